Source: an optimization exercise on an open RTL-to-GDS flow (aim: small area and a short achievable clock period). Production flows keep margins and buffers that such runs may drop. Where RTL was checked, it was by simulation tests only, not by an equivalence proof against the original. The runs stand in the order in which they began. Some may have run side by side, so a run need not build on the results above it, and the first need not be the original design. Not every run is shown, and edits may drop behaviour that the tests do not exercise. Function not checked in runs 4 to 12, 17, 18 and 24: the RTL went through the layout flow alone. No activity file was given, so power comes from the tool's default toggle rates.

[design.v]
module ALU (clk, inA, inB, Sign, ALUFun,outZ);
input [31:0] inA,inB;
input Sign, clk; 
input [5:0]ALUFun;
output [31:0] outZ;
wire [31:0] outZ;
wire tempZ,tempV,tempN;
wire [31:0] result1,result2,result3,result4;
ALU1 addsub(.clk(clk),.inA(inA),.inB(inB),.Sign(Sign),.ALUFun(ALUFun[0]),
	.outZ(tempZ),.outN(tempN),.outV(tempV),.result(result1));
ALU2 compare(.clk(clk),.ALUFun(ALUFun[3:1]),.Z(tempZ),.V(tempV),.N(tempN),
	.result(result2));
ALU3 logic_unit(.clk(clk),.ALUFun(ALUFun[3:0]),.inA(inA),.inB(inB),
	.result(result3));
ALU4 shift(.clk(clk),.ALUFun(ALUFun[1:0]),.inA(inA),.inB(inB),
	.result(result4));
FourMux mux(.clk(clk),.control(ALUFun[5:4]),
	.input1(result1),.input2(result2),.input3(result3),.input4(result4),
	.outZ(outZ));
endmodule
module FourMux(clk,control,input1,input2,input3,input4,outZ);
input [31:0] input1,input2,input3,input4;
input [1:0] control;
input clk;
output [31:0] outZ;
assign outZ = (control == 2'b00) ? input1:
			 (control == 2'b11) ? input2:
			 (control == 2'b01) ? input3:
			 (control == 2'b10) ? input4:
			 32'b0;
endmodule  
module ALU1 (clk, inA, inB, Sign, ALUFun, outZ, outV, outN, result);
input [31:0] inA,inB;
input Sign,ALUFun,clk;
output reg outZ,outV,outN;
output reg [31:0] result;
reg upper;
wire [32:0] in1,in2,in3;
reg [32:0] temp;
assign in1 = {inA[31],inA};
assign in2 = ALUFun ? ~{inB[31],inB} + 1 : {inB[31],inB};
always @(*)
begin
	temp = {in1 + in2};
	result = temp[31:0];
	outZ = Sign ? (temp[31:0] == 32'b0) : (temp[32:0] == 33'b0);
	outV = Sign ? (inA[31] && inB[31] && ~temp[31])||(~inA[31] && ~inB[31] && temp[31]) : (in1[32] + in2[32] != temp[32]);
	outN = Sign ? (result[31]) : 0;
end		
endmodule
module ALU2 (clk,ALUFun,Z,V,N,result);
input clk,Z,V,N;
input [2:0] ALUFun;
output wire [31:0] result;
reg flag;
assign result = {31'b0,flag};
always @(*)
begin
		case(ALUFun)
			3'b000: flag <= ~Z;
			3'b001: flag <= Z;
			3'b010: flag <= N;
			3'b110: flag <= N|Z;
			3'b101: flag <= N;
			3'b111: flag <= ~N;
			default: flag <= 1'b0;
		endcase  
end
endmodule
module ALU3(clk,ALUFun,inA,inB,result);
input clk;
input [3:0] ALUFun;
input [31:0] inA,inB;
output reg [31:0] result;
always @(*)
begin
	case (ALUFun)
		4'b1000: result <= inA & inB;
		4'b1110: result <= inA | inB;
		4'b0110: result <= inA ^ inB;
		4'b0001: result <= ~(inA | inB);
		4'b1010: result <= inA;
		default : result <= 0;
	endcase
end
endmodule  
module ALU4(clk,ALUFun,inA,inB,result);
input clk;
input [1:0] ALUFun;
input [31:0] inA,inB;
output reg [31:0] result;
always @(*)
begin
	result = inB;
	case (ALUFun)
		2'b00:
		begin
			result = inA[4] ? {result[15:0],16'b0} : result;
			result = inA[3] ? {result[23:0],8'b0} : result;
			result = inA[2] ? {result[27:0],4'b0} : result;
			result = inA[1] ? {result[29:0],2'b0} : result;
			result = inA[0] ? {result[30:0],1'b0} : result;
		end 
		2'b01:
		begin
			result = inA[4] ? {16'b0,result[31:16]} : result;
			result = inA[3] ? {8'b0,result[31:8]} : result;
			result = inA[2] ? {4'b0,result[31:4]} : result;
			result = inA[1] ? {2'b0,result[31:2]} : result;
			result = inA[0] ? {1'b0,result[31:1]} : result;
		end
		2'b11: 
		begin
			result = inA[4] ? {{16{inB[31]}},result[31:16]} : result;
			result = inA[3] ? {{8{inB[31]}},result[31:8]} : result;
			result = inA[2] ? {{4{inB[31]}},result[31:4]} : result;
			result = inA[1] ? {{2{inB[31]}},result[31:2]} : result;
			result = inA[0] ? {{inB[31]},result[31:1]} : result;
		end
		default : result = 0;
	endcase
end
endmodule  
module Control(OpCode, Funct, IRQ, 
	PCSrc, RegWrite, RegDst, 
	MemRead, MemWrite, MemtoReg, 
	ALUSrc1, ALUSrc2, ExtOp, LuOp, ALUFun, Sign);
	input [5:0] OpCode;
	input [5:0] Funct;
	input IRQ;
	output [2:0] PCSrc;
	output RegWrite;
	output [1:0] RegDst;
	output MemRead;
	output MemWrite;
	output [1:0] MemtoReg;
	output ALUSrc1;
	output ALUSrc2;
	output ExtOp;
	output LuOp;
	output Sign;
	output [5:0] ALUFun;
	assign PCSrc = 
		IRQ ? 3'b100:
		((OpCode >= 6'h04 && OpCode <= 6'h07) || OpCode == 6'h01) ? 3'b001:
		(OpCode == 6'h02 || OpCode == 6'h03) ? 3'b010:
		(OpCode == 0 && (Funct == 6'h08 || Funct == 6'h09)) ? 3'b011:
		(OpCode >= 6'h08 && OpCode <= 6'h10) ? 3'b000:
		(OpCode == 6'h23 || OpCode == 6'h2b) ? 3'b000:
		(OpCode == 0 && (Funct >= 6'h20 && Funct <= 6'h27)) ? 3'b000:
		(OpCode == 0 && (Funct == 6'h00 || Funct == 6'h02 || Funct == 6'h03 || Funct == 6'h2a)) ? 3'b000:
		3'b101;
	assign RegWrite = 
		(OpCode == 6'h10 || OpCode == 6'h2b) ? 1'b0:
		(OpCode >= 6'h01 && OpCode <= 6'h07 && OpCode != 6'h03) ? 1'b0:
		(OpCode == 6'h00 && Funct == 6'h08) ? 1'b0:
		1'b1;
	assign RegDst = 
		(OpCode == 6'h00 )? 2'b00:
		(OpCode == 6'h03 )? 2'b10:
		(OpCode >= 6'h04 && OpCode <= 6'h10)? 2'b01:
		(OpCode == 6'h01 || OpCode == 6'h02 || OpCode == 6'h23 || OpCode == 6'h2b)? 2'b01:
		2'b11;
	assign MemRead = 
		(OpCode == 6'h23)? 1'b1:
		1'b0;
	assign MemWrite = 
		(OpCode == 6'h2b)? 1'b1:
		1'b0;
	assign MemtoReg = 
		(OpCode == 6'h23)? 2'b01:
		(OpCode >= 6'h08 && OpCode <= 6'h0f) ? 2'b00:
		(OpCode == 0 && (Funct >= 6'h20 && Funct <= 6'h27)) ? 2'b00:
		(OpCode == 0 && (Funct == 6'h00 || Funct == 6'h02 || Funct == 6'h03 || Funct == 6'h2a)) ? 2'b00:
		2'b10;
	assign ALUSrc1 = 
		(OpCode == 6'h00 && Funct <= 6'h03)? 1'b1:
		1'b0;
	assign ALUSrc2 = 
		(OpCode >= 6'h08 && OpCode != 6'h10)? 1'b1:
		1'b0;
	assign ExtOp = 
		(OpCode >= 6'h0c && OpCode <= 6'h0e)? 1'b0:
		1'b1;
	assign LuOp =
		(OpCode == 6'h0f)? 1'b1:
		1'b0;
	assign Sign = 
		(OpCode == 6'h10 || OpCode == 6'h09 || OpCode == 6'h0b) ? 1'b0:
		(OpCode == 6'h00 && Funct <= 6'h01) ? 1'b0:
		1'b1;
	assign ALUFun[5:0] = 
		(OpCode == 6'h00 && (Funct == 6'h22 || Funct == 6'h23))? 6'b000001:
		(OpCode == 6'h00 && Funct == 6'h24)? 6'b011000:
		(OpCode == 6'h0d || (OpCode == 6'h00 && Funct == 6'h25))? 6'b011110: 
		(OpCode == 6'h0e || (OpCode == 6'h00 && Funct == 6'h26))? 6'b010110:
		(OpCode == 6'h00 && Funct == 6'h27)? 6'b010001:
		(OpCode == 6'h0c)? 6'b011000:
		(OpCode == 6'h00 && Funct == 6'h00)? 6'b100000:
		(OpCode == 6'h00 && Funct == 6'h02)? 6'b100001:
		(OpCode == 6'h00 && Funct == 6'h03)? 6'b100011:
		(OpCode == 6'h00 && Funct == 6'h2a)? 6'b110101:
		(OpCode == 6'h0a || OpCode == 6'h0b)? 6'b110101:
		(OpCode == 6'h04)? 6'b110011:
		(OpCode == 6'h05)? 6'b110001:
		(OpCode == 6'h06)? 6'b111101:
		(OpCode == 6'h07)? 6'b111111:
		(OpCode == 6'h01)? 6'b111011:
		6'b000000;
endmodule
module Forward(IDEX_rs,IDEX_rt,IDEX_alusrc2,IDEX_alusrc1,IDEX_memrd,IDEX_memwr,EXMEM_regwr,MEMWB_regwr,EXMEM_rd,EXMEM_rt,MEMWB_rd,EXMEM_memwr,EXMEM_aluctrl2,
	IFID_rs,IFID_rt,IFID_pcsrc,
	ALUctrl1,ALUctrl2,MemWritectrl,CMPctrl1,CMPctrl2);
input [4:0] IDEX_rs,IDEX_rt,EXMEM_rd,MEMWB_rd,EXMEM_rt,IFID_rs,IFID_rt;
input EXMEM_regwr,MEMWB_regwr,IDEX_alusrc2,IDEX_alusrc1,EXMEM_memwr,IDEX_memwr,IDEX_memrd;
input [1:0] EXMEM_aluctrl2;
input [2:0] IFID_pcsrc;
output [1:0] ALUctrl1,ALUctrl2;
output MemWritectrl;
output CMPctrl1,CMPctrl2;
assign ALUctrl1 = 
		(IDEX_rs == EXMEM_rd && EXMEM_regwr && ~IDEX_alusrc1 && EXMEM_rd != 5'b0)? 2'b10:
		(IDEX_rs == MEMWB_rd && MEMWB_regwr && ~IDEX_alusrc1 && MEMWB_rd != 5'b0 && (~EXMEM_regwr || EXMEM_rd != IDEX_rs))? 2'b01:
		2'b00;
assign ALUctrl2 = 
		(IDEX_rt == EXMEM_rd && EXMEM_regwr && (~IDEX_alusrc2 || (IDEX_alusrc2 && IDEX_memwr)) && EXMEM_rd != 5'b0)? 2'b10:
      (IDEX_rt == MEMWB_rd && MEMWB_regwr && (~IDEX_alusrc2 || (IDEX_alusrc2 && IDEX_memwr)) && MEMWB_rd != 5'b0 && (~EXMEM_regwr || EXMEM_rd != IDEX_rs))? 2'b01:
        2'b00;
assign MemWritectrl = 
		(EXMEM_memwr && MEMWB_regwr && EXMEM_rt == MEMWB_rd && EXMEM_aluctrl2 == 2'b00)? 1'b1:
		1'b0;
assign CMPctrl1 = 
		((IFID_pcsrc == 3'b001 || IFID_pcsrc == 3'b011) && EXMEM_rd != 5'b0 && EXMEM_rd == IFID_rs && EXMEM_regwr)? 1'b1:
		1'b0;
assign CMPctrl2 = 
		((IFID_pcsrc == 3'b001 || IFID_pcsrc == 3'b011) && EXMEM_rd != 5'b0 && EXMEM_rd == IFID_rt && EXMEM_regwr)? 1'b1:
		1'b0;
endmodule
module Hazard(IDEX_memread,IFID_memwr,IDEX_jump,IRQ,IDEX_regwr,IDEX_rt,IFID_rs,IFID_rt,EXMEM_rd,IFID_pcsrc,stall,PCWrite,IFFlush,EXFlush,special);
input IDEX_memread,IFID_memwr,IDEX_jump,IDEX_regwr,IRQ;
input [4:0] IDEX_rt,IFID_rs,IFID_rt,EXMEM_rd;
input [2:0] IFID_pcsrc;
output stall,PCWrite,IFFlush,EXFlush,special;
wire special;
assign special = (IDEX_regwr && (IFID_pcsrc == 3'b001 || IFID_pcsrc == 3'b011) && (IFID_rt == EXMEM_rd || IFID_rs == EXMEM_rd) && (EXMEM_rd != 0));
assign PCWrite = ~stall;
assign IFFlush = IRQ? 1'b1:
		IDEX_jump? 1'b1:
		(IFID_pcsrc == 3'b001)? 1'b1:
		(~IFID_memwr && IDEX_memread && (IDEX_rt == IFID_rs || IDEX_rt == IFID_rt))? 1'b1:
		(IDEX_regwr && (IFID_pcsrc == 3'b001 || IFID_pcsrc == 3'b011) && (IFID_rt == EXMEM_rd || IFID_rs == EXMEM_rd) && (EXMEM_rd != 0))? 1'b1:
		1'b0;
assign EXFlush = 
		(~IFID_memwr && IDEX_memread && (IDEX_rt == IFID_rs || IDEX_rt == IFID_rt))? 1'b1:
		(IDEX_regwr && (IFID_pcsrc == 3'b001 || IFID_pcsrc == 3'b011) && (IFID_rt == EXMEM_rd || IFID_rs == EXMEM_rd) && (EXMEM_rd != 0))? 1'b1:
		1'b0;
endmodule  
module RegisterFile(reset, clk, RegWrite, Read_register1, Read_register2, Write_register, Write_data, Read_data1, Read_data2);
	input reset, clk;
	input RegWrite;
	input [4:0] Read_register1, Read_register2, Write_register;
	input [31:0] Write_data;
	output [31:0] Read_data1, Read_data2;
	reg [31:0] RF_data[31:1];
	wire wr_en = RegWrite && (Write_register != 5'b00000);
	assign Read_data1 = (Read_register1 == 5'b00000)? 32'h00000000:
		(wr_en && Write_register == Read_register1)? Write_data: RF_data[Read_register1];
	assign Read_data2 = (Read_register2 == 5'b00000)? 32'h00000000:
		(wr_en && Write_register == Read_register2)? Write_data: RF_data[Read_register2];
	integer i;
	always @(negedge reset or posedge clk)
		if (!reset)
			for (i = 1; i < 32; i = i + 1)
				RF_data[i] <= 32'h00000000;
		else if (wr_en)
			RF_data[Write_register] <= Write_data;
endmodule
module regIFID(clk, reset, IFFlush, PC_plus_4, Instruction, PC_plus_4_ID, Instruction_ID);
	input clk,reset,IFFlush;
 	input [31:0] PC_plus_4;
 	input [31:0] Instruction;
 	output reg [31:0] PC_plus_4_ID;
 	output reg [31:0] Instruction_ID;
 	always @(negedge reset  or posedge clk)
	begin
		if (~reset)
		  begin
			PC_plus_4_ID <= 32'h0;
			Instruction_ID <= 0;
			end
		else if(IFFlush)
		begin
			PC_plus_4_ID <= 32'h0;
			Instruction_ID <= 0;
		end
		else begin
			PC_plus_4_ID <= PC_plus_4;
			Instruction_ID <= Instruction;
		end
	end
 endmodule  
module regIDEX(reset,clk,PC_plus_4_ID, PCSrc, RegWrite, MemRead, MemWrite, MemtoReg, 
	ALUFun, Sign, ALUSrc1, ALUSrc2, Instruction, EXFlush, 
	Databus1, Databus2, Lu_out, Branch_target, RegDst,
	PCSrc_EX, RegWrite_EX, MemRead_EX, MemWrite_EX, MemtoReg_EX, 
	ALUFun_EX, Sign_EX, PC_plus_4_EX, inA_EX, inB_EX, 
	ALUSrc1_EX, ALUSrc2_EX, Instruction_EX,
	Databus1_EX, Databus2_EX, Lu_out_EX, Branch_target_EX, RegDst_EX);
	input reset,clk;
	input [31:0] PC_plus_4_ID, Instruction, Databus1, Databus2, Lu_out, Branch_target;
	input [2:0] PCSrc;
	input [1:0] RegDst;
	input EXFlush;
	input RegWrite;
	input MemRead;
	input MemWrite;
	input [1:0] MemtoReg;
	input ALUSrc1,ALUSrc2;
	input [5:0] ALUFun;
	input Sign;
	output reg [2:0] PCSrc_EX;
	output reg RegWrite_EX;
	output reg MemRead_EX;
	output reg MemWrite_EX;
	output reg [1:0] MemtoReg_EX;
	output reg [5:0] ALUFun_EX;
	output reg Sign_EX;
	output reg [31:0] PC_plus_4_EX,Instruction_EX, Databus1_EX,Databus2_EX, Lu_out_EX, Branch_target_EX,inA_EX,inB_EX;
	output reg [1:0] RegDst_EX;
	output reg ALUSrc1_EX,ALUSrc2_EX;
	always @(negedge reset or posedge clk)
	begin
		if (~reset)
		begin
			PC_plus_4_EX <= 32'h0;
			PCSrc_EX <= 3'b0;
			RegWrite_EX <= 0;
			MemRead_EX <= 0;
			MemWrite_EX <= 0;
			MemtoReg_EX <= 0;
			ALUFun_EX <= 0;
			Sign_EX <= 0;
			Lu_out_EX <= 0;
			Branch_target_EX <= 0;
			Instruction_EX <= 0;
			Databus1_EX <= 0;
			Databus2_EX <= 0;
			RegDst_EX <= 0;
			ALUSrc1_EX<=0;
			ALUSrc2_EX<=0;
		end
		else if(EXFlush)
		begin
			PC_plus_4_EX <= 32'h0;
			PCSrc_EX <= 3'b0;
			RegWrite_EX <= 0;
			MemRead_EX <= 0;
			MemWrite_EX <= 0;
			MemtoReg_EX <= 0;
			ALUFun_EX <= 0;
			Sign_EX <= 0;
			Lu_out_EX <= 0;
			Branch_target_EX <= 0;
			Instruction_EX <= 0;
			Databus1_EX <= 0;
			Databus2_EX <= 0;
			RegDst_EX <= 0;
			ALUSrc1_EX<=0;
			ALUSrc2_EX<=0;
		end
		else 
		begin
			PC_plus_4_EX <= PC_plus_4_ID;
			PCSrc_EX <= PCSrc;
			Instruction_EX <= Instruction;
			RegWrite_EX <= RegWrite;
			MemRead_EX <= MemRead;
			MemWrite_EX <= MemWrite;
			MemtoReg_EX <= MemtoReg;
			ALUFun_EX <= ALUFun;
			Sign_EX <= Sign;
			Lu_out_EX <= Lu_out;
			Branch_target_EX <= Branch_target;
			Databus1_EX <= Databus1;
			Databus2_EX <= Databus2;
			RegDst_EX <= RegDst;
			ALUSrc1_EX<=ALUSrc1;
			ALUSrc2_EX<=ALUSrc2;
		end
	end
endmodule  
module regEXMEM(reset,clk,Instruction, outZ, Databus1, Databus2, PC_plus_4_EX, PCSrc_EX, RegWrite_EX, 
	MemRead_EX, MemWrite_EX, MemtoReg_EX, Write_register_EX,Branch_target,
	Instruction_MEM, outZ_MEM, Databus1_MEM, Databus2_MEM, PCSrc_MEM, RegWrite_MEM, MemRead_MEM,
	MemWrite_MEM, MemtoReg_MEM, PC_plus_4_MEM, Write_register_MEM,
	Branch_target_MEM);
	input reset,clk;
	input [31:0] Instruction, outZ, Databus1, Databus2,Branch_target;
	input [31:0] PC_plus_4_EX;
	input [2:0] PCSrc_EX;
	input RegWrite_EX;
	input MemRead_EX;
	input MemWrite_EX;
	input [1:0] MemtoReg_EX;
	input [1:0] Write_register_EX;
	output reg [31:0] Instruction_MEM, outZ_MEM, Databus1_MEM,Databus2_MEM,Branch_target_MEM;
	output reg [2:0] PCSrc_MEM;
	output reg RegWrite_MEM;
	output reg MemRead_MEM;
	output reg MemWrite_MEM;
	output reg [1:0] MemtoReg_MEM;
	output reg [31:0] PC_plus_4_MEM;
	output reg [1:0] Write_register_MEM;
	always @(negedge reset or posedge clk)
	begin
		if (~reset)
		begin
			Branch_target_MEM <= 0;
			Instruction_MEM <= 0;
			outZ_MEM <= 0;
			Databus1_MEM <= 0;
			Databus2_MEM <= 0;
			PCSrc_MEM <= 0;
			RegWrite_MEM <= 0;
			MemRead_MEM <= 0;
			MemWrite_MEM <= 0;
			MemtoReg_MEM <= 0;
			PC_plus_4_MEM <= 0;
			Write_register_MEM <= 0;
		end
		else 
		begin
			Branch_target_MEM <= Branch_target;
			Instruction_MEM <= Instruction;
			outZ_MEM <= outZ;
			Databus1_MEM <= Databus1;
			Databus2_MEM <= Databus2;
			PCSrc_MEM <= PCSrc_EX;
			RegWrite_MEM <= RegWrite_EX;
			MemRead_MEM <= MemRead_EX;
			MemWrite_MEM <= MemWrite_EX;
			MemtoReg_MEM <= MemtoReg_EX;
			PC_plus_4_MEM <= PC_plus_4_EX;
			Write_register_MEM <= Write_register_EX;
		end
	end
endmodule  
module regMEMWB(reset,clk,PC_plus_4_MEM, RegWrite_MEM, MemtoReg_MEM, Write_register_MEM, Instruction_MEM,
	Read_Data, outZ, IRQ,
	RegWrite_WB, MemtoReg_WB, PC_plus_4_WB, Write_register_WB,Instruction_WB,
	Read_Data_WB, outZ_WB);
	input reset,clk;
	input IRQ;
	input [31:0] PC_plus_4_MEM, Read_Data,outZ,Instruction_MEM;
	input RegWrite_MEM;
	input [1:0] MemtoReg_MEM;
	input [1:0] Write_register_MEM;
	output reg RegWrite_WB;
	output reg [1:0] MemtoReg_WB;
	output reg [31:0] PC_plus_4_WB, Read_Data_WB,outZ_WB,Instruction_WB;
	output reg [1:0] Write_register_WB;
	always @(negedge reset or posedge clk)
	begin
		if (~reset)
		begin
			Read_Data_WB <= 0;
			RegWrite_WB <= 0;
			MemtoReg_WB <= 0;
			PC_plus_4_WB <= 0;
			Write_register_WB <= 0;
			outZ_WB <=0;
			Instruction_WB<=0;
		end
		else 
		begin
			Read_Data_WB <= Read_Data;
			RegWrite_WB <= RegWrite_MEM;
			MemtoReg_WB <= MemtoReg_MEM;
			PC_plus_4_WB <= PC_plus_4_MEM;
			Write_register_WB <= Write_register_MEM;
			outZ_WB <=outZ;
			Instruction_WB<=Instruction_MEM;
		end
	end
endmodule  
module CPU(reset, clk, imem_addr, imem_data, mem_addr, mem_wdata, mem_rdata, mem_read, mem_write);
input reset, clk;
output [31:0] imem_addr;
input [31:0] imem_data;
output [31:0] mem_addr;
output [31:0] mem_wdata;
input [31:0] mem_rdata;
output mem_read;
output mem_write;
reg [31:0] PC_ID,PC_WB;
wire [31:0] PC_plus_ID;
wire [31:0] PC_plus_4_ID, PC_plus_4_EX, PC_plus_4_MEM, PC_plus_4_WB;
wire [31:0] Instruction,Instruction_ID, Instruction_EX, Instruction_MEM,Instruction_WB;
wire [2:0] PCSrc_ID, PCSrc_EX, PCSrc_MEM;
wire RegWrite_ID, RegWrite_EX, RegWrite_MEM, RegWrite_WB;
wire [1:0] RegDst_ID, RegDst_EX, RegDst_MEM, RegDst_WB;
wire MemRead_ID, MemRead_EX, MemRead_MEM;
wire MemWrite_ID, MemWrite_EX,MemWrite_MEM;
wire [1:0] MemtoReg_ID, MemtoReg_EX, MemtoReg_MEM, MemtoReg_WB;
wire ALUSrc1_ID,ALUSrc1_EX;
wire ALUSrc2_ID,ALUSrc2_EX;
wire ExtOp_ID;
wire LuOp_ID;
wire Sign_ID,Sign_EX;
wire IRQ;
assign IRQ = 1'b0;
wire [5:0]ALUFun_ID, ALUFun_EX;
wire [31:0] Databus1_ID, Databus1_EX, Databus1_MEM;
wire [31:0] Databus2_ID, Databus2_EX, Databus2_MEM;
wire [31:0] Databus3_WB;
wire [4:0] Write_register_EX;
wire [4:0] Write_register_MEM;
wire [4:0] Write_register_WB;
assign Write_register_EX = 
						(RegDst_EX == 2'b01)? Instruction_EX[20:16]: 
						(RegDst_EX == 2'b00)? Instruction_EX[15:11]: 
						(RegDst_EX == 2'b10)? 5'b11111:
						5'd26;
assign Write_register_MEM = 
						(RegDst_MEM == 2'b01)? Instruction_MEM[20:16]: 
						(RegDst_MEM == 2'b00)? Instruction_MEM[15:11]: 
						(RegDst_MEM == 2'b10)? 5'b11111:
						5'd26;
assign Write_register_WB = IRQ? 5'd26:
						(RegDst_WB == 2'b01)? Instruction_WB[20:16]: 
						(RegDst_WB == 2'b00)? Instruction_WB[15:11]: 
						(RegDst_WB == 2'b10)? 5'b11111:
						0;
wire [31:0] Ext_out_ID;
assign Ext_out_ID = {ExtOp_ID? {16{Instruction_ID[15]}}: 16'h0000, Instruction_ID[15:0]};
wire [31:0] LU_out_ID, LU_out_EX;
assign LU_out_ID = LuOp_ID? {Instruction_ID[15:0], 16'h0000}: Ext_out_ID;
wire [31:0] ALU_inA;
wire [31:0] ALU_inB;
wire [31:0] outZ_EX,outZ_MEM,outZ_WB;
wire [1:0] alusrc1,alusrc2;
wire [31:0] Databus22_EX;
assign Databus22_EX = 
			     (alusrc2==2'b00)? Databus2_EX:
				 (alusrc2==2'b10)? outZ_MEM: 
				 outZ_WB;
assign ALU_inA = ALUSrc1_EX? {17'h00000, Instruction_EX[10:6]}:
				 (alusrc1==2'b00)? Databus1_EX:
				 (alusrc1==2'b10)? outZ_MEM: outZ_WB;
assign ALU_inB = ALUSrc2_EX? LU_out_EX: 
				 Databus22_EX;
wire [31:0] Read_data_MEM,Read_data_WB;
wire [31:0] Read_data1_MEM;
wire [31:0] Read_data2_MEM;						
reg [31:0] PC;
assign Read_data_MEM = mem_rdata;
wire [31:0] Jump_target_MEM;
assign Jump_target_MEM = {PC_plus_4_MEM[31:28], Instruction_MEM[25:0], 2'b00};
wire [31:0] Branch_target_ID,Branch_target_EX,Branch_target_MEM;
assign Branch_target_ID = PC_plus_4_ID + {Ext_out_ID[29:0], 2'b00};
wire pcsrc1,pcsrc2;
wire [31:0] PC_next;
wire [31:0] PC_plus;
wire [31:0] PC_plus_4;
wire [3:0] pcsrc;
assign PC_plus_4 = PC + 32'd4;
wire [31:0] compare1,compare2;
assign compare1 = (pcsrc1 == 1)? outZ_MEM:Databus1_ID;
assign compare2 = (pcsrc2 == 1)? outZ_MEM:Databus2_ID;
wire compare;
assign compare = (compare1 == compare2)? 1:0;
wire special;
assign Databus3_WB = 
				  (IRQ && special)? PC:
				  (IRQ && compare && PCSrc_EX == 3'b001)? PC:
				  (IRQ && PCSrc_EX == 3'b010)? PC:
				  IRQ? PC-4:			  
				  (MemtoReg_WB == 2'b00)? outZ_WB: 
				  (MemtoReg_WB == 2'b01)? Read_data_WB: 
				  (MemtoReg_WB == 2'b10)? PC_plus_4_WB:
				  0;
wire [31:0] Jump_target;
assign Jump_target = {PC_plus_4[31:28], Instruction_ID[25:0], 2'b00};
wire [31:0] Branch_target;
assign Branch_target =(compare==1)? PC + {LU_out_ID[29:0], 2'b00}: PC;
wire PCWrite;
wire IFFlush,EXFlush;
assign PC_next =(PCSrc_ID == 3'b100)? 32'h00000004: 
				(PCSrc_ID == 3'b101)? 32'h00000008:
				(EXFlush)? PC - 4:
				(PCSrc_ID == 3'b001)? Branch_target:
				(PCSrc_ID == 3'b010)? Jump_target:
				(PCSrc_ID == 3'b011)? Databus1_ID:
				(IFFlush)? PC:				
				(PCSrc_ID == 3'b000)? PC_plus_4: 			
				32'h0;	
assign mem_addr = outZ_MEM;
assign mem_wdata = Databus2_MEM;
assign mem_read = MemRead_MEM;
assign mem_write = MemWrite_MEM;
always @(negedge reset  or posedge clk)
	if (~reset)
		PC <= 32'h0;
	else
		PC <= PC_next;
assign imem_addr = PC;
assign Instruction = imem_data;
regIFID IFID1(.clk(clk), .reset(reset), .IFFlush(IFFlush), .PC_plus_4(PC_plus_4), .Instruction(Instruction),
	.PC_plus_4_ID(PC_plus_4_ID), .Instruction_ID(Instruction_ID));
Control Control1(.OpCode(Instruction_ID[31:26]), .Funct(Instruction_ID[5:0]), .IRQ(IRQ), 
	.PCSrc(PCSrc_ID), .RegWrite(RegWrite_ID), .RegDst(RegDst_ID), 
	.MemRead(MemRead_ID), .MemWrite(MemWrite_ID), .MemtoReg(MemtoReg_ID), 
	.ALUSrc1(ALUSrc1_ID), .ALUSrc2(ALUSrc2_ID), .ExtOp(ExtOp_ID), .LuOp(LuOp_ID), .ALUFun(ALUFun_ID), .Sign(Sign_ID));
wire regwrite22;
assign regwrite22 = RegWrite_WB || IRQ;
RegisterFile register(.reset(reset), .clk(clk), .RegWrite(regwrite22), .Read_register1(Instruction_ID[25:21]), 
	.Read_register2(Instruction_ID[20:16]), .Write_register(Write_register_WB), .Write_data(Databus3_WB), 
	.Read_data1(Databus1_ID), .Read_data2(Databus2_ID));
regIDEX IDEX1(.reset(reset),.clk(clk),.Databus1(Databus1_ID), .Databus2(Databus2_ID),.PC_plus_4_ID(PC_plus_4_ID), .Instruction(Instruction_ID),
	.PCSrc(PCSrc_ID), .RegWrite(RegWrite_ID), .MemRead(MemRead_ID), .MemWrite(MemWrite_ID), .MemtoReg(MemtoReg_ID), 
	.ALUSrc1(ALUSrc1_ID), .ALUSrc2(ALUSrc2_ID),.ALUFun(ALUFun_ID), .Sign(Sign_ID), .EXFlush(EXFlush),
	.Lu_out(LU_out_ID), .Branch_target(Branch_target_ID), .RegDst(RegDst_ID),
	.PCSrc_EX(PCSrc_EX), .RegWrite_EX(RegWrite_EX), .MemRead_EX(MemRead_EX), .MemWrite_EX(MemWrite_EX), 
	.MemtoReg_EX(MemtoReg_EX), .ALUFun_EX(ALUFun_EX), .Sign_EX(Sign_EX), .PC_plus_4_EX(PC_plus_4_EX), 
	.ALUSrc1_EX(ALUSrc1_EX), .ALUSrc2_EX(ALUSrc2_EX), .Instruction_EX(Instruction_EX),
	.Databus1_EX(Databus1_EX), .Databus2_EX(Databus2_EX), .Lu_out_EX(LU_out_EX), .Branch_target_EX(Branch_target_EX),
	.RegDst_EX(RegDst_EX));
ALU alu1(.clk(clk), .inA(ALU_inA), .inB(ALU_inB), .Sign(Sign_EX), .ALUFun(ALUFun_EX), .outZ(outZ_EX));
regEXMEM EXMEM1(.reset(reset),.clk(clk),.Instruction(Instruction_EX),.outZ(outZ_EX), .Databus1(Databus1_EX), .Databus2(Databus22_EX), .PC_plus_4_EX(PC_plus_4_EX), .PCSrc_EX(PCSrc_EX), .RegWrite_EX(RegWrite_EX), 
	.MemRead_EX(MemRead_EX), .MemWrite_EX(MemWrite_EX), .MemtoReg_EX(MemtoReg_EX), .Write_register_EX(RegDst_EX),
	.Branch_target(Branch_target_EX),
	.Instruction_MEM(Instruction_MEM), .outZ_MEM(outZ_MEM), .Databus1_MEM(Databus1_MEM), .Databus2_MEM(Databus2_MEM), .PCSrc_MEM(PCSrc_MEM),.RegWrite_MEM(RegWrite_MEM), .MemRead_MEM(MemRead_MEM), 
	.MemWrite_MEM(MemWrite_MEM), .MemtoReg_MEM(MemtoReg_MEM), .PC_plus_4_MEM(PC_plus_4_MEM), .Write_register_MEM(RegDst_MEM),
	.Branch_target_MEM(Branch_target_MEM));
regMEMWB MEMWB1(.reset(reset),.clk(clk),.PC_plus_4_MEM(PC_plus_4_MEM), .RegWrite_MEM(RegWrite_MEM), .MemtoReg_MEM(MemtoReg_MEM), .Write_register_MEM(RegDst_MEM), 
	.Read_Data(Read_data_MEM), .outZ(outZ_MEM),.Instruction_MEM(Instruction_MEM), .IRQ(IRQ),
	.RegWrite_WB(RegWrite_WB), .MemtoReg_WB(MemtoReg_WB), .PC_plus_4_WB(PC_plus_4_WB), .Write_register_WB(RegDst_WB),
	.Read_Data_WB(Read_data_WB), .outZ_WB(outZ_WB),.Instruction_WB(Instruction_WB));
Forward Forward1(.IDEX_rs(Instruction_EX[25:21]),.IDEX_rt(Instruction_EX[20:16]),.IDEX_alusrc2(ALUSrc2_EX),.IDEX_alusrc1(ALUSrc1_EX),
	.EXMEM_regwr(RegWrite_MEM),.MEMWB_regwr(RegWrite_WB),.EXMEM_rd(Write_register_MEM),.EXMEM_rt(),.MEMWB_rd(Write_register_WB),
	.EXMEM_memwr(MemWrite_MEM),.IDEX_memwr(MemWrite_EX),.EXMEM_aluctrl2(),.IFID_rs(Instruction_ID[25:21]),.IFID_rt(Instruction_ID[20:16]),
	.IDEX_memrd(MemRead_EX),
	.ALUctrl1(alusrc1),.ALUctrl2(alusrc2),.MemWritectrl(),.IFID_pcsrc(PCSrc_ID),
	.CMPctrl1(pcsrc1),.CMPctrl2(pcsrc2));
wire Ifjump;
assign Ifjump = (Instruction_ID[31:26]==6'b000010) || (Instruction_ID[31:26] == 6'b000011) || 
				(Instruction_ID[31:26] == 6'b0 && (Instruction_ID[5:0] == 6'b001000 || Instruction_ID[5:0] == 6'b001001));
Hazard Hd1(.IDEX_memread(MemRead_EX),.IFID_memwr(MemWrite_ID),.IDEX_jump(Ifjump), .IRQ(IRQ), .IDEX_regwr(RegWrite_EX),
		   .IDEX_rt(Instruction_EX[20:16]),.IFID_rs(Instruction_ID[25:21]),.IFID_rt(Instruction_ID[20:16]),
		   .EXMEM_rd(Write_register_EX),.IFID_pcsrc(PCSrc_ID),.stall(),.PCWrite(PCWrite),.IFFlush(IFFlush),.EXFlush(EXFlush),
		   .special(special));
endmodule
[run.sh]
#!/bin/bash
# synth_recipe.tcl (not shown) runs the flow's synth.tcl, then flattens the netlist and writes it again
# the make line also repeats each setting of config.mk as NAME=value (left out here)
make -C /OpenROAD-flow-scripts/flow DESIGN_CONFIG=/design/flow/config.mk WORK_HOME=/design/flow/orfs CLKGATE_MAP_FILE= SYNTH_SCRIPT=/design/flow/synth_recipe.tcl finish
[config.mk]
export PLATFORM = sky130hd
export DESIGN_NAME = CPU
export DESIGN_NICKNAME = CPU
export VERILOG_FILES = /design/flow/design.v
export SDC_FILE = /design/flow/constraint.sdc
export NUM_CORES = 8
export LEC_CHECK = 0
export CAP_MARGIN = 20
export CORE_MARGIN = 2
export CORE_UTILIZATION = 40
export SLEW_MARGIN = 20
[constraint.sdc]
create_clock -name core_clock -period 10.0 [get_ports {clk}]
set_input_delay 2.0000 -clock core_clock [delete_from_list [all_inputs] [get_ports {clk}]]
set_output_delay 2.0000 -clock core_clock [all_outputs]
set_load 0.01 [all_outputs]
==> impl_metrics.csv, run 1 <==
group,metric,value,unit
drt,wl_met3,74500,um
final_layout,layoutNonFillerInstCount,11900,
synth,synthCells,9204,
global_route,grt_antenna_before_repair,60,
setup_path,cp_slowest_cell,"or4_4",
flow_run,maxCapViolCount,0,
die,die_h,455,um
setup_path,startpoint,"EXMEM1.Write_register_MEM[0]",
final_layout,fill_cells,19300,
clock_network,ctsHoldBuffers,0,
place,dp_hpwl,298000,um
clock_network,cts_setup_buffers,0,
sta,max_freq,0.112,GHz
drt,drt_pass1_iterations,14,
clock_network,insertion_delay,0.86,ns
place,port_buffers,163,
drt,viasPerCell,7.21,
synth,avgSynthCellArea,8.83,sq um
global_route,grt_overflow_total,0,
synth,ys_types,109,
synth,async_reset_ff_share,100,%
die,initial_core_util,40.2,%
sta,holdWs,0.335,ns
die,die-area,207000,sq um
final_layout,largest_reg_flops,992,
clock_network,cts.sinks,1474,
synth,yosysTopAreaCell,"dfrtp_1",
run_status,status,"timing/DRC/antenna clean",
synth,ys_seq_area_share,45.4,%
drt,wirelength,463000,um
synth,ys_ff_latch,1474,
clock_network,cts.repair.resized,0,
place,placed_area,86500,sq um
synth,synth_top_area_share,45.4,%
sta,slew_violations,0,
power_and_ir_drop,vdd_ir_drop_max,0.000176,V
setup_path,max_stage_delay,0.78,ns
global_route,grt_pass1_wl,632000,um
clock_network,cts-root-buf,"clkbuf_16",
clock_network,cts_max_level,4,
synth,synth-edff-count,0,
clock_network,cts_inserted_buffers,165,
final_layout,final_util,45.8,%
setup_path,critPathMaxFanout,12,
sta,hold_violations,0,
power_and_ir_drop,p_total,28.2,mW
setup_path,arrival,9.74,ns
final_layout,seq_area,36900,sq um
worst_hold_path,hp-class,"flop to flop",
drt,top_layer_used,"met5",
sta,setup_tns,0,ns
sta,fin_crit,8.95,ns
setup_path,worstSetupStartpointType,"flop",
sta,rsz0062_at_grt,"false",
drt,dr_wl_met2,177000,um
final_layout,syn_to_final_growth,13.8,%
final_layout,largest_register,"register.RF_data",
setup_path,required,10.80,ns
synth,ys_warn_count,11,
sta,worst_pin_slew,1.35,ns
setup_path,path_class,"flop to flop",
clock_network,cts_tree,"built",
setup_path,end_kind,"flop",
setup_path,r2r-start,"EXMEM1.Write_register_MEM[0]",
clock_network,clk_pin_slew_worst_paths,0.08,ns
sta,clock_skew,0.0372,ns
worst_hold_path,hold_start,"EXMEM1.PC_plus_4_MEM[26]",
final_layout,multi_input_area,41500,sq um
drt,drc,0,
drt,antenna_left,0,
die,core-area,202000,sq um
place,dp_cells,11500,
sta,finalCritPeriodShare,89.5,%
power_and_ir_drop,leakage,39.6,nW
synth,synth_commonest_cells,"dfrtp_1 (1474), nor2_1 (975), nand2_1 (835)",
global_route,grt_pass1_vias,78100,
drt,met1_length,172000,um
final_layout,layout.nets,9240,
drt,wl_per_cell,38.9,um
synth,ys.flop_type,"dfrtp_1",
synth,yosys.cell_count.top_type,"dfrtp_1",
die,io_pins,164,
drt,vias,85900,
synth,netlist_top_cells_area,"dfrtp_1 (45%), a22oi_1 (6.4%), a21oi_1 (5.1%)",
drt,detail_route.iter0.violations,17300,
die,rows,165,
sta,setup_viol,0,
die,die_x,455,um
sta,timing.final.ws_setup,1.05,ns
place,pre_cts_slack,1.14,ns
clock_network,cts.path.max_buffers,3,
power_and_ir_drop,power.density,305,nW/um^2
sta,relSlewSlack,8.65,%
final_layout,drive_gt1_share,10.3,%
synth,netlist_area,81300,sq um
final_layout,fin_area,92500,sq um
global_route,grt_use_total,43.4,%
global_route,grt_max_degree,174,
place,globalplace.congestion,1.04,
critical path: cells and delay by family, from the launching register on:
kind            cells  cell delay [ns]
mux                 4             1.54
xor+xnor            2             0.34
buf+inv             1             0.06
flops               1             0.58
simple gates       11             3.50
fa+ha+maj           2             0.68
compound gates      9             2.19
area by class of cell:
class / instances / share of cell area, %
multi-input cells: 6754 / 44.9
flip-flops and latches: 1474 / 39.9
clock buffers: 229 / 5.14
repair buffers: 499 / 4.70
well taps: 2672 / 3.61
clock inverters: 75 / 1.03
inverters: 149 / 0.605
diodes: 51 / 0.138
cell usage in the layout, fill, tap and decap left out, drive strengths merged, types with 59 or more instances in the layout:
cell,synthesis,layout
clkbuf,702,229
nand4,163,163
nor2,980,980
a21oi,835,835
ha,129,129
mux2,76,76
and3,312,312
a221oi,59,59
nand2,835,835
o21ai,705,705
clkdlybuf4s50,0,162
mux2i,137,137
nor3,135,135
xor2,59,59
and2,90,90
nand3,296,296
a2111oi,75,75
buf,125,337
xnor2,142,142
dfrtp,1474,1474
a22oi,694,694
inv,144,156
o22ai,69,69
report_power, final:
part / switching (mW) / internal [mW] / total, mW
registers: 2.09 / 7.64 / 9.73
logic: 8.06 / 3.83 / 11.9
clock network: 2.82 / 3.74 / 6.56
worst paths after layout:
check / endpoint / slack (ns) / cells after the start
hold / removal: MEMWB1.PC_plus_4_WB[26] / 0.34 / 0
max in group asynchronous: register.RF_data[7][31] / 6.63 / 3
setup / recovery: EXMEM1.outZ_MEM[0] / 1.05 / 29
setup reg to reg: EXMEM1.outZ_MEM[0] / 1.05 / 29
min in group asynchronous: register.RF_data[19][1] / 1.15 / 1
hold reg to reg: MEMWB1.PC_plus_4_WB[26] / 0.34 / 0
per-layer routing:
metal  track usage (%)  up-vias
li1                  -    33500
met3              19.7     2302
met5             0.483        -
met1              57.0    41700
met2              57.0     8265
met4              27.9       48
cells by family (layout without fill, tap and decap cells):
| kind of cell | count (synthesis) | after routing | synth area share (%) |
|---|---|---|---|
| simple gates | 3114 | 3114 | 18.1 |
| compound gates | 3089 | 3089 | 24.7 |
| xor+xnor | 201 | 201 | 2.17 |
| flops | 1474 | 1474 | 45.4 |
| other cells | 0 | 51 | 0 |
| mux | 219 | 219 | 2.97 |
| fa+ha+maj | 131 | 131 | 2.04 |
| buf+inv | 976 | 952 | 4.66 |
==> run 2, diff against run 1 <==
==> design.v (replaced) <==
module CPU(reset, clk, imem_addr, imem_data, mem_addr, mem_wdata, mem_rdata, mem_read, mem_write);
input reset, clk;
output [31:0] imem_addr;
input [31:0] imem_data;
output [31:0] mem_addr;
output [31:0] mem_wdata;
input [31:0] mem_rdata;
output mem_read;
output mem_write;
reg [31:0] PC;
reg [31:0] ir;           
reg [31:0] pc4_id;       
reg [31:0] d1_ex, d2_ex, imm_ex;
reg        fwdA_ex, fwdB_ex;
reg        alusrc2_ex, link_ex;
reg        mrd_ex, mwr_ex, rw_ex, mv_ex, wv_ex;
reg [4:0]  wreg_ex;
reg        sub_ex;
reg [2:0]  rsel_ex;      
reg [1:0]  lop_ex;       
reg [1:0]  sop_ex;       
reg [31:0] outZ_mem, d2_mem;
reg        mrd_mem, mwr_mem, mv_mem, wv_mem, link_mem;
reg [4:0]  wreg_mem;
reg [31:0] rf [1:31];
reg [31:1] rvalid;
wire [5:0] op = ir[31:26];
wire [5:0] fn = ir[5:0];
wire [4:0] rs = ir[25:21];
wire [4:0] rt = ir[20:16];
wire [4:0] rd = ir[15:11];
wire [4:0] sh = ir[10:6];
wire [15:0] imm16 = ir[15:0];
wire opR = (op == 6'h00);
wire fn_alu = (fn[5:3] == 3'b100);                        
wire fn_sh  = (fn == 6'h00) || (fn == 6'h02) || (fn == 6'h03);
wire fn_slt = (fn == 6'h2a);
wire fn_jr  = (fn == 6'h08) || (fn == 6'h09);
wire is_branch = (op == 6'h01) || (op[5:2] == 4'b0001);
wire is_jump   = (op == 6'h02) || (op == 6'h03);
wire is_jr     = opR && fn_jr;
wire is_itype  = (op[5:3] == 3'b001) || (op == 6'h10);      
wire is_lw = (op == 6'h23);
wire is_sw = (op == 6'h2b);
wire defined = is_branch || is_jump || is_itype || is_lw || is_sw ||
               (opR && (fn_jr || fn_alu || fn_sh || fn_slt));
wire undef = !defined;
wire regwrite = !((op == 6'h10) || is_sw || ((op[5:3] == 3'b000) && op != 6'h00 && op != 6'h03) ||
                  (opR && fn == 6'h08));
wire [1:0] regdst = opR ? 2'b00 : (op == 6'h03) ? 2'b10 :
                    ((op >= 6'h04 && op <= 6'h10) || op == 6'h01 || op == 6'h02 || is_lw || is_sw) ? 2'b01 : 2'b11;
wire [4:0] wreg = (regdst == 2'b00) ? rd : (regdst == 2'b01) ? rt : (regdst == 2'b10) ? 5'd31 : 5'd26;
wire mv = regwrite && (wreg != 5'd0);
wire wv = mv && (regdst != 2'b11);
wire alusrc1 = opR && (fn[5:2] == 4'b0000);
wire alusrc2 = (op[5:3] != 3'b000) && (op != 6'h10);
wire memtoreg_alu = is_itype && op != 6'h10 || (opR && (fn_alu || fn_sh || fn_slt));
wire link = regwrite && !is_lw && !memtoreg_alu && (regdst != 2'b11);    
wire extop = !(op == 6'h0c || op == 6'h0d || op == 6'h0e);
wire luop = (op == 6'h0f);
wire [31:0] lu_out = luop ? {imm16, 16'h0000} : {extop ? {16{imm16[15]}} : 16'h0000, imm16};
reg sub_d; reg [2:0] rsel_d; reg [1:0] lop_d; reg [1:0] sop_d;
always @(*) begin
    sub_d = 1'b0; rsel_d = 3'd0; lop_d = 2'd0; sop_d = 2'd0;
    if (opR) begin
        case (fn)
        6'h22, 6'h23: sub_d = 1'b1;
        6'h24: begin rsel_d = 3'd3; lop_d = 2'd0; end
        6'h25: begin rsel_d = 3'd3; lop_d = 2'd1; end
        6'h26: begin rsel_d = 3'd3; lop_d = 2'd2; end
        6'h27: begin rsel_d = 3'd3; lop_d = 2'd3; end
        6'h00: begin rsel_d = 3'd4; sop_d = 2'b00; end
        6'h02: begin rsel_d = 3'd4; sop_d = 2'b01; end
        6'h03: begin rsel_d = 3'd4; sop_d = 2'b11; end
        6'h2a: begin rsel_d = 3'd1; sub_d = 1'b1; end
        default: ;
        endcase
    end else begin
        case (op)
        6'h0c: begin rsel_d = 3'd3; lop_d = 2'd0; end
        6'h0d: begin rsel_d = 3'd3; lop_d = 2'd1; end
        6'h0e: begin rsel_d = 3'd3; lop_d = 2'd2; end
        6'h0a: begin rsel_d = 3'd1; sub_d = 1'b1; end
        6'h0b: rsel_d = 3'd2;
        default: ;
        endcase
    end
end
wire [31:0] rf1 = (rs != 5'd0 && rvalid[rs]) ? rf[rs] : 32'h0;
wire [31:0] rf2 = (rt != 5'd0 && rvalid[rt]) ? rf[rt] : 32'h0;
wire ex_hit_rs = (wreg_ex == rs);
wire ex_hit_rt = (wreg_ex == rt);
wire loaduse = !is_sw && mrd_ex && (ex_hit_rs || ex_hit_rt);
wire special = rw_ex && (is_branch || is_jr) && (wreg_ex != 5'd0) && (ex_hit_rs || ex_hit_rt);
wire exflush = loaduse || special;
wire ifflush = is_branch || is_jump || is_jr || exflush;
wire fwdA_d = !alusrc1 && mv_ex && ex_hit_rs;
wire fwdB_d = (!alusrc2 || is_sw) && mv_ex && ex_hit_rt;
wire mem_hit_rs = (wreg_mem == rs);
wire mem_hit_rt = (wreg_mem == rt);
wire wbA = !alusrc1 && wv_mem && mem_hit_rs;
wire wbB = (!alusrc2 || is_sw) && wv_mem && mem_hit_rt && !(rw_ex && ex_hit_rs);
wire cmp1 = mv_mem && mem_hit_rs;
wire cmp2 = mv_mem && mem_hit_rt;
wire [31:0] c1 = cmp1 ? outZ_mem : rf1;
wire [31:0] c2 = cmp2 ? outZ_mem : rf2;
wire taken = (c1 == c2);
wire [31:0] off = {lu_out[29:0], 2'b00};
wire [31:0] addend = exflush ? 32'hfffffffc : is_branch ? off : 32'd4;
wire [31:0] sum = PC + addend;
wire [31:0] PC_next = undef ? 32'h8 :
                      exflush ? sum :
                      is_branch ? (taken ? sum : PC) :
                      is_jump ? {sum[31:28], ir[25:0], 2'b00} :
                      is_jr ? rf1 :
                      sum;
assign imem_addr = PC;
always @(negedge reset or posedge clk)
    if (!reset) PC <= 32'h0;
    else PC <= PC_next;
always @(negedge reset or posedge clk)
    if (!reset) ir <= 32'h0;
    else ir <= ifflush ? 32'h0 : imem_data;
always @(posedge clk) pc4_id <= sum;
always @(posedge clk) begin
    d1_ex  <= alusrc1 ? {27'h0, sh} : (wbA ? outZ_mem : rf1);
    d2_ex  <= wbB ? outZ_mem : rf2;
    imm_ex <= link ? pc4_id : lu_out;
    wreg_ex <= wreg;
    sub_ex <= sub_d; rsel_ex <= rsel_d; lop_ex <= lop_d; sop_ex <= sop_d;
    alusrc2_ex <= alusrc2;
    link_ex <= link;
end
always @(negedge reset or posedge clk)
    if (!reset) begin
        fwdA_ex <= 1'b0; fwdB_ex <= 1'b0; mrd_ex <= 1'b0; mwr_ex <= 1'b0;
        rw_ex <= 1'b0; mv_ex <= 1'b0; wv_ex <= 1'b0;
    end else if (exflush) begin
        fwdA_ex <= 1'b0; fwdB_ex <= 1'b0; mrd_ex <= 1'b0; mwr_ex <= 1'b0;
        rw_ex <= 1'b0; mv_ex <= 1'b0; wv_ex <= 1'b0;
    end else begin
        fwdA_ex <= fwdA_d; fwdB_ex <= fwdB_d; mrd_ex <= is_lw; mwr_ex <= is_sw;
        rw_ex <= regwrite; mv_ex <= mv; wv_ex <= wv;
    end
wire [31:0] inA = fwdA_ex ? outZ_mem : d1_ex;
wire [31:0] d2f = fwdB_ex ? outZ_mem : d2_ex;
wire [31:0] inB = alusrc2_ex ? imm_ex : d2f;
wire [31:0] s = inA + (sub_ex ? ~inB : inB) + {31'h0, sub_ex};
reg [31:0] lres;
always @(*)
    case (lop_ex)
    2'd0: lres = inA & inB;
    2'd1: lres = inA | inB;
    2'd2: lres = inA ^ inB;
    default: lres = ~(inA | inB);
    endcase
wire [63:0] sraw = {{32{inB[31]}}, inB} >> inA[4:0];
reg [31:0] shres;
always @(*)
    case (sop_ex)
    2'b00: shres = inB << inA[4:0];
    2'b01: shres = inB >> inA[4:0];
    2'b11: shres = sraw[31:0];
    default: shres = 32'h0;
    endcase
reg [31:0] alu;
always @(*)
    case (rsel_ex)
    3'd0: alu = s;
    3'd1: alu = {31'h0, s[31]};
    3'd3: alu = lres;
    3'd4: alu = shres;
    default: alu = 32'h0;
    endcase
always @(posedge clk) begin
    outZ_mem <= alu;
    d2_mem <= link_ex ? imm_ex : d2f;
    wreg_mem <= wreg_ex;
    link_mem <= link_ex;
end
always @(negedge reset or posedge clk)
    if (!reset) begin
        mrd_mem <= 1'b0; mwr_mem <= 1'b0; mv_mem <= 1'b0; wv_mem <= 1'b0;
    end else begin
        mrd_mem <= mrd_ex; mwr_mem <= mwr_ex; mv_mem <= mv_ex; wv_mem <= wv_ex;
    end
assign mem_addr = outZ_mem;
assign mem_wdata = d2_mem;
assign mem_read = mrd_mem;
assign mem_write = mwr_mem;
wire [31:0] wdata = mrd_mem ? mem_rdata : link_mem ? d2_mem : outZ_mem;
integer i;
always @(posedge clk)
    for (i = 1; i < 32; i = i + 1)
        if (wv_mem && wreg_mem == i) rf[i] <= wdata;
always @(negedge reset or posedge clk)
    if (!reset) rvalid <= 31'h0;
    else for (i = 1; i < 32; i = i + 1)
        if (wv_mem && wreg_mem == i) rvalid[i] <= 1'b1;
endmodule
==> impl_metrics.csv, run 2 <==
group,metric,value,unit
run_status,status,"timing/DRC/antenna clean",
place,dp_hpwl,238000,um
final_layout,layout_common_cells,"edfxtp_1 (992), a22oi_1 (515), nand2_1 (466), buf_4 (280), o21ai_0 (278)",
final_layout,largest_register,"rf",
setup_path,worstReg2RegEnd,"PC[3]",
clock_network,cts_inserted_buffers,149,
global_route,grt_antenna_before_repair,25,
setup_path,crit_buf_inv,3,
clock_network,cts_tree,"built",
clock_network,cts.repair.resized,0,
die,die_h,413,um
final_layout,syn_to_final_growth,16.3,%
power_and_ir_drop,vdd_ir_drop_max,0.000152,V
clock_network,cts.path.max_buffers,3,
synth,synth_commonest_cells,"edfxtp_1 (992), a22oi_1 (517), nand2_1 (466)",
global_route,grt_pass1_wl,495000,um
sta,hold_violations,0,
drt,wl_met3,57700,um
synth,ys_types,98,
sta,setup_tns,0,ns
setup_path,critPathTopFamily,"compound AO/OA/AOI/OAI gates",
synth,synthCells,5841,
power_and_ir_drop,power.density,275,nW/um^2
final_layout,layoutNonFillerInstCount,8308,
synth,ys.flop_type,"edfxtp_1",
global_route,grt_overflow_total,0,
die,die-area,170000,sq um
place,port_buffers,163,
sta,rsz0062_at_grt,"false",
setup_path,cp_slowest_cell,"dfrtp_1",
synth,ys_seq_area_share,55.0,%
drt,drc,0,
final_layout,layout.nets,6176,
die,io_pins,164,
synth,synth_top_area_share,44.6,%
global_route,grt_pass1_vias,57400,
final_layout,fin_area,77700,sq um
final_layout,drive_gt1_share,14.8,%
synth,async_reset_ff_share,8.09,%
clock_network,cts_setup_buffers,0,
setup_path,path_class,"flop to flop",
sta,clock_skew,0.0440,ns
synth,synth-edff-count,992,
setup_path,startpoint,"ir[21]",
setup_path,crit_cells,17,
setup_path,required,10.68,ns
drt,drt_pass1_iterations,13,
die,initial_core_util,40.4,%
global_route,grt_use_total,42.6,%
sta,slew_violations,0,
sta,relSlewSlack,7.19,%
sta,max_freq,0.140,GHz
setup_path,reg2reg_slack,2.84,ns
sta,holdWs,0.340,ns
synth,yosys.cell_count.top_type,"edfxtp_1",
flow_run,maxCapViolCount,0,
clock_network,insertion_delay,0.84,ns
clock_network,cts-root-buf,"clkbuf_16",
setup_path,crit_path_frequent_cell,"buf_4",
final_layout,layout_commonest_cell,"edfxtp_1",
drt,viasPerCell,7.48,
drt,detail_route.iter0.violations,14200,
drt,top_layer_used,"met5",
synth,yosysTopAreaCell,"edfxtp_1",
clock_network,ctsHoldBuffers,0,
drt,dr_wl_met2,150000,um
clock_network,clk_pin_slew_worst_paths,0.06,ns
synth,netlist_area,66800,sq um
drt,met1_length,129000,um
worst_hold_path,hp-class,"flop to flop",
synth,netlist_top_cells_area,"edfxtp_1 (45%), dfxtp_1 (6.4%), a22oi_1 (5.8%)",
final_layout,largest_reg_flops,992,
setup_path,critPathMaxFanout,58,
die,rows,149,
place,placed_area,72400,sq um
setup_path,crit_end,"PC[3]",
setup_path,worstPathCellList,"ha_1, buf_4, and4b_2, buf_4, a22o_1, a221oi_1, nand3_1, a211o_1, o221ai_1, o221a_2, o221ai_1, nand4_1, nor4_1, a31oi_4, buf_4, a2111oi_0, a21oi_1",
setup_path,r2r-start,"ir[21]",
drt,wirelength,374000,um
setup_path,end_kind,"flop",
die,core-area,165000,sq um
sta,fin_crit,7.16,ns
final_layout,fill_cells,14900,
setup_path,max_stage_delay,0.85,ns
synth,ys_warn_count,34,
place,dp_cells,8006,
drt,antenna_left,0,
place,globalplace.congestion,1.05,
sta,finalCritPeriodShare,71.6,%
drt,wl_per_cell,45.1,um
power_and_ir_drop,leakage,27.8,nW
setup_path,worstSetupStartpointType,"flop",
drt,vias,62100,
setup_path,r2r_cells,17,
power_and_ir_drop,p_total,21.4,mW
sta,worst_pin_slew,1.39,ns
setup_path,arrival,7.84,ns
die,die_x,413,um
clock_network,cts.sinks,1311,
sta,setup_viol,0,
clock_network,cts_max_level,4,
global_route,grt_max_degree,67,
synth,ys_ff_latch,1311,
synth,avgSynthCellArea,11.4,sq um
[run 2: how the worst min path moves through the flow]
stage                     slack, ns  startpoint        to  depth (start not counted)
final                          0.34       wv_ex    wv_mem                          0
after global routing           0.35       wv_ex    wv_mem                          0
after CTS                      0.35       wv_ex    wv_mem                          0
after detailed placement       0.34       wv_ex    wv_mem                          0
after global placement         0.34      mwr_ex   mwr_mem                          0
after floorplan                0.33     link_ex  link_mem                          0
[run 2: routing by layer]
| layer | global-route usage (%) | vias to the layer above |
|---|---|---|
| li1 | - | 23300 |
| met1 | 51.0 | 30100 |
| met2 | 59.4 | 6527 |
| met3 | 18.6 | 2089 |
| met4 | 33.4 | 31 |
| met5 | 1.24 | - |
[run 2: cell families after synthesis]
group | after synthesis | synth area share [%]
AOI/OAI and AO/OA | 1937 | 20.8
buffers and inverters | 613 | 3.73
and+or+nand+nor | 1344 | 10.1
adders and majority gates | 139 | 2.63
muxes | 362 | 5.99
DFF | 1311 | 55.0
xor gates and xnor gates | 135 | 1.78
[run 2: cell type report]
type	count	area (sq um)	area share, %
sequential	1311	36700	47.3
multi-input combinational	3917	28500	36.7
clock buffer	194	4090	5.27
timing repair buffer	454	3940	5.07
tap	2189	2740	3.53
clock inverter	82	1080	1.39
inverter	138	518	0.667
antenna	23	57.6	0.0741
[run 2: metrics by stage]
step                      utilization, %  setup WS, ns
final                               47.0          2.84
after floorplan                        -          3.90
after CTS                           46.9          2.92
after global placement              43.7          2.65
after global routing                47.0          2.22
after detailed placement            43.8          2.97
[run 2: power breakdown]
| group | leakage [nW] | internal (mW) | switching [mW] | total [mW] |
|---|---|---|---|---|
| clock | 2.50 | 3.42 | 2.47 | 5.89 |
| combinational | 13.1 | 2.45 | 5.46 | 7.91 |
| sequential | 12.2 | 6.98 | 0.625 | 7.61 |
==> run 3, diff against run 2 <==
--- a/design.v
+++ b/design.v
@@ -86,8 +86,23 @@
         endcase
     end
 end
-wire [31:0] rf1 = (rs != 5'd0 && rvalid[rs]) ? rf[rs] : 32'h0;
-wire [31:0] rf2 = (rt != 5'd0 && rvalid[rt]) ? rf[rt] : 32'h0;
+wire [30:0] sel1, sel2;
+wire [31:0] rf1, rf2;
+genvar gj, gb;
+generate
+    for (gj = 1; gj < 32; gj = gj + 1) begin : dec
+        assign sel1[gj-1] = rvalid[gj] && (rs == gj);
+        assign sel2[gj-1] = rvalid[gj] && (rt == gj);
+    end
+    for (gb = 0; gb < 32; gb = gb + 1) begin : rdcol
+        wire [30:0] col;
+        for (gj = 1; gj < 32; gj = gj + 1) begin : c
+            assign col[gj-1] = rf[gj][gb];
+        end
+        rf_rdbit u1 (.s(sel1), .d(col), .y(rf1[gb]));
+        rf_rdbit u2 (.s(sel2), .d(col), .y(rf2[gb]));
+    end
+endgenerate
 wire ex_hit_rs = (wreg_ex == rs);
 wire ex_hit_rt = (wreg_ex == rt);
 wire loaduse = !is_sw && mrd_ex && (ex_hit_rs || ex_hit_rt);
@@ -105,11 +120,11 @@
 wire [31:0] c1 = cmp1 ? outZ_mem : rf1;
 wire [31:0] c2 = cmp2 ? outZ_mem : rf2;
 wire taken = (c1 == c2);
-wire [31:0] off = {lu_out[29:0], 2'b00};
-wire [31:0] addend = exflush ? 32'hfffffffc : is_branch ? off : 32'd4;
-wire [31:0] sum = PC + addend;
+wire [31:0] off = {{14{imm16[15]}}, imm16, 2'b00};
+wire [31:0] sum = PC + (is_branch ? off : 32'd4);
+wire [31:0] pcm4 = {PC[31:2] - 30'd1, PC[1:0]};
 wire [31:0] PC_next = undef ? 32'h8 :
-                      exflush ? sum :
+                      exflush ? pcm4 :
                       is_branch ? (taken ? sum : PC) :
                       is_jump ? {sum[31:28], ir[25:0], 2'b00} :
                       is_jr ? rf1 :
@@ -198,3 +213,21 @@
     else for (i = 1; i < 32; i = i + 1)
         if (wv_mem && wreg_mem == i) rvalid[i] <= 1'b1;
 endmodule
+module rf_rdbit(s, d, y);
+input [30:0] s, d;
+output y;
+wire [10:0] g;
+genvar k;
+generate
+    for (k = 0; k < 10; k = k + 1) begin : grp
+        rf_aoi222 u (.a(s[3*k]), .b(d[3*k]), .c(s[3*k+1]), .d(d[3*k+1]), .e(s[3*k+2]), .f(d[3*k+2]), .y(g[k]));
+    end
+endgenerate
+assign g[10] = ~(s[30] & d[30]);
+assign y = ~(&g);
+endmodule
+module rf_aoi222(a, b, c, d, e, f, y);
+input a, b, c, d, e, f;
+output y;
+assign y = ~((a & b) | (c & d) | (e & f));
+endmodule
--- a/config.mk
+++ b/config.mk
@@ -9,3 +9,4 @@
 export CORE_MARGIN = 2
 export CORE_UTILIZATION = 40
 export SLEW_MARGIN = 20
+export SYNTH_HIERARCHICAL = 1
==> impl_metrics.csv, run 3 <==
group,metric,value,unit
run_status,status,"timing/DRC/antenna clean",
die,initial_core_util,40.3,%
synth,yosysTopAreaCell,"edfxtp_1",
clock_network,cts.repair.resized,0,
drt,met1_length,104000,um
sta,relSlewSlack,18.3,%
sta,finalCritPeriodShare,65.0,%
sta,setup_tns,0,ns
final_layout,largest_register,"rf",
drt,top_layer_used,"met5",
drt,wl_per_cell,36.8,um
sta,hold_violations,0,
clock_network,clk_pin_slew_worst_paths,0.07,ns
sta,slew_violations,0,
synth,netlist_area,63000,sq um
clock_network,cts.path.max_buffers,3,
sta,clock_skew,0.0339,ns
clock_network,cts_setup_buffers,0,
setup_path,worstPathCellList,"nor2b_1, nor2b_1, and3_1, buf_4, a222oi_1, nand4_1, a2111o_1, xor2_1, nor3_1, a211oi_1, a2111oi_0, nand4_1, o31ai_4, buf_4, and2_0, a32o_1",
global_route,grt_max_degree,72,
clock_network,cts-root-buf,"clkbuf_16",
synth,ys_types,89,
synth,synthCells,4999,
global_route,grt_use_total,32.6,%
power_and_ir_drop,leakage,25.9,nW
synth,netlist_top_cells_area,"edfxtp_1 (47%), a222oi_1 (10%), dfxtp_1 (6.8%)",
synth,ys_seq_area_share,58.3,%
die,rows,145,
sta,max_freq,0.154,GHz
die,die_h,401,um
setup_path,path_class,"flop to flop",
place,port_buffers,163,
final_layout,layout_common_cells,"edfxtp_1 (992), a222oi_1 (640), nand2_1 (442), o21ai_0 (220), dfxtp_1 (209)",
clock_network,cts_tree,"built",
synth,synth_commonest_cells,"edfxtp_1 (992), a222oi_1 (640), nand2_1 (442)",
synth,ys_ff_latch,1311,
final_layout,drive_gt1_share,12.6,%
power_and_ir_drop,vdd_ir_drop_max,0.000186,V
setup_path,worstSetupStartpointType,"flop",
setup_path,required,10.73,ns
global_route,grt_pass1_wl,375000,um
clock_network,cts.sinks,1311,
synth,async_reset_ff_share,8.09,%
power_and_ir_drop,power.density,258,nW/um^2
global_route,grt_overflow_total,0,
synth,avgSynthCellArea,12.6,sq um
place,pre_cts_slack,3.83,ns
drt,detail_route.iter0.violations,13000,
die,die_x,401,um
synth,synth_top_area_share,47.3,%
drt,drc,0,
setup_path,cp_slowest_cell,"and2_0",
global_route,grt_pass1_vias,48300,
drt,viasPerCell,7.12,
place,dp_hpwl,179000,um
final_layout,largest_reg_flops,992,
setup_path,max_stage_delay,0.82,ns
sta,timing.final.ws_setup,3.50,ns
drt,wirelength,273000,um
drt,dr_wl_met2,113000,um
die,core-area,156000,sq um
final_layout,layout.nets,5421,
sta,fin_crit,6.50,ns
setup_path,arrival,7.23,ns
die,io_pins,164,
flow_run,maxCapViolCount,0,
worst_hold_path,hp-class,"flop to flop",
setup_path,end_kind,"flop",
sta,rsz0062_at_grt,"false",
drt,drt_pass1_iterations,14,
clock_network,insertion_delay,0.82,ns
synth,ys.flop_type,"edfxtp_1",
clock_network,cts_max_level,4,
synth,yosys.cell_count.top_type,"edfxtp_1",
sta,worst_pin_slew,1.19,ns
setup_path,critPathMaxFanout,46,
clock_network,ctsHoldBuffers,0,
final_layout,syn_to_final_growth,15.3,%
global_route,grt_antenna_before_repair,18,
die,die-area,161000,sq um
drt,vias,52800,
drt,antenna_left,0,
final_layout,layout_commonest_cell,"edfxtp_1",
drt,wl_met3,40800,um
sta,setup_viol,0,
clock_network,cts_inserted_buffers,139,
synth,ys_warn_count,8,
synth,synth-edff-count,992,
place,globalplace.congestion,1.00,
run 3: cell types whose count changed after synthesis, moves of 40 or more:
| cell | previous run | this run |
|---|---|---|
| nor2_1 | 250 | 210 |
| and2_1 | 22 | 75 |
| nand3_1 | 117 | 49 |
| buf_2 | 95 | 31 |
| a222oi_1 | 28 | 640 |
| a21oi_1 | 249 | 196 |
| clkbuf_1 | 310 | 161 |
| a221oi_1 | 167 | 2 |
| o21ai_0 | 312 | 252 |
| a22oi_1 | 517 | 24 |
| a2111o_1 | 2 | 64 |
| a22o_1 | 151 | 33 |
run 3: path summary, 6_finish.rpt:
| check | endpoint | start | cells past startpoint | slack (ns) |
|---|---|---|---|---|
| worst max-delay path | PC[19] | ir[22] | 16 | 3.50 |
| worst min-delay path | wv_mem | wv_ex | 0 | 0.36 |
| worst max register to register | PC[19] | ir[22] | 16 | 3.50 |
| worst min register to register | wv_mem | wv_ex | 0 | 0.36 |
| max in group asynchronous | rvalid[8] | reset | 2 | 7.46 |
| min in group asynchronous | ir[7] | reset | 1 | 1.25 |
run 3: per-stage QoR:
step           hold slack (ns)  cell area [sq um]  util, %  cells  power [mW]
2_1_floorplan            0.329              63000        -   4999        10.6
3_3_place_gp             0.332              68000     43.5   7156        13.4
3_5_place_dp             0.337              68000     43.6   7157        13.4
4_1_cts                  0.359              72500     46.4   7408        18.5
5_1_grt                  0.370              72600     46.5   7412        19.2
6_report                 0.359              72600     46.5   7417        18.7
run 3: cells by family after synthesis:
kind of cell | after synthesis | share of synthesized area (%)
compound gates | 1558 | 20.0
xor+xnor | 137 | 1.91
simple gates | 1186 | 9.10
flops | 1311 | 58.3
buf+inv | 369 | 2.34
fa+ha+maj | 113 | 2.27
mux | 325 | 6.09
run 3: area by class of cell:
type / instances / area [sq um]
inverter: 143 / 537
tap: 2058 / 2570
clock inverter: 72 / 732
timing repair buffer: 328 / 2910
fill: 13800 / 83600
multi-input combinational: 3319 / 25400
clock buffer: 179 / 3720
antenna: 7 / 17.5
sequential: 1311 / 36700
run 3: layer usage:
metal / vias up / global-route usage, %
li1: 21500 / -
met1: 26200 / 44.9
met2: 4453 / 46.6
met3: 681 / 10.6
met4: 12 / 14.2
met5: - / 2.29
run 3: critical path: cells and delay by family (launching register included):
kind,cells,cell delay [ns]
xor gates and xnor gates,1,0.12
buffers and inverters,2,0.94
DFF,1,0.52
AOI/OAI and AO/OA,6,1.82
and+or+nand+nor,7,2.96
run 3: per-module statistics from Yosys (local to each module, per instance):
module     copies in the design  flops+latches  cells  cell area (sq um)
CPU                           1           1311   4103              54800
rf_rdbit                     64              0      4               27.5
rf_aoi222                   640              0      1               10.0
run 3: power by group:
group | total (mW) | internal [mW] | switching (mW)
registers | 7.54 | 6.94 | 0.601
logic | 6.09 | 1.94 | 4.15
clock network | 5.12 | 2.82 | 2.29
==> run 4, diff against run 3 <==
==> design.v (replaced) <==
module CPU(reset, clk, imem_addr, imem_data, mem_addr, mem_wdata, mem_rdata, mem_read, mem_write);
input reset, clk;
output [31:0] imem_addr;
input [31:0] imem_data;
output [31:0] mem_addr;
output [31:0] mem_wdata;
input [31:0] mem_rdata;
output mem_read;
output mem_write;
reg [31:0] PC;
reg [31:0] ir;           
reg [31:0] pc4_id;       
reg [31:0] d1_ex;        
reg [31:0] d2_ex;        
reg [31:0] e_ex;         
reg        fwdA_ex, fwdB_ex, fwdS_ex;
reg        mrd_ex, mwr_ex, rw_ex, mv_ex, wv_ex, link_ex;
reg [4:0]  wreg_ex;
reg        sub_ex, add_ex, slt_ex, log_ex, sh_ex;
reg [1:0]  lop_ex, sop_ex;
reg [31:0] outZ_mem, d2_mem;
reg        mrd_mem, mwr_mem, mv_mem, wv_mem, link_mem;
reg [4:0]  wreg_mem;
reg [31:0] rf [1:31];
reg [31:1] rvalid;
wire [4:0] rs = ir[25:21];
wire [4:0] rt = ir[20:16];
wire is_branch, is_jump, is_jr, undef, is_lw, is_sw, regwrite, mv, wv;
wire alusrc1, alusrc2, link;
wire [4:0] wreg;
wire sub_d, add_d, slt_d, log_d, sh_d;
wire [1:0] lop_d, sop_d;
wire [31:0] lu_out;
id_decode dec (.ir(ir), .is_branch(is_branch), .is_jump(is_jump), .is_jr(is_jr), .undef(undef),
    .is_lw(is_lw), .is_sw(is_sw), .regwrite(regwrite), .wreg(wreg), .mv(mv), .wv(wv),
    .alusrc1(alusrc1), .alusrc2(alusrc2), .link(link),
    .sub(sub_d), .add(add_d), .slt(slt_d), .log(log_d), .sh(sh_d), .lop(lop_d), .sop(sop_d),
    .lu_out(lu_out));
wire [30:0] sel1, sel2;
wire [31:0] rf1, rf2;
genvar gj, gb;
generate
    for (gj = 1; gj < 32; gj = gj + 1) begin : dec1
        assign sel1[gj-1] = rvalid[gj] && (rs == gj);
        assign sel2[gj-1] = rvalid[gj] && (rt == gj);
    end
    for (gb = 0; gb < 32; gb = gb + 1) begin : rdcol
        wire [30:0] col;
        for (gj = 1; gj < 32; gj = gj + 1) begin : c
            assign col[gj-1] = rf[gj][gb];
        end
        rf_rdbit u1 (.s(sel1), .d(col), .y(rf1[gb]));
        rf_rdbit u2 (.s(sel2), .d(col), .y(rf2[gb]));
    end
endgenerate
wire ex_hit_rs = (wreg_ex == rs);
wire ex_hit_rt = (wreg_ex == rt);
wire loaduse = !is_sw && mrd_ex && (ex_hit_rs || ex_hit_rt);
wire special = rw_ex && (is_branch || is_jr) && (wreg_ex != 5'd0) && (ex_hit_rs || ex_hit_rt);
wire exflush = loaduse || special;
wire ifflush = is_branch || is_jump || is_jr || exflush;
wire fwdA_d = !alusrc1 && mv_ex && ex_hit_rs;
wire fwdB_d = !alusrc2 && mv_ex && ex_hit_rt;
wire fwdS_d = is_sw && mv_ex && ex_hit_rt;
wire mem_hit_rs = (wreg_mem == rs);
wire mem_hit_rt = (wreg_mem == rt);
wire wbA = !alusrc1 && wv_mem && mem_hit_rs;
wire wbB = (!alusrc2 || is_sw) && wv_mem && mem_hit_rt && !(rw_ex && ex_hit_rs);
wire [31:0] rt_val = wbB ? outZ_mem : rf2;
wire taken;
br_compare cmp (.a(rf1), .b(rf2), .z(outZ_mem), .fa(mv_mem && mem_hit_rs), .fb(mv_mem && mem_hit_rt), .eq(taken));
wire [31:0] PC_next;
next_pc npc (.pc(PC), .ir(ir), .rf1(rf1), .undef(undef), .exflush(exflush), .is_branch(is_branch),
    .taken(taken), .is_jump(is_jump), .is_jr(is_jr), .pc_next(PC_next), .pc4(pc4_next));
wire [31:0] pc4_next;
assign imem_addr = PC;
always @(negedge reset or posedge clk)
    if (!reset) PC <= 32'h0;
    else PC <= PC_next;
always @(negedge reset or posedge clk)
    if (!reset) ir <= 32'h0;
    else ir <= ifflush ? 32'h0 : imem_data;
always @(posedge clk) pc4_id <= pc4_next;
always @(posedge clk) begin
    d1_ex <= alusrc1 ? {27'h0, ir[10:6]} : (wbA ? outZ_mem : rf1);
    d2_ex <= alusrc2 ? lu_out : rt_val;
    e_ex  <= link ? pc4_id : rt_val;
    wreg_ex <= wreg;
    sub_ex <= sub_d; add_ex <= add_d; slt_ex <= slt_d; log_ex <= log_d; sh_ex <= sh_d;
    lop_ex <= lop_d; sop_ex <= sop_d;
    link_ex <= link;
end
always @(negedge reset or posedge clk)
    if (!reset) begin
        fwdA_ex <= 1'b0; fwdB_ex <= 1'b0; fwdS_ex <= 1'b0; mrd_ex <= 1'b0; mwr_ex <= 1'b0;
        rw_ex <= 1'b0; mv_ex <= 1'b0; wv_ex <= 1'b0;
    end else if (exflush) begin
        fwdA_ex <= 1'b0; fwdB_ex <= 1'b0; fwdS_ex <= 1'b0; mrd_ex <= 1'b0; mwr_ex <= 1'b0;
        rw_ex <= 1'b0; mv_ex <= 1'b0; wv_ex <= 1'b0;
    end else begin
        fwdA_ex <= fwdA_d; fwdB_ex <= fwdB_d; fwdS_ex <= fwdS_d; mrd_ex <= is_lw; mwr_ex <= is_sw;
        rw_ex <= regwrite; mv_ex <= mv; wv_ex <= wv;
    end
wire [31:0] inA = fwdA_ex ? outZ_mem : d1_ex;
wire [31:0] inB = fwdB_ex ? outZ_mem : d2_ex;
wire [31:0] alu_out;
alu alu0 (.a(inA), .b(inB), .sub(sub_ex), .add(add_ex), .slt(slt_ex), .log(log_ex), .sh(sh_ex),
    .lop(lop_ex), .sop(sop_ex), .y(alu_out));
always @(posedge clk) begin
    outZ_mem <= alu_out;
    d2_mem <= fwdS_ex ? outZ_mem : e_ex;
    wreg_mem <= wreg_ex;
    link_mem <= link_ex;
end
always @(negedge reset or posedge clk)
    if (!reset) begin
        mrd_mem <= 1'b0; mwr_mem <= 1'b0; mv_mem <= 1'b0; wv_mem <= 1'b0;
    end else begin
        mrd_mem <= mrd_ex; mwr_mem <= mwr_ex; mv_mem <= mv_ex; wv_mem <= wv_ex;
    end
assign mem_addr = outZ_mem;
assign mem_wdata = d2_mem;
assign mem_read = mrd_mem;
assign mem_write = mwr_mem;
wire [31:0] wdata = mrd_mem ? mem_rdata : link_mem ? d2_mem : outZ_mem;
integer i;
always @(posedge clk)
    for (i = 1; i < 32; i = i + 1)
        if (wv_mem && wreg_mem == i) rf[i] <= wdata;
always @(negedge reset or posedge clk)
    if (!reset) rvalid <= 31'h0;
    else for (i = 1; i < 32; i = i + 1)
        if (wv_mem && wreg_mem == i) rvalid[i] <= 1'b1;
endmodule
module id_decode(ir, is_branch, is_jump, is_jr, undef, is_lw, is_sw, regwrite, wreg, mv, wv,
    alusrc1, alusrc2, link, sub, add, slt, log, sh, lop, sop, lu_out);
input [31:0] ir;
output is_branch, is_jump, is_jr, undef, is_lw, is_sw, regwrite, mv, wv, alusrc1, alusrc2, link;
output [4:0] wreg;
output reg sub, add, slt, log, sh;
output reg [1:0] lop, sop;
output [31:0] lu_out;
wire [5:0] op = ir[31:26];
wire [5:0] fn = ir[5:0];
wire [4:0] rt = ir[20:16];
wire [4:0] rd = ir[15:11];
wire [15:0] imm16 = ir[15:0];
wire opR = (op == 6'h00);
wire fn_alu = (fn[5:3] == 3'b100);                        
wire fn_sh  = (fn == 6'h00) || (fn == 6'h02) || (fn == 6'h03);
wire fn_slt = (fn == 6'h2a);
wire fn_jr  = (fn == 6'h08) || (fn == 6'h09);
assign is_branch = (op == 6'h01) || (op[5:2] == 4'b0001);
assign is_jump   = (op == 6'h02) || (op == 6'h03);
assign is_jr     = opR && fn_jr;
wire is_itype  = (op[5:3] == 3'b001) || (op == 6'h10);      
assign is_lw = (op == 6'h23);
assign is_sw = (op == 6'h2b);
wire defined = is_branch || is_jump || is_itype || is_lw || is_sw ||
               (opR && (fn_jr || fn_alu || fn_sh || fn_slt));
assign undef = !defined;
assign regwrite = !((op == 6'h10) || is_sw || ((op[5:3] == 3'b000) && op != 6'h00 && op != 6'h03) ||
                    (opR && fn == 6'h08));
wire [1:0] regdst = opR ? 2'b00 : (op == 6'h03) ? 2'b10 :
                    ((op >= 6'h04 && op <= 6'h10) || op == 6'h01 || op == 6'h02 || is_lw || is_sw) ? 2'b01 : 2'b11;
assign wreg = (regdst == 2'b00) ? rd : (regdst == 2'b01) ? rt : (regdst == 2'b10) ? 5'd31 : 5'd26;
assign mv = regwrite && (wreg != 5'd0);
assign wv = mv && (regdst != 2'b11);
assign alusrc1 = opR && (fn[5:2] == 4'b0000);
assign alusrc2 = (op[5:3] != 3'b000) && (op != 6'h10);
wire memtoreg_alu = is_itype && op != 6'h10 || (opR && (fn_alu || fn_sh || fn_slt));
assign link = regwrite && !is_lw && !memtoreg_alu && (regdst != 2'b11);    
wire extop = !(op == 6'h0c || op == 6'h0d || op == 6'h0e);
wire luop = (op == 6'h0f);
assign lu_out = luop ? {imm16, 16'h0000} : {extop ? {16{imm16[15]}} : 16'h0000, imm16};
always @(*) begin
    sub = 1'b0; add = 1'b1; slt = 1'b0; log = 1'b0; sh = 1'b0; lop = 2'd0; sop = 2'd0;
    if (opR) begin
        case (fn)
        6'h22, 6'h23: sub = 1'b1;
        6'h24: begin add = 1'b0; log = 1'b1; lop = 2'd0; end
        6'h25: begin add = 1'b0; log = 1'b1; lop = 2'd1; end
        6'h26: begin add = 1'b0; log = 1'b1; lop = 2'd2; end
        6'h27: begin add = 1'b0; log = 1'b1; lop = 2'd3; end
        6'h00: begin add = 1'b0; sh = 1'b1; sop = 2'b00; end
        6'h02: begin add = 1'b0; sh = 1'b1; sop = 2'b01; end
        6'h03: begin add = 1'b0; sh = 1'b1; sop = 2'b11; end
        6'h2a: begin add = 1'b0; slt = 1'b1; sub = 1'b1; end
        default: ;
        endcase
    end else begin
        case (op)
        6'h0c: begin add = 1'b0; log = 1'b1; lop = 2'd0; end
        6'h0d: begin add = 1'b0; log = 1'b1; lop = 2'd1; end
        6'h0e: begin add = 1'b0; log = 1'b1; lop = 2'd2; end
        6'h0a: begin add = 1'b0; slt = 1'b1; sub = 1'b1; end
        6'h0b: add = 1'b0;
        default: ;
        endcase
    end
end
endmodule
module br_compare(a, b, z, fa, fb, eq);
input [31:0] a, b, z;
input fa, fb;
output eq;
wire [31:0] x = fa ? z : a;
wire [31:0] y = fb ? z : b;
assign eq = (x == y);
endmodule
module next_pc(pc, ir, rf1, undef, exflush, is_branch, taken, is_jump, is_jr, pc_next, pc4);
input [31:0] pc, ir, rf1;
input undef, exflush, is_branch, taken, is_jump, is_jr;
output [31:0] pc_next, pc4;
wire [31:0] off = {{14{ir[15]}}, ir[15:0], 2'b00};
wire [31:0] sum = pc + (is_branch ? off : 32'd4);
wire [31:0] pcm4 = {pc[31:2] - 30'd1, pc[1:0]};
assign pc4 = sum;
assign pc_next = undef ? 32'h8 :
                 exflush ? pcm4 :
                 is_branch ? (taken ? sum : pc) :
                 is_jump ? {sum[31:28], ir[25:0], 2'b00} :
                 is_jr ? rf1 :
                 sum;
endmodule
module alu(a, b, sub, add, slt, log, sh, lop, sop, y);
input [31:0] a, b;
input sub, add, slt, log, sh;
input [1:0] lop, sop;       
output [31:0] y;
wire [31:0] s = a + (sub ? ~b : b) + {31'h0, sub};
reg [31:0] l;
always @(*)
    case (lop)
    2'd0: l = a & b;
    2'd1: l = a | b;
    2'd2: l = a ^ b;
    default: l = ~(a | b);
    endcase
wire [31:0] br, sr, shv;
wire [63:0] sx;
genvar k;
generate for (k = 0; k < 32; k = k + 1) begin : rv
    assign br[k] = sop[0] ? b[k] : b[31-k];
    assign shv[k] = sop[0] ? sr[k] : sr[31-k];
end endgenerate
assign sx = {{32{sop[1] & b[31]}}, br} >> a[4:0];
assign sr = sx[31:0];
assign y = ({32{add}} & s) | {31'h0, slt & s[31]} | ({32{log}} & l) | ({32{sh}} & shv);
endmodule
module rf_rdbit(s, d, y);
input [30:0] s, d;
output y;
wire [10:0] g;
genvar k;
generate
    for (k = 0; k < 10; k = k + 1) begin : grp
        rf_aoi222 u (.a(s[3*k]), .b(d[3*k]), .c(s[3*k+1]), .d(d[3*k+1]), .e(s[3*k+2]), .f(d[3*k+2]), .y(g[k]));
    end
endgenerate
assign g[10] = ~(s[30] & d[30]);
assign y = ~(&g);
endmodule
module rf_aoi222(a, b, c, d, e, f, y);
input a, b, c, d, e, f;
output y;
assign y = ~((a & b) | (c & d) | (e & f));
endmodule
--- a/config.mk
+++ b/config.mk
@@ -8,5 +8,6 @@
 export CAP_MARGIN = 20
 export CORE_MARGIN = 2
 export CORE_UTILIZATION = 40
+export SETUP_SLACK_MARGIN = 5
 export SLEW_MARGIN = 20
 export SYNTH_HIERARCHICAL = 1
==> impl_metrics.csv, run 4 <==
group,metric,value,unit
run_status,status,"timing/DRC/antenna clean",
drt,drt_pass1_iterations,14,
sta,slew_violations,0,
global_route,grt_overflow_total,0,
synth,netlist_area,63700,sq um
setup_path,worstReg2RegEnd,"PC[27]",
synth,ys_types,99,
power_and_ir_drop,p_total,18.9,mW
sta,rsz0062_at_grt,"true",
sta,clock_skew,0.0412,ns
final_layout,fill_cells,14000,
clock_network,insertion_delay,0.83,ns
clock_network,cts_tree,"built",
final_layout,layout.nets,5513,
sta,hold_violations,0,
setup_path,startpoint,"ir[25]",
final_layout,largest_reg_flops,992,
synth,avgSynthCellArea,12.7,sq um
drt,vias,53700,
setup_path,end_kind,"flop",
drt,wl_per_cell,37.0,um
sta,worst_pin_slew,1.19,ns
sta,setup_viol,0,
synth,netlist_top_cells_area,"edfxtp_1 (47%), a222oi_1 (10%), dfxtp_1 (6.7%)",
setup_path,r2r-start,"ir[25]",
sta,setup_tns,0,ns
setup_path,path_class,"flop to flop",
synth,ys_warn_count,10,
synth,yosysTopAreaCell,"edfxtp_1",
die,rows,146,
setup_path,arrival,6.40,ns
flow_run,maxCapViolCount,0,
place,pre_cts_slack,3.57,ns
final_layout,layout_common_cells,"edfxtp_1 (992), a222oi_1 (647), nand2_1 (305), a21oi_1 (258), buf_4 (216)",
global_route,grt_use_total,33.0,%
global_route,grt_max_degree,87,
worst_hold_path,hp-class,"flop to flop",
clock_network,cts.sinks,1312,
power_and_ir_drop,power.density,252,nW/um^2
power_and_ir_drop,leakage,26.8,nW
synth,ys_ff_latch,1312,
die,die-area,162000,sq um
synth,synth_top_area_share,46.8,%
place,globalplace.congestion,0.989,
setup_path,crit_end,"PC[27]",
drt,viasPerCell,7.14,
worst_hold_path,holdPathStages,0,
final_layout,largest_register,"rf",
die,die_h,403,um
die,initial_core_util,40.2,%
sta,finalCritPeriodShare,57.2,%
synth,ys_seq_area_share,57.7,%
synth,ys.flop_type,"edfxtp_1",
synth,synthCells,5002,
power_and_ir_drop,vdd_ir_drop_max,0.000215,V
drt,antenna_left,0,
drt,drc,0,
sta,timing.final.ws_setup,4.28,ns
sta,max_freq,0.175,GHz
setup_path,worstSetupStartpointType,"flop",
drt,detail_route.iter0.violations,13700,
clock_network,cts_max_level,4,
drt,wirelength,278000,um
setup_path,r2r_cells,21,
die,io_pins,164,
clock_network,clk_pin_slew_worst_paths,0.06,ns
setup_path,required,10.68,ns
die,core-area,158000,sq um
setup_path,reg2reg_slack,4.28,ns
synth,synth-edff-count,992,
global_route,grt_pass1_vias,49500,
sta,fin_crit,5.72,ns
synth,synth_commonest_cells,"edfxtp_1 (992), a222oi_1 (647), nand2_1 (307)",
final_layout,layout_commonest_cell,"edfxtp_1",
die,die_x,403,um
global_route,grt_antenna_before_repair,27,
clock_network,cts_inserted_buffers,139,
clock_network,cts-root-buf,"clkbuf_16",
setup_path,critPathMaxFanout,16,
final_layout,final_util,47.4,%
place,port_buffers,163,
synth,async_reset_ff_share,8.16,%
final_layout,syn_to_final_growth,17.7,%
final_layout,drive_gt1_share,16.9,%
sta,relSlewSlack,20.1,%
synth,yosys.cell_count.top_type,"edfxtp_1",
clock_network,cts.path.max_buffers,3,
place,dp_hpwl,174000,um
global_route,grt_pass1_wl,383000,um
-- run 4: changes by cell type after synthesis, sizes merged, moves of 20 or more --
cell,previous run,this run
nand2,442,308
nor2b,27,107
a21oi,196,272
xor2,46,106
nor4,11,49
o21ai,258,223
mux2i,182,149
a22o,33,4
mux2,108,136
o221ai,38,10
o22ai,46,26
-- run 4: cell type report --
cell class,count,area [sq um],share of cell area (%)
antenna,2,5.00,0.00668
clock buffer,174,3730,4.98
clock inverter,82,900,1.20
inverter,130,492,0.656
multi-input combinational,3323,26200,35.0
sequential,1312,36800,49.0
tap,2072,2590,3.46
timing repair buffer,428,4250,5.67
-- run 4: cells by family (layout without fill, tap and decap cells) --
| logic type | count (synthesis) | after routing | synth area share [%] |
|---|---|---|---|
| compound gates | 1492 | 1492 | 18.8 |
| flops | 1312 | 1312 | 57.7 |
| simple gates | 1194 | 1194 | 9.88 |
| buf+inv | 367 | 814 | 2.40 |
| mux | 325 | 325 | 6.19 |
| xor+xnor | 199 | 199 | 2.75 |
| fa+ha+maj | 113 | 113 | 2.24 |
| other cells | 0 | 2 | 0 |
-- run 4: worst max-delay path, cell delays in order (launching register included) --
cell and delay [ns]:
dfrtp_2 0.52, and2_4 0.20, and3_4 0.21, buf_12 0.17, a222oi_1 0.43, nand4_1 0.60, a2111o_1 0.62, mux2i_1 0.20
xor2_1 0.24, nand4_1 0.14, nor4_2 0.31, a31oi_1 0.16, a211oi_4 0.34, buf_12 0.17, clkinvlp_4 0.12, nor2_4 0.12
a21oi_2 0.06, buf_6 0.16, or3_1 0.32, a211o_1 0.29, o2111ai_2 0.10, nor2_1 0.06
-- run 4: how the worst min path moves through the flow --
stage                        from        to
after CTS                 link_ex  link_mem
final                     link_ex  link_mem
after floorplan           link_ex  link_mem
after global routing      link_ex  link_mem
after global placement    link_ex  link_mem
after detailed placement  link_ex  link_mem
-- run 4: metal layers --
layer | track usage [%] | share of wire (%) | wire length (um) | vias up
met3 | 10.1 | 15 | 40900 | 825
li1 | - | - | - | 21600
met5 | 0 | 0.037 | 104 | -
met1 | 45.0 | 37 | 104000 | 26600
met4 | 15.9 | 6.0 | 16800 | 16
met2 | 47.9 | 42 | 117000 | 4713
-- run 4: timing repair --
action | in CTS | in global routing
gates cloned | 14 | 0
resized for setup | 133 | 45
endpoints found under the setup margin | 30 | 31
pin swaps | 53 | 13
hold buffers | 0 | 0
buffers inserted | 49 | 20
-- run 4: through the flow --
stage                     hold slack [ns]  cell area, sq um  cells
after floorplan                     0.310             63700   5002
after global placement              0.311             68700   7179
after detailed placement            0.313             68700   7180
after CTS                           0.322             74600   7499
after global routing                0.322             74900   7522
final                               0.325             75000   7523
-- run 4: modules after synthesis, one instance, submodules excluded --
module,copies in the design,flip-flops and latches,cells
rf_aoi222,640,0,1
rf_rdbit,64,0,4
CPU,1,1312,2198
br_compare,1,0,140
id_decode,1,0,144
next_pc,1,0,616
alu,1,0,1008
-- run 4: where the power goes --
| group | internal, mW | switching, mW |
|---|---|---|
| Sequential | 7.05 | 0.571 |
| Clock | 2.99 | 2.30 |
| Combinational | 1.90 | 4.04 |
| Total | 11.9 | 6.92 |
==> run 5, diff against run 4 <==
--- a/config.mk
+++ b/config.mk
@@ -8,6 +8,5 @@
 export CAP_MARGIN = 20
 export CORE_MARGIN = 2
 export CORE_UTILIZATION = 40
-export SETUP_SLACK_MARGIN = 5
 export SLEW_MARGIN = 20
 export SYNTH_HIERARCHICAL = 1
==> impl_metrics.csv, run 5 <==
group,metric,value,unit
run_status,status,"timing/DRC/antenna clean",
place,port_buffers,163,
setup_path,worstReg2RegEnd,"PC[29]",
sta,clock_skew,0.0365,ns
power_and_ir_drop,leakage,26.2,nW
worst_hold_path,holdPathEnd,"link_mem",
place,placed_area,68700,sq um
synth,netlist_top_cells_area,"edfxtp_1 (47%), a222oi_1 (10%), dfxtp_1 (6.7%)",
synth,ys_seq_area_share,57.7,%
final_layout,fin_area,73400,sq um
final_layout,layout.nets,5429,
worst_hold_path,hold_start,"link_ex",
setup_path,reg2reg_slack,3.03,ns
synth,ys_types,99,
power_and_ir_drop,vdd_ir_drop_max,0.000216,V
drt,wirelength,273000,um
drt,vias,52900,
sta,max_freq,0.143,GHz
setup_path,critPathMaxFanout,32,
die,core-area,158000,sq um
setup_path,crit_buf_inv,2,
place,globalplace.congestion,0.989,
synth,avgSynthCellArea,12.7,sq um
synth,ys_ff_latch,1312,
sta,fin_crit,6.97,ns
place,pre_cts_slack,3.57,ns
drt,drc,0,
final_layout,syn_to_final_growth,15.2,%
sta,rsz0062_at_grt,"false",
die,io_pins,164,
final_layout,drive_gt1_share,14.1,%
setup_path,max_stage_delay,1.02,ns
synth,synthCells,5002,
drt,detail_route.iter0.violations,13000,
setup_path,end_kind,"flop",
sta,setup_viol,0,
sta,relSlewSlack,15.4,%
die,die_x,403,um
setup_path,critPathTopFamily,"simple AND/OR/NAND/NOR gates",
synth,netlist_area,63700,sq um
clock_network,cts_tree,"built",
die,initial_core_util,40.2,%
drt,drt_pass1_iterations,14,
die,die_h,403,um
sta,holdWs,0.323,ns
worst_hold_path,hp-class,"flop to flop",
sta,setup_tns,0,ns
global_route,grt_overflow_total,0,
final_layout,layout_common_cells,"edfxtp_1 (992), a222oi_1 (647), nand2_1 (306), a21oi_1 (269), dfxtp_1 (208)",
synth,ys.flop_type,"edfxtp_1",
synth,synth_commonest_cells,"edfxtp_1 (992), a222oi_1 (647), nand2_1 (307)",
clock_network,cts_max_level,4,
setup_path,r2r_cells,20,
clock_network,cts_setup_buffers,0,
setup_path,worstPathCellList,"nor2b_1, nor2b_1, and3_2, a222oi_1, nand4_1, a2111o_1, mux2i_1, xor2_1, nand4_1, nor4_1, a31oi_1, a211oi_4, buf_4, inv_1, nand2_1, o21ai_0, nand2_1, a41oi_1, a2111oi_0, a221oi_1",
final_layout,layout_commonest_cell,"edfxtp_1",
place,dp_cells,7180,
setup_path,cp_slowest_cell,"and3_2",
setup_path,arrival,7.62,ns
power_and_ir_drop,p_total,18.7,mW
synth,synth-edff-count,992,
global_route,grt_max_degree,87,
final_layout,final_util,46.4,%
sta,slew_violations,0,
clock_network,cts-root-buf,"clkbuf_16",
drt,wl_per_cell,36.6,um
flow_run,maxCapViolCount,0,
power_and_ir_drop,power.density,255,nW/um^2
drt,antenna_left,0,
clock_network,cts_inserted_buffers,139,
clock_network,cts.path.max_buffers,3,
synth,synth_top_area_share,46.8,%
synth,yosys.cell_count.top_type,"edfxtp_1",
clock_network,cts.sinks,1312,
global_route,grt_use_total,32.4,%
clock_network,clk_pin_slew_worst_paths,0.06,ns
clock_network,ctsHoldBuffers,0,
final_layout,layoutNonFillerInstCount,7442,
synth,ys_warn_count,10,
die,die-area,162000,sq um
worst_hold_path,holdPathStages,0,
sta,finalCritPeriodShare,69.7,%
drt,viasPerCell,7.11,
final_layout,largest_reg_flops,992,
synth,async_reset_ff_share,8.16,%
synth,yosysTopAreaCell,"edfxtp_1",
setup_path,r2r-start,"ir[22]",
sta,hold_violations,0,
setup_path,required,10.66,ns
sta,worst_pin_slew,1.26,ns
setup_path,worstSetupStartpointType,"flop",
place,dp_hpwl,174000,um
die,rows,146,
final_layout,largest_register,"rf",
global_route,grt_pass1_vias,49000,
clock_network,insertion_delay,0.82,ns
global_route,grt_antenna_before_repair,30,
sta,timing.final.ws_setup,3.03,ns
global_route,grt_pass1_wl,376000,um
clock_network,cts.repair.resized,0,
setup_path,path_class,"flop to flop",
run 5: cell families (layout without fill, tap and decap cells):
logic type / count (synthesis) / in the layout / synth area share [%]
adder cells (fa/ha/maj): 113 / 113 / 2.24
XOR/XNOR: 199 / 199 / 2.75
multiplexers: 325 / 325 / 6.19
AO/OA/AOI/OAI: 1492 / 1492 / 18.8
other: 0 / 5 / 0
flip-flops: 1312 / 1312 / 57.7
buffers and inverters: 367 / 730 / 2.40
AND/OR/NAND/NOR: 1194 / 1194 / 9.88
run 5: final cells by class:
type / count / area, sq um
clock buffer: 174 / 3730
timing repair buffer: 344 / 3000
antenna: 5 / 12.5
inverter: 130 / 488
multi-input combinational: 3323 / 25900
sequential: 1312 / 36700
tap: 2072 / 2590
clock inverter: 82 / 900
fill: 14100 / 84800
run 5: layer usage:
layer / vias to the layer above / track usage (%) / share of wire (%)
met5: - / 0.0297 / 0.052
met4: 22 / 14.8 / 5.5
met3: 795 / 10.6 / 15
met2: 4627 / 46.8 / 42
met1: 26000 / 44.1 / 38
li1: 21400 / - / -
run 5: worst max path at each step:
stage                       from      to  slack, ns  cells past startpoint
after floorplan           ir[18]  PC[27]       5.26                     19
after global placement    ir[22]  PC[29]       3.44                     20
after detailed placement  ir[22]  PC[29]       3.57                     20
after CTS                 ir[22]  PC[29]       3.51                     20
after global routing      ir[22]  PC[29]       2.99                     20
final                     ir[22]  PC[29]       3.03                     20
run 5: per-module statistics from Yosys, one instance, submodules excluded:
module	flops+latches	cells inside
id_decode	0	144
rf_rdbit	0	4
alu	0	1008
CPU	1312	2198
rf_aoi222	0	1
next_pc	0	616
br_compare	0	140
run 5: where the power goes:
| part | internal [mW] | switching (mW) |
|---|---|---|
| logic | 1.83 | 3.98 |
| clock network | 2.99 | 2.30 |
| registers | 7.05 | 0.573 |
==> run 6, diff against run 5 <==
--- a/config.mk
+++ b/config.mk
@@ -7,6 +7,7 @@
 export LEC_CHECK = 0
 export CAP_MARGIN = 20
 export CORE_MARGIN = 2
-export CORE_UTILIZATION = 40
+export CORE_UTILIZATION = 30
+export SETUP_SLACK_MARGIN = 5
 export SLEW_MARGIN = 20
 export SYNTH_HIERARCHICAL = 1
==> impl_metrics.csv, run 6 <==
group,metric,value,unit
power_and_ir_drop,power.share.sequential,40.0,%
global_route,grt_overflow_total,0,
power_and_ir_drop,power_frac_clock,27.9,%
final_layout,largest_register,"rf",
power_and_ir_drop,p_total,19.2,mW
power_and_ir_drop,internal_power,12.1,mW
synth,ys_seq_area_share,57.7,%
sta,setup_viol,0,
clock_network,clk_pin_slew_worst_paths,0.06,ns
final_layout,final_util,36.5,%
synth,synth_top_area_share,46.8,%
die,die_h,465,um
drt,vias,54100,
drt,detail_route.iter0.violations,13000,
setup_path,reg2reg_slack,4.40,ns
die,core-area,211000,sq um
die,rows,169,
drt,viasPerCell,6.50,
synth,yosys.cell_count.top_type,"edfxtp_1",
sta,fin_crit,5.60,ns
synth,ys_ff_latch,1312,
place,dp_hpwl,176000,um
sta,rsz0062_at_grt,"true",
synth,netlist_area,63700,sq um
place,placed_area,69600,sq um
setup_path,arrival,6.30,ns
clock_network,cts.sinks,1312,
global_route,grt_pass1_vias,49700,
global_route,grt_pass1_wl,389000,um
setup_path,required,10.70,ns
synth,async_reset_ff_share,8.16,%
final_layout,largest_reg_flops,992,
setup_path,max_stage_delay,0.64,ns
synth,synthCells,5002,
place,pre_cts_slack,3.43,ns
global_route,grt_antenna_before_repair,15,
power_and_ir_drop,leakage,27.3,nW
final_layout,drive_gt1_share,18.3,%
setup_path,worstPathCellList,"nor2b_4, and2_4, and3_4, buf_12, buf_16, buf_4, a222oi_1, nand4_1, a2111o_1, xnor2_1, nand4_1, nor4_2, a31oi_1, a21o_1, a211oi_4, buf_12, clkinvlp_4, nor2_4, a21oi_4, or3_1, a211o_1, o2111ai_2, nor2_1",
sta,slew_violations,0,
final_layout,fin_area,77200,sq um
final_layout,syn_to_final_growth,21.3,%
clock_network,insertion_delay,0.85,ns
final_layout,layout_common_cells,"edfxtp_1 (992), a222oi_1 (647), nand2_1 (303), a21oi_1 (257), buf_4 (209)",
sta,clock_skew,0.0596,ns
power_and_ir_drop,combinationalPowerShare,32.1,%
global_route,grt_use_total,25.0,%
power_and_ir_drop,vdd_ir_drop_max,0.000197,V
synth,ys.flop_type,"edfxtp_1",
clock_network,cts-root-buf,"clkbuf_16",
final_layout,layout_commonest_cell,"edfxtp_1",
power_and_ir_drop,power.density,248,nW/um^2
clock_network,ctsHoldBuffers,0,
clock_network,cts_inserted_buffers,138,
synth,netlist_top_cells_area,"edfxtp_1 (47%), a222oi_1 (10%), dfxtp_1 (6.7%)",
place,port_buffers,163,
clock_network,cts.path.max_buffers,3,
global_route,grt_max_degree,87,
synth,synth-edff-count,992,
setup_path,path_class,"flop to flop",
power_and_ir_drop,switching_power,7.07,mW
setup_path,cp_slowest_cell,"a2111o_1",
sta,finalCritPeriodShare,56.0,%
clock_network,cts_tree,"built",
setup_path,worstSetupStartpointType,"flop",
power_and_ir_drop,p_sw_share,36.9,%
drt,drc,0,
die,die-area,216000,sq um
drt,wirelength,289000,um
die,initial_core_util,30.1,%
setup_path,end_kind,"flop",
sta,max_freq,0.179,GHz
synth,ys_types,99,
die,die_x,465,um
synth,synth_commonest_cells,"edfxtp_1 (992), a222oi_1 (647), nand2_1 (307)",
synth,avgSynthCellArea,12.7,sq um
synth,yosysTopAreaCell,"edfxtp_1",
die,io_pins,164,
sta,setup_tns,0,ns
sta,hold_violations,0,
place,globalplace.congestion,0.991,
drt,wl_per_cell,34.7,um
run_status,status,"timing/DRC/antenna clean",
drt,drt_pass1_iterations,15,
worst_hold_path,hp-class,"flop to flop",
sta,timing.final.ws_setup,4.40,ns
sta,relSlewSlack,15.1,%
flow_run,maxCapViolCount,0,
clock_network,cts_max_level,4,
final_layout,layout.nets,5561,
setup_path,critPathMaxFanout,14,
synth,ys_warn_count,10,
drt,antenna_left,0,
final_layout,fill_cells,20300,
sta,worst_pin_slew,1.24,ns
[run 6: cell counts after synthesis]
Identical to the previous run, type by type.
[run 6: modules after synthesis (local to each module, per instance)]
module      copies in the design  flip-flops and latches  area (sq um)
rf_rdbit                      64                       0          27.5
rf_aoi222                    640                       0          10.0
alu                            1                       0          7170
next_pc                        1                       0          3860
br_compare                     1                       0          1150
CPU                            1                    1312         42400
id_decode                      1                       0           932
[run 6: path summary, 6_finish.rpt]
check | start | to | cells past startpoint
max in group asynchronous | reset | ir[22] | 2
setup reg to reg | ir[24] | PC[27] | 23
setup / recovery | ir[24] | PC[27] | 23
hold reg to reg | link_ex | link_mem | 0
min in group asynchronous | reset | mwr_mem | 1
hold / removal | link_ex | link_mem | 0
[run 6: cell type report]
| type | instances | area, sq um | share of cell area [%] |
|---|---|---|---|
| flip-flops and latches | 1312 | 36800 | 47.6 |
| clock buffers | 175 | 3740 | 4.84 |
| clock inverters | 77 | 986 | 1.28 |
| diodes | 5 | 12.5 | 0.0162 |
| well taps | 2821 | 3530 | 4.57 |
| multi-input cells | 3323 | 26400 | 34.2 |
| repair buffers | 477 | 5280 | 6.83 |
| inverters | 130 | 492 | 0.637 |
[run 6: metal layers]
metal / GRT usage [%] / vias to the layer above / share of wire (%)
met5: 0.111 / - / 0.011
met4: 15.9 / 6 / 7.9
met3: 6.96 / 971 / 14
met2: 35.9 / 4834 / 41
met1: 33.1 / 26600 / 37
li1: - / 21700 / -
[run 6: critical path: cells and delay by family, from the launching register on]
family | cells | cell delay, ns
compound gates | 8 | 2.10
simple gates | 9 | 1.91
buf+inv | 5 | 0.75
flops | 1 | 0.46
xor+xnor | 1 | 0.24
[run 6: kinds of logic (layout without fill, tap and decap cells)]
| kind of cell | Yosys count | count (layout) | synth area share [%] |
|---|---|---|---|
| AO/OA/AOI/OAI | 1492 | 1492 | 18.8 |
| XOR/XNOR | 199 | 199 | 2.75 |
| adder cells (fa/ha/maj) | 113 | 113 | 2.24 |
| buffers and inverters | 367 | 859 | 2.40 |
| flip-flops | 1312 | 1312 | 57.7 |
| multiplexers | 325 | 325 | 6.19 |
| other | 0 | 5 | 0 |
| AND/OR/NAND/NOR | 1194 | 1194 | 9.88 |
[run 6: stage by stage]
step | std cells | hold slack (ns)
after floorplan | 5002 | 0.310
after global placement | 7923 | 0.312
after detailed placement | 7925 | 0.312
after CTS | 8247 | 0.325
after global routing | 8316 | 0.329
final | 8320 | 0.326
[run 6: power by group through the flow]
stage	logic, mW	clock network [mW]	registers [mW]
2_1_floorplan	2.94	0	7.54
6_report	6.14	5.35	7.66
5_1_grt	6.34	5.59	7.68
3_5_place_dp	5.62	0	7.75
3_3_place_gp	5.52	0	7.74
4_1_cts	5.74	5.37	7.64
[run 6: timing repair]
item / 4_1_cts / 5_1_grt
hold endpoints to repair: 0 / 0
setup buffers: 57 / 52
pin swaps: 64 / 79
gates resized for setup: 175 / 135
setup endpoints to repair: 30 / 33
cloned: 13 / 11
==> run 7, diff against run 6 <==
--- a/config.mk
+++ b/config.mk
@@ -7,7 +7,8 @@
 export LEC_CHECK = 0
 export CAP_MARGIN = 20
 export CORE_MARGIN = 2
-export CORE_UTILIZATION = 30
+export CORE_UTILIZATION = 40
+export CTS_BUF_LIST = sky130_fd_sc_hd__clkbuf_8
 export SETUP_SLACK_MARGIN = 5
 export SLEW_MARGIN = 20
 export SYNTH_HIERARCHICAL = 1
==> impl_metrics.csv, run 7 <==
group,metric,value,unit
worst_hold_path,hp-class,"flop to flop",
synth,synth_top_area_share,46.8,%
synth,ys_ff_latch,1312,
setup_path,end_kind,"flop",
synth,synthCells,5002,
sta,hold_violations,0,
final_layout,largest_register,"rf",
global_route,grt_use_total,33.1,%
global_route,grt_max_degree,87,
power_and_ir_drop,power.density,243,nW/um^2
setup_path,worstSetupStartpointType,"flop",
global_route,busiest_layer,"met2",
synth,ys.flop_type,"edfxtp_1",
worst_hold_path,hold_start,"link_ex",
drt,antenna_left,0,
drt,drt_pass1_iterations,12,
place,port_buffers,163,
synth,synth-edff-count,992,
global_route,grt_overflow_total,0,
sta,max_freq,0.174,GHz
power_and_ir_drop,switching_power,6.89,mW
setup_path,path_class,"flop to flop",
clock_network,cts.path.max_buffers,3,
setup_path,crit_buf_inv,6,
final_layout,largest_reg_flops,992,
drt,vias,54000,
setup_path,required,10.86,ns
sta,clock_skew,0.0649,ns
clock_network,cts-root-buf,"clkbuf_8",
power_and_ir_drop,power.share.sequential,42.2,%
drt,wl_per_cell,36.5,um
clock_network,clk_pin_slew_worst_paths,0.06,ns
final_layout,layout_commonest_cell,"edfxtp_1",
final_layout,drive_gt1_share,17.5,%
synth,ys_types,99,
flow_run,maxCapViolCount,0,
synth,ys_seq_area_share,57.7,%
synth,avgSynthCellArea,12.7,sq um
synth,yosys.cell_count.top_type,"edfxtp_1",
die,die_h,403,um
clock_network,cts_max_level,4,
clock_network,cts_tree,"built",
power_and_ir_drop,internal_power,11.2,mW
final_layout,final_util,47.0,%
die,die-area,162000,sq um
die,initial_core_util,40.2,%
global_route,grt_pass1_vias,50100,
power_and_ir_drop,leakage,26.8,nW
clock_network,cts.sinks,1312,
synth,synth_commonest_cells,"edfxtp_1 (992), a222oi_1 (647), nand2_1 (307)",
setup_path,worstReg2RegEnd,"PC[29]",
setup_path,r2r_cells,23,
sta,rsz0062_at_grt,"true",
sta,setup_viol,0,
synth,netlist_top_cells_area,"edfxtp_1 (47%), a222oi_1 (10%), dfxtp_1 (6.7%)",
synth,ys_warn_count,10,
power_and_ir_drop,power_frac_clock,24.8,%
setup_path,r2r-start,"ir[18]",
final_layout,layout.nets,5576,
sta,fin_crit,5.75,ns
clock_network,insertion_delay,1.02,ns
place,globalplace.congestion,0.989,
setup_path,max_stage_delay,0.60,ns
die,die_x,403,um
sta,holdWs,0.330,ns
die,rows,146,
power_and_ir_drop,combinationalPowerShare,32.9,%
drt,detail_route.iter0.violations,13400,
global_route,grt_use_met2,47.9,%
global_route,grt_pass1_wl,384000,um
global_route,grtUsageMet3,11.7,%
setup_path,arrival,6.62,ns
setup_path,crit_path_frequent_cell,"buf_6",
power_and_ir_drop,vdd_ir_drop_max,0.000274,V
synth,async_reset_ff_share,8.16,%
worst_hold_path,holdPathEnd,"link_mem",
sta,setup_tns,0,ns
sta,finalCritPeriodShare,57.5,%
sta,slew_violations,0,
synth,yosysTopAreaCell,"edfxtp_1",
synth,netlist_area,63700,sq um
setup_path,critPathTopFamily,"compound AO/OA/AOI/OAI gates",
sta,worst_pin_slew,1.25,ns
die,core-area,158000,sq um
worst_hold_path,holdPathStages,0,
place,dp_hpwl,174000,um
die,io_pins,164,
setup_path,reg2reg_slack,4.25,ns
clock_network,cts_inserted_buffers,208,
drt,drc,0,
power_and_ir_drop,p_sw_share,38.2,%
run_status,status,"timing/DRC/antenna clean",
drt,wirelength,279000,um
global_route,grt_antenna_before_repair,30,
final_layout,layout_common_cells,"edfxtp_1 (992), a222oi_1 (647), nand2_1 (304), a21oi_1 (261), clkbuf_8 (217)",
power_and_ir_drop,p_total,18.1,mW
sta,relSlewSlack,16.4,%
drt,viasPerCell,7.05,
setup_path,worstPathCellList,"and3b_1, and3_1, buf_6, a222oi_1, nand4_1, a2111o_1, xor2_1, nor4_1, mux2i_1, nor3_1, a31oi_1, a211oi_4, buf_12, clkinvlp_4, buf_6, buf_6, buf_6, nand2_4, o21ai_2, nand2_1, a41oi_2, a2111oi_4, a221oi_2",
setup_path,cp_slowest_cell,"a2111o_1",
final_layout,syn_to_final_growth,16.7,%
setup_path,critPathMaxFanout,32,
global_route,globalRouteMet1Util,44.1,%
## run 7: cell counts after synthesis
No cell type changed its count.
## run 7: worst register-to-register path, cell delays in order, from the launching register on
cell	delay (ns)
dfrtp_2	0.51
and3b_1	0.28
and3_1	0.20
buf_6	0.23
a222oi_1	0.47
nand4_1	0.49
a2111o_1	0.60
xor2_1	0.21
nor4_1	0.31
mux2i_1	0.14
nor3_1	0.27
a31oi_1	0.17
a211oi_4	0.33
buf_12	0.16
clkinvlp_4	0.13
buf_6	0.14
buf_6	0.10
buf_6	0.11
nand2_4	0.09
o21ai_2	0.06
nand2_1	0.10
a41oi_2	0.07
a2111oi_4	0.36
a221oi_2	0.10
## run 7: power by group through the flow
stage | Sequential (mW) | Clock, mW | Combinational, mW
global route | 7.63 | 4.72 | 6.13
floorplan | 7.54 | 0 | 2.94
CTS | 7.58 | 4.49 | 5.65
global placement | 7.69 | 0 | 5.50
finish | 7.62 | 4.48 | 5.95
detailed placement | 7.69 | 0 | 5.55
## run 7: per-layer routing
metal  wire [um]  part of all wire [%]
met3       42500                    15
met2      118000                    42
met4       15700                   5.6
met1      103000                    37
met5         141                 0.051
## run 7: timing repair
| item | CTS | global route |
|---|---|---|
| cloned | 13 | 0 |
| endpoints found under the hold margin | 0 | 0 |
| setup buffers | 38 | 27 |
| setup endpoints to repair | 30 | 31 |
| hold buffers | 0 | 0 |
| pin swaps | 59 | 18 |
| resized for setup | 137 | 62 |
## run 7: stage by stage
| stage | setup slack (ns) | instance area [sq um] | instances |
|---|---|---|---|
| 6_report | 4.25 | 74300 | 7657 |
| 3_5_place_dp | 3.57 | 68700 | 7180 |
| 2_1_floorplan | 5.26 | 63700 | 5002 |
| 3_3_place_gp | 3.44 | 68700 | 7179 |
| 4_1_cts | 4.68 | 73800 | 7618 |
| 5_1_grt | 4.27 | 74300 | 7647 |
## run 7: cell families after synthesis
family,Yosys count,synth area share [%]
AO/OA/AOI/OAI,1492,18.8
XOR/XNOR,199,2.75
adder cells (fa/ha/maj),113,2.24
buffers and inverters,367,2.40
flip-flops,1312,57.7
multiplexers,325,6.19
AND/OR/NAND/NOR,1194,9.88
## run 7: modules after synthesis, one instance, submodules excluded
| module | times used | cells inside |
|---|---|---|
| CPU | 1 | 2198 |
| alu | 1 | 1008 |
| rf_rdbit | 64 | 4 |
| id_decode | 1 | 144 |
| br_compare | 1 | 140 |
| next_pc | 1 | 616 |
| rf_aoi222 | 640 | 1 |
## run 7: cell type report
class / instances / area, sq um
diodes: 11 / 27.5
well taps: 2072 / 2590
clock buffers: 217 / 2990
fillers: 14100 / 83900
inverters: 130 / 492
multi-input cells: 3323 / 26300
clock inverters: 170 / 997
flip-flops and latches: 1312 / 36800
repair buffers: 422 / 4190
## run 7: worst max path at each step
| stage | startpoint | cells after the start | to | slack, ns |
|---|---|---|---|---|
| floorplan | ir[18] | 19 | PC[27] | 5.26 |
| global placement | ir[22] | 20 | PC[29] | 3.44 |
| detailed placement | ir[22] | 20 | PC[29] | 3.57 |
| CTS | ir[24] | 23 | PC[27] | 4.68 |
| global route | ir[18] | 21 | PC[27] | 4.27 |
| finish | ir[18] | 23 | PC[29] | 4.25 |
==> run 8, diff against run 7 <==
--- a/design.v
+++ b/design.v
@@ -69,10 +69,17 @@
 wire [31:0] rt_val = wbB ? outZ_mem : rf2;
 wire taken;
 br_compare cmp (.a(rf1), .b(rf2), .z(outZ_mem), .fa(mv_mem && mem_hit_rs), .fb(mv_mem && mem_hit_rt), .eq(taken));
-wire [31:0] PC_next;
+wire [31:0] pc_other, pc_sum, pc4_next;
 next_pc npc (.pc(PC), .ir(ir), .rf1(rf1), .undef(undef), .exflush(exflush), .is_branch(is_branch),
-    .taken(taken), .is_jump(is_jump), .is_jr(is_jr), .pc_next(PC_next), .pc4(pc4_next));
-wire [31:0] pc4_next;
+    .is_jump(is_jump), .is_jr(is_jr), .pc_other(pc_other), .sum(pc_sum));
+assign pc4_next = pc_sum;
+wire brt = taken && is_branch && !undef && !exflush;
+wire [31:0] PC_next;
+generate
+    for (gb = 0; gb < 32; gb = gb + 1) begin : pcm
+        cpu_mux2 m (.a0(pc_other[gb]), .a1(pc_sum[gb]), .s(brt), .y(PC_next[gb]));
+    end
+endgenerate
 assign imem_addr = PC;
 always @(negedge reset or posedge clk)
     if (!reset) PC <= 32'h0;
@@ -208,45 +215,66 @@
 wire [31:0] y = fb ? z : b;
 assign eq = (x == y);
 endmodule
-module next_pc(pc, ir, rf1, undef, exflush, is_branch, taken, is_jump, is_jr, pc_next, pc4);
+module next_pc(pc, ir, rf1, undef, exflush, is_branch, is_jump, is_jr, pc_other, sum);
 input [31:0] pc, ir, rf1;
-input undef, exflush, is_branch, taken, is_jump, is_jr;
-output [31:0] pc_next, pc4;
+input undef, exflush, is_branch, is_jump, is_jr;
+output [31:0] pc_other, sum;
 wire [31:0] off = {{14{ir[15]}}, ir[15:0], 2'b00};
-wire [31:0] sum = pc + (is_branch ? off : 32'd4);
+cpu_adder32 add (.a(pc), .b(is_branch ? off : 32'd4), .cin(1'b0), .y(sum));
 wire [31:0] pcm4 = {pc[31:2] - 30'd1, pc[1:0]};
-assign pc4 = sum;
-assign pc_next = undef ? 32'h8 :
-                 exflush ? pcm4 :
-                 is_branch ? (taken ? sum : pc) :
-                 is_jump ? {sum[31:28], ir[25:0], 2'b00} :
-                 is_jr ? rf1 :
-                 sum;
+assign pc_other = undef ? 32'h8 :
+                  exflush ? pcm4 :
+                  is_branch ? pc :
+                  is_jump ? {sum[31:28], ir[25:0], 2'b00} :
+                  is_jr ? rf1 :
+                  sum;
+endmodule
+module cpu_mux2(a0, a1, s, y);
+input a0, a1, s;
+output y;
+assign y = s ? a1 : a0;
 endmodule
 module alu(a, b, sub, add, slt, log, sh, lop, sop, y);
 input [31:0] a, b;
 input sub, add, slt, log, sh;
 input [1:0] lop, sop;       
 output [31:0] y;
-wire [31:0] s = a + (sub ? ~b : b) + {31'h0, sub};
-reg [31:0] l;
-always @(*)
-    case (lop)
-    2'd0: l = a & b;
-    2'd1: l = a | b;
-    2'd2: l = a ^ b;
-    default: l = ~(a | b);
-    endcase
-wire [31:0] br, sr, shv;
-wire [63:0] sx;
+wire [31:0] bb = b ^ {32{sub}};
+wire [31:0] s;
+cpu_adder32 add0 (.a(a), .b(bb), .cin(sub), .y(s));
+wire [31:0] g = a & bb, p = a ^ bb, gp = g | p;
+wire [31:0] l = lop[1] ? (lop[0] ? ~gp : p) : (lop[0] ? gp : g);
+wire [31:0] shv;
+alu_shift shf (.b(b), .a(a[4:0]), .sop(sop), .shv(shv));
+assign y = ({32{add}} & s) | {31'h0, slt & s[31]} | ({32{log}} & l) | ({32{sh}} & shv);
+endmodule
+module alu_shift(b, a, sop, shv);
+input [31:0] b;
+input [4:0] a;
+input [1:0] sop;            
+output [31:0] shv;
+wire f = sop[1] & b[31];    
+wire [31:0] l0, l1, l2, l3, l4, l5;
 genvar k;
-generate for (k = 0; k < 32; k = k + 1) begin : rv
-    assign br[k] = sop[0] ? b[k] : b[31-k];
-    assign shv[k] = sop[0] ? sr[k] : sr[31-k];
+generate for (k = 0; k < 32; k = k + 1) begin : g
+    alu_mx2i m0 (.a0(b[31-k]), .a1(b[k]), .s(sop[0]), .y(l0[k]));
+    if (k < 16) begin : s16 alu_mx2i m (.a0(l0[k]), .a1(l0[k+16]), .s(a[4]), .y(l1[k])); end
+    else begin : f16 alu_mx2i m (.a0(l0[k]), .a1(~f), .s(a[4]), .y(l1[k])); end
+    if (k < 24) begin : s8 alu_mx2i m (.a0(l1[k]), .a1(l1[k+8]), .s(a[3]), .y(l2[k])); end
+    else begin : f8 alu_mx2i m (.a0(l1[k]), .a1(f), .s(a[3]), .y(l2[k])); end
+    if (k < 28) begin : s4 alu_mx2i m (.a0(l2[k]), .a1(l2[k+4]), .s(a[2]), .y(l3[k])); end
+    else begin : f4 alu_mx2i m (.a0(l2[k]), .a1(~f), .s(a[2]), .y(l3[k])); end
+    if (k < 30) begin : s2 alu_mx2i m (.a0(l3[k]), .a1(l3[k+2]), .s(a[1]), .y(l4[k])); end
+    else begin : f2 alu_mx2i m (.a0(l3[k]), .a1(f), .s(a[1]), .y(l4[k])); end
+    if (k < 31) begin : s1 alu_mx2i m (.a0(l4[k]), .a1(l4[k+1]), .s(a[0]), .y(l5[k])); end
+    else begin : f1 alu_mx2i m (.a0(l4[k]), .a1(~f), .s(a[0]), .y(l5[k])); end
+    assign shv[k] = sop[0] ? l5[k] : l5[31-k];
 end endgenerate
-assign sx = {{32{sop[1] & b[31]}}, br} >> a[4:0];
-assign sr = sx[31:0];
-assign y = ({32{add}} & s) | {31'h0, slt & s[31]} | ({32{log}} & l) | ({32{sh}} & shv);
+endmodule
+module alu_mx2i(a0, a1, s, y);
+input a0, a1, s;
+output y;
+assign y = ~(s ? a1 : a0);
 endmodule
 module rf_rdbit(s, d, y);
 input [30:0] s, d;
@@ -266,3 +294,172 @@
 output y;
 assign y = ~((a & b) | (c & d) | (e & f));
 endmodule
+module cpu_adder32(a, b, cin, y);
+input [31:0] a, b;
+input cin;
+output [31:0] y;
+wire [31:0] g = a & b, p = a ^ b;
+wire g0c = g[0] | (p[0] & cin);
+wire n0_g = g[1] | (p[1] & g0c);
+wire n0_p = p[1] & p[0];
+wire n1_g = g[3] | (p[3] & g[2]);
+wire n1_p = p[3] & p[2];
+wire n2_g = g[5] | (p[5] & g[4]);
+wire n2_p = p[5] & p[4];
+wire n3_g = g[7] | (p[7] & g[6]);
+wire n3_p = p[7] & p[6];
+wire n4_g = g[9] | (p[9] & g[8]);
+wire n4_p = p[9] & p[8];
+wire n5_g = g[11] | (p[11] & g[10]);
+wire n5_p = p[11] & p[10];
+wire n6_g = g[13] | (p[13] & g[12]);
+wire n6_p = p[13] & p[12];
+wire n7_g = g[15] | (p[15] & g[14]);
+wire n7_p = p[15] & p[14];
+wire n8_g = g[17] | (p[17] & g[16]);
+wire n8_p = p[17] & p[16];
+wire n9_g = g[19] | (p[19] & g[18]);
+wire n9_p = p[19] & p[18];
+wire n10_g = g[21] | (p[21] & g[20]);
+wire n10_p = p[21] & p[20];
+wire n11_g = g[23] | (p[23] & g[22]);
+wire n11_p = p[23] & p[22];
+wire n12_g = g[25] | (p[25] & g[24]);
+wire n12_p = p[25] & p[24];
+wire n13_g = g[27] | (p[27] & g[26]);
+wire n13_p = p[27] & p[26];
+wire n14_g = g[29] | (p[29] & g[28]);
+wire n14_p = p[29] & p[28];
+wire n15_g = g[31] | (p[31] & g[30]);
+wire n15_p = p[31] & p[30];
+wire n16_g = g[2] | (p[2] & n0_g);
+wire n16_p = p[2] & n0_p;
+wire n17_g = n1_g | (n1_p & n0_g);
+wire n17_p = n1_p & n0_p;
+wire n18_g = g[6] | (p[6] & n2_g);
+wire n18_p = p[6] & n2_p;
+wire n19_g = n3_g | (n3_p & n2_g);
+wire n19_p = n3_p & n2_p;
+wire n20_g = g[10] | (p[10] & n4_g);
+wire n20_p = p[10] & n4_p;
+wire n21_g = n5_g | (n5_p & n4_g);
+wire n21_p = n5_p & n4_p;
+wire n22_g = g[14] | (p[14] & n6_g);
+wire n22_p = p[14] & n6_p;
+wire n23_g = n7_g | (n7_p & n6_g);
+wire n23_p = n7_p & n6_p;
+wire n24_g = g[18] | (p[18] & n8_g);
+wire n24_p = p[18] & n8_p;
+wire n25_g = n9_g | (n9_p & n8_g);
+wire n25_p = n9_p & n8_p;
+wire n26_g = g[22] | (p[22] & n10_g);
+wire n26_p = p[22] & n10_p;
+wire n27_g = n11_g | (n11_p & n10_g);
+wire n27_p = n11_p & n10_p;
+wire n28_g = g[26] | (p[26] & n12_g);
+wire n28_p = p[26] & n12_p;
+wire n29_g = n13_g | (n13_p & n12_g);
+wire n29_p = n13_p & n12_p;
+wire n30_g = g[30] | (p[30] & n14_g);
+wire n30_p = p[30] & n14_p;
+wire n31_g = n15_g | (n15_p & n14_g);
+wire n31_p = n15_p & n14_p;
+wire n32_g = g[4] | (p[4] & n17_g);
+wire n32_p = p[4] & n17_p;
+wire n33_g = n2_g | (n2_p & n17_g);
+wire n33_p = n2_p & n17_p;
+wire n34_g = n18_g | (n18_p & n17_g);
+wire n34_p = n18_p & n17_p;
+wire n35_g = n19_g | (n19_p & n17_g);
+wire n35_p = n19_p & n17_p;
+wire n36_g = g[12] | (p[12] & n21_g);
+wire n36_p = p[12] & n21_p;
+wire n37_g = n6_g | (n6_p & n21_g);
+wire n37_p = n6_p & n21_p;
+wire n38_g = n22_g | (n22_p & n21_g);
+wire n38_p = n22_p & n21_p;
+wire n39_g = n23_g | (n23_p & n21_g);
+wire n39_p = n23_p & n21_p;
+wire n40_g = g[20] | (p[20] & n25_g);
+wire n40_p = p[20] & n25_p;
+wire n41_g = n10_g | (n10_p & n25_g);
+wire n41_p = n10_p & n25_p;
+wire n42_g = n26_g | (n26_p & n25_g);
+wire n42_p = n26_p & n25_p;
+wire n43_g = n27_g | (n27_p & n25_g);
+wire n43_p = n27_p & n25_p;
+wire n44_g = g[28] | (p[28] & n29_g);
+wire n44_p = p[28] & n29_p;
+wire n45_g = n14_g | (n14_p & n29_g);
+wire n45_p = n14_p & n29_p;
+wire n46_g = n30_g | (n30_p & n29_g);
+wire n46_p = n30_p & n29_p;
+wire n47_g = n31_g | (n31_p & n29_g);
+wire n47_p = n31_p & n29_p;
+wire n48_g = g[8] | (p[8] & n35_g);
+wire n48_p = p[8] & n35_p;
+wire n49_g = n4_g | (n4_p & n35_g);
+wire n49_p = n4_p & n35_p;
+wire n50_g = n20_g | (n20_p & n35_g);
+wire n50_p = n20_p & n35_p;
+wire n51_g = n21_g | (n21_p & n35_g);
+wire n51_p = n21_p & n35_p;
+wire n52_g = n36_g | (n36_p & n35_g);
+wire n52_p = n36_p & n35_p;
+wire n53_g = n37_g | (n37_p & n35_g);
+wire n53_p = n37_p & n35_p;
+wire n54_g = n38_g | (n38_p & n35_g);
+wire n54_p = n38_p & n35_p;
+wire n55_g = n39_g | (n39_p & n35_g);
+wire n55_p = n39_p & n35_p;
+wire n56_g = g[24] | (p[24] & n43_g);
+wire n56_p = p[24] & n43_p;
+wire n57_g = n12_g | (n12_p & n43_g);
+wire n57_p = n12_p & n43_p;
+wire n58_g = n28_g | (n28_p & n43_g);
+wire n58_p = n28_p & n43_p;
+wire n59_g = n29_g | (n29_p & n43_g);
+wire n59_p = n29_p & n43_p;
+wire n60_g = n44_g | (n44_p & n43_g);
+wire n60_p = n44_p & n43_p;
+wire n61_g = n45_g | (n45_p & n43_g);
+wire n61_p = n45_p & n43_p;
+wire n62_g = n46_g | (n46_p & n43_g);
+wire n62_p = n46_p & n43_p;
+wire n63_g = n47_g | (n47_p & n43_g);
+wire n63_p = n47_p & n43_p;
+wire n64_g = g[16] | (p[16] & n55_g);
+wire n64_p = p[16] & n55_p;
+wire n65_g = n8_g | (n8_p & n55_g);
+wire n65_p = n8_p & n55_p;
+wire n66_g = n24_g | (n24_p & n55_g);
+wire n66_p = n24_p & n55_p;
+wire n67_g = n25_g | (n25_p & n55_g);
+wire n67_p = n25_p & n55_p;
+wire n68_g = n40_g | (n40_p & n55_g);
+wire n68_p = n40_p & n55_p;
+wire n69_g = n41_g | (n41_p & n55_g);
+wire n69_p = n41_p & n55_p;
+wire n70_g = n42_g | (n42_p & n55_g);
+wire n70_p = n42_p & n55_p;
+wire n71_g = n43_g | (n43_p & n55_g);
+wire n71_p = n43_p & n55_p;
+wire n72_g = n56_g | (n56_p & n55_g);
+wire n72_p = n56_p & n55_p;
+wire n73_g = n57_g | (n57_p & n55_g);
+wire n73_p = n57_p & n55_p;
+wire n74_g = n58_g | (n58_p & n55_g);
+wire n74_p = n58_p & n55_p;
+wire n75_g = n59_g | (n59_p & n55_g);
+wire n75_p = n59_p & n55_p;
+wire n76_g = n60_g | (n60_p & n55_g);
+wire n76_p = n60_p & n55_p;
+wire n77_g = n61_g | (n61_p & n55_g);
+wire n77_p = n61_p & n55_p;
+wire n78_g = n62_g | (n62_p & n55_g);
+wire n78_p = n62_p & n55_p;
+wire n79_g = n63_g | (n63_p & n55_g);
+wire n79_p = n63_p & n55_p;
+wire [31:0] c = {n78_g, n77_g, n76_g, n75_g, n74_g, n73_g, n72_g, n71_g, n70_g, n69_g, n68_g, n67_g, n66_g, n65_g, n64_g, n55_g, n54_g, n53_g, n52_g, n51_g, n50_g, n49_g, n48_g, n35_g, n34_g, n33_g, n32_g, n17_g, n16_g, n0_g, g0c, cin};
+assign y = p ^ c;
+endmodule
--- a/config.mk
+++ b/config.mk
@@ -8,7 +8,6 @@
 export CAP_MARGIN = 20
 export CORE_MARGIN = 2
 export CORE_UTILIZATION = 40
-export CTS_BUF_LIST = sky130_fd_sc_hd__clkbuf_8
 export SETUP_SLACK_MARGIN = 5
 export SLEW_MARGIN = 20
 export SYNTH_HIERARCHICAL = 1
==> impl_metrics.csv, run 8 <==
group,metric,value,unit
setup_path,cp_slowest_cell,"a2111o_2",
synth,yosysTopAreaCell,"edfxtp_1",
sta,slew_violations,0,
synth,ys_ff_latch,1312,
final_layout,final_util,47.3,%
clock_network,insertion_delay,0.82,ns
power_and_ir_drop,power.density,252,nW/um^2
synth,yosys.cell_count.top_type,"edfxtp_1",
synth,avgSynthCellArea,13.7,sq um
setup_path,max_stage_delay,0.73,ns
drt,viasPerCell,7.12,
setup_path,required,10.67,ns
clock_network,clk_pin_slew_worst_paths,0.06,ns
clock_network,cts_max_level,4,
power_and_ir_drop,vdd_ir_drop_max,0.000181,V
synth,netlist_area,62500,sq um
drt,drc,0,
die,die-area,159000,sq um
place,placed_area,67500,sq um
clock_network,cts_inserted_buffers,140,
synth,netlist_top_cells_area,"edfxtp_1 (48%), a222oi_1 (10%), dfxtp_1 (6.8%)",
clock_network,cts_tree,"built",
drt,wl_per_cell,37.7,um
clock_network,cts.sinks,1312,
sta,worst_pin_slew,1.13,ns
die,io_pins,164,
synth,ys_types,94,
synth,synth_top_area_share,47.7,%
place,globalplace.congestion,0.984,
die,rows,145,
drt,wirelength,268000,um
synth,synth-edff-count,992,
setup_path,path_class,"flop to flop",
clock_network,ctsHoldBuffers,0,
worst_hold_path,hp-class,"flop to flop",
setup_path,worstPathCellList,"buf_4, and3_4, and3_4, buf_12, a222oi_1, nand4_1, a2111o_2, mux2i_1, xor2_1, nand4_1, nor3_1, a31oi_1, a211oi_2, buf_4, and4b_4, clkbuf_16, mux2_4",
global_route,grt_pass1_vias,46600,
global_route,grt_use_total,31.6,%
setup_path,end_kind,"flop",
synth,synth_commonest_cells,"edfxtp_1 (992), a222oi_1 (641), mux2i_1 (299)",
setup_path,crit_buf_inv,4,
place,port_buffers,163,
die,core-area,156000,sq um
drt,drt_pass1_iterations,17,
final_layout,drive_gt1_share,17.6,%
setup_path,critPathMaxFanout,16,
place,dp_hpwl,164000,um
setup_path,worstSetupStartpointType,"flop",
synth,ys.flop_type,"edfxtp_1",
run_status,status,"timing/DRC/antenna clean",
final_layout,fill_cells,13700,
die,die_h,399,um
synth,ys_warn_count,9,
final_layout,layout.nets,5101,
final_layout,syn_to_final_growth,18.0,%
drt,vias,50700,
global_route,grt_overflow_total,0,
sta,clock_skew,0.0474,ns
sta,finalCritPeriodShare,50.7,%
setup_path,arrival,5.74,ns
final_layout,largest_reg_flops,992,
drt,detail_route.iter0.violations,12600,
final_layout,fin_area,73700,sq um
sta,setup_tns,0,ns
global_route,grt_antenna_before_repair,16,
clock_network,cts.path.max_buffers,3,
sta,rsz0062_at_grt,"true",
drt,antenna_left,0,
synth,async_reset_ff_share,8.16,%
synth,synthCells,4545,
setup_path,critPathTopFamily,"compound AO/OA/AOI/OAI gates",
power_and_ir_drop,leakage,26.2,nW
synth,ys_seq_area_share,58.8,%
final_layout,layout_common_cells,"edfxtp_1 (992), a222oi_1 (641), mux2i_1 (298), dfxtp_1 (210), buf_4 (188)",
global_route,grt_max_degree,68,
die,initial_core_util,40.1,%
sta,fin_crit,5.07,ns
final_layout,layout_commonest_cell,"edfxtp_1",
flow_run,maxCapViolCount,0,
sta,max_freq,0.197,GHz
clock_network,cts-root-buf,"clkbuf_16",
die,die_x,399,um
sta,hold_violations,0,
global_route,grt_pass1_wl,358000,um
sta,setup_viol,0,
sta,relSlewSlack,24.6,%
final_layout,largest_register,"rf",
run 8: through the flow:
stage          instances  power [mW]  hold WS (ns)  setup WS, ns
2_1_floorplan       4547        10.4         0.310          5.02
3_3_place_gp        6761        13.0         0.312          3.77
3_5_place_dp        6761        13.0         0.312          3.66
4_1_cts             7035        18.2         0.329          5.00
5_1_grt             7105        19.0         0.340          4.95
6_report            7115        18.6         0.330          4.93
run 8: final timing paths:
| kind | slack [ns] | cells past startpoint | start | end |
|---|---|---|---|---|
| setup / recovery | 4.93 | 17 | ir[23] | PC[7] |
| min in group asynchronous | 1.27 | 1 | reset | mwr_mem |
| hold reg to reg | 0.33 | 0 | link_ex | link_mem |
| hold / removal | 0.33 | 0 | link_ex | link_mem |
| max in group asynchronous | 7.35 | 2 | reset | ir[23] |
| setup reg to reg | 4.93 | 17 | ir[23] | PC[7] |
run 8: cells by family (layout without fill, tap and decap cells):
group	count (synthesis)	in the layout	synth area share (%)
xor gates and xnor gates	213	213	3.11
DFF	1312	1312	58.8
and+or+nand+nor	935	940	8.34
adders and majority gates	103	103	2.21
muxes	472	472	8.29
buffers and inverters	215	710	1.65
AOI/OAI and AO/OA	1294	1294	17.6
other	1	13	0.00600
run 8: timing repair:
| item | CTS | global route |
|---|---|---|
| setup endpoints to repair | 33 | 33 |
| cloned | 2 | 15 |
| setup buffers | 15 | 55 |
| resized for setup | 76 | 148 |
| pin swaps | 32 | 94 |
run 8: power by group:
part	internal (mW)	switching [mW]	total, mW
Sequential	7.05	0.643	7.69
Clock	2.89	2.29	5.18
Combinational	1.94	3.74	5.68
run 8: per-module statistics from Yosys (local to each module, per instance), a selection:
module       cells inside  flops+latches
id_decode             144              0
cpu_mux2                1              0
rf_rdbit                4              0
alu_shift              38              0
CPU                  2199           1312
cpu_adder32           155              0
rf_aoi222               1              0
alu                   290              0
run 8: worst register-to-register path: stages (launching register included):
cell and delay (ns):
dfrtp_2 0.45, buf_4 0.18, and3_4 0.20, and3_4 0.22, buf_12 0.17, a222oi_1 0.46
nand4_1 0.45, a2111o_2 0.73, mux2i_1 0.23, xor2_1 0.18, nand4_1 0.12, nor3_1 0.20
a31oi_1 0.14, a211oi_2 0.22, buf_4 0.19, and4b_4 0.31, clkbuf_16 0.20, mux2_4 0.30
run 8: cell type report:
class	instances	area [sq um]	share of cell area [%]
Inverter	47	180	0.245
Multi-Input combinational cell	3025	25600	34.7
Clock inverter	74	742	1.01
Antenna cell	10	25.0	0.0340
Timing Repair Buffer	406	4030	5.46
Tap cell	2058	2570	3.49
Sequential cell	1312	36800	49.9
Clock buffer	183	3790	5.14
run 8: routing by layer:
layer | global-route usage, % | part of all wire, % | up-vias
li1 | - | - | 20300
met1 | 42.7 | 37 | 25000
met2 | 44.9 | 42 | 4513
met3 | 11.3 | 16 | 832
met4 | 15.2 | 5.8 | 18
met5 | 0 | 0.047 | -
==> run 9, diff against run 8 <==
==> flow/run.sh (new file) <==
#!/bin/bash
# Standard ORFS layout, with timing repair aimed below the clock period:
# repair_timing works until the setup slack reaches SETUP_SLACK_MARGIN.
set -euo pipefail
bash standard.sh SETUP_SLACK_MARGIN=6.5 finish > standard_flow.log 2>&1
==> standard.sh (new file) <==
#!/bin/bash
# synth_recipe.tcl (not shown) runs the flow's synth.tcl, then flattens the netlist and writes it again
# the make line also repeats each setting of config.mk as NAME=value (left out here)
make -C /OpenROAD-flow-scripts/flow DESIGN_CONFIG=/design/flow/config.mk WORK_HOME=/design/flow/orfs CLKGATE_MAP_FILE= SYNTH_SCRIPT=/design/flow/synth_recipe.tcl "${@:-finish}"
--- a/config.mk
+++ b/config.mk
@@ -8,6 +8,5 @@
 export CAP_MARGIN = 20
 export CORE_MARGIN = 2
 export CORE_UTILIZATION = 40
-export SETUP_SLACK_MARGIN = 5
 export SLEW_MARGIN = 20
 export SYNTH_HIERARCHICAL = 1
removed: run.sh
==> impl_metrics.csv, run 9 <==
group,metric,value,unit
place,dp_hpwl,162000,um
sta,slew_violations,0,
synth,ys.flop_type,"edfxtp_1",
worst_hold_path,hp-class,"flop to flop",
sta,setup_viol,0,
sta,setup_tns,0,ns
drt,wl_met3,52400,um
power_and_ir_drop,vdd_ir_drop_max,0.000229,V
clock_network,clk_pin_slew_worst_paths,0.06,ns
final_layout,layout.nets,5359,
die,core-area,156000,sq um
die,die_h,399,um
final_layout,largest_reg_flops,992,
final_layout,layout_commonest_cell,"edfxtp_1",
drt,vias,54700,
die,die_x,399,um
synth,synth_top_area_share,47.7,%
synth,netlist_top_cells_area,"edfxtp_1 (48%), a222oi_1 (10%), dfxtp_1 (6.8%)",
synth,ys_types,94,
global_route,grt_overflow_total,0,
clock_network,cts-root-buf,"clkbuf_16",
final_layout,syn_to_final_growth,23.3,%
drt,drt_pass1_iterations,15,
sta,fin_crit,5.12,ns
final_layout,layout_common_cells,"edfxtp_1 (992), a222oi_1 (641), buf_4 (378), mux2i_1 (292), nand2_1 (181)",
clock_network,cts.path.max_buffers,3,
flow_run,maxCapViolCount,0,
synth,yosys.cell_count.top_type,"edfxtp_1",
synth,avgSynthCellArea,13.7,sq um
global_route,grt_use_total,33.2,%
synth,ys_warn_count,9,
sta,worst_pin_slew,1.15,ns
die,rows,145,
setup_path,max_stage_delay,0.66,ns
synth,ys_seq_area_share,58.8,%
setup_path,cp_slowest_cell,"a2111o_2",
synth,synth-edff-count,992,
die,io_pins,164,
place,dp_cells,6721,
drt,met1_length,104000,um
sta,hold_violations,0,
drt,detail_route.iter0.violations,14600,
sta,clock_skew,0.0383,ns
clock_network,cts.sinks,1312,
sta,finalCritPeriodShare,51.2,%
clock_network,insertion_delay,0.82,ns
drt,wl_per_cell,40.9,um
final_layout,drive_gt1_share,26.8,%
setup_path,critPathMaxFanout,10,
setup_path,required,10.67,ns
global_route,grt_max_degree,68,
setup_path,path_class,"flop to flop",
sta,timing.final.ws_setup,4.88,ns
power_and_ir_drop,leakage,27.9,nW
power_and_ir_drop,p_total,19.4,mW
synth,synth_commonest_cells,"edfxtp_1 (992), a222oi_1 (641), mux2i_1 (299)",
global_route,grt_pass1_vias,48100,
clock_network,cts_max_level,4,
setup_path,reg2reg_slack,4.88,ns
sta,max_freq,0.195,GHz
sta,rsz0062_at_grt,"true",
drt,wirelength,301000,um
place,globalplace.congestion,0.964,
sta,relSlewSlack,23.1,%
die,die-area,159000,sq um
drt,top_layer_used,"met5",
final_layout,largest_register,"rf",
drt,viasPerCell,7.42,
power_and_ir_drop,power.density,252,nW/um^2
place,port_buffers,163,
drt,antenna_left,0,
global_route,grt_antenna_before_repair,31,
final_layout,layoutNonFillerInstCount,7376,
drt,dr_wl_met2,121000,um
drt,drc,0,
setup_path,worstSetupStartpointType,"flop",
clock_network,cts_inserted_buffers,141,
worst_hold_path,holdPathStages,0,
setup_path,worstPathCellList,"and2_4, nor2b_4, and3_4, a222oi_1, nand4_1, a2111o_2, xor2_1, nor4_2, a32oi_1, nor3_2, a31oi_1, a211oi_2, buf_4, and4b_4, buf_12, mux2_4",
run_status,status,"timing/DRC/antenna clean",
clock_network,cts_tree,"built",
setup_path,r2r_cells,16,
die,initial_core_util,40.1,%
synth,synthCells,4545,
global_route,grt_pass1_wl,374000,um
synth,yosysTopAreaCell,"edfxtp_1",
synth,async_reset_ff_share,8.16,%
place,pre_cts_slack,4.45,ns
synth,ys_ff_latch,1312,
setup_path,end_kind,"flop",
setup_path,arrival,5.79,ns
synth,netlist_area,62500,sq um
run 9: per-stage QoR:
step | util [%] | area [sq um] | hold WS [ns]
floorplan | - | 63000 | 0.310
global placement | 43.4 | 67600 | 0.311
detailed placement | 43.4 | 67600 | 0.316
CTS | 47.5 | 74000 | 0.329
global route | 49.4 | 77000 | 0.330
finish | 49.5 | 77000 | 0.329
run 9: logic make-up (layout without fill, tap and decap cells):
kind of cell,Yosys count,after routing,share of synthesized area [%]
AOI/OAI and AO/OA,1294,1294,17.6
adders and majority gates,103,103,2.21
DFF,1312,1312,58.8
other,1,21,0.00600
xor gates and xnor gates,213,213,3.11
muxes,472,473,8.29
buffers and inverters,215,911,1.65
and+or+nand+nor,935,991,8.34
run 9: repair_timing:
item	4_1_cts	5_1_grt
hold buffers	0	0
pin swaps	65	162
buffers inserted	129	193
hold endpoints to repair	0	0
gates cloned	13	49
setup endpoints to repair	234	117
gates resized for setup	481	203
run 9: per-module statistics from Yosys (local to each module, per instance):
module / flip-flops and latches / copies in the design
rf_aoi222: 0 / 640
CPU: 1312 / 1
rf_rdbit: 0 / 64
alu_shift: 0 / 1
next_pc: 0 / 1
cpu_adder32: 0 / 2
cpu_mux2: 0 / 32
alu: 0 / 1
id_decode: 0 / 1
alu_mx2i: 0 / 192
br_compare: 0 / 1
run 9: path summary, 6_finish.rpt:
path / from / end
setup / recovery: ir[21] / PC[16]
hold / removal: link_ex / link_mem
setup reg to reg: ir[21] / PC[16]
hold reg to reg: link_ex / link_mem
max in group asynchronous: reset / ir[25]
min in group asynchronous: reset / mwr_mem
run 9: cell type report:
cell class / count / area, sq um
clock inverters: 78 / 885
diodes: 18 / 45.0
inverters: 47 / 183
flip-flops and latches: 1312 / 37000
clock buffers: 175 / 3730
repair buffers: 611 / 5540
fillers: 13400 / 78700
well taps: 2058 / 2570
multi-input cells: 3077 / 27000
run 9: routing by layer:
layer / global-route usage [%] / up-vias
met3: 12.5 / 1322
met1: 43.9 / 26900
li1: - / 20900
met5: 0.636 / -
met4: 18.2 / 36
met2: 46.6 / 5582
run 9: worst max-delay path: cells and delay by family, from the launching register on:
family,cells,cell delay (ns)
muxes,1,0.31
xor gates and xnor gates,1,0.21
and+or+nand+nor,7,2.00
DFF,1,0.49
AOI/OAI and AO/OA,5,1.58
buffers and inverters,2,0.37
run 9: power breakdown:
part | switching, mW | internal [mW]
Sequential | 0.597 | 7.11
Combinational | 4.17 | 2.17
Clock | 2.34 | 3.00
Total | 7.10 | 12.3
==> run 10, diff against run 9 <==
--- a/design.v
+++ b/design.v
@@ -10,6 +10,8 @@
 reg [31:0] PC;
 reg [31:0] ir;           
 reg [31:0] pc4_id;       
+reg [7:0]  rs_hi, rt_hi;  
+reg [3:0]  rs_lo, rt_lo;  
 reg [31:0] d1_ex;        
 reg [31:0] d2_ex;        
 reg [31:0] e_ex;         
@@ -41,8 +43,8 @@
 genvar gj, gb;
 generate
     for (gj = 1; gj < 32; gj = gj + 1) begin : dec1
-        assign sel1[gj-1] = rvalid[gj] && (rs == gj);
-        assign sel2[gj-1] = rvalid[gj] && (rt == gj);
+        assign sel1[gj-1] = rvalid[gj] && rs_hi[gj/4] && rs_lo[gj%4];
+        assign sel2[gj-1] = rvalid[gj] && rt_hi[gj/4] && rt_lo[gj%4];
     end
     for (gb = 0; gb < 32; gb = gb + 1) begin : rdcol
         wire [30:0] col;
@@ -84,9 +86,17 @@
 always @(negedge reset or posedge clk)
     if (!reset) PC <= 32'h0;
     else PC <= PC_next;
+wire [31:0] ir_next = ifflush ? 32'h0 : imem_data;
 always @(negedge reset or posedge clk)
     if (!reset) ir <= 32'h0;
-    else ir <= ifflush ? 32'h0 : imem_data;
+    else ir <= ir_next;
+always @(negedge reset or posedge clk)
+    if (!reset) begin
+        rs_hi <= 8'h01; rs_lo <= 4'h1; rt_hi <= 8'h01; rt_lo <= 4'h1;
+    end else begin
+        rs_hi <= 8'h01 << ir_next[25:23]; rs_lo <= 4'h1 << ir_next[22:21];
+        rt_hi <= 8'h01 << ir_next[20:18]; rt_lo <= 4'h1 << ir_next[17:16];
+    end
 always @(posedge clk) pc4_id <= pc4_next;
 always @(posedge clk) begin
     d1_ex <= alusrc1 ? {27'h0, ir[10:6]} : (wbA ? outZ_mem : rf1);
==> run.sh (new file) <==
#!/bin/bash
# synth_recipe.tcl (not shown) runs the flow's synth.tcl, then flattens the netlist and writes it again
# the make line also repeats each setting of config.mk as NAME=value (left out here)
make -C /OpenROAD-flow-scripts/flow DESIGN_CONFIG=/design/flow/config.mk WORK_HOME=/design/flow/orfs CLKGATE_MAP_FILE= SYNTH_SCRIPT=/design/flow/synth_recipe.tcl finish
--- a/config.mk
+++ b/config.mk
@@ -8,5 +8,6 @@
 export CAP_MARGIN = 20
 export CORE_MARGIN = 2
 export CORE_UTILIZATION = 40
+export SETUP_SLACK_MARGIN = 5
 export SLEW_MARGIN = 20
 export SYNTH_HIERARCHICAL = 1
removed: flow/run.sh
removed: standard.sh
==> impl_metrics.csv, run 10 <==
group,metric,value,unit
synth,synth_commonest_cells,"edfxtp_1 (992), a222oi_1 (641), mux2i_1 (299)",
sta,slew_violations,0,
setup_path,worstSetupStartpointType,"flop",
synth,ys.flop_type,"edfxtp_1",
setup_path,critPathMaxFanout,32,
final_layout,largest_reg_flops,992,
drt,vias,50000,
synth,netlist_area,63100,sq um
synth,yosys.cell_count.top_type,"edfxtp_1",
die,die_h,401,um
final_layout,syn_to_final_growth,16.5,%
synth,netlist_top_cells_area,"edfxtp_1 (47%), a222oi_1 (10%), dfxtp_1 (6.8%)",
worst_hold_path,hold_start,"link_ex",
synth,ys_ff_latch,1336,
die,die-area,161000,sq um
setup_path,startpoint,"rt_lo[3]",
die,io_pins,164,
worst_hold_path,hp-class,"flop to flop",
setup_path,required,10.67,ns
synth,synth-edff-count,992,
global_route,grt_overflow_total,0,
clock_network,cts_inserted_buffers,140,
die,die_x,401,um
die,core-area,156000,sq um
setup_path,end_kind,"flop",
synth,avgSynthCellArea,13.8,sq um
drt,wirelength,258000,um
final_layout,layout_common_cells,"edfxtp_1 (992), a222oi_1 (641), mux2i_1 (298), dfxtp_1 (210), a21oi_1 (189)",
sta,relSlewSlack,19.5,%
power_and_ir_drop,power_frac_clock,29.2,%
sta,holdWs,0.323,ns
run_status,status,"timing/DRC/antenna clean",
clock_network,cts.path.max_buffers,3,
sta,clock_skew,0.0479,ns
power_and_ir_drop,switching_power,6.36,mW
power_and_ir_drop,internal_power,12.0,mW
die,rows,145,
global_route,grt_max_degree,76,
synth,synthCells,4562,
synth,ys_seq_area_share,59.2,%
drt,viasPerCell,7.06,
setup_path,arrival,5.77,ns
global_route,grt_pass1_wl,356000,um
global_route,grt_pass1_vias,47100,
place,dp_hpwl,165000,um
clock_network,insertion_delay,0.80,ns
setup_path,path_class,"flop to flop",
place,globalplace.congestion,0.964,
drt,detail_route.iter0.violations,12300,
sta,max_freq,0.196,GHz
drt,drc,0,
clock_network,cts_tree,"built",
setup_path,r2r-start,"rt_lo[3]",
flow_run,maxCapViolCount,0,
place,port_buffers,163,
drt,wl_per_cell,36.4,um
synth,yosysTopAreaCell,"edfxtp_1",
power_and_ir_drop,p_total,18.4,mW
synth,async_reset_ff_share,9.81,%
drt,antenna_left,0,
sta,fin_crit,5.10,ns
synth,synth_top_area_share,47.2,%
place,dp_cells,6801,
final_layout,layout.nets,5076,
sta,setup_tns,0,ns
clock_network,cts-root-buf,"clkbuf_16",
clock_network,clk_pin_slew_worst_paths,0.06,ns
sta,rsz0062_at_grt,"true",
sta,worst_pin_slew,1.20,ns
final_layout,layoutNonFillerInstCount,7084,
power_and_ir_drop,combinationalPowerShare,28.8,%
power_and_ir_drop,p_sw_share,34.6,%
power_and_ir_drop,power.share.sequential,41.9,%
final_layout,largest_register,"rf",
power_and_ir_drop,power.density,250,nW/um^2
final_layout,layout_commonest_cell,"edfxtp_1",
clock_network,cts.sinks,1336,
clock_network,cts_max_level,4,
sta,hold_violations,0,
synth,ys_types,94,
drt,drt_pass1_iterations,12,
final_layout,final_util,47.0,%
power_and_ir_drop,vdd_ir_drop_max,0.000208,V
synth,ys_warn_count,9,
global_route,grt_use_total,30.8,%
global_route,grt_antenna_before_repair,13,
final_layout,drive_gt1_share,16.4,%
sta,setup_viol,0,
sta,finalCritPeriodShare,51.0,%
die,initial_core_util,40.3,%
power_and_ir_drop,leakage,26.3,nW
## run 10: cell types whose count changed in the layout (fill, tap and decap cells not counted), sizes merged, moves of 6 or more
cell           previous run  this run
and3                    140        91
diode                    18         2
clkdlybuf4s50            64       162
and2                     68        59
dlygate4sd2              47         0
dfrtp                   107       127
xnor2                    74        64
clkdlybuf4s15            22         0
xor2                    139       149
buf                     472       199
clkinv                   56        49
and4b                     4        10
nor2b                   108        99
## run 10: cell families (layout without fill, tap and decap cells)
group / after synthesis / in the layout / synth area share, %
flip-flops: 1336 / 1336 / 59.2
AO/OA/AOI/OAI: 1298 / 1298 / 17.5
AND/OR/NAND/NOR: 931 / 932 / 8.28
multiplexers: 472 / 472 / 8.21
XOR/XNOR: 213 / 213 / 3.09
buffers and inverters: 208 / 667 / 1.58
adder cells (fa/ha/maj): 103 / 103 / 2.19
other: 1 / 5 / 0.00595
## run 10: per-module statistics from Yosys (local to each module, per instance), excerpt
module	area, sq um	flip-flops and latches	times used	cells
id_decode	932	0	1	144
rf_rdbit	27.5	0	64	4
rf_aoi222	10.0	0	640	1
cpu_adder32	1290	0	2	155
cpu_mux2	15.0	0	32	1
next_pc	1980	0	1	304
alu_mx2i	10.0	0	192	1
br_compare	1150	0	1	140
CPU	43000	1336	1	2216
alu	2310	0	1	290
## run 10: path summary, 6_finish.rpt
path / endpoint / slack [ns] / cells after the start
min in group asynchronous: ir[13] / 1.17 / 1
min reg2reg: link_mem / 0.32 / 0
max reg2reg: PC[4] / 4.90 / 13
max in group asynchronous: rt_hi[0] / 7.65 / 3
max: PC[4] / 4.90 / 13
min: link_mem / 0.32 / 0
## run 10: layer usage
layer  vias up  global-route usage [%]  wire length, um
met5         -                       0               92
met4        14                    16.5            15900
met3       758                    8.09            35400
met2      4131                    45.0           110000
met1     24800                    41.8            97000
li1      20300                       -                -
## run 10: layout make-up
class	count	area (sq um)
antenna	2	5.00
clock buffer	178	3770
clock inverter	81	910
fill	13700	82900
inverter	46	176
multi-input combinational	3021	25400
sequential	1336	37400
tap	2058	2570
timing repair buffer	362	3290
## run 10: metrics by stage
stage	worst slack (ns)	instance area (sq um)
3_5_place_dp	4.35	68300
2_1_floorplan	5.30	63100
4_1_cts	5.02	73100
6_report	4.90	73400
3_3_place_gp	4.30	68300
5_1_grt	4.99	73400
## run 10: worst max-delay path: stages (launching register included)
cell	delay [ns]
dfrtp_1	0.50
and3_2	0.27
buf_4	0.30
a222oi_1	0.50
nand4_1	0.36
a2111o_1	0.65
xor2_1	0.22
o41ai_1	0.54
a31oi_1	0.15
a21o_1	0.25
a211oi_4	0.35
and4b_4	0.32
buf_12	0.19
mux2_4	0.31
## run 10: repair_timing
action / CTS / global route
resized for setup: 15 / 76
setup endpoints to repair: 32 / 35
cloned: 1 / 0
buffers inserted: 3 / 17
hold buffers: 0 / 0
pin swaps: 3 / 29
## run 10: power groups by stage
stage	Clock, mW	Combinational, mW	Sequential (mW)
after floorplan	0	2.70	7.63
after global placement	0	5.04	7.78
after detailed placement	0	5.08	7.79
after CTS	5.40	5.11	7.68
after global routing	5.63	5.51	7.72
final	5.37	5.30	7.71
==> run 11, diff against run 10 <==
--- a/design.v
+++ b/design.v
@@ -1,3 +1,1065 @@
+module ex_alu(d1, d2x, z, sub, fwdA, fwdB, add, slt, k1, k2, k3, sh, sop, y);
+input [31:0] d1;         
+input [31:0] d2x;        
+input [31:0] z;          
+input sub, fwdA, fwdB, add, slt, sh;
+input k1, k2, k3;        
+input [1:0] sop;         
+output [31:0] y;
+wire [31:0] an, bn, zx, g, p, s, ng, shv;
+cx_xor2 u1 (.a(z[0]), .b(sub), .y(zx[0]));
+cx_mx2i u2 (.a0(d1[0]), .a1(z[0]), .s(fwdA), .y(an[0]));
+cx_mx2i u3 (.a0(d2x[0]), .a1(zx[0]), .s(fwdB), .y(bn[0]));
+cx_nor2 u4 (.a(an[0]), .b(bn[0]), .y(g[0]));
+cx_xor2 u5 (.a(an[0]), .b(bn[0]), .y(p[0]));
+cx_xor2 u6 (.a(z[1]), .b(sub), .y(zx[1]));
+cx_mx2i u7 (.a0(d1[1]), .a1(z[1]), .s(fwdA), .y(an[1]));
+cx_mx2i u8 (.a0(d2x[1]), .a1(zx[1]), .s(fwdB), .y(bn[1]));
+cx_nor2 u9 (.a(an[1]), .b(bn[1]), .y(g[1]));
+cx_xor2 u10 (.a(an[1]), .b(bn[1]), .y(p[1]));
+cx_xor2 u11 (.a(z[2]), .b(sub), .y(zx[2]));
+cx_mx2i u12 (.a0(d1[2]), .a1(z[2]), .s(fwdA), .y(an[2]));
+cx_mx2i u13 (.a0(d2x[2]), .a1(zx[2]), .s(fwdB), .y(bn[2]));
+cx_nor2 u14 (.a(an[2]), .b(bn[2]), .y(g[2]));
+cx_xor2 u15 (.a(an[2]), .b(bn[2]), .y(p[2]));
+cx_xor2 u16 (.a(z[3]), .b(sub), .y(zx[3]));
+cx_mx2i u17 (.a0(d1[3]), .a1(z[3]), .s(fwdA), .y(an[3]));
+cx_mx2i u18 (.a0(d2x[3]), .a1(zx[3]), .s(fwdB), .y(bn[3]));
+cx_nor2 u19 (.a(an[3]), .b(bn[3]), .y(g[3]));
+cx_xor2 u20 (.a(an[3]), .b(bn[3]), .y(p[3]));
+cx_xor2 u21 (.a(z[4]), .b(sub), .y(zx[4]));
+cx_mx2i u22 (.a0(d1[4]), .a1(z[4]), .s(fwdA), .y(an[4]));
+cx_mx2i u23 (.a0(d2x[4]), .a1(zx[4]), .s(fwdB), .y(bn[4]));
+cx_nor2 u24 (.a(an[4]), .b(bn[4]), .y(g[4]));
+cx_xor2 u25 (.a(an[4]), .b(bn[4]), .y(p[4]));
+cx_xor2 u26 (.a(z[5]), .b(sub), .y(zx[5]));
+cx_mx2i u27 (.a0(d1[5]), .a1(z[5]), .s(fwdA), .y(an[5]));
+cx_mx2i u28 (.a0(d2x[5]), .a1(zx[5]), .s(fwdB), .y(bn[5]));
+cx_nor2 u29 (.a(an[5]), .b(bn[5]), .y(g[5]));
+cx_xor2 u30 (.a(an[5]), .b(bn[5]), .y(p[5]));
+cx_xor2 u31 (.a(z[6]), .b(sub), .y(zx[6]));
+cx_mx2i u32 (.a0(d1[6]), .a1(z[6]), .s(fwdA), .y(an[6]));
+cx_mx2i u33 (.a0(d2x[6]), .a1(zx[6]), .s(fwdB), .y(bn[6]));
+cx_nor2 u34 (.a(an[6]), .b(bn[6]), .y(g[6]));
+cx_xor2 u35 (.a(an[6]), .b(bn[6]), .y(p[6]));
+cx_xor2 u36 (.a(z[7]), .b(sub), .y(zx[7]));
+cx_mx2i u37 (.a0(d1[7]), .a1(z[7]), .s(fwdA), .y(an[7]));
+cx_mx2i u38 (.a0(d2x[7]), .a1(zx[7]), .s(fwdB), .y(bn[7]));
+cx_nor2 u39 (.a(an[7]), .b(bn[7]), .y(g[7]));
+cx_xor2 u40 (.a(an[7]), .b(bn[7]), .y(p[7]));
+cx_xor2 u41 (.a(z[8]), .b(sub), .y(zx[8]));
+cx_mx2i u42 (.a0(d1[8]), .a1(z[8]), .s(fwdA), .y(an[8]));
+cx_mx2i u43 (.a0(d2x[8]), .a1(zx[8]), .s(fwdB), .y(bn[8]));
+cx_nor2 u44 (.a(an[8]), .b(bn[8]), .y(g[8]));
+cx_xor2 u45 (.a(an[8]), .b(bn[8]), .y(p[8]));
+cx_xor2 u46 (.a(z[9]), .b(sub), .y(zx[9]));
+cx_mx2i u47 (.a0(d1[9]), .a1(z[9]), .s(fwdA), .y(an[9]));
+cx_mx2i u48 (.a0(d2x[9]), .a1(zx[9]), .s(fwdB), .y(bn[9]));
+cx_nor2 u49 (.a(an[9]), .b(bn[9]), .y(g[9]));
+cx_xor2 u50 (.a(an[9]), .b(bn[9]), .y(p[9]));
+cx_xor2 u51 (.a(z[10]), .b(sub), .y(zx[10]));
+cx_mx2i u52 (.a0(d1[10]), .a1(z[10]), .s(fwdA), .y(an[10]));
+cx_mx2i u53 (.a0(d2x[10]), .a1(zx[10]), .s(fwdB), .y(bn[10]));
+cx_nor2 u54 (.a(an[10]), .b(bn[10]), .y(g[10]));
+cx_xor2 u55 (.a(an[10]), .b(bn[10]), .y(p[10]));
+cx_xor2 u56 (.a(z[11]), .b(sub), .y(zx[11]));
+cx_mx2i u57 (.a0(d1[11]), .a1(z[11]), .s(fwdA), .y(an[11]));
+cx_mx2i u58 (.a0(d2x[11]), .a1(zx[11]), .s(fwdB), .y(bn[11]));
+cx_nor2 u59 (.a(an[11]), .b(bn[11]), .y(g[11]));
+cx_xor2 u60 (.a(an[11]), .b(bn[11]), .y(p[11]));
+cx_xor2 u61 (.a(z[12]), .b(sub), .y(zx[12]));
+cx_mx2i u62 (.a0(d1[12]), .a1(z[12]), .s(fwdA), .y(an[12]));
+cx_mx2i u63 (.a0(d2x[12]), .a1(zx[12]), .s(fwdB), .y(bn[12]));
+cx_nor2 u64 (.a(an[12]), .b(bn[12]), .y(g[12]));
+cx_xor2 u65 (.a(an[12]), .b(bn[12]), .y(p[12]));
+cx_xor2 u66 (.a(z[13]), .b(sub), .y(zx[13]));
+cx_mx2i u67 (.a0(d1[13]), .a1(z[13]), .s(fwdA), .y(an[13]));
+cx_mx2i u68 (.a0(d2x[13]), .a1(zx[13]), .s(fwdB), .y(bn[13]));
+cx_nor2 u69 (.a(an[13]), .b(bn[13]), .y(g[13]));
+cx_xor2 u70 (.a(an[13]), .b(bn[13]), .y(p[13]));
+cx_xor2 u71 (.a(z[14]), .b(sub), .y(zx[14]));
+cx_mx2i u72 (.a0(d1[14]), .a1(z[14]), .s(fwdA), .y(an[14]));
+cx_mx2i u73 (.a0(d2x[14]), .a1(zx[14]), .s(fwdB), .y(bn[14]));
+cx_nor2 u74 (.a(an[14]), .b(bn[14]), .y(g[14]));
+cx_xor2 u75 (.a(an[14]), .b(bn[14]), .y(p[14]));
+cx_xor2 u76 (.a(z[15]), .b(sub), .y(zx[15]));
+cx_mx2i u77 (.a0(d1[15]), .a1(z[15]), .s(fwdA), .y(an[15]));
+cx_mx2i u78 (.a0(d2x[15]), .a1(zx[15]), .s(fwdB), .y(bn[15]));
+cx_nor2 u79 (.a(an[15]), .b(bn[15]), .y(g[15]));
+cx_xor2 u80 (.a(an[15]), .b(bn[15]), .y(p[15]));
+cx_xor2 u81 (.a(z[16]), .b(sub), .y(zx[16]));
+cx_mx2i u82 (.a0(d1[16]), .a1(z[16]), .s(fwdA), .y(an[16]));
+cx_mx2i u83 (.a0(d2x[16]), .a1(zx[16]), .s(fwdB), .y(bn[16]));
+cx_nor2 u84 (.a(an[16]), .b(bn[16]), .y(g[16]));
+cx_xor2 u85 (.a(an[16]), .b(bn[16]), .y(p[16]));
+cx_xor2 u86 (.a(z[17]), .b(sub), .y(zx[17]));
+cx_mx2i u87 (.a0(d1[17]), .a1(z[17]), .s(fwdA), .y(an[17]));
+cx_mx2i u88 (.a0(d2x[17]), .a1(zx[17]), .s(fwdB), .y(bn[17]));
+cx_nor2 u89 (.a(an[17]), .b(bn[17]), .y(g[17]));
+cx_xor2 u90 (.a(an[17]), .b(bn[17]), .y(p[17]));
+cx_xor2 u91 (.a(z[18]), .b(sub), .y(zx[18]));
+cx_mx2i u92 (.a0(d1[18]), .a1(z[18]), .s(fwdA), .y(an[18]));
+cx_mx2i u93 (.a0(d2x[18]), .a1(zx[18]), .s(fwdB), .y(bn[18]));
+cx_nor2 u94 (.a(an[18]), .b(bn[18]), .y(g[18]));
+cx_xor2 u95 (.a(an[18]), .b(bn[18]), .y(p[18]));
+cx_xor2 u96 (.a(z[19]), .b(sub), .y(zx[19]));
+cx_mx2i u97 (.a0(d1[19]), .a1(z[19]), .s(fwdA), .y(an[19]));
+cx_mx2i u98 (.a0(d2x[19]), .a1(zx[19]), .s(fwdB), .y(bn[19]));
+cx_nor2 u99 (.a(an[19]), .b(bn[19]), .y(g[19]));
+cx_xor2 u100 (.a(an[19]), .b(bn[19]), .y(p[19]));
+cx_xor2 u101 (.a(z[20]), .b(sub), .y(zx[20]));
+cx_mx2i u102 (.a0(d1[20]), .a1(z[20]), .s(fwdA), .y(an[20]));
+cx_mx2i u103 (.a0(d2x[20]), .a1(zx[20]), .s(fwdB), .y(bn[20]));
+cx_nor2 u104 (.a(an[20]), .b(bn[20]), .y(g[20]));
+cx_xor2 u105 (.a(an[20]), .b(bn[20]), .y(p[20]));
+cx_xor2 u106 (.a(z[21]), .b(sub), .y(zx[21]));
+cx_mx2i u107 (.a0(d1[21]), .a1(z[21]), .s(fwdA), .y(an[21]));
+cx_mx2i u108 (.a0(d2x[21]), .a1(zx[21]), .s(fwdB), .y(bn[21]));
+cx_nor2 u109 (.a(an[21]), .b(bn[21]), .y(g[21]));
+cx_xor2 u110 (.a(an[21]), .b(bn[21]), .y(p[21]));
+cx_xor2 u111 (.a(z[22]), .b(sub), .y(zx[22]));
+cx_mx2i u112 (.a0(d1[22]), .a1(z[22]), .s(fwdA), .y(an[22]));
+cx_mx2i u113 (.a0(d2x[22]), .a1(zx[22]), .s(fwdB), .y(bn[22]));
+cx_nor2 u114 (.a(an[22]), .b(bn[22]), .y(g[22]));
+cx_xor2 u115 (.a(an[22]), .b(bn[22]), .y(p[22]));
+cx_xor2 u116 (.a(z[23]), .b(sub), .y(zx[23]));
+cx_mx2i u117 (.a0(d1[23]), .a1(z[23]), .s(fwdA), .y(an[23]));
+cx_mx2i u118 (.a0(d2x[23]), .a1(zx[23]), .s(fwdB), .y(bn[23]));
+cx_nor2 u119 (.a(an[23]), .b(bn[23]), .y(g[23]));
+cx_xor2 u120 (.a(an[23]), .b(bn[23]), .y(p[23]));
+cx_xor2 u121 (.a(z[24]), .b(sub), .y(zx[24]));
+cx_mx2i u122 (.a0(d1[24]), .a1(z[24]), .s(fwdA), .y(an[24]));
+cx_mx2i u123 (.a0(d2x[24]), .a1(zx[24]), .s(fwdB), .y(bn[24]));
+cx_nor2 u124 (.a(an[24]), .b(bn[24]), .y(g[24]));
+cx_xor2 u125 (.a(an[24]), .b(bn[24]), .y(p[24]));
+cx_xor2 u126 (.a(z[25]), .b(sub), .y(zx[25]));
+cx_mx2i u127 (.a0(d1[25]), .a1(z[25]), .s(fwdA), .y(an[25]));
+cx_mx2i u128 (.a0(d2x[25]), .a1(zx[25]), .s(fwdB), .y(bn[25]));
+cx_nor2 u129 (.a(an[25]), .b(bn[25]), .y(g[25]));
+cx_xor2 u130 (.a(an[25]), .b(bn[25]), .y(p[25]));
+cx_xor2 u131 (.a(z[26]), .b(sub), .y(zx[26]));
+cx_mx2i u132 (.a0(d1[26]), .a1(z[26]), .s(fwdA), .y(an[26]));
+cx_mx2i u133 (.a0(d2x[26]), .a1(zx[26]), .s(fwdB), .y(bn[26]));
+cx_nor2 u134 (.a(an[26]), .b(bn[26]), .y(g[26]));
+cx_xor2 u135 (.a(an[26]), .b(bn[26]), .y(p[26]));
+cx_xor2 u136 (.a(z[27]), .b(sub), .y(zx[27]));
+cx_mx2i u137 (.a0(d1[27]), .a1(z[27]), .s(fwdA), .y(an[27]));
+cx_mx2i u138 (.a0(d2x[27]), .a1(zx[27]), .s(fwdB), .y(bn[27]));
+cx_nor2 u139 (.a(an[27]), .b(bn[27]), .y(g[27]));
+cx_xor2 u140 (.a(an[27]), .b(bn[27]), .y(p[27]));
+cx_xor2 u141 (.a(z[28]), .b(sub), .y(zx[28]));
+cx_mx2i u142 (.a0(d1[28]), .a1(z[28]), .s(fwdA), .y(an[28]));
+cx_mx2i u143 (.a0(d2x[28]), .a1(zx[28]), .s(fwdB), .y(bn[28]));
+cx_nor2 u144 (.a(an[28]), .b(bn[28]), .y(g[28]));
+cx_xor2 u145 (.a(an[28]), .b(bn[28]), .y(p[28]));
+cx_xor2 u146 (.a(z[29]), .b(sub), .y(zx[29]));
+cx_mx2i u147 (.a0(d1[29]), .a1(z[29]), .s(fwdA), .y(an[29]));
+cx_mx2i u148 (.a0(d2x[29]), .a1(zx[29]), .s(fwdB), .y(bn[29]));
+cx_nor2 u149 (.a(an[29]), .b(bn[29]), .y(g[29]));
+cx_xor2 u150 (.a(an[29]), .b(bn[29]), .y(p[29]));
+cx_xor2 u151 (.a(z[30]), .b(sub), .y(zx[30]));
+cx_mx2i u152 (.a0(d1[30]), .a1(z[30]), .s(fwdA), .y(an[30]));
+cx_mx2i u153 (.a0(d2x[30]), .a1(zx[30]), .s(fwdB), .y(bn[30]));
+cx_nor2 u154 (.a(an[30]), .b(bn[30]), .y(g[30]));
+cx_xor2 u155 (.a(an[30]), .b(bn[30]), .y(p[30]));
+cx_xor2 u156 (.a(z[31]), .b(sub), .y(zx[31]));
+cx_mx2i u157 (.a0(d1[31]), .a1(z[31]), .s(fwdA), .y(an[31]));
+cx_mx2i u158 (.a0(d2x[31]), .a1(zx[31]), .s(fwdB), .y(bn[31]));
+cx_nor2 u159 (.a(an[31]), .b(bn[31]), .y(g[31]));
+cx_xor2 u160 (.a(an[31]), .b(bn[31]), .y(p[31]));
+wire gc161;
+cx_a21oi u162 (.a1(p[0]), .a2(sub), .b1(g[0]), .y(gc161));
+wire iv163;
+cx_inv u164 (.a(gc161), .y(iv163));
+wire G165;
+cx_a21oi u166 (.a1(p[1]), .a2(iv163), .b1(g[1]), .y(G165));
+wire G167;
+cx_a21oi u168 (.a1(p[3]), .a2(g[2]), .b1(g[3]), .y(G167));
+wire P169;
+cx_nand2 u170 (.a(p[3]), .b(p[2]), .y(P169));
+wire G171;
+cx_a21oi u172 (.a1(p[5]), .a2(g[4]), .b1(g[5]), .y(G171));
+wire P173;
+cx_nand2 u174 (.a(p[5]), .b(p[4]), .y(P173));
+wire G175;
+cx_a21oi u176 (.a1(p[7]), .a2(g[6]), .b1(g[7]), .y(G175));
+wire P177;
+cx_nand2 u178 (.a(p[7]), .b(p[6]), .y(P177));
+wire G179;
+cx_a21oi u180 (.a1(p[9]), .a2(g[8]), .b1(g[9]), .y(G179));
+wire P181;
+cx_nand2 u182 (.a(p[9]), .b(p[8]), .y(P181));
+wire G183;
+cx_a21oi u184 (.a1(p[11]), .a2(g[10]), .b1(g[11]), .y(G183));
+wire P185;
+cx_nand2 u186 (.a(p[11]), .b(p[10]), .y(P185));
+wire G187;
+cx_a21oi u188 (.a1(p[13]), .a2(g[12]), .b1(g[13]), .y(G187));
+wire P189;
+cx_nand2 u190 (.a(p[13]), .b(p[12]), .y(P189));
+wire G191;
+cx_a21oi u192 (.a1(p[15]), .a2(g[14]), .b1(g[15]), .y(G191));
+wire P193;
+cx_nand2 u194 (.a(p[15]), .b(p[14]), .y(P193));
+wire G195;
+cx_a21oi u196 (.a1(p[17]), .a2(g[16]), .b1(g[17]), .y(G195));
+wire P197;
+cx_nand2 u198 (.a(p[17]), .b(p[16]), .y(P197));
+wire G199;
+cx_a21oi u200 (.a1(p[19]), .a2(g[18]), .b1(g[19]), .y(G199));
+wire P201;
+cx_nand2 u202 (.a(p[19]), .b(p[18]), .y(P201));
+wire G203;
+cx_a21oi u204 (.a1(p[21]), .a2(g[20]), .b1(g[21]), .y(G203));
+wire P205;
+cx_nand2 u206 (.a(p[21]), .b(p[20]), .y(P205));
+wire G207;
+cx_a21oi u208 (.a1(p[23]), .a2(g[22]), .b1(g[23]), .y(G207));
+wire P209;
+cx_nand2 u210 (.a(p[23]), .b(p[22]), .y(P209));
+wire G211;
+cx_a21oi u212 (.a1(p[25]), .a2(g[24]), .b1(g[25]), .y(G211));
+wire P213;
+cx_nand2 u214 (.a(p[25]), .b(p[24]), .y(P213));
+wire G215;
+cx_a21oi u216 (.a1(p[27]), .a2(g[26]), .b1(g[27]), .y(G215));
+wire P217;
+cx_nand2 u218 (.a(p[27]), .b(p[26]), .y(P217));
+wire G219;
+cx_a21oi u220 (.a1(p[29]), .a2(g[28]), .b1(g[29]), .y(G219));
+wire P221;
+cx_nand2 u222 (.a(p[29]), .b(p[28]), .y(P221));
+wire G223;
+cx_a21oi u224 (.a1(p[31]), .a2(g[30]), .b1(g[31]), .y(G223));
+wire P225;
+cx_nand2 u226 (.a(p[31]), .b(p[30]), .y(P225));
+wire iv227;
+cx_inv u228 (.a(G165), .y(iv227));
+wire G229;
+cx_a21oi u230 (.a1(p[2]), .a2(iv227), .b1(g[2]), .y(G229));
+wire G231;
+cx_o21ai u232 (.a1(P169), .a2(G165), .b1(G167), .y(G231));
+wire iv233;
+cx_inv u234 (.a(G171), .y(iv233));
+wire G235;
+cx_a21oi u236 (.a1(p[6]), .a2(iv233), .b1(g[6]), .y(G235));
+wire iv237;
+cx_inv u238 (.a(P173), .y(iv237));
+wire P239;
+cx_nand2 u240 (.a(p[6]), .b(iv237), .y(P239));
+wire G241;
+cx_o21ai u242 (.a1(P177), .a2(G171), .b1(G175), .y(G241));
+wire P243;
+cx_nor2 u244 (.a(P177), .b(P173), .y(P243));
+wire iv245;
+cx_inv u246 (.a(G179), .y(iv245));
+wire G247;
+cx_a21oi u248 (.a1(p[10]), .a2(iv245), .b1(g[10]), .y(G247));
+wire iv249;
+cx_inv u250 (.a(P181), .y(iv249));
+wire P251;
+cx_nand2 u252 (.a(p[10]), .b(iv249), .y(P251));
+wire G253;
+cx_o21ai u254 (.a1(P185), .a2(G179), .b1(G183), .y(G253));
+wire P255;
+cx_nor2 u256 (.a(P185), .b(P181), .y(P255));
+wire iv257;
+cx_inv u258 (.a(G187), .y(iv257));
+wire G259;
+cx_a21oi u260 (.a1(p[14]), .a2(iv257), .b1(g[14]), .y(G259));
+wire iv261;
+cx_inv u262 (.a(P189), .y(iv261));
+wire P263;
+cx_nand2 u264 (.a(p[14]), .b(iv261), .y(P263));
+wire G265;
+cx_o21ai u266 (.a1(P193), .a2(G187), .b1(G191), .y(G265));
+wire P267;
+cx_nor2 u268 (.a(P193), .b(P189), .y(P267));
+wire iv269;
+cx_inv u270 (.a(G195), .y(iv269));
+wire G271;
+cx_a21oi u272 (.a1(p[18]), .a2(iv269), .b1(g[18]), .y(G271));
+wire iv273;
+cx_inv u274 (.a(P197), .y(iv273));
+wire P275;
+cx_nand2 u276 (.a(p[18]), .b(iv273), .y(P275));
+wire G277;
+cx_o21ai u278 (.a1(P201), .a2(G195), .b1(G199), .y(G277));
+wire P279;
+cx_nor2 u280 (.a(P201), .b(P197), .y(P279));
+wire iv281;
+cx_inv u282 (.a(G203), .y(iv281));
+wire G283;
+cx_a21oi u284 (.a1(p[22]), .a2(iv281), .b1(g[22]), .y(G283));
+wire iv285;
+cx_inv u286 (.a(P205), .y(iv285));
+wire P287;
+cx_nand2 u288 (.a(p[22]), .b(iv285), .y(P287));
+wire G289;
+cx_o21ai u290 (.a1(P209), .a2(G203), .b1(G207), .y(G289));
+wire P291;
+cx_nor2 u292 (.a(P209), .b(P205), .y(P291));
+wire iv293;
+cx_inv u294 (.a(G211), .y(iv293));
+wire G295;
+cx_a21oi u296 (.a1(p[26]), .a2(iv293), .b1(g[26]), .y(G295));
+wire iv297;
+cx_inv u298 (.a(P213), .y(iv297));
+wire P299;
+cx_nand2 u300 (.a(p[26]), .b(iv297), .y(P299));
+wire G301;
+cx_o21ai u302 (.a1(P217), .a2(G211), .b1(G215), .y(G301));
+wire P303;
+cx_nor2 u304 (.a(P217), .b(P213), .y(P303));
+wire iv305;
+cx_inv u306 (.a(G219), .y(iv305));
+wire G307;
+cx_a21oi u308 (.a1(p[30]), .a2(iv305), .b1(g[30]), .y(G307));
+wire iv309;
+cx_inv u310 (.a(P221), .y(iv309));
+wire P311;
+cx_nand2 u312 (.a(p[30]), .b(iv309), .y(P311));
+wire G313;
+cx_o21ai u314 (.a1(P225), .a2(G219), .b1(G223), .y(G313));
+wire P315;
+cx_nor2 u316 (.a(P225), .b(P221), .y(P315));
+wire G317;
+cx_a21oi u318 (.a1(p[4]), .a2(G231), .b1(g[4]), .y(G317));
+wire iv319;
+cx_inv u320 (.a(G231), .y(iv319));
+wire G321;
+cx_o21ai u322 (.a1(P173), .a2(iv319), .b1(G171), .y(G321));
+wire iv323;
+cx_inv u324 (.a(G231), .y(iv323));
+wire G325;
+cx_o21ai u326 (.a1(P239), .a2(iv323), .b1(G235), .y(G325));
+wire G327;
+cx_a21oi u328 (.a1(P243), .a2(G231), .b1(G241), .y(G327));
+wire G329;
+cx_a21oi u330 (.a1(p[12]), .a2(G253), .b1(g[12]), .y(G329));
+wire P331;
+cx_nand2 u332 (.a(p[12]), .b(P255), .y(P331));
+wire iv333;
+cx_inv u334 (.a(G253), .y(iv333));
+wire G335;
+cx_o21ai u336 (.a1(P189), .a2(iv333), .b1(G187), .y(G335));
+wire iv337;
+cx_inv u338 (.a(P255), .y(iv337));
+wire P339;
+cx_nor2 u340 (.a(P189), .b(iv337), .y(P339));
+wire iv341;
+cx_inv u342 (.a(G253), .y(iv341));
+wire G343;
+cx_o21ai u344 (.a1(P263), .a2(iv341), .b1(G259), .y(G343));
+wire iv345;
+cx_inv u346 (.a(P255), .y(iv345));
+wire P347;
+cx_nor2 u348 (.a(P263), .b(iv345), .y(P347));
+wire G349;
+cx_a21oi u350 (.a1(P267), .a2(G253), .b1(G265), .y(G349));
+wire P351;
+cx_nand2 u352 (.a(P267), .b(P255), .y(P351));
+wire G353;
+cx_a21oi u354 (.a1(p[20]), .a2(G277), .b1(g[20]), .y(G353));
+wire P355;
+cx_nand2 u356 (.a(p[20]), .b(P279), .y(P355));
+wire iv357;
+cx_inv u358 (.a(G277), .y(iv357));
+wire G359;
+cx_o21ai u360 (.a1(P205), .a2(iv357), .b1(G203), .y(G359));
+wire iv361;
+cx_inv u362 (.a(P279), .y(iv361));
+wire P363;
+cx_nor2 u364 (.a(P205), .b(iv361), .y(P363));
+wire iv365;
+cx_inv u366 (.a(G277), .y(iv365));
+wire G367;
+cx_o21ai u368 (.a1(P287), .a2(iv365), .b1(G283), .y(G367));
+wire iv369;
+cx_inv u370 (.a(P279), .y(iv369));
+wire P371;
+cx_nor2 u372 (.a(P287), .b(iv369), .y(P371));
+wire G373;
+cx_a21oi u374 (.a1(P291), .a2(G277), .b1(G289), .y(G373));
+wire P375;
+cx_nand2 u376 (.a(P291), .b(P279), .y(P375));
+wire G377;
+cx_a21oi u378 (.a1(p[28]), .a2(G301), .b1(g[28]), .y(G377));
+wire P379;
+cx_nand2 u380 (.a(p[28]), .b(P303), .y(P379));
+wire iv381;
+cx_inv u382 (.a(G301), .y(iv381));
+wire G383;
+cx_o21ai u384 (.a1(P221), .a2(iv381), .b1(G219), .y(G383));
+wire iv385;
+cx_inv u386 (.a(P303), .y(iv385));
+wire P387;
+cx_nor2 u388 (.a(P221), .b(iv385), .y(P387));
+wire iv389;
+cx_inv u390 (.a(G301), .y(iv389));
+wire G391;
+cx_o21ai u392 (.a1(P311), .a2(iv389), .b1(G307), .y(G391));
+wire iv393;
+cx_inv u394 (.a(P303), .y(iv393));
+wire P395;
+cx_nor2 u396 (.a(P311), .b(iv393), .y(P395));
+wire G397;
+cx_a21oi u398 (.a1(P315), .a2(G301), .b1(G313), .y(G397));
+wire P399;
+cx_nand2 u400 (.a(P315), .b(P303), .y(P399));
+wire iv401;
+cx_inv u402 (.a(G327), .y(iv401));
+wire G403;
+cx_a21oi u404 (.a1(p[8]), .a2(iv401), .b1(g[8]), .y(G403));
+wire G405;
+cx_o21ai u406 (.a1(P181), .a2(G327), .b1(G179), .y(G405));
+wire G407;
+cx_o21ai u408 (.a1(P251), .a2(G327), .b1(G247), .y(G407));
+wire iv409;
+cx_inv u410 (.a(G327), .y(iv409));
+wire G411;
+cx_a21oi u412 (.a1(P255), .a2(iv409), .b1(G253), .y(G411));
+wire G413;
+cx_o21ai u414 (.a1(P331), .a2(G327), .b1(G329), .y(G413));
+wire iv415;
+cx_inv u416 (.a(G327), .y(iv415));
+wire G417;
+cx_a21oi u418 (.a1(P339), .a2(iv415), .b1(G335), .y(G417));
+wire iv419;
+cx_inv u420 (.a(G327), .y(iv419));
+wire G421;
+cx_a21oi u422 (.a1(P347), .a2(iv419), .b1(G343), .y(G421));
+wire G423;
+cx_o21ai u424 (.a1(P351), .a2(G327), .b1(G349), .y(G423));
+wire iv425;
+cx_inv u426 (.a(G373), .y(iv425));
+wire G427;
+cx_a21oi u428 (.a1(p[24]), .a2(iv425), .b1(g[24]), .y(G427));
+wire iv429;
+cx_inv u430 (.a(P375), .y(iv429));
+wire P431;
+cx_nand2 u432 (.a(p[24]), .b(iv429), .y(P431));
+wire G433;
+cx_o21ai u434 (.a1(P213), .a2(G373), .b1(G211), .y(G433));
+wire P435;
+cx_nor2 u436 (.a(P213), .b(P375), .y(P435));
+wire G437;
+cx_o21ai u438 (.a1(P299), .a2(G373), .b1(G295), .y(G437));
+wire P439;
+cx_nor2 u440 (.a(P299), .b(P375), .y(P439));
+wire iv441;
+cx_inv u442 (.a(G373), .y(iv441));
+wire G443;
+cx_a21oi u444 (.a1(P303), .a2(iv441), .b1(G301), .y(G443));
+wire iv445;
+cx_inv u446 (.a(P375), .y(iv445));
+wire P447;
+cx_nand2 u448 (.a(P303), .b(iv445), .y(P447));
+wire G449;
+cx_o21ai u450 (.a1(P379), .a2(G373), .b1(G377), .y(G449));
+wire P451;
+cx_nor2 u452 (.a(P379), .b(P375), .y(P451));
+wire iv453;
+cx_inv u454 (.a(G373), .y(iv453));
+wire G455;
+cx_a21oi u456 (.a1(P387), .a2(iv453), .b1(G383), .y(G455));
+wire iv457;
+cx_inv u458 (.a(P375), .y(iv457));
+wire P459;
+cx_nand2 u460 (.a(P387), .b(iv457), .y(P459));
+wire iv461;
+cx_inv u462 (.a(G373), .y(iv461));
+wire G463;
+cx_a21oi u464 (.a1(P395), .a2(iv461), .b1(G391), .y(G463));
+wire iv465;
+cx_inv u466 (.a(P375), .y(iv465));
+wire P467;
+cx_nand2 u468 (.a(P395), .b(iv465), .y(P467));
+wire G469;
+cx_o21ai u470 (.a1(P399), .a2(G373), .b1(G397), .y(G469));
+wire P471;
+cx_nor2 u472 (.a(P399), .b(P375), .y(P471));
+wire G473;
+cx_a21oi u474 (.a1(p[16]), .a2(G423), .b1(g[16]), .y(G473));
+wire iv475;
+cx_inv u476 (.a(G423), .y(iv475));
+wire G477;
+cx_o21ai u478 (.a1(P197), .a2(iv475), .b1(G195), .y(G477));
+wire iv479;
+cx_inv u480 (.a(G423), .y(iv479));
+wire G481;
+cx_o21ai u482 (.a1(P275), .a2(iv479), .b1(G271), .y(G481));
+wire G483;
+cx_a21oi u484 (.a1(P279), .a2(G423), .b1(G277), .y(G483));
+wire iv485;
+cx_inv u486 (.a(G423), .y(iv485));
+wire G487;
+cx_o21ai u488 (.a1(P355), .a2(iv485), .b1(G353), .y(G487));
+wire G489;
+cx_a21oi u490 (.a1(P363), .a2(G423), .b1(G359), .y(G489));
+wire G491;
+cx_a21oi u492 (.a1(P371), .a2(G423), .b1(G367), .y(G491));
+wire iv493;
+cx_inv u494 (.a(G423), .y(iv493));
+wire G495;
+cx_o21ai u496 (.a1(P375), .a2(iv493), .b1(G373), .y(G495));
+wire iv497;
+cx_inv u498 (.a(G423), .y(iv497));
+wire G499;
+cx_o21ai u500 (.a1(P431), .a2(iv497), .b1(G427), .y(G499));
+wire G501;
+cx_a21oi u502 (.a1(P435), .a2(G423), .b1(G433), .y(G501));
+wire G503;
+cx_a21oi u504 (.a1(P439), .a2(G423), .b1(G437), .y(G503));
+wire iv505;
+cx_inv u506 (.a(G423), .y(iv505));
+wire G507;
+cx_o21ai u508 (.a1(P447), .a2(iv505), .b1(G443), .y(G507));
+wire G509;
+cx_a21oi u510 (.a1(P451), .a2(G423), .b1(G449), .y(G509));
+wire iv511;
+cx_inv u512 (.a(G423), .y(iv511));
+wire G513;
+cx_o21ai u514 (.a1(P459), .a2(iv511), .b1(G455), .y(G513));
+wire iv515;
+cx_inv u516 (.a(G423), .y(iv515));
+wire G517;
+cx_o21ai u518 (.a1(P467), .a2(iv515), .b1(G463), .y(G517));
+wire G519;
+cx_a21oi u520 (.a1(P471), .a2(G423), .b1(G469), .y(G519));
+cx_xor2 u521 (.a(p[0]), .b(sub), .y(s[0]));
+cx_xnor2 u522 (.a(p[1]), .b(gc161), .y(s[1]));
+cx_xnor2 u523 (.a(p[2]), .b(G165), .y(s[2]));
+cx_xnor2 u524 (.a(p[3]), .b(G229), .y(s[3]));
+cx_xor2 u525 (.a(p[4]), .b(G231), .y(s[4]));
+cx_xnor2 u526 (.a(p[5]), .b(G317), .y(s[5]));
+cx_xor2 u527 (.a(p[6]), .b(G321), .y(s[6]));
+cx_xor2 u528 (.a(p[7]), .b(G325), .y(s[7]));
+cx_xnor2 u529 (.a(p[8]), .b(G327), .y(s[8]));
+cx_xnor2 u530 (.a(p[9]), .b(G403), .y(s[9]));
+cx_xor2 u531 (.a(p[10]), .b(G405), .y(s[10]));
+cx_xor2 u532 (.a(p[11]), .b(G407), .y(s[11]));
+cx_xnor2 u533 (.a(p[12]), .b(G411), .y(s[12]));
+cx_xor2 u534 (.a(p[13]), .b(G413), .y(s[13]));
+cx_xnor2 u535 (.a(p[14]), .b(G417), .y(s[14]));
+cx_xnor2 u536 (.a(p[15]), .b(G421), .y(s[15]));
+cx_xor2 u537 (.a(p[16]), .b(G423), .y(s[16]));
+cx_xnor2 u538 (.a(p[17]), .b(G473), .y(s[17]));
+cx_xor2 u539 (.a(p[18]), .b(G477), .y(s[18]));
+cx_xor2 u540 (.a(p[19]), .b(G481), .y(s[19]));
+cx_xnor2 u541 (.a(p[20]), .b(G483), .y(s[20]));
+cx_xor2 u542 (.a(p[21]), .b(G487), .y(s[21]));
+cx_xnor2 u543 (.a(p[22]), .b(G489), .y(s[22]));
+cx_xnor2 u544 (.a(p[23]), .b(G491), .y(s[23]));
+cx_xor2 u545 (.a(p[24]), .b(G495), .y(s[24]));
+cx_xor2 u546 (.a(p[25]), .b(G499), .y(s[25]));
+cx_xnor2 u547 (.a(p[26]), .b(G501), .y(s[26]));
+cx_xnor2 u548 (.a(p[27]), .b(G503), .y(s[27]));
+cx_xor2 u549 (.a(p[28]), .b(G507), .y(s[28]));
+cx_xnor2 u550 (.a(p[29]), .b(G509), .y(s[29]));
+cx_xor2 u551 (.a(p[30]), .b(G513), .y(s[30]));
+cx_xor2 u552 (.a(p[31]), .b(G517), .y(s[31]));
+cx_nor2 u553 (.a(g[0]), .b(p[0]), .y(ng[0]));
+cx_nor2 u554 (.a(g[1]), .b(p[1]), .y(ng[1]));
+cx_nor2 u555 (.a(g[2]), .b(p[2]), .y(ng[2]));
+cx_nor2 u556 (.a(g[3]), .b(p[3]), .y(ng[3]));
+cx_nor2 u557 (.a(g[4]), .b(p[4]), .y(ng[4]));
+cx_nor2 u558 (.a(g[5]), .b(p[5]), .y(ng[5]));
+cx_nor2 u559 (.a(g[6]), .b(p[6]), .y(ng[6]));
+cx_nor2 u560 (.a(g[7]), .b(p[7]), .y(ng[7]));
+cx_nor2 u561 (.a(g[8]), .b(p[8]), .y(ng[8]));
+cx_nor2 u562 (.a(g[9]), .b(p[9]), .y(ng[9]));
+cx_nor2 u563 (.a(g[10]), .b(p[10]), .y(ng[10]));
+cx_nor2 u564 (.a(g[11]), .b(p[11]), .y(ng[11]));
+cx_nor2 u565 (.a(g[12]), .b(p[12]), .y(ng[12]));
+cx_nor2 u566 (.a(g[13]), .b(p[13]), .y(ng[13]));
+cx_nor2 u567 (.a(g[14]), .b(p[14]), .y(ng[14]));
+cx_nor2 u568 (.a(g[15]), .b(p[15]), .y(ng[15]));
+cx_nor2 u569 (.a(g[16]), .b(p[16]), .y(ng[16]));
+cx_nor2 u570 (.a(g[17]), .b(p[17]), .y(ng[17]));
+cx_nor2 u571 (.a(g[18]), .b(p[18]), .y(ng[18]));
+cx_nor2 u572 (.a(g[19]), .b(p[19]), .y(ng[19]));
+cx_nor2 u573 (.a(g[20]), .b(p[20]), .y(ng[20]));
+cx_nor2 u574 (.a(g[21]), .b(p[21]), .y(ng[21]));
+cx_nor2 u575 (.a(g[22]), .b(p[22]), .y(ng[22]));
+cx_nor2 u576 (.a(g[23]), .b(p[23]), .y(ng[23]));
+cx_nor2 u577 (.a(g[24]), .b(p[24]), .y(ng[24]));
+cx_nor2 u578 (.a(g[25]), .b(p[25]), .y(ng[25]));
+cx_nor2 u579 (.a(g[26]), .b(p[26]), .y(ng[26]));
+cx_nor2 u580 (.a(g[27]), .b(p[27]), .y(ng[27]));
+cx_nor2 u581 (.a(g[28]), .b(p[28]), .y(ng[28]));
+cx_nor2 u582 (.a(g[29]), .b(p[29]), .y(ng[29]));
+cx_nor2 u583 (.a(g[30]), .b(p[30]), .y(ng[30]));
+cx_nor2 u584 (.a(g[31]), .b(p[31]), .y(ng[31]));
+wire f = sop[1] & ~bn[31];    
+wire fn_ = ~f;
+wire [31:0] l0;
+wire [31:0] l1;
+wire [31:0] l2;
+wire [31:0] l3;
+wire [31:0] l4;
+wire [31:0] l5;
+cx_mx2i u585 (.a0(bn[31]), .a1(bn[0]), .s(sop[0]), .y(l0[0]));
+cx_mx2i u586 (.a0(bn[30]), .a1(bn[1]), .s(sop[0]), .y(l0[1]));
+cx_mx2i u587 (.a0(bn[29]), .a1(bn[2]), .s(sop[0]), .y(l0[2]));
+cx_mx2i u588 (.a0(bn[28]), .a1(bn[3]), .s(sop[0]), .y(l0[3]));
+cx_mx2i u589 (.a0(bn[27]), .a1(bn[4]), .s(sop[0]), .y(l0[4]));
+cx_mx2i u590 (.a0(bn[26]), .a1(bn[5]), .s(sop[0]), .y(l0[5]));
+cx_mx2i u591 (.a0(bn[25]), .a1(bn[6]), .s(sop[0]), .y(l0[6]));
+cx_mx2i u592 (.a0(bn[24]), .a1(bn[7]), .s(sop[0]), .y(l0[7]));
+cx_mx2i u593 (.a0(bn[23]), .a1(bn[8]), .s(sop[0]), .y(l0[8]));
+cx_mx2i u594 (.a0(bn[22]), .a1(bn[9]), .s(sop[0]), .y(l0[9]));
+cx_mx2i u595 (.a0(bn[21]), .a1(bn[10]), .s(sop[0]), .y(l0[10]));
+cx_mx2i u596 (.a0(bn[20]), .a1(bn[11]), .s(sop[0]), .y(l0[11]));
+cx_mx2i u597 (.a0(bn[19]), .a1(bn[12]), .s(sop[0]), .y(l0[12]));
+cx_mx2i u598 (.a0(bn[18]), .a1(bn[13]), .s(sop[0]), .y(l0[13]));
+cx_mx2i u599 (.a0(bn[17]), .a1(bn[14]), .s(sop[0]), .y(l0[14]));
+cx_mx2i u600 (.a0(bn[16]), .a1(bn[15]), .s(sop[0]), .y(l0[15]));
+cx_mx2i u601 (.a0(bn[15]), .a1(bn[16]), .s(sop[0]), .y(l0[16]));
+cx_mx2i u602 (.a0(bn[14]), .a1(bn[17]), .s(sop[0]), .y(l0[17]));
+cx_mx2i u603 (.a0(bn[13]), .a1(bn[18]), .s(sop[0]), .y(l0[18]));
+cx_mx2i u604 (.a0(bn[12]), .a1(bn[19]), .s(sop[0]), .y(l0[19]));
+cx_mx2i u605 (.a0(bn[11]), .a1(bn[20]), .s(sop[0]), .y(l0[20]));
+cx_mx2i u606 (.a0(bn[10]), .a1(bn[21]), .s(sop[0]), .y(l0[21]));
+cx_mx2i u607 (.a0(bn[9]), .a1(bn[22]), .s(sop[0]), .y(l0[22]));
+cx_mx2i u608 (.a0(bn[8]), .a1(bn[23]), .s(sop[0]), .y(l0[23]));
+cx_mx2i u609 (.a0(bn[7]), .a1(bn[24]), .s(sop[0]), .y(l0[24]));
+cx_mx2i u610 (.a0(bn[6]), .a1(bn[25]), .s(sop[0]), .y(l0[25]));
+cx_mx2i u611 (.a0(bn[5]), .a1(bn[26]), .s(sop[0]), .y(l0[26]));
+cx_mx2i u612 (.a0(bn[4]), .a1(bn[27]), .s(sop[0]), .y(l0[27]));
+cx_mx2i u613 (.a0(bn[3]), .a1(bn[28]), .s(sop[0]), .y(l0[28]));
+cx_mx2i u614 (.a0(bn[2]), .a1(bn[29]), .s(sop[0]), .y(l0[29]));
+cx_mx2i u615 (.a0(bn[1]), .a1(bn[30]), .s(sop[0]), .y(l0[30]));
+cx_mx2i u616 (.a0(bn[0]), .a1(bn[31]), .s(sop[0]), .y(l0[31]));
+cx_mx2i u617 (.a0(l0[16]), .a1(l0[0]), .s(an[4]), .y(l1[0]));
+cx_mx2i u618 (.a0(l0[17]), .a1(l0[1]), .s(an[4]), .y(l1[1]));
+cx_mx2i u619 (.a0(l0[18]), .a1(l0[2]), .s(an[4]), .y(l1[2]));
+cx_mx2i u620 (.a0(l0[19]), .a1(l0[3]), .s(an[4]), .y(l1[3]));
+cx_mx2i u621 (.a0(l0[20]), .a1(l0[4]), .s(an[4]), .y(l1[4]));
+cx_mx2i u622 (.a0(l0[21]), .a1(l0[5]), .s(an[4]), .y(l1[5]));
+cx_mx2i u623 (.a0(l0[22]), .a1(l0[6]), .s(an[4]), .y(l1[6]));
+cx_mx2i u624 (.a0(l0[23]), .a1(l0[7]), .s(an[4]), .y(l1[7]));
+cx_mx2i u625 (.a0(l0[24]), .a1(l0[8]), .s(an[4]), .y(l1[8]));
+cx_mx2i u626 (.a0(l0[25]), .a1(l0[9]), .s(an[4]), .y(l1[9]));
+cx_mx2i u627 (.a0(l0[26]), .a1(l0[10]), .s(an[4]), .y(l1[10]));
+cx_mx2i u628 (.a0(l0[27]), .a1(l0[11]), .s(an[4]), .y(l1[11]));
+cx_mx2i u629 (.a0(l0[28]), .a1(l0[12]), .s(an[4]), .y(l1[12]));
+cx_mx2i u630 (.a0(l0[29]), .a1(l0[13]), .s(an[4]), .y(l1[13]));
+cx_mx2i u631 (.a0(l0[30]), .a1(l0[14]), .s(an[4]), .y(l1[14]));
+cx_mx2i u632 (.a0(l0[31]), .a1(l0[15]), .s(an[4]), .y(l1[15]));
+cx_mx2i u633 (.a0(f), .a1(l0[16]), .s(an[4]), .y(l1[16]));
+cx_mx2i u634 (.a0(f), .a1(l0[17]), .s(an[4]), .y(l1[17]));
+cx_mx2i u635 (.a0(f), .a1(l0[18]), .s(an[4]), .y(l1[18]));
+cx_mx2i u636 (.a0(f), .a1(l0[19]), .s(an[4]), .y(l1[19]));
+cx_mx2i u637 (.a0(f), .a1(l0[20]), .s(an[4]), .y(l1[20]));
+cx_mx2i u638 (.a0(f), .a1(l0[21]), .s(an[4]), .y(l1[21]));
+cx_mx2i u639 (.a0(f), .a1(l0[22]), .s(an[4]), .y(l1[22]));
+cx_mx2i u640 (.a0(f), .a1(l0[23]), .s(an[4]), .y(l1[23]));
+cx_mx2i u641 (.a0(f), .a1(l0[24]), .s(an[4]), .y(l1[24]));
+cx_mx2i u642 (.a0(f), .a1(l0[25]), .s(an[4]), .y(l1[25]));
+cx_mx2i u643 (.a0(f), .a1(l0[26]), .s(an[4]), .y(l1[26]));
+cx_mx2i u644 (.a0(f), .a1(l0[27]), .s(an[4]), .y(l1[27]));
+cx_mx2i u645 (.a0(f), .a1(l0[28]), .s(an[4]), .y(l1[28]));
+cx_mx2i u646 (.a0(f), .a1(l0[29]), .s(an[4]), .y(l1[29]));
+cx_mx2i u647 (.a0(f), .a1(l0[30]), .s(an[4]), .y(l1[30]));
+cx_mx2i u648 (.a0(f), .a1(l0[31]), .s(an[4]), .y(l1[31]));
+cx_mx2i u649 (.a0(l1[8]), .a1(l1[0]), .s(an[3]), .y(l2[0]));
+cx_mx2i u650 (.a0(l1[9]), .a1(l1[1]), .s(an[3]), .y(l2[1]));
+cx_mx2i u651 (.a0(l1[10]), .a1(l1[2]), .s(an[3]), .y(l2[2]));
+cx_mx2i u652 (.a0(l1[11]), .a1(l1[3]), .s(an[3]), .y(l2[3]));
+cx_mx2i u653 (.a0(l1[12]), .a1(l1[4]), .s(an[3]), .y(l2[4]));
+cx_mx2i u654 (.a0(l1[13]), .a1(l1[5]), .s(an[3]), .y(l2[5]));
+cx_mx2i u655 (.a0(l1[14]), .a1(l1[6]), .s(an[3]), .y(l2[6]));
+cx_mx2i u656 (.a0(l1[15]), .a1(l1[7]), .s(an[3]), .y(l2[7]));
+cx_mx2i u657 (.a0(l1[16]), .a1(l1[8]), .s(an[3]), .y(l2[8]));
+cx_mx2i u658 (.a0(l1[17]), .a1(l1[9]), .s(an[3]), .y(l2[9]));
+cx_mx2i u659 (.a0(l1[18]), .a1(l1[10]), .s(an[3]), .y(l2[10]));
+cx_mx2i u660 (.a0(l1[19]), .a1(l1[11]), .s(an[3]), .y(l2[11]));
+cx_mx2i u661 (.a0(l1[20]), .a1(l1[12]), .s(an[3]), .y(l2[12]));
+cx_mx2i u662 (.a0(l1[21]), .a1(l1[13]), .s(an[3]), .y(l2[13]));
+cx_mx2i u663 (.a0(l1[22]), .a1(l1[14]), .s(an[3]), .y(l2[14]));
+cx_mx2i u664 (.a0(l1[23]), .a1(l1[15]), .s(an[3]), .y(l2[15]));
+cx_mx2i u665 (.a0(l1[24]), .a1(l1[16]), .s(an[3]), .y(l2[16]));
+cx_mx2i u666 (.a0(l1[25]), .a1(l1[17]), .s(an[3]), .y(l2[17]));
+cx_mx2i u667 (.a0(l1[26]), .a1(l1[18]), .s(an[3]), .y(l2[18]));
+cx_mx2i u668 (.a0(l1[27]), .a1(l1[19]), .s(an[3]), .y(l2[19]));
+cx_mx2i u669 (.a0(l1[28]), .a1(l1[20]), .s(an[3]), .y(l2[20]));
+cx_mx2i u670 (.a0(l1[29]), .a1(l1[21]), .s(an[3]), .y(l2[21]));
+cx_mx2i u671 (.a0(l1[30]), .a1(l1[22]), .s(an[3]), .y(l2[22]));
+cx_mx2i u672 (.a0(l1[31]), .a1(l1[23]), .s(an[3]), .y(l2[23]));
+cx_mx2i u673 (.a0(fn_), .a1(l1[24]), .s(an[3]), .y(l2[24]));
+cx_mx2i u674 (.a0(fn_), .a1(l1[25]), .s(an[3]), .y(l2[25]));
+cx_mx2i u675 (.a0(fn_), .a1(l1[26]), .s(an[3]), .y(l2[26]));
+cx_mx2i u676 (.a0(fn_), .a1(l1[27]), .s(an[3]), .y(l2[27]));
+cx_mx2i u677 (.a0(fn_), .a1(l1[28]), .s(an[3]), .y(l2[28]));
+cx_mx2i u678 (.a0(fn_), .a1(l1[29]), .s(an[3]), .y(l2[29]));
+cx_mx2i u679 (.a0(fn_), .a1(l1[30]), .s(an[3]), .y(l2[30]));
+cx_mx2i u680 (.a0(fn_), .a1(l1[31]), .s(an[3]), .y(l2[31]));
+cx_mx2i u681 (.a0(l2[4]), .a1(l2[0]), .s(an[2]), .y(l3[0]));
+cx_mx2i u682 (.a0(l2[5]), .a1(l2[1]), .s(an[2]), .y(l3[1]));
+cx_mx2i u683 (.a0(l2[6]), .a1(l2[2]), .s(an[2]), .y(l3[2]));
+cx_mx2i u684 (.a0(l2[7]), .a1(l2[3]), .s(an[2]), .y(l3[3]));
+cx_mx2i u685 (.a0(l2[8]), .a1(l2[4]), .s(an[2]), .y(l3[4]));
+cx_mx2i u686 (.a0(l2[9]), .a1(l2[5]), .s(an[2]), .y(l3[5]));
+cx_mx2i u687 (.a0(l2[10]), .a1(l2[6]), .s(an[2]), .y(l3[6]));
+cx_mx2i u688 (.a0(l2[11]), .a1(l2[7]), .s(an[2]), .y(l3[7]));
+cx_mx2i u689 (.a0(l2[12]), .a1(l2[8]), .s(an[2]), .y(l3[8]));
+cx_mx2i u690 (.a0(l2[13]), .a1(l2[9]), .s(an[2]), .y(l3[9]));
+cx_mx2i u691 (.a0(l2[14]), .a1(l2[10]), .s(an[2]), .y(l3[10]));
+cx_mx2i u692 (.a0(l2[15]), .a1(l2[11]), .s(an[2]), .y(l3[11]));
+cx_mx2i u693 (.a0(l2[16]), .a1(l2[12]), .s(an[2]), .y(l3[12]));
+cx_mx2i u694 (.a0(l2[17]), .a1(l2[13]), .s(an[2]), .y(l3[13]));
+cx_mx2i u695 (.a0(l2[18]), .a1(l2[14]), .s(an[2]), .y(l3[14]));
+cx_mx2i u696 (.a0(l2[19]), .a1(l2[15]), .s(an[2]), .y(l3[15]));
+cx_mx2i u697 (.a0(l2[20]), .a1(l2[16]), .s(an[2]), .y(l3[16]));
+cx_mx2i u698 (.a0(l2[21]), .a1(l2[17]), .s(an[2]), .y(l3[17]));
+cx_mx2i u699 (.a0(l2[22]), .a1(l2[18]), .s(an[2]), .y(l3[18]));
+cx_mx2i u700 (.a0(l2[23]), .a1(l2[19]), .s(an[2]), .y(l3[19]));
+cx_mx2i u701 (.a0(l2[24]), .a1(l2[20]), .s(an[2]), .y(l3[20]));
+cx_mx2i u702 (.a0(l2[25]), .a1(l2[21]), .s(an[2]), .y(l3[21]));
+cx_mx2i u703 (.a0(l2[26]), .a1(l2[22]), .s(an[2]), .y(l3[22]));
+cx_mx2i u704 (.a0(l2[27]), .a1(l2[23]), .s(an[2]), .y(l3[23]));
+cx_mx2i u705 (.a0(l2[28]), .a1(l2[24]), .s(an[2]), .y(l3[24]));
+cx_mx2i u706 (.a0(l2[29]), .a1(l2[25]), .s(an[2]), .y(l3[25]));
+cx_mx2i u707 (.a0(l2[30]), .a1(l2[26]), .s(an[2]), .y(l3[26]));
+cx_mx2i u708 (.a0(l2[31]), .a1(l2[27]), .s(an[2]), .y(l3[27]));
+cx_mx2i u709 (.a0(f), .a1(l2[28]), .s(an[2]), .y(l3[28]));
+cx_mx2i u710 (.a0(f), .a1(l2[29]), .s(an[2]), .y(l3[29]));
+cx_mx2i u711 (.a0(f), .a1(l2[30]), .s(an[2]), .y(l3[30]));
+cx_mx2i u712 (.a0(f), .a1(l2[31]), .s(an[2]), .y(l3[31]));
+cx_mx2i u713 (.a0(l3[2]), .a1(l3[0]), .s(an[1]), .y(l4[0]));
+cx_mx2i u714 (.a0(l3[3]), .a1(l3[1]), .s(an[1]), .y(l4[1]));
+cx_mx2i u715 (.a0(l3[4]), .a1(l3[2]), .s(an[1]), .y(l4[2]));
+cx_mx2i u716 (.a0(l3[5]), .a1(l3[3]), .s(an[1]), .y(l4[3]));
+cx_mx2i u717 (.a0(l3[6]), .a1(l3[4]), .s(an[1]), .y(l4[4]));
+cx_mx2i u718 (.a0(l3[7]), .a1(l3[5]), .s(an[1]), .y(l4[5]));
+cx_mx2i u719 (.a0(l3[8]), .a1(l3[6]), .s(an[1]), .y(l4[6]));
+cx_mx2i u720 (.a0(l3[9]), .a1(l3[7]), .s(an[1]), .y(l4[7]));
+cx_mx2i u721 (.a0(l3[10]), .a1(l3[8]), .s(an[1]), .y(l4[8]));
+cx_mx2i u722 (.a0(l3[11]), .a1(l3[9]), .s(an[1]), .y(l4[9]));
+cx_mx2i u723 (.a0(l3[12]), .a1(l3[10]), .s(an[1]), .y(l4[10]));
+cx_mx2i u724 (.a0(l3[13]), .a1(l3[11]), .s(an[1]), .y(l4[11]));
+cx_mx2i u725 (.a0(l3[14]), .a1(l3[12]), .s(an[1]), .y(l4[12]));
+cx_mx2i u726 (.a0(l3[15]), .a1(l3[13]), .s(an[1]), .y(l4[13]));
+cx_mx2i u727 (.a0(l3[16]), .a1(l3[14]), .s(an[1]), .y(l4[14]));
+cx_mx2i u728 (.a0(l3[17]), .a1(l3[15]), .s(an[1]), .y(l4[15]));
+cx_mx2i u729 (.a0(l3[18]), .a1(l3[16]), .s(an[1]), .y(l4[16]));
+cx_mx2i u730 (.a0(l3[19]), .a1(l3[17]), .s(an[1]), .y(l4[17]));
+cx_mx2i u731 (.a0(l3[20]), .a1(l3[18]), .s(an[1]), .y(l4[18]));
+cx_mx2i u732 (.a0(l3[21]), .a1(l3[19]), .s(an[1]), .y(l4[19]));
+cx_mx2i u733 (.a0(l3[22]), .a1(l3[20]), .s(an[1]), .y(l4[20]));
+cx_mx2i u734 (.a0(l3[23]), .a1(l3[21]), .s(an[1]), .y(l4[21]));
+cx_mx2i u735 (.a0(l3[24]), .a1(l3[22]), .s(an[1]), .y(l4[22]));
+cx_mx2i u736 (.a0(l3[25]), .a1(l3[23]), .s(an[1]), .y(l4[23]));
+cx_mx2i u737 (.a0(l3[26]), .a1(l3[24]), .s(an[1]), .y(l4[24]));
+cx_mx2i u738 (.a0(l3[27]), .a1(l3[25]), .s(an[1]), .y(l4[25]));
+cx_mx2i u739 (.a0(l3[28]), .a1(l3[26]), .s(an[1]), .y(l4[26]));
+cx_mx2i u740 (.a0(l3[29]), .a1(l3[27]), .s(an[1]), .y(l4[27]));
+cx_mx2i u741 (.a0(l3[30]), .a1(l3[28]), .s(an[1]), .y(l4[28]));
+cx_mx2i u742 (.a0(l3[31]), .a1(l3[29]), .s(an[1]), .y(l4[29]));
+cx_mx2i u743 (.a0(fn_), .a1(l3[30]), .s(an[1]), .y(l4[30]));
+cx_mx2i u744 (.a0(fn_), .a1(l3[31]), .s(an[1]), .y(l4[31]));
+cx_mx2i u745 (.a0(l4[1]), .a1(l4[0]), .s(an[0]), .y(l5[0]));
+cx_mx2i u746 (.a0(l4[2]), .a1(l4[1]), .s(an[0]), .y(l5[1]));
+cx_mx2i u747 (.a0(l4[3]), .a1(l4[2]), .s(an[0]), .y(l5[2]));
+cx_mx2i u748 (.a0(l4[4]), .a1(l4[3]), .s(an[0]), .y(l5[3]));
+cx_mx2i u749 (.a0(l4[5]), .a1(l4[4]), .s(an[0]), .y(l5[4]));
+cx_mx2i u750 (.a0(l4[6]), .a1(l4[5]), .s(an[0]), .y(l5[5]));
+cx_mx2i u751 (.a0(l4[7]), .a1(l4[6]), .s(an[0]), .y(l5[6]));
+cx_mx2i u752 (.a0(l4[8]), .a1(l4[7]), .s(an[0]), .y(l5[7]));
+cx_mx2i u753 (.a0(l4[9]), .a1(l4[8]), .s(an[0]), .y(l5[8]));
+cx_mx2i u754 (.a0(l4[10]), .a1(l4[9]), .s(an[0]), .y(l5[9]));
+cx_mx2i u755 (.a0(l4[11]), .a1(l4[10]), .s(an[0]), .y(l5[10]));
+cx_mx2i u756 (.a0(l4[12]), .a1(l4[11]), .s(an[0]), .y(l5[11]));
+cx_mx2i u757 (.a0(l4[13]), .a1(l4[12]), .s(an[0]), .y(l5[12]));
+cx_mx2i u758 (.a0(l4[14]), .a1(l4[13]), .s(an[0]), .y(l5[13]));
+cx_mx2i u759 (.a0(l4[15]), .a1(l4[14]), .s(an[0]), .y(l5[14]));
+cx_mx2i u760 (.a0(l4[16]), .a1(l4[15]), .s(an[0]), .y(l5[15]));
+cx_mx2i u761 (.a0(l4[17]), .a1(l4[16]), .s(an[0]), .y(l5[16]));
+cx_mx2i u762 (.a0(l4[18]), .a1(l4[17]), .s(an[0]), .y(l5[17]));
+cx_mx2i u763 (.a0(l4[19]), .a1(l4[18]), .s(an[0]), .y(l5[18]));
+cx_mx2i u764 (.a0(l4[20]), .a1(l4[19]), .s(an[0]), .y(l5[19]));
+cx_mx2i u765 (.a0(l4[21]), .a1(l4[20]), .s(an[0]), .y(l5[20]));
+cx_mx2i u766 (.a0(l4[22]), .a1(l4[21]), .s(an[0]), .y(l5[21]));
+cx_mx2i u767 (.a0(l4[23]), .a1(l4[22]), .s(an[0]), .y(l5[22]));
+cx_mx2i u768 (.a0(l4[24]), .a1(l4[23]), .s(an[0]), .y(l5[23]));
+cx_mx2i u769 (.a0(l4[25]), .a1(l4[24]), .s(an[0]), .y(l5[24]));
+cx_mx2i u770 (.a0(l4[26]), .a1(l4[25]), .s(an[0]), .y(l5[25]));
+cx_mx2i u771 (.a0(l4[27]), .a1(l4[26]), .s(an[0]), .y(l5[26]));
+cx_mx2i u772 (.a0(l4[28]), .a1(l4[27]), .s(an[0]), .y(l5[27]));
+cx_mx2i u773 (.a0(l4[29]), .a1(l4[28]), .s(an[0]), .y(l5[28]));
+cx_mx2i u774 (.a0(l4[30]), .a1(l4[29]), .s(an[0]), .y(l5[29]));
+cx_mx2i u775 (.a0(l4[31]), .a1(l4[30]), .s(an[0]), .y(l5[30]));
+cx_mx2i u776 (.a0(f), .a1(l4[31]), .s(an[0]), .y(l5[31]));
+cx_mx2i u777 (.a0(l5[31]), .a1(l5[0]), .s(sop[0]), .y(shv[0]));
+cx_mx2i u778 (.a0(l5[30]), .a1(l5[1]), .s(sop[0]), .y(shv[1]));
+cx_mx2i u779 (.a0(l5[29]), .a1(l5[2]), .s(sop[0]), .y(shv[2]));
+cx_mx2i u780 (.a0(l5[28]), .a1(l5[3]), .s(sop[0]), .y(shv[3]));
+cx_mx2i u781 (.a0(l5[27]), .a1(l5[4]), .s(sop[0]), .y(shv[4]));
+cx_mx2i u782 (.a0(l5[26]), .a1(l5[5]), .s(sop[0]), .y(shv[5]));
+cx_mx2i u783 (.a0(l5[25]), .a1(l5[6]), .s(sop[0]), .y(shv[6]));
+cx_mx2i u784 (.a0(l5[24]), .a1(l5[7]), .s(sop[0]), .y(shv[7]));
+cx_mx2i u785 (.a0(l5[23]), .a1(l5[8]), .s(sop[0]), .y(shv[8]));
+cx_mx2i u786 (.a0(l5[22]), .a1(l5[9]), .s(sop[0]), .y(shv[9]));
+cx_mx2i u787 (.a0(l5[21]), .a1(l5[10]), .s(sop[0]), .y(shv[10]));
+cx_mx2i u788 (.a0(l5[20]), .a1(l5[11]), .s(sop[0]), .y(shv[11]));
+cx_mx2i u789 (.a0(l5[19]), .a1(l5[12]), .s(sop[0]), .y(shv[12]));
+cx_mx2i u790 (.a0(l5[18]), .a1(l5[13]), .s(sop[0]), .y(shv[13]));
+cx_mx2i u791 (.a0(l5[17]), .a1(l5[14]), .s(sop[0]), .y(shv[14]));
+cx_mx2i u792 (.a0(l5[16]), .a1(l5[15]), .s(sop[0]), .y(shv[15]));
+cx_mx2i u793 (.a0(l5[15]), .a1(l5[16]), .s(sop[0]), .y(shv[16]));
+cx_mx2i u794 (.a0(l5[14]), .a1(l5[17]), .s(sop[0]), .y(shv[17]));
+cx_mx2i u795 (.a0(l5[13]), .a1(l5[18]), .s(sop[0]), .y(shv[18]));
+cx_mx2i u796 (.a0(l5[12]), .a1(l5[19]), .s(sop[0]), .y(shv[19]));
+cx_mx2i u797 (.a0(l5[11]), .a1(l5[20]), .s(sop[0]), .y(shv[20]));
+cx_mx2i u798 (.a0(l5[10]), .a1(l5[21]), .s(sop[0]), .y(shv[21]));
+cx_mx2i u799 (.a0(l5[9]), .a1(l5[22]), .s(sop[0]), .y(shv[22]));
+cx_mx2i u800 (.a0(l5[8]), .a1(l5[23]), .s(sop[0]), .y(shv[23]));
+cx_mx2i u801 (.a0(l5[7]), .a1(l5[24]), .s(sop[0]), .y(shv[24]));
+cx_mx2i u802 (.a0(l5[6]), .a1(l5[25]), .s(sop[0]), .y(shv[25]));
+cx_mx2i u803 (.a0(l5[5]), .a1(l5[26]), .s(sop[0]), .y(shv[26]));
+cx_mx2i u804 (.a0(l5[4]), .a1(l5[27]), .s(sop[0]), .y(shv[27]));
+cx_mx2i u805 (.a0(l5[3]), .a1(l5[28]), .s(sop[0]), .y(shv[28]));
+cx_mx2i u806 (.a0(l5[2]), .a1(l5[29]), .s(sop[0]), .y(shv[29]));
+cx_mx2i u807 (.a0(l5[1]), .a1(l5[30]), .s(sop[0]), .y(shv[30]));
+cx_mx2i u808 (.a0(l5[0]), .a1(l5[31]), .s(sop[0]), .y(shv[31]));
+wire x809;
+cx_nand2 u810 (.a(add), .b(s[0]), .y(x809));
+wire x811;
+cx_a222oi u812 (.a1(g[0]), .a2(k1), .b1(p[0]), .b2(k2), .c1(ng[0]), .c2(k3), .y(x811));
+wire x813;
+cx_a22oi u814 (.a1(sh), .a2(shv[0]), .b1(slt), .b2(s[31]), .y(x813));
+cx_nand3 u815 (.a(x809), .b(x811), .c(x813), .y(y[0]));
+wire x816;
+cx_nand2 u817 (.a(add), .b(s[1]), .y(x816));
+wire x818;
+cx_a222oi u819 (.a1(g[1]), .a2(k1), .b1(p[1]), .b2(k2), .c1(ng[1]), .c2(k3), .y(x818));
+wire x820;
+cx_nand2 u821 (.a(sh), .b(shv[1]), .y(x820));
+cx_nand3 u822 (.a(x816), .b(x818), .c(x820), .y(y[1]));
+wire x823;
+cx_nand2 u824 (.a(add), .b(s[2]), .y(x823));
+wire x825;
+cx_a222oi u826 (.a1(g[2]), .a2(k1), .b1(p[2]), .b2(k2), .c1(ng[2]), .c2(k3), .y(x825));
+wire x827;
+cx_nand2 u828 (.a(sh), .b(shv[2]), .y(x827));
+cx_nand3 u829 (.a(x823), .b(x825), .c(x827), .y(y[2]));
+wire x830;
+cx_nand2 u831 (.a(add), .b(s[3]), .y(x830));
+wire x832;
+cx_a222oi u833 (.a1(g[3]), .a2(k1), .b1(p[3]), .b2(k2), .c1(ng[3]), .c2(k3), .y(x832));
+wire x834;
+cx_nand2 u835 (.a(sh), .b(shv[3]), .y(x834));
+cx_nand3 u836 (.a(x830), .b(x832), .c(x834), .y(y[3]));
+wire x837;
+cx_nand2 u838 (.a(add), .b(s[4]), .y(x837));
+wire x839;
+cx_a222oi u840 (.a1(g[4]), .a2(k1), .b1(p[4]), .b2(k2), .c1(ng[4]), .c2(k3), .y(x839));
+wire x841;
+cx_nand2 u842 (.a(sh), .b(shv[4]), .y(x841));
+cx_nand3 u843 (.a(x837), .b(x839), .c(x841), .y(y[4]));
+wire x844;
+cx_nand2 u845 (.a(add), .b(s[5]), .y(x844));
+wire x846;
+cx_a222oi u847 (.a1(g[5]), .a2(k1), .b1(p[5]), .b2(k2), .c1(ng[5]), .c2(k3), .y(x846));
+wire x848;
+cx_nand2 u849 (.a(sh), .b(shv[5]), .y(x848));
+cx_nand3 u850 (.a(x844), .b(x846), .c(x848), .y(y[5]));
+wire x851;
+cx_nand2 u852 (.a(add), .b(s[6]), .y(x851));
+wire x853;
+cx_a222oi u854 (.a1(g[6]), .a2(k1), .b1(p[6]), .b2(k2), .c1(ng[6]), .c2(k3), .y(x853));
+wire x855;
+cx_nand2 u856 (.a(sh), .b(shv[6]), .y(x855));
+cx_nand3 u857 (.a(x851), .b(x853), .c(x855), .y(y[6]));
+wire x858;
+cx_nand2 u859 (.a(add), .b(s[7]), .y(x858));
+wire x860;
+cx_a222oi u861 (.a1(g[7]), .a2(k1), .b1(p[7]), .b2(k2), .c1(ng[7]), .c2(k3), .y(x860));
+wire x862;
+cx_nand2 u863 (.a(sh), .b(shv[7]), .y(x862));
+cx_nand3 u864 (.a(x858), .b(x860), .c(x862), .y(y[7]));
+wire x865;
+cx_nand2 u866 (.a(add), .b(s[8]), .y(x865));
+wire x867;
+cx_a222oi u868 (.a1(g[8]), .a2(k1), .b1(p[8]), .b2(k2), .c1(ng[8]), .c2(k3), .y(x867));
+wire x869;
+cx_nand2 u870 (.a(sh), .b(shv[8]), .y(x869));
+cx_nand3 u871 (.a(x865), .b(x867), .c(x869), .y(y[8]));
+wire x872;
+cx_nand2 u873 (.a(add), .b(s[9]), .y(x872));
+wire x874;
+cx_a222oi u875 (.a1(g[9]), .a2(k1), .b1(p[9]), .b2(k2), .c1(ng[9]), .c2(k3), .y(x874));
+wire x876;
+cx_nand2 u877 (.a(sh), .b(shv[9]), .y(x876));
+cx_nand3 u878 (.a(x872), .b(x874), .c(x876), .y(y[9]));
+wire x879;
+cx_nand2 u880 (.a(add), .b(s[10]), .y(x879));
+wire x881;
+cx_a222oi u882 (.a1(g[10]), .a2(k1), .b1(p[10]), .b2(k2), .c1(ng[10]), .c2(k3), .y(x881));
+wire x883;
+cx_nand2 u884 (.a(sh), .b(shv[10]), .y(x883));
+cx_nand3 u885 (.a(x879), .b(x881), .c(x883), .y(y[10]));
+wire x886;
+cx_nand2 u887 (.a(add), .b(s[11]), .y(x886));
+wire x888;
+cx_a222oi u889 (.a1(g[11]), .a2(k1), .b1(p[11]), .b2(k2), .c1(ng[11]), .c2(k3), .y(x888));
+wire x890;
+cx_nand2 u891 (.a(sh), .b(shv[11]), .y(x890));
+cx_nand3 u892 (.a(x886), .b(x888), .c(x890), .y(y[11]));
+wire x893;
+cx_nand2 u894 (.a(add), .b(s[12]), .y(x893));
+wire x895;
+cx_a222oi u896 (.a1(g[12]), .a2(k1), .b1(p[12]), .b2(k2), .c1(ng[12]), .c2(k3), .y(x895));
+wire x897;
+cx_nand2 u898 (.a(sh), .b(shv[12]), .y(x897));
+cx_nand3 u899 (.a(x893), .b(x895), .c(x897), .y(y[12]));
+wire x900;
+cx_nand2 u901 (.a(add), .b(s[13]), .y(x900));
+wire x902;
+cx_a222oi u903 (.a1(g[13]), .a2(k1), .b1(p[13]), .b2(k2), .c1(ng[13]), .c2(k3), .y(x902));
+wire x904;
+cx_nand2 u905 (.a(sh), .b(shv[13]), .y(x904));
+cx_nand3 u906 (.a(x900), .b(x902), .c(x904), .y(y[13]));
+wire x907;
+cx_nand2 u908 (.a(add), .b(s[14]), .y(x907));
+wire x909;
+cx_a222oi u910 (.a1(g[14]), .a2(k1), .b1(p[14]), .b2(k2), .c1(ng[14]), .c2(k3), .y(x909));
+wire x911;
+cx_nand2 u912 (.a(sh), .b(shv[14]), .y(x911));
+cx_nand3 u913 (.a(x907), .b(x909), .c(x911), .y(y[14]));
+wire x914;
+cx_nand2 u915 (.a(add), .b(s[15]), .y(x914));
+wire x916;
+cx_a222oi u917 (.a1(g[15]), .a2(k1), .b1(p[15]), .b2(k2), .c1(ng[15]), .c2(k3), .y(x916));
+wire x918;
+cx_nand2 u919 (.a(sh), .b(shv[15]), .y(x918));
+cx_nand3 u920 (.a(x914), .b(x916), .c(x918), .y(y[15]));
+wire x921;
+cx_nand2 u922 (.a(add), .b(s[16]), .y(x921));
+wire x923;
+cx_a222oi u924 (.a1(g[16]), .a2(k1), .b1(p[16]), .b2(k2), .c1(ng[16]), .c2(k3), .y(x923));
+wire x925;
+cx_nand2 u926 (.a(sh), .b(shv[16]), .y(x925));
+cx_nand3 u927 (.a(x921), .b(x923), .c(x925), .y(y[16]));
+wire x928;
+cx_nand2 u929 (.a(add), .b(s[17]), .y(x928));
+wire x930;
+cx_a222oi u931 (.a1(g[17]), .a2(k1), .b1(p[17]), .b2(k2), .c1(ng[17]), .c2(k3), .y(x930));
+wire x932;
+cx_nand2 u933 (.a(sh), .b(shv[17]), .y(x932));
+cx_nand3 u934 (.a(x928), .b(x930), .c(x932), .y(y[17]));
+wire x935;
+cx_nand2 u936 (.a(add), .b(s[18]), .y(x935));
+wire x937;
+cx_a222oi u938 (.a1(g[18]), .a2(k1), .b1(p[18]), .b2(k2), .c1(ng[18]), .c2(k3), .y(x937));
+wire x939;
+cx_nand2 u940 (.a(sh), .b(shv[18]), .y(x939));
+cx_nand3 u941 (.a(x935), .b(x937), .c(x939), .y(y[18]));
+wire x942;
+cx_nand2 u943 (.a(add), .b(s[19]), .y(x942));
+wire x944;
+cx_a222oi u945 (.a1(g[19]), .a2(k1), .b1(p[19]), .b2(k2), .c1(ng[19]), .c2(k3), .y(x944));
+wire x946;
+cx_nand2 u947 (.a(sh), .b(shv[19]), .y(x946));
+cx_nand3 u948 (.a(x942), .b(x944), .c(x946), .y(y[19]));
+wire x949;
+cx_nand2 u950 (.a(add), .b(s[20]), .y(x949));
+wire x951;
+cx_a222oi u952 (.a1(g[20]), .a2(k1), .b1(p[20]), .b2(k2), .c1(ng[20]), .c2(k3), .y(x951));
+wire x953;
+cx_nand2 u954 (.a(sh), .b(shv[20]), .y(x953));
+cx_nand3 u955 (.a(x949), .b(x951), .c(x953), .y(y[20]));
+wire x956;
+cx_nand2 u957 (.a(add), .b(s[21]), .y(x956));
+wire x958;
+cx_a222oi u959 (.a1(g[21]), .a2(k1), .b1(p[21]), .b2(k2), .c1(ng[21]), .c2(k3), .y(x958));
+wire x960;
+cx_nand2 u961 (.a(sh), .b(shv[21]), .y(x960));
+cx_nand3 u962 (.a(x956), .b(x958), .c(x960), .y(y[21]));
+wire x963;
+cx_nand2 u964 (.a(add), .b(s[22]), .y(x963));
+wire x965;
+cx_a222oi u966 (.a1(g[22]), .a2(k1), .b1(p[22]), .b2(k2), .c1(ng[22]), .c2(k3), .y(x965));
+wire x967;
+cx_nand2 u968 (.a(sh), .b(shv[22]), .y(x967));
+cx_nand3 u969 (.a(x963), .b(x965), .c(x967), .y(y[22]));
+wire x970;
+cx_nand2 u971 (.a(add), .b(s[23]), .y(x970));
+wire x972;
+cx_a222oi u973 (.a1(g[23]), .a2(k1), .b1(p[23]), .b2(k2), .c1(ng[23]), .c2(k3), .y(x972));
+wire x974;
+cx_nand2 u975 (.a(sh), .b(shv[23]), .y(x974));
+cx_nand3 u976 (.a(x970), .b(x972), .c(x974), .y(y[23]));
+wire x977;
+cx_nand2 u978 (.a(add), .b(s[24]), .y(x977));
+wire x979;
+cx_a222oi u980 (.a1(g[24]), .a2(k1), .b1(p[24]), .b2(k2), .c1(ng[24]), .c2(k3), .y(x979));
+wire x981;
+cx_nand2 u982 (.a(sh), .b(shv[24]), .y(x981));
+cx_nand3 u983 (.a(x977), .b(x979), .c(x981), .y(y[24]));
+wire x984;
+cx_nand2 u985 (.a(add), .b(s[25]), .y(x984));
+wire x986;
+cx_a222oi u987 (.a1(g[25]), .a2(k1), .b1(p[25]), .b2(k2), .c1(ng[25]), .c2(k3), .y(x986));
+wire x988;
+cx_nand2 u989 (.a(sh), .b(shv[25]), .y(x988));
+cx_nand3 u990 (.a(x984), .b(x986), .c(x988), .y(y[25]));
+wire x991;
+cx_nand2 u992 (.a(add), .b(s[26]), .y(x991));
+wire x993;
+cx_a222oi u994 (.a1(g[26]), .a2(k1), .b1(p[26]), .b2(k2), .c1(ng[26]), .c2(k3), .y(x993));
+wire x995;
+cx_nand2 u996 (.a(sh), .b(shv[26]), .y(x995));
+cx_nand3 u997 (.a(x991), .b(x993), .c(x995), .y(y[26]));
+wire x998;
+cx_nand2 u999 (.a(add), .b(s[27]), .y(x998));
+wire x1000;
+cx_a222oi u1001 (.a1(g[27]), .a2(k1), .b1(p[27]), .b2(k2), .c1(ng[27]), .c2(k3), .y(x1000));
+wire x1002;
+cx_nand2 u1003 (.a(sh), .b(shv[27]), .y(x1002));
+cx_nand3 u1004 (.a(x998), .b(x1000), .c(x1002), .y(y[27]));
+wire x1005;
+cx_nand2 u1006 (.a(add), .b(s[28]), .y(x1005));
+wire x1007;
+cx_a222oi u1008 (.a1(g[28]), .a2(k1), .b1(p[28]), .b2(k2), .c1(ng[28]), .c2(k3), .y(x1007));
+wire x1009;
+cx_nand2 u1010 (.a(sh), .b(shv[28]), .y(x1009));
+cx_nand3 u1011 (.a(x1005), .b(x1007), .c(x1009), .y(y[28]));
+wire x1012;
+cx_nand2 u1013 (.a(add), .b(s[29]), .y(x1012));
+wire x1014;
+cx_a222oi u1015 (.a1(g[29]), .a2(k1), .b1(p[29]), .b2(k2), .c1(ng[29]), .c2(k3), .y(x1014));
+wire x1016;
+cx_nand2 u1017 (.a(sh), .b(shv[29]), .y(x1016));
+cx_nand3 u1018 (.a(x1012), .b(x1014), .c(x1016), .y(y[29]));
+wire x1019;
+cx_nand2 u1020 (.a(add), .b(s[30]), .y(x1019));
+wire x1021;
+cx_a222oi u1022 (.a1(g[30]), .a2(k1), .b1(p[30]), .b2(k2), .c1(ng[30]), .c2(k3), .y(x1021));
+wire x1023;
+cx_nand2 u1024 (.a(sh), .b(shv[30]), .y(x1023));
+cx_nand3 u1025 (.a(x1019), .b(x1021), .c(x1023), .y(y[30]));
+wire x1026;
+cx_nand2 u1027 (.a(add), .b(s[31]), .y(x1026));
+wire x1028;
+cx_a222oi u1029 (.a1(g[31]), .a2(k1), .b1(p[31]), .b2(k2), .c1(ng[31]), .c2(k3), .y(x1028));
+wire x1030;
+cx_nand2 u1031 (.a(sh), .b(shv[31]), .y(x1030));
+cx_nand3 u1032 (.a(x1026), .b(x1028), .c(x1030), .y(y[31]));
+endmodule
+module cx_nand2(a, b, y); input a, b; output y; assign y = ~(a & b); endmodule
+module cx_nor2(a, b, y); input a, b; output y; assign y = ~(a | b); endmodule
+module cx_xor2(a, b, y); input a, b; output y; assign y = a ^ b; endmodule
+module cx_xnor2(a, b, y); input a, b; output y; assign y = ~(a ^ b); endmodule
+module cx_inv(a, y); input a; output y; assign y = ~a; endmodule
+module cx_a21oi(a1, a2, b1, y); input a1, a2, b1; output y; assign y = ~((a1 & a2) | b1); endmodule
+module cx_o21ai(a1, a2, b1, y); input a1, a2, b1; output y; assign y = ~((a1 | a2) & b1); endmodule
+module cx_a22oi(a1, a2, b1, b2, y); input a1, a2, b1, b2; output y; assign y = ~((a1 & a2) | (b1 & b2)); endmodule
+module cx_a222oi(a1, a2, b1, b2, c1, c2, y); input a1, a2, b1, b2, c1, c2; output y;
+    assign y = ~((a1 & a2) | (b1 & b2) | (c1 & c2)); endmodule
+module cx_mx2i(a0, a1, s, y); input a0, a1, s; output y; assign y = ~(s ? a1 : a0); endmodule
+module cx_nand3(a, b, c, y); input a, b, c; output y; assign y = ~(a & b & c); endmodule
 module CPU(reset, clk, imem_addr, imem_data, mem_addr, mem_wdata, mem_rdata, mem_read, mem_write);
 input reset, clk;
 output [31:0] imem_addr;
@@ -10,21 +1072,43 @@
 reg [31:0] PC;
 reg [31:0] ir;           
 reg [31:0] pc4_id;       
-reg [7:0]  rs_hi, rt_hi;  
-reg [3:0]  rs_lo, rt_lo;  
+reg [31:0] rf1_id, rf2_id;   
+reg        hit1_id, hit2_id;  
 reg [31:0] d1_ex;        
-reg [31:0] d2_ex;        
+reg [31:0] d2x_ex;       
 reg [31:0] e_ex;         
 reg        fwdA_ex, fwdB_ex, fwdS_ex;
 reg        mrd_ex, mwr_ex, rw_ex, mv_ex, wv_ex, link_ex;
 reg [4:0]  wreg_ex;
-reg        sub_ex, add_ex, slt_ex, log_ex, sh_ex;
-reg [1:0]  lop_ex, sop_ex;
+reg        sub_ex, add_ex, slt_ex, sh_ex, k1_ex, k2_ex, k3_ex;
+reg [1:0]  sop_ex;
 reg [31:0] outZ_mem, d2_mem;
 reg        mrd_mem, mwr_mem, mv_mem, wv_mem, link_mem;
 reg [4:0]  wreg_mem;
+reg [31:0] wdata_wb;
 reg [31:0] rf [1:31];
 reg [31:1] rvalid;
+wire [4:0] nrs = imem_data[25:21];
+wire [4:0] nrt = imem_data[20:16];
+wire [30:0] sel1, sel2;
+wire [31:0] rf1_if, rf2_if;
+genvar gj, gb;
+generate
+    for (gj = 1; gj < 32; gj = gj + 1) begin : dec1
+        assign sel1[gj-1] = rvalid[gj] && (nrs == gj);
+        assign sel2[gj-1] = rvalid[gj] && (nrt == gj);
+    end
+    for (gb = 0; gb < 32; gb = gb + 1) begin : rdcol
+        wire [30:0] col;
+        for (gj = 1; gj < 32; gj = gj + 1) begin : c
+            assign col[gj-1] = rf[gj][gb];
+        end
+        rf_rdbit u1 (.s(sel1), .d(col), .y(rf1_if[gb]));
+        rf_rdbit u2 (.s(sel2), .d(col), .y(rf2_if[gb]));
+    end
+endgenerate
+wire hit1_if = wv_mem && (wreg_mem == nrs);
+wire hit2_if = wv_mem && (wreg_mem == nrt);
 wire [4:0] rs = ir[25:21];
 wire [4:0] rt = ir[20:16];
 wire is_branch, is_jump, is_jr, undef, is_lw, is_sw, regwrite, mv, wv;
@@ -38,23 +1122,8 @@
     .alusrc1(alusrc1), .alusrc2(alusrc2), .link(link),
     .sub(sub_d), .add(add_d), .slt(slt_d), .log(log_d), .sh(sh_d), .lop(lop_d), .sop(sop_d),
     .lu_out(lu_out));
-wire [30:0] sel1, sel2;
-wire [31:0] rf1, rf2;
-genvar gj, gb;
-generate
-    for (gj = 1; gj < 32; gj = gj + 1) begin : dec1
-        assign sel1[gj-1] = rvalid[gj] && rs_hi[gj/4] && rs_lo[gj%4];
-        assign sel2[gj-1] = rvalid[gj] && rt_hi[gj/4] && rt_lo[gj%4];
-    end
-    for (gb = 0; gb < 32; gb = gb + 1) begin : rdcol
-        wire [30:0] col;
-        for (gj = 1; gj < 32; gj = gj + 1) begin : c
-            assign col[gj-1] = rf[gj][gb];
-        end
-        rf_rdbit u1 (.s(sel1), .d(col), .y(rf1[gb]));
-        rf_rdbit u2 (.s(sel2), .d(col), .y(rf2[gb]));
-    end
-endgenerate
+wire [31:0] rf1 = hit1_id ? wdata_wb : rf1_id;
+wire [31:0] rf2 = hit2_id ? wdata_wb : rf2_id;
 wire ex_hit_rs = (wreg_ex == rs);
 wire ex_hit_rt = (wreg_ex == rt);
 wire loaduse = !is_sw && mrd_ex && (ex_hit_rs || ex_hit_rt);
@@ -86,25 +1155,29 @@
 always @(negedge reset or posedge clk)
     if (!reset) PC <= 32'h0;
     else PC <= PC_next;
-wire [31:0] ir_next = ifflush ? 32'h0 : imem_data;
 always @(negedge reset or posedge clk)
     if (!reset) ir <= 32'h0;
-    else ir <= ir_next;
+    else ir <= ifflush ? 32'h0 : imem_data;
+always @(posedge clk) begin
+    pc4_id <= pc4_next;
+    rf1_id <= rf1_if;
+    rf2_id <= rf2_if;
+end
 always @(negedge reset or posedge clk)
     if (!reset) begin
-        rs_hi <= 8'h01; rs_lo <= 4'h1; rt_hi <= 8'h01; rt_lo <= 4'h1;
+        hit1_id <= 1'b0; hit2_id <= 1'b0;
     end else begin
-        rs_hi <= 8'h01 << ir_next[25:23]; rs_lo <= 4'h1 << ir_next[22:21];
-        rt_hi <= 8'h01 << ir_next[20:18]; rt_lo <= 4'h1 << ir_next[17:16];
+        hit1_id <= hit1_if; hit2_id <= hit2_if;
     end
-always @(posedge clk) pc4_id <= pc4_next;
 always @(posedge clk) begin
     d1_ex <= alusrc1 ? {27'h0, ir[10:6]} : (wbA ? outZ_mem : rf1);
-    d2_ex <= alusrc2 ? lu_out : rt_val;
+    d2x_ex <= (alusrc2 ? lu_out : rt_val) ^ {32{sub_d}};
     e_ex  <= link ? pc4_id : rt_val;
     wreg_ex <= wreg;
-    sub_ex <= sub_d; add_ex <= add_d; slt_ex <= slt_d; log_ex <= log_d; sh_ex <= sh_d;
-    lop_ex <= lop_d; sop_ex <= sop_d;
+    sub_ex <= sub_d; add_ex <= add_d; slt_ex <= slt_d; sh_ex <= sh_d; sop_ex <= sop_d;
+    k1_ex <= log_d && !lop_d[1];                 
+    k2_ex <= log_d && (lop_d == 2'd1 || lop_d == 2'd2);   
+    k3_ex <= log_d && (lop_d == 2'd3);           
     link_ex <= link;
 end
 always @(negedge reset or posedge clk)
@@ -118,11 +1191,9 @@
         fwdA_ex <= fwdA_d; fwdB_ex <= fwdB_d; fwdS_ex <= fwdS_d; mrd_ex <= is_lw; mwr_ex <= is_sw;
         rw_ex <= regwrite; mv_ex <= mv; wv_ex <= wv;
     end
-wire [31:0] inA = fwdA_ex ? outZ_mem : d1_ex;
-wire [31:0] inB = fwdB_ex ? outZ_mem : d2_ex;
 wire [31:0] alu_out;
-alu alu0 (.a(inA), .b(inB), .sub(sub_ex), .add(add_ex), .slt(slt_ex), .log(log_ex), .sh(sh_ex),
-    .lop(lop_ex), .sop(sop_ex), .y(alu_out));
+ex_alu alu0 (.d1(d1_ex), .d2x(d2x_ex), .z(outZ_mem), .sub(sub_ex), .fwdA(fwdA_ex), .fwdB(fwdB_ex),
+    .add(add_ex), .slt(slt_ex), .k1(k1_ex), .k2(k2_ex), .k3(k3_ex), .sh(sh_ex), .sop(sop_ex), .y(alu_out));
 always @(posedge clk) begin
     outZ_mem <= alu_out;
     d2_mem <= fwdS_ex ? outZ_mem : e_ex;
@@ -140,6 +1211,7 @@
 assign mem_read = mrd_mem;
 assign mem_write = mwr_mem;
 wire [31:0] wdata = mrd_mem ? mem_rdata : link_mem ? d2_mem : outZ_mem;
+always @(posedge clk) wdata_wb <= wdata;
 integer i;
 always @(posedge clk)
     for (i = 1; i < 32; i = i + 1)
@@ -221,9 +1293,16 @@
 input [31:0] a, b, z;
 input fa, fb;
 output eq;
-wire [31:0] x = fa ? z : a;
-wire [31:0] y = fb ? z : b;
-assign eq = (x == y);
+wire eab, ezb, eaz;
+cpu_eq32 c0 (.x(a), .y(b), .e(eab));
+cpu_eq32 c1 (.x(z), .y(b), .e(ezb));
+cpu_eq32 c2 (.x(a), .y(z), .e(eaz));
+assign eq = fa ? (fb | ezb) : (fb ? eaz : eab);
+endmodule
+module cpu_eq32(x, y, e);
+input [31:0] x, y;
+output e;
+assign e = (x == y);
 endmodule
 module next_pc(pc, ir, rf1, undef, exflush, is_branch, is_jump, is_jr, pc_other, sum);
 input [31:0] pc, ir, rf1;
@@ -244,48 +1323,6 @@
 output y;
 assign y = s ? a1 : a0;
 endmodule
-module alu(a, b, sub, add, slt, log, sh, lop, sop, y);
-input [31:0] a, b;
-input sub, add, slt, log, sh;
-input [1:0] lop, sop;       
-output [31:0] y;
-wire [31:0] bb = b ^ {32{sub}};
-wire [31:0] s;
-cpu_adder32 add0 (.a(a), .b(bb), .cin(sub), .y(s));
-wire [31:0] g = a & bb, p = a ^ bb, gp = g | p;
-wire [31:0] l = lop[1] ? (lop[0] ? ~gp : p) : (lop[0] ? gp : g);
-wire [31:0] shv;
-alu_shift shf (.b(b), .a(a[4:0]), .sop(sop), .shv(shv));
-assign y = ({32{add}} & s) | {31'h0, slt & s[31]} | ({32{log}} & l) | ({32{sh}} & shv);
-endmodule
-module alu_shift(b, a, sop, shv);
-input [31:0] b;
-input [4:0] a;
-input [1:0] sop;            
-output [31:0] shv;
-wire f = sop[1] & b[31];    
-wire [31:0] l0, l1, l2, l3, l4, l5;
-genvar k;
-generate for (k = 0; k < 32; k = k + 1) begin : g
-    alu_mx2i m0 (.a0(b[31-k]), .a1(b[k]), .s(sop[0]), .y(l0[k]));
-    if (k < 16) begin : s16 alu_mx2i m (.a0(l0[k]), .a1(l0[k+16]), .s(a[4]), .y(l1[k])); end
-    else begin : f16 alu_mx2i m (.a0(l0[k]), .a1(~f), .s(a[4]), .y(l1[k])); end
-    if (k < 24) begin : s8 alu_mx2i m (.a0(l1[k]), .a1(l1[k+8]), .s(a[3]), .y(l2[k])); end
-    else begin : f8 alu_mx2i m (.a0(l1[k]), .a1(f), .s(a[3]), .y(l2[k])); end
-    if (k < 28) begin : s4 alu_mx2i m (.a0(l2[k]), .a1(l2[k+4]), .s(a[2]), .y(l3[k])); end
-    else begin : f4 alu_mx2i m (.a0(l2[k]), .a1(~f), .s(a[2]), .y(l3[k])); end
-    if (k < 30) begin : s2 alu_mx2i m (.a0(l3[k]), .a1(l3[k+2]), .s(a[1]), .y(l4[k])); end
-    else begin : f2 alu_mx2i m (.a0(l3[k]), .a1(f), .s(a[1]), .y(l4[k])); end
-    if (k < 31) begin : s1 alu_mx2i m (.a0(l4[k]), .a1(l4[k+1]), .s(a[0]), .y(l5[k])); end
-    else begin : f1 alu_mx2i m (.a0(l4[k]), .a1(~f), .s(a[0]), .y(l5[k])); end
-    assign shv[k] = sop[0] ? l5[k] : l5[31-k];
-end endgenerate
-endmodule
-module alu_mx2i(a0, a1, s, y);
-input a0, a1, s;
-output y;
-assign y = ~(s ? a1 : a0);
-endmodule
 module rf_rdbit(s, d, y);
 input [30:0] s, d;
 output y;
==> impl_metrics.csv, run 11 <==
group,metric,value,unit
final_layout,syn_to_final_growth,16.3,%
drt,drt_pass1_iterations,14,
run_status,status,"timing/DRC/antenna clean",
global_route,grt_use_total,30.3,%
place,dp_hpwl,160000,um
setup_path,r2r_cells,19,
synth,synth_commonest_cells,"edfxtp_1 (992), a222oi_1 (672), mux2i_1 (381)",
drt,dr_wl_met2,116000,um
power_and_ir_drop,leakage,27.9,nW
worst_hold_path,hp-class,"flop to flop",
drt,viasPerCell,6.86,
synth,synthCells,4865,
setup_path,critPathTopFamily,"simple AND/OR/NAND/NOR gates",
sta,holdWs,0.325,ns
final_layout,drive_gt1_share,14.4,%
setup_path,reg2reg_slack,5.21,ns
synth,async_reset_ff_share,7.73,%
place,port_buffers,163,
global_route,grt_antenna_before_repair,16,
clock_network,ctsHoldBuffers,0,
synth,ys.flop_type,"edfxtp_1",
clock_network,insertion_delay,0.83,ns
final_layout,largest_register,"rf",
synth,yosys.cell_count.top_type,"edfxtp_1",
synth,netlist_area,65200,sq um
die,die_h,408,um
synth,yosysTopAreaCell,"edfxtp_1",
power_and_ir_drop,power.density,256,nW/um^2
worst_hold_path,holdPathStages,0,
setup_path,worstPathCellList,"clkdlybuf4s50_1, nor2b_1, nor2b_1, and3_1, buf_4, a222oi_1, nand4_1, a2111o_1",
setup_path,startpoint,"imem_data[23]",
sta,worst_pin_slew,1.21,ns
sta,setup_viol,0,
place,globalplace.congestion,0.958,
synth,avgSynthCellArea,13.4,sq um
final_layout,layout.nets,5306,
synth,ys_ff_latch,1410,
clock_network,cts.path.max_buffers,3,
power_and_ir_drop,internal_power,12.6,mW
drt,antenna_left,0,
setup_path,arrival,5.56,ns
power_and_ir_drop,vdd_ir_drop_max,0.000173,V
synth,ys_seq_area_share,59.4,%
worst_hold_path,holdPathEnd,"link_mem",
setup_path,end_kind,"flop",
final_layout,fill_cells,14400,
final_layout,layout_commonest_cell,"edfxtp_1",
sta,finalCritPeriodShare,48.4,%
drt,met1_length,96800,um
drt,vias,51500,
drt,wl_per_cell,34.9,um
flow_run,maxCapViolCount,0,
clock_network,cts-root-buf,"clkbuf_16",
final_layout,layout_common_cells,"edfxtp_1 (992), a222oi_1 (672), mux2i_1 (376), dfxtp_1 (306), nand2_1 (304)",
sta,rsz0062_at_grt,"false",
final_layout,largest_reg_flops,992,
drt,wl_met3,34500,um
sta,relSlewSlack,18.7,%
clock_network,cts_tree,"built",
setup_path,path_class,"input port to flop",
die,die_x,408,um
power_and_ir_drop,power_frac_clock,29.0,%
worst_hold_path,hold_start,"link_ex",
global_route,grt_max_degree,102,
global_route,grt_pass1_vias,49600,
drt,drc,0,
die,initial_core_util,40.2,%
sta,setup_tns,0,ns
power_and_ir_drop,switching_power,6.83,mW
drt,top_layer_used,"met5",
power_and_ir_drop,p_sw_share,35.2,%
sta,hold_violations,0,
die,core-area,162000,sq um
clock_network,cts_max_level,4,
sta,max_freq,0.207,GHz
clock_network,cts_inserted_buffers,148,
sta,clock_skew,0.0591,ns
power_and_ir_drop,power.share.sequential,43.6,%
global_route,grt_pass1_wl,365000,um
global_route,grt_overflow_total,0,
setup_path,worstSetupStartpointType,"input port",
setup_path,max_stage_delay,0.94,ns
die,io_pins,164,
drt,detail_route.iter0.violations,10900,
synth,synth_top_area_share,45.7,%
die,rows,148,
die,die-area,166000,sq um
power_and_ir_drop,combinationalPowerShare,27.4,%
setup_path,required,10.72,ns
synth,ys_types,91,
drt,wirelength,262000,um
setup_path,worstReg2RegEnd,"PC[27]",
setup_path,r2r-start,"ir[26]",
clock_network,clk_pin_slew_worst_paths,0.06,ns
sta,fin_crit,4.84,ns
synth,synth-edff-count,992,
setup_path,crit_buf_inv,2,
clock_network,cts.sinks,1410,
sta,slew_violations,0,
setup_path,critPathMaxFanout,18,
setup_path,crit_path_frequent_cell,"nor2b_1",
synth,ys_warn_count,9,
synth,netlist_top_cells_area,"edfxtp_1 (46%), a222oi_1 (10%), dfxtp_1 (9.5%)",
setup_path,cp_slowest_cell,"clkdlybuf4s50_1",
[run 11: layout make-up]
type	count	area [sq um]	area share, %
multi-input cells	3224	26000	34.4
clock inverters	75	905	1.19
clock buffers	198	4050	5.35
inverters	77	293	0.387
repair buffers	342	3020	3.99
well taps	2175	2720	3.59
diodes	4	10.0	0.0132
flip-flops and latches	1410	38700	51.1
[run 11: kinds of logic after synthesis]
kind of cell	share of synthesized area, %
DFF	59.4
AOI/OAI and AO/OA	17.0
and+or+nand+nor	9.69
muxes	8.30
xor gates and xnor gates	3.31
buffers and inverters	1.49
adders and majority gates	0.780
other	0.00576
[run 11: worst reg2reg max path: stages (launching register included)]
cell and delay [ns]:
dfrtp_2 0.54, nor2b_2 0.31, nor2_1 0.08, nor3_2 0.13, clkbuf_8 0.31, and2_4 0.39, ha_1 0.32, and3_1 0.23
and3_1 0.19, a32oi_1 0.21, o21ai_2 0.13, a21boi_2 0.26, inv_1 0.09, a41o_1 0.26, xor2_1 0.29, mux2i_1 0.12
a211oi_1 0.33, a211oi_1 0.09, a311oi_1 0.28, mux2_4 0.20
[run 11: modules after synthesis, one instance, submodules excluded, a selection]
module / times used / flops+latches
cx_nor2: 79 / 0
cx_nand2: 93 / 0
cpu_mux2: 32 / 0
CPU: 1 / 1410
rf_aoi222: 640 / 0
cx_nand3: 32 / 0
cx_inv: 50 / 0
cx_a222oi: 32 / 0
ex_alu: 1 / 0
[run 11: routing by layer]
metal / vias up / track usage (%)
met5: - / 0
met4: 10 / 15.8
met3: 770 / 9.34
met2: 3951 / 46.6
met1: 25400 / 38.4
li1: 21300 / -
[run 11: per-stage QoR]
step	power (mW)	setup WS [ns]	cell area [sq um]	instances	utilization (%)
after floorplan	11.2	5.02	65200	4867	-
after global placement	13.6	4.47	70700	7221	43.6
after detailed placement	13.7	4.51	70700	7221	43.6
after CTS	19.2	5.05	75700	7496	46.6
after global routing	20.0	4.99	75700	7501	46.7
final	19.4	5.16	75700	7505	46.7
[run 11: repair_timing]
item / 4_1_cts / 5_1_grt
resized for setup: 5 / 6
setup buffers: 1 / 3
endpoints found under the setup margin: 31 / 16
pin swaps: 0 / 0
gates cloned: 1 / 0
[run 11: worst max path at each step]
stage | endpoint | slack, ns | cells after the start
6_report | rf1_id[12] | 5.16 | 8
5_1_grt | PC[17] | 4.99 | 14
4_1_cts | PC[27] | 5.05 | 19
3_5_place_dp | PC[17] | 4.51 | 14
3_3_place_gp | PC[17] | 4.47 | 14
2_1_floorplan | outZ_mem[0] | 5.02 | 11
[run 11: power groups by stage]
stage	registers [mW]	clock network, mW	logic (mW)
final	8.46	5.63	5.32
after global routing	8.50	5.90	5.62
after CTS	8.42	5.65	5.16
after detailed placement	8.54	0	5.14
after global placement	8.53	0	5.07
after floorplan	8.23	0	3.01
==> run 12, diff against run 11 <==
--- a/design.v
+++ b/design.v
@@ -1138,17 +1138,25 @@
 wire wbA = !alusrc1 && wv_mem && mem_hit_rs;
 wire wbB = (!alusrc2 || is_sw) && wv_mem && mem_hit_rt && !(rw_ex && ex_hit_rs);
 wire [31:0] rt_val = wbB ? outZ_mem : rf2;
-wire taken;
-br_compare cmp (.a(rf1), .b(rf2), .z(outZ_mem), .fa(mv_mem && mem_hit_rs), .fb(mv_mem && mem_hit_rt), .eq(taken));
+wire eab, ezb, eaz;
+cpu_eq32 c0 (.x(rf1), .y(rf2), .e(eab));
+cpu_eq32 c1 (.x(outZ_mem), .y(rf2), .e(ezb));
+cpu_eq32 c2 (.x(rf1), .y(outZ_mem), .e(eaz));
+wire fa = mv_mem && mem_hit_rs;
+wire fb = mv_mem && mem_hit_rt;
+wire br_ok = is_branch && !undef && !exflush;
+wire [3:0] brsel = {br_ok && fa && fb, br_ok && !fa && fb, br_ok && fa && !fb, br_ok && !fa && !fb};
 wire [31:0] pc_other, pc_sum, pc4_next;
 next_pc npc (.pc(PC), .ir(ir), .rf1(rf1), .undef(undef), .exflush(exflush), .is_branch(is_branch),
     .is_jump(is_jump), .is_jr(is_jr), .pc_other(pc_other), .sum(pc_sum));
 assign pc4_next = pc_sum;
-wire brt = taken && is_branch && !undef && !exflush;
+wire [1:0] brt;
+br_taken bt0 (.sel(brsel), .eab(eab), .ezb(ezb), .eaz(eaz), .t(brt[0]));
+br_taken bt1 (.sel(brsel), .eab(eab), .ezb(ezb), .eaz(eaz), .t(brt[1]));
 wire [31:0] PC_next;
 generate
     for (gb = 0; gb < 32; gb = gb + 1) begin : pcm
-        cpu_mux2 m (.a0(pc_other[gb]), .a1(pc_sum[gb]), .s(brt), .y(PC_next[gb]));
+        cpu_mux2 m (.a0(pc_other[gb]), .a1(pc_sum[gb]), .s(brt[gb/16]), .y(PC_next[gb]));
     end
 endgenerate
 assign imem_addr = PC;
@@ -1289,15 +1297,11 @@
     end
 end
 endmodule
-module br_compare(a, b, z, fa, fb, eq);
-input [31:0] a, b, z;
-input fa, fb;
-output eq;
-wire eab, ezb, eaz;
-cpu_eq32 c0 (.x(a), .y(b), .e(eab));
-cpu_eq32 c1 (.x(z), .y(b), .e(ezb));
-cpu_eq32 c2 (.x(a), .y(z), .e(eaz));
-assign eq = fa ? (fb | ezb) : (fb ? eaz : eab);
+module br_taken(sel, eab, ezb, eaz, t);
+input [3:0] sel;
+input eab, ezb, eaz;
+output t;
+assign t = (sel[0] & eab) | (sel[1] & ezb) | (sel[2] & eaz) | sel[3];
 endmodule
 module cpu_eq32(x, y, e);
 input [31:0] x, y;
==> impl_metrics.csv, run 12 <==
group,metric,value,unit
synth,synth-compound-area-share,16.5,%
setup_path,end_kind,"flop",
clock_network,clk_pin_slew_worst_paths,0.06,ns
die,rows,147,
worst_hold_path,hp-class,"flop to flop",
setup_path,required,10.70,ns
synth,netlist_top_cells_area,"edfxtp_1 (46%), a222oi_1 (10%), dfxtp_1 (9.5%)",
final_layout,layout_commonest_cell,"edfxtp_1",
die,core-area,161000,sq um
die,die-area,165000,sq um
die,initial_core_util,40.3,%
power_and_ir_drop,leakage,28.0,nW
final_layout,final_util,46.9,%
place,port_buffers,163,
run_status,status,"timing/DRC/antenna clean",
sta,setup_viol,0,
flow_run,maxCapViolCount,0,
drt,drc,0,
setup_path,arrival,5.59,ns
place,dp_cells,7172,
clock_network,cts.sinks,1410,
setup_path,critPathMaxFanout,35,
global_route,grt_antenna_before_repair,22,
synth,synth_simple_gate_area_share,9.40,%
final_layout,fin_area,75400,sq um
synth,synthCells,4819,
synth,yosysTopAreaCell,"edfxtp_1",
place,globalplace.congestion,0.931,
clock_network,cts_tree,"built",
clock_network,cts.path.max_buffers,3,
synth,ys_ff_latch,1410,
synth,netlist_area,64800,sq um
final_layout,drive_gt1_share,13.7,%
sta,max_freq,0.205,GHz
global_route,grt_overflow_total,0,
sta,rsz0062_at_grt,"false",
clock_network,ctsHoldBuffers,0,
global_route,grt_pass1_vias,49400,
sta,relSlewSlack,25.8,%
synth,synth_commonest_cells,"edfxtp_1 (992), a222oi_1 (672), mux2i_1 (411)",
final_layout,layoutNonFillerInstCount,7460,
clock_network,cts_inserted_buffers,150,
sta,hold_violations,0,
sta,slew_violations,0,
sta,finalCritPeriodShare,48.9,%
drt,viasPerCell,6.91,
final_layout,largest_register,"rf",
clock_network,cts_max_level,4,
die,die_h,406,um
power_and_ir_drop,p_total,19.3,mW
die,io_pins,164,
synth,synthMuxAreaShare,8.81,%
sta,timing.final.ws_setup,5.11,ns
final_layout,layout.nets,5273,
power_and_ir_drop,power.density,255,nW/um^2
drt,detail_route.iter0.violations,11100,
setup_path,worstSetupStartpointType,"flop",
setup_path,path_class,"flop to flop",
final_layout,largest_reg_flops,992,
place,placed_area,70300,sq um
place,pre_cts_slack,4.72,ns
synth,synth_top_area_share,46.0,%
drt,wl_per_cell,35.1,um
synth,synth_xor_area_share,3.38,%
clock_network,insertion_delay,0.82,ns
power_and_ir_drop,vdd_ir_drop_max,0.000171,V
final_layout,fill_cells,14200,
synth,ys.flop_type,"edfxtp_1",
synth,async_reset_ff_share,7.73,%
synth,yosys.cell_count.top_type,"edfxtp_1",
sta,worst_pin_slew,1.11,ns
clock_network,cts-root-buf,"clkbuf_16",
final_layout,layout_common_cells,"edfxtp_1 (992), a222oi_1 (672), mux2i_1 (406), nand2_1 (309), dfxtp_1 (306)",
sta,clock_skew,0.0295,ns
global_route,grt_use_total,30.6,%
drt,vias,51500,
synth,ys_types,95,
die,die_x,406,um
synth,avgSynthCellArea,13.4,sq um
place,dp_hpwl,161000,um
drt,wirelength,262000,um
global_route,grt_max_degree,74,
synth,synth_top_family_by_area,"compound AO/OA/AOI/OAI gates",
synth,ys_seq_area_share,59.7,%
synth,ys_warn_count,9,
global_route,grt_pass1_wl,361000,um
synth,synth_fa_ha_area_share,0.784,%
final_layout,syn_to_final_growth,16.4,%
sta,setup_tns,0,ns
sta,fin_crit,4.89,ns
drt,drt_pass1_iterations,15,
drt,antenna_left,0,
synth,synth-edff-count,992,
sta,holdWs,0.340,ns
-- run 12: Yosys stat by module (local to each module, per instance), a selection --
module / flip-flops and latches / area [sq um]
cx_o21ai: 0 / 5.00
cx_xor2: 0 / 8.76
rf_aoi222: 0 / 10.0
cx_nand2: 0 / 3.75
ex_alu: 0 / 12.5
br_taken: 0 / 16.3
-- run 12: path summary, 6_finish.rpt --
kind,from,cells after the start,slack [ns],end
max reg2reg,ir[29],15,5.11,PC[17]
max in group asynchronous,reset,2,7.37,rvalid[14]
min in group asynchronous,reset,1,1.27,PC[29]
min reg2reg,link_ex,0,0.34,link_mem
max,ir[29],15,5.11,PC[17]
min,link_ex,0,0.34,link_mem
-- run 12: layout make-up --
cell class	instances	area, sq um	share of cell area (%)
Clock inverter	74	798	1.06
Tap cell	2160	2700	3.58
Sequential cell	1410	38700	51.3
Antenna cell	4	10.0	0.0133
Timing Repair Buffer	336	2980	3.95
Multi-Input combinational cell	3194	25700	34.1
Clock buffer	204	4170	5.53
Inverter	78	297	0.393
-- run 12: logic make-up after synthesis --
| logic type | Yosys count |
|---|---|
| AO/OA/AOI/OAI | 1195 |
| multiplexers | 542 |
| AND/OR/NAND/NOR | 1166 |
| flip-flops | 1410 |
| adder cells (fa/ha/maj) | 37 |
| other | 1 |
| XOR/XNOR | 250 |
| buffers and inverters | 218 |
-- run 12: report_power, final --
part	internal (mW)	switching, mW	leakage [nW]
Clock	3.23	2.42	2.43
Combinational	1.73	3.48	12.6
Sequential	7.59	0.802	13.0
Total	12.6	6.70	28.0
-- run 12: layer usage --
metal	global-route usage (%)	up-vias	part of all wire, %
met5	0	-	0.035
met4	18.2	14	6.5
met3	8.38	906	13
met2	46.5	4103	44
met1	39.1	25400	36
li1	-	21100	-
-- run 12: critical path: stages, from the launching register on --
cell and delay (ns):
dfrtp_1 0.56, or4_4 0.61, or4_4 0.49, nor4_4 0.19, and2_2 0.20, buf_6 0.41
o21ai_1 0.16, o22ai_2 0.23, nand2_1 0.20, inv_1 0.09, buf_4 0.38, clkinvlp_4 0.14
buf_4 0.21, o311ai_0 0.41, a31oi_1 0.16, mux2_4 0.28
-- run 12: what timing repair did --
action	4_1_cts	5_1_grt
gates cloned	0	1
buffers inserted	0	3
hold endpoints to repair	0	0
setup endpoints to repair	32	30
gates resized for setup	5	11
==> run 13: too many edits to list; what changed since run 12 <==
design.v: 1516 -> 1486 lines; modules unchanged: 18
  ex_alu: edited, 1050 -> 1018 lines, shown in part
  cx_a21boi: new, 1 line
  cx_o21bai: new, 1 line
  CPU: edited, 169 -> 168 lines
  next_pc: edited, 14 -> 15 lines
==> module ex_alu, changes in run 13, first 54 of 1527 lines <==
@@ -170,9 +170,9 @@
 wire gc161;
 cx_a21oi u162 (.a1(p[0]), .a2(sub), .b1(g[0]), .y(gc161));
 wire iv163;
-cx_inv u164 (.a(gc161), .y(iv163));
+cx_inv u164 (.a(p[1]), .y(iv163));
 wire G165;
-cx_a21oi u166 (.a1(p[1]), .a2(iv163), .b1(g[1]), .y(G165));
+cx_o21bai u166 (.a1(iv163), .a2(gc161), .b1_n(g[1]), .y(G165));
 wire G167;
 cx_a21oi u168 (.a1(p[3]), .a2(g[2]), .b1(g[3]), .y(G167));
 wire P169;
@@ -233,364 +233,332 @@
 cx_a21oi u224 (.a1(p[31]), .a2(g[30]), .b1(g[31]), .y(G223));
 wire P225;
 cx_nand2 u226 (.a(p[31]), .b(p[30]), .y(P225));
-wire iv227;
-cx_inv u228 (.a(G165), .y(iv227));
-wire G229;
-cx_a21oi u230 (.a1(p[2]), .a2(iv227), .b1(g[2]), .y(G229));
+wire G227;
+cx_a21oi u228 (.a1(p[2]), .a2(G165), .b1(g[2]), .y(G227));
+wire iv229;
+cx_inv u230 (.a(P169), .y(iv229));
 wire G231;
-cx_o21ai u232 (.a1(P169), .a2(G165), .b1(G167), .y(G231));
+cx_a21boi u232 (.a1(iv229), .a2(G165), .b1_n(G167), .y(G231));
 wire iv233;
-cx_inv u234 (.a(G171), .y(iv233));
+cx_inv u234 (.a(p[6]), .y(iv233));
 wire G235;
-cx_a21oi u236 (.a1(p[6]), .a2(iv233), .b1(g[6]), .y(G235));
-wire iv237;
-cx_inv u238 (.a(P173), .y(iv237));
-wire P239;
-cx_nand2 u240 (.a(p[6]), .b(iv237), .y(P239));
-wire G241;
-cx_o21ai u242 (.a1(P177), .a2(G171), .b1(G175), .y(G241));
-wire P243;
-cx_nor2 u244 (.a(P177), .b(P173), .y(P243));
-wire iv245;
-cx_inv u246 (.a(G179), .y(iv245));
-wire G247;
-cx_a21oi u248 (.a1(p[10]), .a2(iv245), .b1(g[10]), .y(G247));
-wire iv249;
-cx_inv u250 (.a(P181), .y(iv249));
+cx_o21bai u236 (.a1(iv233), .a2(G171), .b1_n(g[6]), .y(G235));
+wire P237;
+cx_nor2 u238 (.a(iv233), .b(P173), .y(P237));
+wire G239;
+cx_o21ai u240 (.a1(P177), .a2(G171), .b1(G175), .y(G239));
+wire P241;
+cx_nor2 u242 (.a(P177), .b(P173), .y(P241));
+wire iv243;
==> module cx_a21boi as of run 13 <==
module cx_a21boi(a1, a2, b1_n, y); input a1, a2, b1_n; output y; assign y = ~((a1 & a2) | ~b1_n); endmodule
==> module cx_o21bai as of run 13 <==
module cx_o21bai(a1, a2, b1_n, y); input a1, a2, b1_n; output y; assign y = ~((a1 | a2) & ~b1_n); endmodule
==> module CPU, changes in run 13 <==
@@ -84,17 +84,16 @@
 wire fb = mv_mem && mem_hit_rt;
 wire br_ok = is_branch && !undef && !exflush;
 wire [3:0] brsel = {br_ok && fa && fb, br_ok && !fa && fb, br_ok && fa && !fb, br_ok && !fa && !fb};
-wire [31:0] pc_other, pc_sum, pc4_next;
+wire [31:0] pc_other, pc_btgt, pc4_next;
 next_pc npc (.pc(PC), .ir(ir), .rf1(rf1), .undef(undef), .exflush(exflush), .is_branch(is_branch),
-    .is_jump(is_jump), .is_jr(is_jr), .pc_other(pc_other), .sum(pc_sum));
-assign pc4_next = pc_sum;
+    .is_jump(is_jump), .is_jr(is_jr), .pc_other(pc_other), .btgt(pc_btgt), .pc4(pc4_next));
 wire [1:0] brt;
 br_taken bt0 (.sel(brsel), .eab(eab), .ezb(ezb), .eaz(eaz), .t(brt[0]));
 br_taken bt1 (.sel(brsel), .eab(eab), .ezb(ezb), .eaz(eaz), .t(brt[1]));
 wire [31:0] PC_next;
 generate
     for (gb = 0; gb < 32; gb = gb + 1) begin : pcm
-        cpu_mux2 m (.a0(pc_other[gb]), .a1(pc_sum[gb]), .s(brt[gb/16]), .y(PC_next[gb]));
+        cpu_mux2 m (.a0(pc_other[gb]), .a1(pc_btgt[gb]), .s(brt[gb/16]), .y(PC_next[gb]));
     end
 endgenerate
 assign imem_addr = PC;
==> module next_pc as of run 13 <==
module next_pc(pc, ir, rf1, undef, exflush, is_branch, is_jump, is_jr, pc_other, btgt, pc4);
input [31:0] pc, ir, rf1;
input undef, exflush, is_branch, is_jump, is_jr;
output [31:0] pc_other, btgt, pc4;
wire [31:0] off = {{14{ir[15]}}, ir[15:0], 2'b00};
cpu_adder32 add (.a(pc), .b(off), .cin(1'b0), .y(btgt));
assign pc4 = {pc[31:2] + 30'd1, pc[1:0]};
wire [31:0] pcm4 = {pc[31:2] - 30'd1, pc[1:0]};
assign pc_other = undef ? 32'h8 :
                  exflush ? pcm4 :
                  is_branch ? pc :
                  is_jump ? {pc4[31:28], ir[25:0], 2'b00} :
                  is_jr ? rf1 :
                  pc4;
endmodule
removed: run.sh
==> flow/run.sh (new file) <==
#!/bin/bash
# Layout: the standard ORFS flow (standard.sh), with
#  - timing repair aimed below the clock period (repair_timing runs until the setup
#    slack reaches SETUP_SLACK_MARGIN),
#  - plain buffers on the ports instead of the delay cells buffer_ports picks,
#  - clock tree synthesis without dummy loads.
# ORFS writes each step's full log under orfs/logs; make's own output goes to flow.log.
set -euo pipefail
bash standard.sh \
    SETUP_SLACK_MARGIN=6.5 \
    "BUFFER_PORTS_ARGS=-buffer_cell sky130_fd_sc_hd__buf_2" \
    "CTS_ARGS=-sink_clustering_enable -repair_clock_nets -dont_use_dummy_load" \
    finish > flow.log 2>&1
==> standard.sh (new file) <==
#!/bin/bash
# synth_recipe.tcl (not shown) runs the flow's synth.tcl, then flattens the netlist and writes it again
# the make line also repeats each setting of config.mk as NAME=value (left out here)
make -C /OpenROAD-flow-scripts/flow DESIGN_CONFIG=/design/flow/config.mk WORK_HOME=/design/flow/orfs CLKGATE_MAP_FILE= SYNTH_SCRIPT=/design/flow/synth_recipe.tcl "${@:-finish}"
--- a/config.mk
+++ b/config.mk
@@ -8,6 +8,5 @@
 export CAP_MARGIN = 20
 export CORE_MARGIN = 2
 export CORE_UTILIZATION = 40
-export SETUP_SLACK_MARGIN = 5
 export SLEW_MARGIN = 20
 export SYNTH_HIERARCHICAL = 1
==> impl_metrics.csv, run 13 <==
group,metric,value,unit
drt,detail_route.iter0.violations,12500,
synth,ys_ff_latch,1410,
place,port_buffers,163,
final_layout,layout_common_cells,"edfxtp_1 (992), a222oi_1 (673), mux2i_1 (366), nand2_1 (320), dfxtp_1 (278)",
setup_path,reg2reg_slack,6.16,ns
synth,async_reset_ff_share,7.73,%
sta,setup_tns,0,ns
setup_path,required,10.65,ns
global_route,grt_max_degree,82,
final_layout,layout.nets,5439,
synth,ys.flop_type,"edfxtp_1",
synth,avgSynthCellArea,13.3,sq um
sta,max_freq,0.260,GHz
die,core-area,163000,sq um
global_route,grt_overflow_total,0,
place,globalplace.congestion,0.955,
clock_network,insertion_delay,0.83,ns
setup_path,critPathMaxFanout,3,
clock_network,clk_pin_slew_worst_paths,0.05,ns
synth,yosysTopAreaCell,"edfxtp_1",
power_and_ir_drop,vdd_ir_drop_max,0.000236,V
place,dp_hpwl,162000,um
die,die_x,409,um
power_and_ir_drop,leakage,27.1,nW
sta,slew_violations,0,
clock_network,cts_max_level,4,
sta,hold_violations,0,
drt,wirelength,289000,um
die,rows,148,
flow_run,maxCapViolCount,0,
synth,ys_warn_count,9,
clock_network,cts_inserted_buffers,151,
clock_network,cts.path.max_buffers,3,
synth,netlist_area,65500,sq um
global_route,grt_pass1_vias,49600,
setup_path,worstSetupStartpointType,"flop",
drt,wl_per_cell,38.4,um
final_layout,fin_area,76000,sq um
synth,synthCells,4944,
power_and_ir_drop,power.density,240,nW/um^2
drt,vias,53900,
synth,synth-edff-count,992,
final_layout,largest_register,"rf",
power_and_ir_drop,p_total,18.2,mW
global_route,grt_use_total,30.5,%
clock_network,cts-root-buf,"clkbuf_16",
setup_path,end_kind,"flop",
sta,fin_crit,3.84,ns
final_layout,syn_to_final_growth,16.0,%
clock_network,cts.sinks,1410,
die,initial_core_util,40.3,%
final_layout,layout_commonest_cell,"edfxtp_1",
place,placed_area,70000,sq um
setup_path,r2r-start,"ir[31]",
drt,viasPerCell,7.17,
run_status,status,"timing/DRC/antenna clean",
sta,clock_skew,0.101,ns
clock_network,cts_tree,"built",
die,die_h,409,um
synth,yosys.cell_count.top_type,"edfxtp_1",
sta,worst_pin_slew,1.19,ns
sta,relSlewSlack,19.8,%
drt,drt_pass1_iterations,17,
worst_hold_path,hp-class,"flop to flop",
drt,drc,0,
synth,ys_types,101,
final_layout,largest_reg_flops,992,
die,die-area,167000,sq um
setup_path,startpoint,"ir[31]",
sta,finalCritPeriodShare,38.4,%
synth,ys_seq_area_share,59.1,%
synth,synth_top_area_share,45.5,%
setup_path,path_class,"flop to flop",
final_layout,drive_gt1_share,20.7,%
drt,antenna_left,0,
synth,netlist_top_cells_area,"edfxtp_1 (45%), a222oi_1 (10%), dfxtp_1 (9.4%)",
clock_network,ctsHoldBuffers,0,
sta,timing.final.ws_setup,6.16,ns
global_route,grt_pass1_wl,367000,um
sta,setup_viol,0,
setup_path,arrival,4.49,ns
sta,rsz0062_at_grt,"true",
die,io_pins,164,
synth,synth_commonest_cells,"edfxtp_1 (992), a222oi_1 (673), mux2i_1 (392)",
place,pre_cts_slack,5.06,ns
worst_hold_path,hold_start,"link_ex",
global_route,grt_antenna_before_repair,15,
## run 13: changes by cell type after synthesis, moves of 14 or more
cell / delta
a21oi_2: -18
clkbuf_1: +24
mux2i_1: -19
nand2_1: +19
nor2_1: +21
o21ai_1: -14
o21bai_1: +25
xor2_1: +15
## run 13: repair_timing
item,in CTS,in global routing
pin swaps,10,62
setup buffers,66,20
endpoints found under the setup margin,220,175
resized for setup,177,127
cloned,5,39
## run 13: cell families after synthesis
logic type               share of synthesized area (%)
buffers and inverters                             1.47
other                                          0.00572
adder cells (fa/ha/maj)                          0.794
flip-flops                                        59.1
AO/OA/AOI/OAI                                     16.5
multiplexers                                      8.56
XOR/XNOR                                          3.72
AND/OR/NAND/NOR                                   9.86
## run 13: per-module statistics from Yosys (local to each module, per instance), excerpt
| module | flip-flops and latches | cells |
|---|---|---|
| CPU | 1410 | 2404 |
| cpu_eq32 | 0 | 43 |
| ex_alu | 0 | 2 |
| cx_a21boi | 0 | 1 |
| cx_mx2i | 0 | 1 |
| cx_a21oi | 0 | 1 |
| cx_xor2 | 0 | 1 |
| cx_xnor2 | 0 | 1 |
| cx_nand3 | 0 | 1 |
| cx_inv | 0 | 1 |
| cx_nor2 | 0 | 1 |
| cx_nand2 | 0 | 1 |
## run 13: metal layers
layer / vias up / routed length [um] / GRT usage [%]
li1: 21500 / - / -
met5: - / 111 / 0
met1: 26500 / 101000 / 39.7
met3: 1074 / 39900 / 7.75
met4: 16 / 22900 / 17.3
met2: 4824 / 125000 / 46.1
## run 13: path summary, 6_finish.rpt
| check | end | depth (start not counted) |
|---|---|---|
| max reg2reg | PC[13] | 14 |
| max in group asynchronous | PC[28] | 2 |
| max | PC[13] | 14 |
| min | link_mem | 0 |
| min reg2reg | link_mem | 0 |
| min in group asynchronous | fwdA_ex | 1 |
## run 13: layout make-up
| cell class | instances | area [sq um] |
|---|---|---|
| multi-input cells | 3344 | 27800 |
| flip-flops and latches | 1410 | 38800 |
| inverters | 67 | 263 |
| well taps | 2175 | 2720 |
| repair buffers | 360 | 2600 |
| clock buffers | 151 | 3780 |
| diodes | 7 | 17.5 |
| repair inverters | 1 | 6.26 |
| fillers | 14300 | 86800 |
## run 13: critical path, stage by stage, from the launching register on
cell	delay [ns]
dfrtp_2	0.42
or4_4	0.52
or4_4	0.45
nor4_4	0.17
and2_4	0.23
o21ai_4	0.07
o22ai_4	0.15
nand2_4	0.09
inv_8	0.10
nor4b_4	0.33
nand2_4	0.10
or4_1	0.43
a31o_2	0.27
o311a_1	0.12
mux2_4	0.26
## run 13: power by group
part | switching [mW] | internal, mW
registers | 0.846 | 7.55
logic | 3.45 | 1.60
clock network | 2.16 | 2.63
## run 13: stage by stage
stage,util [%],std cells,hold WS (ns)
floorplan,-,4946,0.310
global placement,43.0,7226,0.313
detailed placement,43.0,7227,0.316
CTS,46.0,7449,0.327
global route,46.7,7508,0.335
finish,46.7,7515,0.326
==> run 14, diff against run 13 <==
--- a/design.v
+++ b/design.v
@@ -1030,6 +1030,9 @@
 module cx_a21boi(a1, a2, b1_n, y); input a1, a2, b1_n; output y; assign y = ~((a1 & a2) | ~b1_n); endmodule
 module cx_o21bai(a1, a2, b1_n, y); input a1, a2, b1_n; output y; assign y = ~((a1 | a2) & ~b1_n); endmodule
 module cx_nand3(a, b, c, y); input a, b, c; output y; assign y = ~(a & b & c); endmodule
+module cx_nand4(a, b, c, d, y); input a, b, c, d; output y; assign y = ~(a & b & c & d); endmodule
+module cx_nor3(a, b, c, y); input a, b, c; output y; assign y = ~(a | b | c); endmodule
+module cx_and3(a, b, c, y); input a, b, c; output y; assign y = a & b & c; endmodule
 module CPU(reset, clk, imem_addr, imem_data, mem_addr, mem_wdata, mem_rdata, mem_read, mem_write);
 input reset, clk;
 output [31:0] imem_addr;
@@ -1042,8 +1045,10 @@
 reg [31:0] PC;
 reg [31:0] ir;           
 reg [31:0] pc4_id;       
-reg [31:0] rf1_id, rf2_id;   
+reg [31:0] rf1n_id, rf2n_id;  
 reg        hit1_id, hit2_id;  
+reg        br_id, jmp_id, jr_id, und_id, sw_id, nas1_id, as2_id, nbs_id, link_id;
+reg        exh_rs, exh_rt, memh_rs, memh_rt;
 reg [31:0] d1_ex;        
 reg [31:0] d2x_ex;       
 reg [31:0] e_ex;         
@@ -1055,70 +1060,76 @@
 reg [31:0] outZ_mem, d2_mem;
 reg        mrd_mem, mwr_mem, mv_mem, wv_mem, link_mem;
 reg [4:0]  wreg_mem;
-reg [31:0] wdata_wb;
+reg [31:0] wdatan_wb;
 reg [31:0] rf [1:31];
 reg [31:1] rvalid;
+wire ifflush;
+wire [4:0] wreg;
 wire [4:0] nrs = imem_data[25:21];
 wire [4:0] nrt = imem_data[20:16];
 wire [30:0] sel1, sel2;
-wire [31:0] rf1_if, rf2_if;
+wire [31:0] rf1n_if, rf2n_if;
+rf_dec dc1 (.n(nrs), .valid(rvalid), .sel(sel1));
+rf_dec dc2 (.n(nrt), .valid(rvalid), .sel(sel2));
 genvar gj, gb;
 generate
-    for (gj = 1; gj < 32; gj = gj + 1) begin : dec1
-        assign sel1[gj-1] = rvalid[gj] && (nrs == gj);
-        assign sel2[gj-1] = rvalid[gj] && (nrt == gj);
-    end
     for (gb = 0; gb < 32; gb = gb + 1) begin : rdcol
         wire [30:0] col;
         for (gj = 1; gj < 32; gj = gj + 1) begin : c
             assign col[gj-1] = rf[gj][gb];
         end
-        rf_rdbit u1 (.s(sel1), .d(col), .y(rf1_if[gb]));
-        rf_rdbit u2 (.s(sel2), .d(col), .y(rf2_if[gb]));
+        rf_rdbit_n u1 (.s(sel1), .d(col), .yn(rf1n_if[gb]));
+        rf_rdbit_n u2 (.s(sel2), .d(col), .yn(rf2n_if[gb]));
     end
 endgenerate
 wire hit1_if = wv_mem && (wreg_mem == nrs);
 wire hit2_if = wv_mem && (wreg_mem == nrt);
+wire [31:0] ir_next = ifflush ? 32'h0 : imem_data;
+wire n_br, n_jmp, n_jr, n_und, n_sw, n_as1, n_as2, n_link;
+id_decode pdec (.ir(ir_next), .is_branch(n_br), .is_jump(n_jmp), .is_jr(n_jr), .undef(n_und),
+    .is_lw(), .is_sw(n_sw), .regwrite(), .wreg(), .mv(), .wv(), .alusrc1(n_as1), .alusrc2(n_as2),
+    .link(n_link), .sub(), .add(), .slt(), .log(), .sh(), .lop(), .sop(), .lu_out());
+wire [4:0] rs_next = ir_next[25:21];
+wire [4:0] rt_next = ir_next[20:16];
 wire [4:0] rs = ir[25:21];
 wire [4:0] rt = ir[20:16];
-wire is_branch, is_jump, is_jr, undef, is_lw, is_sw, regwrite, mv, wv;
-wire alusrc1, alusrc2, link;
-wire [4:0] wreg;
+wire is_lw, regwrite, mv, wv;
 wire sub_d, add_d, slt_d, log_d, sh_d;
 wire [1:0] lop_d, sop_d;
 wire [31:0] lu_out;
-id_decode dec (.ir(ir), .is_branch(is_branch), .is_jump(is_jump), .is_jr(is_jr), .undef(undef),
-    .is_lw(is_lw), .is_sw(is_sw), .regwrite(regwrite), .wreg(wreg), .mv(mv), .wv(wv),
-    .alusrc1(alusrc1), .alusrc2(alusrc2), .link(link),
+id_decode dec (.ir(ir), .is_branch(), .is_jump(), .is_jr(), .undef(),
+    .is_lw(is_lw), .is_sw(), .regwrite(regwrite), .wreg(wreg), .mv(mv), .wv(wv),
+    .alusrc1(), .alusrc2(), .link(),
     .sub(sub_d), .add(add_d), .slt(slt_d), .log(log_d), .sh(sh_d), .lop(lop_d), .sop(sop_d),
     .lu_out(lu_out));
-wire [31:0] rf1 = hit1_id ? wdata_wb : rf1_id;
-wire [31:0] rf2 = hit2_id ? wdata_wb : rf2_id;
-wire ex_hit_rs = (wreg_ex == rs);
-wire ex_hit_rt = (wreg_ex == rt);
-wire loaduse = !is_sw && mrd_ex && (ex_hit_rs || ex_hit_rt);
-wire special = rw_ex && (is_branch || is_jr) && (wreg_ex != 5'd0) && (ex_hit_rs || ex_hit_rt);
+wire [31:0] rf1, rf2;
+generate
+    for (gb = 0; gb < 32; gb = gb + 1) begin : byp
+        cx_mx2i m1 (.a0(rf1n_id[gb]), .a1(wdatan_wb[gb]), .s(hit1_id), .y(rf1[gb]));
+        cx_mx2i m2 (.a0(rf2n_id[gb]), .a1(wdatan_wb[gb]), .s(hit2_id), .y(rf2[gb]));
+    end
+endgenerate
+wire loaduse = !sw_id && mrd_ex && (exh_rs || exh_rt);
+wire special = rw_ex && (br_id || jr_id) && (wreg_ex != 5'd0) && (exh_rs || exh_rt);
 wire exflush = loaduse || special;
-wire ifflush = is_branch || is_jump || is_jr || exflush;
-wire fwdA_d = !alusrc1 && mv_ex && ex_hit_rs;
-wire fwdB_d = !alusrc2 && mv_ex && ex_hit_rt;
-wire fwdS_d = is_sw && mv_ex && ex_hit_rt;
-wire mem_hit_rs = (wreg_mem == rs);
-wire mem_hit_rt = (wreg_mem == rt);
-wire wbA = !alusrc1 && wv_mem && mem_hit_rs;
-wire wbB = (!alusrc2 || is_sw) && wv_mem && mem_hit_rt && !(rw_ex && ex_hit_rs);
+assign ifflush = br_id || jmp_id || jr_id || exflush;
+wire fwdA_d = nas1_id && mv_ex && exh_rs;
+wire fwdB_d = !as2_id && mv_ex && exh_rt;
+wire fwdS_d = sw_id && mv_ex && exh_rt;
+wire wbA = nas1_id && wv_mem && memh_rs;
+wire wbB = !nbs_id && wv_mem && memh_rt && !(rw_ex && exh_rs);
 wire [31:0] rt_val = wbB ? outZ_mem : rf2;
 wire eab, ezb, eaz;
 cpu_eq32 c0 (.x(rf1), .y(rf2), .e(eab));
 cpu_eq32 c1 (.x(outZ_mem), .y(rf2), .e(ezb));
 cpu_eq32 c2 (.x(rf1), .y(outZ_mem), .e(eaz));
-wire fa = mv_mem && mem_hit_rs;
-wire fb = mv_mem && mem_hit_rt;
-wire br_ok = is_branch && !undef && !exflush;
+wire fa = mv_mem && memh_rs;
+wire fb = mv_mem && memh_rt;
+wire br_ok = br_id && !und_id && !exflush;
 wire [3:0] brsel = {br_ok && fa && fb, br_ok && !fa && fb, br_ok && fa && !fb, br_ok && !fa && !fb};
 wire [31:0] pc_other, pc_btgt, pc4_next;
-next_pc npc (.pc(PC), .ir(ir), .rf1(rf1), .undef(undef), .exflush(exflush), .is_branch(is_branch),
-    .is_jump(is_jump), .is_jr(is_jr), .pc_other(pc_other), .btgt(pc_btgt), .pc4(pc4_next));
+next_pc npc (.pc(PC), .ir(ir), .rf1(rf1), .undef(und_id), .exflush(exflush), .is_branch(br_id),
+    .is_jump(jmp_id), .is_jr(jr_id), .pc_other(pc_other), .btgt(pc_btgt), .pc4(pc4_next));
 wire [1:0] brt;
 br_taken bt0 (.sel(brsel), .eab(eab), .ezb(ezb), .eaz(eaz), .t(brt[0]));
 br_taken bt1 (.sel(brsel), .eab(eab), .ezb(ezb), .eaz(eaz), .t(brt[1]));
@@ -1133,12 +1144,23 @@
     if (!reset) PC <= 32'h0;
     else PC <= PC_next;
 always @(negedge reset or posedge clk)
-    if (!reset) ir <= 32'h0;
-    else ir <= ifflush ? 32'h0 : imem_data;
+    if (!reset) begin
+        ir <= 32'h0;
+        br_id <= 1'b0; jmp_id <= 1'b0; jr_id <= 1'b0; und_id <= 1'b0; sw_id <= 1'b0;
+        nas1_id <= 1'b0; as2_id <= 1'b0; nbs_id <= 1'b0; link_id <= 1'b0;
+    end else begin
+        ir <= ir_next;
+        br_id <= n_br; jmp_id <= n_jmp; jr_id <= n_jr; und_id <= n_und; sw_id <= n_sw;
+        nas1_id <= !n_as1; as2_id <= n_as2; nbs_id <= n_as2 && !n_sw; link_id <= n_link;
+    end
 always @(posedge clk) begin
     pc4_id <= pc4_next;
-    rf1_id <= rf1_if;
-    rf2_id <= rf2_if;
+    rf1n_id <= rf1n_if;
+    rf2n_id <= rf2n_if;
+    exh_rs <= (wreg == rs_next);
+    exh_rt <= (wreg == rt_next);
+    memh_rs <= (wreg_ex == rs_next);
+    memh_rt <= (wreg_ex == rt_next);
 end
 always @(negedge reset or posedge clk)
     if (!reset) begin
@@ -1147,15 +1169,15 @@
         hit1_id <= hit1_if; hit2_id <= hit2_if;
     end
 always @(posedge clk) begin
-    d1_ex <= alusrc1 ? {27'h0, ir[10:6]} : (wbA ? outZ_mem : rf1);
-    d2x_ex <= (alusrc2 ? lu_out : rt_val) ^ {32{sub_d}};
-    e_ex  <= link ? pc4_id : rt_val;
+    d1_ex <= !nas1_id ? {27'h0, ir[10:6]} : (wbA ? outZ_mem : rf1);
+    d2x_ex <= (as2_id ? lu_out : rt_val) ^ {32{sub_d}};
+    e_ex  <= link_id ? pc4_id : rt_val;
     wreg_ex <= wreg;
     sub_ex <= sub_d; add_ex <= add_d; slt_ex <= slt_d; sh_ex <= sh_d; sop_ex <= sop_d;
     k1_ex <= log_d && !lop_d[1];                 
     k2_ex <= log_d && (lop_d == 2'd1 || lop_d == 2'd2);   
     k3_ex <= log_d && (lop_d == 2'd3);           
-    link_ex <= link;
+    link_ex <= link_id;
 end
 always @(negedge reset or posedge clk)
     if (!reset) begin
@@ -1165,7 +1187,7 @@
         fwdA_ex <= 1'b0; fwdB_ex <= 1'b0; fwdS_ex <= 1'b0; mrd_ex <= 1'b0; mwr_ex <= 1'b0;
         rw_ex <= 1'b0; mv_ex <= 1'b0; wv_ex <= 1'b0;
     end else begin
-        fwdA_ex <= fwdA_d; fwdB_ex <= fwdB_d; fwdS_ex <= fwdS_d; mrd_ex <= is_lw; mwr_ex <= is_sw;
+        fwdA_ex <= fwdA_d; fwdB_ex <= fwdB_d; fwdS_ex <= fwdS_d; mrd_ex <= is_lw; mwr_ex <= sw_id;
         rw_ex <= regwrite; mv_ex <= mv; wv_ex <= wv;
     end
 wire [31:0] alu_out;
@@ -1188,7 +1210,7 @@
 assign mem_read = mrd_mem;
 assign mem_write = mwr_mem;
 wire [31:0] wdata = mrd_mem ? mem_rdata : link_mem ? d2_mem : outZ_mem;
-always @(posedge clk) wdata_wb <= wdata;
+always @(posedge clk) wdatan_wb <= ~wdata;
 integer i;
 always @(posedge clk)
     for (i = 1; i < 32; i = i + 1)
@@ -1297,23 +1319,45 @@
 output y;
 assign y = s ? a1 : a0;
 endmodule
-module rf_rdbit(s, d, y);
+module rf_rdbit_n(s, d, yn);
 input [30:0] s, d;
-output y;
+output yn;
 wire [10:0] g;
+wire [2:0] h;
 genvar k;
 generate
     for (k = 0; k < 10; k = k + 1) begin : grp
-        rf_aoi222 u (.a(s[3*k]), .b(d[3*k]), .c(s[3*k+1]), .d(d[3*k+1]), .e(s[3*k+2]), .f(d[3*k+2]), .y(g[k]));
+        cx_a222oi u (.a1(s[3*k]), .a2(d[3*k]), .b1(s[3*k+1]), .b2(d[3*k+1]), .c1(s[3*k+2]), .c2(d[3*k+2]), .y(g[k]));
     end
 endgenerate
-assign g[10] = ~(s[30] & d[30]);
-assign y = ~(&g);
+cx_nand2 u10 (.a(s[30]), .b(d[30]), .y(g[10]));
+cx_nand4 v0 (.a(g[0]), .b(g[1]), .c(g[2]), .d(g[3]), .y(h[0]));
+cx_nand4 v1 (.a(g[4]), .b(g[5]), .c(g[6]), .d(g[7]), .y(h[1]));
+cx_nand3 v2 (.a(g[8]), .b(g[9]), .c(g[10]), .y(h[2]));
+cx_nor3 o (.a(h[0]), .b(h[1]), .c(h[2]), .y(yn));
 endmodule
-module rf_aoi222(a, b, c, d, e, f, y);
-input a, b, c, d, e, f;
-output y;
-assign y = ~((a & b) | (c & d) | (e & f));
+module rf_dec(n, valid, sel);
+input [4:0] n;
+input [31:1] valid;
+output [30:0] sel;
+wire [4:0] nn;
+wire [7:0] hi;
+wire [3:0] lo;
+genvar k;
+generate
+    for (k = 0; k < 5; k = k + 1) begin : iv
+        cx_inv u (.a(n[k]), .y(nn[k]));
+    end
+    for (k = 0; k < 8; k = k + 1) begin : h
+        cx_nor3 u (.a(k & 4 ? nn[4] : n[4]), .b(k & 2 ? nn[3] : n[3]), .c(k & 1 ? nn[2] : n[2]), .y(hi[k]));
+    end
+    for (k = 0; k < 4; k = k + 1) begin : l
+        cx_nor2 u (.a(k & 2 ? nn[1] : n[1]), .b(k & 1 ? nn[0] : n[0]), .y(lo[k]));
+    end
+    for (k = 1; k < 32; k = k + 1) begin : s
+        cx_and3 u (.a(valid[k]), .b(hi[k/4]), .c(lo[k%4]), .y(sel[k-1]));
+    end
+endgenerate
 endmodule
 module cpu_adder32(a, b, cin, y);
 input [31:0] a, b;
==> impl_metrics.csv, run 14 <==
group,metric,value,unit
run_status,status,"timing/DRC/antenna clean",
drt,drt_pass1_iterations,15,
place,globalplace.congestion,0.998,
clock_network,cts.sinks,1423,
setup_path,worstSetupStartpointType,"input port",
setup_path,crit_buf_inv,2,
sta,clock_skew,0.0883,ns
synth,avgSynthCellArea,13.3,sq um
setup_path,max_stage_delay,0.59,ns
power_and_ir_drop,power_frac_clock,28.2,%
setup_path,required,10.66,ns
final_layout,largest_reg_flops,992,
global_route,grt_pass1_wl,375000,um
setup_path,path_class,"input port to flop",
power_and_ir_drop,switching_power,5.58,mW
drt,vias,52200,
flow_run,maxCapViolCount,0,
drt,viasPerCell,6.94,
worst_hold_path,holdPathStages,0,
sta,fin_crit,3.54,ns
setup_path,r2r_cells,10,
power_and_ir_drop,power.share.sequential,49.1,%
die,core-area,165000,sq um
setup_path,crit_cells,7,
sta,max_freq,0.282,GHz
power_and_ir_drop,vdd_ir_drop_max,0.000166,V
final_layout,drive_gt1_share,18.9,%
global_route,grt_use_total,31.0,%
sta,slew_violations,0,
setup_path,arrival,4.21,ns
setup_path,r2r-start,"wreg_ex[1]",
place,placed_area,70600,sq um
die,die_x,411,um
worst_hold_path,hold_start,"link_ex",
final_layout,fill_cells,14700,
final_layout,largest_register,"rf",
setup_path,critPathMaxFanout,32,
sta,setup_tns,0,ns
setup_path,reg2reg_slack,6.55,ns
power_and_ir_drop,p_sw_share,32.9,%
worst_hold_path,holdPathEnd,"link_mem",
die,initial_core_util,40.2,%
clock_network,cts.path.max_buffers,3,
power_and_ir_drop,combinationalPowerShare,22.8,%
synth,netlist_area,66300,sq um
clock_network,clk_pin_slew_worst_paths,0.05,ns
clock_network,insertion_delay,0.80,ns
synth,synthCells,4983,
setup_path,cp_slowest_cell,"buf_4",
global_route,grt_pass1_vias,49600,
sta,relSlewSlack,15.9,%
setup_path,worstPathCellList,"buf_2, nor2_1, and3_1, buf_4, a222oi_1, nand4_1, nor3_2",
sta,setup_viol,0,
synth,ys_warn_count,9,
global_route,grt_max_degree,98,
worst_hold_path,hp-class,"flop to flop",
clock_network,cts_inserted_buffers,151,
drt,antenna_left,0,
setup_path,end_kind,"flop",
clock_network,cts_tree,"built",
final_layout,layout.nets,5435,
setup_path,worstReg2RegEnd,"PC[18]",
final_layout,layout_common_cells,"edfxtp_1 (992), a222oi_1 (673), mux2i_1 (351), nand2_1 (324), dfxtp_1 (277)",
sta,rsz0062_at_grt,"false",
clock_network,cts-root-buf,"clkbuf_16",
drt,drc,0,
sta,hold_violations,0,
sta,worst_pin_slew,1.26,ns
global_route,grt_antenna_before_repair,16,
final_layout,syn_to_final_growth,13.9,%
clock_network,cts_max_level,4,
power_and_ir_drop,internal_power,11.4,mW
place,dp_hpwl,170000,um
clock_network,ctsHoldBuffers,0,
die,rows,149,
drt,wirelength,272000,um
final_layout,layout_commonest_cell,"edfxtp_1",
die,io_pins,164,
drt,wl_per_cell,36.2,um
global_route,grt_overflow_total,0,
final_layout,fin_area,75500,sq um
drt,detail_route.iter0.violations,11600,
place,port_buffers,163,
die,die-area,169000,sq um
die,die_h,411,um
power_and_ir_drop,power.density,224,nW/um^2
setup_path,critPathTopFamily,"simple AND/OR/NAND/NOR gates",
sta,finalCritPeriodShare,35.4,%
power_and_ir_drop,leakage,26.4,nW
power_and_ir_drop,p_total,16.9,mW
## run 14: cell types whose count changed in the layout (fill, tap and decap cells not counted), sizes merged, moves of 36 or more
cell / delta
a21oi: -62
nor3: +77
o21ai: -61
nand3: +62
or3: -63
and3: -39
inv: +41
a2111o: -64
nor2b: +36
## run 14: worst max-delay path by stage
stage          slack, ns           from            end
2_1_floorplan       6.37  imem_data[30]        link_id
3_5_place_dp        5.27  imem_data[24]    rf1n_id[18]
3_3_place_gp        5.32  imem_data[24]    rf1n_id[20]
4_1_cts             6.51         PC[11]  imem_addr[11]
5_1_grt             6.50  imem_data[20]    rf2n_id[18]
6_report            6.46  imem_data[16]     rf2n_id[5]
## run 14: metrics by stage
step                std cells  utilization [%]  hold WS, ns  setup WS, ns
global route             7518             45.8        0.332          6.50
finish                   7526             45.8        0.326          6.46
CTS                      7504             45.5        0.327          6.51
floorplan                4985                -        0.310          6.37
detailed placement       7333             42.9        0.315          5.27
global placement         7333             42.8        0.314          5.32
## run 14: final cells by class
cell class | instances | area (sq um) | share of cell area, %
sequential | 1423 | 39200 | 51.9
multi-input combinational | 3298 | 26800 | 35.6
clock buffer | 151 | 3780 | 5.01
tap | 2189 | 2740 | 3.63
timing repair buffer | 347 | 2480 | 3.29
inverter | 110 | 413 | 0.547
antenna | 8 | 20.0 | 0.0265
## run 14: power by group through the flow
stage	clock (mW)	combinational (mW)	sequential, mW
2_1_floorplan	0	2.25	7.92
3_3_place_gp	0	3.57	8.35
3_5_place_dp	0	3.62	8.36
4_1_cts	4.81	3.70	8.27
5_1_grt	5.04	4.08	8.32
6_report	4.77	3.86	8.31
## run 14: timing repair
action / in CTS / in global routing
endpoints found under the setup margin: 183 / 120
buffers inserted: 17 / 11
resized for setup: 136 / 67
cloned: 3 / 1
pin swaps: 2 / 1
## run 14: worst register-to-register path: cells and delay by family, from the launching register on
| kind | cells | cell delay, ns |
|---|---|---|
| AOI/OAI and AO/OA | 3 | 0.94 |
| buffers and inverters | 2 | 0.59 |
| DFF | 1 | 0.37 |
| muxes | 2 | 0.52 |
| and+or+nand+nor | 3 | 0.92 |
## run 14: metal layers
metal	routed length (um)	share of wire (%)	global-route usage [%]	vias to the layer above
li1	-	-	-	21400
met1	99200	36	39.7	26000
met2	119000	44	47.1	4011
met3	35400	13	8.22	839
met4	18300	6.7	18.1	8
met5	52	0.019	0	-
==> run 15, diff against run 14 <==
--- a/flow/run.sh
+++ b/flow/run.sh
@@ -9,5 +9,5 @@
 bash standard.sh \
     SETUP_SLACK_MARGIN=6.5 \
     "BUFFER_PORTS_ARGS=-buffer_cell sky130_fd_sc_hd__buf_2" \
-    "CTS_ARGS=-sink_clustering_enable -repair_clock_nets -dont_use_dummy_load" \
+    "CTS_ARGS=-sink_clustering_enable -repair_clock_nets -dont_use_dummy_load -buf_list sky130_fd_sc_hd__clkbuf_8 -sink_clustering_size 12 -sink_clustering_max_diameter 80" \
     finish > flow.log 2>&1
==> impl_metrics.csv, run 15 <==
group,metric,value,unit
sta,finalCritPeriodShare,35.5,%
place,dp_hpwl,170000,um
final_layout,syn_to_final_growth,11.8,%
die,die-area,169000,sq um
die,die_h,411,um
synth,avgSynthCellArea,13.3,sq um
place,placed_area,70600,sq um
drt,drc,0,
final_layout,drive_gt1_share,19.8,%
global_route,grt_overflow_total,0,
die,io_pins,164,
drt,wirelength,274000,um
final_layout,fin_area,74100,sq um
setup_path,critPathMaxFanout,2,
power_and_ir_drop,power_frac_clock,20.4,%
clock_network,cts.path.max_buffers,3,
synth,netlist_area,66300,sq um
clock_network,ctsHoldBuffers,0,
power_and_ir_drop,power.density,209,nW/um^2
power_and_ir_drop,combinationalPowerShare,28.0,%
global_route,grt_antenna_before_repair,14,
die,die_x,411,um
sta,fin_crit,3.55,ns
drt,drt_pass1_iterations,13,
clock_network,cts.sinks,1423,
clock_network,cts_inserted_buffers,138,
global_route,grt_use_total,31.2,%
power_and_ir_drop,vdd_ir_drop_max,0.000194,V
clock_network,cts-root-buf,"clkbuf_8",
setup_path,required,8.00,ns
sta,clock_skew,0.110,ns
sta,hold_violations,0,
drt,vias,52300,
setup_path,worstSetupStartpointType,"flop",
drt,viasPerCell,6.90,
drt,detail_route.iter0.violations,11500,
power_and_ir_drop,power.share.sequential,51.6,%
place,globalplace.congestion,0.998,
drt,antenna_left,0,
final_layout,layout_commonest_cell,"edfxtp_1",
final_layout,layout.nets,5482,
setup_path,path_class,"flop to output port",
clock_network,insertion_delay,0.93,ns
power_and_ir_drop,leakage,25.8,nW
die,initial_core_util,40.2,%
synth,ys_warn_count,9,
drt,wl_per_cell,36.1,um
die,core-area,165000,sq um
power_and_ir_drop,internal_power,10.1,mW
sta,slew_violations,0,
global_route,grt_pass1_wl,377000,um
setup_path,reg2reg_slack,6.50,ns
synth,synthCells,4983,
final_layout,final_util,44.9,%
final_layout,layout_common_cells,"edfxtp_1 (992), a222oi_1 (673), mux2i_1 (345), nand2_1 (324), dfxtp_1 (275)",
clock_network,cts_max_level,4,
sta,worst_pin_slew,1.26,ns
sta,max_freq,0.282,GHz
sta,setup_viol,0,
flow_run,maxCapViolCount,0,
power_and_ir_drop,switching_power,5.44,mW
setup_path,end_kind,"output port",
power_and_ir_drop,p_sw_share,35.1,%
sta,setup_tns,0,ns
clock_network,clk_pin_slew_worst_paths,0.08,ns
global_route,grt_pass1_vias,49900,
worst_hold_path,hp-class,"flop to flop",
die,rows,149,
final_layout,largest_register,"rf",
clock_network,cts_tree,"built",
global_route,grt_max_degree,98,
sta,rsz0062_at_grt,"true",
place,port_buffers,163,
final_layout,largest_reg_flops,992,
setup_path,arrival,1.55,ns
sta,relSlewSlack,16.3,%
run_status,status,"timing/DRC/antenna clean",
-- run 15: layer usage --
metal / routed length [um] / GRT usage (%)
met5: 48 / 0
met4: 17600 / 17.5
met3: 36200 / 8.42
met2: 121000 / 48.0
met1: 98500 / 39.7
-- run 15: final timing paths --
| path | endpoint | depth (start not counted) | start |
|---|---|---|---|
| worst max-delay path | mem_read | 2 | mrd_mem |
| worst min-delay path | link_mem | 0 | link_ex |
| worst max register to register | PC[18] | 10 | wreg_ex[1] |
| worst min register to register | link_mem | 0 | link_ex |
| max in group asynchronous | hit2_id | 2 | reset |
| min in group asynchronous | ir[24] | 1 | reset |
-- run 15: power groups by stage --
stage / Sequential (mW) / Clock, mW / Combinational, mW
2_1_floorplan: 7.92 / 0 / 2.25
3_3_place_gp: 8.35 / 0 / 3.57
3_5_place_dp: 8.36 / 0 / 3.62
4_1_cts: 7.98 / 3.19 / 4.14
5_1_grt: 8.04 / 3.41 / 4.54
6_report: 8.01 / 3.16 / 4.33
-- run 15: per-stage QoR --
step	setup slack, ns	hold WS, ns	instances	total power [mW]
3_5_place_dp	5.27	0.315	7333	12.0
4_1_cts	6.38	0.331	7556	15.3
5_1_grt	6.39	0.337	7567	16.0
2_1_floorplan	6.37	0.310	4985	10.2
6_report	6.45	0.331	7572	15.5
3_3_place_gp	5.32	0.314	7333	11.9
-- run 15: layout make-up --
type | count | area (sq um)
Clock buffer | 138 | 1900
Timing Repair Buffer | 407 | 2920
Sequential cell | 1423 | 39200
Inverter | 110 | 413
Multi-Input combinational cell | 3298 | 26900
Fill cell | 14800 | 90700
Tap cell | 2189 | 2740
Antenna cell | 7 | 17.5
-- run 15: worst max-delay path, cell delays in order, from the launching register on --
cell and delay, ns:
dfrtp_2 0.43, buf_12 0.15, buf_6 0.12
-- run 15: repair_timing --
action / CTS / global route
gates cloned: 3 / 1
setup buffers: 82 / 5
pin swaps: 2 / 0
setup endpoints to repair: 174 / 83
resized for setup: 155 / 50
==> run 16, diff against run 15 <==
--- a/flow/run.sh
+++ b/flow/run.sh
@@ -9,5 +9,5 @@
 bash standard.sh \
     SETUP_SLACK_MARGIN=6.5 \
     "BUFFER_PORTS_ARGS=-buffer_cell sky130_fd_sc_hd__buf_2" \
-    "CTS_ARGS=-sink_clustering_enable -repair_clock_nets -dont_use_dummy_load -buf_list sky130_fd_sc_hd__clkbuf_8 -sink_clustering_size 12 -sink_clustering_max_diameter 80" \
+    "CTS_ARGS=-sink_clustering_enable -repair_clock_nets -dont_use_dummy_load -buf_list sky130_fd_sc_hd__clkbuf_16 -sink_clustering_size 20 -sink_clustering_max_diameter 100" \
     finish > flow.log 2>&1
==> impl_metrics.csv, run 16 <==
group,metric,value,unit
run_status,status,"timing/DRC/antenna clean",
final_layout,drive_gt1_share,18.0,%
sta,hold_violations,0,
final_layout,largest_reg_flops,992,
worst_hold_path,hp-class,"flop to flop",
clock_network,cts.path.max_buffers,3,
global_route,grtUsageMet3,7.42,%
sta,setup_viol,0,
setup_path,worstSetupStartpointType,"input port",
clock_network,cts_inserted_buffers,82,
final_layout,syn_to_final_growth,11.4,%
sta,max_freq,0.283,GHz
sta,slew_violations,0,
die,io_pins,164,
sta,clock_skew,0.0856,ns
clock_network,cts.sinks,1423,
sta,holdWs,0.332,ns
drt,detail_route.iter0.violations,12000,
global_route,grt_pass1_vias,48900,
clock_network,cts_max_level,3,
place,dp_hpwl,170000,um
drt,drc,0,
drt,viasPerCell,6.95,
drt,wl_per_cell,36.3,um
sta,finalCritPeriodShare,35.4,%
place,pre_cts_slack,5.27,ns
power_and_ir_drop,leakage,25.5,nW
die,rows,149,
power_and_ir_drop,vdd_ir_drop_max,0.000149,V
global_route,grt_overflow_total,0,
synth,netlist_area,66300,sq um
sta,fin_crit,3.54,ns
sta,relSlewSlack,12.0,%
final_layout,layoutNonFillerInstCount,7449,
sta,setup_tns,0,ns
global_route,grt_antenna_before_repair,12,
clock_network,ctsHoldBuffers,0,
global_route,grt_use_met2,47.3,%
power_and_ir_drop,power.density,210,nW/um^2
global_route,grt_pass1_wl,372000,um
sta,timing.final.ws_setup,6.46,ns
global_route,grt_max_degree,98,
die,die_h,411,um
drt,drt_pass1_iterations,12,
final_layout,layout_common_cells,"edfxtp_1 (992), a222oi_1 (673), mux2i_1 (342), nand2_1 (324), dfxtp_1 (277)",
synth,ys_warn_count,9,
drt,antenna_left,0,
setup_path,end_kind,"flop",
setup_path,critPathMaxFanout,32,
drt,wirelength,271000,um
setup_path,arrival,4.10,ns
synth,synthCells,4983,
place,globalplace.congestion,0.998,
clock_network,clk_pin_slew_worst_paths,0.09,ns
clock_network,cts-root-buf,"clkbuf_16",
final_layout,layout_commonest_cell,"edfxtp_1",
global_route,grt_use_total,30.7,%
global_route,busiest_layer,"met2",
global_route,globalRouteMet1Util,39.9,%
die,core-area,165000,sq um
place,dp_cells,7333,
final_layout,largest_register,"rf",
drt,vias,51800,
die,initial_core_util,40.2,%
setup_path,path_class,"input port to flop",
die,die_x,411,um
place,port_buffers,163,
setup_path,required,10.56,ns
sta,rsz0062_at_grt,"false",
synth,avgSynthCellArea,13.3,sq um
clock_network,insertion_delay,0.75,ns
final_layout,layout.nets,5359,
flow_run,maxCapViolCount,0,
sta,worst_pin_slew,1.32,ns
clock_network,cts_tree,"built",
die,die-area,169000,sq um
## run 16: metrics by stage
| step | utilization, % | power [mW] | area, sq um |
|---|---|---|---|
| 3_3_place_gp | 42.8 | 11.9 | 70600 |
| 4_1_cts | 44.4 | 15.3 | 73200 |
| 5_1_grt | 44.8 | 16.0 | 73800 |
| 2_1_floorplan | - | 10.2 | 66300 |
| 3_5_place_dp | 42.9 | 12.0 | 70600 |
| 6_report | 44.8 | 15.5 | 73800 |
## run 16: cell type report
type	instances	area, sq um
multi-input combinational	3298	26900
clock buffer	82	2050
inverter	110	413
timing repair buffer	340	2460
sequential	1423	39200
antenna	7	17.5
tap	2189	2740
fill	14800	91000
## run 16: path summary, 6_finish.rpt
kind,startpoint,endpoint,slack [ns],depth (start not counted)
min in group asynchronous,reset,ir[28],1.32,1
setup / recovery,imem_data[19],rf2n_id[2],6.46,8
max in group asynchronous,reset,hit2_id,7.37,2
setup reg to reg,wreg_ex[1],PC[18],6.54,10
hold / removal,link_ex,link_mem,0.33,0
hold reg to reg,link_ex,link_mem,0.33,0
## run 16: critical path: stages
cell	delay, ns
buf_2	0.32
inv_1	0.20
nor3_2	0.34
and3_1	0.20
buf_4	0.51
a222oi_1	0.15
nand4_1	0.21
nor3_2	0.07
## run 16: metal layers
| metal | routed length, um | vias to the layer above |
|---|---|---|
| met5 | 47 | - |
| met4 | 17500 | 8 |
| met3 | 34600 | 751 |
| met2 | 120000 | 4045 |
| met1 | 99000 | 25800 |
| li1 | - | 21200 |
## run 16: report_power, final
part	internal (mW)	switching (mW)
clock	1.46	1.90
combinational	1.25	2.59
sequential	7.45	0.855
total	10.2	5.34
## run 16: what timing repair did
action,4_1_cts,5_1_grt
gates resized for setup,133,97
cloned,3,1
pin swaps,2,3
buffers inserted,9,14
setup endpoints to repair,181,137
==> run 17, diff against run 16 <==
--- a/design.v
+++ b/design.v
@@ -1045,8 +1045,7 @@
 reg [31:0] PC;
 reg [31:0] ir;           
 reg [31:0] pc4_id;       
-reg [31:0] rf1n_id, rf2n_id;  
-reg        hit1_id, hit2_id;  
+reg [30:0] sel1_id, sel2_id;  
 reg        br_id, jmp_id, jr_id, und_id, sw_id, nas1_id, as2_id, nbs_id, link_id;
 reg        exh_rs, exh_rt, memh_rs, memh_rt;
 reg [31:0] d1_ex;        
@@ -1060,30 +1059,16 @@
 reg [31:0] outZ_mem, d2_mem;
 reg        mrd_mem, mwr_mem, mv_mem, wv_mem, link_mem;
 reg [4:0]  wreg_mem;
-reg [31:0] wdatan_wb;
 reg [31:0] rf [1:31];
 reg [31:1] rvalid;
 wire ifflush;
 wire [4:0] wreg;
 wire [4:0] nrs = imem_data[25:21];
 wire [4:0] nrt = imem_data[20:16];
+wire [31:1] rvalid_next;
 wire [30:0] sel1, sel2;
-wire [31:0] rf1n_if, rf2n_if;
-rf_dec dc1 (.n(nrs), .valid(rvalid), .sel(sel1));
-rf_dec dc2 (.n(nrt), .valid(rvalid), .sel(sel2));
-genvar gj, gb;
-generate
-    for (gb = 0; gb < 32; gb = gb + 1) begin : rdcol
-        wire [30:0] col;
-        for (gj = 1; gj < 32; gj = gj + 1) begin : c
-            assign col[gj-1] = rf[gj][gb];
-        end
-        rf_rdbit_n u1 (.s(sel1), .d(col), .yn(rf1n_if[gb]));
-        rf_rdbit_n u2 (.s(sel2), .d(col), .yn(rf2n_if[gb]));
-    end
-endgenerate
-wire hit1_if = wv_mem && (wreg_mem == nrs);
-wire hit2_if = wv_mem && (wreg_mem == nrt);
+rf_dec dc1 (.n(nrs), .valid(rvalid_next), .sel(sel1));
+rf_dec dc2 (.n(nrt), .valid(rvalid_next), .sel(sel2));
 wire [31:0] ir_next = ifflush ? 32'h0 : imem_data;
 wire n_br, n_jmp, n_jr, n_und, n_sw, n_as1, n_as2, n_link;
 id_decode pdec (.ir(ir_next), .is_branch(n_br), .is_jump(n_jmp), .is_jr(n_jr), .undef(n_und),
@@ -1102,15 +1087,22 @@
     .alusrc1(), .alusrc2(), .link(),
     .sub(sub_d), .add(add_d), .slt(slt_d), .log(log_d), .sh(sh_d), .lop(lop_d), .sop(sop_d),
     .lu_out(lu_out));
-wire [31:0] rf1, rf2;
+wire [31:0] rf1n, rf2n, rf1, rf2;
+genvar gj, gb;
 generate
-    for (gb = 0; gb < 32; gb = gb + 1) begin : byp
-        cx_mx2i m1 (.a0(rf1n_id[gb]), .a1(wdatan_wb[gb]), .s(hit1_id), .y(rf1[gb]));
-        cx_mx2i m2 (.a0(rf2n_id[gb]), .a1(wdatan_wb[gb]), .s(hit2_id), .y(rf2[gb]));
+    for (gb = 0; gb < 32; gb = gb + 1) begin : rdcol
+        wire [30:0] col;
+        for (gj = 1; gj < 32; gj = gj + 1) begin : c
+            assign col[gj-1] = rf[gj][gb];
+        end
+        rf_rdbit_n u1 (.s(sel1_id), .d(col), .yn(rf1n[gb]));
+        rf_rdbit_n u2 (.s(sel2_id), .d(col), .yn(rf2n[gb]));
     end
 endgenerate
+assign rf1 = ~rf1n;
+assign rf2 = ~rf2n;
 wire loaduse = !sw_id && mrd_ex && (exh_rs || exh_rt);
-wire special = rw_ex && (br_id || jr_id) && (wreg_ex != 5'd0) && (exh_rs || exh_rt);
+wire special = mv_ex && (br_id || jr_id) && (exh_rs || exh_rt);    
 wire exflush = loaduse || special;
 assign ifflush = br_id || jmp_id || jr_id || exflush;
 wire fwdA_d = nas1_id && mv_ex && exh_rs;
@@ -1120,9 +1112,9 @@
 wire wbB = !nbs_id && wv_mem && memh_rt && !(rw_ex && exh_rs);
 wire [31:0] rt_val = wbB ? outZ_mem : rf2;
 wire eab, ezb, eaz;
-cpu_eq32 c0 (.x(rf1), .y(rf2), .e(eab));
-cpu_eq32 c1 (.x(outZ_mem), .y(rf2), .e(ezb));
-cpu_eq32 c2 (.x(rf1), .y(outZ_mem), .e(eaz));
+cpu_eq32 c0 (.x(rf1n), .y(rf2n), .e(eab));
+cpu_neq32 c1 (.x(outZ_mem), .yn(rf2n), .e(ezb));
+cpu_neq32 c2 (.x(outZ_mem), .yn(rf1n), .e(eaz));
 wire fa = mv_mem && memh_rs;
 wire fb = mv_mem && memh_rt;
 wire br_ok = br_id && !und_id && !exflush;
@@ -1155,19 +1147,13 @@
     end
 always @(posedge clk) begin
     pc4_id <= pc4_next;
-    rf1n_id <= rf1n_if;
-    rf2n_id <= rf2n_if;
+    sel1_id <= sel1;
+    sel2_id <= sel2;
     exh_rs <= (wreg == rs_next);
     exh_rt <= (wreg == rt_next);
     memh_rs <= (wreg_ex == rs_next);
     memh_rt <= (wreg_ex == rt_next);
 end
-always @(negedge reset or posedge clk)
-    if (!reset) begin
-        hit1_id <= 1'b0; hit2_id <= 1'b0;
-    end else begin
-        hit1_id <= hit1_if; hit2_id <= hit2_if;
-    end
 always @(posedge clk) begin
     d1_ex <= !nas1_id ? {27'h0, ir[10:6]} : (wbA ? outZ_mem : rf1);
     d2x_ex <= (as2_id ? lu_out : rt_val) ^ {32{sub_d}};
@@ -1210,15 +1196,18 @@
 assign mem_read = mrd_mem;
 assign mem_write = mwr_mem;
 wire [31:0] wdata = mrd_mem ? mem_rdata : link_mem ? d2_mem : outZ_mem;
-always @(posedge clk) wdatan_wb <= ~wdata;
 integer i;
 always @(posedge clk)
     for (i = 1; i < 32; i = i + 1)
         if (wv_mem && wreg_mem == i) rf[i] <= wdata;
+generate
+    for (gj = 1; gj < 32; gj = gj + 1) begin : rv
+        assign rvalid_next[gj] = rvalid[gj] || (wv_mem && wreg_mem == gj);
+    end
+endgenerate
 always @(negedge reset or posedge clk)
     if (!reset) rvalid <= 31'h0;
-    else for (i = 1; i < 32; i = i + 1)
-        if (wv_mem && wreg_mem == i) rvalid[i] <= 1'b1;
+    else rvalid <= rvalid_next;
 endmodule
 module id_decode(ir, is_branch, is_jump, is_jr, undef, is_lw, is_sw, regwrite, wreg, mv, wv,
     alusrc1, alusrc2, link, sub, add, slt, log, sh, lop, sop, lu_out);
@@ -1294,6 +1283,11 @@
 output t;
 assign t = (sel[0] & eab) | (sel[1] & ezb) | (sel[2] & eaz) | sel[3];
 endmodule
+module cpu_neq32(x, yn, e);
+input [31:0] x, yn;
+output e;
+assign e = &(x ^ yn);
+endmodule
 module cpu_eq32(x, y, e);
 input [31:0] x, y;
 output e;
--- a/flow/run.sh
+++ b/flow/run.sh
@@ -3,7 +3,8 @@
 #  - timing repair aimed below the clock period (repair_timing runs until the setup
 #    slack reaches SETUP_SLACK_MARGIN),
 #  - plain buffers on the ports instead of the delay cells buffer_ports picks,
-#  - clock tree synthesis without dummy loads.
+#  - clock tree synthesis without dummy loads, with larger leaf clusters and only the
+#    largest clock buffer, which needs fewer buffers in all.
 # ORFS writes each step's full log under orfs/logs; make's own output goes to flow.log.
 set -euo pipefail
 bash standard.sh \
==> impl_metrics.csv, run 17 <==
group,metric,value,unit
run_status,status,"timing/DRC/antenna clean",
synth,synthCells,4864,
final_layout,layout_commonest_cell,"edfxtp_1",
worst_hold_path,hp-class,"flop to flop",
power_and_ir_drop,switching_power,5.58,mW
final_layout,drive_gt1_share,19.7,%
setup_path,critPathMaxFanout,8,
sta,finalCritPeriodShare,40.2,%
synth,ys_warn_count,9,
clock_network,cts.sinks,1387,
die,die_h,405,um
die,die_x,405,um
drt,drc,0,
clock_network,cts_max_level,3,
power_and_ir_drop,leakage,25.5,nW
drt,top_layer_used,"met5",
power_and_ir_drop,power_frac_clock,21.1,%
final_layout,final_util,45.7,%
place,dp_hpwl,172000,um
power_and_ir_drop,vdd_ir_drop_max,0.000250,V
drt,met1_length,99500,um
power_and_ir_drop,power.density,213,nW/um^2
drt,viasPerCell,7.03,
clock_network,cts_tree,"built",
sta,fin_crit,4.02,ns
drt,antenna_left,0,
flow_run,maxCapViolCount,0,
sta,rsz0062_at_grt,"true",
clock_network,cts.path.max_buffers,3,
final_layout,fill_cells,14300,
place,port_buffers,163,
drt,detail_route.iter0.violations,13600,
drt,wl_met3,39700,um
sta,max_freq,0.249,GHz
sta,relSlewSlack,16.9,%
global_route,grt_use_total,31.7,%
place,globalplace.congestion,0.983,
die,die-area,164000,sq um
final_layout,layout_common_cells,"edfxtp_1 (992), a222oi_1 (672), nand2_1 (349), mux2i_1 (308), dfxtp_1 (219)",
setup_path,path_class,"flop to flop",
clock_network,cts_inserted_buffers,81,
clock_network,insertion_delay,0.75,ns
drt,wl_per_cell,36.6,um
power_and_ir_drop,combinationalPowerShare,29.2,%
final_layout,syn_to_final_growth,13.6,%
die,initial_core_util,40.2,%
power_and_ir_drop,power.share.sequential,49.6,%
sta,setup_viol,0,
clock_network,clk_pin_slew_worst_paths,0.09,ns
sta,slew_violations,0,
die,core-area,160000,sq um
die,rows,147,
power_and_ir_drop,internal_power,10.0,mW
setup_path,arrival,4.57,ns
setup_path,required,10.55,ns
drt,dr_wl_met2,117000,um
sta,timing.final.ws_setup,5.98,ns
global_route,grt_pass1_wl,369000,um
drt,vias,52000,
final_layout,layout.nets,5332,
sta,hold_violations,0,
die,io_pins,164,
global_route,grt_max_degree,66,
synth,avgSynthCellArea,13.2,sq um
drt,wirelength,271000,um
global_route,grt_overflow_total,0,
power_and_ir_drop,p_sw_share,35.7,%
final_layout,largest_reg_flops,992,
sta,worst_pin_slew,1.24,ns
place,pre_cts_slack,5.17,ns
synth,netlist_area,64400,sq um
global_route,grt_pass1_vias,47400,
final_layout,largest_register,"rf",
setup_path,worstSetupStartpointType,"flop",
setup_path,end_kind,"flop",
clock_network,cts-root-buf,"clkbuf_16",
sta,clock_skew,0.119,ns
drt,drt_pass1_iterations,16,
sta,setup_tns,0,ns
global_route,grt_antenna_before_repair,14,
==> run 17: path summary, 6_finish.rpt <==
check / startpoint / to / slack, ns / depth (start not counted)
max: sel1_id[15] / PC[23] / 5.98 / 14
min: link_ex / link_mem / 0.33 / 0
max reg2reg: sel1_id[15] / PC[23] / 5.98 / 14
min reg2reg: link_ex / link_mem / 0.33 / 0
max in group asynchronous: reset / rvalid[5] / 7.20 / 2
min in group asynchronous: reset / PC[19] / 1.40 / 1
==> run 17: per-stage QoR <==
step	cell area (sq um)	hold WS [ns]	total power [mW]	instances
2_1_floorplan	64500	0.310	9.87	4866
3_3_place_gp	68900	0.312	11.9	7194
3_5_place_dp	68900	0.315	11.9	7194
4_1_cts	72800	0.331	15.3	7372
5_1_grt	73200	0.352	16.0	7386
6_report	73200	0.330	15.6	7395
==> run 17: final cells by class <==
type | count | area [sq um] | area share [%]
flip-flops and latches | 1387 | 38500 | 52.5
multi-input cells | 3218 | 26100 | 35.7
repair buffers | 428 | 3450 | 4.71
well taps | 2160 | 2700 | 3.69
clock buffers | 81 | 2030 | 2.77
inverters | 112 | 420 | 0.574
diodes | 9 | 22.5 | 0.0308
==> run 17: per-layer routing <==
metal	up-vias	global-route usage [%]
li1	21000	-
met1	25700	42.6
met2	4476	47.5
met3	831	9.17
met4	8	13.7
met5	-	0.327
==> run 17: timing repair <==
| item | 4_1_cts | 5_1_grt |
|---|---|---|
| setup endpoints to repair | 120 | 62 |
| setup buffers | 95 | 11 |
| gates resized for setup | 219 | 52 |
| pin swaps | 129 | 37 |
| cloned | 2 | 1 |
| hold buffers | 0 | 0 |
| endpoints found under the hold margin | 0 | 0 |
==> run 17: critical path, stage by stage, from the launching register on <==
cell	delay [ns]
dfxtp_4	0.41
buf_12	0.16
buf_12	0.15
a222oi_1	0.45
nand4_1	0.59
nor3_4	0.47
xnor2_1	0.13
nor4_2	0.28
nand4_1	0.16
nor2_2	0.22
buf_4	0.14
a22oi_2	0.08
nand2_4	0.15
buf_12	0.15
mux2_4	0.29
==> run 17: power by group through the flow <==
stage / Sequential, mW / Clock, mW / Combinational [mW]
after floorplan: 7.68 / 0 / 2.19
after global placement: 7.81 / 0 / 4.05
after detailed placement: 7.81 / 0 / 4.09
after CTS: 7.70 / 3.30 / 4.33
after global routing: 7.76 / 3.49 / 4.74
final: 7.75 / 3.30 / 4.56
==> run 18, diff against run 17 <==
--- a/design.v
+++ b/design.v
@@ -1045,7 +1045,8 @@
 reg [31:0] PC;
 reg [31:0] ir;           
 reg [31:0] pc4_id;       
-reg [30:0] sel1_id, sel2_id;  
+reg [31:0] rf1n_id, rf2n_id;  
+reg        hit1_id, hit2_id;  
 reg        br_id, jmp_id, jr_id, und_id, sw_id, nas1_id, as2_id, nbs_id, link_id;
 reg        exh_rs, exh_rt, memh_rs, memh_rt;
 reg [31:0] d1_ex;        
@@ -1059,16 +1060,30 @@
 reg [31:0] outZ_mem, d2_mem;
 reg        mrd_mem, mwr_mem, mv_mem, wv_mem, link_mem;
 reg [4:0]  wreg_mem;
+reg [31:0] wdatan_wb;
 reg [31:0] rf [1:31];
 reg [31:1] rvalid;
 wire ifflush;
 wire [4:0] wreg;
 wire [4:0] nrs = imem_data[25:21];
 wire [4:0] nrt = imem_data[20:16];
-wire [31:1] rvalid_next;
 wire [30:0] sel1, sel2;
-rf_dec dc1 (.n(nrs), .valid(rvalid_next), .sel(sel1));
-rf_dec dc2 (.n(nrt), .valid(rvalid_next), .sel(sel2));
+wire [31:0] rf1n_if, rf2n_if;
+rf_dec dc1 (.n(nrs), .valid(rvalid), .sel(sel1));
+rf_dec dc2 (.n(nrt), .valid(rvalid), .sel(sel2));
+genvar gj, gb;
+generate
+    for (gb = 0; gb < 32; gb = gb + 1) begin : rdcol
+        wire [30:0] col;
+        for (gj = 1; gj < 32; gj = gj + 1) begin : c
+            assign col[gj-1] = rf[gj][gb];
+        end
+        rf_rdbit_n u1 (.s(sel1), .d(col), .yn(rf1n_if[gb]));
+        rf_rdbit_n u2 (.s(sel2), .d(col), .yn(rf2n_if[gb]));
+    end
+endgenerate
+wire hit1_if = wv_mem && (wreg_mem == nrs);
+wire hit2_if = wv_mem && (wreg_mem == nrt);
 wire [31:0] ir_next = ifflush ? 32'h0 : imem_data;
 wire n_br, n_jmp, n_jr, n_und, n_sw, n_as1, n_as2, n_link;
 id_decode pdec (.ir(ir_next), .is_branch(n_br), .is_jump(n_jmp), .is_jr(n_jr), .undef(n_und),
@@ -1087,20 +1102,13 @@
     .alusrc1(), .alusrc2(), .link(),
     .sub(sub_d), .add(add_d), .slt(slt_d), .log(log_d), .sh(sh_d), .lop(lop_d), .sop(sop_d),
     .lu_out(lu_out));
-wire [31:0] rf1n, rf2n, rf1, rf2;
-genvar gj, gb;
+wire [31:0] rf1, rf2;
 generate
-    for (gb = 0; gb < 32; gb = gb + 1) begin : rdcol
-        wire [30:0] col;
-        for (gj = 1; gj < 32; gj = gj + 1) begin : c
-            assign col[gj-1] = rf[gj][gb];
-        end
-        rf_rdbit_n u1 (.s(sel1_id), .d(col), .yn(rf1n[gb]));
-        rf_rdbit_n u2 (.s(sel2_id), .d(col), .yn(rf2n[gb]));
+    for (gb = 0; gb < 32; gb = gb + 1) begin : byp
+        cx_mx2i m1 (.a0(rf1n_id[gb]), .a1(wdatan_wb[gb]), .s(hit1_id), .y(rf1[gb]));
+        cx_mx2i m2 (.a0(rf2n_id[gb]), .a1(wdatan_wb[gb]), .s(hit2_id), .y(rf2[gb]));
     end
 endgenerate
-assign rf1 = ~rf1n;
-assign rf2 = ~rf2n;
 wire loaduse = !sw_id && mrd_ex && (exh_rs || exh_rt);
 wire special = mv_ex && (br_id || jr_id) && (exh_rs || exh_rt);    
 wire exflush = loaduse || special;
@@ -1112,9 +1120,9 @@
 wire wbB = !nbs_id && wv_mem && memh_rt && !(rw_ex && exh_rs);
 wire [31:0] rt_val = wbB ? outZ_mem : rf2;
 wire eab, ezb, eaz;
-cpu_eq32 c0 (.x(rf1n), .y(rf2n), .e(eab));
-cpu_neq32 c1 (.x(outZ_mem), .yn(rf2n), .e(ezb));
-cpu_neq32 c2 (.x(outZ_mem), .yn(rf1n), .e(eaz));
+cpu_eq32 c0 (.x(rf1), .y(rf2), .e(eab));
+cpu_eq32 c1 (.x(outZ_mem), .y(rf2), .e(ezb));
+cpu_eq32 c2 (.x(rf1), .y(outZ_mem), .e(eaz));
 wire fa = mv_mem && memh_rs;
 wire fb = mv_mem && memh_rt;
 wire br_ok = br_id && !und_id && !exflush;
@@ -1147,13 +1155,19 @@
     end
 always @(posedge clk) begin
     pc4_id <= pc4_next;
-    sel1_id <= sel1;
-    sel2_id <= sel2;
+    rf1n_id <= rf1n_if;
+    rf2n_id <= rf2n_if;
     exh_rs <= (wreg == rs_next);
     exh_rt <= (wreg == rt_next);
     memh_rs <= (wreg_ex == rs_next);
     memh_rt <= (wreg_ex == rt_next);
 end
+always @(negedge reset or posedge clk)
+    if (!reset) begin
+        hit1_id <= 1'b0; hit2_id <= 1'b0;
+    end else begin
+        hit1_id <= hit1_if; hit2_id <= hit2_if;
+    end
 always @(posedge clk) begin
     d1_ex <= !nas1_id ? {27'h0, ir[10:6]} : (wbA ? outZ_mem : rf1);
     d2x_ex <= (as2_id ? lu_out : rt_val) ^ {32{sub_d}};
@@ -1196,18 +1210,15 @@
 assign mem_read = mrd_mem;
 assign mem_write = mwr_mem;
 wire [31:0] wdata = mrd_mem ? mem_rdata : link_mem ? d2_mem : outZ_mem;
+always @(posedge clk) wdatan_wb <= ~wdata;
 integer i;
 always @(posedge clk)
     for (i = 1; i < 32; i = i + 1)
         if (wv_mem && wreg_mem == i) rf[i] <= wdata;
-generate
-    for (gj = 1; gj < 32; gj = gj + 1) begin : rv
-        assign rvalid_next[gj] = rvalid[gj] || (wv_mem && wreg_mem == gj);
-    end
-endgenerate
 always @(negedge reset or posedge clk)
     if (!reset) rvalid <= 31'h0;
-    else rvalid <= rvalid_next;
+    else for (i = 1; i < 32; i = i + 1)
+        if (wv_mem && wreg_mem == i) rvalid[i] <= 1'b1;
 endmodule
 module id_decode(ir, is_branch, is_jump, is_jr, undef, is_lw, is_sw, regwrite, wreg, mv, wv,
     alusrc1, alusrc2, link, sub, add, slt, log, sh, lop, sop, lu_out);
@@ -1283,11 +1294,6 @@
 output t;
 assign t = (sel[0] & eab) | (sel[1] & ezb) | (sel[2] & eaz) | sel[3];
 endmodule
-module cpu_neq32(x, yn, e);
-input [31:0] x, yn;
-output e;
-assign e = &(x ^ yn);
-endmodule
 module cpu_eq32(x, y, e);
 input [31:0] x, y;
 output e;
@@ -1335,21 +1341,23 @@
 input [31:1] valid;
 output [30:0] sel;
 wire [4:0] nn;
-wire [7:0] hi;
-wire [3:0] lo;
+wire [7:0] hin;
+wire [3:0] lon;
+wire [31:1] vn;
 genvar k;
 generate
     for (k = 0; k < 5; k = k + 1) begin : iv
         cx_inv u (.a(n[k]), .y(nn[k]));
     end
     for (k = 0; k < 8; k = k + 1) begin : h
-        cx_nor3 u (.a(k & 4 ? nn[4] : n[4]), .b(k & 2 ? nn[3] : n[3]), .c(k & 1 ? nn[2] : n[2]), .y(hi[k]));
+        cx_nand3 u (.a(k & 4 ? n[4] : nn[4]), .b(k & 2 ? n[3] : nn[3]), .c(k & 1 ? n[2] : nn[2]), .y(hin[k]));
     end
     for (k = 0; k < 4; k = k + 1) begin : l
-        cx_nor2 u (.a(k & 2 ? nn[1] : n[1]), .b(k & 1 ? nn[0] : n[0]), .y(lo[k]));
+        cx_nand2 u (.a(k & 2 ? n[1] : nn[1]), .b(k & 1 ? n[0] : nn[0]), .y(lon[k]));
     end
     for (k = 1; k < 32; k = k + 1) begin : s
-        cx_and3 u (.a(valid[k]), .b(hi[k/4]), .c(lo[k%4]), .y(sel[k-1]));
+        cx_inv v (.a(valid[k]), .y(vn[k]));
+        cx_nor3 u (.a(vn[k]), .b(hin[k/4]), .c(lon[k%4]), .y(sel[k-1]));
     end
 endgenerate
 endmodule
==> impl_metrics.csv, run 18 <==
group,metric,value,unit
setup_path,critPathTopFamily,"simple AND/OR/NAND/NOR gates",
synth,netlist_area,66600,sq um
sta,clock_skew,0.122,ns
die,io_pins,164,
final_layout,final_util,45.3,%
setup_path,worstReg2RegEnd,"PC[25]",
run_status,status,"timing/DRC/antenna clean",
synth,synthCells,5043,
setup_path,critPathMaxFanout,32,
setup_path,worstPathCellList,"buf_2, inv_1, nand2_4, nor3_4, buf_4, a222oi_1, nand4_1, nor3_2",
clock_network,cts.path.max_buffers,3,
sta,slew_violations,0,
global_route,busiest_layer,"met2",
final_layout,syn_to_final_growth,12.4,%
drt,antenna_left,0,
clock_network,cts_max_level,3,
place,port_buffers,163,
drt,wirelength,268000,um
setup_path,required,10.67,ns
setup_path,arrival,4.29,ns
clock_network,cts_tree,"built",
final_layout,drive_gt1_share,19.1,%
setup_path,r2r_cells,10,
clock_network,ctsHoldBuffers,0,
die,die_h,412,um
clock_network,cts_inserted_buffers,82,
worst_hold_path,hold_start,"link_ex",
drt,drt_pass1_iterations,13,
final_layout,largest_register,"rf",
global_route,grt_antenna_before_repair,7,
die,die-area,170000,sq um
setup_path,max_stage_delay,0.42,ns
power_and_ir_drop,leakage,26.0,nW
clock_network,cts.sinks,1423,
setup_path,crit_cells,8,
worst_hold_path,holdPathStages,0,
drt,detail_route.iter0.violations,11600,
setup_path,r2r-start,"hit2_id",
final_layout,largest_reg_flops,992,
global_route,grtUsageMet3,9.25,%
global_route,grt_overflow_total,0,
clock_network,cts-root-buf,"clkbuf_16",
flow_run,maxCapViolCount,0,
setup_path,cp_slowest_cell,"a222oi_1",
sta,rsz0062_at_grt,"true",
sta,worst_pin_slew,1.20,ns
global_route,grt_max_degree,98,
sta,finalCritPeriodShare,36.1,%
final_layout,layout_commonest_cell,"edfxtp_1",
power_and_ir_drop,power.density,210,nW/um^2
power_and_ir_drop,p_total,15.7,mW
power_and_ir_drop,vdd_ir_drop_max,0.000120,V
sta,max_freq,0.277,GHz
drt,vias,51800,
clock_network,clk_pin_slew_worst_paths,0.08,ns
global_route,grt_use_met2,46.7,%
setup_path,crit_buf_inv,3,
global_route,globalRouteMet1Util,38.8,%
sta,relSlewSlack,20.1,%
die,initial_core_util,40.3,%
setup_path,startpoint,"imem_data[21]",
sta,setup_tns,0,ns
final_layout,layout_common_cells,"edfxtp_1 (992), a222oi_1 (673), mux2i_1 (349), nand2_1 (328), dfxtp_1 (277)",
clock_network,insertion_delay,0.75,ns
place,dp_cells,7400,
final_layout,layoutNonFillerInstCount,7524,
drt,drc,0,
global_route,grt_pass1_vias,49600,
sta,hold_violations,0,
final_layout,layout.nets,5435,
place,dp_hpwl,168000,um
die,rows,149,
drt,viasPerCell,6.89,
die,core-area,165000,sq um
setup_path,worstSetupStartpointType,"input port",
global_route,grt_pass1_wl,372000,um
synth,avgSynthCellArea,13.2,sq um
sta,fin_crit,3.61,ns
global_route,grt_use_total,30.6,%
setup_path,crit_end,"rf1n_id[6]",
worst_hold_path,hp-class,"flop to flop",
setup_path,path_class,"input port to flop",
die,die_x,412,um
setup_path,end_kind,"flop",
sta,holdWs,0.335,ns
drt,wl_per_cell,35.6,um
setup_path,reg2reg_slack,6.46,ns
place,globalplace.congestion,0.971,
sta,setup_viol,0,
synth,ys_warn_count,9,
==> run 18: final cells by class <==
type                    instances  area [sq um]
fillers                     14800         90300
inverters                     176           683
clock buffers                  82          2050
diodes                          6          15.0
repair buffers                357          2640
well taps                    2189          2740
multi-input cells            3291         27600
flip-flops and latches       1423         39100
==> run 18: worst min-delay path by stage <==
stage,to
finish,link_mem
global route,link_mem
CTS,link_mem
detailed placement,link_mem
global placement,link_mem
floorplan,link_mem
==> run 18: layer usage <==
layer	vias up	share of wire, %	routed length [um]
li1	21300	-	-
met1	25800	36	97800
met2	3928	44	118000
met3	781	13	35400
met4	8	6.4	17200
met5	-	0.017	46
==> run 18: worst register-to-register path: cells and delay by family (launching register included) <==
kind,cells,cell delay [ns]
and+or+nand+nor,4,0.86
DFF,1,0.70
buffers and inverters,2,0.58
xor gates and xnor gates,1,0.14
muxes,2,1.03
AOI/OAI and AO/OA,1,0.09
==> run 18: metrics by stage <==
stage / setup WS (ns) / cell area (sq um)
2_1_floorplan: 6.37 / 67300
3_3_place_gp: 5.43 / 71600
3_5_place_dp: 5.42 / 71700
4_1_cts: 6.50 / 74300
5_1_grt: 6.41 / 74900
6_report: 6.39 / 74900
==> run 18: timing repair <==
action | in CTS | in global routing
resized for setup | 114 | 81
setup endpoints to repair | 166 | 102
pin swaps | 6 | 36
setup buffers | 16 | 15
==> run 18: where the power goes <==
| part | switching, mW | internal [mW] | total, mW |
|---|---|---|---|
| combinational | 2.78 | 1.33 | 4.10 |
| sequential | 0.786 | 7.45 | 8.23 |
| clock | 1.91 | 1.46 | 3.36 |
| total | 5.47 | 10.2 | 15.7 |
==> run 19, diff against run 18 <==
--- a/design.v
+++ b/design.v
@@ -1341,23 +1341,21 @@
 input [31:1] valid;
 output [30:0] sel;
 wire [4:0] nn;
-wire [7:0] hin;
-wire [3:0] lon;
-wire [31:1] vn;
+wire [7:0] hi;
+wire [3:0] lo;
 genvar k;
 generate
     for (k = 0; k < 5; k = k + 1) begin : iv
         cx_inv u (.a(n[k]), .y(nn[k]));
     end
     for (k = 0; k < 8; k = k + 1) begin : h
-        cx_nand3 u (.a(k & 4 ? n[4] : nn[4]), .b(k & 2 ? n[3] : nn[3]), .c(k & 1 ? n[2] : nn[2]), .y(hin[k]));
+        cx_nor3 u (.a(k & 4 ? nn[4] : n[4]), .b(k & 2 ? nn[3] : n[3]), .c(k & 1 ? nn[2] : n[2]), .y(hi[k]));
     end
     for (k = 0; k < 4; k = k + 1) begin : l
-        cx_nand2 u (.a(k & 2 ? n[1] : nn[1]), .b(k & 1 ? n[0] : nn[0]), .y(lon[k]));
+        cx_nor2 u (.a(k & 2 ? nn[1] : n[1]), .b(k & 1 ? nn[0] : n[0]), .y(lo[k]));
     end
     for (k = 1; k < 32; k = k + 1) begin : s
-        cx_inv v (.a(valid[k]), .y(vn[k]));
-        cx_nor3 u (.a(vn[k]), .b(hin[k/4]), .c(lon[k%4]), .y(sel[k-1]));
+        cx_and3 u (.a(valid[k]), .b(hi[k/4]), .c(lo[k%4]), .y(sel[k-1]));
     end
 endgenerate
 endmodule
==> impl_metrics.csv, run 19 <==
group,metric,value,unit
final_layout,drive_gt1_share,18.0,%
sta,slew_violations,0,
die,initial_core_util,40.2,%
die,io_pins,164,
sta,hold_violations,0,
clock_network,cts.sinks,1423,
sta,setup_viol,0,
final_layout,syn_to_final_growth,11.7,%
place,dp_hpwl,170000,um
global_route,grt_max_degree,98,
drt,wl_per_cell,36.1,um
place,globalplace.congestion,0.972,
place,dp_cells,7348,
flow_run,maxCapViolCount,0,
clock_network,cts_inserted_buffers,82,
die,die_x,411,um
setup_path,cp_slowest_cell,"buf_4",
final_layout,final_util,44.9,%
clock_network,clk_pin_slew_worst_paths,0.08,ns
synth,netlist_area,66200,sq um
place,port_buffers,163,
global_route,grt_use_total,30.7,%
final_layout,layout_common_cells,"edfxtp_1 (992), a222oi_1 (673), mux2i_1 (348), nand2_1 (329), dfxtp_1 (280)",
setup_path,crit_path_frequent_cell,"nor3_2",
global_route,grt_pass1_wl,372000,um
setup_path,path_class,"input port to flop",
setup_path,end_kind,"flop",
final_layout,layoutNonFillerInstCount,7461,
power_and_ir_drop,power.density,212,nW/um^2
final_layout,largest_reg_flops,992,
drt,antenna_left,0,
sta,clock_skew,0.0998,ns
drt,vias,51700,
drt,wirelength,270000,um
setup_path,critPathMaxFanout,32,
sta,worst_pin_slew,1.17,ns
synth,ys_warn_count,9,
run_status,status,"timing/DRC/antenna clean",
final_layout,largest_register,"rf",
power_and_ir_drop,vdd_ir_drop_max,0.000140,V
die,die-area,169000,sq um
setup_path,worstPathCellList,"buf_2, inv_1, nor3_2, and3_1, buf_4, a222oi_1, nand4_1, nor3_2",
sta,rsz0062_at_grt,"true",
power_and_ir_drop,leakage,25.6,nW
final_layout,layout.nets,5375,
clock_network,cts_tree,"built",
drt,drc,0,
setup_path,required,10.62,ns
sta,max_freq,0.284,GHz
sta,setup_tns,0,ns
clock_network,cts-root-buf,"clkbuf_16",
sta,fin_crit,3.52,ns
synth,synthCells,4981,
global_route,grt_antenna_before_repair,12,
clock_network,ctsHoldBuffers,0,
final_layout,layout_commonest_cell,"edfxtp_1",
setup_path,worstSetupStartpointType,"input port",
drt,drt_pass1_iterations,17,
clock_network,cts.path.max_buffers,3,
drt,detail_route.iter0.violations,11500,
die,die_h,411,um
die,rows,149,
global_route,grt_overflow_total,0,
clock_network,cts_max_level,3,
drt,viasPerCell,6.93,
clock_network,insertion_delay,0.75,ns
sta,finalCritPeriodShare,35.2,%
sta,relSlewSlack,22.0,%
global_route,grt_pass1_vias,48600,
synth,avgSynthCellArea,13.3,sq um
die,core-area,165000,sq um
setup_path,max_stage_delay,0.54,ns
worst_hold_path,hp-class,"flop to flop",
setup_path,arrival,4.15,ns
run 19: path summary, 6_finish.rpt:
kind | startpoint | to | slack, ns | depth (start not counted)
max | imem_data[20] | rf2n_id[16] | 6.48 | 8
max in group asynchronous | reset | hit2_id | 7.35 | 2
min reg2reg | link_ex | link_mem | 0.33 | 0
max reg2reg | hit1_id | PC[16] | 6.55 | 10
min in group asynchronous | reset | ir[13] | 1.30 | 1
min | link_ex | link_mem | 0.33 | 0
run 19: cell type report:
cell class | instances | area, sq um
repair buffers | 358 | 2670
well taps | 2189 | 2740
flip-flops and latches | 1423 | 39100
diodes | 3 | 7.51
fillers | 14800 | 90700
multi-input cells | 3292 | 26900
clock buffers | 82 | 2050
inverters | 114 | 428
run 19: critical path: cells and delay by family:
kind / cells / cell delay, ns
simple gates: 4 / 0.88
compound gates: 1 / 0.26
buf+inv: 3 / 0.96
run 19: where the power goes:
| group | total (mW) | leakage [nW] | switching, mW | internal, mW |
|---|---|---|---|---|
| Combinational | 4.04 | 11.5 | 2.70 | 1.33 |
| Clock | 3.36 | 1.01 | 1.91 | 1.46 |
| Sequential | 8.24 | 13.1 | 0.795 | 7.45 |
| Total | 15.6 | 25.6 | 5.40 | 10.2 |
run 19: repair_timing:
| action | 4_1_cts | 5_1_grt |
|---|---|---|
| pin swaps | 2 | 2 |
| resized for setup | 129 | 93 |
| gates cloned | 2 | 1 |
| buffers inserted | 7 | 14 |
| setup endpoints to repair | 147 | 145 |
| hold endpoints to repair | 0 | 0 |
run 19: routing by layer:
metal,part of all wire (%),global-route usage (%),vias to the layer above
met1,36,39.1,25500
met4,6.1,15.8,22
met5,0.065,0,-
li1,-,-,21200
met2,43,45.9,4204
met3,14,11.1,789
run 19: through the flow:
step	hold slack, ns	area, sq um	total power, mW	worst slack, ns
3_5_place_dp	0.312	70700	12.1	5.31
2_1_floorplan	0.310	66200	10.2	6.37
5_1_grt	0.347	74000	16.1	6.46
4_1_cts	0.329	73300	15.4	6.50
3_3_place_gp	0.312	70700	12.0	5.42
6_report	0.329	74000	15.6	6.48
==> run 20, diff against run 19 <==
--- a/flow/run.sh
+++ b/flow/run.sh
@@ -8,7 +8,7 @@
 # ORFS writes each step's full log under orfs/logs; make's own output goes to flow.log.
 set -euo pipefail
 bash standard.sh \
-    SETUP_SLACK_MARGIN=6.5 \
+    SETUP_SLACK_MARGIN=6.2 \
     "BUFFER_PORTS_ARGS=-buffer_cell sky130_fd_sc_hd__buf_2" \
     "CTS_ARGS=-sink_clustering_enable -repair_clock_nets -dont_use_dummy_load -buf_list sky130_fd_sc_hd__clkbuf_16 -sink_clustering_size 20 -sink_clustering_max_diameter 100" \
     finish > flow.log 2>&1
==> impl_metrics.csv, run 20 <==
group,metric,value,unit
clock_network,clk_pin_slew_worst_paths,0.09,ns
setup_path,critPathTopFamily,"buffers and inverters",
clock_network,cts_inserted_buffers,83,
final_layout,largest_reg_flops,992,
setup_path,cp_slowest_cell,"buf_4",
setup_path,crit_buf_inv,3,
power_and_ir_drop,leakage,25.4,nW
drt,antenna_left,0,
final_layout,fill_cells,14700,
sta,clock_skew,0.120,ns
drt,wl_per_cell,34.9,um
final_layout,syn_to_final_growth,10.3,%
sta,worst_pin_slew,1.18,ns
worst_hold_path,hp-class,"flop to flop",
die,die_x,411,um
place,dp_cells,7347,
clock_network,cts-root-buf,"clkbuf_16",
sta,relSlewSlack,21.5,%
synth,synthCells,4981,
setup_path,end_kind,"flop",
setup_path,critPathMaxFanout,32,
die,io_pins,164,
clock_network,cts_max_level,3,
sta,finalCritPeriodShare,38.8,%
setup_path,path_class,"input port to flop",
die,rows,149,
drt,detail_route.iter0.violations,11800,
synth,ys_warn_count,9,
clock_network,cts_tree,"built",
setup_path,required,10.58,ns
power_and_ir_drop,power.density,212,nW/um^2
power_and_ir_drop,p_total,15.5,mW
drt,vias,51400,
sta,max_freq,0.258,GHz
clock_network,ctsHoldBuffers,0,
setup_path,max_stage_delay,0.49,ns
drt,wirelength,260000,um
sta,setup_tns,0,ns
synth,avgSynthCellArea,13.3,sq um
die,core-area,165000,sq um
setup_path,worstSetupStartpointType,"input port",
place,port_buffers,163,
setup_path,crit_path_frequent_cell,"nor3_2",
place,dp_hpwl,164000,um
final_layout,layoutNonFillerInstCount,7439,
die,initial_core_util,40.2,%
clock_network,cts.path.max_buffers,3,
global_route,grt_pass1_wl,362000,um
die,die-area,169000,sq um
global_route,grt_pass1_vias,48700,
synth,netlist_area,66200,sq um
drt,drc,0,
sta,timing.final.ws_setup,6.12,ns
sta,slew_violations,0,
sta,setup_viol,0,
place,globalplace.congestion,1.02,
flow_run,maxCapViolCount,0,
final_layout,largest_register,"rf",
place,pre_cts_slack,5.45,ns
drt,viasPerCell,6.91,
clock_network,cts.sinks,1423,
global_route,grt_overflow_total,0,
final_layout,layout.nets,5354,
setup_path,arrival,4.45,ns
global_route,grt_use_total,29.5,%
final_layout,drive_gt1_share,15.9,%
run_status,status,"timing/DRC/antenna clean",
power_and_ir_drop,vdd_ir_drop_max,0.000136,V
sta,fin_crit,3.88,ns
setup_path,worstPathCellList,"buf_2, inv_1, nor3_2, and3_1, buf_4, a222oi_1, nand4_1, nor3_2",
global_route,grt_max_degree,98,
final_layout,layout_common_cells,"edfxtp_1 (992), a222oi_1 (673), mux2i_1 (367), nand2_1 (330), dfxtp_1 (301)",
final_layout,layout_commonest_cell,"edfxtp_1",
clock_network,insertion_delay,0.75,ns
sta,rsz0062_at_grt,"false",
drt,drt_pass1_iterations,11,
global_route,grt_antenna_before_repair,7,
sta,holdWs,0.330,ns
die,die_h,411,um
sta,hold_violations,0,
-- run 20: final timing paths --
kind | from | end | slack [ns] | cells past startpoint
min reg2reg | link_ex | link_mem | 0.33 | 0
min | link_ex | link_mem | 0.33 | 0
max reg2reg | hit2_id | PC[14] | 6.17 | 9
max | imem_data[25] | rf1n_id[8] | 6.12 | 8
max in group asynchronous | reset | fwdA_ex | 7.16 | 2
min in group asynchronous | reset | PC[25] | 1.36 | 1
-- run 20: final cells by class --
class,count,area [sq um],share of cell area [%]
timing repair buffer,337,2210,3.03
sequential,1423,39000,53.5
tap,2189,2740,3.75
antenna,2,5.00,0.00685
inverter,114,428,0.586
multi-input combinational,3291,26500,36.3
clock buffer,83,2080,2.84
-- run 20: report_power, final --
group,switching [mW],internal [mW]
Clock,1.91,1.48
Sequential,0.687,7.43
Combinational,2.72,1.28
-- run 20: what timing repair did --
action,4_1_cts,5_1_grt
setup endpoints to repair,65,55
resized for setup,10,30
pin swaps,1,1
hold endpoints to repair,0,0
buffers inserted,3,2
-- run 20: per-layer routing --
metal | up-vias | GRT usage [%] | share of wire, %
met5 | - | 0.170 | 0.028
met4 | 8 | 14.8 | 5.9
met3 | 778 | 7.53 | 13
met1 | 25500 | 38.9 | 37
met2 | 4006 | 45.1 | 44
li1 | 21100 | - | -
-- run 20: per-stage QoR --
step                      util, %  cell area [sq um]
after floorplan                 -              66200
after global placement       42.9              70700
after global routing         44.4              73000
after CTS                    44.3              72900
after detailed placement     42.9              70700
final                        44.4              73100
==> run 21, diff against run 20 <==
--- a/flow/run.sh
+++ b/flow/run.sh
@@ -8,7 +8,7 @@
 # ORFS writes each step's full log under orfs/logs; make's own output goes to flow.log.
 set -euo pipefail
 bash standard.sh \
-    SETUP_SLACK_MARGIN=6.2 \
+    SETUP_SLACK_MARGIN=5.9 \
     "BUFFER_PORTS_ARGS=-buffer_cell sky130_fd_sc_hd__buf_2" \
     "CTS_ARGS=-sink_clustering_enable -repair_clock_nets -dont_use_dummy_load -buf_list sky130_fd_sc_hd__clkbuf_16 -sink_clustering_size 20 -sink_clustering_max_diameter 100" \
     finish > flow.log 2>&1
==> impl_metrics.csv, run 21 <==
group,metric,value,unit
sta,timing.final.ws_setup,5.95,ns
clock_network,insertion_delay,0.75,ns
drt,drt_pass1_iterations,14,
setup_path,worstSetupStartpointType,"input port",
sta,relSlewSlack,20.2,%
power_and_ir_drop,power.density,212,nW/um^2
setup_path,arrival,4.59,ns
run_status,status,"timing/DRC/antenna clean",
synth,netlist_area,66200,sq um
final_layout,largest_register,"rf",
die,die-area,169000,sq um
power_and_ir_drop,leakage,25.3,nW
final_layout,largest_reg_flops,992,
drt,antenna_left,0,
clock_network,cts.sinks,1423,
drt,wirelength,262000,um
sta,max_freq,0.247,GHz
worst_hold_path,hp-class,"flop to flop",
place,pre_cts_slack,5.38,ns
die,initial_core_util,40.2,%
sta,slew_violations,0,
setup_path,startpoint,"imem_data[17]",
synth,ys_warn_count,9,
final_layout,drive_gt1_share,15.3,%
global_route,grt_use_total,29.8,%
die,rows,149,
sta,worst_pin_slew,1.19,ns
synth,synthCells,4981,
setup_path,end_kind,"flop",
setup_path,required,10.54,ns
drt,wl_per_cell,35.3,um
sta,setup_viol,0,
sta,hold_violations,0,
place,port_buffers,163,
sta,setup_tns,0,ns
clock_network,cts_inserted_buffers,82,
sta,fin_crit,4.05,ns
setup_path,path_class,"input port to flop",
setup_path,r2r-start,"hit1_id",
worst_hold_path,hold_start,"link_ex",
clock_network,clk_pin_slew_worst_paths,0.09,ns
power_and_ir_drop,vdd_ir_drop_max,0.000141,V
drt,vias,51500,
place,dp_hpwl,165000,um
synth,avgSynthCellArea,13.3,sq um
die,io_pins,164,
flow_run,maxCapViolCount,0,
clock_network,cts_max_level,3,
final_layout,layout_commonest_cell,"edfxtp_1",
setup_path,critPathMaxFanout,24,
place,globalplace.congestion,0.995,
die,die_x,411,um
clock_network,cts.path.max_buffers,3,
final_layout,layout_common_cells,"edfxtp_1 (992), a222oi_1 (673), mux2i_1 (384), nand2_1 (331), dfxtp_1 (305)",
drt,viasPerCell,6.93,
sta,finalCritPeriodShare,40.5,%
sta,clock_skew,0.103,ns
global_route,grt_overflow_total,0,
drt,detail_route.iter0.violations,11500,
die,core-area,165000,sq um
global_route,grt_pass1_vias,48200,
sta,rsz0062_at_grt,"false",
final_layout,syn_to_final_growth,10.0,%
final_layout,layout.nets,5345,
drt,drc,0,
die,die_h,411,um
clock_network,cts-root-buf,"clkbuf_16",
global_route,grt_max_degree,98,
global_route,grt_antenna_before_repair,9,
global_route,grt_pass1_wl,363000,um
clock_network,cts_tree,"built",
==> run 21: changes by cell type in the layout (fill, tap and decap cells not counted), sizes merged <==
cell    previous run  this run
buf              336       328
clkbuf            84        83
==> run 21: metrics by stage <==
step | utilization [%] | power (mW) | instance area, sq um | hold slack [ns] | cells
CTS | 44.2 | 15.3 | 72700 | 0.332 | 7423
global placement | 42.9 | 12.0 | 70600 | 0.314 | 7341
global route | 44.3 | 16.0 | 72800 | 0.345 | 7428
detailed placement | 42.9 | 12.1 | 70700 | 0.313 | 7341
floorplan | - | 10.2 | 66200 | 0.310 | 4983
finish | 44.3 | 15.5 | 72800 | 0.331 | 7430
==> run 21: path summary, 6_finish.rpt <==
kind	slack, ns	end	cells past startpoint
max	5.95	rf2n_id[9]	8
min	0.33	link_mem	0
max reg2reg	5.98	PC[28]	10
min reg2reg	0.33	link_mem	0
max in group asynchronous	7.17	fwdB_ex	2
min in group asynchronous	1.37	PC[22]	1
==> run 21: critical path, cell delays in order <==
cell	delay, ns
buf_2	0.26
inv_1	0.10
nor2_1	0.53
and3_1	0.66
buf_4	0.54
a222oi_1	0.22
nand4_1	0.17
nor3_2	0.06
==> run 21: cell type report <==
| type | instances | area, sq um |
|---|---|---|
| timing repair buffer | 329 | 2130 |
| sequential | 1423 | 39000 |
| antenna | 2 | 5.00 |
| inverter | 114 | 428 |
| multi-input combinational | 3291 | 26500 |
| clock buffer | 82 | 2050 |
| fill | 14900 | 91800 |
| tap | 2189 | 2740 |
==> run 21: report_power, final <==
group	internal, mW	switching, mW	total, mW	leakage [nW]
Clock	1.46	1.89	3.34	1.01
Combinational	1.28	2.75	4.04	11.1
Sequential	7.43	0.670	8.10	13.1
==> run 21: routing by layer <==
metal	GRT usage, %	share of wire [%]	up-vias
met5	0	0.021	-
met4	15.6	6.2	8
met3	8.18	13	817
met2	44.7	43	4018
met1	39.2	37	25500
li1	-	-	21100
==> run 21: what timing repair did <==
action / 4_1_cts / 5_1_grt
hold endpoints to repair: 0 / 0
buffers inserted: 0 / 2
resized for setup: 4 / 2
setup endpoints to repair: 33 / 48
pin swaps: 0 / 1
hold buffers: 0 / 0
==> run 22, diff against run 21 <==
--- a/flow/run.sh
+++ b/flow/run.sh
@@ -8,7 +8,7 @@
 # ORFS writes each step's full log under orfs/logs; make's own output goes to flow.log.
 set -euo pipefail
 bash standard.sh \
-    SETUP_SLACK_MARGIN=5.9 \
+    SETUP_SLACK_MARGIN=6.5 \
     "BUFFER_PORTS_ARGS=-buffer_cell sky130_fd_sc_hd__buf_2" \
     "CTS_ARGS=-sink_clustering_enable -repair_clock_nets -dont_use_dummy_load -buf_list sky130_fd_sc_hd__clkbuf_16 -sink_clustering_size 20 -sink_clustering_max_diameter 100" \
     finish > flow.log 2>&1
--- a/config.mk
+++ b/config.mk
@@ -8,5 +8,6 @@
 export CAP_MARGIN = 20
 export CORE_MARGIN = 2
 export CORE_UTILIZATION = 40
+export PLACE_DENSITY = 0.72
 export SLEW_MARGIN = 20
 export SYNTH_HIERARCHICAL = 1
==> impl_metrics.csv, run 22 <==
group,metric,value,unit
setup_path,cp_slowest_cell,"buf_4",
sta,slew_violations,0,
run_status,status,"timing/DRC/antenna clean",
global_route,grt_use_total,28.3,%
sta,holdWs,0.330,ns
sta,timing.final.ws_setup,6.40,ns
clock_network,cts.path.max_buffers,3,
power_and_ir_drop,leakage,25.4,nW
setup_path,crit_buf_inv,3,
sta,setup_tns,0,ns
clock_network,cts.sinks,1423,
final_layout,drive_gt1_share,17.8,%
setup_path,worstPathCellList,"buf_2, inv_1, nor2_2, and3_1, buf_4, a222oi_1, nand4_1, nor3_2",
final_layout,layout_commonest_cell,"edfxtp_1",
place,globalplace.congestion,0.992,
setup_path,r2r_cells,11,
setup_path,arrival,4.21,ns
worst_hold_path,hp-class,"flop to flop",
sta,finalCritPeriodShare,36.0,%
sta,relSlewSlack,22.2,%
place,dp_hpwl,156000,um
place,placed_area,70500,sq um
clock_network,clk_pin_slew_worst_paths,0.08,ns
global_route,grt_antenna_before_repair,17,
synth,synthCells,4981,
setup_path,worstReg2RegEnd,"outZ_mem[8]",
setup_path,critPathTopFamily,"simple AND/OR/NAND/NOR gates",
power_and_ir_drop,vdd_ir_drop_max,0.000153,V
flow_run,maxCapViolCount,0,
clock_network,ctsHoldBuffers,0,
final_layout,fill_cells,14700,
final_layout,layoutNonFillerInstCount,7436,
final_layout,largest_register,"rf",
place,pre_cts_slack,5.41,ns
drt,vias,52300,
sta,max_freq,0.278,GHz
drt,wl_per_cell,33.9,um
sta,worst_pin_slew,1.17,ns
drt,detail_route.iter0.violations,12100,
sta,setup_viol,0,
die,core-area,165000,sq um
setup_path,r2r-start,"fwdB_ex",
final_layout,layout_common_cells,"edfxtp_1 (992), a222oi_1 (673), mux2i_1 (343), nand2_1 (330), dfxtp_1 (277)",
final_layout,syn_to_final_growth,11.0,%
setup_path,required,10.62,ns
worst_hold_path,hold_start,"link_ex",
setup_path,max_stage_delay,0.54,ns
worst_hold_path,holdPathEnd,"link_mem",
die,io_pins,164,
clock_network,cts_max_level,3,
clock_network,cts-root-buf,"clkbuf_16",
drt,viasPerCell,7.03,
clock_network,insertion_delay,0.73,ns
drt,antenna_left,0,
die,die-area,169000,sq um
power_and_ir_drop,power.density,209,nW/um^2
die,die_h,411,um
die,rows,149,
drt,drc,0,
synth,netlist_area,66200,sq um
setup_path,reg2reg_slack,6.61,ns
power_and_ir_drop,p_total,15.4,mW
final_layout,largest_reg_flops,992,
drt,drt_pass1_iterations,14,
drt,wirelength,252000,um
setup_path,path_class,"input port to flop",
die,die_x,411,um
clock_network,cts_tree,"built",
place,port_buffers,163,
global_route,grt_max_degree,98,
sta,rsz0062_at_grt,"true",
clock_network,cts_inserted_buffers,81,
worst_hold_path,holdPathStages,0,
setup_path,critPathMaxFanout,32,
global_route,grt_pass1_wl,350000,um
sta,hold_violations,0,
sta,fin_crit,3.60,ns
sta,clock_skew,0.0803,ns
final_layout,final_util,44.7,%
synth,ys_warn_count,9,
setup_path,worstSetupStartpointType,"input port",
synth,avgSynthCellArea,13.3,sq um
final_layout,fin_area,73500,sq um
final_layout,layout.nets,5347,
global_route,grt_pass1_vias,49200,
global_route,grt_overflow_total,0,
die,initial_core_util,40.2,%
setup_path,end_kind,"flop",
place,dp_cells,7321,
-- run 22: changes by cell type in the layout (fill, tap and decap cells not counted), sizes merged --
cell and change:
clkinv -4, diode +4, and3 +2, buf -2, clkbuf +2, clkinvlp +2, inv +2
-- run 22: repair_timing --
item | in CTS | in global routing
pin swaps | 7 | 31
cloned | 1 | 1
resized for setup | 133 | 97
endpoints found under the setup margin | 177 | 123
setup buffers | 7 | 19
-- run 22: power breakdown --
group | internal (mW) | switching (mW)
Clock | 1.44 | 1.87
Sequential | 7.45 | 0.790
Combinational | 1.26 | 2.59
Total | 10.1 | 5.25
-- run 22: worst max path at each step --
| stage | from | end | slack, ns | cells past startpoint |
|---|---|---|---|---|
| 2_1_floorplan | imem_data[30] | link_id | 6.37 | 7 |
| 3_3_place_gp | imem_data[21] | rf1n_id[14] | 5.46 | 7 |
| 3_5_place_dp | imem_data[21] | rf1n_id[29] | 5.41 | 7 |
| 4_1_cts | fwdB_ex | outZ_mem[0] | 6.50 | 12 |
| 5_1_grt | imem_data[25] | rf1n_id[27] | 6.48 | 8 |
| 6_report | imem_data[22] | rf1n_id[13] | 6.40 | 8 |
-- run 22: layout make-up --
class | count | area [sq um] | area share (%)
sequential | 1423 | 39100 | 53.2
multi-input combinational | 3293 | 26900 | 36.6
tap | 2189 | 2740 | 3.73
timing repair buffer | 330 | 2300 | 3.13
clock buffer | 81 | 2030 | 2.76
inverter | 114 | 440 | 0.599
antenna | 6 | 15.0 | 0.0204
-- run 22: per-layer routing --
layer	global-route usage, %	share of wire, %	vias to the layer above
met1	36.4	35	25500
met2	42.3	43	4723
li1	-	-	21100
met4	15.1	6.4	20
met5	0	0.12	-
met3	9.31	16	880
==> run 23, diff against run 22 <==
--- a/flow/run.sh
+++ b/flow/run.sh
@@ -8,7 +8,7 @@
 # ORFS writes each step's full log under orfs/logs; make's own output goes to flow.log.
 set -euo pipefail
 bash standard.sh \
-    SETUP_SLACK_MARGIN=6.5 \
+    SETUP_SLACK_MARGIN=6.7 \
     "BUFFER_PORTS_ARGS=-buffer_cell sky130_fd_sc_hd__buf_2" \
     "CTS_ARGS=-sink_clustering_enable -repair_clock_nets -dont_use_dummy_load -buf_list sky130_fd_sc_hd__clkbuf_16 -sink_clustering_size 20 -sink_clustering_max_diameter 100" \
     finish > flow.log 2>&1
--- a/config.mk
+++ b/config.mk
@@ -8,6 +8,5 @@
 export CAP_MARGIN = 20
 export CORE_MARGIN = 2
 export CORE_UTILIZATION = 40
-export PLACE_DENSITY = 0.72
 export SLEW_MARGIN = 20
 export SYNTH_HIERARCHICAL = 1
==> impl_metrics.csv, run 23 <==
group,metric,value,unit
drt,wl_per_cell,39.1,um
global_route,grt_pass1_vias,51600,
sta,setup_tns,0,ns
final_layout,drive_gt1_share,22.9,%
synth,synthCells,4981,
drt,vias,54900,
die,initial_core_util,40.2,%
place,globalplace.congestion,0.970,
die,die_h,411,um
clock_network,insertion_delay,0.77,ns
sta,hold_violations,0,
worst_hold_path,hp-class,"flop to flop",
power_and_ir_drop,power_frac_clock,21.0,%
synth,netlist_area,66200,sq um
final_layout,syn_to_final_growth,16.1,%
drt,detail_route.iter0.violations,14100,
sta,slew_violations,0,
setup_path,worstSetupStartpointType,"input port",
final_layout,layout.nets,5530,
clock_network,cts-root-buf,"clkbuf_16",
synth,avgSynthCellArea,13.3,sq um
sta,rsz0062_at_grt,"true",
global_route,grt_overflow_total,0,
clock_network,cts.path.max_buffers,3,
clock_network,cts_tree,"built",
run_status,status,"timing/DRC/antenna clean",
place,port_buffers,163,
die,io_pins,164,
clock_network,cts.sinks,1423,
sta,relSlewSlack,21.3,%
drt,drc,0,
die,rows,149,
final_layout,largest_register,"rf",
final_layout,final_util,46.7,%
global_route,grt_max_degree,98,
die,die_x,411,um
flow_run,maxCapViolCount,0,
power_and_ir_drop,p_sw_share,35.3,%
sta,fin_crit,3.45,ns
setup_path,path_class,"input port to flop",
global_route,grt_antenna_before_repair,7,
final_layout,layout_commonest_cell,"edfxtp_1",
global_route,grt_pass1_wl,400000,um
final_layout,largest_reg_flops,992,
die,die-area,169000,sq um
sta,max_freq,0.290,GHz
die,core-area,165000,sq um
drt,viasPerCell,7.20,
sta,worst_pin_slew,1.18,ns
sta,finalCritPeriodShare,34.5,%
power_and_ir_drop,internal_power,10.5,mW
power_and_ir_drop,leakage,26.6,nW
final_layout,layout_common_cells,"edfxtp_1 (992), a222oi_1 (673), nand2_1 (327), mux2i_1 (313), dfxtp_1 (270)",
power_and_ir_drop,switching_power,5.71,mW
power_and_ir_drop,power.share.sequential,49.9,%
setup_path,critPathMaxFanout,16,
power_and_ir_drop,vdd_ir_drop_max,0.000187,V
synth,ys_warn_count,9,
sta,clock_skew,0.120,ns
clock_network,cts_inserted_buffers,83,
drt,wirelength,298000,um
power_and_ir_drop,power.density,210,nW/um^2
power_and_ir_drop,combinationalPowerShare,29.2,%
clock_network,cts_max_level,3,
setup_path,end_kind,"flop",
setup_path,required,10.66,ns
clock_network,clk_pin_slew_worst_paths,0.08,ns
setup_path,arrival,4.11,ns
place,dp_hpwl,171000,um
drt,antenna_left,0,
drt,drt_pass1_iterations,17,
sta,setup_viol,0,
global_route,grt_use_total,33.5,%
clock_network,ctsHoldBuffers,0,
==> run 23: cell types whose count changed in the layout (fill, tap and decap cells not counted), moves of 21 or more <==
cell	delta
and3_1	-58
dfxtp_4	+22
and3_4	+55
buf_4	+90
buf_12	+64
mux2i_1	-30
buf_6	+21
mux2i_4	+33
==> run 23: final cells by class <==
| class | instances | area [sq um] |
|---|---|---|
| fillers | 14400 | 87700 |
| inverters | 114 | 458 |
| flip-flops and latches | 1423 | 39200 |
| diodes | 8 | 20.0 |
| well taps | 2189 | 2740 |
| clock buffers | 83 | 2080 |
| repair buffers | 492 | 4490 |
| multi-input cells | 3312 | 27900 |
==> run 23: what timing repair did <==
item                                    4_1_cts  5_1_grt
endpoints found under the setup margin      202      139
setup buffers                               145       42
pin swaps                                    19       35
resized for setup                           326      159
cloned                                       16        9
==> run 23: final timing paths <==
path,from,to,slack (ns),depth (start not counted)
worst min register to register,link_ex,link_mem,0.33,0
worst min-delay path,link_ex,link_mem,0.33,0
worst max-delay path,imem_data[17],rf2n_id[16],6.55,7
worst max register to register,fwdB_ex,outZ_mem[20],6.76,11
min in group asynchronous,reset,PC[3],1.40,1
max in group asynchronous,reset,fwdB_ex,7.44,2
==> run 23: per-stage QoR <==
step / instance area (sq um) / total power, mW / hold slack (ns) / std cells / setup WS (ns)
after floorplan: 66300 / 10.2 / 0.310 / 4983 / 6.37
after CTS: 75400 / 15.8 / 0.329 / 7562 / 6.62
after detailed placement: 70600 / 12.1 / 0.319 / 7318 / 5.43
after global placement: 70600 / 12.0 / 0.314 / 7318 / 5.25
after global routing: 76900 / 16.6 / 0.337 / 7613 / 6.60
final: 76900 / 16.2 / 0.330 / 7621 / 6.55
==> run 23: power groups by stage <==
stage	combinational [mW]	sequential (mW)	clock, mW
2_1_floorplan	2.29	7.94	0
4_1_cts	4.42	7.99	3.40
5_1_grt	4.92	8.10	3.60
3_5_place_dp	3.81	8.27	0
6_report	4.72	8.07	3.39
3_3_place_gp	3.75	8.26	0
==> run 23: critical path, cell delays in order <==
cell	delay, ns
buf_4	0.22
nor2_4	0.14
and3_4	0.26
buf_12	0.18
a222oi_1	0.88
nand4_1	0.24
nor3_2	0.14
==> run 23: layer usage <==
layer / up-vias / global-route usage, % / part of all wire [%] / wire length (um)
met5: - / 0.791 / 0.10 / 307
met3: 1246 / 14.8 / 16 / 46500
li1: 21500 / - / - / -
met1: 27200 / 40.3 / 35 / 103000
met4: 10 / 21.2 / 8.4 / 25000
met2: 4906 / 48.9 / 41 / 124000
==> run 24, diff against run 23 <==
--- a/design.v
+++ b/design.v
@@ -1046,7 +1046,7 @@
 reg [31:0] ir;           
 reg [31:0] pc4_id;       
 reg [31:0] rf1n_id, rf2n_id;  
-reg        hit1_id, hit2_id;  
+reg        hit1_id, hit2_id, hit1c_id, hit2c_id;  
 reg        br_id, jmp_id, jr_id, und_id, sw_id, nas1_id, as2_id, nbs_id, link_id;
 reg        exh_rs, exh_rt, memh_rs, memh_rt;
 reg [31:0] d1_ex;        
@@ -1067,10 +1067,10 @@
 wire [4:0] wreg;
 wire [4:0] nrs = imem_data[25:21];
 wire [4:0] nrt = imem_data[20:16];
-wire [30:0] sel1, sel2;
+wire [30:0] sel1, sel2, sel1b, sel2b;
 wire [31:0] rf1n_if, rf2n_if;
-rf_dec dc1 (.n(nrs), .valid(rvalid), .sel(sel1));
-rf_dec dc2 (.n(nrt), .valid(rvalid), .sel(sel2));
+rf_dec dc1 (.n(nrs), .valid(rvalid), .sel(sel1), .sel2(sel1b));
+rf_dec dc2 (.n(nrt), .valid(rvalid), .sel(sel2), .sel2(sel2b));
 genvar gj, gb;
 generate
     for (gb = 0; gb < 32; gb = gb + 1) begin : rdcol
@@ -1078,12 +1078,15 @@
         for (gj = 1; gj < 32; gj = gj + 1) begin : c
             assign col[gj-1] = rf[gj][gb];
         end
-        rf_rdbit_n u1 (.s(sel1), .d(col), .yn(rf1n_if[gb]));
-        rf_rdbit_n u2 (.s(sel2), .d(col), .yn(rf2n_if[gb]));
+        rf_rdbit_n u1 (.s(gb < 16 ? sel1 : sel1b), .d(col), .yn(rf1n_if[gb]));
+        rf_rdbit_n u2 (.s(gb < 16 ? sel2 : sel2b), .d(col), .yn(rf2n_if[gb]));
     end
 endgenerate
-wire hit1_if = wv_mem && (wreg_mem == nrs);
-wire hit2_if = wv_mem && (wreg_mem == nrt);
+wire hit1_if, hit2_if, hit1c_if, hit2c_if;
+cpu_hit h1 (.v(wv_mem), .w(wreg_mem), .n(nrs), .hit(hit1_if));
+cpu_hit h2 (.v(wv_mem), .w(wreg_mem), .n(nrt), .hit(hit2_if));
+cpu_hit h1c (.v(wv_mem), .w(wreg_mem), .n(nrs), .hit(hit1c_if));
+cpu_hit h2c (.v(wv_mem), .w(wreg_mem), .n(nrt), .hit(hit2c_if));
 wire [31:0] ir_next = ifflush ? 32'h0 : imem_data;
 wire n_br, n_jmp, n_jr, n_und, n_sw, n_as1, n_as2, n_link;
 id_decode pdec (.ir(ir_next), .is_branch(n_br), .is_jump(n_jmp), .is_jr(n_jr), .undef(n_und),
@@ -1102,11 +1105,13 @@
     .alusrc1(), .alusrc2(), .link(),
     .sub(sub_d), .add(add_d), .slt(slt_d), .log(log_d), .sh(sh_d), .lop(lop_d), .sop(sop_d),
     .lu_out(lu_out));
-wire [31:0] rf1, rf2;
+wire [31:0] rf1, rf2, rf1c, rf2c;    
 generate
     for (gb = 0; gb < 32; gb = gb + 1) begin : byp
         cx_mx2i m1 (.a0(rf1n_id[gb]), .a1(wdatan_wb[gb]), .s(hit1_id), .y(rf1[gb]));
         cx_mx2i m2 (.a0(rf2n_id[gb]), .a1(wdatan_wb[gb]), .s(hit2_id), .y(rf2[gb]));
+        cx_mx2i m3 (.a0(rf1n_id[gb]), .a1(wdatan_wb[gb]), .s(hit1c_id), .y(rf1c[gb]));
+        cx_mx2i m4 (.a0(rf2n_id[gb]), .a1(wdatan_wb[gb]), .s(hit2c_id), .y(rf2c[gb]));
     end
 endgenerate
 wire loaduse = !sw_id && mrd_ex && (exh_rs || exh_rt);
@@ -1120,9 +1125,9 @@
 wire wbB = !nbs_id && wv_mem && memh_rt && !(rw_ex && exh_rs);
 wire [31:0] rt_val = wbB ? outZ_mem : rf2;
 wire eab, ezb, eaz;
-cpu_eq32 c0 (.x(rf1), .y(rf2), .e(eab));
-cpu_eq32 c1 (.x(outZ_mem), .y(rf2), .e(ezb));
-cpu_eq32 c2 (.x(rf1), .y(outZ_mem), .e(eaz));
+cpu_eq32 c0 (.x(rf1c), .y(rf2c), .e(eab));
+cpu_eq32 c1 (.x(outZ_mem), .y(rf2c), .e(ezb));
+cpu_eq32 c2 (.x(rf1c), .y(outZ_mem), .e(eaz));
 wire fa = mv_mem && memh_rs;
 wire fb = mv_mem && memh_rt;
 wire br_ok = br_id && !und_id && !exflush;
@@ -1164,9 +1169,9 @@
 end
 always @(negedge reset or posedge clk)
     if (!reset) begin
-        hit1_id <= 1'b0; hit2_id <= 1'b0;
+        hit1_id <= 1'b0; hit2_id <= 1'b0; hit1c_id <= 1'b0; hit2c_id <= 1'b0;
     end else begin
-        hit1_id <= hit1_if; hit2_id <= hit2_if;
+        hit1_id <= hit1_if; hit2_id <= hit2_if; hit1c_id <= hit1c_if; hit2c_id <= hit2c_if;
     end
 always @(posedge clk) begin
     d1_ex <= !nas1_id ? {27'h0, ir[10:6]} : (wbA ? outZ_mem : rf1);
@@ -1294,6 +1299,12 @@
 output t;
 assign t = (sel[0] & eab) | (sel[1] & ezb) | (sel[2] & eaz) | sel[3];
 endmodule
+module cpu_hit(v, w, n, hit);
+input v;
+input [4:0] w, n;
+output hit;
+assign hit = v && (w == n);
+endmodule
 module cpu_eq32(x, y, e);
 input [31:0] x, y;
 output e;
@@ -1336,26 +1347,29 @@
 cx_nand3 v2 (.a(g[8]), .b(g[9]), .c(g[10]), .y(h[2]));
 cx_nor3 o (.a(h[0]), .b(h[1]), .c(h[2]), .y(yn));
 endmodule
-module rf_dec(n, valid, sel);
+module rf_dec(n, valid, sel, sel2);
 input [4:0] n;
 input [31:1] valid;
-output [30:0] sel;
+output [30:0] sel, sel2;    
 wire [4:0] nn;
-wire [7:0] hi;
-wire [3:0] lo;
+wire [7:0] hin;
+wire [3:0] lon;
+wire [31:1] vn;
 genvar k;
 generate
     for (k = 0; k < 5; k = k + 1) begin : iv
         cx_inv u (.a(n[k]), .y(nn[k]));
     end
     for (k = 0; k < 8; k = k + 1) begin : h
-        cx_nor3 u (.a(k & 4 ? nn[4] : n[4]), .b(k & 2 ? nn[3] : n[3]), .c(k & 1 ? nn[2] : n[2]), .y(hi[k]));
+        cx_nand3 u (.a(k & 4 ? n[4] : nn[4]), .b(k & 2 ? n[3] : nn[3]), .c(k & 1 ? n[2] : nn[2]), .y(hin[k]));
     end
     for (k = 0; k < 4; k = k + 1) begin : l
-        cx_nor2 u (.a(k & 2 ? nn[1] : n[1]), .b(k & 1 ? nn[0] : n[0]), .y(lo[k]));
+        cx_nand2 u (.a(k & 2 ? n[1] : nn[1]), .b(k & 1 ? n[0] : nn[0]), .y(lon[k]));
     end
     for (k = 1; k < 32; k = k + 1) begin : s
-        cx_and3 u (.a(valid[k]), .b(hi[k/4]), .c(lo[k%4]), .y(sel[k-1]));
+        cx_inv v (.a(valid[k]), .y(vn[k]));
+        cx_nor3 u (.a(vn[k]), .b(hin[k/4]), .c(lon[k%4]), .y(sel[k-1]));
+        cx_nor3 u2 (.a(vn[k]), .b(hin[k/4]), .c(lon[k%4]), .y(sel2[k-1]));
     end
 endgenerate
 endmodule
--- a/flow/run.sh
+++ b/flow/run.sh
@@ -8,7 +8,7 @@
 # ORFS writes each step's full log under orfs/logs; make's own output goes to flow.log.
 set -euo pipefail
 bash standard.sh \
-    SETUP_SLACK_MARGIN=6.7 \
+    SETUP_SLACK_MARGIN=6.5 \
     "BUFFER_PORTS_ARGS=-buffer_cell sky130_fd_sc_hd__buf_2" \
     "CTS_ARGS=-sink_clustering_enable -repair_clock_nets -dont_use_dummy_load -buf_list sky130_fd_sc_hd__clkbuf_16 -sink_clustering_size 20 -sink_clustering_max_diameter 100" \
     finish > flow.log 2>&1
==> impl_metrics.csv, run 24 <==
group,metric,value,unit
final_layout,layout_commonest_cell,"edfxtp_1",
drt,wl_per_cell,34.3,um
setup_path,startpoint,"hit2c_id",
place,port_buffers,163,
clock_network,cts_inserted_buffers,84,
sta,slew_violations,0,
power_and_ir_drop,power.density,205,nW/um^2
global_route,grt_use_total,29.6,%
power_and_ir_drop,combinationalPowerShare,27.1,%
final_layout,largest_register,"rf",
sta,worst_pin_slew,1.15,ns
power_and_ir_drop,leakage,27.1,nW
final_layout,layout_common_cells,"edfxtp_1 (992), a222oi_1 (675), mux2i_1 (426), nand2_1 (340), dfxtp_1 (290)",
synth,synthCells,5180,
synth,ys_warn_count,9,
setup_path,reg2reg_slack,6.48,ns
clock_network,cts.sinks,1425,
final_layout,syn_to_final_growth,14.3,%
setup_path,required,10.56,ns
worst_hold_path,holdPathStages,0,
die,core-area,169000,sq um
sta,timing.final.ws_setup,6.48,ns
drt,antenna_left,0,
drt,drc,0,
setup_path,worstReg2RegEnd,"PC[3]",
sta,finalCritPeriodShare,35.2,%
clock_network,clk_pin_slew_worst_paths,0.09,ns
power_and_ir_drop,internal_power,10.3,mW
die,initial_core_util,40.2,%
synth,avgSynthCellArea,13.1,sq um
setup_path,arrival,4.08,ns
sta,hold_violations,0,
final_layout,largest_reg_flops,992,
setup_path,crit_end,"PC[3]",
global_route,grt_max_degree,98,
global_route,grt_pass1_wl,374000,um
power_and_ir_drop,power_frac_clock,21.5,%
drt,vias,53200,
place,pre_cts_slack,4.88,ns
drt,wirelength,268000,um
final_layout,layout.nets,5683,
setup_path,path_class,"flop to flop",
sta,setup_viol,0,
global_route,grt_antenna_before_repair,5,
clock_network,cts.path.max_buffers,3,
final_layout,drive_gt1_share,20.5,%
sta,max_freq,0.284,GHz
setup_path,r2r-start,"hit2c_id",
sta,clock_skew,0.131,ns
drt,viasPerCell,6.83,
setup_path,end_kind,"flop",
clock_network,cts_tree,"built",
power_and_ir_drop,power.share.sequential,51.4,%
place,globalplace.congestion,0.978,
drt,drt_pass1_iterations,14,
die,io_pins,164,
power_and_ir_drop,vdd_ir_drop_max,0.000137,V
place,dp_cells,7568,
final_layout,layoutNonFillerInstCount,7799,
clock_network,ctsHoldBuffers,0,
worst_hold_path,hp-class,"flop to flop",
setup_path,r2r_cells,9,
setup_path,critPathMaxFanout,32,
drt,detail_route.iter0.violations,11400,
global_route,grt_overflow_total,0,
clock_network,cts-root-buf,"clkbuf_16",
final_layout,final_util,46.0,%
die,rows,151,
setup_path,worstSetupStartpointType,"flop",
place,dp_hpwl,178000,um
global_route,grt_pass1_vias,50200,
run_status,status,"timing/DRC/antenna clean",
clock_network,cts_max_level,3,
power_and_ir_drop,switching_power,5.59,mW
die,die_x,416,um
flow_run,maxCapViolCount,0,
sta,relSlewSlack,21.0,%
sta,setup_tns,0,ns
power_and_ir_drop,p_sw_share,35.2,%
clock_network,insertion_delay,0.76,ns
die,die-area,173000,sq um
synth,netlist_area,68000,sq um
die,die_h,416,um
sta,fin_crit,3.52,ns
sta,rsz0062_at_grt,"true",
[run 24: repair_timing]
| item | in CTS | in global routing |
|---|---|---|
| hold endpoints to repair | 0 | 0 |
| setup buffers | 109 | 31 |
| endpoints found under the setup margin | 171 | 99 |
| pin swaps | 72 | 11 |
| gates resized for setup | 108 | 67 |
[run 24: worst min-delay path by stage]
stage	startpoint	end	slack, ns
after floorplan	link_ex	link_mem	0.31
after global placement	link_ex	link_mem	0.32
after detailed placement	link_ex	link_mem	0.32
after CTS	link_ex	link_mem	0.33
after global routing	link_ex	link_mem	0.33
final	link_ex	link_mem	0.33
[run 24: per-stage QoR]
stage	hold slack, ns	total power [mW]	area [sq um]
2_1_floorplan	0.310	10.4	68000
3_3_place_gp	0.317	12.3	72900
3_5_place_dp	0.323	12.3	72900
4_1_cts	0.331	15.7	77100
5_1_grt	0.331	16.4	77700
6_report	0.326	15.9	77700
[run 24: power by group through the flow]
stage	Sequential [mW]	Combinational [mW]	Clock, mW
2_1_floorplan	7.99	2.38	0
3_5_place_dp	8.25	4.06	0
5_1_grt	8.21	4.55	3.64
6_report	8.17	4.31	3.42
4_1_cts	8.14	4.13	3.45
3_3_place_gp	8.24	4.01	0
[run 24: worst max-delay path, stage by stage (launching register included)]
cell and delay, ns:
dfrtp_2 0.36, buf_6 0.37, mux2i_1 0.69, xor2_1 0.16, nor4_1 0.29, nand4_1 0.14
nor2_1 0.43, a22oi_1 0.20, nand2_4 0.35, mux2_4 0.33
[run 24: per-layer routing]
metal | vias up | GRT usage [%] | part of all wire (%)
met2 | 4040 | 47.6 | 46
met3 | 726 | 6.30 | 12
met1 | 26400 | 38.3 | 37
met5 | - | 0 | 0.0093
li1 | 22100 | - | -
met4 | 4 | 13.8 | 5.7
[run 24: area by class of cell]
| class | count | area [sq um] |
|---|---|---|
| Antenna cell | 4 | 10.0 |
| Clock buffer | 84 | 2100 |
| Fill cell | 14900 | 91400 |
| Inverter | 174 | 664 |
| Multi-Input combinational cell | 3434 | 28800 |
| Sequential cell | 1425 | 39200 |
| Tap cell | 2218 | 2780 |
| Timing Repair Buffer | 460 | 4180 |
==> run 25, diff against run 24 <==
==> design.v: back to that of run 19 <==
--- a/config.mk
+++ b/config.mk
@@ -5,8 +5,8 @@
 export SDC_FILE = /design/flow/constraint.sdc
 export NUM_CORES = 8
 export LEC_CHECK = 0
-export CAP_MARGIN = 20
+export CAP_MARGIN = 5
 export CORE_MARGIN = 2
 export CORE_UTILIZATION = 40
-export SLEW_MARGIN = 20
+export SLEW_MARGIN = 5
 export SYNTH_HIERARCHICAL = 1
==> impl_metrics.csv, run 25 <==
group,metric,value,unit
drt,drc,0,
setup_path,startpoint,"imem_data[20]",
final_layout,syn_to_final_growth,11.6,%
die,io_pins,164,
die,die_h,411,um
sta,max_freq,0.283,GHz
die,core-area,165000,sq um
global_route,grt_max_degree,98,
place,globalplace.congestion,0.972,
clock_network,cts.path.max_buffers,3,
power_and_ir_drop,vdd_ir_drop_max,0.000140,V
setup_path,arrival,4.08,ns
setup_path,critPathMaxFanout,32,
synth,synthCells,4981,
synth,avgSynthCellArea,13.3,sq um
worst_hold_path,hp-class,"flop to flop",
power_and_ir_drop,combinationalPowerShare,25.6,%
drt,detail_route.iter0.violations,11600,
power_and_ir_drop,power.share.sequential,52.9,%
place,dp_hpwl,170000,um
final_layout,layout_commonest_cell,"edfxtp_1",
final_layout,largest_reg_flops,992,
sta,rsz0062_at_grt,"true",
drt,antenna_left,1,
run_status,status,"complete, but fails checks",
die,rows,149,
global_route,grt_antenna_before_repair,15,
power_and_ir_drop,power_frac_clock,21.5,%
final_layout,layout.nets,5365,
sta,relSlewSlack,14.3,%
global_route,grt_pass1_wl,372000,um
final_layout,drive_gt1_share,17.9,%
place,port_buffers,163,
setup_path,required,10.55,ns
sta,setup_tns,0,ns
drt,wl_per_cell,36.2,um
clock_network,cts_inserted_buffers,82,
clock_network,cts_tree,"built",
place,placed_area,70700,sq um
run_status,so_faults,"antenna rules",
die,initial_core_util,40.2,%
final_layout,fill_cells,14700,
flow_run,maxCapViolCount,0,
die,die_x,411,um
final_layout,fin_area,73900,sq um
sta,worst_pin_slew,1.27,ns
global_route,grt_use_total,30.7,%
clock_network,cts_max_level,3,
drt,vias,51600,
sta,clock_skew,0.0831,ns
power_and_ir_drop,internal_power,10.2,mW
clock_network,clk_pin_slew_worst_paths,0.08,ns
setup_path,r2r-start,"PC[4]",
final_layout,multi_input_area,27000,sq um
sta,setup_viol,0,
synth,netlist_area,66200,sq um
sta,hold_violations,0,
final_layout,largest_register,"rf",
drt,viasPerCell,6.92,
clock_network,cts.sinks,1423,
synth,ys_warn_count,9,
power_and_ir_drop,switching_power,5.39,mW
power_and_ir_drop,leakage,25.6,nW
sta,slew_violations,0,
clock_network,insertion_delay,0.74,ns
sta,fin_crit,3.53,ns
final_layout,layout_common_cells,"edfxtp_1 (992), a222oi_1 (673), mux2i_1 (343), nand2_1 (329), dfxtp_1 (279)",
setup_path,worstSetupStartpointType,"input port",
power_and_ir_drop,p_sw_share,34.5,%
worst_hold_path,hold_start,"link_ex",
setup_path,end_kind,"flop",
drt,drt_pass1_iterations,13,
global_route,grt_pass1_vias,48600,
drt,wirelength,270000,um
global_route,grt_overflow_total,0,
final_layout,seq_area,39100,sq um
clock_network,cts-root-buf,"clkbuf_16",
power_and_ir_drop,power.density,211,nW/um^2
sta,finalCritPeriodShare,35.3,%
setup_path,path_class,"input port to flop",
die,die-area,169000,sq um
## run 25: metrics by stage
| stage | cells | hold slack [ns] | util [%] | setup slack, ns | power [mW] |
|---|---|---|---|---|---|
| after detailed placement | 7349 | 0.316 | 43.0 | 5.35 | 12.1 |
| after CTS | 7438 | 0.332 | 44.5 | 6.50 | 15.4 |
| after floorplan | 4983 | 0.310 | - | 6.37 | 10.2 |
| after global placement | 7348 | 0.312 | 42.9 | 5.42 | 12.0 |
| after global routing | 7448 | 0.335 | 44.9 | 6.46 | 16.1 |
| final | 7455 | 0.333 | 44.9 | 6.47 | 15.6 |
## run 25: final cells by class
cell class | instances | area share, %
repair buffers | 348 | 3.47
flip-flops and latches | 1423 | 53.0
multi-input cells | 3292 | 36.5
diodes | 7 | 0.0237
well taps | 2189 | 3.71
clock buffers | 82 | 2.78
inverters | 114 | 0.579
## run 25: metal layers
layer	wire (um)	vias up	part of all wire [%]	GRT usage, %
li1	-	21200	-	-
met1	97800	25400	36	39.4
met2	115000	4192	43	45.4
met3	39100	832	14	10.7
met4	17600	18	6.5	17.0
met5	115	-	0.043	0
## run 25: worst paths after layout
path	end	slack, ns	depth (start not counted)
setup / recovery	rf2n_id[4]	6.47	8
hold / removal	link_mem	0.33	0
setup reg to reg	PC[15]	6.55	6
hold reg to reg	link_mem	0.33	0
max in group asynchronous	hit2_id	7.30	2
min in group asynchronous	PC[13]	1.29	1
## run 25: power by group through the flow
stage          logic [mW]  registers (mW)  clock network (mW)
2_1_floorplan        2.29            7.94                   0
4_1_cts              3.82            8.21                3.37
6_report             3.99            8.26                3.35
3_5_place_dp         3.77            8.29                   0
5_1_grt              4.21            8.29                3.56
3_3_place_gp         3.72            8.28                   0
## run 25: timing repair
item	4_1_cts	5_1_grt
resized for setup	145	110
pin swaps	2	2
setup buffers	4	10
endpoints found under the hold margin	0	0
setup endpoints to repair	147	135
hold buffers	0	0
gates cloned	3	0
## run 25: critical path: stages
cell and delay, ns:
buf_2 0.26, inv_1 0.18, nor3_2 0.33, and3_1 0.21
buf_4 0.50, a222oi_1 0.19, nand4_1 0.24, nor3_2 0.08
==> run 26, diff against run 25 <==
==> config.mk (replaced) <==
export PLATFORM = sky130hd
export DESIGN_NAME = CPU
export DESIGN_NICKNAME = CPU
export VERILOG_FILES = /design/flow/design.v
export SDC_FILE = /design/flow/constraint.sdc
export NUM_CORES = 8
export LEC_CHECK = 0
export CAP_MARGIN = 20
export CORE_MARGIN = 2
export CORE_UTILIZATION = 50
export SLEW_MARGIN = 20
export SYNTH_HIERARCHICAL = 1
==> impl_metrics.csv, run 26 <==
group,metric,value,unit
run_status,status,"timing/DRC/antenna clean",
drt,viasPerCell,7.59,
setup_path,startpoint,"imem_data[18]",
sta,worst_pin_slew,1.21,ns
drt,wl_per_cell,40.0,um
setup_path,critPathMaxFanout,19,
setup_path,end_kind,"flop",
drt,drt_pass1_iterations,17,
drt,detail_route.iter0.violations,14200,
drt,wirelength,282000,um
synth,ys_warn_count,9,
sta,setup_tns,0,ns
clock_network,cts.path.max_buffers,3,
flow_run,maxCapViolCount,0,
final_layout,syn_to_final_growth,11.6,%
sta,rsz0062_at_grt,"true",
clock_network,insertion_delay,0.75,ns
sta,fin_crit,3.59,ns
global_route,grt_max_degree,98,
sta,finalCritPeriodShare,35.9,%
power_and_ir_drop,power.density,213,nW/um^2
final_layout,layout.nets,5398,
clock_network,clk_pin_slew_worst_paths,0.08,ns
die,initial_core_util,50.4,%
setup_path,arrival,4.15,ns
worst_hold_path,hold_start,"link_ex",
setup_path,worstSetupStartpointType,"input port",
synth,avgSynthCellArea,13.3,sq um
drt,vias,53600,
global_route,grt_pass1_vias,50000,
clock_network,cts_max_level,3,
drt,drc,0,
global_route,grt_antenna_before_repair,12,
global_route,grt_overflow_total,0,
die,die_h,368,um
place,port_buffers,163,
sta,hold_violations,0,
setup_path,path_class,"input port to flop",
final_layout,layout_common_cells,"edfxtp_1 (992), a222oi_1 (673), mux2i_1 (339), nand2_1 (327), dfxtp_1 (295)",
worst_hold_path,hp-class,"flop to flop",
clock_network,cts-root-buf,"clkbuf_16",
final_layout,fill_cells,10800,
setup_path,r2r-start,"wv_mem",
sta,clock_skew,0.0840,ns
die,rows,133,
final_layout,largest_reg_flops,992,
final_layout,largest_register,"rf",
die,die_x,368,um
place,globalplace.congestion,1.01,
sta,max_freq,0.278,GHz
power_and_ir_drop,p_total,15.8,mW
drt,antenna_left,0,
setup_path,required,10.56,ns
clock_network,cts_inserted_buffers,83,
synth,synthCells,4981,
clock_network,cts_tree,"built",
sta,slew_violations,0,
final_layout,layout_commonest_cell,"edfxtp_1",
die,die-area,135000,sq um
power_and_ir_drop,vdd_ir_drop_max,0.000142,V
synth,netlist_area,66200,sq um
global_route,grt_pass1_wl,386000,um
global_route,grt_use_total,40.2,%
die,core-area,131000,sq um
die,io_pins,164,
place,dp_hpwl,176000,um
sta,setup_viol,0,
sta,relSlewSlack,19.3,%
final_layout,drive_gt1_share,19.0,%
power_and_ir_drop,leakage,25.7,nW
clock_network,cts.sinks,1423,
==> run 26: cell type report <==
class,count,area [sq um],area share (%)
multi-input cells,3292,27200,36.7
well taps,1755,2200,2.97
inverters,114,428,0.579
flip-flops and latches,1423,39100,52.9
repair buffers,380,2950,3.99
diodes,6,15.0,0.0203
clock buffers,83,2080,2.81
==> run 26: per-layer routing <==
layer / up-vias / track usage, % / part of all wire [%]
li1: 21200 / - / -
met1: 26300 / 51.3 / 35
met2: 4940 / 59.0 / 42
met3: 1099 / 14.8 / 15
met4: 16 / 22.4 / 7.1
met5: - / 0.214 / 0.044
==> run 26: per-stage QoR <==
stage                     util, %  hold WS (ns)  instance area, sq um  cells  setup slack (ns)
after floorplan                 -         0.310                 66200   4983              6.37
after global placement       53.4         0.310                 70200   6916              5.11
after detailed placement     53.4         0.315                 70200   6917              5.19
after CTS                    55.6         0.330                 73100   7012              6.47
after global routing         56.2         0.346                 73900   7048              6.45
final                        56.2         0.329                 73900   7053              6.41
==> run 26: worst max-delay path, stage by stage <==
cell and delay (ns):
buf_2 0.31, inv_1 0.22, nor3_2 0.33, and3_4 0.49, buf_6 0.39, a222oi_1 0.17
nand4_1 0.15, nor3_2 0.06
==> run 26: path summary, 6_finish.rpt <==
kind,to,slack (ns),cells after the start
setup / recovery,rf2n_id[1],6.41,8
hold / removal,link_mem,0.33,0
setup reg to reg,d2x_ex[14],6.61,5
hold reg to reg,link_mem,0.33,0
max in group asynchronous,hit2_id,7.30,2
min in group asynchronous,PC[27],1.30,1
==> run 26: repair_timing <==
action                     in CTS  in global routing
hold buffers                    0                  0
cloned                          0                  1
setup endpoints to repair     170                143
setup buffers                  12                 33
resized for setup             221                122
pin swaps                       5                 13
==> run 26: power by group <==
part	switching, mW	leakage (nW)	internal, mW	total (mW)
Clock	1.91	1.02	1.47	3.38
Combinational	2.94	11.6	1.35	4.29
Sequential	0.640	13.1	7.44	8.08
==> run 27, diff against run 26 <==
--- a/flow/run.sh
+++ b/flow/run.sh
@@ -10,5 +10,5 @@
 bash standard.sh \
     SETUP_SLACK_MARGIN=6.5 \
     "BUFFER_PORTS_ARGS=-buffer_cell sky130_fd_sc_hd__buf_2" \
-    "CTS_ARGS=-sink_clustering_enable -repair_clock_nets -dont_use_dummy_load -buf_list sky130_fd_sc_hd__clkbuf_16 -sink_clustering_size 20 -sink_clustering_max_diameter 100" \
+    "CTS_ARGS=-sink_clustering_enable -repair_clock_nets -dont_use_dummy_load -buf_list sky130_fd_sc_hd__clkbuf_16 -sink_clustering_size 26 -sink_clustering_max_diameter 110" \
     finish > flow.log 2>&1
--- a/config.mk
+++ b/config.mk
@@ -7,6 +7,6 @@
 export LEC_CHECK = 0
 export CAP_MARGIN = 20
 export CORE_MARGIN = 2
-export CORE_UTILIZATION = 50
+export CORE_UTILIZATION = 40
 export SLEW_MARGIN = 20
 export SYNTH_HIERARCHICAL = 1
==> impl_metrics.csv, run 27 <==
group,metric,value,unit
global_route,grt_use_total,30.7,%
final_layout,drive_gt1_share,17.8,%
sta,relSlewSlack,20.9,%
clock_network,insertion_delay,0.74,ns
setup_path,required,10.61,ns
setup_path,worstSetupStartpointType,"input port",
setup_path,r2r_cells,10,
clock_network,clk_pin_slew_worst_paths,0.10,ns
drt,detail_route.iter0.violations,11500,
global_route,grt_overflow_total,0,
synth,synthCells,4981,
sta,hold_violations,0,
worst_hold_path,hp-class,"flop to flop",
setup_path,end_kind,"flop",
power_and_ir_drop,leakage,25.4,nW
final_layout,largest_register,"rf",
sta,setup_viol,0,
synth,netlist_area,66200,sq um
power_and_ir_drop,power.density,208,nW/um^2
power_and_ir_drop,p_total,15.3,mW
setup_path,arrival,4.17,ns
setup_path,path_class,"input port to flop",
final_layout,largest_reg_flops,992,
final_layout,layout.nets,5354,
final_layout,seq_area,39100,sq um
die,die_x,411,um
clock_network,cts_max_level,3,
global_route,grt_pass1_vias,48400,
synth,avgSynthCellArea,13.3,sq um
sta,finalCritPeriodShare,35.6,%
die,initial_core_util,40.2,%
final_layout,layout_commonest_cell,"edfxtp_1",
die,io_pins,164,
die,die_h,411,um
die,die-area,169000,sq um
clock_network,cts.path.max_buffers,3,
drt,drc,0,
place,placed_area,70700,sq um
sta,rsz0062_at_grt,"false",
sta,worst_pin_slew,1.19,ns
power_and_ir_drop,vdd_ir_drop_max,0.000139,V
flow_run,maxCapViolCount,0,
final_layout,syn_to_final_growth,11.1,%
clock_network,cts.sinks,1423,
place,globalplace.congestion,0.972,
worst_hold_path,holdPathStages,0,
sta,slew_violations,0,
final_layout,fin_area,73600,sq um
clock_network,cts_tree,"built",
place,dp_hpwl,170000,um
drt,vias,51500,
die,core-area,165000,sq um
global_route,grt_max_degree,98,
final_layout,fill_cells,14800,
final_layout,multi_input_area,27000,sq um
synth,ys_warn_count,9,
setup_path,critPathMaxFanout,32,
global_route,grt_antenna_before_repair,17,
drt,wirelength,269000,um
sta,max_freq,0.281,GHz
place,port_buffers,163,
clock_network,ctsHoldBuffers,0,
drt,antenna_left,0,
clock_network,cts_inserted_buffers,67,
drt,wl_per_cell,36.2,um
final_layout,layout_common_cells,"edfxtp_1 (992), a222oi_1 (673), mux2i_1 (350), nand2_1 (329), dfxtp_1 (279)",
die,rows,149,
run_status,status,"timing/DRC/antenna clean",
drt,viasPerCell,6.92,
sta,setup_tns,0,ns
global_route,grt_pass1_wl,371000,um
sta,clock_skew,0.0967,ns
clock_network,cts-root-buf,"clkbuf_16",
sta,fin_crit,3.56,ns
drt,drt_pass1_iterations,14,
[run 27: cell count changes in the layout (fill, tap and decap cells not counted), moves of 7 or more]
cell and change:
buf_8 -15, mux2i_2 -18, mux2i_1 +11, and3_4 -42
mux2i_4 +7, dfxtp_4 +11, dfxtp_1 -16, and3_1 +44
clkbuf_16 -14
[run 27: metrics by stage]
step	cells	hold slack, ns	worst slack [ns]	util [%]
2_1_floorplan	4983	0.310	6.37	-
3_3_place_gp	7348	0.312	5.42	42.9
3_5_place_dp	7348	0.312	5.31	43.0
4_1_cts	7426	0.332	6.50	44.3
5_1_grt	7439	0.350	6.48	44.7
6_report	7449	0.332	6.44	44.7
[run 27: cell type report]
type | instances | share of cell area (%)
Timing Repair Buffer | 352 | 3.56
Tap cell | 2189 | 3.72
Sequential cell | 1423 | 53.2
Clock buffer | 67 | 2.28
Multi-Input combinational cell | 3292 | 36.6
Antenna cell | 12 | 0.0408
Inverter | 114 | 0.581
[run 27: path summary, 6_finish.rpt]
check	startpoint	end	slack, ns
max	imem_data[20]	rf2n_id[16]	6.44
min	link_ex	link_mem	0.33
max reg2reg	hit1_id	PC[16]	6.54
min reg2reg	link_ex	link_mem	0.33
max in group asynchronous	reset	hit2_id	7.35
min in group asynchronous	reset	ir[13]	1.29
[run 27: what timing repair did]
item,CTS,global route
gates cloned,3,0
gates resized for setup,137,95
setup endpoints to repair,144,139
buffers inserted,8,8
pin swaps,2,4
[run 27: where the power goes]
part | internal [mW] | total (mW) | switching, mW
clock | 1.21 | 3.05 | 1.85
sequential | 7.46 | 8.26 | 0.800
combinational | 1.32 | 4.02 | 2.70
[run 27: critical path: stages]
cell,delay (ns)
buf_2,0.25
inv_1,0.18
nor3_2,0.34
and3_1,0.21
buf_4,0.55
a222oi_1,0.26
nand4_1,0.25
nor3_2,0.09
[run 27: metal layers]
| metal | wire [um] | share of wire, % | GRT usage [%] | vias up |
|---|---|---|---|---|
| li1 | - | - | - | 21200 |
| met1 | 96300 | 36 | 38.8 | 25500 |
| met2 | 116000 | 43 | 45.7 | 4132 |
| met3 | 39900 | 15 | 11.5 | 784 |
| met4 | 17000 | 6.3 | 16.3 | 18 |
| met5 | 124 | 0.046 | 0 | - |

==> port drivers added, routing unchanged <==
In the flow no input, the clock included, has a driving cell. The finished layouts below were timed again as built, in two steps. Step 1, drivers: a clkbuf_16 drives clk and a buf_2 each remaining input, both assumed. Step 2 adds t to the input delays and takes it off the output delays; t is the mean of the earliest and latest rising clock arrival at the registers after step 1. Input paths then give back, and output paths get back, about the clock's delay inside the block. Three values: no drivers, after step 1, after step 2; two values: the first two.
run	shift t [ns]	slack for setup (ns)	hold slack, ns
run 1	0.940	1.053 / 1.053 / 1.053	0.335 / 0.335 / 0.335
run 2	0.915	2.840 / 2.840 / 2.840	0.340 / 0.340 / 0.340
run 3	0.891	3.503 / 3.503 / 3.503	0.359 / 0.359 / 0.359
run 4	0.901	4.284 / 4.284 / 4.284	0.325 / 0.325 / 0.325
run 5	0.889	3.031 / 3.031 / 3.031	0.323 / 0.323 / 0.323
run 6	0.902	4.400 / 4.400 / 4.400	0.326 / 0.326 / 0.326
run 7	1.072	4.248 / 4.248 / 4.248	0.330 / 0.330 / 0.330
run 8	0.885	4.927 / 4.927 / 4.927	0.330 / 0.330 / 0.330
run 9	0.894	4.880 / 4.880 / 4.880	0.329 / 0.329 / 0.329
run 10	0.853	4.896 / 4.896 / 4.896	0.323 / 0.323 / 0.323
run 11	0.891	5.159 / 5.203 / 4.313	0.325 / 0.325 / 0.325
run 12	0.886	5.112 / 5.112 / 4.593	0.340 / 0.340 / 0.340
run 13	0.867	6.160 / 6.160 / 5.391	0.326 / 0.326 / 0.326
run 14	0.839	6.456 / 6.421 / 5.584	0.326 / 0.326 / 0.326
run 15	0.949	6.450 / 6.378 / 5.452	0.331 / 0.331 / 0.331
run 16	0.786	6.464 / 6.418 / 5.632	0.332 / 0.332 / 0.332
run 17	0.773	5.983 / 5.983 / 5.983	0.330 / 0.330 / 0.330
run 18	0.775	6.388 / 6.325 / 5.549	0.335 / 0.335 / 0.335
run 19	0.786	6.477 / 6.395 / 5.608	0.329 / 0.329 / 0.329
run 20	0.780	6.125 / 6.127 / 5.347	0.330 / 0.330 / 0.330
run 21	0.780	5.951 / 5.970 / 5.190	0.331 / 0.331 / 0.331
run 22	0.772	6.403 / 6.306 / 5.534	0.330 / 0.330 / 0.330
run 23	0.793	6.550 / 6.488 / 5.695	0.330 / 0.330 / 0.330
run 24	0.775	6.483 / 6.449 / 5.759	0.326 / 0.326 / 0.326
run 25	0.780	6.470 / 6.392 / 5.612	0.333 / 0.333 / 0.333
run 26	0.783	6.409 / 6.256 / 5.473	0.329 / 0.329 / 0.329
run 27	0.776	6.439 / 6.363 / 5.586	0.332 / 0.332 / 0.332
The setup slack of run 15, which loses most, moves by -0.072 ns with the drivers and by -0.998 ns with both steps.
